This design comes from an exercise in tuning for small area, a short achievable clock period and few clock cycles on the open sky130 flow, not from production work. RTL that was checked went through simulation tests only; none was proved equivalent to the original. Order is by start time. A run may have started before the one above it ended, and the first run may already hold edits. The series may have gaps, and a smaller design here may also do less where the tests do not look. Only the layout flow was run in runs 2 to 5, 8 to 13, 20 and 25; the RTL was not checked for function there. No activity file was given, so power comes from the tool's default toggle rates.

==> design.v <==
module LASER (
    input            CLK,
    input            RST,
    input      [3:0] X,
    input      [3:0] Y,
    output reg [3:0] C1X,
    output reg [3:0] C1Y,
    output reg [3:0] C2X,
    output reg [3:0] C2Y,
    output           DONE
);
    parameter READ      = 3'd0;    
    parameter CIRCLE1   = 3'd1;    
    parameter ASSIGN1   = 3'd2;    
    parameter CIRCLE2   = 3'd3;    
    parameter ASSIGN2   = 3'd4;    
    parameter FINISH    = 3'd5;    
    wire signed [8:0] distance_temp_1;  
    wire signed [8:0] distance_temp_2;  
    wire signed [8:0] distance1_1;      
    wire signed [8:0] distance2_1;      
    wire signed [8:0] distance1_2;      
    wire signed [8:0] distance2_2;      
    reg  [2:0] cur_state;
    reg  [2:0] nxt_state;
    reg  [3:0] temp_X;
    reg  [3:0] temp_Y;
    reg  [9:0] prev_max_points;   
    reg  [9:0] prev_max_points1;  
    reg  [9:0] prev_max_points2;  
    reg  [9:0] count_points;      
    reg  [9:0] count_points1;     
    reg  [9:0] count_points2;     
    reg  [9:0] max_points;        
    reg  [3:0] store_X [39:0];    
    reg  [3:0] store_Y [39:0];    
    reg  [5:0] counter_rd;        
    reg  [2:0] counter;
    always @(*) begin
        case (cur_state)
            READ: begin
                if(counter_rd == 6'd39)
                    nxt_state = CIRCLE1;
                else
                    nxt_state = READ;
            end
            CIRCLE1: begin
                if(temp_X == 4'd15 && temp_Y == 4'd15 && counter_rd == 6'd40)
                    nxt_state = ASSIGN1;
                else
                    nxt_state = CIRCLE1;
            end
            ASSIGN1:
                if(counter_rd == 6'd1) begin
                    if(DONE)
                    nxt_state = READ;
                    else
                        nxt_state = CIRCLE2;
                end
                else
                    nxt_state = ASSIGN1;
            CIRCLE2: begin
                if(temp_X == 4'd15 && temp_Y == 4'd15 && counter_rd == 6'd40)
                    nxt_state = ASSIGN2;
                else
                    nxt_state = CIRCLE2;
            end
            ASSIGN2:
                if(counter_rd == 6'd1) begin
                    if(DONE)
                    nxt_state = READ;
                    else
                        nxt_state = CIRCLE1;
                end
                else
                    nxt_state = ASSIGN2;
            default: 
                nxt_state = READ;
        endcase
    end
    always @(posedge CLK) begin
        if(RST)
            cur_state <= READ;
        else
            cur_state <= nxt_state;
    end
    always @(posedge CLK) begin
        if(RST)
            counter_rd <= 6'd0;
        else if(cur_state == ASSIGN1 || cur_state == ASSIGN2) begin
            if(counter_rd == 6'd1)
                counter_rd <= 6'd0;
            else
                counter_rd <= counter_rd + 6'd1;
        end
        else if(cur_state == READ) begin
            if(counter_rd == 6'd39)
                counter_rd <= 6'd0;
            else if(~DONE)
                counter_rd <= counter_rd + 6'd1;
        end
        else begin
            if(counter_rd == 6'd40)
                counter_rd <= 6'd0;
            else if(~DONE)
                counter_rd <= counter_rd + 6'd2;
        end
    end
    integer idx;
    always @(posedge CLK) begin
        if(RST) begin
            for(idx=0; idx<40; idx=idx+1)
                store_X[idx] <= 4'd0;
        end
        else if(cur_state == READ)
            store_X[counter_rd] <= X;
    end
    always @(posedge CLK) begin
        if(RST) begin
            for(idx=0; idx<40; idx=idx+1)
                store_Y[idx] <= 4'd0;
        end
        else if(cur_state == READ)
            store_Y[counter_rd] <= Y;
    end
    always @(posedge CLK) begin
        if(RST) begin
            temp_X <= 4'd0;
            temp_Y <= 4'd0;
        end
        else if(cur_state == CIRCLE1 || cur_state == CIRCLE2) begin
            if(counter_rd == 6'd40) begin
                if(temp_X == 4'd15) begin
                    temp_X <= 4'd0;
                    temp_Y <= temp_Y + 4'd1;
                end
                else
                    temp_X <= temp_X + 4'd1;
            end
            else begin
                temp_X <= temp_X;
                temp_Y <= temp_Y; 
            end
        end
        else if(cur_state == ASSIGN1 || cur_state == ASSIGN2) begin
            temp_X <= 4'd0;
            temp_Y <= 4'd0;
        end
        else if(DONE) begin
            temp_X <= 4'd0;
            temp_Y <= 4'd0;
        end   
    end
    always @(posedge CLK) begin
        if(RST) begin
            C1X <= 4'd0;
            C1Y <= 4'd0;
        end
        else if(cur_state == CIRCLE1) begin
            if(count_points >= max_points) begin
                C1X <= temp_X;
                C1Y <= temp_Y;
            end
        end
        else if(cur_state == READ) begin
            C1X <= 4'd0;
            C1Y <= 4'd0;
        end
    end
    always @(posedge CLK) begin
        if(RST) begin
            C2X <= 4'd0;
            C2Y <= 4'd0;
        end
        else if(cur_state == CIRCLE2) begin
            if(count_points >= max_points) begin
                C2X <= temp_X;
                C2Y <= temp_Y;
            end
        end
        else if(cur_state == READ) begin
            C2X <= 4'd0;
            C2Y <= 4'd0;
        end
    end
    always @(posedge CLK) begin
        if(RST)
            prev_max_points <= 10'd0;
        else if((cur_state == ASSIGN1 || cur_state == ASSIGN2) && counter_rd == 6'd0)
            prev_max_points <= max_points;
        else if(cur_state == READ)
            prev_max_points <= 10'd0;
    end
    assign distance_temp_1 = (temp_X-store_X[counter_rd])*(temp_X-store_X[counter_rd]) + (temp_Y-store_Y[counter_rd])*(temp_Y-store_Y[counter_rd]);
    assign distance_temp_2 = (temp_X-store_X[counter_rd + 6'd1])*(temp_X-store_X[counter_rd + 6'd1]) + (temp_Y-store_Y[counter_rd + 6'd1])*(temp_Y-store_Y[counter_rd + 6'd1]);
    assign distance1_1 = (C1X-store_X[counter_rd])*(C1X-store_X[counter_rd]) + (C1Y-store_Y[counter_rd])*(C1Y-store_Y[counter_rd]);
    assign distance2_1 = (C2X-store_X[counter_rd])*(C2X-store_X[counter_rd]) + (C2Y-store_Y[counter_rd])*(C2Y-store_Y[counter_rd]);
    assign distance1_2 = (C1X-store_X[counter_rd + 6'd1])*(C1X-store_X[counter_rd + 6'd1]) + (C1Y-store_Y[counter_rd + 6'd1])*(C1Y-store_Y[counter_rd + 6'd1]);
    assign distance2_2 = (C2X-store_X[counter_rd + 6'd1])*(C2X-store_X[counter_rd + 6'd1]) + (C2Y-store_Y[counter_rd + 6'd1])*(C2Y-store_Y[counter_rd + 6'd1]);
    always @(posedge CLK) begin
        if(RST)
            count_points <= 10'd0;
        else if(cur_state == CIRCLE1) begin
            if(counter_rd == 6'd40)
                count_points <= 10'd0;
            else if((distance_temp_1 <= 9'd16 && distance2_2 <= 9'd16) || (distance_temp_2 <= 9'd16 && distance2_1 <= 9'd16) ||
                    (distance_temp_1 <= 9'd16 && distance_temp_2 <= 9'd16) || (distance2_1 <= 9'd16 && distance2_2 <= 9'd16))
                count_points <= count_points + 10'd2;
            else if(distance_temp_1 > 9'd16 && distance_temp_2 > 9'd16 && distance2_1 > 9'd16 && distance2_2 > 9'd16)
                count_points <= count_points;
            else
                count_points <= count_points + 10'd1;
        end
        else if(cur_state == CIRCLE2) begin
            if(counter_rd == 6'd40)
                count_points <= 10'd0;
            else if((distance_temp_1 <= 9'd16 && distance1_2 <= 9'd16) || (distance_temp_2 <= 9'd16 && distance1_1 <= 9'd16) ||
                    (distance_temp_1 <= 9'd16 && distance_temp_2 <= 9'd16) || (distance1_1 <= 9'd16 && distance1_2 <= 9'd16))
                count_points <= count_points + 10'd2;
            else if(distance_temp_1 > 9'd16 && distance_temp_2 > 9'd16 && distance1_1 > 9'd16 && distance1_2 > 9'd16)
                count_points <= count_points;
            else
                count_points <= count_points + 10'd1;
        end
        else
            count_points <= 10'd0;                            
    end
    always @(posedge CLK) begin
        if(RST)
            max_points <= 10'd0;
        else if(DONE)
            max_points <= 10'd0;
        else begin
            if(count_points > max_points)
                max_points <= count_points;
        end
    end
    always @(posedge CLK) begin
        if(RST)
            counter <= 3'd0;
        else if((cur_state == ASSIGN1 || cur_state == ASSIGN2) && counter_rd == 6'd0) begin
            if(max_points == prev_max_points)
                counter <= counter + 3'd1;
            else
                counter <= 3'd0;
        end
        else if(cur_state == READ)
            counter <= 3'd0;
    end
    assign DONE = (counter == 3'd3)? 1'd1 : 1'd0;
endmodule
==> run.sh <==
#!/bin/bash
# synth_recipe.tcl (not shown) runs the flow's synth.tcl, then flattens the netlist and writes it again
# the make line also repeats each setting of config.mk as NAME=value (left out here)
make -C /OpenROAD-flow-scripts/flow DESIGN_CONFIG=/design/flow/config.mk WORK_HOME=/design/flow/orfs CLKGATE_MAP_FILE= SYNTH_SCRIPT=/design/flow/synth_recipe.tcl finish
==> config.mk <==
export PLATFORM = sky130hd
export DESIGN_NAME = LASER
export DESIGN_NICKNAME = LASER
export VERILOG_FILES = /design/flow/design.v
export SDC_FILE = /design/flow/constraint.sdc
export NUM_CORES = 4
export LEC_CHECK = 0
export CAP_MARGIN = 20
export CORE_MARGIN = 2
export CORE_UTILIZATION = 40
export SLEW_MARGIN = 20
==> constraint.sdc <==
create_clock -name core_clock -period 11.0 [get_ports {CLK}]
set_input_delay 2.2000 -clock core_clock [delete_from_list [all_inputs] [get_ports {CLK}]]
set_output_delay 2.2000 -clock core_clock [all_outputs]
set_load 0.01 [all_outputs]
==> summary.md, run 1 <==
| Metric | Value |
|---|---|
| Top post-synthesis cells by area | edfxtp_1, mux4_2, fa_1 |
| Post-Route Utilization | 44.04% |
| Number of synthesized flops with an enable pin | 512 |
| Die height | 320.3 um |
| Port Buffers | 26 |
| Setup Crit Path Kind | register to register |
| Cells after Synth | 2,979 |
| Ys Warns | 1 |
| Die ar. | 102,600 um2 |
| Dpl cell area | 41,900 um2 |
| Post-CTS Resized | 0 |
| Worst-path clk slew | 0.06 ns |
| Initial Util | 40.15% |
| TritonCTS Buffers | 59 |
| Post-Route Skew | 0.02177 ns |
| CTS max path bufs | 3 |
| Crit share post-route | 93.13% |
| Synthesized flop and latch total | 584 |
| HP Class | register to register |
| Largest net degree at the start of global routing | 76 |
| Total track usage | 20.76% |
| Num rows | 116 |
| Vias in the first global route | 24,810 |
| Required @ worst endpoint | 11.49 ns |
| Max-slew violation count | 0 |
| Drt initial violations | 2,207 |
| Chip Width | 320.3 um |
| P&R area growth vs syn | 9.693% |
| Crit-path max FO | 20 |
| Worst rel slew slack | 24.69% |
| Post-route ant nets | 0 |
| Fillcell total | 8,891 |
| Cell taking the most area after synthesis | edfxtp_1 |
| Initial antenna violation count | 1 |
| Skew-Pair Late Insertion Delay | 0.64 ns |
| MaxCap Viol Count | 0 |
| Mapped cell area | 40,030 um2 |
| Final hold slack | 0.4785 ns |
| # DRC | 0 |
| CTS Sinks | 584 |
| Detailed Routing Iterations Pass 1 | 5 |
| Io pins | 27 |
| H-Tree Depth | 2 |
| CP max stage cell | dfxtp_4 |
| Via count | 24,530 |
| Number of diodes | 0 |
| First-pass GRT wire length | 160.8 mm |
| CP startpoint kind | register |
| Fraction of layout cells with a size suffix above 1 | 17.65% |
| Peak Freq | 97.62 MHz |
| Dpl hpwl | 75.75 mm |
| Fin area | 43,910 um2 |
| RSZ-0062 raised after global routing | no |
| Gpl congestion | 0.8707 |
| Vias per Instance | 5.673 |
| Critical Path Sink Type | register |
| Post-synth cell types | 79 |
| Hold Startpoint | prev_max_points[8] |
| Core area | 99,710 um2 |
| Clock root buffer | clkbuf_16 |
| GR Overflow Total | 0 |
| Prevailing post-synth register cell | edfxtp_1 |
| Crit path from | counter_rd[0] |
| Mean Syn Cell Area | 13.44 um2 |
| Final hold vios | 0 |
| Total negative slack | 0 ns |
| CTS tree | yes |
| Wire per inst | 24.27 um |
| Post-CTS setup buffers | 0 |
| Aggregate routed wire length | 104.9 mm |
| Post-synth ARST share | 0% |
| CTS Hold Buffers Added | 0 |
| Clock period minus worst slack | 10.24 ns |
| Layout Nets | 3,374 |
| R2R Path Start | counter_rd[0] |
| Worst-Margin Slew | 1.126 ns |
| # setup viols final | 0 |
| Status | finished clean |
| Sequential area share after synthesis | 42.01% |
| CP arrival | 10.73 ns |
| Share of the synthesized area in the top cell type | 38.41% |
| Crit-path max cell delay | 0.61 ns |
worst max-delay path: cells and delay by family, from the launching register on:
kind / cells / cell delay [ns]
compound gates: 9 / 1.90
fa+ha+maj: 9 / 4.02
buf+inv: 8 / 0.98
flops: 1 / 0.61
mux: 3 / 1.44
simple gates: 5 / 1.10
cells in the mapped netlist (4+ instances only):
library cell and n:
or2_1 40, or2_2 10, and2_1 338, a31o_1 4
mux2i_1 11, o21ai_0 16, nand3_1 33, nor3b_1 8
o21ai_1 4, or3b_2 8, nand2_1 113, xor2_1 37
clkbuf_1 103, nor2_1 222, mux4_2 336, xnor3_1 18
edfxtp_1 512, dfxtp_1 72, o31ai_1 4, inv_1 315
o2bb2ai_1 5, o2111ai_1 5, nor2b_1 21, nor3_1 25
nand3b_1 5, nor4_1 5, a211oi_1 14, and3_1 6
a21o_1 20, a21oi_1 74, a31oi_1 14, buf_1 33
ha_1 189, nand4_1 11, nand2b_1 26, a211oi_2 4
xnor2_1 56, fa_1 200
final timing paths:
check	endpoint	slack (ns)	cells after the start
setup / recovery	count_points[4]	0.76	34
hold / removal	prev_max_points[8]	0.48	2
setup reg to reg	count_points[4]	0.76	34
hold reg to reg	prev_max_points[8]	0.48	2
kinds of logic after synthesis:
| family | synth area share [%] |
|---|---|
| AO/OA/AOI/OAI | 3.760 |
| XOR/XNOR | 3.129 |
| adder cells (fa/ha/maj) | 15.91 |
| buffers and inverters | 4.301 |
| flip-flops | 42.01 |
| multiplexers | 19.21 |
| AND/OR/NAND/NOR | 11.68 |
stage by stage:
stage               cells  setup WS, ns
finish               4324        0.7558
global route         4324        0.1205
CTS                  4323        0.7595
detailed placement   4211        0.7820
global placement     4211        0.8443
floorplan            2979        0.1821
cells in the final DEF (no fill, tap or decap), types with 55 or more instances in the layout:
cell / instances
edfxtp_1: 512
and2_1: 338
mux4_2: 336
inv_1: 315
nor2_1: 220
fa_1: 200
ha_1: 188
nand2_1: 113
a21oi_1: 73
dfxtp_1: 67
clkbuf_16: 60
xnor2_1: 55
registers in the layout, summed over array words and instances, names as in the netlist, named ones only:
name,cells
cur_state,3
C1Y,4
temp_Y,4
C1X,4
prev_max_points,10
store_X,256
C2X,4
temp_X,4
max_points,10
C2Y,4
counter_rd,6
count_points,10
counter,3
store_Y,256
layout make-up:
type / count / area [um2] / share of cell area (%)
repair buffers: 76 / 730.7 / 1.664
clock inverters: 39 / 449.2 / 1.023
flip-flops and latches: 584 / 16830 / 38.33
clock buffers: 73 / 1550 / 3.531
well taps: 1298 / 1624 / 3.699
inverters: 316 / 1186 / 2.701
multi-input cells: 1938 / 21540 / 49.05
metal layers:
| metal | up-vias | track usage, % | wire (um) |
|---|---|---|---|
| met1 | 12800 | 28.47 | 43790 |
| li1 | 10800 | - | - |
| met3 | 161 | 2.513 | 5958 |
| met4 | 2 | 6.364 | 3384 |
| met5 | - | 0 | 12 |
| met2 | 770 | 34.64 | 51790 |
Testbench counts, summed over its fixed seeds: cycles 1,771,978.
Power of run 1 is left out: the tool's default activity adds up to more than one toggle a clock period on the data nets, which glitch-free logic cannot reach.
--- run 2: outline of the changes from run 1 ---
design.v: 251 -> 2026 lines; modules unchanged: 0
  LASER: edited, 251 -> 2026 lines, shown in part
==> module LASER as of run 2, first 61 of 2026 lines <==
module LASER (
    input            CLK,
    input            RST,
    input      [3:0] X,
    input      [3:0] Y,
    output reg [3:0] C1X,
    output reg [3:0] C1Y,
    output reg [3:0] C2X,
    output reg [3:0] C2Y,
    output reg       DONE
);
  reg [159:0] tx, ty;
  reg [39:0]  tm;
  reg         inp;        
  reg  [5:0]  icnt;
  reg         s0v;        
  reg  [3:0]  row;
  reg         mcyc;       
  reg         pend;       
  reg         mv;         
  reg  [5:0]  B;
  reg  [1:0]  cnt;
  reg  [5:0]  bcnt;
  reg  [3:0]  bx, by;
  wire [3:0] yq = mcyc ? by : row;
  function [8:0] lohi(input [3:0] y, input [3:0] px, input [3:0] py, input full);
    reg [4:0] dy; reg e4, e3, e2, e0; reg [2:0] wd; reg [4:0] lo, hi;
    begin
      dy = {1'b0, y} - {1'b0, py};
      e4 = (dy == 5'd0);
      e3 = (dy <= 5'd2) | (dy >= 5'd30);
      e2 = (dy <= 5'd3) | (dy >= 5'd29);
      e0 = (dy <= 5'd4) | (dy >= 5'd28);
      wd = e4 ? 3'd4 : e3 ? 3'd3 : e2 ? 3'd2 : 3'd0;
      lo = {1'b0, px} - {2'b0, wd};
      hi = {1'b0, px} + {2'b0, wd};
      lohi[8] = full | e0;
      lohi[7:4] = full ? 4'd0 : (lo[4] ? 4'd0 : lo[3:0]);
      lohi[3:0] = full ? 4'd15 : (hi[4] ? 4'd15 : hi[3:0]);
    end
  endfunction
  function [15:0] therm(input [8:0] lh);
    reg [3:0] l, h; integer x;
    begin
      l = lh[7:4]; h = lh[3:0];
      for (x = 0; x < 16; x = x + 1)
        therm[x] = lh[8] & (l <= x) & (x <= h);
    end
  endfunction
  wire [8:0] lh0 = lohi(yq, tx[3:0], ty[3:0], tm[0] & ~mcyc);
  wire [15:0] bv0 = therm(lh0);
  wire hit0 = lh0[8] & (lh0[7:4] <= bx) & (bx <= lh0[3:0]);
  wire b0_0 = bv0[0];
  wire b0_1 = bv0[1];
  wire b0_2 = bv0[2];
  wire b0_3 = bv0[3];
  wire b0_4 = bv0[4];
  wire b0_5 = bv0[5];
  wire b0_6 = bv0[6];
  wire b0_7 = bv0[7];
  wire b0_8 = bv0[8];
==> run 2 against run 1 <==
Compared with the run above:
- setup slack improved by 0.24 ns
- synthesized cell count rose to 2.8 times the previous value
- non-clock buffer count shrank 3
- area after synthesis grew 79%
- hold slack got worse by 0.15 ns
- clock skew increased by 0.040 ns
- register-to-register slack better by 0.24 ns
- via count increased to 2.5 times the previous value
- still clean
==> summary.md, run 2 <==
| Metric | Value |
|---|---|
| Fillcell total | 17,490 (+97%) |
| CTS Hold Buffers Added | 0 (unchanged) |
| Cell taking the most area after synthesis | fa_1 |
| Cells after Synth | 8,360 (+180%) |
| Prevailing post-synth register cell | dfxtp_1 |
| Mean Syn Cell Area | 8.562 um2 (-36%) |
| Mux cell area share after synthesis | 0.8635% (-18 points) |
| Worst-path clk slew | 0.06 ns (about the same) |
| Crit share post-route | 90.92% (-2.2 points) |
| Total negative slack | 0 ns (unchanged) |
| TritonCTS Buffers | 73 (+24%) |
| Die ar. | 182,400 um2 (+78%) |
| Vias in the first global route | 60,950 (+150%) |
| Core area | 178,000 um2 (+79%) |
| Status | finished clean |
| Wire per inst | 24.62 um (+1.5%) |
| Layout Nets | 9,905 (+190%) |
| Post-CTS setup buffers | 0 (unchanged) |
| Aggregate routed wire length | 264.6 mm (+150%) |
| Worst rel slew slack | 18.26% (-6.4 points) |
| Io pins | 27 (unchanged) |
| Largest net degree at the start of global routing | 49 (-36%) |
| Initial antenna violation count | 10 (+9) |
| Drt initial violations | 5,947 (+170%) |
| Chip Width | 427.0 um (+33%) |
| Critical Path Sink Type | register |
| Dpl hpwl | 219.7 mm (+190%) |
| CP arrival | 10.68 ns (-0.05 ns) |
| Peak Freq | 99.99 MHz (+2.4%) |
| Most used routing layer | met2 |
| Largest regs | tx (160), ty (160), c1 (96) |
| Commonest cells post-synth | inv_1, ha_1, fa_1, nand2_1, dfxtp_1 |
| RSZ-0062 raised after global routing | no |
| Initial Util | 40.21% (+0.061 points) |
| Final hold vios | 0 (unchanged) |
| Detailed Routing Iterations Pass 1 | 6 (+1) |
| Mapped cell area | 71,580 um2 (+79%) |
| Sequential area share after synthesis | 15.51% (-27 points) |
| Fraction of the mapped netlist area in compound gates | 21.41% (+18 points) |
| Met3 usage | 4.307% (+1.8 points) |
| P&R area growth vs syn | 7.694% |
| Synthesized flop and latch total | 532 (-8.9%) |
| Port Buffers | 26 (unchanged) |
| Post-route ant nets | 0 (unchanged) |
| Fraction of layout cells with a size suffix above 1 | 4.447% (-13 points) |
| Ys Warns | 2 (+1) |
| GR Overflow Total | 0 (unchanged) |
| Post-synthesis adder-cell area fraction | 34.45% (+19 points) |
| Max-slew violation count | 0 (unchanged) |
| Synth Area in Simple Gates | 16.20% (+4.5 points) |
| Vias per Instance | 5.808 (+2.4%) |
| # setup viols final | 0 (unchanged) |
| Crit-path max FO | 16 (-20%) |
| CP startpoint kind | register |
| Clock period minus worst slack | 10.00 ns (-0.2427 ns) |
| CTS Sinks | 532 (-8.9%) |
| Grt met1 use | 38.83% (+10 points) |
| CTS tree | yes |
| Most frequent cells in the layout | inv_1, ha_1, fa_1 |
| Worst-Margin Slew | 1.222 ns (+0.09604 ns) |
| Setup Crit Path Kind | register to register |
| Most common cell after layout, fill and taps aside | inv_1 |
| First-pass GRT wire length | 391.2 mm (+140%) |
| CTS max path bufs | 3 (unchanged) |
| H-Tree Depth | 3 (+1) |
| Post-Route Skew | 0.06144 ns (+0.03967 ns) |
| Number of synthesized flops with an enable pin | 45 (-91%) |
| Required @ worst endpoint | 11.68 ns (+0.19 ns) |
| Num rows | 155 (+34%) |
| Post-CTS Resized | 0 (unchanged) |
| Post-Synth XOR/XNOR Area | 3.980% (+0.85 points) |
| # DRC | 0 (unchanged) |
| Gpl congestion | 1.059 (+22%) |
| HP Class | register to register |
| Top post-synthesis cells by area | fa_1, ha_1, dfxtp_1 |
| Skew-Pair Late Insertion Delay | 0.75 ns (+0.11 ns) |
| Total track usage | 28.66% (+7.9 points) |
| Most frequent cell after synthesis | inv_1 |
| MaxCap Viol Count | 0 (unchanged) |
| Clock root buffer | clkbuf_16 |
| Largest family of logic cells by synthesized area | adder cells |
| Post-synth cell types | 117 (+48%) |
| Global routing usage on met2 | 45.03% (+10 points) |
| Die height | 427.0 um (+33%) |
| Via count | 62,430 (+150%) |
| Share of the synthesized area in the top cell type | 18.43% (-20 points) |
| Post-synth ARST share | 0% (unchanged) |
[run 2: cell count changes after synthesis, moves of 409 or more]
cell	before	now
a21oi_1	74	483
ha_1	189	906
edfxtp_1	512	45
dfxtp_1	72	487
fa_1	200	659
inv_1	315	1253
[run 2: cell type report]
class	instances	area, um2	share of cell area, %
diodes	7	17.52	0.02272
flip-flops and latches	532	11100	14.40
clock inverters	38	531.8	0.6898
inverters	1255	4711	6.111
repair buffers	73	630.6	0.8180
well taps	2355	2947	3.822
clock buffers	94	2057	2.668
multi-input cells	6395	55090	71.46
[run 2: final timing paths]
kind	startpoint	endpoint	slack, ns	cells after the start
min reg2reg	y1[2]	ry[2]	0.33	0
max	row[0]	c1[14][4]	1.0	26
min	y1[2]	ry[2]	0.33	0
max reg2reg	row[0]	c1[14][4]	1.0	26
[run 2: metal layers]
| layer | part of all wire [%] | wire length [um] | vias up |
|---|---|---|---|
| met5 | 0.010 | 27 | - |
| met1 | 44 | 117200 | 30480 |
| met3 | 6.7 | 17670 | 504 |
| met4 | 5.2 | 13670 | 4 |
| li1 | - | - | 29120 |
| met2 | 44 | 116000 | 2327 |
[run 2: logic make-up (layout without fill, tap and decap cells)]
logic type,count (synthesis),after routing
compound gates,2206,2206
fa+ha+maj,1578,1578
flops,532,532
mux,59,59
xor+xnor,319,319
other cells,0,7
simple gates,2233,2233
buf+inv,1433,1460
[run 2: per-stage QoR]
| stage | cell area [um2] | instances | utilization [%] | setup WS, ns | hold WS [ns] |
|---|---|---|---|---|---|
| 5_1_grt | 77080 | 10750 | 43.29 | 0.5929 | 0.3334 |
| 4_1_cts | 77050 | 10740 | 43.28 | 1.049 | 0.3317 |
| 6_report | 77090 | 10750 | 43.30 | 0.9985 | 0.3282 |
| 3_3_place_gp | 74460 | 10610 | 41.82 | 1.100 | 0.3108 |
| 3_5_place_dp | 74460 | 10610 | 41.82 | 1.110 | 0.3138 |
| 2_1_floorplan | 71580 | 8360 | - | 0.4500 | 0.3096 |
[run 2: critical path, stage by stage (launching register included)]
cell	delay, ns
edfxtp_1	0.49
mux2i_4	0.78
buf_12	0.28
buf_4	0.24
ha_1	0.19
inv_1	0.05
fa_1	0.39
xnor2_1	0.18
a211o_1	0.25
nor3_1	0.49
nor2_1	0.11
or2_2	0.33
ha_1	0.30
o21bai_1	0.15
a21oi_1	0.09
xnor2_1	0.53
o32ai_1	0.43
a2111oi_0	0.86
fa_1	0.57
fa_1	0.57
fa_1	0.47
fa_1	0.53
fa_1	0.46
fa_1	0.43
ha_1	0.34
a31oi_1	0.21
xnor2_1	0.14
Power of run 2 is not shown: the default activity estimate is doubtful for this run.
--- run 3: outline of the changes from run 2 ---
design.v: 2026 -> 2471 lines; modules unchanged: 0
  LASER: edited, 2026 -> 2471 lines, shown in part
==> module LASER, changes in run 3, first 50 of 4430 lines <==
@@ -11,2016 +11,2461 @@
 );
   reg [159:0] tx, ty;
   reg [39:0]  tm;
-  reg         inp;        
+  reg         inp, inp_d;    
   reg  [5:0]  icnt;
-  reg         s0v;        
-  reg  [3:0]  row;
-  reg         mcyc;       
-  reg         pend;       
-  reg         mv;         
+  reg  [3:0]  yq;            
+  reg         aV, aM;        
+  reg         bV, bM, bL, cV, cL, dV, dL, eV, eL;
+  reg  [3:0]  bY, cY, dY, eY;
+  reg  [3:0]  mx;            
+  reg         pe;            
+  reg         mv;            
   reg  [5:0]  B;
   reg  [1:0]  cnt;
   reg  [5:0]  bcnt;
   reg  [3:0]  bx, by;
-  wire [3:0] yq = mcyc ? by : row;
-  function [8:0] lohi(input [3:0] y, input [3:0] px, input [3:0] py, input full);
-    reg [4:0] dy; reg e4, e3, e2, e0; reg [2:0] wd; reg [4:0] lo, hi;
+  function [2:0] rclass(input [3:0] y, input [3:0] p);
+    reg [4:0] d;
     begin
-      dy = {1'b0, y} - {1'b0, py};
-      e4 = (dy == 5'd0);
-      e3 = (dy <= 5'd2) | (dy >= 5'd30);
-      e2 = (dy <= 5'd3) | (dy >= 5'd29);
-      e0 = (dy <= 5'd4) | (dy >= 5'd28);
-      wd = e4 ? 3'd4 : e3 ? 3'd3 : e2 ? 3'd2 : 3'd0;
-      lo = {1'b0, px} - {2'b0, wd};
-      hi = {1'b0, px} + {2'b0, wd};
-      lohi[8] = full | e0;
-      lohi[7:4] = full ? 4'd0 : (lo[4] ? 4'd0 : lo[3:0]);
-      lohi[3:0] = full ? 4'd15 : (hi[4] ? 4'd15 : hi[3:0]);
+      d = {1'b0, y} - {1'b0, p};
+      if (d == 5'd0)                       rclass = 3'b111;
+      else if (d <= 5'd2 || d >= 5'd30)    rclass = 3'b110;
+      else if (d == 5'd3 || d == 5'd29)    rclass = 3'b101;
+      else if (d == 5'd4 || d == 5'd28)    rclass = 3'b100;
+      else                                 rclass = 3'b000;
     end
   endfunction
-  function [15:0] therm(input [8:0] lh);
-    reg [3:0] l, h; integer x;
==> run 3 against run 2 <==
Compared with the run above:
- flip-flop and latch count increased by 367
- area after synthesis increased by 5.7%
- critical path type unchanged
- critical path depth decreased by 8
- setup slack improved by 3.9 ns
- clock skew increased by 0.016 ns
- register-to-register slack improved by 3.9 ns
- first-iteration DRC count decreased by 16%
- cell count increased by 0.12%
- highest routed layer is now met4
==> summary.md, run 3 <==
| Metric | Value |
|---|---|
| CTS tree | yes |
| Pwr per Cell Area | 217.7 nW/um2 |
| Setup slack after placement | 4.878 ns (+3.768 ns) |
| Initial antenna violation count | 7 (-3) |
| Io pins | 27 (unchanged) |
| Prevailing post-synth register cell | dfxtp_1 |
| CP bufs+invs | 2 (-1) |
| Hold Path End | eY[1] |
| CTS max path bufs | 3 (unchanged) |
| Clock period minus worst slack | 6.096 ns (-3.905 ns) |
| CP most frequent cell | ha_1 |
| Post-CTS setup buffers | 0 (unchanged) |
| Maximum VDD drop | 0.1668 mV |
| CTS Hold Buffers Added | 0 (unchanged) |
| Most frequent cells in the layout | inv_1, ha_1, dfxtp_1 |
| Total negative slack | 0 ns (unchanged) |
| Setup Crit Path Kind | register to register |
| Total power | 0.01793 W |
| Crit share post-route | 55.42% (-36 points) |
| Largest regs | tx (160), ty (160), tm (40) |
| Post-Route Skew | 0.07745 ns (+0.01602 ns) |
| Cell taking the most area after synthesis | dfxtp_1 |
| Max-slew violation count | 0 (unchanged) |
| Layout Nets | 9,801 (-1.0%) |
| Clock root buffer | clkbuf_16 |
| Hold path cells | 0 (unchanged) |
| Status | finished clean |
| Commonest cells post-synth | inv_1, ha_1, dfxtp_1, fa_1, nand2_1 |
| Post-synth cell types | 104 (-11%) |
| Post-CTS Resized | 0 (unchanged) |
| Number of synthesized flops with an enable pin | 33 (-27%) |
| CP arrival | 6.62 ns (-4.06 ns) |
| Die height | 438.8 um (+2.8%) |
| CP startpoint kind | register |
| Largest net degree at the start of global routing | 42 (-14%) |
| Critical Path Sink Type | register |
| R2R cell count | 18 (-31%) |
| Final hold vios | 0 (unchanged) |
| R2R setup slack | 4.90 ns (+3.91 ns) |
| Total track usage | 24.85% (-3.8 points) |
| Post-synth ARST share | 0% (unchanged) |
| Most frequent cell after synthesis | inv_1 |
| Crit-path max FO | 16 (unchanged) |
| Dpl hpwl | 198.9 mm (-9.5%) |
| HP Class | register to register |
| # setup viols final | 0 (unchanged) |
| RSZ-0062 raised after global routing | no |
| Mapped cell area | 75,630 um2 (+5.7%) |
| Detailed Routing Iterations Pass 1 | 19 (+13) |
| Final WS setup | 4.904 ns (+3.905 ns) |
| Sequential area share after synthesis | 24.23% (+8.7 points) |
| Num rows | 159 (+2.6%) |
| Aggregate routed wire length | 241.3 mm (-8.8%) |
| Top post-synthesis cells by area | dfxtp_1, fa_1, ha_1 |
| Chip Width | 438.8 um (+2.8%) |
| Fillcell total | 18,230 (+4.2%) |
| Hold Startpoint | dY[1] |
| CP delay by family, top | compound AO/OA/AOI/OAI gates |
| Ys Warns | 1 (-1) |
| R2r endpoint | mx[1] |
| Peak Freq | 164.0 MHz (+64%) |
| Pleak | 38.62 nW |
| CP max stage cell | o31ai_2 |
| Vias per Instance | 5.480 (-5.6%) |
| R2R Path Start | gc2[2] |
| Core area | 187,800 um2 (+5.5%) |
| Footprint of the multi-input gates | 51,990 um2 (-5.6%) |
| First-pass GRT wire length | 363.5 mm (-7.1%) |
| MaxCap Viol Count | 0 (unchanged) |
| Required @ worst endpoint | 11.52 ns (-0.16 ns) |
| Crit-path max cell delay | 0.91 ns (+0.05 ns) |
| Mean Syn Cell Area | 9.293 um2 (+8.5%) |
| Most common cell after layout, fill and taps aside | inv_1 |
| CTS Sinks | 899 (+69%) |
| H-Tree Depth | 3 (unchanged) |
| Gpl congestion | 0.9993 (-5.6%) |
| Port Buffers | 26 (unchanged) |
| Cell-by-cell listing of the critical path | inv_1, ha_1, a21o_1, a31oi_1, o21ai_1, a221oi_1, inv_1, ha_1, o21a_1, nor2_1, o31ai_2, mux2_2, ha_1, nor2b_1, o21ai_0, a41oi_2, nor2b_2, mux2_2 |
| Post-route ant nets | 0 (unchanged) |
| P&R area growth vs syn | 8.887% |
| Via count | 58,980 (-5.5%) |
| Drt initial violations | 5,015 (-16%) |
| Worst-path clk slew | 0.06 ns (about the same) |
| Synthesized flop and latch total | 899 (+69%) |
| Register Area | 18,330 um2 (+65%) |
| Die ar. | 192,600 um2 (+5.6%) |
| Vias in the first global route | 58,530 (-4.0%) |
| Worst rel slew slack | 27.23% (+9.0 points) |
| Cells after Synth | 8,139 (-2.6%) |
| GR Overflow Total | 0 (unchanged) |
| Post-Route Utilization | 43.85% (+0.55 points) |
| Skew-Pair Late Insertion Delay | 0.78 ns (+0.03 ns) |
| TritonCTS Buffers | 101 (+38%) |
| Wire per inst | 22.42 um (-8.9%) |
| Worst-Margin Slew | 1.085 ns (-0.1366 ns) |
| Share of the synthesized area in the top cell type | 22.92% (+4.5 points) |
| Initial Util | 40.27% (+0.067 points) |
| Fraction of layout cells with a size suffix above 1 | 4.695% (+0.25 points) |
| # DRC | 0 (unchanged) |
## run 3: cell count changes in the layout (fill, tap and decap cells not counted), sizes merged, moves of 58 or more
cell	before	now
a21oi	488	430
a41o	10	114
nand3	175	92
dfxtp	487	866
xnor2	183	124
mux2i	37	132
## run 3: final cells by class
cell class / instances / area share (%)
Tap cell: 2495 / 3.791
Inverter: 1275 / 5.823
Multi-Input combinational cell: 5851 / 63.12
Antenna cell: 3 / 0.009116
Timing Repair Buffer: 50 / 0.5895
Clock buffer: 126 / 3.414
Clock inverter: 63 / 0.9906
Sequential cell: 899 / 22.26
## run 3: logic make-up after synthesis
kind of cell | share of synthesized area, %
AO/OA/AOI/OAI | 17.20
XOR/XNOR | 2.571
adder cells (fa/ha/maj) | 33.20
buffers and inverters | 7.046
flip-flops | 24.23
multiplexers | 1.955
AND/OR/NAND/NOR | 13.79
## run 3: worst max path at each step
stage,startpoint,to,slack (ns),depth (start not counted)
5_1_grt,gc2[2],mx[2],4.60,18
3_3_place_gp,gc2[2],mx[1],4.69,18
2_1_floorplan,gc2[2],mx[0],6.25,21
3_5_place_dp,gc2[2],mx[1],4.88,18
4_1_cts,gc2[2],mx[1],4.88,18
6_report,gc2[2],mx[1],4.90,18
## run 3: routing by layer
layer  vias up  GRT usage [%]  share of wire, %
li1      27920              -                 -
met1     28730          34.41                46
met2      1953          38.70                44
met3       374          3.772               6.5
met4         0          10.05               4.4
met5         -              0                 0
## run 3: report_power, final
| group | total, W | internal (W) | switching (W) |
|---|---|---|---|
| sequential | 0.00427 | 0.00389 | 0.000377 |
| combinational | 0.00999 | 0.00377 | 0.00622 |
| clock | 0.00367 | 0.00210 | 0.00157 |
## run 3: metrics by stage
| step | std cells | area [um2] | hold WS [ns] |
|---|---|---|---|
| 2_1_floorplan | 8139 | 75630 | 0.3096 |
| 4_1_cts | 10760 | 82350 | 0.3239 |
| 5_1_grt | 10760 | 82350 | 0.3175 |
| 3_3_place_gp | 10570 | 78690 | 0.3099 |
| 6_report | 10760 | 82360 | 0.3204 |
| 3_5_place_dp | 10570 | 78720 | 0.3121 |
## Run 4: large edit since run 3, in outline
design.v: 2471 -> 2688 lines; modules unchanged: 0
  LASER: edited, 2471 -> 2688 lines, shown in part
==> module LASER, changes in run 4, first 47 of 2214 lines <==
@@ -15,8 +15,8 @@
   reg  [5:0]  icnt;
   reg  [3:0]  yq;            
   reg         aV, aM;        
-  reg         bV, bM, bL, cV, cL, dV, dL, eV, eL;
-  reg  [3:0]  bY, cY, dY, eY;
+  reg         bV, bM, bL, cV, cL, dV, dL, eV, eL, fV, fL;
+  reg  [3:0]  bY, cY, dY, eY, fY;
   reg  [3:0]  mx;            
   reg         pe;            
   reg         mv;            
@@ -46,6 +46,26 @@
       lohi[3:0] = (full | hi[4]) ? 4'd15 : hi[3:0];
     end
   endfunction
+  function [15:0] therm(input [2:0] c, input [3:0] px);
+    reg w2, w3, w4; integer x;
+    begin
+      w2 = c[1] | c[0]; w3 = c[1]; w4 = c[1] & c[0];
+      for (x = 0; x < 16; x = x + 1)
+        therm[x] = c[2]
+          & ((px <= x) | (w2 & (px <= x + 2)) | (w3 & (px <= x + 3)) | (w4 & (px <= x + 4)))
+          & ((px >= x) | (w2 & (px + 2 >= x)) | (w3 & (px + 3 >= x)) | (w4 & (px + 4 >= x)));
+    end
+  endfunction
+  function [15:0] rings(input [2:0] c, input [3:0] px);
+    reg w2, w3, w4; reg [23:0] oh; integer x;
+    begin
+      w2 = c[1] | c[0]; w3 = c[1]; w4 = c[1] & c[0];
+      oh = 24'd0; oh[px + 4] = 1'b1;
+      for (x = 0; x < 16; x = x + 1)
+        rings[x] = c[2] & (oh[x+4] | (w2 & (oh[x+3] | oh[x+5] | oh[x+2] | oh[x+6]))
+                       | (w3 & (oh[x+1] | oh[x+7])) | (w4 & (oh[x] | oh[x+8])));
+    end
+  endfunction
   reg [2:0] ca0;
   reg [2:0] ca1;
   reg [2:0] ca2;
@@ -128,7 +148,7 @@
     ca38 <= rclass(yq, ty[155:152]);
     ca39 <= rclass(yq, ty[159:156]);
   end
-  wire [8:0] lh0 = lohi(ca0, tx[7:4], tm[1] & ~bM);
+  wire [8:0] lh0 = lohi(ca0, tx[7:4], tm[1]);
   wire hit0 = lh0[8] & (lh0[7:4] <= mx) & (mx <= lh0[3:0]);
   wire b0_0 = lh0[8] & (lh0[7:4] <= 4'd0) & (4'd0 <= lh0[3:0]);
   wire b0_1 = lh0[8] & (lh0[7:4] <= 4'd1) & (4'd1 <= lh0[3:0]);
==> run 4 against run 3 <==
Compared with the run above:
- still clean on timing, DRC and antenna
- register-to-register slack improved by 1.5 ns
- clock skew is 0.0050 ns higher
- cell count grew 2.1%
- sequential share of layout area is 2.0 points higher
- non-clock buffer count is 8 higher
- count of clock-buffer cells in the layout grew 20
- die area grew 2.3%
- design area rose by 2.8%
- combinational power down 12%
- power fell by 1.0%
- largest cell class unchanged
==> summary.md, run 4 <==
| Metric | Value |
|---|---|
| Dpl cell area | 80,580 um2 (+2.4%) |
| CTS max path bufs | 3 (unchanged) |
| Die ar. | 197,000 um2 (+2.3%) |
| Die height | 443.9 um (+1.2%) |
| Hold Startpoint | ty[78] |
| CTS Sinks | 1,011 (+12%) |
| Final hold vios | 0 (unchanged) |
| R2R setup slack | 6.45 ns (+1.54 ns) |
| Worst-Margin Slew | 1.120 ns (+0.03488 ns) |
| Number of synthesized flops with an enable pin | 33 (unchanged) |
| Crit-path max FO | 10 (-6) |
| Total track usage | 25.10% (+0.25 points) |
| Fillcell total | 18,580 (+1.9%) |
| Pleak | 39.98 nW (+3.5%) |
| Dpl hpwl | 205.1 mm (+3.1%) |
| RSZ-0062 raised after global routing | no |
| MaxCap Viol Count | 0 (unchanged) |
| Post-CTS setup buffers | 0 (unchanged) |
| Num rows | 161 (+1.3%) |
| Cell taking the most area after synthesis | dfxtp_1 |
| Required @ worst endpoint | 11.63 ns (+0.11 ns) |
| Post-synth ARST share | 0% (unchanged) |
| Sequential area share after synthesis | 26.58% (+2.3 points) |
| Fin area | 84,650 um2 (+2.8%) |
| Mapped cell area | 77,400 um2 (+2.3%) |
| Pwr per Cell Area | 209.6 nW/um2 (-3.7%) |
| Total power | 0.01775 W (-1.0%) |
| Io pins | 27 (unchanged) |
| Peak Freq | 219.6 MHz (+34%) |
| Setup Crit Path Kind | register to register |
| R2r endpoint | tm[1] |
| Post-route ant nets | 0 (unchanged) |
| Maximum VDD drop | 0.1812 mV (+8.6%) |
| Clock period minus worst slack | 4.554 ns (-1.543 ns) |
| # setup viols final | 0 (unchanged) |
| Vias in the first global route | 60,070 (+2.6%) |
| Most frequent cells in the layout | inv_1, dfxtp_1, ha_1 |
| Worst-path clk slew | 0.06 ns (about the same) |
| Clock root buffer | clkbuf_16 |
| Post-synth cell types | 94 (-9.6%) |
| Initial antenna violation count | 10 (+3) |
| Commonest cells post-synth | inv_1, dfxtp_1, ha_1, fa_1, nand2_1 |
| Aggregate routed wire length | 250.4 mm (+3.8%) |
| Initial Util | 40.23% (about the same) |
| Most frequent cell after synthesis | inv_1 |
| Critical Path Sink Type | register |
| Most common cell after layout, fill and taps aside | inv_1 |
| Ys Warns | 1 (unchanged) |
| Status | finished clean |
| Post-CTS Resized | 0 (unchanged) |
| HP Class | register to register |
| R2R cell count | 16 (-2) |
| CTS tree | yes |
| Post-Route Skew | 0.08246 ns (+0.005010 ns) |
| Top post-synthesis cells by area | dfxtp_1, fa_1, ha_1 |
| Worst rel slew slack | 23.41% (-3.8 points) |
| Wire per inst | 22.80 um (+1.7%) |
| Hold Path End | ty[82] |
| Core area | 192,400 um2 (+2.4%) |
| Synthesized flop and latch total | 1,011 (+12%) |
| P&R area growth vs syn | 9.371% |
| Setup slack after placement | 6.458 ns (+1.579 ns) |
| Fraction of layout cells with a size suffix above 1 | 4.415% (-0.28 points) |
| Cells after Synth | 8,287 (+1.8%) |
| Port Buffers | 26 (unchanged) |
| Prevailing post-synth register cell | dfxtp_1 |
| Vias per Instance | 5.483 (about the same) |
| Detailed Routing Iterations Pass 1 | 6 (-13) |
| R2R Path Start | tx[3] |
| Final hold slack | 0.2909 ns (-0.02958 ns) |
| Gpl congestion | 1.001 (+0.20%) |
| Share of the synthesized area in the top cell type | 25.30% (+2.4 points) |
| # DRC | 0 (unchanged) |
| First-pass GRT wire length | 375.2 mm (+3.2%) |
| TritonCTS Buffers | 118 (+17%) |
| Crit share post-route | 41.40% (-14 points) |
| Total negative slack | 0 ns (unchanged) |
| CTS Hold Buffers Added | 0 (unchanged) |
| Via count | 60,220 (+2.1%) |
| Max-slew violation count | 0 (unchanged) |
| Drt initial violations | 5,021 (+0.12%) |
| Layout Nets | 9,954 (+1.6%) |
| Largest regs | tx (160), ty (160), tm (40) |
| Chip Width | 443.9 um (+1.2%) |
| Skew-Pair Late Insertion Delay | 0.81 ns (+0.03 ns) |
| GR Overflow Total | 0 (unchanged) |
| Mean Syn Cell Area | 9.340 um2 (+0.51%) |
| CP startpoint kind | register |
| Largest net degree at the start of global routing | 38 (-9.5%) |
| Hold path cells | 0 (unchanged) |
| H-Tree Depth | 3 (unchanged) |
| Final WS setup | 6.446 ns (+1.543 ns) |
| CP arrival | 5.19 ns (-1.43 ns) |
[run 4: cell types whose count changed after synthesis, moves of 24 or more]
cell and change:
a32oi_1 +24, a41o_1 -113, and2_1 -57, dfxtp_1 +112
nand2b_1 -56, nand4_1 +50, nor2_1 +59, nor2b_1 +28
o21a_1 +73, o21ai_0 +29, o21bai_1 -33
[run 4: final cells by class]
type	count	area, um2	area share [%]
clock inverter	74	812.0	0.9592
tap	2526	3161	3.733
sequential	1011	20570	24.30
multi-input combinational	5899	51610	60.97
timing repair buffer	58	500.5	0.5912
inverter	1261	4735	5.593
clock buffer	146	3239	3.827
antenna	9	22.52	0.02660
[run 4: logic make-up (layout without fill, tap and decap cells)]
logic type | after synthesis | in the layout | share of synthesized area, %
compound gates | 1877 | 1877 | 16.20
other cells | 0 | 9 | 0
flops | 1011 | 1011 | 26.58
fa+ha+maj | 1606 | 1606 | 32.30
simple gates | 2018 | 2018 | 13.38
xor+xnor | 233 | 233 | 2.637
mux | 165 | 165 | 2.156
buf+inv | 1377 | 1539 | 6.751
[run 4: worst max path at each step]
stage,startpoint,end,depth (start not counted)
after floorplan,yq[1],ca24[0],7
after global placement,tx[3],tm[1],16
after detailed placement,tx[3],tm[1],16
after CTS,tx[3],tm[1],16
after global routing,tx[3],tm[1],16
final,tx[3],tm[1],16
[run 4: report_power, final]
| part | switching (W) | internal, W | total, W | leakage [nW] |
|---|---|---|---|---|
| clock network | 0.00175 | 0.00232 | 0.00408 | 1.96 |
| registers | 0.000508 | 0.00436 | 0.00487 | 8.44 |
| logic | 0.00535 | 0.00345 | 0.00880 | 29.6 |
[run 4: per-layer routing]
metal / wire, um / track usage (%)
met5: 12 / 0
met4: 10240 / 9.204
met1: 114100 / 34.52
met3: 13590 / 3.461
met2: 112500 / 40.13
[run 4: worst max-delay path: stages, from the launching register on]
cell and delay [ns]:
dfxtp_1 0.55, and2_1 0.24, inv_1 0.08, fa_1 0.52
fa_1 0.44, fa_1 0.54, inv_1 0.05, fa_1 0.53
ha_1 0.14, inv_1 0.06, fa_1 0.38, xor2_1 0.16
xnor2_1 0.18, xnor2_1 0.16, nor3_1 0.06, a31oi_1 0.18
o41ai_1 0.10
[run 4: stage by stage]
stage	instances	util (%)
after floorplan	8287	-
after global placement	10760	41.89
after detailed placement	10760	41.89
after CTS	10980	43.99
after global routing	10980	43.99
final	10980	44.00
==> run 5: changes to the inputs <==
--- a/config.mk
+++ b/config.mk
@@ -8,4 +8,5 @@
 export CAP_MARGIN = 20
 export CORE_MARGIN = 2
 export CORE_UTILIZATION = 40
+export SETUP_SLACK_MARGIN = 5
 export SLEW_MARGIN = 20
==> run 5 against run 4 <==
Compared with the run above:
- global-route usage is the same
- area after synthesis is the same
- first-iteration DRC count unchanged
- critical path depth is the same
- clock power about the same
- critical path type unchanged
==> summary.md, run 5 <==
| Metric | Value |
|---|---|
| Core area | 192,400 um2 (unchanged) |
| CP startpoint kind | register |
| Die height | 443.9 um (unchanged) |
| Pleak | 39.98 nW (unchanged) |
| Total negative slack | 0 ns (unchanged) |
| Max-slew violation count | 0 (unchanged) |
| Required @ worst endpoint | 11.63 ns (about the same) |
| Clock root buffer | clkbuf_16 |
| R2r endpoint | tm[1] |
| R2R setup slack | 6.45 ns (about the same) |
| # setup viols final | 0 (unchanged) |
| Largest net degree at the start of global routing | 38 (unchanged) |
| Setup Crit Path Kind | register to register |
| Commonest cells post-synth | inv_1, dfxtp_1, ha_1, fa_1, nand2_1 |
| Hold path cells | 0 (unchanged) |
| Synth Area in Simple Gates | 13.38% (unchanged) |
| Pwr per Cell Area | 209.6 nW/um2 (unchanged) |
| Crit share post-route | 41.40% (unchanged) |
| Cell taking the most area after synthesis | dfxtp_1 |
| Post-synthesis adder-cell area fraction | 32.30% (unchanged) |
| R2R Path Start | tx[3] |
| Vias per Instance | 5.483 (unchanged) |
| MaxCap Viol Count | 0 (unchanged) |
| Ys Warns | 1 (unchanged) |
| Gpl congestion | 1.001 (unchanged) |
| Via count | 60,220 (unchanged) |
| CTS Sinks | 1,011 (unchanged) |
| Skew-Pair Late Insertion Delay | 0.81 ns (about the same) |
| Post-Synth XOR/XNOR Area | 2.637% (unchanged) |
| Top post-synthesis cells by area | dfxtp_1, fa_1, ha_1 |
| Most common cell after layout, fill and taps aside | inv_1 |
| R2R cell count | 16 (unchanged) |
| Io pins | 27 (unchanged) |
| Wire per inst | 22.80 um (unchanged) |
| Crit-path max FO | 10 (unchanged) |
| Drt initial violations | 5,021 (unchanged) |
| # DRC | 0 (unchanged) |
| Hold Path End | ty[82] |
| Cells after Synth | 8,287 (unchanged) |
| Dpl hpwl | 205.1 mm (unchanged) |
| P&R area growth vs syn | 9.371% (unchanged) |
| CP most frequent cell | fa_1 |
| GR Overflow Total | 0 (unchanged) |
| Num rows | 161 (unchanged) |
| Initial Util | 40.23% (unchanged) |
| Worst-path clk slew | 0.06 ns (about the same) |
| Total power | 0.01775 W (unchanged) |
| Peak Freq | 219.6 MHz (unchanged) |
| Post-Route Skew | 0.08246 ns (unchanged) |
| CTS max path bufs | 3 (unchanged) |
| Total track usage | 25.10% (unchanged) |
| Critical Path Sink Type | register |
| Aggregate routed wire length | 250.4 mm (unchanged) |
| Sequential area share after synthesis | 26.58% (unchanged) |
| First-pass GRT wire length | 375.2 mm (unchanged) |
| Clock period minus worst slack | 4.554 ns (unchanged) |
| Final hold vios | 0 (unchanged) |
| HP Class | register to register |
| TritonCTS Buffers | 118 (unchanged) |
| Mapped cell area | 77,400 um2 (unchanged) |
| Fraction of layout cells with a size suffix above 1 | 4.415% (unchanged) |
| CTS tree | yes |
| Layout Nets | 9,954 (unchanged) |
| Maximum VDD drop | 0.1812 mV (unchanged) |
| RSZ-0062 raised after global routing | no |
| Post-route ant nets | 0 (unchanged) |
| Post-synth ARST share | 0% (unchanged) |
| Mux cell area share after synthesis | 2.156% (unchanged) |
| CP max stage cell | dfxtp_1 |
| Post-synth cell types | 94 (unchanged) |
| Crit-path max cell delay | 0.55 ns (about the same) |
| H-Tree Depth | 3 (unchanged) |
| Number of synthesized flops with an enable pin | 33 (unchanged) |
| Hold Startpoint | ty[78] |
| Prevailing post-synth register cell | dfxtp_1 |
| Synthesized flop and latch total | 1,011 (unchanged) |
| Post-CTS Resized | 0 (unchanged) |
| Post-CTS setup buffers | 0 (unchanged) |
| Post-Route Utilization | 44.00% (unchanged) |
| Most frequent cells in the layout | inv_1, dfxtp_1, ha_1 |
| Initial antenna violation count | 10 (unchanged) |
| CP arrival | 5.19 ns (about the same) |
| Worst rel slew slack | 23.41% (unchanged) |
| Share of the synthesized area in the top cell type | 25.30% (unchanged) |
| Largest regs | tx (160), ty (160), tm (40) |
| Status | finished clean |
| Worst-Margin Slew | 1.120 ns (unchanged) |
| Detailed Routing Iterations Pass 1 | 6 (unchanged) |
| CTS Hold Buffers Added | 0 (unchanged) |
| Chip Width | 443.9 um (unchanged) |
| Cell-by-cell listing of the critical path | and2_1, inv_1, fa_1, fa_1, fa_1, inv_1, fa_1, ha_1, inv_1, fa_1, xor2_1, xnor2_1, xnor2_1, nor3_1, a31oi_1, o41ai_1 |
| Mean Syn Cell Area | 9.340 um2 (unchanged) |
| Port Buffers | 26 (unchanged) |
| Vias in the first global route | 60,070 (unchanged) |
| Fraction of the mapped netlist area in compound gates | 16.20% (unchanged) |
| Largest family of logic cells by synthesized area | adder cells |
| Most frequent cell after synthesis | inv_1 |
| Die ar. | 197,000 um2 (unchanged) |
## run 5: cell counts after synthesis
Identical to the previous run, type by type.
## run 5: area by class of cell
| class | count | area (um2) |
|---|---|---|
| repair buffers | 58 | 500.5 |
| multi-input cells | 5899 | 51610 |
| flip-flops and latches | 1011 | 20570 |
| fillers | 18580 | 107700 |
| clock buffers | 146 | 3239 |
| well taps | 2526 | 3161 |
| inverters | 1261 | 4735 |
| clock inverters | 74 | 812.0 |
| diodes | 9 | 22.52 |
## run 5: where the power goes
group / total, W / internal, W / switching, W
Combinational: 0.00880 / 0.00345 / 0.00535
Clock: 0.00408 / 0.00232 / 0.00175
Sequential: 0.00487 / 0.00436 / 0.000508
Total: 0.0177 / 0.0101 / 0.00761
## run 5: how the worst max path moves through the flow
stage / from / slack (ns) / endpoint / cells past startpoint
6_report: tx[3] / 6.45 / tm[1] / 16
4_1_cts: tx[3] / 6.43 / tm[1] / 16
5_1_grt: tx[3] / 6.15 / tm[1] / 16
3_5_place_dp: tx[3] / 6.46 / tm[1] / 16
3_3_place_gp: tx[3] / 6.41 / tm[1] / 16
2_1_floorplan: yq[1] / 6.62 / ca24[0] / 7
## run 5: stage by stage
step           setup WS, ns  cell area (um2)  hold slack, ns  cells
5_1_grt               6.145            84630          0.3063  10980
4_1_cts               6.435            84630          0.2954  10980
2_1_floorplan         6.616            77400          0.3096   8287
3_5_place_dp          6.458            80580          0.3138  10760
6_report              6.446            84650          0.2909  10980
3_3_place_gp          6.412            80580          0.3097  10760
## run 5: metal layers
metal	wire length, um	up-vias	global-route usage [%]
met1	114100	29430	34.52
met3	13590	412	3.461
met4	10240	2	9.204
met2	112500	1883	40.13
li1	-	28490	-
met5	12	-	0
## run 5: critical path, delay by kind of cell, from the launching register on
kind	cells	cell delay [ns]
DFF	1	0.55
buffers and inverters	3	0.19
adders and majority gates	6	2.55
xor gates and xnor gates	3	0.50
and+or+nand+nor	2	0.30
AOI/OAI and AO/OA	2	0.28
## run 5: cells by family (layout without fill, tap and decap cells)
logic type / Yosys count / in the layout
XOR/XNOR: 233 / 233
AND/OR/NAND/NOR: 2018 / 2018
adder cells (fa/ha/maj): 1606 / 1606
buffers and inverters: 1377 / 1539
other: 0 / 9
multiplexers: 165 / 165
AO/OA/AOI/OAI: 1877 / 1877
flip-flops: 1011 / 1011
==> run 6: changes to the inputs <==
--- a/design.v
+++ b/design.v
@@ -14,11 +14,10 @@
   reg         inp, inp_d;    
   reg  [5:0]  icnt;
   reg  [3:0]  yq;            
-  reg         aV, aM;        
+  reg         aV;            
   reg         bV, bM, bL, cV, cL, dV, dL, eV, eL, fV, fL;
   reg  [3:0]  bY, cY, dY, eY, fY;
   reg  [3:0]  mx;            
-  reg         pe;            
   reg         mv;            
   reg  [5:0]  B;
   reg  [1:0]  cnt;
@@ -107,46 +106,46 @@
   reg [2:0] ca38;
   reg [2:0] ca39;
   always @(posedge CLK) begin
-    ca0 <= rclass(yq, ty[3:0]);
-    ca1 <= rclass(yq, ty[7:4]);
-    ca2 <= rclass(yq, ty[11:8]);
-    ca3 <= rclass(yq, ty[15:12]);
-    ca4 <= rclass(yq, ty[19:16]);
-    ca5 <= rclass(yq, ty[23:20]);
-    ca6 <= rclass(yq, ty[27:24]);
-    ca7 <= rclass(yq, ty[31:28]);
-    ca8 <= rclass(yq, ty[35:32]);
-    ca9 <= rclass(yq, ty[39:36]);
-    ca10 <= rclass(yq, ty[43:40]);
-    ca11 <= rclass(yq, ty[47:44]);
-    ca12 <= rclass(yq, ty[51:48]);
-    ca13 <= rclass(yq, ty[55:52]);
-    ca14 <= rclass(yq, ty[59:56]);
-    ca15 <= rclass(yq, ty[63:60]);
-    ca16 <= rclass(yq, ty[67:64]);
-    ca17 <= rclass(yq, ty[71:68]);
-    ca18 <= rclass(yq, ty[75:72]);
-    ca19 <= rclass(yq, ty[79:76]);
-    ca20 <= rclass(yq, ty[83:80]);
-    ca21 <= rclass(yq, ty[87:84]);
-    ca22 <= rclass(yq, ty[91:88]);
-    ca23 <= rclass(yq, ty[95:92]);
-    ca24 <= rclass(yq, ty[99:96]);
-    ca25 <= rclass(yq, ty[103:100]);
-    ca26 <= rclass(yq, ty[107:104]);
-    ca27 <= rclass(yq, ty[111:108]);
-    ca28 <= rclass(yq, ty[115:112]);
-    ca29 <= rclass(yq, ty[119:116]);
-    ca30 <= rclass(yq, ty[123:120]);
-    ca31 <= rclass(yq, ty[127:124]);
-    ca32 <= rclass(yq, ty[131:128]);
-    ca33 <= rclass(yq, ty[135:132]);
-    ca34 <= rclass(yq, ty[139:136]);
-    ca35 <= rclass(yq, ty[143:140]);
-    ca36 <= rclass(yq, ty[147:144]);
-    ca37 <= rclass(yq, ty[151:148]);
-    ca38 <= rclass(yq, ty[155:152]);
-    ca39 <= rclass(yq, ty[159:156]);
+    ca0 <= rclass(ya, ty[3:0]);
+    ca1 <= rclass(ya, ty[7:4]);
+    ca2 <= rclass(ya, ty[11:8]);
+    ca3 <= rclass(ya, ty[15:12]);
+    ca4 <= rclass(ya, ty[19:16]);
+    ca5 <= rclass(ya, ty[23:20]);
+    ca6 <= rclass(ya, ty[27:24]);
+    ca7 <= rclass(ya, ty[31:28]);
+    ca8 <= rclass(ya, ty[35:32]);
+    ca9 <= rclass(ya, ty[39:36]);
+    ca10 <= rclass(ya, ty[43:40]);
+    ca11 <= rclass(ya, ty[47:44]);
+    ca12 <= rclass(ya, ty[51:48]);
+    ca13 <= rclass(ya, ty[55:52]);
+    ca14 <= rclass(ya, ty[59:56]);
+    ca15 <= rclass(ya, ty[63:60]);
+    ca16 <= rclass(ya, ty[67:64]);
+    ca17 <= rclass(ya, ty[71:68]);
+    ca18 <= rclass(ya, ty[75:72]);
+    ca19 <= rclass(ya, ty[79:76]);
+    ca20 <= rclass(ya, ty[83:80]);
+    ca21 <= rclass(ya, ty[87:84]);
+    ca22 <= rclass(ya, ty[91:88]);
+    ca23 <= rclass(ya, ty[95:92]);
+    ca24 <= rclass(ya, ty[99:96]);
+    ca25 <= rclass(ya, ty[103:100]);
+    ca26 <= rclass(ya, ty[107:104]);
+    ca27 <= rclass(ya, ty[111:108]);
+    ca28 <= rclass(ya, ty[115:112]);
+    ca29 <= rclass(ya, ty[119:116]);
+    ca30 <= rclass(ya, ty[123:120]);
+    ca31 <= rclass(ya, ty[127:124]);
+    ca32 <= rclass(ya, ty[131:128]);
+    ca33 <= rclass(ya, ty[135:132]);
+    ca34 <= rclass(ya, ty[139:136]);
+    ca35 <= rclass(ya, ty[143:140]);
+    ca36 <= rclass(ya, ty[147:144]);
+    ca37 <= rclass(ya, ty[151:148]);
+    ca38 <= rclass(ya, ty[155:152]);
+    ca39 <= rclass(ya, ty[159:156]);
   end
   wire [8:0] lh0 = lohi(ca0, tx[7:4], tm[1]);
   wire hit0 = lh0[8] & (lh0[7:4] <= mx) & (mx <= lh0[3:0]);
@@ -2629,31 +2628,32 @@
   wire [5:0] nbc = take ? fc : bcnt;
   wire [3:0] nbx = take ? fi : bx;
   wire [3:0] nby = take ? fY : by;
+  wire       pe  = fV & fL;                  
+  wire [3:0] ya  = pe ? nby : yq;            
   wire [3:0] ox = mv ? C2X : C1X;
   wire [3:0] oy = mv ? C2Y : C1Y;
-  wire       same = (bx == ox) && (by == oy);
-  wire       eqB  = (bcnt == B);
+  wire       same = (nbx == ox) && (nby == oy);
+  wire       eqB  = (nbc == B);
   wire       fin  = same | (eqB & (cnt == 2'd2));
   wire [3:0] hx = tx[3:0], hy = ty[3:0];
-  wire in00 = (hx <= 4'd4) && (hy <= 4'd4) && ({2'b0, hx} * {2'b0, hx} + {2'b0, hy} * {2'b0, hy} <= 6'd16);
+  wire in00 = ((hx == 4'd0) & (hy <= 4'd4)) | ((hx <= 4'd2) & (hy <= 4'd3)) |
+              ((hx <= 4'd3) & (hy <= 4'd2)) | ((hx <= 4'd4) & (hy == 4'd0));
   wire [39:0] hitv = {hit39,hit38,hit37,hit36,hit35,hit34,hit33,hit32,hit31,hit30,hit29,hit28,hit27,hit26,hit25,hit24,hit23,hit22,hit21,hit20,hit19,hit18,hit17,hit16,hit15,hit14,hit13,hit12,hit11,hit10,hit9,hit8,hit7,hit6,hit5,hit4,hit3,hit2,hit1,hit0};
   always @(posedge CLK) begin
     tx <= {tx[155:0], inp ? X : tx[159:156]};
     ty <= {ty[155:0], inp ? Y : ty[159:156]};
     if (bM)      tm <= {hitv[37:0], hitv[39:38]};
-    else if (aM) tm <= 40'd0;
+    else if (pe) tm <= 40'd0;
     else         tm <= {tm[38:1], inp_d ? in00 : tm[0], tm[39]};
     bY <= yq; cY <= bY; dY <= cY; eY <= dY; fY <= eY;
     bL <= (yq == 4'd15); cL <= bL; dL <= cL; eL <= dL; fL <= eL;
     bcnt <= nbc; bx <= nbx; by <= nby;
     if (RST) begin
       inp <= 1'b1; inp_d <= 1'b0; icnt <= 6'd0; DONE <= 1'b0;
-      aV <= 1'b0; aM <= 1'b0; bV <= 1'b0; bM <= 1'b0; cV <= 1'b0; dV <= 1'b0; eV <= 1'b0; fV <= 1'b0;
-      pe <= 1'b0;
+      aV <= 1'b0; bV <= 1'b0; bM <= 1'b0; cV <= 1'b0; dV <= 1'b0; eV <= 1'b0; fV <= 1'b0;
     end else begin
       inp_d <= inp;
-      bV <= aV & ~aM; bM <= aM; cV <= bV; dV <= cV; eV <= dV; fV <= eV;
-      pe <= 1'b0; aM <= 1'b0;
+      bV <= aV; bM <= pe; cV <= bV; dV <= cV; eV <= dV; fV <= eV;
       if (inp) begin
         icnt <= icnt + 6'd1;
         C1X <= 4'd0; C1Y <= 4'd0; C2X <= 4'd0; C2Y <= 4'd0;
@@ -2666,17 +2666,15 @@
       if (DONE) begin
         DONE <= 1'b0; inp <= 1'b1; icnt <= 6'd0;
       end
-      if (aV & ~aM) begin
+      if (aV) begin
         yq <= yq + 4'd1;
         if (yq == 4'd15) aV <= 1'b0;
       end
-      if (fV & fL) begin
-        pe <= 1'b1; aM <= 1'b1; yq <= nby; mx <= nbx;
-      end
       if (pe) begin
-        if (mv) begin C2X <= bx; C2Y <= by; end
-        else    begin C1X <= bx; C1Y <= by; end
-        B <= bcnt; cnt <= eqB ? cnt + 2'd1 : 2'd0;
+        mx <= nbx;
+        if (mv) begin C2X <= nbx; C2Y <= nby; end
+        else    begin C1X <= nbx; C1Y <= nby; end
+        B <= nbc; cnt <= eqB ? cnt + 2'd1 : 2'd0;
         bcnt <= 6'd0;
         if (fin) DONE <= 1'b1;
         else begin
--- a/config.mk
+++ b/config.mk
@@ -8,5 +8,4 @@
 export CAP_MARGIN = 20
 export CORE_MARGIN = 2
 export CORE_UTILIZATION = 40
-export SETUP_SLACK_MARGIN = 5
 export SLEW_MARGIN = 20
==> run 6 against run 5 <==
Compared with the run above:
- sequential share of layout area grew 0.40 points
- register-to-register slack worse by 0.99 ns
- count of clock-buffer cells in the layout grew 2
- first-iteration DRC count increased by 2.9%
- wire length is 2.1% lower
- clock power rose by 3%
- global-route usage rose by 0.18 points
- design area fell by 1.7%
- critical path type unchanged
- critical endpoint is now ca26[0]
- largest cell class unchanged
==> summary.md, run 6 <==
| Metric | Value |
|---|---|
| Status | finished clean |
| CTS max path bufs | 3 (unchanged) |
| Cell taking the most area after synthesis | dfxtp_1 |
| Post-synth ARST share | 0% (unchanged) |
| Total track usage | 25.28% (+0.18 points) |
| Prevailing post-synth register cell | dfxtp_1 |
| Worst-Margin Slew | 1.035 ns (-0.08441 ns) |
| Fin area | 83,220 um2 (-1.7%) |
| Max-slew violation count | 0 (unchanged) |
| CP arrival | 6.23 ns (+1.04 ns) |
| Post-CTS setup buffers | 0 (unchanged) |
| Required @ worst endpoint | 11.68 ns (+0.05 ns) |
| CTS Hold Buffers Added | 0 (unchanged) |
| Setup Crit Path Kind | register to register |
| GR Overflow Total | 0 (unchanged) |
| Via count | 58,780 (-2.4%) |
| Layout Nets | 9,862 (-0.92%) |
| Post-synthesis adder-cell area fraction | 32.77% (+0.47 points) |
| Largest family of logic cells by synthesized area | adder cells |
| Chip Width | 439.2 um (-1.1%) |
| Total power | 0.01904 W (+7.3%) |
| Most frequent cell after synthesis | inv_1 |
| Largest net degree at the start of global routing | 54 (+42%) |
| Most frequent cells in the layout | inv_1, dfxtp_1, ha_1 |
| HP Class | register to register |
| # setup viols final | 0 (unchanged) |
| Clock root buffer | clkbuf_16 |
| Gpl congestion | 0.9847 (-1.7%) |
| Share of the synthesized area in the top cell type | 25.82% (+0.52 points) |
| Core area | 188,000 um2 (-2.3%) |
| Final hold slack | 0.2957 ns (+0.004806 ns) |
| Dpl hpwl | 200.2 mm (-2.4%) |
| CP delay by family, top | compound AO/OA/AOI/OAI gates |
| Clock period minus worst slack | 5.548 ns (+0.9944 ns) |
| Drt initial violations | 5,165 (+2.9%) |
| Vias in the first global route | 58,680 (-2.3%) |
| RSZ-0062 raised after global routing | no |
| Post-route ant nets | 0 (unchanged) |
| Post-synth cell types | 85 (-9.6%) |
| Post-Route Skew | 0.08849 ns (+0.006031 ns) |
| Cell-by-cell listing of the critical path | inv_1, ha_1, o211ai_1, o21ai_2, a41oi_4, mux2i_1, nor2_1, a21oi_4, buf_4, ha_1, inv_1, a21o_1, a21oi_1, xor2_1, a2111o_1, mux2_2, o22ai_1 |
| Peak Freq | 180.2 MHz (-18%) |
| Io pins | 27 (unchanged) |
| Number of synthesized flops with an enable pin | 33 (unchanged) |
| Critical Path Sink Type | register |
| Top post-synthesis cells by area | dfxtp_1, fa_1, ha_1 |
| Fraction of the mapped netlist area in compound gates | 14.93% (-1.3 points) |
| CP bufs+invs | 3 (unchanged) |
| Total negative slack | 0 ns (unchanged) |
| Mapped cell area | 75,750 um2 (-2.1%) |
| Ys Warns | 1 (unchanged) |
| Maximum VDD drop | 0.1360 mV (-25%) |
| Vias per Instance | 5.415 (-1.2%) |
| Final hold vios | 0 (unchanged) |
| Largest regs | tx (160), ty (160), tm (40) |
| P&R area growth vs syn | 9.857% |
| Post-Route Utilization | 44.27% (+0.26 points) |
| Crit-path max cell delay | 0.75 ns (+0.20 ns) |
| Crit share post-route | 50.44% (+9.0 points) |
| Synthesized flop and latch total | 1,010 (-0.099%) |
| Wire per inst | 22.59 um (-0.93%) |
| Detailed Routing Iterations Pass 1 | 7 (+1) |
| Crit-path max FO | 32 (+22) |
| Fraction of layout cells with a size suffix above 1 | 4.691% (+0.28 points) |
| Hold Path End | eY[1] |
| Most common cell after layout, fill and taps aside | inv_1 |
| Initial antenna violation count | 15 (+5) |
| CP startpoint kind | register |
| Port Buffers | 26 (unchanged) |
| CP max stage cell | a41oi_4 |
| Die ar. | 192,900 um2 (-2.1%) |
| Num rows | 159 (-1.2%) |
| Initial Util | 40.29% (+0.060 points) |
| R2R setup slack | 5.45 ns (-0.99 ns) |
| Dpl cell area | 79,030 um2 (-1.9%) |
| CTS Sinks | 1,010 (-0.099%) |
| R2R Path Start | bcnt[1] |
| Worst rel slew slack | 29.19% (+5.8 points) |
| Post-Synth XOR/XNOR Area | 3.341% (+0.70 points) |
| Synth Area in Simple Gates | 12.60% (-0.78 points) |
| # DRC | 0 (unchanged) |
| Cells after Synth | 8,182 (-1.3%) |
| Hold Startpoint | dY[1] |
| Hold path cells | 0 (unchanged) |
| Skew-Pair Late Insertion Delay | 0.82 ns (about the same) |
| Aggregate routed wire length | 245.1 mm (-2.1%) |
| H-Tree Depth | 3 (unchanged) |
| CTS tree | yes |
| First-pass GRT wire length | 368.8 mm (-1.7%) |
| Commonest cells post-synth | inv_1, dfxtp_1, ha_1, fa_1, nand2_1 |
| Worst-path clk slew | 0.06 ns (about the same) |
| Post-CTS Resized | 0 (unchanged) |
| R2r endpoint | ca26[0] |
| Sequential area share after synthesis | 27.13% (+0.55 points) |
| Pleak | 39.62 nW (-0.90%) |
| TritonCTS Buffers | 114 (-3.4%) |
| MaxCap Viol Count | 0 (unchanged) |
| Pwr per Cell Area | 228.8 nW/um2 (+9.2%) |
| Die height | 439.2 um (-1.1%) |
| Mean Syn Cell Area | 9.258 um2 (-0.87%) |
| R2R cell count | 17 (+1) |
| Mux cell area share after synthesis | 2.309% (+0.15 points) |
-- run 6: final cells by class --
class / count / area [um2]
Fill cell: 18100 / 104800
Antenna cell: 3 / 7.507
Inverter: 1294 / 4868
Clock inverter: 67 / 1007
Timing Repair Buffer: 56 / 485.5
Sequential cell: 1010 / 20550
Multi-Input combinational cell: 5781 / 50010
Clock buffer: 148 / 3171
Tap cell: 2495 / 3122
-- run 6: where the power goes --
part / total (W) / leakage (nW) / switching, W / internal (W)
logic: 0.00990 / 29.2 / 0.00603 / 0.00387
clock network: 0.00419 / 2.00 / 0.00175 / 0.00244
registers: 0.00495 / 8.43 / 0.000537 / 0.00441
total: 0.0190 / 39.6 / 0.00831 / 0.0107
-- run 6: stage by stage --
| stage | setup WS (ns) | instances |
|---|---|---|
| global route | 5.127 | 10850 |
| global placement | 5.601 | 10640 |
| detailed placement | 5.503 | 10640 |
| floorplan | 2.939 | 8182 |
| finish | 5.452 | 10850 |
| CTS | 5.422 | 10850 |
-- run 6: worst reg2reg max path, stage by stage, from the launching register on --
cell and delay, ns:
dfxtp_1 0.36, inv_1 0.06, ha_1 0.29, o211ai_1 0.20, o21ai_2 0.11, a41oi_4 0.75, mux2i_1 0.39, nor2_1 0.13
a21oi_4 0.56, buf_4 0.62, ha_1 0.53, inv_1 0.05, a21o_1 0.17, a21oi_1 0.20, xor2_1 0.14, a2111o_1 0.43
mux2_2 0.28, o22ai_1 0.14
-- run 6: cells by family (layout without fill, tap and decap cells) --
| kind of cell | count (synthesis) | after routing |
|---|---|---|
| xor+xnor | 289 | 289 |
| other cells | 0 | 3 |
| mux | 168 | 168 |
| buf+inv | 1391 | 1565 |
| simple gates | 1971 | 1971 |
| flops | 1010 | 1010 |
| compound gates | 1758 | 1758 |
| fa+ha+maj | 1595 | 1595 |
-- run 6: worst max-delay path by stage --
| stage | to | from | cells past startpoint | slack, ns |
|---|---|---|---|---|
| floorplan | ca7[0] | fc[0] | 13 | 2.94 |
| CTS | ca26[0] | bcnt[1] | 17 | 5.42 |
| global route | ca25[0] | bcnt[1] | 17 | 5.13 |
| finish | ca26[0] | bcnt[1] | 17 | 5.45 |
| global placement | ca9[0] | fc[0] | 17 | 5.60 |
| detailed placement | ca26[0] | bcnt[1] | 17 | 5.50 |
-- run 6: per-layer routing --
| layer | global-route usage [%] | vias up | routed length, um |
|---|---|---|---|
| met2 | 40.19 | 1941 | 109300 |
| met4 | 8.990 | 10 | 9519 |
| met1 | 35.17 | 28710 | 111900 |
| met3 | 3.243 | 393 | 14310 |
| li1 | - | 27730 | - |
| met5 | 0 | - | 63 |
Testbench counts for the RTL of run 6, summed over its fixed seeds: cycles 6,950.
==> run 7: changes to the inputs <==
==> flow/run.sh (new file) <==
#!/bin/bash
# The standard layout (standard.sh), with one change: the buffer that
# buffer_ports puts on every input and output port is sky130_fd_sc_hd__buf_2.
set -euo pipefail
bash standard.sh BUFFER_PORTS_ARGS="-buffer_cell sky130_fd_sc_hd__buf_2" finish > orfs_make.log 2>&1
==> standard.sh (new file) <==
#!/bin/bash
# synth_recipe.tcl (not shown) runs the flow's synth.tcl, then flattens the netlist and writes it again
# the make line also repeats each setting of config.mk as NAME=value (left out here)
make -C /OpenROAD-flow-scripts/flow DESIGN_CONFIG=/design/flow/config.mk WORK_HOME=/design/flow/orfs CLKGATE_MAP_FILE= SYNTH_SCRIPT=/design/flow/synth_recipe.tcl "${@:-finish}"
removed: run.sh
==> run 7 against run 6 <==
Compared with the run above:
- area after synthesis unchanged
- utilization decreased by 0.18 points
- via count rose by 0.16%
- combinational power decreased by 0.7%
- clock power shrank 4%
- sequential power barely moved
- count of clock-buffer cells in the layout is 10 lower
- sequential share of layout area increased by 0.10 points
- critical path type unchanged
- critical endpoint is now ca9[0]
==> summary.md, run 7 <==
| Metric | Value |
|---|---|
| # DRC | 0 (unchanged) |
| CTS tree | yes |
| Cells after Synth | 8,182 (unchanged) |
| Share of the synthesized area in the top cell type | 25.82% (unchanged) |
| Max-slew violation count | 0 (unchanged) |
| Critical Path End | ca9[0] |
| MaxCap Viol Count | 0 (unchanged) |
| Register Area | 20,550 um2 (unchanged) |
| R2R cell count | 17 (unchanged) |
| Post-CTS Resized | 0 (unchanged) |
| CP bufs+invs | 3 (unchanged) |
| R2r endpoint | ca9[0] |
| Drt initial violations | 5,721 (+11%) |
| P&R area growth vs syn | 9.415% |
| Worst-Margin Slew | 1.034 ns (-0.001601 ns) |
| Total track usage | 25.02% (-0.26 points) |
| Gpl congestion | 1.002 (+1.8%) |
| HP Class | register to register |
| Post-route non-filler standard cell count | 10,860 (+0.028%) |
| Setup Crit Path Kind | register to register |
| Initial Util | 40.29% (unchanged) |
| Mean Syn Cell Area | 9.258 um2 (unchanged) |
| CP arrival | 5.76 ns (-0.47 ns) |
| Vias per Instance | 5.422 (+0.13%) |
| Post-route ant nets | 0 (unchanged) |
| Vias in the first global route | 58,440 (-0.42%) |
| Commonest cells post-synth | inv_1, dfxtp_1, ha_1, fa_1, nand2_1 |
| CP delay by family, top | compound AO/OA/AOI/OAI gates |
| Largest regs | tx (160), ty (160), tm (40) |
| Critical Path Sink Type | register |
| Worst-path clk slew | 0.06 ns (about the same) |
| Initial antenna violation count | 15 (unchanged) |
| Port Buffers | 26 (unchanged) |
| TritonCTS Buffers | 114 (unchanged) |
| Switching share of power | 43.94% (+0.27 points) |
| CP startpoint kind | register |
| Combinational group share of total power | 52.2% (+0.2 points) |
| Synthesized flop and latch total | 1,010 (unchanged) |
| Dpl hpwl | 198.3 mm (-0.98%) |
| Number of synthesized flops with an enable pin | 33 (unchanged) |
| Io pins | 27 (unchanged) |
| Cell-by-cell listing of the critical path | inv_1, ha_1, nor3b_1, o21ai_2, a41oi_4, mux2i_1, nor2_1, a21oi_4, buf_4, ha_1, inv_1, a21o_1, a21oi_1, xor2_1, a2111o_1, mux2_2, o22ai_1 |
| Post-Route Skew | 0.04605 ns (-0.04244 ns) |
| Largest net degree at the start of global routing | 41 (-24%) |
| First-pass GRT wire length | 365.5 mm (-0.91%) |
| Critical path depth in cells | 17 (unchanged) |
| # setup viols final | 0 (unchanged) |
| Via count | 58,870 (+0.16%) |
| Sequential area share after synthesis | 27.13% (unchanged) |
| Crit-path max cell delay | 0.71 ns (-0.04 ns) |
| R2R Path Start | fc[0] |
| CTS Sinks | 1,010 (unchanged) |
| Ys Warns | 1 (unchanged) |
| Mapped cell area | 75,750 um2 (unchanged) |
| Pwr per Cell Area | 227.0 nW/um2 (-0.77%) |
| Prevailing post-synth register cell | dfxtp_1 |
| Fraction of layout cells with a size suffix above 1 | 4.989% (+0.30 points) |
| Placed cell count | 10,640 (+0.019%) |
| Core area | 188,000 um2 (unchanged) |
| Clock root buffer | clkbuf_16 |
| Die height | 439.2 um (unchanged) |
| Status | finished clean |
| CP max stage cell | buf_4 |
| GR Overflow Total | 0 (unchanged) |
| RSZ-0062 raised after global routing | no |
| CTS max path bufs | 3 (unchanged) |
| Num rows | 159 (unchanged) |
| Crit-path max FO | 33 (+3.1%) |
| Skew-Pair Late Insertion Delay | 0.80 ns (-0.02 ns) |
| Most frequent cell after synthesis | inv_1 |
| Pleak | 39.56 nW (-0.14%) |
| Footprint of the multi-input gates | 50,010 um2 (about the same) |
| Fillcell total | 18,060 (-0.23%) |
| CTS Hold Buffers Added | 0 (unchanged) |
| Worst rel slew slack | 29.29% (+0.11 points) |
| Most common cell after layout, fill and taps aside | inv_1 |
| Maximum VDD drop | 0.1500 mV (+10%) |
| Top post-synthesis cells by area | dfxtp_1, fa_1, ha_1 |
| R2R setup slack | 5.91 ns (+0.46 ns) |
| Post-CTS setup buffers | 0 (unchanged) |
| Most frequent cells in the layout | inv_1, dfxtp_1, ha_1 |
| Psw | 0.008269 W (-0.55%) |
| Cell taking the most area after synthesis | dfxtp_1 |
| Peak Freq | 196.6 MHz (+9.1%) |
| Wire per inst | 22.40 um (-0.81%) |
| Die ar. | 192,900 um2 (unchanged) |
| Final hold vios | 0 (unchanged) |
| Crit path from | fc[0] |
| Detailed Routing Iterations Pass 1 | 9 (+2) |
| Clock period minus worst slack | 5.085 ns (-0.4630 ns) |
| Layout Nets | 9,864 (+0.020%) |
| Clock share of power | 21.5% (-0.5 points) |
| H-Tree Depth | 3 (unchanged) |
| Total negative slack | 0 ns (unchanged) |
| Aggregate routed wire length | 243.2 mm (-0.79%) |
| Required @ worst endpoint | 11.68 ns (about the same) |
| Chip Width | 439.2 um (unchanged) |
| Post-synth ARST share | 0% (unchanged) |
| Crit share post-route | 46.23% (-4.2 points) |
| Share of power burned in registers | 26.3% (+0.3 points) |
| Int Pwr | 0.01055 W (-1.7%) |
| Post-synth cell types | 85 (unchanged) |
-- run 7: worst min-delay path by stage --
stage / from / endpoint / slack (ns) / cells past startpoint
finish: cY[1] / dY[1] / 0.32 / 0
global placement: cY[1] / dY[1] / 0.31 / 0
detailed placement: eY[3] / fY[3] / 0.31 / 0
floorplan: bL / cL / 0.31 / 0
global route: bY[3] / cY[3] / 0.33 / 0
CTS: dL / eL / 0.32 / 0
-- run 7: layout make-up --
type | instances | share of cell area, %
Inverter | 1294 | 5.874
Clock inverter | 77 | 1.116
Tap cell | 2495 | 3.766
Sequential cell | 1010 | 24.79
Timing Repair Buffer | 58 | 0.4468
Antenna cell | 4 | 0.01208
Multi-Input combinational cell | 5781 | 60.33
Clock buffer | 138 | 3.659
-- run 7: metrics by stage --
| step | worst slack, ns | utilization [%] | hold slack [ns] | instance area [um2] | total power [W] |
|---|---|---|---|---|---|
| after floorplan | 2.939 | - | 0.3096 | 75750 | 0.01150 |
| after global placement | 6.027 | 41.98 | 0.3115 | 78920 | 0.01451 |
| after detailed placement | 5.908 | 41.98 | 0.3121 | 78920 | 0.01466 |
| after CTS | 5.859 | 44.08 | 0.3237 | 82870 | 0.01879 |
| after global routing | 5.680 | 44.08 | 0.3329 | 82870 | 0.02020 |
| final | 5.915 | 44.09 | 0.3238 | 82880 | 0.01882 |
-- run 7: layer usage --
metal	GRT usage [%]	share of wire, %	vias up
met5	0	0.019	-
li1	-	-	27730
met2	40.05	45	2133
met4	9.234	4.1	6
met1	34.34	45	28590
met3	3.376	6.6	411
-- run 7: power by group through the flow --
stage / combinational (W) / sequential, W / clock (W)
after floorplan: 0.00677 / 0.00472 / 0
after global placement: 0.00949 / 0.00502 / 0
after detailed placement: 0.00963 / 0.00503 / 0
after CTS: 0.00972 / 0.00496 / 0.00411
after global routing: 0.0110 / 0.00499 / 0.00426
final: 0.00983 / 0.00495 / 0.00404
-- run 7: cells by family (layout without fill, tap and decap cells) --
| logic type | after synthesis | count (layout) | share of synthesized area [%] |
|---|---|---|---|
| buffers and inverters | 1391 | 1567 | 6.927 |
| multiplexers | 168 | 168 | 2.309 |
| AO/OA/AOI/OAI | 1758 | 1758 | 14.93 |
| adder cells (fa/ha/maj) | 1595 | 1595 | 32.77 |
| XOR/XNOR | 289 | 289 | 3.341 |
| AND/OR/NAND/NOR | 1971 | 1971 | 12.60 |
| other | 0 | 4 | 0 |
| flip-flops | 1010 | 1010 | 27.13 |
-- run 7: worst reg2reg max path: cells and delay by family, from the launching register on --
family,cells,cell delay [ns]
AO/OA/AOI/OAI,7,1.99
buffers and inverters,3,0.82
adder cells (fa/ha/maj),2,0.71
multiplexers,2,0.62
flip-flops,1,0.37
AND/OR/NAND/NOR,2,0.34
XOR/XNOR,1,0.13
==> run 8: changes to the inputs <==
--- a/design.v
+++ b/design.v
@@ -18,6 +18,7 @@
   reg         bV, bM, bL, cV, cL, dV, dL, eV, eL, fV, fL;
   reg  [3:0]  bY, cY, dY, eY, fY;
   reg  [3:0]  mx;            
+  wire        tk15;
   reg         mv;            
   reg  [5:0]  B;
   reg  [1:0]  cnt;
@@ -106,46 +107,46 @@
   reg [2:0] ca38;
   reg [2:0] ca39;
   always @(posedge CLK) begin
-    ca0 <= rclass(ya, ty[3:0]);
-    ca1 <= rclass(ya, ty[7:4]);
-    ca2 <= rclass(ya, ty[11:8]);
-    ca3 <= rclass(ya, ty[15:12]);
-    ca4 <= rclass(ya, ty[19:16]);
-    ca5 <= rclass(ya, ty[23:20]);
-    ca6 <= rclass(ya, ty[27:24]);
-    ca7 <= rclass(ya, ty[31:28]);
-    ca8 <= rclass(ya, ty[35:32]);
-    ca9 <= rclass(ya, ty[39:36]);
-    ca10 <= rclass(ya, ty[43:40]);
-    ca11 <= rclass(ya, ty[47:44]);
-    ca12 <= rclass(ya, ty[51:48]);
-    ca13 <= rclass(ya, ty[55:52]);
-    ca14 <= rclass(ya, ty[59:56]);
-    ca15 <= rclass(ya, ty[63:60]);
-    ca16 <= rclass(ya, ty[67:64]);
-    ca17 <= rclass(ya, ty[71:68]);
-    ca18 <= rclass(ya, ty[75:72]);
-    ca19 <= rclass(ya, ty[79:76]);
-    ca20 <= rclass(ya, ty[83:80]);
-    ca21 <= rclass(ya, ty[87:84]);
-    ca22 <= rclass(ya, ty[91:88]);
-    ca23 <= rclass(ya, ty[95:92]);
-    ca24 <= rclass(ya, ty[99:96]);
-    ca25 <= rclass(ya, ty[103:100]);
-    ca26 <= rclass(ya, ty[107:104]);
-    ca27 <= rclass(ya, ty[111:108]);
-    ca28 <= rclass(ya, ty[115:112]);
-    ca29 <= rclass(ya, ty[119:116]);
-    ca30 <= rclass(ya, ty[123:120]);
-    ca31 <= rclass(ya, ty[127:124]);
-    ca32 <= rclass(ya, ty[131:128]);
-    ca33 <= rclass(ya, ty[135:132]);
-    ca34 <= rclass(ya, ty[139:136]);
-    ca35 <= rclass(ya, ty[143:140]);
-    ca36 <= rclass(ya, ty[147:144]);
-    ca37 <= rclass(ya, ty[151:148]);
-    ca38 <= rclass(ya, ty[155:152]);
-    ca39 <= rclass(ya, ty[159:156]);
+    ca0 <= tk15 ? rclass(4'd15, ty[3:0]) : rclass(yq, ty[3:0]);
+    ca1 <= tk15 ? rclass(4'd15, ty[7:4]) : rclass(yq, ty[7:4]);
+    ca2 <= tk15 ? rclass(4'd15, ty[11:8]) : rclass(yq, ty[11:8]);
+    ca3 <= tk15 ? rclass(4'd15, ty[15:12]) : rclass(yq, ty[15:12]);
+    ca4 <= tk15 ? rclass(4'd15, ty[19:16]) : rclass(yq, ty[19:16]);
+    ca5 <= tk15 ? rclass(4'd15, ty[23:20]) : rclass(yq, ty[23:20]);
+    ca6 <= tk15 ? rclass(4'd15, ty[27:24]) : rclass(yq, ty[27:24]);
+    ca7 <= tk15 ? rclass(4'd15, ty[31:28]) : rclass(yq, ty[31:28]);
+    ca8 <= tk15 ? rclass(4'd15, ty[35:32]) : rclass(yq, ty[35:32]);
+    ca9 <= tk15 ? rclass(4'd15, ty[39:36]) : rclass(yq, ty[39:36]);
+    ca10 <= tk15 ? rclass(4'd15, ty[43:40]) : rclass(yq, ty[43:40]);
+    ca11 <= tk15 ? rclass(4'd15, ty[47:44]) : rclass(yq, ty[47:44]);
+    ca12 <= tk15 ? rclass(4'd15, ty[51:48]) : rclass(yq, ty[51:48]);
+    ca13 <= tk15 ? rclass(4'd15, ty[55:52]) : rclass(yq, ty[55:52]);
+    ca14 <= tk15 ? rclass(4'd15, ty[59:56]) : rclass(yq, ty[59:56]);
+    ca15 <= tk15 ? rclass(4'd15, ty[63:60]) : rclass(yq, ty[63:60]);
+    ca16 <= tk15 ? rclass(4'd15, ty[67:64]) : rclass(yq, ty[67:64]);
+    ca17 <= tk15 ? rclass(4'd15, ty[71:68]) : rclass(yq, ty[71:68]);
+    ca18 <= tk15 ? rclass(4'd15, ty[75:72]) : rclass(yq, ty[75:72]);
+    ca19 <= tk15 ? rclass(4'd15, ty[79:76]) : rclass(yq, ty[79:76]);
+    ca20 <= tk15 ? rclass(4'd15, ty[83:80]) : rclass(yq, ty[83:80]);
+    ca21 <= tk15 ? rclass(4'd15, ty[87:84]) : rclass(yq, ty[87:84]);
+    ca22 <= tk15 ? rclass(4'd15, ty[91:88]) : rclass(yq, ty[91:88]);
+    ca23 <= tk15 ? rclass(4'd15, ty[95:92]) : rclass(yq, ty[95:92]);
+    ca24 <= tk15 ? rclass(4'd15, ty[99:96]) : rclass(yq, ty[99:96]);
+    ca25 <= tk15 ? rclass(4'd15, ty[103:100]) : rclass(yq, ty[103:100]);
+    ca26 <= tk15 ? rclass(4'd15, ty[107:104]) : rclass(yq, ty[107:104]);
+    ca27 <= tk15 ? rclass(4'd15, ty[111:108]) : rclass(yq, ty[111:108]);
+    ca28 <= tk15 ? rclass(4'd15, ty[115:112]) : rclass(yq, ty[115:112]);
+    ca29 <= tk15 ? rclass(4'd15, ty[119:116]) : rclass(yq, ty[119:116]);
+    ca30 <= tk15 ? rclass(4'd15, ty[123:120]) : rclass(yq, ty[123:120]);
+    ca31 <= tk15 ? rclass(4'd15, ty[127:124]) : rclass(yq, ty[127:124]);
+    ca32 <= tk15 ? rclass(4'd15, ty[131:128]) : rclass(yq, ty[131:128]);
+    ca33 <= tk15 ? rclass(4'd15, ty[135:132]) : rclass(yq, ty[135:132]);
+    ca34 <= tk15 ? rclass(4'd15, ty[139:136]) : rclass(yq, ty[139:136]);
+    ca35 <= tk15 ? rclass(4'd15, ty[143:140]) : rclass(yq, ty[143:140]);
+    ca36 <= tk15 ? rclass(4'd15, ty[147:144]) : rclass(yq, ty[147:144]);
+    ca37 <= tk15 ? rclass(4'd15, ty[151:148]) : rclass(yq, ty[151:148]);
+    ca38 <= tk15 ? rclass(4'd15, ty[155:152]) : rclass(yq, ty[155:152]);
+    ca39 <= tk15 ? rclass(4'd15, ty[159:156]) : rclass(yq, ty[159:156]);
   end
   wire [8:0] lh0 = lohi(ca0, tx[7:4], tm[1]);
   wire hit0 = lh0[8] & (lh0[7:4] <= mx) & (mx <= lh0[3:0]);
@@ -2629,7 +2630,7 @@
   wire [3:0] nbx = take ? fi : bx;
   wire [3:0] nby = take ? fY : by;
   wire       pe  = fV & fL;                  
-  wire [3:0] ya  = pe ? nby : yq;            
+  assign     tk15 = pe & take;
   wire [3:0] ox = mv ? C2X : C1X;
   wire [3:0] oy = mv ? C2Y : C1Y;
   wire       same = (nbx == ox) && (nby == oy);
@@ -2669,7 +2670,8 @@
       if (aV) begin
         yq <= yq + 4'd1;
         if (yq == 4'd15) aV <= 1'b0;
-      end
+      end else if (~inp)
+        yq <= nby;
       if (pe) begin
         mx <= nbx;
         if (mv) begin C2X <= nbx; C2Y <= nby; end
==> run 8 against run 7 <==
Compared with the run above:
- register-to-register slack better by 0.64 ns
- largest cell class unchanged
- clock power increased by 3%
- critical path depth grew 2
- highest routed layer unchanged
- largest power group unchanged
- sequential share of layout area decreased by 0.44 points
- still clean on timing, DRC and antenna
- critical endpoint is now gc1[1]
==> summary.md, run 8 <==
| Metric | Value |
|---|---|
| Status | finished clean |
| Share of the synthesized area in the top cell type | 25.37% (-0.45 points) |
| R2R Path Start | cn5[0] |
| Gpl congestion | 1.007 (+0.45%) |
| H-Tree Depth | 3 (unchanged) |
| Most common cell after layout, fill and taps aside | inv_1 |
| Synthesized flop and latch total | 1,010 (unchanged) |
| CP arrival | 5.12 ns (-0.64 ns) |
| Die height | 443.0 um (+0.87%) |
| CP bufs+invs | 2 (-1) |
| Port Buffers | 26 (unchanged) |
| Worst-Margin Slew | 0.9636 ns (-0.07021 ns) |
| Cell-by-cell listing of the critical path | inv_1, ha_1, nand2b_1, a21o_1, a21o_1, a21o_1, a21o_1, a21oi_2, mux2i_1, inv_1, ha_1, nand2b_1, a21o_1, a21oi_1, nor2b_1, o21ai_0, nand2b_1, a21oi_2, mux2i_1 |
| Mapped cell area | 77,090 um2 (+1.8%) |
| GR Overflow Total | 0 (unchanged) |
| Setup Crit Path Kind | register to register |
| Post-route ant nets | 0 (unchanged) |
| TritonCTS Buffers | 114 (unchanged) |
| Drt initial violations | 5,230 (-8.6%) |
| Vias in the first global route | 60,270 (+3.1%) |
| Largest net degree at the start of global routing | 61 (+49%) |
| Post-synthesis adder-cell area fraction | 31.93% (-0.83 points) |
| CTS tree | yes |
| Num rows | 161 (+1.3%) |
| Post-CTS setup buffers | 0 (unchanged) |
| Clock period minus worst slack | 4.445 ns (-0.6403 ns) |
| R2R setup slack | 6.56 ns (+0.64 ns) |
| Sequential area share after synthesis | 26.66% (-0.47 points) |
| CTS Hold Buffers Added | 0 (unchanged) |
| Post-synth ARST share | 0% (unchanged) |
| Detailed Routing Iterations Pass 1 | 6 (-3) |
| Commonest cells post-synth | inv_1, dfxtp_1, ha_1, fa_1, nor2_1 |
| Required @ worst endpoint | 11.68 ns (about the same) |
| Total track usage | 25.73% (+0.71 points) |
| Number of synthesized flops with an enable pin | 33 (unchanged) |
| Worst rel slew slack | 35.26% (+6.0 points) |
| Post-Route Skew | 0.04956 ns (+0.003505 ns) |
| Post-synth cell types | 79 (-7.1%) |
| Wire per inst | 23.07 um (+3.0%) |
| CP most frequent cell | a21o_1 |
| # DRC | 0 (unchanged) |
| Critical path depth in cells | 19 (+2) |
| Aggregate routed wire length | 256.4 mm (+5.4%) |
| Crit-path max cell delay | 0.52 ns (-0.19 ns) |
| Mean Syn Cell Area | 9.148 um2 (-1.2%) |
| Maximum VDD drop | 0.1537 mV (+2.5%) |
| P&R area growth vs syn | 9.443% (about the same) |
| Post-Synth XOR/XNOR Area | 3.908% (+0.57 points) |
| Pleak | 39.93 nW (+0.91%) |
| Max-slew violation count | 0 (unchanged) |
| Clock root buffer | clkbuf_16 |
| Prevailing post-synth register cell | dfxtp_1 |
| Cells after Synth | 8,427 (+3.0%) |
| Dpl hpwl | 210.7 mm (+6.3%) |
| Core area | 192,000 um2 (+2.1%) |
| Post-CTS Resized | 0 (unchanged) |
| Fraction of the mapped netlist area in compound gates | 16.25% (+1.3 points) |
| Final hold vios | 0 (unchanged) |
| Total negative slack | 0 ns (unchanged) |
| HP Class | register to register |
| CTS Sinks | 1,010 (unchanged) |
| Largest regs | tx (160), ty (160), tm (40) |
| Largest family of logic cells by synthesized area | adder cells |
| Crit share post-route | 40.41% (-5.8 points) |
| Most used routing layer | met2 |
| Ys Warns | 1 (unchanged) |
| CP delay by family, top | compound AO/OA/AOI/OAI gates |
| Critical Path End | gc1[1] |
| CP startpoint kind | register |
| Grt met1 use | 35.65% (+1.3 points) |
| Met3 usage | 3.420% (+0.044 points) |
| Most frequent cell after synthesis | inv_1 |
| Most frequent cells in the layout | inv_1, dfxtp_1, ha_1 |
| Skew-Pair Late Insertion Delay | 0.79 ns (about the same) |
| Die ar. | 196,300 um2 (+1.7%) |
| Initial antenna violation count | 10 (-5) |
| Cell taking the most area after synthesis | dfxtp_1 |
| CTS max path bufs | 3 (unchanged) |
| Mux cell area share after synthesis | 2.389% (+0.080 points) |
| Vias per Instance | 5.512 (+1.7%) |
| CP max stage cell | a21oi_2 |
| Crit-path max FO | 8 (-76%) |
| Pwr per Cell Area | 227.1 nW/um2 (about the same) |
| R2R cell count | 19 (+2) |
| Fraction of layout cells with a size suffix above 1 | 4.253% (-0.74 points) |
| Initial Util | 40.16% (-0.14 points) |
| Top post-synthesis cells by area | dfxtp_1, fa_1, ha_1 |
| Layout Nets | 10,080 (+2.1%) |
| Io pins | 27 (unchanged) |
| Critical Path Sink Type | register |
| Crit path from | cn5[0] |
| Global routing usage on met2 | 41.20% (+1.1 points) |
| # setup viols final | 0 (unchanged) |
| MaxCap Viol Count | 0 (unchanged) |
| Via count | 61,270 (+4.1%) |
| First-pass GRT wire length | 382.1 mm (+4.6%) |
| Worst-path clk slew | 0.06 ns (about the same) |
| RSZ-0062 raised after global routing | no |
| Total power | 0.01916 W (+1.8%) |
| Synth Area in Simple Gates | 12.33% (-0.27 points) |
| Peak Freq | 225.0 MHz (+14%) |
| R2r endpoint | gc1[1] |
| Chip Width | 443.0 um (+0.87%) |
[run 8: cell types whose count changed after synthesis, moves of 68 or more]
| cell | change |
|---|---|
| nor2_1 | +182 |
| a21oi_1 | +92 |
| a31oi_1 | +70 |
| o211ai_1 | +72 |
| nand2_1 | -84 |
| inv_1 | -68 |
[run 8: per-stage QoR]
stage	setup slack [ns]	cells	utilization, %	instance area [um2]	hold WS (ns)
after floorplan	6.703	8427	-	77090	0.3096
after global placement	6.334	10900	41.78	80210	0.3108
after detailed placement	6.393	10900	41.78	80210	0.3121
after CTS	6.347	11110	43.94	84340	0.3228
after global routing	6.361	11110	43.94	84350	0.3322
final	6.555	11120	43.95	84370	0.3234
[run 8: metal layers]
metal  vias to the layer above  share of wire, %
li1                      28830                 -
met1                     30030                45
met2                      2022                45
met3                       391               5.7
met4                         2               3.7
met5                         -            0.0051
[run 8: area by class of cell]
cell class	instances	area, um2
Tap cell	2526	3161
Fill cell	18600	107600
Antenna cell	7	17.52
Sequential cell	1010	20550
Inverter	1223	4602
Clock buffer	156	3262
Clock inverter	54	877.1
Multi-Input combinational cell	6081	51520
Timing Repair Buffer	59	377.9
[run 8: worst register-to-register path: stages (launching register included)]
cell and delay [ns]:
dfxtp_1 0.33, inv_1 0.05, ha_1 0.26, nand2b_1 0.14, a21o_1 0.17, a21o_1 0.17
a21o_1 0.17, a21o_1 0.18, a21oi_2 0.52, mux2i_1 0.45, inv_1 0.10, ha_1 0.28
nand2b_1 0.14, a21o_1 0.17, a21oi_1 0.15, nor2b_1 0.06, o21ai_0 0.14, nand2b_1 0.10
a21oi_2 0.45, mux2i_1 0.33
[run 8: logic make-up (layout without fill, tap and decap cells)]
| group | after synthesis | count (layout) |
|---|---|---|
| AO/OA/AOI/OAI | 1956 | 1956 |
| flip-flops | 1010 | 1010 |
| multiplexers | 180 | 180 |
| AND/OR/NAND/NOR | 2022 | 2022 |
| other | 0 | 7 |
| XOR/XNOR | 344 | 344 |
| buffers and inverters | 1336 | 1492 |
| adder cells (fa/ha/maj) | 1579 | 1579 |
[run 8: worst min path at each step]
stage,to,from,slack [ns],depth (start not counted)
after global placement,dY[0],cY[0],0.31,0
after floorplan,cL,bL,0.31,0
after CTS,eY[1],dY[1],0.32,0
after detailed placement,fY[0],eY[0],0.31,0
final,eY[1],dY[1],0.32,0
after global routing,cY[3],bY[3],0.33,0
[run 8: report_power, final]
part	leakage, nW	internal [W]	switching (W)
sequential	8.43	0.00441	0.000585
combinational	29.5	0.00392	0.00610
clock	1.97	0.00247	0.00169
==> run 9: changes to the inputs <==
--- a/design.v
+++ b/design.v
@@ -36,11 +36,14 @@
     end
   endfunction
   function [8:0] lohi(input [2:0] c, input [3:0] px, input full);
-    reg [2:0] wd; reg [4:0] lo, hi;
+    reg [4:0] lo, hi;
     begin
-      wd = (c[1:0] == 2'd0) ? 3'd0 : {1'b0, c[1:0]} + 3'd1;
-      lo = {1'b0, px} - {2'b0, wd};
-      hi = {1'b0, px} + {2'b0, wd};
+      case (c[1:0])
+        2'd0:    begin lo = {1'b0, px};         hi = {1'b0, px};         end
+        2'd1:    begin lo = {1'b0, px} - 5'd2;  hi = {1'b0, px} + 5'd2;  end
+        2'd2:    begin lo = {1'b0, px} - 5'd3;  hi = {1'b0, px} + 5'd3;  end
+        default: begin lo = {1'b0, px} - 5'd4;  hi = {1'b0, px} + 5'd4;  end
+      endcase
       lohi[8]   = full | c[2];
       lohi[7:4] = (full | lo[4]) ? 4'd0 : lo[3:0];
       lohi[3:0] = (full | hi[4]) ? 4'd15 : hi[3:0];
==> run 9 against run 8 <==
Compared with the run above:
- area after synthesis grew 5.0%
- first-iteration DRC count grew 20%
- hold slack lost 0.0014 ns
- clock skew rose by 0.0097 ns
- wire length grew 3.9%
- cell count is 9.1% higher
- utilization fell by 0.36 points
- maximum frequency down 7.3%
- sequential power up 7.4%
- register-to-register slack got worse by 0.35 ns
- sequential share of layout area fell by 0.98 points
- critical path type unchanged
- critical endpoint is now fc[0]
- largest cell class unchanged
==> summary.md, run 9 <==
| Metric | Value |
|---|---|
| # setup viols final | 0 (unchanged) |
| Dpl hpwl | 210.9 mm (about the same) |
| Die ar. | 206,000 um2 (+4.9%) |
| Layout Nets | 10,870 (+7.8%) |
| TritonCTS Buffers | 113 (-0.88%) |
| Synthesized flop and latch total | 1,010 (unchanged) |
| Post-synth ARST share | 0% (unchanged) |
| Post-route ant nets | 0 (unchanged) |
| Drt initial violations | 6,296 (+20%) |
| Prevailing post-synth register cell | dfxtp_1 |
| Vias per Instance | 5.591 (+1.4%) |
| Switching share of power | 45.20% (+1.5 points) |
| # DRC | 0 (unchanged) |
| Fillcell total | 19,540 (+5.1%) |
| Fin area | 87,910 um2 (+4.2%) |
| Chip Width | 453.8 um (+2.4%) |
| GR Overflow Total | 0 (unchanged) |
| Total track usage | 25.49% (-0.24 points) |
| Required @ worst endpoint | 11.66 ns (-0.02 ns) |
| Status | finished clean |
| Via count | 67,790 (+11%) |
| Mux cell area share after synthesis | 2.246% (-0.14 points) |
| Fraction of the mapped netlist area in compound gates | 19.70% (+3.4 points) |
| CP max stage cell | a21oi_1 |
| Most common cell after layout, fill and taps aside | inv_1 |
| Post-CTS setup buffers | 0 (unchanged) |
| HP Class | register to register |
| Final WS setup | 6.206 ns (-0.3494 ns) |
| Sequential area share after synthesis | 25.39% (-1.3 points) |
| Largest net degree at the start of global routing | 83 (+36%) |
| Number of synthesized flops with an enable pin | 33 (unchanged) |
| CTS Sinks | 1,010 (unchanged) |
| Most frequent cells in the layout | inv_1, dfxtp_1, ha_1 |
| Register Area | 20,550 um2 (unchanged) |
| Cell taking the most area after synthesis | dfxtp_1 |
| Vias in the first global route | 65,640 (+8.9%) |
| Skew-Pair Late Insertion Delay | 0.81 ns (+0.02 ns) |
| Post-Route Skew | 0.05923 ns (+0.009676 ns) |
| Wire per inst | 21.97 um (-4.8%) |
| Critical Path Sink Type | register |
| R2R setup slack | 6.21 ns (-0.35 ns) |
| Int Pwr | 0.01128 W (+4.5%) |
| Crit-path max cell delay | 0.86 ns (+0.34 ns) |
| Post-Synth XOR/XNOR Area | 3.203% (-0.71 points) |
| Crit share post-route | 43.58% (+3.2 points) |
| Clock root buffer | clkbuf_16 |
| Max-slew violation count | 0 (unchanged) |
| P&R area growth vs syn | 8.614% |
| Largest regs | tx (160), ty (160), tm (40) |
| Pleak | 41.43 nW (+3.8%) |
| First-pass GRT wire length | 403.4 mm (+5.6%) |
| Setup slack after placement | 5.895 ns (-0.4980 ns) |
| MaxCap Viol Count | 0 (unchanged) |
| Share of power burned in registers | 26.0% (about the same) |
| CTS tree | yes |
| Combinational group share of total power | 54.3% (+2.0 points) |
| Worst rel slew slack | 26.11% (-9.2 points) |
| Die height | 453.8 um (+2.4%) |
| Core area | 201,700 um2 (+5.1%) |
| Most frequent cell after synthesis | inv_1 |
| Post-CTS Resized | 0 (unchanged) |
| Worst-Margin Slew | 1.108 ns (+0.1447 ns) |
| Dpl cell area | 83,910 um2 (+4.6%) |
| Initial antenna violation count | 12 (+2) |
| Cell-by-cell listing of the critical path | inv_1, ha_1, nand2b_1, a21o_1, a21o_1, a21o_1, a21o_1, a21oi_1, mux2i_1, ha_1, nand2b_1, a21o_1, a21o_1, a21o_1, a21o_1, a21oi_2, inv_1, mux2i_1 |
| Peak Freq | 208.6 MHz (-7.3%) |
| CTS max path bufs | 3 (unchanged) |
| Final hold vios | 0 (unchanged) |
| CTS Hold Buffers Added | 0 (unchanged) |
| Commonest cells post-synth | inv_1, dfxtp_1, ha_1, nand2_1, a21oi_1 |
| Mean Syn Cell Area | 8.630 um2 (-5.7%) |
| Cells after Synth | 9,379 (+11%) |
| Largest family of logic cells by synthesized area | adder cells |
| Mapped cell area | 80,940 um2 (+5.0%) |
| CP arrival | 5.46 ns (+0.34 ns) |
| Initial Util | 40.13% (about the same) |
| Ys Warns | 1 (unchanged) |
| Setup Crit Path Kind | register to register |
| Gpl congestion | 1.015 (+0.77%) |
| Crit-path max FO | 11 (+3) |
| Clock share of power | 19.7% (-2.0 points) |
| Clock period minus worst slack | 4.794 ns (+0.3494 ns) |
| Post-synthesis adder-cell area fraction | 28.61% (-3.3 points) |
| Detailed Routing Iterations Pass 1 | 9 (+3) |
| Post-synth cell types | 95 (+20%) |
| Psw | 0.009301 W (+11%) |
| RSZ-0062 raised after global routing | no |
| Num rows | 165 (+2.5%) |
| CP startpoint kind | register |
| Fraction of layout cells with a size suffix above 1 | 4.117% (-0.14 points) |
| CP most frequent cell | a21o_1 |
| Aggregate routed wire length | 266.4 mm (+3.9%) |
| CP bufs+invs | 2 (unchanged) |
| Io pins | 27 (unchanged) |
| CP delay by family, top | compound AO/OA/AOI/OAI gates |
| Footprint of the multi-input gates | 54,600 um2 (+6.0%) |
| Pwr per Cell Area | 234.1 nW/um2 (+3.1%) |
| Synth Area in Simple Gates | 13.68% (+1.3 points) |
| Worst-path clk slew | 0.06 ns (about the same) |
| Total negative slack | 0 ns (unchanged) |
| Maximum VDD drop | 0.2388 mV (+55%) |
| Share of the synthesized area in the top cell type | 24.17% (-1.2 points) |
| H-Tree Depth | 3 (unchanged) |
| Port Buffers | 26 (unchanged) |
| Top post-synthesis cells by area | dfxtp_1, ha_1, fa_1 |
[run 9: kinds of logic (layout without fill, tap and decap cells)]
group | Yosys count | in the layout
XOR/XNOR | 296 | 296
multiplexers | 177 | 177
buffers and inverters | 1533 | 1602
adder cells (fa/ha/maj) | 1512 | 1512
other | 0 | 6
AND/OR/NAND/NOR | 2372 | 2372
flip-flops | 1010 | 1010
AO/OA/AOI/OAI | 2479 | 2479
[run 9: through the flow]
step	total power (W)	hold slack (ns)	cells	utilization [%]
after floorplan	0.01261	0.3096	9379	-
after global placement	0.01617	0.3104	11910	41.60
after detailed placement	0.01636	0.3121	11910	41.60
after CTS	0.02050	0.3273	12120	43.57
after global routing	0.02210	0.3291	12120	43.58
final	0.02058	0.3220	12130	43.58
[run 9: cell type report]
type / count / share of cell area, %
Sequential cell: 1010 / 23.38
Clock inverter: 73 / 1.062
Inverter: 1332 / 5.705
Clock buffer: 136 / 3.463
Multi-Input combinational cell: 6836 / 62.12
Timing Repair Buffer: 61 / 0.4569
Tap cell: 2672 / 3.803
Antenna cell: 6 / 0.01708
[run 9: path summary, 6_finish.rpt]
kind,startpoint,end,cells past startpoint
setup / recovery,gc3[0],fc[0],18
hold / removal,dY[3],eY[3],0
setup reg to reg,gc3[0],fc[0],18
hold reg to reg,dY[3],eY[3],0
[run 9: layer usage]
layer	share of wire, %	GRT usage, %
met3	7.1	4.151
met4	3.7	9.131
met1	45	35.08
met2	44	40.23
met5	0	0
[run 9: power groups by stage]
stage / registers [W] / clock network, W / logic (W)
2_1_floorplan: 0.00495 / 0 / 0.00766
3_3_place_gp: 0.00541 / 0 / 0.0108
3_5_place_dp: 0.00542 / 0 / 0.0109
4_1_cts: 0.00535 / 0.00412 / 0.0110
5_1_grt: 0.00542 / 0.00427 / 0.0124
6_report: 0.00536 / 0.00405 / 0.0112
==> run 10: changes to the inputs <==
--- a/design.v
+++ b/design.v
@@ -36,14 +36,11 @@
     end
   endfunction
   function [8:0] lohi(input [2:0] c, input [3:0] px, input full);
-    reg [4:0] lo, hi;
+    reg [2:0] wd; reg [4:0] lo, hi;
     begin
-      case (c[1:0])
-        2'd0:    begin lo = {1'b0, px};         hi = {1'b0, px};         end
-        2'd1:    begin lo = {1'b0, px} - 5'd2;  hi = {1'b0, px} + 5'd2;  end
-        2'd2:    begin lo = {1'b0, px} - 5'd3;  hi = {1'b0, px} + 5'd3;  end
-        default: begin lo = {1'b0, px} - 5'd4;  hi = {1'b0, px} + 5'd4;  end
-      endcase
+      wd = (c[1:0] == 2'd0) ? 3'd0 : {1'b0, c[1:0]} + 3'd1;
+      lo = {1'b0, px} - {2'b0, wd};
+      hi = {1'b0, px} + {2'b0, wd};
       lohi[8]   = full | c[2];
       lohi[7:4] = (full | lo[4]) ? 4'd0 : lo[3:0];
       lohi[3:0] = (full | hi[4]) ? 4'd15 : hi[3:0];
@@ -69,6 +66,31 @@
                        | (w3 & (oh[x+1] | oh[x+7])) | (w4 & (oh[x] | oh[x+8])));
     end
   endfunction
+  function [3:0] rclass4(input [3:0] y, input [3:0] p);
+    reg [4:0] d;
+    begin
+      d = {1'b0, y} - {1'b0, p};
+      rclass4[3] = (d <= 5'd4) | (d >= 5'd28);
+      rclass4[2] = (d <= 5'd3) | (d >= 5'd29);
+      rclass4[1] = (d <= 5'd2) | (d >= 5'd30);
+      rclass4[0] = (d == 5'd0);
+    end
+  endfunction
+  function [15:0] rings2(input [3:0] g, input [3:0] px, input full);
+    reg [3:0] ph, pl; reg [23:0] oh; reg G0, G2, G3, G4; integer k, x;
+    begin
+      for (k = 0; k < 4; k = k + 1) begin
+        ph[k] = full | (px[3:2] == k);
+        pl[k] = full | (px[1:0] == k);
+      end
+      oh = 24'd0;
+      for (k = 0; k < 16; k = k + 1) oh[k + 4] = ph[k / 4] & pl[k % 4];
+      G0 = full | g[3]; G2 = full | g[2]; G3 = full | g[1]; G4 = full | g[0];
+      for (x = 0; x < 16; x = x + 1)
+        rings2[x] = (G0 & oh[x+4]) | (G2 & (oh[x+3] | oh[x+5] | oh[x+2] | oh[x+6]))
+                  | (G3 & (oh[x+1] | oh[x+7])) | (G4 & (oh[x] | oh[x+8]));
+    end
+  endfunction
   reg [2:0] ca0;
   reg [2:0] ca1;
   reg [2:0] ca2;
@@ -2572,61 +2594,76 @@
     cn14 <= sum14[5:0];
     cn15 <= sum15[5:0];
   end
-  wire td0_0 = (cn1 >= cn0);
-  wire [5:0] cd0_0 = td0_0 ? cn1 : cn0;
-  wire [3:0] id0_0 = td0_0 ? 4'd1 : 4'd0;
-  wire td0_1 = (cn3 >= cn2);
-  wire [5:0] cd0_1 = td0_1 ? cn3 : cn2;
-  wire [3:0] id0_1 = td0_1 ? 4'd3 : 4'd2;
-  wire td0_2 = (cn5 >= cn4);
-  wire [5:0] cd0_2 = td0_2 ? cn5 : cn4;
-  wire [3:0] id0_2 = td0_2 ? 4'd5 : 4'd4;
-  wire td0_3 = (cn7 >= cn6);
-  wire [5:0] cd0_3 = td0_3 ? cn7 : cn6;
-  wire [3:0] id0_3 = td0_3 ? 4'd7 : 4'd6;
-  wire td0_4 = (cn9 >= cn8);
-  wire [5:0] cd0_4 = td0_4 ? cn9 : cn8;
-  wire [3:0] id0_4 = td0_4 ? 4'd9 : 4'd8;
-  wire td0_5 = (cn11 >= cn10);
-  wire [5:0] cd0_5 = td0_5 ? cn11 : cn10;
-  wire [3:0] id0_5 = td0_5 ? 4'd11 : 4'd10;
-  wire td0_6 = (cn13 >= cn12);
-  wire [5:0] cd0_6 = td0_6 ? cn13 : cn12;
-  wire [3:0] id0_6 = td0_6 ? 4'd13 : 4'd12;
-  wire td0_7 = (cn15 >= cn14);
-  wire [5:0] cd0_7 = td0_7 ? cn15 : cn14;
-  wire [3:0] id0_7 = td0_7 ? 4'd15 : 4'd14;
-  wire td1_0 = (cd0_1 >= cd0_0);
-  wire [5:0] cd1_0 = td1_0 ? cd0_1 : cd0_0;
-  wire [3:0] id1_0 = td1_0 ? id0_1 : id0_0;
-  wire td1_1 = (cd0_3 >= cd0_2);
-  wire [5:0] cd1_1 = td1_1 ? cd0_3 : cd0_2;
-  wire [3:0] id1_1 = td1_1 ? id0_3 : id0_2;
-  wire td1_2 = (cd0_5 >= cd0_4);
-  wire [5:0] cd1_2 = td1_2 ? cd0_5 : cd0_4;
-  wire [3:0] id1_2 = td1_2 ? id0_5 : id0_4;
-  wire td1_3 = (cd0_7 >= cd0_6);
-  wire [5:0] cd1_3 = td1_3 ? cd0_7 : cd0_6;
-  wire [3:0] id1_3 = td1_3 ? id0_7 : id0_6;
+  wire d_0_ge10 = (cn1 >= cn0);
+  wire d_0_ge20 = (cn2 >= cn0);
+  wire d_0_ge21 = (cn2 >= cn1);
+  wire d_0_ge30 = (cn3 >= cn0);
+  wire d_0_ge31 = (cn3 >= cn1);
+  wire d_0_ge32 = (cn3 >= cn2);
+  wire d_0_s0 = ~d_0_ge10 & ~d_0_ge20 & ~d_0_ge30;
+  wire d_0_s1 = d_0_ge10 & ~d_0_ge21 & ~d_0_ge31;
+  wire d_0_s2 = d_0_ge20 & d_0_ge21 & ~d_0_ge32;
+  wire d_0_s3 = d_0_ge30 & d_0_ge31 & d_0_ge32;
+  wire [5:0] cd_0 = ({6{d_0_s0}} & cn0) | ({6{d_0_s1}} & cn1) | ({6{d_0_s2}} & cn2) | ({6{d_0_s3}} & cn3);
+  wire [3:0] id_0 = ({4{d_0_s0}} & 4'd0) | ({4{d_0_s1}} & 4'd1) | ({4{d_0_s2}} & 4'd2) | ({4{d_0_s3}} & 4'd3);
+  wire d_1_ge10 = (cn5 >= cn4);
+  wire d_1_ge20 = (cn6 >= cn4);
+  wire d_1_ge21 = (cn6 >= cn5);
+  wire d_1_ge30 = (cn7 >= cn4);
+  wire d_1_ge31 = (cn7 >= cn5);
+  wire d_1_ge32 = (cn7 >= cn6);
+  wire d_1_s0 = ~d_1_ge10 & ~d_1_ge20 & ~d_1_ge30;
+  wire d_1_s1 = d_1_ge10 & ~d_1_ge21 & ~d_1_ge31;
+  wire d_1_s2 = d_1_ge20 & d_1_ge21 & ~d_1_ge32;
+  wire d_1_s3 = d_1_ge30 & d_1_ge31 & d_1_ge32;
+  wire [5:0] cd_1 = ({6{d_1_s0}} & cn4) | ({6{d_1_s1}} & cn5) | ({6{d_1_s2}} & cn6) | ({6{d_1_s3}} & cn7);
+  wire [3:0] id_1 = ({4{d_1_s0}} & 4'd4) | ({4{d_1_s1}} & 4'd5) | ({4{d_1_s2}} & 4'd6) | ({4{d_1_s3}} & 4'd7);
+  wire d_2_ge10 = (cn9 >= cn8);
+  wire d_2_ge20 = (cn10 >= cn8);
+  wire d_2_ge21 = (cn10 >= cn9);
+  wire d_2_ge30 = (cn11 >= cn8);
+  wire d_2_ge31 = (cn11 >= cn9);
+  wire d_2_ge32 = (cn11 >= cn10);
+  wire d_2_s0 = ~d_2_ge10 & ~d_2_ge20 & ~d_2_ge30;
+  wire d_2_s1 = d_2_ge10 & ~d_2_ge21 & ~d_2_ge31;
+  wire d_2_s2 = d_2_ge20 & d_2_ge21 & ~d_2_ge32;
+  wire d_2_s3 = d_2_ge30 & d_2_ge31 & d_2_ge32;
+  wire [5:0] cd_2 = ({6{d_2_s0}} & cn8) | ({6{d_2_s1}} & cn9) | ({6{d_2_s2}} & cn10) | ({6{d_2_s3}} & cn11);
+  wire [3:0] id_2 = ({4{d_2_s0}} & 4'd8) | ({4{d_2_s1}} & 4'd9) | ({4{d_2_s2}} & 4'd10) | ({4{d_2_s3}} & 4'd11);
+  wire d_3_ge10 = (cn13 >= cn12);
+  wire d_3_ge20 = (cn14 >= cn12);
+  wire d_3_ge21 = (cn14 >= cn13);
+  wire d_3_ge30 = (cn15 >= cn12);
+  wire d_3_ge31 = (cn15 >= cn13);
+  wire d_3_ge32 = (cn15 >= cn14);
+  wire d_3_s0 = ~d_3_ge10 & ~d_3_ge20 & ~d_3_ge30;
+  wire d_3_s1 = d_3_ge10 & ~d_3_ge21 & ~d_3_ge31;
+  wire d_3_s2 = d_3_ge20 & d_3_ge21 & ~d_3_ge32;
+  wire d_3_s3 = d_3_ge30 & d_3_ge31 & d_3_ge32;
+  wire [5:0] cd_3 = ({6{d_3_s0}} & cn12) | ({6{d_3_s1}} & cn13) | ({6{d_3_s2}} & cn14) | ({6{d_3_s3}} & cn15);
+  wire [3:0] id_3 = ({4{d_3_s0}} & 4'd12) | ({4{d_3_s1}} & 4'd13) | ({4{d_3_s2}} & 4'd14) | ({4{d_3_s3}} & 4'd15);
   reg [5:0] gc0, gc1, gc2, gc3; reg [3:0] gi0, gi1, gi2, gi3;
   always @(posedge CLK) begin
-    gc0 <= cd1_0; gi0 <= id1_0;
-    gc1 <= cd1_1; gi1 <= id1_1;
-    gc2 <= cd1_2; gi2 <= id1_2;
-    gc3 <= cd1_3; gi3 <= id1_3;
+    gc0 <= cd_0; gi0 <= id_0;
+    gc1 <= cd_1; gi1 <= id_1;
+    gc2 <= cd_2; gi2 <= id_2;
+    gc3 <= cd_3; gi3 <= id_3;
   end
-  wire te0_0 = (gc1 >= gc0);
-  wire [5:0] ce0_0 = te0_0 ? gc1 : gc0;
-  wire [3:0] ie0_0 = te0_0 ? gi1 : gi0;
-  wire te0_1 = (gc3 >= gc2);
-  wire [5:0] ce0_1 = te0_1 ? gc3 : gc2;
-  wire [3:0] ie0_1 = te0_1 ? gi3 : gi2;
-  wire te1_0 = (ce0_1 >= ce0_0);
-  wire [5:0] ce1_0 = te1_0 ? ce0_1 : ce0_0;
-  wire [3:0] ie1_0 = te1_0 ? ie0_1 : ie0_0;
+  wire e_0_ge10 = (gc1 >= gc0);
+  wire e_0_ge20 = (gc2 >= gc0);
+  wire e_0_ge21 = (gc2 >= gc1);
+  wire e_0_ge30 = (gc3 >= gc0);
+  wire e_0_ge31 = (gc3 >= gc1);
+  wire e_0_ge32 = (gc3 >= gc2);
+  wire e_0_s0 = ~e_0_ge10 & ~e_0_ge20 & ~e_0_ge30;
+  wire e_0_s1 = e_0_ge10 & ~e_0_ge21 & ~e_0_ge31;
+  wire e_0_s2 = e_0_ge20 & e_0_ge21 & ~e_0_ge32;
+  wire e_0_s3 = e_0_ge30 & e_0_ge31 & e_0_ge32;
+  wire [5:0] ce_0 = ({6{e_0_s0}} & gc0) | ({6{e_0_s1}} & gc1) | ({6{e_0_s2}} & gc2) | ({6{e_0_s3}} & gc3);
+  wire [3:0] ie_0 = ({4{e_0_s0}} & gi0) | ({4{e_0_s1}} & gi1) | ({4{e_0_s2}} & gi2) | ({4{e_0_s3}} & gi3);
   reg [5:0] fc; reg [3:0] fi;
   always @(posedge CLK) begin
-    fc <= ce1_0; fi <= ie1_0;
+    fc <= ce_0; fi <= ie_0;
   end
   wire       take = fV & (fc >= bcnt);
   wire [5:0] nbc = take ? fc : bcnt;
==> run 10 against run 9 <==
Compared with the run above:
- clock skew down 0.021 ns
- combinational power down 19%
- non-clock buffer count shrank 2
- wire length is 1.1% lower
- power decreased by 11%
- area after synthesis fell by 3.2%
- via count decreased by 7.7%
- maximum frequency rose by 17%
- global-route usage up 0.71 points
- setup slack improved by 0.69 ns
- utilization is 0.51 points higher
- first-iteration DRC count decreased by 6.9%
- critical endpoint is now r9_1_2
- largest cell class unchanged
- largest power group unchanged
==> summary.md, run 10 <==
| Metric | Value |
|---|---|
| Status | finished clean |
| Core area | 194,800 um2 (-3.4%) |
| Hold path cells | 0 (unchanged) |
| Post-synth cell types | 83 (-13%) |
| Hold Startpoint | eY[2] |
| Max-slew violation count | 0 (unchanged) |
| R2R cell count | 14 (-4) |
| GR Overflow Total | 0 (unchanged) |
| Switching share of power | 43.50% (-1.7 points) |
| Largest regs | tx (160), ty (160), tm (40) |
| Via count | 62,600 (-7.7%) |
| Post-synth ARST share | 0% (unchanged) |
| Largest net degree at the start of global routing | 61 (-27%) |
| Fraction of layout cells with a size suffix above 1 | 4.291% (+0.17 points) |
| Num rows | 162 (-1.8%) |
| Ys Warns | 1 (unchanged) |
| Pwr per Cell Area | 213.7 nW/um2 (-8.7%) |
| Maximum VDD drop | 0.1741 mV (-27%) |
| # DRC | 0 (unchanged) |
| Cell taking the most area after synthesis | dfxtp_1 |
| Post-route ant nets | 0 (unchanged) |
| Initial Util | 40.23% (+0.10 points) |
| Sequential area share after synthesis | 26.30% (+0.91 points) |
| Die height | 446.6 um (-1.6%) |
| Vias in the first global route | 62,240 (-5.2%) |
| Dpl hpwl | 216.4 mm (+2.6%) |
| CP startpoint kind | register |
| Commonest cells post-synth | inv_1, ha_1, dfxtp_1, fa_1, nor2_1 |
| First-pass GRT wire length | 393.5 mm (-2.5%) |
| Most frequent cell after synthesis | inv_1 |
| Gpl congestion | 1.030 (+1.5%) |
| Number of synthesized flops with an enable pin | 33 (unchanged) |
| Wire per inst | 23.18 um (+5.5%) |
| Synthesized flop and latch total | 1,013 (+0.30%) |
| Mean Syn Cell Area | 9.132 um2 (+5.8%) |
| Share of the synthesized area in the top cell type | 25.04% (+0.87 points) |
| Crit-path max FO | 8 (-3) |
| Clock share of power | 23.3% (+3.6 points) |
| Psw | 0.007986 W (-14%) |
| Pleak | 40.45 nW (-2.4%) |
| R2r endpoint | r9_1_2 |
| Top post-synthesis cells by area | dfxtp_1, ha_1, fa_1 |
| CTS max path bufs | 3 (unchanged) |
| MaxCap Viol Count | 0 (unchanged) |
| Layout Nets | 10,340 (-4.9%) |
| RSZ-0062 raised after global routing | no |
| Int Pwr | 0.01037 W (-8.0%) |
| Io pins | 27 (unchanged) |
| Worst-Margin Slew | 1.132 ns (+0.02394 ns) |
| Most common cell after layout, fill and taps aside | inv_1 |
| Post-CTS setup buffers | 0 (unchanged) |
| Die ar. | 199,500 um2 (-3.2%) |
| Required @ worst endpoint | 11.63 ns (-0.03 ns) |
| Initial antenna violation count | 12 (unchanged) |
| Clock period minus worst slack | 4.102 ns (-0.6927 ns) |
| Post-Route Skew | 0.03791 ns (-0.02133 ns) |
| Peak Freq | 243.8 MHz (+17%) |
| CTS Sinks | 1,013 (+0.30%) |
| CP arrival | 4.73 ns (-0.73 ns) |
| Prevailing post-synth register cell | dfxtp_1 |
| Critical Path Sink Type | register |
| Setup Crit Path Kind | register to register |
| Detailed Routing Iterations Pass 1 | 7 (-2) |
| Hold Path End | fY[2] |
| Crit share post-route | 37.29% (-6.3 points) |
| Drt initial violations | 5,863 (-6.9%) |
| Clock root buffer | clkbuf_16 |
| Share of power burned in registers | 27.3% (+1.3 points) |
| Total negative slack | 0 ns (unchanged) |
| Cells after Synth | 8,581 (-8.5%) |
| Total track usage | 26.20% (+0.71 points) |
| Final hold vios | 0 (unchanged) |
| Vias per Instance | 5.507 (-1.5%) |
| Combinational group share of total power | 49.4% (-4.9 points) |
| Mapped cell area | 78,360 um2 (-3.2%) |
| # setup viols final | 0 (unchanged) |
| Post-CTS Resized | 0 (unchanged) |
| CTS Hold Buffers Added | 0 (unchanged) |
| Aggregate routed wire length | 263.4 mm (-1.1%) |
| P&R area growth vs syn | 9.608% |
| Fillcell total | 18,610 (-4.8%) |
| Skew-Pair Late Insertion Delay | 0.78 ns (-0.03 ns) |
| R2R setup slack | 6.90 ns (+0.69 ns) |
| CTS tree | yes |
| Total power | 0.01836 W (-11%) |
| Port Buffers | 26 (unchanged) |
| R2R Path Start | ca24[0] |
| Worst-path clk slew | 0.06 ns (about the same) |
| H-Tree Depth | 3 (unchanged) |
| TritonCTS Buffers | 112 (-0.88%) |
| Worst rel slew slack | 24.52% (-1.6 points) |
| Chip Width | 446.6 um (-1.6%) |
| Most frequent cells in the layout | inv_1, ha_1, dfxtp_1 |
| HP Class | register to register |
[run 10: cell families (layout without fill, tap and decap cells)]
group,count (synthesis),in the layout,synth area share [%]
compound gates,1992,1992,16.31
xor+xnor,358,358,4.002
fa+ha+maj,1686,1686,33.13
buf+inv,1282,1441,6.159
flops,1013,1013,26.30
mux,68,68,0.9149
other cells,0,3,0
simple gates,2182,2182,13.18
[run 10: power groups by stage]
| stage | Sequential, W | Combinational, W | Clock (W) |
|---|---|---|---|
| finish | 0.00500 | 0.00907 | 0.00428 |
| detailed placement | 0.00507 | 0.00882 | 0 |
| floorplan | 0.00470 | 0.00611 | 0 |
| CTS | 0.00500 | 0.00890 | 0.00436 |
| global route | 0.00504 | 0.0101 | 0.00448 |
| global placement | 0.00507 | 0.00864 | 0 |
[run 10: worst max-delay path, stage by stage, from the launching register on]
cell and delay [ns]:
dfxtp_1 0.33, inv_1 0.05, ha_1 0.35, inv_1 0.10, fa_1 0.43, nor2b_1 0.15
o21ai_0 0.21, nand2b_1 0.12, a21oi_1 0.52, nor2_1 0.18, o21ai_0 0.16, a31oi_1 0.11
a21boi_0 0.24, fa_1 0.56, fa_1 0.45
[run 10: metrics by stage]
stage	utilization (%)	hold WS [ns]	cell area [um2]	instances	worst slack, ns
2_1_floorplan	-	0.3096	78360	8581	6.703
3_3_place_gp	41.91	0.3105	81650	11150	6.881
3_5_place_dp	41.92	0.3121	81650	11150	6.940
4_1_cts	44.07	0.3264	85850	11360	6.947
5_1_grt	44.09	0.3245	85880	11370	6.532
6_report	44.09	0.3220	85890	11370	6.898
[run 10: layout make-up]
cell class	instances	area, um2	share of cell area, %
sequential	1013	20610	24.00
multi-input combinational	6286	52970	61.68
clock buffer	138	3113	3.625
inverter	1171	4407	5.131
timing repair buffer	59	400.4	0.4662
tap	2624	3283	3.823
clock inverter	73	1089	1.267
antenna	3	7.507	0.008741
[run 10: layer usage]
| layer | wire length [um] | vias to the layer above | track usage, % |
|---|---|---|---|
| met3 | 16600 | 433 | 3.405 |
| met4 | 11940 | 2 | 10.86 |
| met5 | 8 | - | 0 |
| li1 | - | 29430 | - |
| met1 | 119500 | 30550 | 36.41 |
| met2 | 115400 | 2180 | 40.96 |
[run 10: worst max path at each step]
stage / from / endpoint / slack (ns) / cells after the start
detailed placement: ca27[0] / r9_0_3 / 6.94 / 14
floorplan: yq[1] / ca11[0] / 6.70 / 7
global placement: ca27[0] / r2_0_3 / 6.88 / 12
finish: ca24[0] / r9_1_2 / 6.90 / 14
global route: ca27[0] / r1_0_3 / 6.53 / 12
CTS: ca27[0] / r9_0_3 / 6.95 / 14
## Run 11: large edit since run 10, in outline
design.v: 2728 -> 2984 lines; modules unchanged: 0
  LASER: edited, 2728 -> 2984 lines, shown in part
==> module LASER as of run 11, first 55 of 2984 lines <==
module LASER (
    input            CLK,
    input            RST,
    input      [3:0] X,
    input      [3:0] Y,
    output reg [3:0] C1X,
    output reg [3:0] C1Y,
    output reg [3:0] C2X,
    output reg [3:0] C2Y,
    output reg       DONE
);
  reg [159:0] tx, ty;
  reg [39:0]  tm;
  reg         inp, inp_d;    
  reg  [5:0]  icnt;
  reg  [3:0]  yq;            
  reg         aV;            
  reg         bV, bM, bL, cV, cL, dV, dL, eV, eL, fV, fL;
  reg  [3:0]  bY, cY, dY, eY, fY;
  reg  [3:0]  mx;            
  wire        tk15;
  reg         mv;            
  reg  [5:0]  B;
  reg  [1:0]  cnt;
  reg  [5:0]  bcnt;
  reg  [3:0]  bx, by;
  function [2:0] rclass(input [3:0] y, input [3:0] p);
    reg [4:0] d;
    begin
      d = {1'b0, y} - {1'b0, p};
      if (d == 5'd0)                       rclass = 3'b111;
      else if (d <= 5'd2 || d >= 5'd30)    rclass = 3'b110;
      else if (d == 5'd3 || d == 5'd29)    rclass = 3'b101;
      else if (d == 5'd4 || d == 5'd28)    rclass = 3'b100;
      else                                 rclass = 3'b000;
    end
  endfunction
  function [8:0] lohi(input [2:0] c, input [3:0] px, input full);
    reg [2:0] wd; reg [4:0] lo, hi;
    begin
      wd = (c[1:0] == 2'd0) ? 3'd0 : {1'b0, c[1:0]} + 3'd1;
      lo = {1'b0, px} - {2'b0, wd};
      hi = {1'b0, px} + {2'b0, wd};
      lohi[8]   = full | c[2];
      lohi[7:4] = (full | lo[4]) ? 4'd0 : lo[3:0];
      lohi[3:0] = (full | hi[4]) ? 4'd15 : hi[3:0];
    end
  endfunction
  function [15:0] therm(input [2:0] c, input [3:0] px);
    reg w2, w3, w4; integer x;
    begin
      w2 = c[1] | c[0]; w3 = c[1]; w4 = c[1] & c[0];
      for (x = 0; x < 16; x = x + 1)
        therm[x] = c[2]
          & ((px <= x) | (w2 & (px <= x + 2)) | (w3 & (px <= x + 3)) | (w4 & (px <= x + 4)))
==> run 11 against run 10 <==
Compared with the run above:
- sequential share of layout area up 1.6 points
- synthesized cell count up 7.1%
- design area up 5.5%
- first-iteration DRC count down 7.8%
- count of clock-buffer cells in the layout up 25
- via count up 4.5%
- maximum frequency up 6.4%
- utilization up 0.12 points
- register-to-register slack better by 0.25 ns
- area after synthesis up 5.6%
- wire length up 3.9%
- cell count up 5.9%
- largest power group unchanged
==> summary.md, run 11 <==
| Metric | Value |
|---|---|
| Post-Route Skew | 0.03707 ns (-0.0008370 ns) |
| Pleak | 43.12 nW (+6.6%) |
| Worst-Margin Slew | 1.186 ns (+0.05409 ns) |
| Dpl hpwl | 223.8 mm (+3.4%) |
| Initial Util | 40.35% (+0.13 points) |
| Largest regs | tx (160), ty (160), tm (40) |
| Most frequent cell after synthesis | inv_1 |
| Synthesized flop and latch total | 1,141 (+13%) |
| Io pins | 27 (unchanged) |
| Sequential area share after synthesis | 28.01% (+1.7 points) |
| Share of the synthesized area in the top cell type | 26.81% (+1.8 points) |
| Clock period minus worst slack | 3.856 ns (-0.2458 ns) |
| H-Tree Depth | 4 (+1) |
| CP delay by family, top | adder cells |
| Die height | 458.8 um (+2.7%) |
| Prevailing post-synth register cell | dfxtp_1 |
| Most frequent cells in the layout | inv_1, dfxtp_1, ha_1 |
| Int Pwr | 0.01183 W (+14%) |
| Switching share of power | 43.82% (+0.31 points) |
| Worst-path clk slew | 0.06 ns (about the same) |
| CTS tree | yes |
| Gpl congestion | 0.9922 (-3.6%) |
| Maximum VDD drop | 0.2238 mV (+29%) |
| Post-CTS Resized | 0 (unchanged) |
| Crit-path max FO | 3 (-5) |
| Total negative slack | 0 ns (unchanged) |
| Initial antenna violation count | 20 (+8) |
| Aggregate routed wire length | 273.8 mm (+3.9%) |
| Post-synth cell types | 78 (-6.0%) |
| Skew-Pair Late Insertion Delay | 0.81 ns (+0.03 ns) |
| Psw | 0.009227 W (+16%) |
| Die ar. | 210,500 um2 (+5.5%) |
| Critical Path Sink Type | register |
| Status | finished clean |
| Post-route ant nets | 0 (unchanged) |
| Post-CTS setup buffers | 0 (unchanged) |
| Peak Freq | 259.3 MHz (+6.4%) |
| RSZ-0062 raised after global routing | no |
| Required @ worst endpoint | 11.70 ns (+0.07 ns) |
| Worst rel slew slack | 19.87% (-4.6 points) |
| Share of power burned in registers | 26.2% (-1.1 points) |
| CP arrival | 4.55 ns (-0.18 ns) |
| Via count | 65,380 (+4.5%) |
| HP Class | register to register |
| Top post-synthesis cells by area | dfxtp_1, fa_1, ha_1 |
| First-pass GRT wire length | 408.8 mm (+3.9%) |
| Fraction of layout cells with a size suffix above 1 | 4.198% (-0.092 points) |
| P&R area growth vs syn | 9.571% (about the same) |
| Layout Nets | 10,930 (+5.7%) |
| Most common cell after layout, fill and taps aside | inv_1 |
| CP bufs+invs | 0 (-2) |
| Max-slew violation count | 0 (unchanged) |
| Pwr per Cell Area | 232.3 nW/um2 (+8.7%) |
| Final hold vios | 0 (unchanged) |
| Number of synthesized flops with an enable pin | 33 (unchanged) |
| CP most frequent cell | fa_1 |
| Num rows | 166 (+2.5%) |
| # setup viols final | 0 (unchanged) |
| Cell-by-cell listing of the critical path | fa_1, fa_1, fa_1, fa_1, fa_1, ha_1, a31oi_1, xnor2_1 |
| Cell taking the most area after synthesis | dfxtp_1 |
| Crit share post-route | 35.05% (-2.2 points) |
| CP max stage cell | dfxtp_1 |
| Post-synth ARST share | 0% (unchanged) |
| Chip Width | 458.8 um (+2.7%) |
| Combinational group share of total power | 51.1% (+1.7 points) |
| Largest net degree at the start of global routing | 64 (+4.9%) |
| CTS Sinks | 1,141 (+13%) |
| Vias in the first global route | 64,780 (+4.1%) |
| Drt initial violations | 5,406 (-7.8%) |
| Fillcell total | 19,690 (+5.8%) |
| Clock share of power | 22.7% (-0.6 points) |
| Total power | 0.02106 W (+15%) |
| Clock root buffer | clkbuf_16 |
| CP startpoint kind | register |
| Crit-path max cell delay | 0.56 ns (about the same) |
| Port Buffers | 26 (unchanged) |
| TritonCTS Buffers | 134 (+20%) |
| CTS Hold Buffers Added | 0 (unchanged) |
| Mapped cell area | 82,720 um2 (+5.6%) |
| Core area | 205,000 um2 (+5.2%) |
| Mean Syn Cell Area | 8.998 um2 (-1.5%) |
| # DRC | 0 (unchanged) |
| Vias per Instance | 5.432 (-1.4%) |
| CTS max path bufs | 3 (unchanged) |
| Wire per inst | 22.74 um (-1.9%) |
| Ys Warns | 1 (unchanged) |
| MaxCap Viol Count | 0 (unchanged) |
| Cells after Synth | 9,194 (+7.1%) |
| GR Overflow Total | 0 (unchanged) |
| Total track usage | 25.76% (-0.44 points) |
| Detailed Routing Iterations Pass 1 | 8 (+1) |
| Setup Crit Path Kind | register to register |
| Commonest cells post-synth | inv_1, dfxtp_1, ha_1, nand2_1, fa_1 |
## run 11: cell types whose count changed in the layout (fill, tap and decap cells not counted), moves of 32 or more
| cell | previous run | this run |
|---|---|---|
| a211oi_1 | 108 | 49 |
| a22oi_1 | 55 | 17 |
| and2_1 | 44 | 76 |
| dfxtp_1 | 978 | 1107 |
| inv_1 | 1163 | 1586 |
| nand2_1 | 565 | 659 |
| nand2b_1 | 237 | 187 |
| nand3_1 | 155 | 221 |
| nor2_1 | 640 | 568 |
| nor2b_1 | 208 | 149 |
| o211ai_1 | 103 | 192 |
| o21ai_0 | 460 | 498 |
| o21bai_1 | 27 | 67 |
## run 11: worst paths after layout
kind / to / slack (ns) / start / cells past startpoint
worst min-delay path: fL / 0.32 / eL / 0
worst max-delay path: cn10[4] / 7.14 / r10_0_1 / 8
worst min register to register: fL / 0.32 / eL / 0
worst max register to register: cn10[4] / 7.14 / r10_0_1 / 8
## run 11: worst reg2reg max path, stage by stage, from the launching register on
cell and delay, ns:
dfxtp_1 0.56, fa_1 0.57, fa_1 0.48, fa_1 0.46, fa_1 0.46, fa_1 0.50, ha_1 0.36, a31oi_1 0.22
xnor2_1 0.15
## run 11: layout make-up
type	instances	area, um2	share of cell area, %
clock buffers	163	3675	4.054
well taps	2688	3363	3.711
inverters	1594	5995	6.613
diodes	12	30.03	0.03313
clock inverters	76	1027	1.133
flip-flops and latches	1141	23170	25.57
multi-input cells	6302	52980	58.46
repair buffers	61	392.9	0.4334
## run 11: metal layers
metal | track usage, % | share of wire (%) | up-vias
met5 | 0 | 0.0044 | -
met4 | 9.576 | 4.0 | 2
met3 | 3.936 | 6.3 | 442
met2 | 40.63 | 44 | 2189
met1 | 35.54 | 45 | 31940
li1 | - | - | 30810
## run 11: metrics by stage
stage	cell area (um2)	util (%)	hold WS (ns)	worst slack (ns)	cells
floorplan	82720	-	0.3096	6.703	9194
global route	90610	44.20	0.3301	6.993	12030
CTS	90610	44.20	0.3199	7.142	12030
detailed placement	85900	41.90	0.3121	7.192	11790
finish	90640	44.22	0.3203	7.144	12040
global placement	85900	41.90	0.3115	7.220	11790
## run 11: power by group through the flow
| stage | Clock, W | Combinational, W | Sequential, W |
|---|---|---|---|
| after floorplan | 0 | 0.00692 | 0.00531 |
| after global placement | 0 | 0.0103 | 0.00558 |
| after detailed placement | 0 | 0.0105 | 0.00559 |
| after CTS | 0.00486 | 0.0106 | 0.00551 |
| after global routing | 0.00503 | 0.0119 | 0.00557 |
| final | 0.00478 | 0.0108 | 0.00552 |
## run 11: cell families after synthesis
family	synth area share, %
multiplexers	0.8939
flip-flops	28.01
XOR/XNOR	3.737
adder cells (fa/ha/maj)	31.35
AND/OR/NAND/NOR	11.97
buffers and inverters	7.989
AO/OA/AOI/OAI	16.04
==> run 12: changes to the inputs <==
--- a/design.v
+++ b/design.v
@@ -18,7 +18,9 @@
   reg         bV, bM, bL, cV, cL, dV, dL, eV, eL, fV, fL;
   reg  [3:0]  bY, cY, dY, eY, fY;
   reg  [3:0]  mx;            
-  wire        tk15;
+  wire [3:0]  ya;            
+  reg         aS, bS, cS, dS, eS, fS;    
+  reg         tail, tfirst, tookd, ended;
   reg         mv;            
   reg  [5:0]  B;
   reg  [1:0]  cnt;
@@ -132,46 +134,46 @@
   reg [2:0] ca38;
   reg [2:0] ca39;
   always @(posedge CLK) begin
-    ca0 <= tk15 ? rclass(4'd15, ty[3:0]) : rclass(yq, ty[3:0]);
-    ca1 <= tk15 ? rclass(4'd15, ty[7:4]) : rclass(yq, ty[7:4]);
-    ca2 <= tk15 ? rclass(4'd15, ty[11:8]) : rclass(yq, ty[11:8]);
-    ca3 <= tk15 ? rclass(4'd15, ty[15:12]) : rclass(yq, ty[15:12]);
-    ca4 <= tk15 ? rclass(4'd15, ty[19:16]) : rclass(yq, ty[19:16]);
-    ca5 <= tk15 ? rclass(4'd15, ty[23:20]) : rclass(yq, ty[23:20]);
-    ca6 <= tk15 ? rclass(4'd15, ty[27:24]) : rclass(yq, ty[27:24]);
-    ca7 <= tk15 ? rclass(4'd15, ty[31:28]) : rclass(yq, ty[31:28]);
-    ca8 <= tk15 ? rclass(4'd15, ty[35:32]) : rclass(yq, ty[35:32]);
-    ca9 <= tk15 ? rclass(4'd15, ty[39:36]) : rclass(yq, ty[39:36]);
-    ca10 <= tk15 ? rclass(4'd15, ty[43:40]) : rclass(yq, ty[43:40]);
-    ca11 <= tk15 ? rclass(4'd15, ty[47:44]) : rclass(yq, ty[47:44]);
-    ca12 <= tk15 ? rclass(4'd15, ty[51:48]) : rclass(yq, ty[51:48]);
-    ca13 <= tk15 ? rclass(4'd15, ty[55:52]) : rclass(yq, ty[55:52]);
-    ca14 <= tk15 ? rclass(4'd15, ty[59:56]) : rclass(yq, ty[59:56]);
-    ca15 <= tk15 ? rclass(4'd15, ty[63:60]) : rclass(yq, ty[63:60]);
-    ca16 <= tk15 ? rclass(4'd15, ty[67:64]) : rclass(yq, ty[67:64]);
-    ca17 <= tk15 ? rclass(4'd15, ty[71:68]) : rclass(yq, ty[71:68]);
-    ca18 <= tk15 ? rclass(4'd15, ty[75:72]) : rclass(yq, ty[75:72]);
-    ca19 <= tk15 ? rclass(4'd15, ty[79:76]) : rclass(yq, ty[79:76]);
-    ca20 <= tk15 ? rclass(4'd15, ty[83:80]) : rclass(yq, ty[83:80]);
-    ca21 <= tk15 ? rclass(4'd15, ty[87:84]) : rclass(yq, ty[87:84]);
-    ca22 <= tk15 ? rclass(4'd15, ty[91:88]) : rclass(yq, ty[91:88]);
-    ca23 <= tk15 ? rclass(4'd15, ty[95:92]) : rclass(yq, ty[95:92]);
-    ca24 <= tk15 ? rclass(4'd15, ty[99:96]) : rclass(yq, ty[99:96]);
-    ca25 <= tk15 ? rclass(4'd15, ty[103:100]) : rclass(yq, ty[103:100]);
-    ca26 <= tk15 ? rclass(4'd15, ty[107:104]) : rclass(yq, ty[107:104]);
-    ca27 <= tk15 ? rclass(4'd15, ty[111:108]) : rclass(yq, ty[111:108]);
-    ca28 <= tk15 ? rclass(4'd15, ty[115:112]) : rclass(yq, ty[115:112]);
-    ca29 <= tk15 ? rclass(4'd15, ty[119:116]) : rclass(yq, ty[119:116]);
-    ca30 <= tk15 ? rclass(4'd15, ty[123:120]) : rclass(yq, ty[123:120]);
-    ca31 <= tk15 ? rclass(4'd15, ty[127:124]) : rclass(yq, ty[127:124]);
-    ca32 <= tk15 ? rclass(4'd15, ty[131:128]) : rclass(yq, ty[131:128]);
-    ca33 <= tk15 ? rclass(4'd15, ty[135:132]) : rclass(yq, ty[135:132]);
-    ca34 <= tk15 ? rclass(4'd15, ty[139:136]) : rclass(yq, ty[139:136]);
-    ca35 <= tk15 ? rclass(4'd15, ty[143:140]) : rclass(yq, ty[143:140]);
-    ca36 <= tk15 ? rclass(4'd15, ty[147:144]) : rclass(yq, ty[147:144]);
-    ca37 <= tk15 ? rclass(4'd15, ty[151:148]) : rclass(yq, ty[151:148]);
-    ca38 <= tk15 ? rclass(4'd15, ty[155:152]) : rclass(yq, ty[155:152]);
-    ca39 <= tk15 ? rclass(4'd15, ty[159:156]) : rclass(yq, ty[159:156]);
+    ca0 <= rclass(ya, ty[3:0]);
+    ca1 <= rclass(ya, ty[7:4]);
+    ca2 <= rclass(ya, ty[11:8]);
+    ca3 <= rclass(ya, ty[15:12]);
+    ca4 <= rclass(ya, ty[19:16]);
+    ca5 <= rclass(ya, ty[23:20]);
+    ca6 <= rclass(ya, ty[27:24]);
+    ca7 <= rclass(ya, ty[31:28]);
+    ca8 <= rclass(ya, ty[35:32]);
+    ca9 <= rclass(ya, ty[39:36]);
+    ca10 <= rclass(ya, ty[43:40]);
+    ca11 <= rclass(ya, ty[47:44]);
+    ca12 <= rclass(ya, ty[51:48]);
+    ca13 <= rclass(ya, ty[55:52]);
+    ca14 <= rclass(ya, ty[59:56]);
+    ca15 <= rclass(ya, ty[63:60]);
+    ca16 <= rclass(ya, ty[67:64]);
+    ca17 <= rclass(ya, ty[71:68]);
+    ca18 <= rclass(ya, ty[75:72]);
+    ca19 <= rclass(ya, ty[79:76]);
+    ca20 <= rclass(ya, ty[83:80]);
+    ca21 <= rclass(ya, ty[87:84]);
+    ca22 <= rclass(ya, ty[91:88]);
+    ca23 <= rclass(ya, ty[95:92]);
+    ca24 <= rclass(ya, ty[99:96]);
+    ca25 <= rclass(ya, ty[103:100]);
+    ca26 <= rclass(ya, ty[107:104]);
+    ca27 <= rclass(ya, ty[111:108]);
+    ca28 <= rclass(ya, ty[115:112]);
+    ca29 <= rclass(ya, ty[119:116]);
+    ca30 <= rclass(ya, ty[123:120]);
+    ca31 <= rclass(ya, ty[127:124]);
+    ca32 <= rclass(ya, ty[131:128]);
+    ca33 <= rclass(ya, ty[135:132]);
+    ca34 <= rclass(ya, ty[139:136]);
+    ca35 <= rclass(ya, ty[143:140]);
+    ca36 <= rclass(ya, ty[147:144]);
+    ca37 <= rclass(ya, ty[151:148]);
+    ca38 <= rclass(ya, ty[155:152]);
+    ca39 <= rclass(ya, ty[159:156]);
   end
   wire [8:0] lh0 = lohi(ca0, tx[7:4], tm[1]);
   wire hit0 = lh0[8] & (lh0[7:4] <= mx) & (mx <= lh0[3:0]);
@@ -2921,17 +2923,20 @@
   always @(posedge CLK) begin
     fc <= ce_0; fi <= ie_0;
   end
-  wire       take = fV & (fc >= bcnt);
+  wire       cur  = fV & ~fS;                  
+  wire       take = cur & (fc >= bcnt);
   wire [5:0] nbc = take ? fc : bcnt;
   wire [3:0] nbx = take ? fi : bx;
   wire [3:0] nby = take ? fY : by;
-  wire       pe  = fV & fL;                  
-  assign     tk15 = pe & take;
+  wire       pe  = cur & fL;                   
   wire [3:0] ox = mv ? C2X : C1X;
   wire [3:0] oy = mv ? C2Y : C1Y;
   wire       same = (nbx == ox) && (nby == oy);
   wire       eqB  = (nbc == B);
   wire       fin  = same | (eqB & (cnt == 2'd2));
+  wire       kall = pe & (fin | take);         
+  wire       issue = tail & (tfirst | tookd);
+  assign     ya = issue ? by : yq;
   wire [3:0] hx = tx[3:0], hy = ty[3:0];
   wire in00 = ((hx == 4'd0) & (hy <= 4'd4)) | ((hx <= 4'd2) & (hy <= 4'd3)) |
               ((hx <= 4'd3) & (hy <= 4'd2)) | ((hx <= 4'd4) & (hy == 4'd0));
@@ -2939,23 +2944,33 @@
   always @(posedge CLK) begin
     tx <= {tx[155:0], inp ? X : tx[159:156]};
     ty <= {ty[155:0], inp ? Y : ty[159:156]};
-    if (bM)      tm <= {hitv[37:0], hitv[39:38]};
-    else if (pe) tm <= 40'd0;
+    if (issue)   tm <= 40'd0;
+    else if (bM) tm <= {hitv[37:0], hitv[39:38]};
     else         tm <= {tm[38:1], inp_d ? in00 : tm[0], tm[39]};
     bY <= yq; cY <= bY; dY <= cY; eY <= dY; fY <= eY;
     bL <= (yq == 4'd15); cL <= bL; dL <= cL; eL <= dL; fL <= eL;
+    bS <= aS & ~pe; cS <= bS & ~pe; dS <= cS & ~pe; eS <= dS & ~pe; fS <= eS & ~pe;
     bcnt <= nbc; bx <= nbx; by <= nby;
+    tookd <= take;
+    if (issue) mx <= bx;
     if (RST) begin
       inp <= 1'b1; inp_d <= 1'b0; icnt <= 6'd0; DONE <= 1'b0;
       aV <= 1'b0; bV <= 1'b0; bM <= 1'b0; cV <= 1'b0; dV <= 1'b0; eV <= 1'b0; fV <= 1'b0;
+      tail <= 1'b0; tfirst <= 1'b0; ended <= 1'b0;
     end else begin
       inp_d <= inp;
-      bV <= aV; bM <= pe; cV <= bV; dV <= cV; eV <= dV; fV <= eV;
+      bV <= aV & ~issue & ~kall;
+      bM <= issue & ~kall;
+      cV <= bV & ~(issue & bS) & ~kall;
+      dV <= cV & ~(issue & cS) & ~kall;
+      eV <= dV & ~(issue & dS) & ~kall;
+      fV <= eV & ~(issue & eS) & ~kall;
+      tfirst <= 1'b0;
       if (inp) begin
         icnt <= icnt + 6'd1;
         C1X <= 4'd0; C1Y <= 4'd0; C2X <= 4'd0; C2Y <= 4'd0;
         mv <= 1'b0; B <= 6'd0; cnt <= 2'd0; bcnt <= 6'd0;
-        yq <= 4'd0;
+        yq <= 4'd0; aS <= 1'b0;
         if (icnt == 6'd39) begin
           inp <= 1'b0; aV <= 1'b1;
         end
@@ -2963,20 +2978,29 @@
       if (DONE) begin
         DONE <= 1'b0; inp <= 1'b1; icnt <= 6'd0;
       end
-      if (aV) begin
+      if (issue) begin
+        aV <= 1'b1; yq <= 4'd0; aS <= ~(ended | pe);
+        if (ended | pe) begin tail <= 1'b0; ended <= 1'b0; end
+      end else if (aV) begin
         yq <= yq + 4'd1;
-        if (yq == 4'd15) aV <= 1'b0;
-      end else if (~inp)
-        yq <= nby;
+        if (yq == 4'd15) begin
+          aV <= 1'b0;
+          if (~aS) begin tail <= 1'b1; tfirst <= 1'b1; end
+        end
+      end
       if (pe) begin
-        mx <= nbx;
+        aS <= 1'b0;
         if (mv) begin C2X <= nbx; C2Y <= nby; end
         else    begin C1X <= nbx; C1Y <= nby; end
         B <= nbc; cnt <= eqB ? cnt + 2'd1 : 2'd0;
         bcnt <= 6'd0;
-        if (fin) DONE <= 1'b1;
-        else begin
-          mv <= ~mv; aV <= 1'b1; yq <= 4'd0;
+        mv <= ~mv;
+        if (fin) begin
+          DONE <= 1'b1; tail <= 1'b0; ended <= 1'b0; aV <= 1'b0;
+        end else if (take) begin
+          tail <= 1'b1; ended <= 1'b1; aV <= 1'b0;
+        end else begin
+          tail <= 1'b0; ended <= 1'b0;
         end
       end
     end
==> run 12 against run 11 <==
Compared with the run above:
- die area down 1.7%
- via count down 3.7%
- sequential share of layout area up 0.59 points
- combinational power up 8%
- critical path type unchanged
- critical endpoint is now ca12[0]
- sequential power up 2%
- non-clock buffer count down 6
- first-iteration DRC count up 12%
- synthesized cell count down 3.3%
- utilization about the same
- power up 5.9%
- design area down 1.3%
- hold slack better by 0.0039 ns
- still clean on timing, DRC and antenna
==> summary.md, run 12 <==
| Metric | Value |
|---|---|
| Crit share post-route | 39.06% (+4.0 points) |
| Maximum VDD drop | 0.2124 mV (-5.1%) |
| Synth Area in Simple Gates | 12.60% (+0.63 points) |
| Initial Util | 40.24% (-0.11 points) |
| Core area | 202,100 um2 (-1.4%) |
| Wire per inst | 22.79 um (+0.19%) |
| Setup Crit Path Kind | register to register |
| Via count | 62,950 (-3.7%) |
| Fraction of the mapped netlist area in compound gates | 14.84% (-1.2 points) |
| Pleak | 42.75 nW (-0.84%) |
| # setup viols final | 0 (unchanged) |
| Post-route ant nets | 0 (unchanged) |
| Die height | 454.9 um (-0.84%) |
| Sequential area share after synthesis | 28.75% (+0.74 points) |
| Required @ worst endpoint | 11.73 ns (+0.03 ns) |
| Number of synthesized flops with an enable pin | 34 (+3.0%) |
| R2R Path Start | tail |
| CP startpoint kind | register |
| # DRC | 0 (unchanged) |
| CTS Hold Buffers Added | 0 (unchanged) |
| Share of the synthesized area in the top cell type | 27.50% (+0.68 points) |
| Chip Width | 454.9 um (-0.84%) |
| Worst-Margin Slew | 0.9755 ns (-0.2109 ns) |
| CTS tree | yes |
| Max-slew violation count | 0 (unchanged) |
| First-pass GRT wire length | 397.2 mm (-2.8%) |
| Mean Syn Cell Area | 9.147 um2 (+1.7%) |
| Largest family of logic cells by synthesized area | adder cells |
| MaxCap Viol Count | 0 (unchanged) |
| Commonest cells post-synth | inv_1, dfxtp_1, ha_1, fa_1, nand2_1 |
| Ys Warns | 1 (unchanged) |
| Mapped cell area | 81,330 um2 (-1.7%) |
| Aggregate routed wire length | 267.2 mm (-2.4%) |
| CTS max path bufs | 3 (unchanged) |
| Post-Synth XOR/XNOR Area | 3.242% (-0.50 points) |
| Worst rel slew slack | 34.47% (+15 points) |
| Total track usage | 25.69% (-0.076 points) |
| Fin area | 89,420 um2 (-1.3%) |
| Detailed Routing Iterations Pass 1 | 8 (unchanged) |
| Clock period minus worst slack | 4.296 ns (+0.4405 ns) |
| Crit path from | tail |
| Mux cell area share after synthesis | 0.7523% (-0.14 points) |
| Cell taking the most area after synthesis | dfxtp_1 |
| Pwr per Cell Area | 249.3 nW/um2 (+7.3%) |
| Total power | 0.02229 W (+5.9%) |
| Setup slack after placement | 6.719 ns (-0.4726 ns) |
| Dpl cell area | 84,510 um2 (-1.6%) |
| Final hold vios | 0 (unchanged) |
| Largest net degree at the start of global routing | 43 (-33%) |
| Post-Route Skew | 0.05632 ns (+0.01925 ns) |
| Synthesized flop and latch total | 1,151 (+0.88%) |
| Post-synthesis adder-cell area fraction | 31.90% (+0.55 points) |
| RSZ-0062 raised after global routing | no |
| Crit-path max FO | 26 (+23) |
| Status | finished clean |
| H-Tree Depth | 4 (unchanged) |
| Fraction of layout cells with a size suffix above 1 | 4.310% (+0.11 points) |
| Final hold slack | 0.3242 ns (+0.003895 ns) |
| Critical Path Sink Type | register |
| Most frequent cell after synthesis | inv_1 |
| GR Overflow Total | 0 (unchanged) |
| Initial antenna violation count | 10 (-50%) |
| Peak Freq | 232.8 MHz (-10%) |
| Drt initial violations | 6,042 (+12%) |
| Gpl congestion | 1.003 (+1.1%) |
| Io pins | 27 (unchanged) |
| Post-CTS Resized | 0 (unchanged) |
| Dpl hpwl | 217.3 mm (-2.9%) |
| Most frequent cells in the layout | inv_1, dfxtp_1, ha_1 |
| HP Class | register to register |
| CP arrival | 5.03 ns (+0.48 ns) |
| Vias in the first global route | 63,000 (-2.7%) |
| Prevailing post-synth register cell | dfxtp_1 |
| Top post-synthesis cells by area | dfxtp_1, ha_1, fa_1 |
| Vias per Instance | 5.368 (-1.2%) |
| Die ar. | 206,900 um2 (-1.7%) |
| P&R area growth vs syn | 9.949% |
| Post-CTS setup buffers | 0 (unchanged) |
| Post-synth ARST share | 0% (unchanged) |
| Post-synth cell types | 74 (-5.1%) |
| Skew-Pair Late Insertion Delay | 0.84 ns (+0.03 ns) |
| Port Buffers | 26 (unchanged) |
| Most common cell after layout, fill and taps aside | inv_1 |
| Final WS setup | 6.704 ns (-0.4405 ns) |
| TritonCTS Buffers | 136 (+1.5%) |
| Largest regs | tx (160), ty (160), tm (40) |
| Clock root buffer | clkbuf_16 |
| Total negative slack | 0 ns (unchanged) |
| Worst-path clk slew | 0.06 ns (about the same) |
| Num rows | 165 (-0.60%) |
| Hold Startpoint | bY[2] |
| Cells after Synth | 8,891 (-3.3%) |
| CTS Sinks | 1,151 (+0.88%) |
| Layout Nets | 10,640 (-2.6%) |
[run 12: cell types whose count changed after synthesis, sizes merged, moves of 66 or more]
cell,previous run,this run
o21ai,503,430
nand4,11,133
o211ai,192,125
nor2,569,444
a31oi,92,26
a21oi,554,449
a21o,167,262
xor2,165,99
[run 12: worst paths after layout]
| check | cells after the start | endpoint | slack [ns] |
|---|---|---|---|
| worst max register to register | 13 | ca12[0] | 6.70 |
| worst min register to register | 0 | cY[2] | 0.32 |
| worst min-delay path | 0 | cY[2] | 0.32 |
| worst max-delay path | 13 | ca12[0] | 6.70 |
[run 12: per-stage QoR]
step,cells,util (%)
floorplan,8891,-
global placement,11480,41.81
detailed placement,11480,41.81
CTS,11720,44.23
global route,11720,44.24
finish,11730,44.24
[run 12: cells by family after synthesis]
group                      after synthesis
adders and majority gates             1685
buffers and inverters                 1707
xor gates and xnor gates               301
DFF                                   1151
and+or+nand+nor                       2122
muxes                                   58
AOI/OAI and AO/OA                     1867
[run 12: area by class of cell]
cell class | instances | area (um2)
multi-input combinational | 6033 | 51530
sequential | 1151 | 23390
clock inverter | 71 | 1197
inverter | 1568 | 5898
timing repair buffer | 55 | 347.8
tap | 2672 | 3343
fill | 19400 | 112700
clock buffer | 171 | 3695
antenna | 7 | 17.52
[run 12: report_power, final]
group / internal, W / leakage, nW / switching [W] / total [W]
Combinational: 0.00447 / 30.8 / 0.00727 / 0.0117
Sequential: 0.00502 / 9.58 / 0.000592 / 0.00561
Clock: 0.00294 / 2.38 / 0.00200 / 0.00494
[run 12: metal layers]
metal / GRT usage [%] / wire length [um] / up-vias
li1: - / - / 29740
met1: 35.43 / 121400 / 30630
met2: 40.48 / 117900 / 2156
met3: 4.075 / 17040 / 429
met4: 9.499 / 10820 / 2
met5: 0 / 12 / -
[run 12: worst max-delay path: stages, from the launching register on]
cell and delay, ns:
dfxtp_1 0.33, o21ai_1 0.07, buf_4 0.19, inv_2 0.59, nand2_1 0.15, nand2_2 0.68, buf_4 0.62, ha_1 0.38
a21oi_1 0.18, xnor2_1 0.10, o21bai_1 0.17, or2_2 0.32, mux2i_1 0.17, a21o_1 0.14
==> run 13: changes to the inputs <==
--- a/config.mk
+++ b/config.mk
@@ -7,5 +7,5 @@
 export LEC_CHECK = 0
 export CAP_MARGIN = 20
 export CORE_MARGIN = 2
-export CORE_UTILIZATION = 40
+export CORE_UTILIZATION = 60
 export SLEW_MARGIN = 20
==> run 13 against run 12 <==
Compared with the run above:
- synthesized cell count did not move
- clock power decreased by 7.9%
- wire length shrank 5.6%
- hold slack barely moved
- cell count shrank 7.6%
- maximum frequency up 1.3%
- clock skew shrank 0.021 ns
- via count increased by 1.8%
- global-route usage is 11 points higher
- count of clock-buffer cells in the layout rose by 3
- combinational power hardly changed
==> summary.md, run 13 <==
| Metric | Value |
|---|---|
| Sequential area share after synthesis | 28.75% (unchanged) |
| Prevailing post-synth register cell | dfxtp_1 |
| Io pins | 27 (unchanged) |
| Dpl cell area | 83,420 um2 (-1.3%) |
| CP arrival | 4.95 ns (-0.08 ns) |
| P&R area growth vs syn | 8.134% |
| Largest regs | tx (160), ty (160), tm (40) |
| CP max stage cell | mux2i_4 |
| Cells after Synth | 8,891 (unchanged) |
| Most frequent cell after synthesis | inv_1 |
| Initial Util | 60.26% (+20 points) |
| CTS Hold Buffers Added | 0 (unchanged) |
| GR Overflow Total | 0 (unchanged) |
| Maximum VDD drop | 0.2508 mV (+18%) |
| Mean Syn Cell Area | 9.147 um2 (unchanged) |
| Die ar. | 138,500 um2 (-33%) |
| Detailed Routing Iterations Pass 1 | 6 (-2) |
| H-Tree Depth | 4 (unchanged) |
| Clock period minus worst slack | 4.243 ns (-0.05306 ns) |
| Fillcell total | 11,230 (-42%) |
| Psw | 0.01003 W (+1.7%) |
| Peak Freq | 235.7 MHz (+1.3%) |
| Combinational group share of total power | 54.1% (+1.4 points) |
| Cell-by-cell listing of the critical path | o21ai_1, buf_4, mux2i_4, buf_4, buf_4, ha_1, inv_1, a21o_1, a21oi_1, xnor2_1, a21oi_1, nand2_1, mux2_2, o22ai_1 |
| Vias in the first global route | 61,930 (-1.7%) |
| Pleak | 42.58 nW (-0.42%) |
| Grt met1 use | 50.96% (+16 points) |
| Crit-path max cell delay | 0.86 ns (+0.18 ns) |
| Worst-path clk slew | 0.06 ns (about the same) |
| Aggregate routed wire length | 252.4 mm (-5.6%) |
| Status | finished clean |
| Share of the synthesized area in the top cell type | 27.50% (unchanged) |
| HP Class | register to register |
| Num rows | 135 (-18%) |
| Post-CTS setup buffers | 0 (unchanged) |
| Total negative slack | 0 ns (unchanged) |
| Number of synthesized flops with an enable pin | 34 (unchanged) |
| # DRC | 0 (unchanged) |
| Vias per Instance | 5.916 (+10%) |
| Global routing usage on met2 | 55.78% (+15 points) |
| Switching share of power | 45.21% (+0.98 points) |
| Most frequent cells in the layout | inv_1, dfxtp_1, ha_1 |
| Share of power burned in registers | 25.3% (about the same) |
| Dpl hpwl | 206.9 mm (-4.8%) |
| Placed cell count | 10,590 (-7.7%) |
| Port Buffers | 26 (unchanged) |
| Drt initial violations | 6,587 (+9.0%) |
| Worst rel slew slack | 29.63% (-4.8 points) |
| Met3 usage | 6.374% (+2.3 points) |
| Die height | 372.2 um (-18%) |
| Skew-Pair Late Insertion Delay | 0.79 ns (-0.05 ns) |
| CTS Sinks | 1,151 (unchanged) |
| Post-Route Skew | 0.03565 ns (-0.02067 ns) |
| Cell taking the most area after synthesis | dfxtp_1 |
| CTS max path bufs | 3 (unchanged) |
| Crit-path max FO | 19 (-27%) |
| Post-route ant nets | 0 (unchanged) |
| Fraction of layout cells with a size suffix above 1 | 4.363% (+0.053 points) |
| MaxCap Viol Count | 0 (unchanged) |
| Commonest cells post-synth | inv_1, dfxtp_1, ha_1, fa_1, nand2_1 |
| Wire per inst | 23.29 um (+2.2%) |
| Required @ worst endpoint | 11.70 ns (-0.03 ns) |
| Final hold vios | 0 (unchanged) |
| Top post-synthesis cells by area | dfxtp_1, ha_1, fa_1 |
| Post-synth ARST share | 0% (unchanged) |
| Core area | 135,000 um2 (-33%) |
| Crit share post-route | 38.58% (-0.48 points) |
| # setup viols final | 0 (unchanged) |
| Post-route non-filler standard cell count | 10,840 (-7.6%) |
| Total track usage | 36.30% (+11 points) |
| Largest net degree at the start of global routing | 44 (+2.3%) |
| Setup slack after placement | 6.848 ns (+0.1285 ns) |
| Clock root buffer | clkbuf_16 |
| Synthesized flop and latch total | 1,151 (unchanged) |
| Chip Width | 372.2 um (-18%) |
| Post-synth cell types | 74 (unchanged) |
| Setup Crit Path Kind | register to register |
| Initial antenna violation count | 25 (+15) |
| RSZ-0062 raised after global routing | no |
| Clock share of power | 20.5% (-1.7 points) |
| First-pass GRT wire length | 376.0 mm (-5.3%) |
| Post-CTS Resized | 0 (unchanged) |
| Gpl congestion | 1.038 (+3.6%) |
| Mapped cell area | 81,330 um2 (unchanged) |
| CP startpoint kind | register |
| Via count | 64,100 (+1.8%) |
| Most used routing layer | met2 |
| Critical Path Sink Type | register |
| CP most frequent cell | buf_4 |
| CTS tree | yes |
| Int Pwr | 0.01215 W (-2.3%) |
| Layout Nets | 10,640 (unchanged) |
| TritonCTS Buffers | 133 (-2.2%) |
| Fin area | 87,940 um2 (-1.7%) |
| Max-slew violation count | 0 (unchanged) |
| Final WS setup | 6.757 ns (+0.05306 ns) |
| Worst-Margin Slew | 1.033 ns (+0.05793 ns) |
| Ys Warns | 1 (unchanged) |
| Most common cell after layout, fill and taps aside | inv_1 |
| Pwr per Cell Area | 252.2 nW/um2 (+1.2%) |
run 13: cell count changes in the layout (fill, tap and decap cells not counted), sizes merged, moves of 4 or more:
cell	delta
inv	-4
diode	-5
clkinvlp	+11
clkinv	+4
bufinv	-13
run 13: worst paths after layout:
kind | startpoint | to | slack, ns | cells past startpoint
setup / recovery | tookd | ca21[0] | 6.76 | 14
hold / removal | bY[3] | cY[3] | 0.32 | 0
setup reg to reg | tookd | ca21[0] | 6.76 | 14
hold reg to reg | bY[3] | cY[3] | 0.32 | 0
run 13: cell families (layout without fill, tap and decap cells):
kind of cell | Yosys count | count (layout) | share of synthesized area (%)
DFF | 1151 | 1151 | 28.75
adders and majority gates | 1685 | 1685 | 31.90
AOI/OAI and AO/OA | 1867 | 1867 | 14.84
buffers and inverters | 1707 | 1869 | 7.908
xor gates and xnor gates | 301 | 301 | 3.242
and+or+nand+nor | 2122 | 2122 | 12.60
muxes | 58 | 58 | 0.7523
other | 0 | 2 | 0
run 13: worst max-delay path, delay by kind of cell (launching register included):
family	cells	cell delay (ns)
compound gates	5	1.00
xor+xnor	1	0.13
fa+ha+maj	1	0.27
buf+inv	4	1.12
flops	1	0.30
mux	2	1.14
simple gates	1	0.13
run 13: cell type report:
type | instances | area (um2) | area share (%)
flip-flops and latches | 1151 | 23390 | 26.59
diodes | 2 | 5.005 | 0.005691
repair buffers | 58 | 370.4 | 0.4211
inverters | 1568 | 5897 | 6.705
well taps | 1781 | 2228 | 2.534
clock inverters | 69 | 798.3 | 0.9077
clock buffers | 174 | 3724 | 4.234
multi-input cells | 6033 | 51530 | 58.60
run 13: power groups by stage:
stage	Combinational (W)	Sequential, W	Clock, W
after floorplan	0.00777	0.00540	0
after global placement	0.0113	0.00567	0
after detailed placement	0.0116	0.00568	0
after CTS	0.0117	0.00560	0.00461
after global routing	0.0132	0.00566	0.00476
final	0.0120	0.00562	0.00455
run 13: through the flow:
stage	utilization [%]	hold slack [ns]	total power [W]
2_1_floorplan	-	0.3096	0.01317
3_3_place_gp	61.81	0.3110	0.01700
3_5_place_dp	61.81	0.3121	0.01725
4_1_cts	65.16	0.3239	0.02188
5_1_grt	65.16	0.3247	0.02361
6_report	65.16	0.3240	0.02218
run 13: metal layers:
metal	part of all wire (%)	wire length (um)
met5	0.032	81
met4	4.3	10790
met3	8.7	21940
met2	44	110100
met1	43	109500
==> run 14: changes to the inputs <==
--- a/design.v
+++ b/design.v
@@ -11,14 +11,15 @@
 );
   reg [159:0] tx, ty;
   reg [39:0]  tm;
-  reg         inp, inp_d;    
+  reg         inp;           
   reg  [5:0]  icnt;
   reg  [3:0]  yq;            
   reg         aV;            
   reg         bV, bM, bL, cV, cL, dV, dL, eV, eL, fV, fL;
   reg  [3:0]  bY, cY, dY, eY, fY;
   reg  [3:0]  mx;            
-  wire [3:0]  ya;            
+  reg  [3:0]  ya;            
+  reg         issue;         
   reg         aS, bS, cS, dS, eS, fS;    
   reg         tail, tfirst, tookd, ended;
   reg         mv;            
@@ -173,7 +174,7 @@
     ca36 <= rclass(ya, ty[147:144]);
     ca37 <= rclass(ya, ty[151:148]);
     ca38 <= rclass(ya, ty[155:152]);
-    ca39 <= rclass(ya, ty[159:156]);
+    ca39 <= inp ? rclass(4'd0, Y) : rclass(ya, ty[159:156]);
   end
   wire [8:0] lh0 = lohi(ca0, tx[7:4], tm[1]);
   wire hit0 = lh0[8] & (lh0[7:4] <= mx) & (mx <= lh0[3:0]);
@@ -2935,18 +2936,26 @@
   wire       eqB  = (nbc == B);
   wire       fin  = same | (eqB & (cnt == 2'd2));
   wire       kall = pe & (fin | take);         
-  wire       issue = tail & (tfirst | tookd);
-  assign     ya = issue ? by : yq;
-  wire [3:0] hx = tx[3:0], hy = ty[3:0];
-  wire in00 = ((hx == 4'd0) & (hy <= 4'd4)) | ((hx <= 4'd2) & (hy <= 4'd3)) |
-              ((hx <= 4'd3) & (hy <= 4'd2)) | ((hx <= 4'd4) & (hy == 4'd0));
+  wire       tfirst_n = ~RST & ~issue & aV & (yq == 4'd15) & ~aS;
+  wire       tail_n = RST ? 1'b0 :
+                      pe ? (~fin & take) :
+                      (issue & (ended | pe)) ? 1'b0 :
+                      tfirst_n ? 1'b1 : tail;
+  wire       issue_n = tail_n & (tfirst_n | take);
+  wire [3:0] yq_n = issue ? 4'd0 : aV ? yq + 4'd1 : inp ? 4'd0 : yq;
+  always @(posedge CLK) begin
+    issue <= issue_n;
+    ya <= issue_n ? nby : yq_n;
+  end
+  wire in00 = ((X == 4'd0) & (Y <= 4'd4)) | ((X <= 4'd2) & (Y <= 4'd3)) |
+              ((X <= 4'd3) & (Y <= 4'd2)) | ((X <= 4'd4) & (Y == 4'd0));
   wire [39:0] hitv = {hit39,hit38,hit37,hit36,hit35,hit34,hit33,hit32,hit31,hit30,hit29,hit28,hit27,hit26,hit25,hit24,hit23,hit22,hit21,hit20,hit19,hit18,hit17,hit16,hit15,hit14,hit13,hit12,hit11,hit10,hit9,hit8,hit7,hit6,hit5,hit4,hit3,hit2,hit1,hit0};
   always @(posedge CLK) begin
     tx <= {tx[155:0], inp ? X : tx[159:156]};
     ty <= {ty[155:0], inp ? Y : ty[159:156]};
     if (issue)   tm <= 40'd0;
     else if (bM) tm <= {hitv[37:0], hitv[39:38]};
-    else         tm <= {tm[38:1], inp_d ? in00 : tm[0], tm[39]};
+    else         tm <= {tm[38:0], inp ? in00 : tm[39]};
     bY <= yq; cY <= bY; dY <= cY; eY <= dY; fY <= eY;
     bL <= (yq == 4'd15); cL <= bL; dL <= cL; eL <= dL; fL <= eL;
     bS <= aS & ~pe; cS <= bS & ~pe; dS <= cS & ~pe; eS <= dS & ~pe; fS <= eS & ~pe;
@@ -2954,11 +2963,10 @@
     tookd <= take;
     if (issue) mx <= bx;
     if (RST) begin
-      inp <= 1'b1; inp_d <= 1'b0; icnt <= 6'd0; DONE <= 1'b0;
+      inp <= 1'b1; icnt <= 6'd0; DONE <= 1'b0;
       aV <= 1'b0; bV <= 1'b0; bM <= 1'b0; cV <= 1'b0; dV <= 1'b0; eV <= 1'b0; fV <= 1'b0;
       tail <= 1'b0; tfirst <= 1'b0; ended <= 1'b0;
     end else begin
-      inp_d <= inp;
       bV <= aV & ~issue & ~kall;
       bM <= issue & ~kall;
       cV <= bV & ~(issue & bS) & ~kall;
@@ -2971,9 +2979,8 @@
         C1X <= 4'd0; C1Y <= 4'd0; C2X <= 4'd0; C2Y <= 4'd0;
         mv <= 1'b0; B <= 6'd0; cnt <= 2'd0; bcnt <= 6'd0;
         yq <= 4'd0; aS <= 1'b0;
-        if (icnt == 6'd39) begin
-          inp <= 1'b0; aV <= 1'b1;
-        end
+        if (icnt == 6'd38) aV <= 1'b1;    
+        if (icnt == 6'd39) inp <= 1'b0;
       end
       if (DONE) begin
         DONE <= 1'b0; inp <= 1'b1; icnt <= 6'd0;
--- a/config.mk
+++ b/config.mk
@@ -7,5 +7,5 @@
 export LEC_CHECK = 0
 export CAP_MARGIN = 20
 export CORE_MARGIN = 2
-export CORE_UTILIZATION = 60
+export CORE_UTILIZATION = 40
 export SLEW_MARGIN = 20
==> run 14 against run 13 <==
Compared with the run above:
- clock power up 4%
- area after synthesis about the same
- via count fell by 2.1%
==> summary.md, run 14 <==
| Metric | Value |
|---|---|
| CP bufs+invs | 4 (unchanged) |
| Worst rel slew slack | 28.73% (-0.90 points) |
| Detailed Routing Iterations Pass 1 | 6 (unchanged) |
| Post-CTS Resized | 0 (unchanged) |
| Critical Path Sink Type | register |
| Final WS setup | 7.084 ns (+0.3274 ns) |
| CP delay by family, top | adder cells |
| Max-slew violation count | 0 (unchanged) |
| Post-Route Skew | 0.02936 ns (-0.006293 ns) |
| Crit-path max FO | 3 (-16) |
| R2R setup slack | 7.08 ns (+0.33 ns) |
| Fillcell total | 19,540 (+74%) |
| MaxCap Viol Count | 0 (unchanged) |
| Cell-by-cell listing of the critical path | inv_1, fa_1, inv_1, fa_1, fa_1, inv_1, fa_1, fa_1, inv_1, ha_1, and4_1, o21a_1 |
| Crit-path max cell delay | 0.54 ns (-0.32 ns) |
| CP arrival | 4.60 ns (-0.35 ns) |
| Setup slack after placement | 6.979 ns (+0.1307 ns) |
| Largest net degree at the start of global routing | 46 (+4.5%) |
| Cell taking the most area after synthesis | dfxtp_1 |
| Total power | 0.01849 W (-17%) |
| Fraction of layout cells with a size suffix above 1 | 4.168% (-0.19 points) |
| Hold Startpoint | dY[1] |
| Mapped cell area | 81,400 um2 (about the same) |
| Port Buffers | 26 (unchanged) |
| Prevailing post-synth register cell | dfxtp_1 |
| Vias per Instance | 5.300 (-10%) |
| CTS Hold Buffers Added | 0 (unchanged) |
| # setup viols final | 0 (unchanged) |
| Wire per inst | 21.92 um (-5.9%) |
| Chip Width | 455.1 um (+22%) |
| Peak Freq | 255.4 MHz (+8.4%) |
| Total negative slack | 0 ns (unchanged) |
| Number of synthesized flops with an enable pin | 34 (unchanged) |
| CP startpoint kind | register |
| P&R area growth vs syn | 9.767% |
| Die height | 455.1 um (+22%) |
| Required @ worst endpoint | 11.68 ns (-0.02 ns) |
| Footprint of the multi-input gates | 51,260 um2 (-0.54%) |
| Most frequent cells in the layout | inv_1, dfxtp_1, ha_1 |
| Post-synth ARST share | 0% (unchanged) |
| Post-route ant nets | 0 (unchanged) |
| RSZ-0062 raised after global routing | no |
| Most frequent cell after synthesis | inv_1 |
| Initial antenna violation count | 14 (-44%) |
| Pwr per Cell Area | 207.0 nW/um2 (-18%) |
| Layout Nets | 10,750 (+1.1%) |
| R2r endpoint | cn3[5] |
| GR Overflow Total | 0 (unchanged) |
| Commonest cells post-synth | inv_1, dfxtp_1, ha_1, nand2_1, fa_1 |
| First-pass GRT wire length | 388.7 mm (+3.4%) |
| Worst-path clk slew | 0.06 ns (about the same) |
| Sequential area share after synthesis | 28.78% (about the same) |
| CP max stage cell | fa_1 |
| CTS max path bufs | 3 (unchanged) |
| Clock root buffer | clkbuf_16 |
| Io pins | 27 (unchanged) |
| CTS tree | yes |
| Initial Util | 40.23% (-20 points) |
| Hold Path End | eY[1] |
| Via count | 62,760 (-2.1%) |
| CP most frequent cell | fa_1 |
| Final hold vios | 0 (unchanged) |
| Largest regs | tx (160), ty (160), tm (40) |
| Die ar. | 207,100 um2 (+50%) |
| R2R cell count | 12 (-2) |
| Core area | 202,300 um2 (+50%) |
| Mean Syn Cell Area | 9.059 um2 (-0.96%) |
| Crit share post-route | 35.60% (-3.0 points) |
| Hold path cells | 0 (unchanged) |
| Drt initial violations | 5,187 (-21%) |
| Maximum VDD drop | 0.1865 mV (-26%) |
| Num rows | 165 (+22%) |
| Pleak | 43.44 nW (+2.0%) |
| Total track usage | 25.00% (-11 points) |
| Post-synth cell types | 74 (unchanged) |
| CTS Sinks | 1,153 (+0.17%) |
| Dpl hpwl | 212.5 mm (+2.7%) |
| TritonCTS Buffers | 138 (+3.8%) |
| Post-CTS setup buffers | 0 (unchanged) |
| Top post-synthesis cells by area | dfxtp_1, ha_1, fa_1 |
| HP Class | register to register |
| Cells after Synth | 8,985 (+1.1%) |
| H-Tree Depth | 4 (unchanged) |
| Ys Warns | 1 (unchanged) |
| Register Area | 23,430 um2 (+0.20%) |
| Clock period minus worst slack | 3.916 ns (-0.3274 ns) |
| Skew-Pair Late Insertion Delay | 0.80 ns (about the same) |
| Synthesized flop and latch total | 1,153 (+0.17%) |
| # DRC | 0 (unchanged) |
| Status | finished clean |
| Worst-Margin Slew | 1.061 ns (+0.02749 ns) |
| Setup Crit Path Kind | register to register |
| Share of the synthesized area in the top cell type | 27.52% (about the same) |
| Vias in the first global route | 62,940 (+1.6%) |
| Most common cell after layout, fill and taps aside | inv_1 |
| Aggregate routed wire length | 259.5 mm (+2.8%) |
| Gpl congestion | 0.9744 (-6.2%) |
| R2R Path Start | r3_0_4 |
## run 14: layout make-up
type	instances	share of cell area (%)
inverters	1665	7.006
clock inverters	73	0.9159
diodes	5	0.01400
clock buffers	178	4.327
repair buffers	56	0.3977
flip-flops and latches	1153	26.23
multi-input cells	6039	57.37
well taps	2672	3.742
## run 14: kinds of logic after synthesis
family                     Yosys count  share of synthesized area, %
DFF                               1153                         28.78
buffers and inverters             1793                         8.293
xor gates and xnor gates           311                         3.346
AOI/OAI and AO/OA                 1903                         14.95
muxes                               56                        0.7040
and+or+nand+nor                   2080                         11.99
adders and majority gates         1689                         31.94
## run 14: worst reg2reg max path: stages (launching register included)
cell and delay [ns]:
dfxtp_1 0.52, inv_1 0.11, fa_1 0.51, inv_1 0.05, fa_1 0.43, fa_1 0.54
inv_1 0.05, fa_1 0.46, fa_1 0.44, inv_1 0.07, ha_1 0.26, and4_1 0.19
o21a_1 0.17
## run 14: layer usage
metal | part of all wire, % | global-route usage (%) | wire, um | vias to the layer above
met4 | 4.7 | 10.69 | 12150 | 2
met3 | 5.6 | 3.544 | 14410 | 430
met5 | 0.0042 | 0 | 11 | -
li1 | - | - | - | 29860
met1 | 45 | 33.82 | 116900 | 30510
met2 | 45 | 39.88 | 116000 | 1950
## run 14: through the flow
| stage | area (um2) | hold WS [ns] | instances | utilization [%] |
|---|---|---|---|---|
| floorplan | 81400 | 0.3096 | 8985 | - |
| global placement | 84620 | 0.3127 | 11590 | 41.83 |
| detailed placement | 84630 | 0.3121 | 11590 | 41.83 |
| CTS | 89310 | 0.3248 | 11840 | 44.14 |
| global route | 89340 | 0.3306 | 11840 | 44.16 |
| finish | 89350 | 0.3250 | 11840 | 44.16 |
## run 14: worst max-delay path by stage
| stage | from | endpoint | depth (start not counted) |
|---|---|---|---|
| 2_1_floorplan | ya[1] | ca4[0] | 8 |
| 3_3_place_gp | RST | ya[2] | 7 |
| 3_5_place_dp | RST | ya[2] | 5 |
| 4_1_cts | r3_0_4 | cn3[5] | 12 |
| 5_1_grt | bcnt[2] | fV | 10 |
| 6_report | r3_0_4 | cn3[5] | 12 |
## run 14: report_power, final
| part | leakage, nW | internal, W | total, W | switching, W |
|---|---|---|---|---|
| clock network | 2.28 | 0.00273 | 0.00473 | 0.00199 |
| registers | 9.60 | 0.00484 | 0.00528 | 0.000436 |
| logic | 31.6 | 0.00328 | 0.00849 | 0.00521 |
| total | 43.4 | 0.0108 | 0.0185 | 0.00764 |
Testbench counts for the RTL of run 14, summed over its fixed seeds: cycles 6,413.
==> run 15: changes to the inputs <==
--- a/config.mk
+++ b/config.mk
@@ -5,6 +5,7 @@
 export SDC_FILE = /design/flow/constraint.sdc
 export NUM_CORES = 4
 export LEC_CHECK = 0
+export ABC_AREA = 1
 export CAP_MARGIN = 20
 export CORE_MARGIN = 2
 export CORE_UTILIZATION = 40
==> run 15 against run 14 <==
Compared with the run above:
- non-clock buffer count up 2
- via count up 6.9%
- power down 0.97%
- register-to-register slack better by 0.03 ns
- hold slack worse by 0.0067 ns
- clock power down 3%
- maximum frequency up 0.82%
- global-route usage up 0.53 points
- cell count up 11%
- combinational power about the same
- critical path type unchanged
- utilization up 0.072 points
- critical endpoint is now ca8[2]
==> summary.md, run 15 <==
| Metric | Value |
|---|---|
| Post-CTS setup buffers | 0 (unchanged) |
| CP most frequent cell | nand2_1 |
| Total track usage | 25.54% (+0.53 points) |
| P&R area growth vs syn | 9.748% (about the same) |
| Required @ worst endpoint | 11.75 ns (+0.07 ns) |
| Most frequent cell after synthesis | inv_1 |
| HP Class | register to register |
| Detailed Routing Iterations Pass 1 | 6 (unchanged) |
| Crit share post-route | 35.31% (-0.29 points) |
| Clock share of power | 25.1% (-0.5 points) |
| Post-route ant nets | 0 (unchanged) |
| Io pins | 27 (unchanged) |
| Number of synthesized flops with an enable pin | 34 (unchanged) |
| Cells after Synth | 10,160 (+13%) |
| Setup slack after placement | 7.022 ns (+0.04302 ns) |
| Pwr per Cell Area | 199.7 nW/um2 (-3.5%) |
| Crit path from | ya[1] |
| Cell taking the most area after synthesis | dfxtp_1 |
| CP arrival | 4.64 ns (+0.04 ns) |
| TritonCTS Buffers | 134 (-2.9%) |
| First-pass GRT wire length | 408.5 mm (+5.1%) |
| Worst-path clk slew | 0.06 ns (about the same) |
| Chip Width | 461.0 um (+1.3%) |
| Hold Startpoint | bY[3] |
| Die height | 461.0 um (+1.3%) |
| Share of power burned in registers | 28.7% (+0.2 points) |
| Footprint of the multi-input gates | 49,570 um2 (-3.3%) |
| Post-Route Utilization | 44.23% (+0.072 points) |
| Die ar. | 212,500 um2 (+2.6%) |
| Vias in the first global route | 67,400 (+7.1%) |
| Share of the synthesized area in the top cell type | 26.81% (-0.71 points) |
| Peak Freq | 257.5 MHz (+0.82%) |
| Ys Warns | 1 (unchanged) |
| Worst-Margin Slew | 1.016 ns (-0.04446 ns) |
| Largest net degree at the start of global routing | 37 (-20%) |
| Gpl congestion | 0.9914 (+1.7%) |
| Fraction of layout cells with a size suffix above 1 | 3.230% (-0.94 points) |
| MaxCap Viol Count | 0 (unchanged) |
| Register Area | 23,430 um2 (about the same) |
| Aggregate routed wire length | 271.7 mm (+4.7%) |
| Initial Util | 40.30% (+0.073 points) |
| Worst rel slew slack | 32.16% (+3.4 points) |
| Synthesized flop and latch total | 1,153 (unchanged) |
| Post-synth ARST share | 0% (unchanged) |
| Via count | 67,080 (+6.9%) |
| Post-Route Skew | 0.03197 ns (+0.002617 ns) |
| Mapped cell area | 83,540 um2 (+2.6%) |
| Port Buffers | 26 (unchanged) |
| CTS Hold Buffers Added | 0 (unchanged) |
| Vias per Instance | 5.082 (-4.1%) |
| Largest regs | tx (160), ty (160), tm (40) |
| Clock root buffer | clkbuf_16 |
| CP max stage cell | buf_4 |
| Sequential area share after synthesis | 28.04% (-0.74 points) |
| Final hold slack | 0.3183 ns (-0.006703 ns) |
| Layout Nets | 12,000 (+12%) |
| Most common cell after layout, fill and taps aside | inv_1 |
| Wire per inst | 20.58 um (-6.1%) |
| Hold path cells | 0 (unchanged) |
| # setup viols final | 0 (unchanged) |
| Num rows | 167 (+1.2%) |
| Switching share of power | 42.84% (+1.5 points) |
| Total negative slack | 0 ns (unchanged) |
| Skew-Pair Late Insertion Delay | 0.82 ns (+0.02 ns) |
| Setup Crit Path Kind | register to register |
| Combinational group share of total power | 46.2% (+0.3 points) |
| R2R Path Start | ya[1] |
| Post-synth cell types | 63 (-15%) |
| Int Pwr | 0.01047 W (-3.5%) |
| Fillcell total | 20,330 (+4.0%) |
| CTS Sinks | 1,153 (unchanged) |
| Total power | 0.01831 W (-0.97%) |
| Status | finished clean |
| Top post-synthesis cells by area | dfxtp_1, ha_1, fa_1 |
| CP startpoint kind | register |
| # DRC | 0 (unchanged) |
| H-Tree Depth | 4 (unchanged) |
| Cell-by-cell listing of the critical path | buf_4, buf_4, ha_1, nand3_1, nand2_1, xnor2_1, inv_1, nor2_1, nand2_1, o21ai_0, nor2_1, nand2_1 |
| R2R cell count | 12 (unchanged) |
| Final hold vios | 0 (unchanged) |
| Prevailing post-synth register cell | dfxtp_1 |
| Final WS setup | 7.116 ns (+0.03189 ns) |
| Drt initial violations | 5,558 (+7.2%) |
| Maximum VDD drop | 0.2134 mV (+14%) |
| Post-CTS Resized | 0 (unchanged) |
| Most frequent cells in the layout | inv_1, dfxtp_1, nand2_1 |
| Critical Path Sink Type | register |
| Max-slew violation count | 0 (unchanged) |
| Crit-path max cell delay | 0.69 ns (+0.15 ns) |
| Dpl hpwl | 226.5 mm (+6.6%) |
| Pleak | 47.77 nW (+9.9%) |
| CTS max path bufs | 3 (unchanged) |
| CTS tree | yes |
| Crit-path max FO | 36 (+33) |
| Psw | 0.007844 W (+2.6%) |
| Mean Syn Cell Area | 8.220 um2 (-9.3%) |
| GR Overflow Total | 0 (unchanged) |
| Initial antenna violation count | 15 (+1) |
| Commonest cells post-synth | inv_1, dfxtp_1, nand2_1, ha_1, nor2_1 |
| Clock period minus worst slack | 3.884 ns (-0.03189 ns) |
| RSZ-0062 raised after global routing | no |
| Core area | 207,300 um2 (+2.5%) |
## run 15: per-stage QoR
stage,instances,instance area [um2]
after floorplan,10160,83540
after global placement,12950,87170
after detailed placement,12950,87170
after CTS,13190,91660
after global routing,13190,91660
final,13200,91690
## run 15: worst paths after layout
path | slack (ns) | end
worst min-delay path | 0.32 | cY[3]
worst max register to register | 7.12 | ca8[2]
worst min register to register | 0.32 | cY[3]
worst max-delay path | 7.12 | ca8[2]
## run 15: power by group through the flow
stage	combinational (W)	clock [W]	sequential [W]
2_1_floorplan	0.00546	0	0.00515
3_3_place_gp	0.00809	0	0.00532
3_5_place_dp	0.00825	0	0.00533
4_1_cts	0.00832	0.00468	0.00525
5_1_grt	0.00943	0.00484	0.00530
6_report	0.00846	0.00460	0.00525
## run 15: kinds of logic after synthesis
family	after synthesis	synth area share [%]
buffers and inverters	2801	12.63
DFF	1153	28.04
AOI/OAI and AO/OA	1572	12.11
and+or+nand+nor	2666	13.14
adders and majority gates	1690	31.13
muxes	2	0.02396
xor gates and xnor gates	279	2.925
## run 15: worst max-delay path, delay by kind of cell, from the launching register on
family	cells	cell delay (ns)
buf+inv	3	1.39
compound gates	1	0.64
flops	1	0.61
simple gates	6	0.59
fa+ha+maj	1	0.36
xor+xnor	1	0.15
## run 15: area by class of cell
class / count / share of cell area (%)
inverter: 2743 / 11.24
timing repair buffer: 58 / 0.4039
clock buffer: 169 / 4.008
clock inverter: 69 / 0.8952
multi-input combinational: 6209 / 54.06
antenna: 10 / 0.02729
tap: 2788 / 3.805
sequential: 1153 / 25.56
## run 15: layer usage
metal  vias up  global-route usage (%)  share of wire [%]
met1     32400                   33.84                 44
met4        10                   9.841                4.2
met5         -                       0              0.027
met3       440                   4.226                5.9
met2      1900                   41.52                 45
li1      32330                       -                  -
==> run 16: changes to the inputs <==
--- a/config.mk
+++ b/config.mk
@@ -5,8 +5,9 @@
 export SDC_FILE = /design/flow/constraint.sdc
 export NUM_CORES = 4
 export LEC_CHECK = 0
-export ABC_AREA = 1
 export CAP_MARGIN = 20
 export CORE_MARGIN = 2
 export CORE_UTILIZATION = 40
+export CTS_CLUSTER_DIAMETER = 100
+export CTS_CLUSTER_SIZE = 24
 export SLEW_MARGIN = 20
==> run 16 against run 15 <==
Compared with the run above:
- count of clock-buffer cells in the layout is 93 lower
- cell count down 11%
- power down 8.7%
==> summary.md, run 16 <==
| Metric | Value |
|---|---|
| Die ar. | 207,100 um2 (-2.5%) |
| Cell taking the most area after synthesis | dfxtp_1 |
| Total track usage | 24.75% (-0.79 points) |
| Synthesized flop and latch total | 1,153 (unchanged) |
| Commonest cells post-synth | inv_1, dfxtp_1, ha_1, nand2_1, fa_1 |
| CP startpoint kind | register |
| RSZ-0062 raised after global routing | no |
| Post-synthesis adder-cell area fraction | 31.94% (+0.81 points) |
| Initial Util | 40.23% (-0.073 points) |
| Fraction of layout cells with a size suffix above 1 | 2.770% (-0.46 points) |
| Maximum VDD drop | 0.1791 mV (-16%) |
| Via count | 62,170 (-7.3%) |
| Post-route ant nets | 0 (unchanged) |
| Post-Route Utilization | 42.95% (-1.3 points) |
| Initial antenna violation count | 15 (unchanged) |
| CTS Hold Buffers Added | 0 (unchanged) |
| Psw | 0.007313 W (-6.8%) |
| Combinational group share of total power | 50.8% (+4.6 points) |
| Switching share of power | 43.76% (+0.92 points) |
| Aggregate routed wire length | 257.2 mm (-5.3%) |
| Final hold vios | 0 (unchanged) |
| First-pass GRT wire length | 385.6 mm (-5.6%) |
| Clock period minus worst slack | 3.870 ns (-0.01351 ns) |
| # DRC | 0 (unchanged) |
| Most frequent cells in the layout | inv_1, dfxtp_1, ha_1 |
| Worst-Margin Slew | 1.104 ns (+0.08743 ns) |
| Total negative slack | 0 ns (unchanged) |
| Cells after Synth | 8,985 (-12%) |
| Sequential area share after synthesis | 28.78% (+0.74 points) |
| Number of synthesized flops with an enable pin | 34 (unchanged) |
| Post-Synth XOR/XNOR Area | 3.346% (+0.42 points) |
| CTS max path bufs | 3 (unchanged) |
| Num rows | 165 (-1.2%) |
| Largest family of logic cells by synthesized area | adder cells |
| P&R area growth vs syn | 6.743% |
| GR Overflow Total | 0 (unchanged) |
| HP Class | register to register |
| Peak Freq | 258.4 MHz (+0.35%) |
| Critical Path Sink Type | register |
| Share of the synthesized area in the top cell type | 27.52% (+0.71 points) |
| Max-slew violation count | 0 (unchanged) |
| Mux cell area share after synthesis | 0.7040% (+0.68 points) |
| CTS Sinks | 1,153 (unchanged) |
| Worst rel slew slack | 26.25% (-5.9 points) |
| Worst-path clk slew | 0.10 ns (+0.04 ns) |
| Crit-path max FO | 3 (-92%) |
| # setup viols final | 0 (unchanged) |
| Layout Nets | 10,680 (-11%) |
| Clock share of power | 17.6% (-7.5 points) |
| Most frequent cell after synthesis | inv_1 |
| Pleak | 42.25 nW (-12%) |
| Core area | 202,300 um2 (-2.4%) |
| Pwr per Cell Area | 192.4 nW/um2 (-3.7%) |
| Clock root buffer | clkbuf_16 |
| Die height | 455.1 um (-1.3%) |
| Mean Syn Cell Area | 9.059 um2 (+10%) |
| Skew-Pair Late Insertion Delay | 0.74 ns (-0.08 ns) |
| Status | finished clean |
| Vias in the first global route | 62,090 (-7.9%) |
| Post-synth ARST share | 0% (unchanged) |
| Drt initial violations | 4,898 (-12%) |
| Synth Area in Simple Gates | 11.99% (-1.2 points) |
| Top post-synthesis cells by area | dfxtp_1, ha_1, fa_1 |
| Vias per Instance | 5.312 (+4.5%) |
| Post-synth cell types | 74 (+17%) |
| Fraction of the mapped netlist area in compound gates | 14.95% (+2.8 points) |
| Largest net degree at the start of global routing | 46 (+24%) |
| Crit share post-route | 35.19% (-0.12 points) |
| H-Tree Depth | 3 (-1) |
| Io pins | 27 (unchanged) |
| Post-CTS Resized | 0 (unchanged) |
| Dpl hpwl | 212.5 mm (-6.2%) |
| R2R setup slack | 7.13 ns (about the same) |
| Gpl congestion | 0.9744 (-1.7%) |
| Post-CTS setup buffers | 0 (unchanged) |
| Largest regs | tx (160), ty (160), tm (40) |
| Required @ worst endpoint | 11.64 ns (-0.11 ns) |
| Post-Route Skew | 0.04659 ns (+0.01461 ns) |
| TritonCTS Buffers | 69 (-49%) |
| MaxCap Viol Count | 0 (unchanged) |
| Ys Warns | 1 (unchanged) |
| Most common cell after layout, fill and taps aside | inv_1 |
| Wire per inst | 21.98 um (+6.8%) |
| Share of power burned in registers | 31.5% (+2.8 points) |
| Port Buffers | 26 (unchanged) |
| Detailed Routing Iterations Pass 1 | 9 (+3) |
| CP arrival | 4.51 ns (-0.13 ns) |
| Int Pwr | 0.009401 W (-10%) |
| Mapped cell area | 81,400 um2 (-2.6%) |
| Setup Crit Path Kind | register to register |
| CTS tree | yes |
| Prevailing post-synth register cell | dfxtp_1 |
| Chip Width | 455.1 um (-1.3%) |
-- run 16: cell count changes in the layout (fill, tap and decap cells not counted), moves of 80 or more --
| cell | previous run | this run |
|---|---|---|
| a21o_1 | 7 | 231 |
| a32o_1 | 80 | 0 |
| and2_1 | 0 | 80 |
| inv_1 | 2732 | 1658 |
| nand2_1 | 1073 | 654 |
| nand2b_1 | 0 | 148 |
| nand3_1 | 323 | 183 |
| nor2_1 | 1035 | 509 |
| nor2b_1 | 0 | 112 |
| nor3_1 | 61 | 174 |
| o211ai_1 | 225 | 119 |
| o21ai_0 | 352 | 481 |
| xnor2_1 | 100 | 202 |
-- run 16: final timing paths --
kind,from,end,cells after the start
max,r3_0_4,cn3[5],12
max reg2reg,r3_0_4,cn3[5],12
min,dY[1],eY[1],0
min reg2reg,dY[1],eY[1],0
-- run 16: per-layer routing --
layer  vias to the layer above  track usage (%)  part of all wire (%)
met2                      1852            39.65                    45
met4                         2            10.34                   4.5
met3                       373            2.816                   5.6
met5                         -                0                0.0047
met1                     30290            33.87                    45
li1                      29650                -                     -
-- run 16: per-stage QoR --
| stage | cells | cell area [um2] | power (W) | setup WS [ns] | hold slack (ns) |
|---|---|---|---|---|---|
| finish | 11700 | 86890 | 0.01671 | 7.130 | 0.3251 |
| global route | 11700 | 86870 | 0.01791 | 6.973 | 0.3417 |
| CTS | 11700 | 86850 | 0.01668 | 7.153 | 0.3319 |
| detailed placement | 11590 | 84630 | 0.01368 | 6.979 | 0.3121 |
| global placement | 11590 | 84620 | 0.01351 | 7.000 | 0.3127 |
| floorplan | 8985 | 81400 | 0.01071 | 6.764 | 0.3096 |
-- run 16: critical path, cell delays in order (launching register included) --
cell	delay [ns]
dfxtp_1	0.51
inv_1	0.10
fa_1	0.51
inv_1	0.05
fa_1	0.43
fa_1	0.54
inv_1	0.05
fa_1	0.46
fa_1	0.44
inv_1	0.07
ha_1	0.26
and4_1	0.19
o21a_1	0.17
-- run 16: cell type report --
type,instances,area [um2]
fillers,19750,115400
well taps,2672,3343
repair buffers,56,355.3
multi-input cells,6039,51250
clock inverters,35,467.9
clock buffers,76,1753
flip-flops and latches,1153,23430
inverters,1665,6260
diodes,8,20.02
-- run 16: power groups by stage --
stage	logic, W	registers (W)	clock network (W)
floorplan	0.00553	0.00517	0
global route	0.00942	0.00533	0.00317
detailed placement	0.00831	0.00536	0
CTS	0.00837	0.00527	0.00304
global placement	0.00816	0.00535	0
finish	0.00850	0.00527	0.00294
-- run 16: logic make-up (layout without fill, tap and decap cells) --
logic type | count (synthesis) | after routing
AOI/OAI and AO/OA | 1903 | 1903
xor gates and xnor gates | 311 | 311
adders and majority gates | 1689 | 1689
buffers and inverters | 1793 | 1832
DFF | 1153 | 1153
muxes | 56 | 56
other | 0 | 8
and+or+nand+nor | 2080 | 2080
==> run 17: changes to the inputs <==
--- a/design.v
+++ b/design.v
@@ -21,7 +21,7 @@
   reg  [3:0]  ya;            
   reg         issue;         
   reg         aS, bS, cS, dS, eS, fS;    
-  reg         tail, tfirst, tookd, ended;
+  reg         tail, tfirst, tookd, ended, kall;
   reg         mv;            
   reg  [5:0]  B;
   reg  [1:0]  cnt;
@@ -49,51 +49,6 @@
       lohi[3:0] = (full | hi[4]) ? 4'd15 : hi[3:0];
     end
   endfunction
-  function [15:0] therm(input [2:0] c, input [3:0] px);
-    reg w2, w3, w4; integer x;
-    begin
-      w2 = c[1] | c[0]; w3 = c[1]; w4 = c[1] & c[0];
-      for (x = 0; x < 16; x = x + 1)
-        therm[x] = c[2]
-          & ((px <= x) | (w2 & (px <= x + 2)) | (w3 & (px <= x + 3)) | (w4 & (px <= x + 4)))
-          & ((px >= x) | (w2 & (px + 2 >= x)) | (w3 & (px + 3 >= x)) | (w4 & (px + 4 >= x)));
-    end
-  endfunction
-  function [15:0] rings(input [2:0] c, input [3:0] px);
-    reg w2, w3, w4; reg [23:0] oh; integer x;
-    begin
-      w2 = c[1] | c[0]; w3 = c[1]; w4 = c[1] & c[0];
-      oh = 24'd0; oh[px + 4] = 1'b1;
-      for (x = 0; x < 16; x = x + 1)
-        rings[x] = c[2] & (oh[x+4] | (w2 & (oh[x+3] | oh[x+5] | oh[x+2] | oh[x+6]))
-                       | (w3 & (oh[x+1] | oh[x+7])) | (w4 & (oh[x] | oh[x+8])));
-    end
-  endfunction
-  function [3:0] rclass4(input [3:0] y, input [3:0] p);
-    reg [4:0] d;
-    begin
-      d = {1'b0, y} - {1'b0, p};
-      rclass4[3] = (d <= 5'd4) | (d >= 5'd28);
-      rclass4[2] = (d <= 5'd3) | (d >= 5'd29);
-      rclass4[1] = (d <= 5'd2) | (d >= 5'd30);
-      rclass4[0] = (d == 5'd0);
-    end
-  endfunction
-  function [15:0] rings2(input [3:0] g, input [3:0] px, input full);
-    reg [3:0] ph, pl; reg [23:0] oh; reg G0, G2, G3, G4; integer k, x;
-    begin
-      for (k = 0; k < 4; k = k + 1) begin
-        ph[k] = full | (px[3:2] == k);
-        pl[k] = full | (px[1:0] == k);
-      end
-      oh = 24'd0;
-      for (k = 0; k < 16; k = k + 1) oh[k + 4] = ph[k / 4] & pl[k % 4];
-      G0 = full | g[3]; G2 = full | g[2]; G3 = full | g[1]; G4 = full | g[0];
-      for (x = 0; x < 16; x = x + 1)
-        rings2[x] = (G0 & oh[x+4]) | (G2 & (oh[x+3] | oh[x+5] | oh[x+2] | oh[x+6]))
-                  | (G3 & (oh[x+1] | oh[x+7])) | (G4 & (oh[x] | oh[x+8]));
-    end
-  endfunction
   reg [2:0] ca0;
   reg [2:0] ca1;
   reg [2:0] ca2;
@@ -2932,10 +2887,11 @@
   wire       pe  = cur & fL;                   
   wire [3:0] ox = mv ? C2X : C1X;
   wire [3:0] oy = mv ? C2Y : C1Y;
-  wire       same = (nbx == ox) && (nby == oy);
-  wire       eqB  = (nbc == B);
-  wire       fin  = same | (eqB & (cnt == 2'd2));
-  wire       kall = pe & (fin | take);         
+  wire       eqBt = (fc == B), eqBb = (bcnt == B);
+  wire       fint = ((fi == ox) && (fY == oy)) | (eqBt & (cnt == 2'd2));
+  wire       finb = ((bx == ox) && (by == oy)) | (eqBb & (cnt == 2'd2));
+  wire       eqB  = take ? eqBt : eqBb;
+  wire       fin  = take ? fint : finb;
   wire       tfirst_n = ~RST & ~issue & aV & (yq == 4'd15) & ~aS;
   wire       tail_n = RST ? 1'b0 :
                       pe ? (~fin & take) :
@@ -2965,10 +2921,11 @@
     if (RST) begin
       inp <= 1'b1; icnt <= 6'd0; DONE <= 1'b0;
       aV <= 1'b0; bV <= 1'b0; bM <= 1'b0; cV <= 1'b0; dV <= 1'b0; eV <= 1'b0; fV <= 1'b0;
-      tail <= 1'b0; tfirst <= 1'b0; ended <= 1'b0;
+      tail <= 1'b0; tfirst <= 1'b0; ended <= 1'b0; kall <= 1'b0;
     end else begin
+      kall <= pe & (fin | take);
       bV <= aV & ~issue & ~kall;
-      bM <= issue & ~kall;
+      bM <= issue;
       cV <= bV & ~(issue & bS) & ~kall;
       dV <= cV & ~(issue & cS) & ~kall;
       eV <= dV & ~(issue & dS) & ~kall;
@@ -2985,6 +2942,7 @@
       if (DONE) begin
         DONE <= 1'b0; inp <= 1'b1; icnt <= 6'd0;
       end
+      if (kall) aV <= 1'b0;
       if (issue) begin
         aV <= 1'b1; yq <= 4'd0; aS <= ~(ended | pe);
         if (ended | pe) begin tail <= 1'b0; ended <= 1'b0; end
@@ -3003,9 +2961,9 @@
         bcnt <= 6'd0;
         mv <= ~mv;
         if (fin) begin
-          DONE <= 1'b1; tail <= 1'b0; ended <= 1'b0; aV <= 1'b0;
+          DONE <= 1'b1; tail <= 1'b0; ended <= 1'b0;
         end else if (take) begin
-          tail <= 1'b1; ended <= 1'b1; aV <= 1'b0;
+          tail <= 1'b1; ended <= 1'b1;
         end else begin
           tail <= 1'b0; ended <= 1'b0;
         end
--- a/config.mk
+++ b/config.mk
@@ -8,6 +8,4 @@
 export CAP_MARGIN = 20
 export CORE_MARGIN = 2
 export CORE_UTILIZATION = 40
-export CTS_CLUSTER_DIAMETER = 100
-export CTS_CLUSTER_SIZE = 24
 export SLEW_MARGIN = 20
==> run 17 against run 16 <==
Compared with the run above:
- clock skew shrank 0.012 ns
- critical path depth shrank 4
- largest cell class unchanged
- largest power group unchanged
- maximum frequency grew 4.8%
- first-iteration DRC count grew 5.7%
==> summary.md, run 17 <==
| Metric | Value |
|---|---|
| Post-route ant nets | 0 (unchanged) |
| Number of synthesized flops with an enable pin | 34 (unchanged) |
| CP delay by family, top | adder cells |
| Most frequent cell after synthesis | inv_1 |
| Dpl hpwl | 213.4 mm (+0.42%) |
| Clock period minus worst slack | 3.693 ns (-0.1777 ns) |
| Clock root buffer | clkbuf_16 |
| CP startpoint kind | register |
| Share of the synthesized area in the top cell type | 27.57% (+0.051 points) |
| Dpl cell area | 84,500 um2 (-0.14%) |
| CP max stage cell | fa_1 |
| Max-slew violation count | 0 (unchanged) |
| RSZ-0062 raised after global routing | no |
| Setup Crit Path Kind | register to register |
| Skew-Pair Late Insertion Delay | 0.82 ns (+0.08 ns) |
| Post-synth cell types | 83 (+12%) |
| Total negative slack | 0 ns (unchanged) |
| Maximum VDD drop | 0.1573 mV (-12%) |
| Post-synth ARST share | 0% (unchanged) |
| Mapped cell area | 81,320 um2 (about the same) |
| CTS Sinks | 1,154 (+0.087%) |
| Placed cell count | 11,480 (-0.87%) |
| Cell-by-cell listing of the critical path | fa_1, fa_1, fa_1, fa_1, fa_1, ha_1, a31oi_1, xnor2_1 |
| CTS Hold Buffers Added | 0 (unchanged) |
| Via count | 62,390 (+0.37%) |
| Pwr per Cell Area | 202.4 nW/um2 (+5.2%) |
| Num rows | 165 (unchanged) |
| Crit path from | r10_1_6 |
| Wire per inst | 22.23 um (+1.2%) |
| Footprint of the multi-input gates | 51,410 um2 (+0.30%) |
| Io pins | 27 (unchanged) |
| Most frequent cells in the layout | inv_1, dfxtp_1, ha_1 |
| Worst rel slew slack | 32.00% (+5.7 points) |
| Chip Width | 454.9 um (about the same) |
| Most common cell after layout, fill and taps aside | inv_1 |
| Drt initial violations | 5,179 (+5.7%) |
| Largest net degree at the start of global routing | 47 (+2.2%) |
| Aggregate routed wire length | 261.0 mm (+1.5%) |
| Crit-path max cell delay | 0.69 ns (+0.15 ns) |
| P&R area growth vs syn | 9.786% |
| CP bufs+invs | 0 (-4) |
| Post-CTS setup buffers | 0 (unchanged) |
| Final hold vios | 0 (unchanged) |
| Prevailing post-synth register cell | dfxtp_1 |
| H-Tree Depth | 4 (+1) |
| First-pass GRT wire length | 389.1 mm (+0.91%) |
| Critical Path Sink Type | register |
| Gpl congestion | 0.9753 (about the same) |
| TritonCTS Buffers | 136 (+97%) |
| Fin area | 89,280 um2 (+2.8%) |
| MaxCap Viol Count | 0 (unchanged) |
| Largest regs | tx (160), ty (160), tm (40) |
| Ys Warns | 1 (unchanged) |
| HP Class | register to register |
| Post-CTS Resized | 0 (unchanged) |
| R2r endpoint | cn10[4] |
| Peak Freq | 270.8 MHz (+4.8%) |
| Synthesized flop and latch total | 1,154 (+0.087%) |
| # setup viols final | 0 (unchanged) |
| Layout Nets | 10,650 (-0.31%) |
| CP arrival | 4.41 ns (-0.10 ns) |
| Core area | 202,100 um2 (-0.10%) |
| Total track usage | 25.12% (+0.37 points) |
| Port Buffers | 26 (unchanged) |
| Critical path depth in cells | 8 (-4) |
| Detailed Routing Iterations Pass 1 | 8 (-1) |
| Top post-synthesis cells by area | dfxtp_1, ha_1, fa_1 |
| Required @ worst endpoint | 11.72 ns (+0.08 ns) |
| R2R Path Start | r10_1_6 |
| Vias in the first global route | 62,320 (+0.37%) |
| Worst-path clk slew | 0.06 ns (-0.04 ns) |
| Commonest cells post-synth | inv_1, dfxtp_1, ha_1, nand2_1, fa_1 |
| Crit share post-route | 33.57% (-1.6 points) |
| Initial antenna violation count | 10 (-5) |
| CTS tree | yes |
| Fraction of layout cells with a size suffix above 1 | 3.863% (+1.1 points) |
| Die height | 454.9 um (about the same) |
| # DRC | 0 (unchanged) |
| Critical Path End | cn10[4] |
| Initial Util | 40.23% (about the same) |
| Vias per Instance | 5.315 (about the same) |
| Post-route non-filler standard cell count | 11,740 (+0.30%) |
| R2R cell count | 8 (-4) |
| Register Area | 23,450 um2 (about the same) |
| Post-Route Skew | 0.03484 ns (-0.01174 ns) |
| CTS max path bufs | 3 (unchanged) |
| Post-Route Utilization | 44.17% (+1.2 points) |
| Cells after Synth | 8,884 (-1.1%) |
| Fillcell total | 19,360 (-1.9%) |
| Mean Syn Cell Area | 9.153 um2 (+1.0%) |
| Status | finished clean |
| Crit-path max FO | 3 (unchanged) |
| R2R setup slack | 7.31 ns (+0.18 ns) |
| Worst-Margin Slew | 1.018 ns (-0.08605 ns) |
| GR Overflow Total | 0 (unchanged) |
| Sequential area share after synthesis | 28.83% (+0.052 points) |
| Pleak | 43.49 nW (+3.0%) |
| CP most frequent cell | fa_1 |
| Cell taking the most area after synthesis | dfxtp_1 |
| Die ar. | 206,900 um2 (about the same) |
## run 17: changes by cell type in the layout (fill, tap and decap cells not counted), sizes merged, moves of 30 or more
cell and change:
nor2 -136, clkbuf +109, inv -77, a21oi +39
nor2b +32, a21o -30
## run 17: logic make-up after synthesis
logic type | count (synthesis) | share of synthesized area [%]
buffers and inverters | 1716 | 7.978
DFF | 1154 | 28.83
and+or+nand+nor | 2031 | 12.05
adders and majority gates | 1689 | 31.97
AOI/OAI and AO/OA | 1919 | 15.00
xor gates and xnor gates | 305 | 3.285
muxes | 70 | 0.8924
## run 17: stage by stage
stage | hold slack, ns | power, W | worst slack [ns]
after floorplan | 0.3096 | 0.01037 | 6.562
after global placement | 0.3100 | 0.01304 | 7.024
after detailed placement | 0.3121 | 0.01319 | 6.995
after CTS | 0.3263 | 0.01808 | 7.335
after global routing | 0.3343 | 0.01927 | 7.028
final | 0.3258 | 0.01807 | 7.307
## run 17: how the worst min path moves through the flow
| stage | from | endpoint | slack [ns] | depth (start not counted) |
|---|---|---|---|---|
| finish | bY[2] | cY[2] | 0.33 | 0 |
| global route | eL | fL | 0.33 | 0 |
| CTS | bY[2] | cY[2] | 0.33 | 0 |
| detailed placement | bY[2] | cY[2] | 0.31 | 0 |
| global placement | dY[1] | eY[1] | 0.31 | 0 |
| floorplan | bL | cL | 0.31 | 0 |
## run 17: cell type report
type                            instances  share of cell area [%]
Clock inverter                         63                  0.9236
Inverter                             1594                   6.713
Timing Repair Buffer                   51                  0.3644
Antenna cell                            6                 0.01682
Multi-Input combinational cell       6014                   57.58
Sequential cell                      1154                   26.27
Clock buffer                          185                   4.384
Tap cell                             2672                   3.745
## run 17: per-layer routing
| layer | part of all wire [%] | routed length, um | GRT usage (%) |
|---|---|---|---|
| met2 | 44 | 115300 | 39.38 |
| met4 | 4.5 | 11770 | 10.58 |
| met1 | 46 | 119500 | 34.68 |
| met5 | 0 | 0 | 0 |
| met3 | 5.5 | 14430 | 3.466 |
## run 17: power by group
group	total [W]	switching, W	internal [W]
clock	0.00478	0.00197	0.00281
combinational	0.00801	0.00493	0.00308
sequential	0.00528	0.000440	0.00484
total	0.0181	0.00734	0.0107
Testbench counts for the RTL of run 17, summed over its fixed seeds: cycles 6,413.
==> run 18: changes to the inputs <==
--- a/config.mk
+++ b/config.mk
@@ -8,4 +8,6 @@
 export CAP_MARGIN = 20
 export CORE_MARGIN = 2
 export CORE_UTILIZATION = 40
+export CTS_CLUSTER_DIAMETER = 100
+export CTS_CLUSTER_SIZE = 28
 export SLEW_MARGIN = 20
==> run 18 against run 17 <==
Compared with the run above:
- still clean on timing, DRC and antenna
- critical path depth is the same
- power shrank 11%
- via count shrank 1.3%
- design area shrank 2.9%
- critical path type unchanged
==> summary.md, run 18 <==
| Metric | Value |
|---|---|
| Post-CTS Resized | 0 (unchanged) |
| Pwr per Cell Area | 185.2 nW/um2 (-8.5%) |
| # setup viols final | 0 (unchanged) |
| Die ar. | 206,900 um2 (unchanged) |
| Most frequent cells in the layout | inv_1, dfxtp_1, ha_1 |
| Register Area | 23,450 um2 (unchanged) |
| Io pins | 27 (unchanged) |
| Num rows | 165 (unchanged) |
| RSZ-0062 raised after global routing | no |
| Largest regs | tx (160), ty (160), tm (40) |
| Via count | 61,600 (-1.3%) |
| Peak Freq | 268.7 MHz (-0.78%) |
| Footprint of the multi-input gates | 51,410 um2 (unchanged) |
| Pleak | 42.18 nW (-3.0%) |
| Max-slew violation count | 0 (unchanged) |
| Crit-path max FO | 3 (unchanged) |
| Post-synth cell types | 83 (unchanged) |
| Commonest cells post-synth | inv_1, dfxtp_1, ha_1, nand2_1, fa_1 |
| Fillcell total | 19,600 (+1.2%) |
| Die height | 454.9 um (unchanged) |
| Wire per inst | 22.32 um (+0.40%) |
| Total negative slack | 0 ns (unchanged) |
| Post-CTS setup buffers | 0 (unchanged) |
| Fraction of layout cells with a size suffix above 1 | 2.457% (-1.4 points) |
| CTS Sinks | 1,154 (unchanged) |
| Initial antenna violation count | 15 (+5) |
| Synthesized flop and latch total | 1,154 (unchanged) |
| Gpl congestion | 0.9753 (unchanged) |
| Status | finished clean |
| Most common cell after layout, fill and taps aside | inv_1 |
| Largest net degree at the start of global routing | 47 (unchanged) |
| # DRC | 0 (unchanged) |
| Critical Path Sink Type | register |
| Detailed Routing Iterations Pass 1 | 8 (unchanged) |
| HP Class | register to register |
| Required @ worst endpoint | 11.69 ns (-0.03 ns) |
| Core area | 202,100 um2 (unchanged) |
| Top post-synthesis cells by area | dfxtp_1, ha_1, fa_1 |
| Skew-Pair Late Insertion Delay | 0.79 ns (-0.03 ns) |
| Worst rel slew slack | 31.36% (-0.64 points) |
| CTS Hold Buffers Added | 0 (unchanged) |
| Maximum VDD drop | 0.1750 mV (+11%) |
| Total track usage | 24.80% (-0.33 points) |
| Aggregate routed wire length | 258.6 mm (-0.91%) |
| Clock root buffer | clkbuf_16 |
| Ys Warns | 1 (unchanged) |
| Final WS setup | 7.278 ns (-0.02890 ns) |
| Final hold slack | 0.3300 ns (+0.004141 ns) |
| Chip Width | 454.9 um (unchanged) |
| Most frequent cell after synthesis | inv_1 |
| Worst-path clk slew | 0.11 ns (+0.05 ns) |
| GR Overflow Total | 0 (unchanged) |
| Setup Crit Path Kind | register to register |
| Dpl hpwl | 213.4 mm (unchanged) |
| Mean Syn Cell Area | 9.153 um2 (unchanged) |
| Crit share post-route | 33.83% (+0.26 points) |
| CTS tree | yes |
| Prevailing post-synth register cell | dfxtp_1 |
| CP arrival | 4.41 ns (about the same) |
| P&R area growth vs syn | 6.548% |
| MaxCap Viol Count | 0 (unchanged) |
| Final hold vios | 0 (unchanged) |
| Sequential area share after synthesis | 28.83% (unchanged) |
| TritonCTS Buffers | 60 (-56%) |
| H-Tree Depth | 2 (-2) |
| Share of the synthesized area in the top cell type | 27.57% (unchanged) |
| Initial Util | 40.23% (unchanged) |
| Vias per Instance | 5.316 (about the same) |
| Vias in the first global route | 61,380 (-1.5%) |
| Drt initial violations | 5,196 (+0.33%) |
| Setup slack after placement | 6.995 ns (unchanged) |
| Cell taking the most area after synthesis | dfxtp_1 |
| Post-synth ARST share | 0% (unchanged) |
| CTS max path bufs | 3 (unchanged) |
| Total power | 0.01605 W (-11%) |
| Cells after Synth | 8,884 (unchanged) |
| Worst-Margin Slew | 1.030 ns (+0.01182 ns) |
| Layout Nets | 10,570 (-0.71%) |
| Post-route ant nets | 0 (unchanged) |
| Post-Route Utilization | 42.87% (-1.3 points) |
| Port Buffers | 26 (unchanged) |
| Post-Route Skew | 0.04937 ns (+0.01452 ns) |
| First-pass GRT wire length | 385.4 mm (-0.96%) |
| Clock period minus worst slack | 3.722 ns (+0.02890 ns) |
| Mapped cell area | 81,320 um2 (unchanged) |
| CP startpoint kind | register |
| Number of synthesized flops with an enable pin | 34 (unchanged) |
run 18: changes by cell type in the layout (fill, tap and decap cells not counted), sizes merged:
cell	change
inv	-3
clkinv	-12
diode	-5
clkinvlp	-5
bufinv	-10
clkbuf	-118
run 18: cell families after synthesis:
kind of cell               after synthesis  synth area share [%]
and+or+nand+nor                       2031                 12.05
AOI/OAI and AO/OA                     1919                 15.00
DFF                                   1154                 28.83
xor gates and xnor gates               305                 3.285
muxes                                   70                0.8924
buffers and inverters                 1716                 7.978
adders and majority gates             1689                 31.97
run 18: area by class of cell:
| cell class | count | area share, % |
|---|---|---|
| diodes | 1 | 0.002888 |
| clock buffers | 67 | 1.788 |
| clock inverters | 33 | 0.6570 |
| inverters | 1594 | 6.917 |
| multi-input cells | 6014 | 59.33 |
| flip-flops and latches | 1154 | 27.07 |
| well taps | 2672 | 3.859 |
| repair buffers | 51 | 0.3755 |
run 18: worst paths after layout:
check / to / cells past startpoint / start / slack [ns]
max: cn10[4] / 8 / r10_1_6 / 7.28
min: cY[1] / 0 / bY[1] / 0.33
max reg2reg: cn10[4] / 8 / r10_1_6 / 7.28
min reg2reg: cY[1] / 0 / bY[1] / 0.33
run 18: power breakdown:
part	switching [W]	total (W)	internal [W]
Combinational	0.00491	0.00798	0.00307
Clock	0.00165	0.00280	0.00115
Sequential	0.000438	0.00527	0.00483
Total	0.00700	0.0160	0.00905
run 18: metal layers:
metal / share of wire [%] / wire, um / global-route usage, % / vias to the layer above
li1: - / - / - / 29450
met1: 46 / 118300 / 34.66 / 30040
met2: 44 / 114700 / 39.33 / 1754
met3: 5.6 / 14500 / 2.891 / 349
met4: 4.3 / 11110 / 9.178 / 2
met5: 0.0046 / 12 / 0 / -
run 18: stage by stage:
stage | area [um2] | instances
CTS | 86620 | 11580
finish | 86640 | 11590
global placement | 84500 | 11480
detailed placement | 84500 | 11480
global route | 86640 | 11590
floorplan | 81320 | 8884
run 18: critical path, cell delays in order, from the launching register on:
cell,delay (ns)
dfxtp_1,0.34
fa_1,0.68
fa_1,0.48
fa_1,0.47
fa_1,0.43
fa_1,0.51
ha_1,0.36
a31oi_1,0.21
xnor2_1,0.14
==> run 19: changes to the inputs <==
--- a/config.mk
+++ b/config.mk
@@ -9,5 +9,5 @@
 export CORE_MARGIN = 2
 export CORE_UTILIZATION = 40
 export CTS_CLUSTER_DIAMETER = 100
-export CTS_CLUSTER_SIZE = 28
+export CTS_CLUSTER_SIZE = 24
 export SLEW_MARGIN = 20
==> run 19 against run 18 <==
Compared with the run above:
- still clean
- clock power up 8.6%
- largest cell class unchanged
- area after synthesis unchanged
- highest routed layer unchanged
- critical endpoint unchanged
- count of clock-buffer cells in the layout up 17
==> summary.md, run 19 <==
| Metric | Value |
|---|---|
| Worst rel slew slack | 31.72% (+0.36 points) |
| Post-synth ARST share | 0% (unchanged) |
| Worst-Margin Slew | 1.024 ns (-0.005421 ns) |
| Most frequent cells in the layout | inv_1, dfxtp_1, ha_1 |
| Worst-path clk slew | 0.09 ns (-0.02 ns) |
| Dpl cell area | 84,500 um2 (unchanged) |
| Clock period minus worst slack | 3.693 ns (-0.02901 ns) |
| Int Pwr | 0.009278 W (+2.6%) |
| Io pins | 27 (unchanged) |
| Status | finished clean |
| R2R cell count | 8 (unchanged) |
| MaxCap Viol Count | 0 (unchanged) |
| R2R setup slack | 7.31 ns (+0.03 ns) |
| Critical Path Sink Type | register |
| Final WS setup | 7.307 ns (+0.02901 ns) |
| Vias in the first global route | 61,570 (+0.31%) |
| Cells after Synth | 8,884 (unchanged) |
| Ys Warns | 1 (unchanged) |
| Setup slack after placement | 6.995 ns (unchanged) |
| Combinational group share of total power | 49.1% (-0.6 points) |
| GR Overflow Total | 0 (unchanged) |
| Crit-path max FO | 3 (unchanged) |
| CP startpoint kind | register |
| Most common cell after layout, fill and taps aside | inv_1 |
| Synthesized flop and latch total | 1,154 (unchanged) |
| Layout Nets | 10,580 (+0.085%) |
| CTS Sinks | 1,154 (unchanged) |
| Drt initial violations | 5,227 (+0.60%) |
| Mapped cell area | 81,320 um2 (unchanged) |
| Post-CTS setup buffers | 0 (unchanged) |
| RSZ-0062 raised after global routing | no |
| Post-route ant nets | 0 (unchanged) |
| Post-Route Utilization | 42.99% (+0.12 points) |
| Crit share post-route | 33.57% (-0.26 points) |
| TritonCTS Buffers | 69 (+15%) |
| Total negative slack | 0 ns (unchanged) |
| Share of the synthesized area in the top cell type | 27.57% (unchanged) |
| Required @ worst endpoint | 11.66 ns (-0.03 ns) |
| Clock root buffer | clkbuf_16 |
| Chip Width | 454.9 um (unchanged) |
| Max-slew violation count | 0 (unchanged) |
| Vias per Instance | 5.326 (+0.19%) |
| Post-Route Skew | 0.03882 ns (-0.01055 ns) |
| # setup viols final | 0 (unchanged) |
| Num rows | 165 (unchanged) |
| CTS Hold Buffers Added | 0 (unchanged) |
| Cell taking the most area after synthesis | dfxtp_1 |
| Pwr per Cell Area | 187.6 nW/um2 (+1.3%) |
| Post-synth cell types | 83 (unchanged) |
| Initial antenna violation count | 13 (-2) |
| # DRC | 0 (unchanged) |
| Detailed Routing Iterations Pass 1 | 9 (+1) |
| Pleak | 42.31 nW (+0.30%) |
| Port Buffers | 26 (unchanged) |
| Clock share of power | 18.6% (+1.2 points) |
| Die ar. | 206,900 um2 (unchanged) |
| Gpl congestion | 0.9753 (unchanged) |
| Number of synthesized flops with an enable pin | 34 (unchanged) |
| Largest net degree at the start of global routing | 47 (unchanged) |
| Dpl hpwl | 213.4 mm (unchanged) |
| CP arrival | 4.35 ns (-0.06 ns) |
| Switching share of power | 43.09% (-0.54 points) |
| Maximum VDD drop | 0.1420 mV (-19%) |
| Hold path cells | 0 (unchanged) |
| Fin area | 86,890 um2 (+0.28%) |
| Prevailing post-synth register cell | dfxtp_1 |
| Via count | 61,800 (+0.33%) |
| Most frequent cell after synthesis | inv_1 |
| Initial Util | 40.23% (unchanged) |
| Core area | 202,100 um2 (unchanged) |
| First-pass GRT wire length | 386.1 mm (+0.18%) |
| P&R area growth vs syn | 6.848% |
| Aggregate routed wire length | 259.0 mm (+0.14%) |
| Setup Crit Path Kind | register to register |
| Sequential area share after synthesis | 28.83% (unchanged) |
| Largest regs | tx (160), ty (160), tm (40) |
| Post-CTS Resized | 0 (unchanged) |
| H-Tree Depth | 3 (+1) |
| Fraction of layout cells with a size suffix above 1 | 2.554% (+0.097 points) |
| Psw | 0.007026 W (+0.33%) |
| CTS tree | yes |
| HP Class | register to register |
| Fillcell total | 19,560 (-0.17%) |
| Top post-synthesis cells by area | dfxtp_1, ha_1, fa_1 |
| Total track usage | 24.87% (+0.076 points) |
| CTS max path bufs | 3 (unchanged) |
| Wire per inst | 22.32 um (about the same) |
| Commonest cells post-synth | inv_1, dfxtp_1, ha_1, nand2_1, fa_1 |
| Peak Freq | 270.8 MHz (+0.79%) |
| Mean Syn Cell Area | 9.153 um2 (unchanged) |
| Die height | 454.9 um (unchanged) |
| Share of power burned in registers | 32.3% (-0.5 points) |
| Final hold vios | 0 (unchanged) |
| Skew-Pair Late Insertion Delay | 0.74 ns (-0.05 ns) |
-- run 19: cell count changes in the layout (fill, tap and decap cells not counted) --
| cell | previous run | this run |
|---|---|---|
| clkinv_16 | 6 | 1 |
| clkinv_2 | 3 | 1 |
| clkbuf_1 | 6 | 10 |
| inv_6 | 2 | 3 |
| inv_8 | 3 | 4 |
| bufinv_16 | 2 | 4 |
| diode_2 | 1 | 4 |
| clkbuf_16 | 61 | 73 |
| clkbuf_8 | 0 | 1 |
| inv_16 | 3 | 4 |
| clkinv_8 | 7 | 8 |
| inv_12 | 4 | 1 |
-- run 19: final timing paths --
| check | start | end |
|---|---|---|
| setup / recovery | r10_1_6 | cn10[4] |
| hold reg to reg | bY[2] | cY[2] |
| setup reg to reg | r10_1_6 | cn10[4] |
| hold / removal | bY[2] | cY[2] |
-- run 19: layer usage --
metal	GRT usage (%)	part of all wire, %	wire length [um]	up-vias
met3	2.913	5.4	14040	342
met2	39.30	44	114800	1746
met1	34.65	46	118900	30220
met4	9.784	4.3	11130	6
li1	-	-	-	29490
met5	0	0.049	128	-
-- run 19: cell type report --
type / count / area (um2) / share of cell area (%)
tap: 2672 / 3343 / 3.848
clock inverter: 29 / 476.7 / 0.5486
timing repair buffer: 51 / 325.3 / 0.3744
multi-input combinational: 6014 / 51410 / 59.17
clock buffer: 84 / 1878 / 2.161
antenna: 4 / 10.01 / 0.01152
inverter: 1594 / 5993 / 6.898
sequential: 1154 / 23450 / 26.99
-- run 19: cells by family (layout without fill, tap and decap cells) --
group	after synthesis	after routing	share of synthesized area, %
compound gates	1919	1919	15.00
xor+xnor	305	305	3.285
fa+ha+maj	1689	1689	31.97
buf+inv	1716	1758	7.978
flops	1154	1154	28.83
mux	70	70	0.8924
other cells	0	4	0
simple gates	2031	2031	12.05
-- run 19: stage by stage --
step	hold slack (ns)	std cells	total power, W
after detailed placement	0.3121	11480	0.01319
after floorplan	0.3096	8884	0.01037
after global routing	0.3350	11600	0.01745
final	0.3319	11600	0.01630
after global placement	0.3100	11480	0.01304
after CTS	0.3286	11600	0.01629
-- run 19: worst max-delay path: stages (launching register included) --
cell	delay, ns
dfxtp_1	0.33
fa_1	0.69
fa_1	0.49
fa_1	0.47
fa_1	0.43
fa_1	0.51
ha_1	0.36
a31oi_1	0.21
xnor2_1	0.13
-- run 19: power groups by stage --
stage                     Clock (W)  Sequential (W)  Combinational, W
after global routing        0.00324         0.00532           0.00889
after detailed placement          0         0.00536           0.00783
after global placement            0         0.00535           0.00769
after floorplan                   0         0.00517           0.00521
after CTS                   0.00312         0.00527           0.00791
final                       0.00304         0.00527           0.00800
==> run 20: changes to the inputs <==
--- a/design.v
+++ b/design.v
@@ -131,8 +131,16 @@
     ca38 <= rclass(ya, ty[155:152]);
     ca39 <= inp ? rclass(4'd0, Y) : rclass(ya, ty[159:156]);
   end
+  function leq4(input [3:0] a, input [3:0] b);
+    reg c; integer k;
+    begin
+      c = 1'b1;
+      for (k = 0; k < 4; k = k + 1)
+        c = (b[k] & ~a[k]) | (b[k] & c) | (~a[k] & c);
+      leq4 = c;
+    end
+  endfunction
   wire [8:0] lh0 = lohi(ca0, tx[7:4], tm[1]);
-  wire hit0 = lh0[8] & (lh0[7:4] <= mx) & (mx <= lh0[3:0]);
   wire b0_0 = lh0[8] & (lh0[7:4] <= 4'd0) & (4'd0 <= lh0[3:0]);
   wire b0_1 = lh0[8] & (lh0[7:4] <= 4'd1) & (4'd1 <= lh0[3:0]);
   wire b0_2 = lh0[8] & (lh0[7:4] <= 4'd2) & (4'd2 <= lh0[3:0]);
@@ -149,8 +157,10 @@
   wire b0_13 = lh0[8] & (lh0[7:4] <= 4'd13) & (4'd13 <= lh0[3:0]);
   wire b0_14 = lh0[8] & (lh0[7:4] <= 4'd14) & (4'd14 <= lh0[3:0]);
   wire b0_15 = lh0[8] & (lh0[7:4] <= 4'd15) & (4'd15 <= lh0[3:0]);
+  wire hl0 = leq4(lh0[7:4], mx);
+  wire hh0 = leq4(mx, lh0[3:0]);
+  wire hit0 = lh0[8] & hl0 & hh0;
   wire [8:0] lh1 = lohi(ca1, tx[11:8], tm[2]);
-  wire hit1 = lh1[8] & (lh1[7:4] <= mx) & (mx <= lh1[3:0]);
   wire b1_0 = lh1[8] & (lh1[7:4] <= 4'd0) & (4'd0 <= lh1[3:0]);
   wire b1_1 = lh1[8] & (lh1[7:4] <= 4'd1) & (4'd1 <= lh1[3:0]);
   wire b1_2 = lh1[8] & (lh1[7:4] <= 4'd2) & (4'd2 <= lh1[3:0]);
@@ -167,8 +177,10 @@
   wire b1_13 = lh1[8] & (lh1[7:4] <= 4'd13) & (4'd13 <= lh1[3:0]);
   wire b1_14 = lh1[8] & (lh1[7:4] <= 4'd14) & (4'd14 <= lh1[3:0]);
   wire b1_15 = lh1[8] & (lh1[7:4] <= 4'd15) & (4'd15 <= lh1[3:0]);
+  wire hl1 = leq4(lh1[7:4], mx);
+  wire hh1 = leq4(mx, lh1[3:0]);
+  wire hit1 = lh1[8] & hl1 & hh1;
   wire [8:0] lh2 = lohi(ca2, tx[15:12], tm[3]);
-  wire hit2 = lh2[8] & (lh2[7:4] <= mx) & (mx <= lh2[3:0]);
   wire b2_0 = lh2[8] & (lh2[7:4] <= 4'd0) & (4'd0 <= lh2[3:0]);
   wire b2_1 = lh2[8] & (lh2[7:4] <= 4'd1) & (4'd1 <= lh2[3:0]);
   wire b2_2 = lh2[8] & (lh2[7:4] <= 4'd2) & (4'd2 <= lh2[3:0]);
@@ -185,8 +197,10 @@
   wire b2_13 = lh2[8] & (lh2[7:4] <= 4'd13) & (4'd13 <= lh2[3:0]);
   wire b2_14 = lh2[8] & (lh2[7:4] <= 4'd14) & (4'd14 <= lh2[3:0]);
   wire b2_15 = lh2[8] & (lh2[7:4] <= 4'd15) & (4'd15 <= lh2[3:0]);
+  wire hl2 = leq4(lh2[7:4], mx);
+  wire hh2 = leq4(mx, lh2[3:0]);
+  wire hit2 = lh2[8] & hl2 & hh2;
   wire [8:0] lh3 = lohi(ca3, tx[19:16], tm[4]);
-  wire hit3 = lh3[8] & (lh3[7:4] <= mx) & (mx <= lh3[3:0]);
   wire b3_0 = lh3[8] & (lh3[7:4] <= 4'd0) & (4'd0 <= lh3[3:0]);
   wire b3_1 = lh3[8] & (lh3[7:4] <= 4'd1) & (4'd1 <= lh3[3:0]);
   wire b3_2 = lh3[8] & (lh3[7:4] <= 4'd2) & (4'd2 <= lh3[3:0]);
@@ -203,8 +217,10 @@
   wire b3_13 = lh3[8] & (lh3[7:4] <= 4'd13) & (4'd13 <= lh3[3:0]);
   wire b3_14 = lh3[8] & (lh3[7:4] <= 4'd14) & (4'd14 <= lh3[3:0]);
   wire b3_15 = lh3[8] & (lh3[7:4] <= 4'd15) & (4'd15 <= lh3[3:0]);
+  wire hl3 = leq4(lh3[7:4], mx);
+  wire hh3 = leq4(mx, lh3[3:0]);
+  wire hit3 = lh3[8] & hl3 & hh3;
   wire [8:0] lh4 = lohi(ca4, tx[23:20], tm[5]);
-  wire hit4 = lh4[8] & (lh4[7:4] <= mx) & (mx <= lh4[3:0]);
   wire b4_0 = lh4[8] & (lh4[7:4] <= 4'd0) & (4'd0 <= lh4[3:0]);
   wire b4_1 = lh4[8] & (lh4[7:4] <= 4'd1) & (4'd1 <= lh4[3:0]);
   wire b4_2 = lh4[8] & (lh4[7:4] <= 4'd2) & (4'd2 <= lh4[3:0]);
@@ -221,8 +237,10 @@
   wire b4_13 = lh4[8] & (lh4[7:4] <= 4'd13) & (4'd13 <= lh4[3:0]);
   wire b4_14 = lh4[8] & (lh4[7:4] <= 4'd14) & (4'd14 <= lh4[3:0]);
   wire b4_15 = lh4[8] & (lh4[7:4] <= 4'd15) & (4'd15 <= lh4[3:0]);
+  wire hl4 = leq4(lh4[7:4], mx);
+  wire hh4 = leq4(mx, lh4[3:0]);
+  wire hit4 = lh4[8] & hl4 & hh4;
   wire [8:0] lh5 = lohi(ca5, tx[27:24], tm[6]);
-  wire hit5 = lh5[8] & (lh5[7:4] <= mx) & (mx <= lh5[3:0]);
   wire b5_0 = lh5[8] & (lh5[7:4] <= 4'd0) & (4'd0 <= lh5[3:0]);
   wire b5_1 = lh5[8] & (lh5[7:4] <= 4'd1) & (4'd1 <= lh5[3:0]);
   wire b5_2 = lh5[8] & (lh5[7:4] <= 4'd2) & (4'd2 <= lh5[3:0]);
@@ -239,8 +257,10 @@
   wire b5_13 = lh5[8] & (lh5[7:4] <= 4'd13) & (4'd13 <= lh5[3:0]);
   wire b5_14 = lh5[8] & (lh5[7:4] <= 4'd14) & (4'd14 <= lh5[3:0]);
   wire b5_15 = lh5[8] & (lh5[7:4] <= 4'd15) & (4'd15 <= lh5[3:0]);
+  wire hl5 = leq4(lh5[7:4], mx);
+  wire hh5 = leq4(mx, lh5[3:0]);
+  wire hit5 = lh5[8] & hl5 & hh5;
   wire [8:0] lh6 = lohi(ca6, tx[31:28], tm[7]);
-  wire hit6 = lh6[8] & (lh6[7:4] <= mx) & (mx <= lh6[3:0]);
   wire b6_0 = lh6[8] & (lh6[7:4] <= 4'd0) & (4'd0 <= lh6[3:0]);
   wire b6_1 = lh6[8] & (lh6[7:4] <= 4'd1) & (4'd1 <= lh6[3:0]);
   wire b6_2 = lh6[8] & (lh6[7:4] <= 4'd2) & (4'd2 <= lh6[3:0]);
@@ -257,8 +277,10 @@
   wire b6_13 = lh6[8] & (lh6[7:4] <= 4'd13) & (4'd13 <= lh6[3:0]);
   wire b6_14 = lh6[8] & (lh6[7:4] <= 4'd14) & (4'd14 <= lh6[3:0]);
   wire b6_15 = lh6[8] & (lh6[7:4] <= 4'd15) & (4'd15 <= lh6[3:0]);
+  wire hl6 = leq4(lh6[7:4], mx);
+  wire hh6 = leq4(mx, lh6[3:0]);
+  wire hit6 = lh6[8] & hl6 & hh6;
   wire [8:0] lh7 = lohi(ca7, tx[35:32], tm[8]);
-  wire hit7 = lh7[8] & (lh7[7:4] <= mx) & (mx <= lh7[3:0]);
   wire b7_0 = lh7[8] & (lh7[7:4] <= 4'd0) & (4'd0 <= lh7[3:0]);
   wire b7_1 = lh7[8] & (lh7[7:4] <= 4'd1) & (4'd1 <= lh7[3:0]);
   wire b7_2 = lh7[8] & (lh7[7:4] <= 4'd2) & (4'd2 <= lh7[3:0]);
@@ -275,8 +297,10 @@
   wire b7_13 = lh7[8] & (lh7[7:4] <= 4'd13) & (4'd13 <= lh7[3:0]);
   wire b7_14 = lh7[8] & (lh7[7:4] <= 4'd14) & (4'd14 <= lh7[3:0]);
   wire b7_15 = lh7[8] & (lh7[7:4] <= 4'd15) & (4'd15 <= lh7[3:0]);
+  wire hl7 = leq4(lh7[7:4], mx);
+  wire hh7 = leq4(mx, lh7[3:0]);
+  wire hit7 = lh7[8] & hl7 & hh7;
   wire [8:0] lh8 = lohi(ca8, tx[39:36], tm[9]);
-  wire hit8 = lh8[8] & (lh8[7:4] <= mx) & (mx <= lh8[3:0]);
   wire b8_0 = lh8[8] & (lh8[7:4] <= 4'd0) & (4'd0 <= lh8[3:0]);
   wire b8_1 = lh8[8] & (lh8[7:4] <= 4'd1) & (4'd1 <= lh8[3:0]);
   wire b8_2 = lh8[8] & (lh8[7:4] <= 4'd2) & (4'd2 <= lh8[3:0]);
@@ -293,8 +317,10 @@
   wire b8_13 = lh8[8] & (lh8[7:4] <= 4'd13) & (4'd13 <= lh8[3:0]);
   wire b8_14 = lh8[8] & (lh8[7:4] <= 4'd14) & (4'd14 <= lh8[3:0]);
   wire b8_15 = lh8[8] & (lh8[7:4] <= 4'd15) & (4'd15 <= lh8[3:0]);
+  wire hl8 = leq4(lh8[7:4], mx);
+  wire hh8 = leq4(mx, lh8[3:0]);
+  wire hit8 = lh8[8] & hl8 & hh8;
   wire [8:0] lh9 = lohi(ca9, tx[43:40], tm[10]);
-  wire hit9 = lh9[8] & (lh9[7:4] <= mx) & (mx <= lh9[3:0]);
   wire b9_0 = lh9[8] & (lh9[7:4] <= 4'd0) & (4'd0 <= lh9[3:0]);
   wire b9_1 = lh9[8] & (lh9[7:4] <= 4'd1) & (4'd1 <= lh9[3:0]);
   wire b9_2 = lh9[8] & (lh9[7:4] <= 4'd2) & (4'd2 <= lh9[3:0]);
@@ -311,8 +337,10 @@
   wire b9_13 = lh9[8] & (lh9[7:4] <= 4'd13) & (4'd13 <= lh9[3:0]);
   wire b9_14 = lh9[8] & (lh9[7:4] <= 4'd14) & (4'd14 <= lh9[3:0]);
   wire b9_15 = lh9[8] & (lh9[7:4] <= 4'd15) & (4'd15 <= lh9[3:0]);
+  wire hl9 = leq4(lh9[7:4], mx);
+  wire hh9 = leq4(mx, lh9[3:0]);
+  wire hit9 = lh9[8] & hl9 & hh9;
   wire [8:0] lh10 = lohi(ca10, tx[47:44], tm[11]);
-  wire hit10 = lh10[8] & (lh10[7:4] <= mx) & (mx <= lh10[3:0]);
   wire b10_0 = lh10[8] & (lh10[7:4] <= 4'd0) & (4'd0 <= lh10[3:0]);
   wire b10_1 = lh10[8] & (lh10[7:4] <= 4'd1) & (4'd1 <= lh10[3:0]);
   wire b10_2 = lh10[8] & (lh10[7:4] <= 4'd2) & (4'd2 <= lh10[3:0]);
@@ -329,8 +357,10 @@
   wire b10_13 = lh10[8] & (lh10[7:4] <= 4'd13) & (4'd13 <= lh10[3:0]);
   wire b10_14 = lh10[8] & (lh10[7:4] <= 4'd14) & (4'd14 <= lh10[3:0]);
   wire b10_15 = lh10[8] & (lh10[7:4] <= 4'd15) & (4'd15 <= lh10[3:0]);
+  wire hl10 = leq4(lh10[7:4], mx);
+  wire hh10 = leq4(mx, lh10[3:0]);
+  wire hit10 = lh10[8] & hl10 & hh10;
   wire [8:0] lh11 = lohi(ca11, tx[51:48], tm[12]);
-  wire hit11 = lh11[8] & (lh11[7:4] <= mx) & (mx <= lh11[3:0]);
   wire b11_0 = lh11[8] & (lh11[7:4] <= 4'd0) & (4'd0 <= lh11[3:0]);
   wire b11_1 = lh11[8] & (lh11[7:4] <= 4'd1) & (4'd1 <= lh11[3:0]);
   wire b11_2 = lh11[8] & (lh11[7:4] <= 4'd2) & (4'd2 <= lh11[3:0]);
@@ -347,8 +377,10 @@
   wire b11_13 = lh11[8] & (lh11[7:4] <= 4'd13) & (4'd13 <= lh11[3:0]);
   wire b11_14 = lh11[8] & (lh11[7:4] <= 4'd14) & (4'd14 <= lh11[3:0]);
   wire b11_15 = lh11[8] & (lh11[7:4] <= 4'd15) & (4'd15 <= lh11[3:0]);
+  wire hl11 = leq4(lh11[7:4], mx);
+  wire hh11 = leq4(mx, lh11[3:0]);
+  wire hit11 = lh11[8] & hl11 & hh11;
   wire [8:0] lh12 = lohi(ca12, tx[55:52], tm[13]);
-  wire hit12 = lh12[8] & (lh12[7:4] <= mx) & (mx <= lh12[3:0]);
   wire b12_0 = lh12[8] & (lh12[7:4] <= 4'd0) & (4'd0 <= lh12[3:0]);
   wire b12_1 = lh12[8] & (lh12[7:4] <= 4'd1) & (4'd1 <= lh12[3:0]);
   wire b12_2 = lh12[8] & (lh12[7:4] <= 4'd2) & (4'd2 <= lh12[3:0]);
@@ -365,8 +397,10 @@
   wire b12_13 = lh12[8] & (lh12[7:4] <= 4'd13) & (4'd13 <= lh12[3:0]);
   wire b12_14 = lh12[8] & (lh12[7:4] <= 4'd14) & (4'd14 <= lh12[3:0]);
   wire b12_15 = lh12[8] & (lh12[7:4] <= 4'd15) & (4'd15 <= lh12[3:0]);
+  wire hl12 = leq4(lh12[7:4], mx);
+  wire hh12 = leq4(mx, lh12[3:0]);
+  wire hit12 = lh12[8] & hl12 & hh12;
   wire [8:0] lh13 = lohi(ca13, tx[59:56], tm[14]);
-  wire hit13 = lh13[8] & (lh13[7:4] <= mx) & (mx <= lh13[3:0]);
   wire b13_0 = lh13[8] & (lh13[7:4] <= 4'd0) & (4'd0 <= lh13[3:0]);
   wire b13_1 = lh13[8] & (lh13[7:4] <= 4'd1) & (4'd1 <= lh13[3:0]);
   wire b13_2 = lh13[8] & (lh13[7:4] <= 4'd2) & (4'd2 <= lh13[3:0]);
@@ -383,8 +417,10 @@
   wire b13_13 = lh13[8] & (lh13[7:4] <= 4'd13) & (4'd13 <= lh13[3:0]);
   wire b13_14 = lh13[8] & (lh13[7:4] <= 4'd14) & (4'd14 <= lh13[3:0]);
   wire b13_15 = lh13[8] & (lh13[7:4] <= 4'd15) & (4'd15 <= lh13[3:0]);
+  wire hl13 = leq4(lh13[7:4], mx);
+  wire hh13 = leq4(mx, lh13[3:0]);
+  wire hit13 = lh13[8] & hl13 & hh13;
   wire [8:0] lh14 = lohi(ca14, tx[63:60], tm[15]);
-  wire hit14 = lh14[8] & (lh14[7:4] <= mx) & (mx <= lh14[3:0]);
   wire b14_0 = lh14[8] & (lh14[7:4] <= 4'd0) & (4'd0 <= lh14[3:0]);
   wire b14_1 = lh14[8] & (lh14[7:4] <= 4'd1) & (4'd1 <= lh14[3:0]);
   wire b14_2 = lh14[8] & (lh14[7:4] <= 4'd2) & (4'd2 <= lh14[3:0]);
@@ -401,8 +437,10 @@
   wire b14_13 = lh14[8] & (lh14[7:4] <= 4'd13) & (4'd13 <= lh14[3:0]);
   wire b14_14 = lh14[8] & (lh14[7:4] <= 4'd14) & (4'd14 <= lh14[3:0]);
   wire b14_15 = lh14[8] & (lh14[7:4] <= 4'd15) & (4'd15 <= lh14[3:0]);
+  wire hl14 = leq4(lh14[7:4], mx);
+  wire hh14 = leq4(mx, lh14[3:0]);
+  wire hit14 = lh14[8] & hl14 & hh14;
   wire [8:0] lh15 = lohi(ca15, tx[67:64], tm[16]);
-  wire hit15 = lh15[8] & (lh15[7:4] <= mx) & (mx <= lh15[3:0]);
   wire b15_0 = lh15[8] & (lh15[7:4] <= 4'd0) & (4'd0 <= lh15[3:0]);
   wire b15_1 = lh15[8] & (lh15[7:4] <= 4'd1) & (4'd1 <= lh15[3:0]);
   wire b15_2 = lh15[8] & (lh15[7:4] <= 4'd2) & (4'd2 <= lh15[3:0]);
@@ -419,8 +457,10 @@
   wire b15_13 = lh15[8] & (lh15[7:4] <= 4'd13) & (4'd13 <= lh15[3:0]);
   wire b15_14 = lh15[8] & (lh15[7:4] <= 4'd14) & (4'd14 <= lh15[3:0]);
   wire b15_15 = lh15[8] & (lh15[7:4] <= 4'd15) & (4'd15 <= lh15[3:0]);
+  wire hl15 = leq4(lh15[7:4], mx);
+  wire hh15 = leq4(mx, lh15[3:0]);
+  wire hit15 = lh15[8] & hl15 & hh15;
   wire [8:0] lh16 = lohi(ca16, tx[71:68], tm[17]);
-  wire hit16 = lh16[8] & (lh16[7:4] <= mx) & (mx <= lh16[3:0]);
   wire b16_0 = lh16[8] & (lh16[7:4] <= 4'd0) & (4'd0 <= lh16[3:0]);
   wire b16_1 = lh16[8] & (lh16[7:4] <= 4'd1) & (4'd1 <= lh16[3:0]);
   wire b16_2 = lh16[8] & (lh16[7:4] <= 4'd2) & (4'd2 <= lh16[3:0]);
@@ -437,8 +477,10 @@
   wire b16_13 = lh16[8] & (lh16[7:4] <= 4'd13) & (4'd13 <= lh16[3:0]);
   wire b16_14 = lh16[8] & (lh16[7:4] <= 4'd14) & (4'd14 <= lh16[3:0]);
   wire b16_15 = lh16[8] & (lh16[7:4] <= 4'd15) & (4'd15 <= lh16[3:0]);
+  wire hl16 = leq4(lh16[7:4], mx);
+  wire hh16 = leq4(mx, lh16[3:0]);
+  wire hit16 = lh16[8] & hl16 & hh16;
   wire [8:0] lh17 = lohi(ca17, tx[75:72], tm[18]);
-  wire hit17 = lh17[8] & (lh17[7:4] <= mx) & (mx <= lh17[3:0]);
   wire b17_0 = lh17[8] & (lh17[7:4] <= 4'd0) & (4'd0 <= lh17[3:0]);
   wire b17_1 = lh17[8] & (lh17[7:4] <= 4'd1) & (4'd1 <= lh17[3:0]);
   wire b17_2 = lh17[8] & (lh17[7:4] <= 4'd2) & (4'd2 <= lh17[3:0]);
@@ -455,8 +497,10 @@
   wire b17_13 = lh17[8] & (lh17[7:4] <= 4'd13) & (4'd13 <= lh17[3:0]);
   wire b17_14 = lh17[8] & (lh17[7:4] <= 4'd14) & (4'd14 <= lh17[3:0]);
   wire b17_15 = lh17[8] & (lh17[7:4] <= 4'd15) & (4'd15 <= lh17[3:0]);
+  wire hl17 = leq4(lh17[7:4], mx);
+  wire hh17 = leq4(mx, lh17[3:0]);
+  wire hit17 = lh17[8] & hl17 & hh17;
   wire [8:0] lh18 = lohi(ca18, tx[79:76], tm[19]);
-  wire hit18 = lh18[8] & (lh18[7:4] <= mx) & (mx <= lh18[3:0]);
   wire b18_0 = lh18[8] & (lh18[7:4] <= 4'd0) & (4'd0 <= lh18[3:0]);
   wire b18_1 = lh18[8] & (lh18[7:4] <= 4'd1) & (4'd1 <= lh18[3:0]);
   wire b18_2 = lh18[8] & (lh18[7:4] <= 4'd2) & (4'd2 <= lh18[3:0]);
@@ -473,8 +517,10 @@
   wire b18_13 = lh18[8] & (lh18[7:4] <= 4'd13) & (4'd13 <= lh18[3:0]);
   wire b18_14 = lh18[8] & (lh18[7:4] <= 4'd14) & (4'd14 <= lh18[3:0]);
   wire b18_15 = lh18[8] & (lh18[7:4] <= 4'd15) & (4'd15 <= lh18[3:0]);
+  wire hl18 = leq4(lh18[7:4], mx);
+  wire hh18 = leq4(mx, lh18[3:0]);
+  wire hit18 = lh18[8] & hl18 & hh18;
   wire [8:0] lh19 = lohi(ca19, tx[83:80], tm[20]);
-  wire hit19 = lh19[8] & (lh19[7:4] <= mx) & (mx <= lh19[3:0]);
   wire b19_0 = lh19[8] & (lh19[7:4] <= 4'd0) & (4'd0 <= lh19[3:0]);
   wire b19_1 = lh19[8] & (lh19[7:4] <= 4'd1) & (4'd1 <= lh19[3:0]);
   wire b19_2 = lh19[8] & (lh19[7:4] <= 4'd2) & (4'd2 <= lh19[3:0]);
@@ -491,8 +537,10 @@
   wire b19_13 = lh19[8] & (lh19[7:4] <= 4'd13) & (4'd13 <= lh19[3:0]);
   wire b19_14 = lh19[8] & (lh19[7:4] <= 4'd14) & (4'd14 <= lh19[3:0]);
   wire b19_15 = lh19[8] & (lh19[7:4] <= 4'd15) & (4'd15 <= lh19[3:0]);
+  wire hl19 = leq4(lh19[7:4], mx);
+  wire hh19 = leq4(mx, lh19[3:0]);
+  wire hit19 = lh19[8] & hl19 & hh19;
   wire [8:0] lh20 = lohi(ca20, tx[87:84], tm[21]);
-  wire hit20 = lh20[8] & (lh20[7:4] <= mx) & (mx <= lh20[3:0]);
   wire b20_0 = lh20[8] & (lh20[7:4] <= 4'd0) & (4'd0 <= lh20[3:0]);
   wire b20_1 = lh20[8] & (lh20[7:4] <= 4'd1) & (4'd1 <= lh20[3:0]);
   wire b20_2 = lh20[8] & (lh20[7:4] <= 4'd2) & (4'd2 <= lh20[3:0]);
@@ -509,8 +557,10 @@
   wire b20_13 = lh20[8] & (lh20[7:4] <= 4'd13) & (4'd13 <= lh20[3:0]);
   wire b20_14 = lh20[8] & (lh20[7:4] <= 4'd14) & (4'd14 <= lh20[3:0]);
   wire b20_15 = lh20[8] & (lh20[7:4] <= 4'd15) & (4'd15 <= lh20[3:0]);
+  wire hl20 = leq4(lh20[7:4], mx);
+  wire hh20 = leq4(mx, lh20[3:0]);
+  wire hit20 = lh20[8] & hl20 & hh20;
   wire [8:0] lh21 = lohi(ca21, tx[91:88], tm[22]);
-  wire hit21 = lh21[8] & (lh21[7:4] <= mx) & (mx <= lh21[3:0]);
   wire b21_0 = lh21[8] & (lh21[7:4] <= 4'd0) & (4'd0 <= lh21[3:0]);
   wire b21_1 = lh21[8] & (lh21[7:4] <= 4'd1) & (4'd1 <= lh21[3:0]);
   wire b21_2 = lh21[8] & (lh21[7:4] <= 4'd2) & (4'd2 <= lh21[3:0]);
@@ -527,8 +577,10 @@
   wire b21_13 = lh21[8] & (lh21[7:4] <= 4'd13) & (4'd13 <= lh21[3:0]);
   wire b21_14 = lh21[8] & (lh21[7:4] <= 4'd14) & (4'd14 <= lh21[3:0]);
   wire b21_15 = lh21[8] & (lh21[7:4] <= 4'd15) & (4'd15 <= lh21[3:0]);
+  wire hl21 = leq4(lh21[7:4], mx);
+  wire hh21 = leq4(mx, lh21[3:0]);
+  wire hit21 = lh21[8] & hl21 & hh21;
   wire [8:0] lh22 = lohi(ca22, tx[95:92], tm[23]);
-  wire hit22 = lh22[8] & (lh22[7:4] <= mx) & (mx <= lh22[3:0]);
   wire b22_0 = lh22[8] & (lh22[7:4] <= 4'd0) & (4'd0 <= lh22[3:0]);
   wire b22_1 = lh22[8] & (lh22[7:4] <= 4'd1) & (4'd1 <= lh22[3:0]);
   wire b22_2 = lh22[8] & (lh22[7:4] <= 4'd2) & (4'd2 <= lh22[3:0]);
@@ -545,8 +597,10 @@
   wire b22_13 = lh22[8] & (lh22[7:4] <= 4'd13) & (4'd13 <= lh22[3:0]);
   wire b22_14 = lh22[8] & (lh22[7:4] <= 4'd14) & (4'd14 <= lh22[3:0]);
   wire b22_15 = lh22[8] & (lh22[7:4] <= 4'd15) & (4'd15 <= lh22[3:0]);
+  wire hl22 = leq4(lh22[7:4], mx);
+  wire hh22 = leq4(mx, lh22[3:0]);
+  wire hit22 = lh22[8] & hl22 & hh22;
   wire [8:0] lh23 = lohi(ca23, tx[99:96], tm[24]);
-  wire hit23 = lh23[8] & (lh23[7:4] <= mx) & (mx <= lh23[3:0]);
   wire b23_0 = lh23[8] & (lh23[7:4] <= 4'd0) & (4'd0 <= lh23[3:0]);
   wire b23_1 = lh23[8] & (lh23[7:4] <= 4'd1) & (4'd1 <= lh23[3:0]);
   wire b23_2 = lh23[8] & (lh23[7:4] <= 4'd2) & (4'd2 <= lh23[3:0]);
@@ -563,8 +617,10 @@
   wire b23_13 = lh23[8] & (lh23[7:4] <= 4'd13) & (4'd13 <= lh23[3:0]);
   wire b23_14 = lh23[8] & (lh23[7:4] <= 4'd14) & (4'd14 <= lh23[3:0]);
   wire b23_15 = lh23[8] & (lh23[7:4] <= 4'd15) & (4'd15 <= lh23[3:0]);
+  wire hl23 = leq4(lh23[7:4], mx);
+  wire hh23 = leq4(mx, lh23[3:0]);
+  wire hit23 = lh23[8] & hl23 & hh23;
   wire [8:0] lh24 = lohi(ca24, tx[103:100], tm[25]);
-  wire hit24 = lh24[8] & (lh24[7:4] <= mx) & (mx <= lh24[3:0]);
   wire b24_0 = lh24[8] & (lh24[7:4] <= 4'd0) & (4'd0 <= lh24[3:0]);
   wire b24_1 = lh24[8] & (lh24[7:4] <= 4'd1) & (4'd1 <= lh24[3:0]);
   wire b24_2 = lh24[8] & (lh24[7:4] <= 4'd2) & (4'd2 <= lh24[3:0]);
@@ -581,8 +637,10 @@
   wire b24_13 = lh24[8] & (lh24[7:4] <= 4'd13) & (4'd13 <= lh24[3:0]);
   wire b24_14 = lh24[8] & (lh24[7:4] <= 4'd14) & (4'd14 <= lh24[3:0]);
   wire b24_15 = lh24[8] & (lh24[7:4] <= 4'd15) & (4'd15 <= lh24[3:0]);
+  wire hl24 = leq4(lh24[7:4], mx);
+  wire hh24 = leq4(mx, lh24[3:0]);
+  wire hit24 = lh24[8] & hl24 & hh24;
   wire [8:0] lh25 = lohi(ca25, tx[107:104], tm[26]);
-  wire hit25 = lh25[8] & (lh25[7:4] <= mx) & (mx <= lh25[3:0]);
   wire b25_0 = lh25[8] & (lh25[7:4] <= 4'd0) & (4'd0 <= lh25[3:0]);
   wire b25_1 = lh25[8] & (lh25[7:4] <= 4'd1) & (4'd1 <= lh25[3:0]);
   wire b25_2 = lh25[8] & (lh25[7:4] <= 4'd2) & (4'd2 <= lh25[3:0]);
@@ -599,8 +657,10 @@
   wire b25_13 = lh25[8] & (lh25[7:4] <= 4'd13) & (4'd13 <= lh25[3:0]);
   wire b25_14 = lh25[8] & (lh25[7:4] <= 4'd14) & (4'd14 <= lh25[3:0]);
   wire b25_15 = lh25[8] & (lh25[7:4] <= 4'd15) & (4'd15 <= lh25[3:0]);
+  wire hl25 = leq4(lh25[7:4], mx);
+  wire hh25 = leq4(mx, lh25[3:0]);
+  wire hit25 = lh25[8] & hl25 & hh25;
   wire [8:0] lh26 = lohi(ca26, tx[111:108], tm[27]);
-  wire hit26 = lh26[8] & (lh26[7:4] <= mx) & (mx <= lh26[3:0]);
   wire b26_0 = lh26[8] & (lh26[7:4] <= 4'd0) & (4'd0 <= lh26[3:0]);
   wire b26_1 = lh26[8] & (lh26[7:4] <= 4'd1) & (4'd1 <= lh26[3:0]);
   wire b26_2 = lh26[8] & (lh26[7:4] <= 4'd2) & (4'd2 <= lh26[3:0]);
@@ -617,8 +677,10 @@
   wire b26_13 = lh26[8] & (lh26[7:4] <= 4'd13) & (4'd13 <= lh26[3:0]);
   wire b26_14 = lh26[8] & (lh26[7:4] <= 4'd14) & (4'd14 <= lh26[3:0]);
   wire b26_15 = lh26[8] & (lh26[7:4] <= 4'd15) & (4'd15 <= lh26[3:0]);
+  wire hl26 = leq4(lh26[7:4], mx);
+  wire hh26 = leq4(mx, lh26[3:0]);
+  wire hit26 = lh26[8] & hl26 & hh26;
   wire [8:0] lh27 = lohi(ca27, tx[115:112], tm[28]);
-  wire hit27 = lh27[8] & (lh27[7:4] <= mx) & (mx <= lh27[3:0]);
   wire b27_0 = lh27[8] & (lh27[7:4] <= 4'd0) & (4'd0 <= lh27[3:0]);
   wire b27_1 = lh27[8] & (lh27[7:4] <= 4'd1) & (4'd1 <= lh27[3:0]);
   wire b27_2 = lh27[8] & (lh27[7:4] <= 4'd2) & (4'd2 <= lh27[3:0]);
@@ -635,8 +697,10 @@
   wire b27_13 = lh27[8] & (lh27[7:4] <= 4'd13) & (4'd13 <= lh27[3:0]);
   wire b27_14 = lh27[8] & (lh27[7:4] <= 4'd14) & (4'd14 <= lh27[3:0]);
   wire b27_15 = lh27[8] & (lh27[7:4] <= 4'd15) & (4'd15 <= lh27[3:0]);
+  wire hl27 = leq4(lh27[7:4], mx);
+  wire hh27 = leq4(mx, lh27[3:0]);
+  wire hit27 = lh27[8] & hl27 & hh27;
   wire [8:0] lh28 = lohi(ca28, tx[119:116], tm[29]);
-  wire hit28 = lh28[8] & (lh28[7:4] <= mx) & (mx <= lh28[3:0]);
   wire b28_0 = lh28[8] & (lh28[7:4] <= 4'd0) & (4'd0 <= lh28[3:0]);
   wire b28_1 = lh28[8] & (lh28[7:4] <= 4'd1) & (4'd1 <= lh28[3:0]);
   wire b28_2 = lh28[8] & (lh28[7:4] <= 4'd2) & (4'd2 <= lh28[3:0]);
@@ -653,8 +717,10 @@
   wire b28_13 = lh28[8] & (lh28[7:4] <= 4'd13) & (4'd13 <= lh28[3:0]);
   wire b28_14 = lh28[8] & (lh28[7:4] <= 4'd14) & (4'd14 <= lh28[3:0]);
   wire b28_15 = lh28[8] & (lh28[7:4] <= 4'd15) & (4'd15 <= lh28[3:0]);
+  wire hl28 = leq4(lh28[7:4], mx);
+  wire hh28 = leq4(mx, lh28[3:0]);
+  wire hit28 = lh28[8] & hl28 & hh28;
   wire [8:0] lh29 = lohi(ca29, tx[123:120], tm[30]);
-  wire hit29 = lh29[8] & (lh29[7:4] <= mx) & (mx <= lh29[3:0]);
   wire b29_0 = lh29[8] & (lh29[7:4] <= 4'd0) & (4'd0 <= lh29[3:0]);
   wire b29_1 = lh29[8] & (lh29[7:4] <= 4'd1) & (4'd1 <= lh29[3:0]);
   wire b29_2 = lh29[8] & (lh29[7:4] <= 4'd2) & (4'd2 <= lh29[3:0]);
@@ -671,8 +737,10 @@
   wire b29_13 = lh29[8] & (lh29[7:4] <= 4'd13) & (4'd13 <= lh29[3:0]);
   wire b29_14 = lh29[8] & (lh29[7:4] <= 4'd14) & (4'd14 <= lh29[3:0]);
   wire b29_15 = lh29[8] & (lh29[7:4] <= 4'd15) & (4'd15 <= lh29[3:0]);
+  wire hl29 = leq4(lh29[7:4], mx);
+  wire hh29 = leq4(mx, lh29[3:0]);
+  wire hit29 = lh29[8] & hl29 & hh29;
   wire [8:0] lh30 = lohi(ca30, tx[127:124], tm[31]);
-  wire hit30 = lh30[8] & (lh30[7:4] <= mx) & (mx <= lh30[3:0]);
   wire b30_0 = lh30[8] & (lh30[7:4] <= 4'd0) & (4'd0 <= lh30[3:0]);
   wire b30_1 = lh30[8] & (lh30[7:4] <= 4'd1) & (4'd1 <= lh30[3:0]);
   wire b30_2 = lh30[8] & (lh30[7:4] <= 4'd2) & (4'd2 <= lh30[3:0]);
@@ -689,8 +757,10 @@
   wire b30_13 = lh30[8] & (lh30[7:4] <= 4'd13) & (4'd13 <= lh30[3:0]);
   wire b30_14 = lh30[8] & (lh30[7:4] <= 4'd14) & (4'd14 <= lh30[3:0]);
   wire b30_15 = lh30[8] & (lh30[7:4] <= 4'd15) & (4'd15 <= lh30[3:0]);
+  wire hl30 = leq4(lh30[7:4], mx);
+  wire hh30 = leq4(mx, lh30[3:0]);
+  wire hit30 = lh30[8] & hl30 & hh30;
   wire [8:0] lh31 = lohi(ca31, tx[131:128], tm[32]);
-  wire hit31 = lh31[8] & (lh31[7:4] <= mx) & (mx <= lh31[3:0]);
   wire b31_0 = lh31[8] & (lh31[7:4] <= 4'd0) & (4'd0 <= lh31[3:0]);
   wire b31_1 = lh31[8] & (lh31[7:4] <= 4'd1) & (4'd1 <= lh31[3:0]);
   wire b31_2 = lh31[8] & (lh31[7:4] <= 4'd2) & (4'd2 <= lh31[3:0]);
@@ -707,8 +777,10 @@
   wire b31_13 = lh31[8] & (lh31[7:4] <= 4'd13) & (4'd13 <= lh31[3:0]);
   wire b31_14 = lh31[8] & (lh31[7:4] <= 4'd14) & (4'd14 <= lh31[3:0]);
   wire b31_15 = lh31[8] & (lh31[7:4] <= 4'd15) & (4'd15 <= lh31[3:0]);
+  wire hl31 = leq4(lh31[7:4], mx);
+  wire hh31 = leq4(mx, lh31[3:0]);
+  wire hit31 = lh31[8] & hl31 & hh31;
   wire [8:0] lh32 = lohi(ca32, tx[135:132], tm[33]);
-  wire hit32 = lh32[8] & (lh32[7:4] <= mx) & (mx <= lh32[3:0]);
   wire b32_0 = lh32[8] & (lh32[7:4] <= 4'd0) & (4'd0 <= lh32[3:0]);
   wire b32_1 = lh32[8] & (lh32[7:4] <= 4'd1) & (4'd1 <= lh32[3:0]);
   wire b32_2 = lh32[8] & (lh32[7:4] <= 4'd2) & (4'd2 <= lh32[3:0]);
@@ -725,8 +797,10 @@
   wire b32_13 = lh32[8] & (lh32[7:4] <= 4'd13) & (4'd13 <= lh32[3:0]);
   wire b32_14 = lh32[8] & (lh32[7:4] <= 4'd14) & (4'd14 <= lh32[3:0]);
   wire b32_15 = lh32[8] & (lh32[7:4] <= 4'd15) & (4'd15 <= lh32[3:0]);
+  wire hl32 = leq4(lh32[7:4], mx);
+  wire hh32 = leq4(mx, lh32[3:0]);
+  wire hit32 = lh32[8] & hl32 & hh32;
   wire [8:0] lh33 = lohi(ca33, tx[139:136], tm[34]);
-  wire hit33 = lh33[8] & (lh33[7:4] <= mx) & (mx <= lh33[3:0]);
   wire b33_0 = lh33[8] & (lh33[7:4] <= 4'd0) & (4'd0 <= lh33[3:0]);
   wire b33_1 = lh33[8] & (lh33[7:4] <= 4'd1) & (4'd1 <= lh33[3:0]);
   wire b33_2 = lh33[8] & (lh33[7:4] <= 4'd2) & (4'd2 <= lh33[3:0]);
@@ -743,8 +817,10 @@
   wire b33_13 = lh33[8] & (lh33[7:4] <= 4'd13) & (4'd13 <= lh33[3:0]);
   wire b33_14 = lh33[8] & (lh33[7:4] <= 4'd14) & (4'd14 <= lh33[3:0]);
   wire b33_15 = lh33[8] & (lh33[7:4] <= 4'd15) & (4'd15 <= lh33[3:0]);
+  wire hl33 = leq4(lh33[7:4], mx);
+  wire hh33 = leq4(mx, lh33[3:0]);
+  wire hit33 = lh33[8] & hl33 & hh33;
   wire [8:0] lh34 = lohi(ca34, tx[143:140], tm[35]);
-  wire hit34 = lh34[8] & (lh34[7:4] <= mx) & (mx <= lh34[3:0]);
   wire b34_0 = lh34[8] & (lh34[7:4] <= 4'd0) & (4'd0 <= lh34[3:0]);
   wire b34_1 = lh34[8] & (lh34[7:4] <= 4'd1) & (4'd1 <= lh34[3:0]);
   wire b34_2 = lh34[8] & (lh34[7:4] <= 4'd2) & (4'd2 <= lh34[3:0]);
@@ -761,8 +837,10 @@
   wire b34_13 = lh34[8] & (lh34[7:4] <= 4'd13) & (4'd13 <= lh34[3:0]);
   wire b34_14 = lh34[8] & (lh34[7:4] <= 4'd14) & (4'd14 <= lh34[3:0]);
   wire b34_15 = lh34[8] & (lh34[7:4] <= 4'd15) & (4'd15 <= lh34[3:0]);
+  wire hl34 = leq4(lh34[7:4], mx);
+  wire hh34 = leq4(mx, lh34[3:0]);
+  wire hit34 = lh34[8] & hl34 & hh34;
   wire [8:0] lh35 = lohi(ca35, tx[147:144], tm[36]);
-  wire hit35 = lh35[8] & (lh35[7:4] <= mx) & (mx <= lh35[3:0]);
   wire b35_0 = lh35[8] & (lh35[7:4] <= 4'd0) & (4'd0 <= lh35[3:0]);
   wire b35_1 = lh35[8] & (lh35[7:4] <= 4'd1) & (4'd1 <= lh35[3:0]);
   wire b35_2 = lh35[8] & (lh35[7:4] <= 4'd2) & (4'd2 <= lh35[3:0]);
@@ -779,8 +857,10 @@
   wire b35_13 = lh35[8] & (lh35[7:4] <= 4'd13) & (4'd13 <= lh35[3:0]);
   wire b35_14 = lh35[8] & (lh35[7:4] <= 4'd14) & (4'd14 <= lh35[3:0]);
   wire b35_15 = lh35[8] & (lh35[7:4] <= 4'd15) & (4'd15 <= lh35[3:0]);
+  wire hl35 = leq4(lh35[7:4], mx);
+  wire hh35 = leq4(mx, lh35[3:0]);
+  wire hit35 = lh35[8] & hl35 & hh35;
   wire [8:0] lh36 = lohi(ca36, tx[151:148], tm[37]);
-  wire hit36 = lh36[8] & (lh36[7:4] <= mx) & (mx <= lh36[3:0]);
   wire b36_0 = lh36[8] & (lh36[7:4] <= 4'd0) & (4'd0 <= lh36[3:0]);
   wire b36_1 = lh36[8] & (lh36[7:4] <= 4'd1) & (4'd1 <= lh36[3:0]);
   wire b36_2 = lh36[8] & (lh36[7:4] <= 4'd2) & (4'd2 <= lh36[3:0]);
@@ -797,8 +877,10 @@
   wire b36_13 = lh36[8] & (lh36[7:4] <= 4'd13) & (4'd13 <= lh36[3:0]);
   wire b36_14 = lh36[8] & (lh36[7:4] <= 4'd14) & (4'd14 <= lh36[3:0]);
   wire b36_15 = lh36[8] & (lh36[7:4] <= 4'd15) & (4'd15 <= lh36[3:0]);
+  wire hl36 = leq4(lh36[7:4], mx);
+  wire hh36 = leq4(mx, lh36[3:0]);
+  wire hit36 = lh36[8] & hl36 & hh36;
   wire [8:0] lh37 = lohi(ca37, tx[155:152], tm[38]);
-  wire hit37 = lh37[8] & (lh37[7:4] <= mx) & (mx <= lh37[3:0]);
   wire b37_0 = lh37[8] & (lh37[7:4] <= 4'd0) & (4'd0 <= lh37[3:0]);
   wire b37_1 = lh37[8] & (lh37[7:4] <= 4'd1) & (4'd1 <= lh37[3:0]);
   wire b37_2 = lh37[8] & (lh37[7:4] <= 4'd2) & (4'd2 <= lh37[3:0]);
@@ -815,8 +897,10 @@
   wire b37_13 = lh37[8] & (lh37[7:4] <= 4'd13) & (4'd13 <= lh37[3:0]);
   wire b37_14 = lh37[8] & (lh37[7:4] <= 4'd14) & (4'd14 <= lh37[3:0]);
   wire b37_15 = lh37[8] & (lh37[7:4] <= 4'd15) & (4'd15 <= lh37[3:0]);
+  wire hl37 = leq4(lh37[7:4], mx);
+  wire hh37 = leq4(mx, lh37[3:0]);
+  wire hit37 = lh37[8] & hl37 & hh37;
   wire [8:0] lh38 = lohi(ca38, tx[159:156], tm[39]);
-  wire hit38 = lh38[8] & (lh38[7:4] <= mx) & (mx <= lh38[3:0]);
   wire b38_0 = lh38[8] & (lh38[7:4] <= 4'd0) & (4'd0 <= lh38[3:0]);
   wire b38_1 = lh38[8] & (lh38[7:4] <= 4'd1) & (4'd1 <= lh38[3:0]);
   wire b38_2 = lh38[8] & (lh38[7:4] <= 4'd2) & (4'd2 <= lh38[3:0]);
@@ -833,8 +917,10 @@
   wire b38_13 = lh38[8] & (lh38[7:4] <= 4'd13) & (4'd13 <= lh38[3:0]);
   wire b38_14 = lh38[8] & (lh38[7:4] <= 4'd14) & (4'd14 <= lh38[3:0]);
   wire b38_15 = lh38[8] & (lh38[7:4] <= 4'd15) & (4'd15 <= lh38[3:0]);
+  wire hl38 = leq4(lh38[7:4], mx);
+  wire hh38 = leq4(mx, lh38[3:0]);
+  wire hit38 = lh38[8] & hl38 & hh38;
   wire [8:0] lh39 = lohi(ca39, tx[3:0], tm[0]);
-  wire hit39 = lh39[8] & (lh39[7:4] <= mx) & (mx <= lh39[3:0]);
   wire b39_0 = lh39[8] & (lh39[7:4] <= 4'd0) & (4'd0 <= lh39[3:0]);
   wire b39_1 = lh39[8] & (lh39[7:4] <= 4'd1) & (4'd1 <= lh39[3:0]);
   wire b39_2 = lh39[8] & (lh39[7:4] <= 4'd2) & (4'd2 <= lh39[3:0]);
@@ -851,6 +937,9 @@
   wire b39_13 = lh39[8] & (lh39[7:4] <= 4'd13) & (4'd13 <= lh39[3:0]);
   wire b39_14 = lh39[8] & (lh39[7:4] <= 4'd14) & (4'd14 <= lh39[3:0]);
   wire b39_15 = lh39[8] & (lh39[7:4] <= 4'd15) & (4'd15 <= lh39[3:0]);
+  wire hl39 = leq4(lh39[7:4], mx);
+  wire hh39 = leq4(mx, lh39[3:0]);
+  wire hit39 = lh39[8] & hl39 & hh39;
   wire p0_s1 = b0_0 ^ b1_0 ^ b2_0;
   wire p0_c1 = (b0_0 & b1_0) | (b0_0 & b2_0) | (b1_0 & b2_0);
   wire p0_s2 = b3_0 ^ b4_0 ^ b5_0;
==> run 20 against run 19 <==
Compared with the run above:
- synthesized cell count increased by 1.3%
- setup slack got worse by 0.090 ns
- combinational power decreased by 15%
- utilization decreased by 0.41 points
- maximum frequency decreased by 2.4%
- critical endpoint is now cn1[4]
- clock power decreased by 6.9%
- register-to-register slack got worse by 0.09 ns
- cell count decreased by 0.28%
- still clean on timing, DRC and antenna
- largest power group unchanged
- non-clock buffer count increased by 6
- die area decreased by 1.6%
- area after synthesis decreased by 1.6%
==> summary.md, run 20 <==
| Metric | Value |
|---|---|
| Top post-synthesis cells by area | dfxtp_1, fa_1, ha_1 |
| Gpl congestion | 0.9875 (+1.3%) |
| Crit-path max cell delay | 0.56 ns (-0.13 ns) |
| Number of synthesized flops with an enable pin | 34 (unchanged) |
| Final WS setup | 7.217 ns (-0.08986 ns) |
| Io pins | 27 (unchanged) |
| CP bufs+invs | 2 (+2) |
| MaxCap Viol Count | 0 (unchanged) |
| Setup slack after placement | 6.979 ns (-0.01642 ns) |
| Via count | 62,070 (+0.44%) |
| Maximum VDD drop | 0.1536 mV (+8.2%) |
| Post-synth ARST share | 0% (unchanged) |
| RSZ-0062 raised after global routing | no |
| First-pass GRT wire length | 379.1 mm (-1.8%) |
| Post-Route Utilization | 42.59% (-0.41 points) |
| Final hold vios | 0 (unchanged) |
| CP delay by family, top | adder cells |
| Max-slew violation count | 0 (unchanged) |
| CP most frequent cell | fa_1 |
| P&R area growth vs syn | 6.032% |
| CTS max path bufs | 3 (unchanged) |
| Detailed Routing Iterations Pass 1 | 7 (-2) |
| Share of the synthesized area in the top cell type | 28.02% (+0.45 points) |
| CP arrival | 4.44 ns (+0.09 ns) |
| Commonest cells post-synth | inv_1, dfxtp_1, ha_1, nand2_1, fa_1 |
| Most common cell after layout, fill and taps aside | inv_1 |
| Cells after Synth | 8,997 (+1.3%) |
| Peak Freq | 264.4 MHz (-2.4%) |
| Worst-Margin Slew | 1.058 ns (+0.03340 ns) |
| Initial antenna violation count | 13 (unchanged) |
| Post-synth cell types | 96 (+16%) |
| Sequential area share after synthesis | 29.30% (+0.47 points) |
| Critical Path Sink Type | register |
| Pwr per Cell Area | 175.0 nW/um2 (-6.7%) |
| Die ar. | 203,600 um2 (-1.6%) |
| Die height | 451.3 um (-0.79%) |
| Fillcell total | 19,350 (-1.1%) |
| Largest net degree at the start of global routing | 71 (+51%) |
| Met2 wire length | 112.3 mm (-2.2%) |
| CTS Sinks | 1,154 (unchanged) |
| Clock root buffer | clkbuf_16 |
| Required @ worst endpoint | 11.65 ns (about the same) |
| GR Overflow Total | 0 (unchanged) |
| Ys Warns | 1 (unchanged) |
| Drt initial violations | 5,898 (+13%) |
| Chip Width | 451.3 um (-0.79%) |
| Total power | 0.01485 W (-8.9%) |
| Cell-by-cell listing of the critical path | fa_1, fa_1, fa_1, inv_1, fa_1, fa_1, inv_1, ha_1, a31oi_1, xor2_1 |
| # DRC | 0 (unchanged) |
| Crit-path max FO | 3 (unchanged) |
| Post-CTS Resized | 0 (unchanged) |
| # setup viols final | 0 (unchanged) |
| Port Buffers | 26 (unchanged) |
| Worst rel slew slack | 29.40% (-2.3 points) |
| Most frequent cell after synthesis | inv_1 |
| Worst-path clk slew | 0.10 ns (about the same) |
| Dpl hpwl | 207.2 mm (-2.9%) |
| HP Class | register to register |
| Initial Util | 40.16% (-0.072 points) |
| Most frequent cells in the layout | inv_1, dfxtp_1, ha_1 |
| Aggregate routed wire length | 252.4 mm (-2.6%) |
| Top Layer Used | met5 |
| Fraction of layout cells with a size suffix above 1 | 2.504% (-0.050 points) |
| CTS tree | yes |
| Clock period minus worst slack | 3.783 ns (+0.08986 ns) |
| Mapped cell area | 80,020 um2 (-1.6%) |
| Cell taking the most area after synthesis | dfxtp_1 |
| TritonCTS Buffers | 66 (-4.3%) |
| Skew-Pair Late Insertion Delay | 0.75 ns (about the same) |
| Vias per Instance | 5.365 (+0.72%) |
| Core area | 199,200 um2 (-1.4%) |
| Crit share post-route | 34.39% (+0.82 points) |
| Largest regs | tx (160), ty (160), tm (40) |
| Post-CTS setup buffers | 0 (unchanged) |
| Layout Nets | 10,250 (-3.1%) |
| Num rows | 164 (-0.61%) |
| CP startpoint kind | register |
| Vias in the first global route | 60,940 (-1.0%) |
| Mean Syn Cell Area | 8.894 um2 (-2.8%) |
| Setup Crit Path Kind | register to register |
| Total negative slack | 0 ns (unchanged) |
| Pleak | 39.78 nW (-6.0%) |
| Wire per inst | 21.82 um (-2.3%) |
| CP max stage cell | fa_1 |
| Post-route ant nets | 0 (unchanged) |
| Prevailing post-synth register cell | dfxtp_1 |
| Status | finished clean |
| Detail Route met3 WL | 14.75 mm (+5.1%) |
| Total track usage | 24.47% (-0.40 points) |
| Synthesized flop and latch total | 1,154 (unchanged) |
| Post-Route Skew | 0.05715 ns (+0.01833 ns) |
| H-Tree Depth | 3 (unchanged) |
| Wire length on met1 | 114.5 mm (-3.7%) |
| CTS Hold Buffers Added | 0 (unchanged) |
[run 20: cell count changes in the layout (fill, tap and decap cells not counted), moves of 25 or more]
cell      change
o21ai_0      -80
o21ai_1      +66
nand2b_1     -57
nor2b_1      -73
a41oi_1      -80
nor2_1      +140
a31oi_1      +38
inv_1        +45
o22ai_1      +36
ha_1        -319
o21a_1       -25
maj3_1       +81
[run 20: logic make-up after synthesis]
kind of cell / Yosys count / synth area share (%)
AOI/OAI and AO/OA: 2044 / 16.48
xor gates and xnor gates: 337 / 3.688
adders and majority gates: 1456 / 28.58
buffers and inverters: 1889 / 8.955
DFF: 1154 / 29.30
muxes: 91 / 1.179
and+or+nand+nor: 2026 / 11.82
[run 20: final cells by class]
class,instances,area [um2],share of cell area (%)
sequential,1154,23450,27.64
timing repair buffer,57,375.4,0.4424
antenna,7,17.52,0.02064
clock inverter,22,341.6,0.4026
multi-input combinational,5954,49420,58.24
tap,2656,3323,3.917
clock buffer,79,1763,2.078
inverter,1640,6158,7.258
[run 20: worst paths after layout]
kind                             start  cells past startpoint      to  slack [ns]
worst max-delay path            r1_0_3                     10  cn1[4]        7.22
worst min-delay path                eL                      0      fL        0.34
worst max register to register  r1_0_3                     10  cn1[4]        7.22
worst min register to register      eL                      0      fL        0.34
[run 20: power breakdown]
part / switching, W / internal [W] / total [W] / leakage [nW]
sequential: 0.000424 / 0.00475 / 0.00517 / 9.60
clock: 0.00161 / 0.00123 / 0.00283 / 1.02
combinational: 0.00431 / 0.00254 / 0.00684 / 29.2
total: 0.00634 / 0.00851 / 0.0148 / 39.8
[run 20: per-stage QoR]
stage          cells  cell area, um2  hold WS (ns)
2_1_floorplan   8997           80020        0.3096
3_3_place_gp   11460           82730        0.3111
3_5_place_dp   11460           82730        0.3146
4_1_cts        11560           84830        0.3372
5_1_grt        11570           84840        0.3368
6_report       11570           84850        0.3357
[run 20: layer usage]
metal  GRT usage [%]  vias to the layer above
met5               0                        -
met2           38.73                     2017
met4           9.521                        6
met1           33.99                    30200
met3           2.964                      349
li1                -                    29490
==> run 21: changes to the inputs <==
--- a/design.v
+++ b/design.v
@@ -2897,48 +2897,57 @@
     cn14 <= sum14[5:0];
     cn15 <= sum15[5:0];
   end
-  wire d_0_ge10 = (cn1 >= cn0);
-  wire d_0_ge20 = (cn2 >= cn0);
-  wire d_0_ge21 = (cn2 >= cn1);
-  wire d_0_ge30 = (cn3 >= cn0);
-  wire d_0_ge31 = (cn3 >= cn1);
-  wire d_0_ge32 = (cn3 >= cn2);
+  function leq6(input [5:0] a, input [5:0] b);
+    reg c; integer k;
+    begin
+      c = 1'b1;
+      for (k = 0; k < 6; k = k + 1)
+        c = (b[k] & ~a[k]) | (b[k] & c) | (~a[k] & c);
+      leq6 = c;
+    end
+  endfunction
+  wire d_0_ge10 = leq6(cn0, cn1);
+  wire d_0_ge20 = leq6(cn0, cn2);
+  wire d_0_ge21 = leq6(cn1, cn2);
+  wire d_0_ge30 = leq6(cn0, cn3);
+  wire d_0_ge31 = leq6(cn1, cn3);
+  wire d_0_ge32 = leq6(cn2, cn3);
   wire d_0_s0 = ~d_0_ge10 & ~d_0_ge20 & ~d_0_ge30;
   wire d_0_s1 = d_0_ge10 & ~d_0_ge21 & ~d_0_ge31;
   wire d_0_s2 = d_0_ge20 & d_0_ge21 & ~d_0_ge32;
   wire d_0_s3 = d_0_ge30 & d_0_ge31 & d_0_ge32;
   wire [5:0] cd_0 = ({6{d_0_s0}} & cn0) | ({6{d_0_s1}} & cn1) | ({6{d_0_s2}} & cn2) | ({6{d_0_s3}} & cn3);
   wire [3:0] id_0 = ({4{d_0_s0}} & 4'd0) | ({4{d_0_s1}} & 4'd1) | ({4{d_0_s2}} & 4'd2) | ({4{d_0_s3}} & 4'd3);
-  wire d_1_ge10 = (cn5 >= cn4);
-  wire d_1_ge20 = (cn6 >= cn4);
-  wire d_1_ge21 = (cn6 >= cn5);
-  wire d_1_ge30 = (cn7 >= cn4);
-  wire d_1_ge31 = (cn7 >= cn5);
-  wire d_1_ge32 = (cn7 >= cn6);
+  wire d_1_ge10 = leq6(cn4, cn5);
+  wire d_1_ge20 = leq6(cn4, cn6);
+  wire d_1_ge21 = leq6(cn5, cn6);
+  wire d_1_ge30 = leq6(cn4, cn7);
+  wire d_1_ge31 = leq6(cn5, cn7);
+  wire d_1_ge32 = leq6(cn6, cn7);
   wire d_1_s0 = ~d_1_ge10 & ~d_1_ge20 & ~d_1_ge30;
   wire d_1_s1 = d_1_ge10 & ~d_1_ge21 & ~d_1_ge31;
   wire d_1_s2 = d_1_ge20 & d_1_ge21 & ~d_1_ge32;
   wire d_1_s3 = d_1_ge30 & d_1_ge31 & d_1_ge32;
   wire [5:0] cd_1 = ({6{d_1_s0}} & cn4) | ({6{d_1_s1}} & cn5) | ({6{d_1_s2}} & cn6) | ({6{d_1_s3}} & cn7);
   wire [3:0] id_1 = ({4{d_1_s0}} & 4'd4) | ({4{d_1_s1}} & 4'd5) | ({4{d_1_s2}} & 4'd6) | ({4{d_1_s3}} & 4'd7);
-  wire d_2_ge10 = (cn9 >= cn8);
-  wire d_2_ge20 = (cn10 >= cn8);
-  wire d_2_ge21 = (cn10 >= cn9);
-  wire d_2_ge30 = (cn11 >= cn8);
-  wire d_2_ge31 = (cn11 >= cn9);
-  wire d_2_ge32 = (cn11 >= cn10);
+  wire d_2_ge10 = leq6(cn8, cn9);
+  wire d_2_ge20 = leq6(cn8, cn10);
+  wire d_2_ge21 = leq6(cn9, cn10);
+  wire d_2_ge30 = leq6(cn8, cn11);
+  wire d_2_ge31 = leq6(cn9, cn11);
+  wire d_2_ge32 = leq6(cn10, cn11);
   wire d_2_s0 = ~d_2_ge10 & ~d_2_ge20 & ~d_2_ge30;
   wire d_2_s1 = d_2_ge10 & ~d_2_ge21 & ~d_2_ge31;
   wire d_2_s2 = d_2_ge20 & d_2_ge21 & ~d_2_ge32;
   wire d_2_s3 = d_2_ge30 & d_2_ge31 & d_2_ge32;
   wire [5:0] cd_2 = ({6{d_2_s0}} & cn8) | ({6{d_2_s1}} & cn9) | ({6{d_2_s2}} & cn10) | ({6{d_2_s3}} & cn11);
   wire [3:0] id_2 = ({4{d_2_s0}} & 4'd8) | ({4{d_2_s1}} & 4'd9) | ({4{d_2_s2}} & 4'd10) | ({4{d_2_s3}} & 4'd11);
-  wire d_3_ge10 = (cn13 >= cn12);
-  wire d_3_ge20 = (cn14 >= cn12);
-  wire d_3_ge21 = (cn14 >= cn13);
-  wire d_3_ge30 = (cn15 >= cn12);
-  wire d_3_ge31 = (cn15 >= cn13);
-  wire d_3_ge32 = (cn15 >= cn14);
+  wire d_3_ge10 = leq6(cn12, cn13);
+  wire d_3_ge20 = leq6(cn12, cn14);
+  wire d_3_ge21 = leq6(cn13, cn14);
+  wire d_3_ge30 = leq6(cn12, cn15);
+  wire d_3_ge31 = leq6(cn13, cn15);
+  wire d_3_ge32 = leq6(cn14, cn15);
   wire d_3_s0 = ~d_3_ge10 & ~d_3_ge20 & ~d_3_ge30;
   wire d_3_s1 = d_3_ge10 & ~d_3_ge21 & ~d_3_ge31;
   wire d_3_s2 = d_3_ge20 & d_3_ge21 & ~d_3_ge32;
@@ -2952,12 +2961,12 @@
     gc2 <= cd_2; gi2 <= id_2;
     gc3 <= cd_3; gi3 <= id_3;
   end
-  wire e_0_ge10 = (gc1 >= gc0);
-  wire e_0_ge20 = (gc2 >= gc0);
-  wire e_0_ge21 = (gc2 >= gc1);
-  wire e_0_ge30 = (gc3 >= gc0);
-  wire e_0_ge31 = (gc3 >= gc1);
-  wire e_0_ge32 = (gc3 >= gc2);
+  wire e_0_ge10 = leq6(gc0, gc1);
+  wire e_0_ge20 = leq6(gc0, gc2);
+  wire e_0_ge21 = leq6(gc1, gc2);
+  wire e_0_ge30 = leq6(gc0, gc3);
+  wire e_0_ge31 = leq6(gc1, gc3);
+  wire e_0_ge32 = leq6(gc2, gc3);
   wire e_0_s0 = ~e_0_ge10 & ~e_0_ge20 & ~e_0_ge30;
   wire e_0_s1 = e_0_ge10 & ~e_0_ge21 & ~e_0_ge31;
   wire e_0_s2 = e_0_ge20 & e_0_ge21 & ~e_0_ge32;
==> run 21 against run 20 <==
Compared with the run above:
- still clean
- via count shrank 0.14%
- area after synthesis shrank 1.4%
- hold slack lost 0.0047 ns
- sequential share of layout area grew 0.32 points
- global-route usage grew 0.29 points
- clock power grew 3%
- utilization grew 0.077 points
- critical path type unchanged
==> summary.md, run 21 <==
| Metric | Value |
|---|---|
| R2r endpoint | cn2[5] |
| Chip Width | 448.2 um (-0.69%) |
| Initial antenna violation count | 20 (+7) |
| Drt initial violations | 5,627 (-4.6%) |
| HP Class | register to register |
| Ys Warns | 1 (unchanged) |
| H-Tree Depth | 3 (unchanged) |
| Cell taking the most area after synthesis | dfxtp_1 |
| Pleak | 38.79 nW (-2.5%) |
| Layout Nets | 9,972 (-2.7%) |
| Worst-path clk slew | 0.10 ns (about the same) |
| Post-CTS setup buffers | 0 (unchanged) |
| Synthesized flop and latch total | 1,154 (unchanged) |
| Post-CTS Resized | 0 (unchanged) |
| Required @ worst endpoint | 11.64 ns (about the same) |
| CP arrival | 4.44 ns (about the same) |
| Post-Route Skew | 0.04352 ns (-0.01362 ns) |
| # setup viols final | 0 (unchanged) |
| Io pins | 27 (unchanged) |
| Sequential area share after synthesis | 29.71% (+0.41 points) |
| First-pass GRT wire length | 376.5 mm (-0.68%) |
| Share of the synthesized area in the top cell type | 28.41% (+0.39 points) |
| Most common cell after layout, fill and taps aside | inv_1 |
| CTS Sinks | 1,154 (unchanged) |
| Most frequent cells in the layout | inv_1, dfxtp_1, fa_1 |
| Core area | 196,600 um2 (-1.3%) |
| Worst-Margin Slew | 1.316 ns (+0.2588 ns) |
| Crit share post-route | 34.58% (+0.20 points) |
| CTS max path bufs | 3 (unchanged) |
| Die height | 448.2 um (-0.69%) |
| Post-route non-filler standard cell count | 11,450 (-0.99%) |
| Total negative slack | 0 ns (unchanged) |
| Cells after Synth | 8,871 (-1.4%) |
| Most frequent cell after synthesis | inv_1 |
| Number of synthesized flops with an enable pin | 34 (unchanged) |
| R2R Path Start | r2_1_4 |
| Via count | 61,980 (-0.14%) |
| Aggregate routed wire length | 251.2 mm (-0.47%) |
| Commonest cells post-synth | inv_1, dfxtp_1, fa_1, nand2_1, ha_1 |
| Port Buffers | 26 (unchanged) |
| Register Area | 23,450 um2 (about the same) |
| Die ar. | 200,900 um2 (-1.4%) |
| Vias per Instance | 5.411 (+0.87%) |
| Setup Crit Path Kind | register to register |
| Wire per inst | 21.93 um (+0.53%) |
| Top post-synthesis cells by area | dfxtp_1, fa_1, ha_1 |
| Worst rel slew slack | 11.65% (-18 points) |
| Skew-Pair Late Insertion Delay | 0.73 ns (-0.02 ns) |
| CTS Hold Buffers Added | 0 (unchanged) |
| Post-route ant nets | 0 (unchanged) |
| Hold path cells | 0 (unchanged) |
| Placed cell count | 11,340 (-1.0%) |
| R2R cell count | 10 (unchanged) |
| Dpl hpwl | 205.9 mm (-0.64%) |
| Num rows | 163 (-0.61%) |
| Vias in the first global route | 60,320 (-1.0%) |
| Crit-path max FO | 3 (unchanged) |
| Fraction of layout cells with a size suffix above 1 | 2.849% (+0.35 points) |
| Mean Syn Cell Area | 8.896 um2 (about the same) |
| Post-synth cell types | 102 (+6.3%) |
| Fillcell total | 19,450 (+0.51%) |
| Clock period minus worst slack | 3.804 ns (+0.02156 ns) |
| Post-synth ARST share | 0% (unchanged) |
| Peak Freq | 262.9 MHz (-0.57%) |
| GR Overflow Total | 0 (unchanged) |
| Maximum VDD drop | 0.2867 mV (+87%) |
| CTS tree | yes |
| MaxCap Viol Count | 0 (unchanged) |
| Final hold vios | 0 (unchanged) |
| Initial Util | 40.14% (about the same) |
| Detailed Routing Iterations Pass 1 | 6 (-1) |
| Gpl congestion | 1.000 (+1.3%) |
| CP startpoint kind | register |
| RSZ-0062 raised after global routing | no |
| Hold Startpoint | eY[1] |
| Largest net degree at the start of global routing | 81 (+14%) |
| Status | finished clean |
| # DRC | 0 (unchanged) |
| Largest regs | tx (160), ty (160), tm (40) |
| Footprint of the multi-input gates | 48,320 um2 (-2.2%) |
| Max-slew violation count | 0 (unchanged) |
| Total track usage | 24.76% (+0.29 points) |
| Mapped cell area | 78,920 um2 (-1.4%) |
| R2R setup slack | 7.20 ns (-0.02 ns) |
| Pwr per Cell Area | 265.7 nW/um2 (+52%) |
| TritonCTS Buffers | 68 (+3.0%) |
| Clock root buffer | clkbuf_16 |
| Hold Path End | fY[1] |
| Dpl cell area | 81,650 um2 (-1.3%) |
| Prevailing post-synth register cell | dfxtp_1 |
| Critical Path Sink Type | register |
| Fin area | 83,880 um2 (-1.1%) |
| P&R area growth vs syn | 6.285% |
==> run 21: worst max-delay path by stage <==
stage                  from       to  slack (ns)  cells past startpoint
floorplan             ya[1]  ca39[0]        6.79                      8
global placement       Y[1]    tm[0]        6.98                      9
detailed placement     Y[1]    tm[0]        6.90                      9
global route         r0_1_0   cn0[4]        7.03                     12
CTS                 r12_0_0  cn12[4]        7.21                     12
finish               r2_1_4   cn2[5]        7.20                     10
==> run 21: kinds of logic after synthesis <==
family	Yosys count	share of synthesized area [%]
other	1	0.004752
XOR/XNOR	338	3.751
flip-flops	1154	29.71
multiplexers	93	1.197
AO/OA/AOI/OAI	2086	17.46
adder cells (fa/ha/maj)	1305	26.53
AND/OR/NAND/NOR	2015	12.27
buffers and inverters	1879	9.086
==> run 21: cell type report <==
type,instances,share of cell area (%)
clock inverters,29,0.4729
inverters,1653,7.401
diodes,4,0.01193
clock buffers,79,2.165
repair buffers,55,0.4445
well taps,2640,3.938
flip-flops and latches,1154,27.96
multi-input cells,5840,57.61
==> run 21: critical path: stages (launching register included) <==
cell and delay, ns:
dfxtp_1 0.56, fa_1 0.53, fa_1 0.41, fa_1 0.51
inv_1 0.05, fa_1 0.50, inv_1 0.05, fa_1 0.39
ha_1 0.33, a41o_1 0.25, and2_1 0.15
==> run 21: power by group <==
group	leakage, nW	total (W)	switching, W	internal [W]
sequential	9.65	0.00602	0.000782	0.00524
clock	1.07	0.00291	0.00163	0.00127
combinational	28.1	0.0134	0.00836	0.00500
==> run 21: per-layer routing <==
metal | routed length (um) | global-route usage, % | share of wire [%]
met1 | 114500 | 34.55 | 46
met2 | 113300 | 39.65 | 45
met3 | 15510 | 3.252 | 6.2
met4 | 7800 | 7.867 | 3.1
met5 | 55 | 0 | 0.022
==> run 21: per-stage QoR <==
step	hold slack, ns	utilization [%]	worst slack (ns)	power [W]
after floorplan	0.3096	-	6.788	0.01458
after global placement	0.3100	41.53	6.979	0.01904
after detailed placement	0.3121	41.53	6.895	0.01919
after CTS	0.3354	42.66	7.209	0.02219
after global routing	0.3432	42.66	7.032	0.02407
final	0.3310	42.66	7.196	0.02228
Testbench counts for the RTL of run 21, summed over its fixed seeds: cycles 6,413.
==> run 22: changes to the inputs <==
--- a/config.mk
+++ b/config.mk
@@ -7,7 +7,7 @@
 export LEC_CHECK = 0
 export CAP_MARGIN = 20
 export CORE_MARGIN = 2
-export CORE_UTILIZATION = 40
+export CORE_UTILIZATION = 55
 export CTS_CLUSTER_DIAMETER = 100
 export CTS_CLUSTER_SIZE = 24
 export SLEW_MARGIN = 20
==> run 22 against run 21 <==
Compared with the run above:
- still clean on timing, DRC and antenna
- critical path depth rose by 2
- flip-flop and latch count did not move
- die area fell by 27%
- count of clock-buffer cells in the layout fell by 11
- sequential share of layout area rose by 0.48 points
- synthesized cell count did not move
- register-to-register slack improved by 0.02 ns
- sequential power barely moved
- highest routed layer unchanged
==> summary.md, run 22 <==
| Metric | Value |
|---|---|
| CP max stage cell | fa_1 |
| Post-synth ARST share | 0% (unchanged) |
| Crit-path max FO | 3 (unchanged) |
| Post-CTS Resized | 0 (unchanged) |
| Chip Width | 382.8 um (-15%) |
| Drt initial violations | 5,841 (+3.8%) |
| R2R setup slack | 7.22 ns (+0.02 ns) |
| Final hold vios | 0 (unchanged) |
| Worst-path clk slew | 0.10 ns (about the same) |
| MaxCap Viol Count | 0 (unchanged) |
| Fraction of layout cells with a size suffix above 1 | 2.561% (-0.29 points) |
| Cell taking the most area after synthesis | dfxtp_1 |
| R2r endpoint | cn0[4] |
| Total power | 0.02181 W (-2.1%) |
| Crit share post-route | 34.37% (-0.21 points) |
| Share of the synthesized area in the top cell type | 28.41% (unchanged) |
| Num rows | 138 (-15%) |
| # DRC | 0 (unchanged) |
| Cells after Synth | 8,871 (unchanged) |
| Most frequent cells in the layout | inv_1, dfxtp_1, fa_1 |
| Via count | 61,770 (-0.34%) |
| Required @ worst endpoint | 11.64 ns (about the same) |
| Setup Crit Path Kind | register to register |
| Core area | 141,900 um2 (-28%) |
| R2R cell count | 12 (+2) |
| Io pins | 27 (unchanged) |
| Mean Syn Cell Area | 8.896 um2 (unchanged) |
| Die height | 382.8 um (-15%) |
| RSZ-0062 raised after global routing | no |
| TritonCTS Buffers | 58 (-15%) |
| Hold path cells | 0 (unchanged) |
| Critical Path Sink Type | register |
| CP startpoint kind | register |
| Die ar. | 146,500 um2 (-27%) |
| Number of synthesized flops with an enable pin | 34 (unchanged) |
| Worst rel slew slack | 17.78% (+6.1 points) |
| Post-synth cell types | 102 (unchanged) |
| Cell-by-cell listing of the critical path | inv_1, fa_1, inv_1, fa_1, fa_1, inv_1, fa_1, fa_1, inv_1, ha_1, a31oi_1, xor2_1 |
| Mapped cell area | 78,920 um2 (unchanged) |
| Wire per inst | 22.79 um (+3.9%) |
| Pwr per Cell Area | 264.4 nW/um2 (-0.46%) |
| CTS max path bufs | 3 (unchanged) |
| Dpl hpwl | 198.1 mm (-3.8%) |
| Footprint of the multi-input gates | 48,310 um2 (about the same) |
| Sequential area share after synthesis | 29.71% (unchanged) |
| Clock period minus worst slack | 3.781 ns (-0.02329 ns) |
| CP bufs+invs | 4 (+2) |
| Prevailing post-synth register cell | dfxtp_1 |
| Initial Util | 55.60% (+15 points) |
| GR Overflow Total | 0 (unchanged) |
| CP delay by family, top | adder cells |
| Port Buffers | 26 (unchanged) |
| Worst-Margin Slew | 1.225 ns (-0.09128 ns) |
| Maximum VDD drop | 0.3564 mV (+24%) |
| CTS tree | yes |
| Hold Startpoint | dY[0] |
| Vias per Instance | 5.782 (+6.9%) |
| HP Class | register to register |
| Fillcell total | 12,870 (-34%) |
| Total track usage | 33.05% (+8.3 points) |
| # setup viols final | 0 (unchanged) |
| Peak Freq | 264.5 MHz (+0.62%) |
| Most frequent cell after synthesis | inv_1 |
| Gpl congestion | 0.9986 (-0.15%) |
| Initial antenna violation count | 17 (-15%) |
| Clock root buffer | clkbuf_16 |
| Hold Path End | eY[0] |
| Status | finished clean |
| Layout Nets | 9,963 (-0.090%) |
| Commonest cells post-synth | inv_1, dfxtp_1, fa_1, nand2_1, ha_1 |
| R2R Path Start | r0_1_0 |
| CTS Sinks | 1,154 (unchanged) |
| Post-route ant nets | 0 (unchanged) |
| Post-CTS setup buffers | 0 (unchanged) |
| Post-Route Skew | 0.03317 ns (-0.01035 ns) |
| Largest regs | tx (160), ty (160), tm (40) |
| Largest net degree at the start of global routing | 81 (unchanged) |
| Top post-synthesis cells by area | dfxtp_1, fa_1, ha_1 |
| Ys Warns | 1 (unchanged) |
| H-Tree Depth | 2 (-1) |
| Synthesized flop and latch total | 1,154 (unchanged) |
| Vias in the first global route | 59,940 (-0.63%) |
| Skew-Pair Late Insertion Delay | 0.73 ns (about the same) |
| First-pass GRT wire length | 368.8 mm (-2.1%) |
| Critical path depth in cells | 12 (+2) |
| Register Area | 23,450 um2 (unchanged) |
| Detailed Routing Iterations Pass 1 | 6 (unchanged) |
| P&R area growth vs syn | 4.500% |
| Crit-path max cell delay | 0.57 ns (about the same) |
| Aggregate routed wire length | 243.5 mm (-3.1%) |
| Most common cell after layout, fill and taps aside | inv_1 |
| Max-slew violation count | 0 (unchanged) |
| CP most frequent cell | fa_1 |
| Pleak | 38.55 nW (-0.60%) |
| CP arrival | 4.42 ns (-0.02 ns) |
| CTS Hold Buffers Added | 0 (unchanged) |
| Total negative slack | 0 ns (unchanged) |
==> run 22: per-layer routing <==
| metal | up-vias | track usage, % | part of all wire, % |
|---|---|---|---|
| li1 | 29180 | - | - |
| met1 | 29800 | 46.39 | 44 |
| met2 | 2361 | 50.16 | 43 |
| met3 | 426 | 5.276 | 7.8 |
| met4 | 4 | 14.95 | 5.2 |
| met5 | - | 0 | 0.010 |
==> run 22: area by class of cell <==
type                       count  area share [%]
timing repair buffer          56          0.4461
clock buffer                  68           1.895
antenna                        8         0.02428
clock inverter                14          0.2200
multi-input combinational   5840           58.58
tap                         1890           2.868
sequential                  1154           28.44
inverter                    1653           7.528
==> run 22: worst max path at each step <==
stage                        from       to
after floorplan             ya[1]  ca39[0]
after global placement       Y[0]    tm[0]
after detailed placement     Y[0]    tm[0]
after CTS                  r0_1_0   cn0[4]
after global routing      r13_1_0  cn13[4]
final                      r0_1_0   cn0[4]
==> run 22: kinds of logic after synthesis <==
logic type | after synthesis | synth area share, %
other | 1 | 0.004752
adders and majority gates | 1305 | 26.53
and+or+nand+nor | 2015 | 12.27
muxes | 93 | 1.197
AOI/OAI and AO/OA | 2086 | 17.46
xor gates and xnor gates | 338 | 3.751
buffers and inverters | 1879 | 9.086
DFF | 1154 | 29.71
==> run 22: per-stage QoR <==
step | std cells | worst slack, ns | utilization, % | instance area (um2) | hold slack (ns)
after floorplan | 8873 | 6.788 | - | 78920 | 0.3096
after global placement | 10590 | 7.026 | 56.86 | 80700 | 0.3102
after detailed placement | 10590 | 6.987 | 56.86 | 80700 | 0.3121
after CTS | 10680 | 7.237 | 58.09 | 82450 | 0.3348
after global routing | 10680 | 7.076 | 58.09 | 82450 | 0.3429
final | 10680 | 7.219 | 58.10 | 82470 | 0.3321
==> run 22: report_power, final <==
group / switching (W) / internal [W] / leakage, nW
logic: 0.00829 / 0.00497 / 28.1
clock network: 0.00146 / 0.00105 / 0.839
registers: 0.000807 / 0.00524 / 9.65
total: 0.0106 / 0.0113 / 38.6
==> run 23: changes to the inputs <==
--- a/design.v
+++ b/design.v
@@ -2262,7 +2262,6 @@
   wire q0_c32 = (q0_c30 & q0_s31) | (q0_c30 & q0_c21) | (q0_s31 & q0_c21);
   wire q0_s33 = q0_c31 ^ q0_c29 ^ q0_c27;
   wire q0_c33 = (q0_c31 & q0_c29) | (q0_c31 & q0_c27) | (q0_c29 & q0_c27);
-  wire [5:0] sum0 = {1'b0,q0_c33,q0_c32,q0_s32,q0_s30,q0_s22} + {1'b0,1'b0,q0_s33,1'b0,1'b0,q0_s23};
   wire q1_s47 = r1_0_0 ^ r1_0_1 ^ r1_0_2;
   wire q1_c47 = (r1_0_0 & r1_0_1) | (r1_0_0 & r1_0_2) | (r1_0_1 & r1_0_2);
   wire q1_s48 = r1_0_3 ^ r1_0_4 ^ r1_0_5;
@@ -2303,7 +2302,6 @@
   wire q1_c65 = (q1_c63 & q1_s64) | (q1_c63 & q1_c54) | (q1_s64 & q1_c54);
   wire q1_s66 = q1_c64 ^ q1_c62 ^ q1_c60;
   wire q1_c66 = (q1_c64 & q1_c62) | (q1_c64 & q1_c60) | (q1_c62 & q1_c60);
-  wire [5:0] sum1 = {1'b0,q1_c66,q1_c65,q1_s65,q1_s63,q1_s55} + {1'b0,1'b0,q1_s66,1'b0,1'b0,q1_s56};
   wire q2_s80 = r2_0_0 ^ r2_0_1 ^ r2_0_2;
   wire q2_c80 = (r2_0_0 & r2_0_1) | (r2_0_0 & r2_0_2) | (r2_0_1 & r2_0_2);
   wire q2_s81 = r2_0_3 ^ r2_0_4 ^ r2_0_5;
@@ -2344,7 +2342,6 @@
   wire q2_c98 = (q2_c96 & q2_s97) | (q2_c96 & q2_c87) | (q2_s97 & q2_c87);
   wire q2_s99 = q2_c97 ^ q2_c95 ^ q2_c93;
   wire q2_c99 = (q2_c97 & q2_c95) | (q2_c97 & q2_c93) | (q2_c95 & q2_c93);
-  wire [5:0] sum2 = {1'b0,q2_c99,q2_c98,q2_s98,q2_s96,q2_s88} + {1'b0,1'b0,q2_s99,1'b0,1'b0,q2_s89};
   wire q3_s113 = r3_0_0 ^ r3_0_1 ^ r3_0_2;
   wire q3_c113 = (r3_0_0 & r3_0_1) | (r3_0_0 & r3_0_2) | (r3_0_1 & r3_0_2);
   wire q3_s114 = r3_0_3 ^ r3_0_4 ^ r3_0_5;
@@ -2385,7 +2382,6 @@
   wire q3_c131 = (q3_c129 & q3_s130) | (q3_c129 & q3_c120) | (q3_s130 & q3_c120);
   wire q3_s132 = q3_c130 ^ q3_c128 ^ q3_c126;
   wire q3_c132 = (q3_c130 & q3_c128) | (q3_c130 & q3_c126) | (q3_c128 & q3_c126);
-  wire [5:0] sum3 = {1'b0,q3_c132,q3_c131,q3_s131,q3_s129,q3_s121} + {1'b0,1'b0,q3_s132,1'b0,1'b0,q3_s122};
   wire q4_s146 = r4_0_0 ^ r4_0_1 ^ r4_0_2;
   wire q4_c146 = (r4_0_0 & r4_0_1) | (r4_0_0 & r4_0_2) | (r4_0_1 & r4_0_2);
   wire q4_s147 = r4_0_3 ^ r4_0_4 ^ r4_0_5;
@@ -2426,7 +2422,6 @@
   wire q4_c164 = (q4_c162 & q4_s163) | (q4_c162 & q4_c153) | (q4_s163 & q4_c153);
   wire q4_s165 = q4_c163 ^ q4_c161 ^ q4_c159;
   wire q4_c165 = (q4_c163 & q4_c161) | (q4_c163 & q4_c159) | (q4_c161 & q4_c159);
-  wire [5:0] sum4 = {1'b0,q4_c165,q4_c164,q4_s164,q4_s162,q4_s154} + {1'b0,1'b0,q4_s165,1'b0,1'b0,q4_s155};
   wire q5_s179 = r5_0_0 ^ r5_0_1 ^ r5_0_2;
   wire q5_c179 = (r5_0_0 & r5_0_1) | (r5_0_0 & r5_0_2) | (r5_0_1 & r5_0_2);
   wire q5_s180 = r5_0_3 ^ r5_0_4 ^ r5_0_5;
@@ -2467,7 +2462,6 @@
   wire q5_c197 = (q5_c195 & q5_s196) | (q5_c195 & q5_c186) | (q5_s196 & q5_c186);
   wire q5_s198 = q5_c196 ^ q5_c194 ^ q5_c192;
   wire q5_c198 = (q5_c196 & q5_c194) | (q5_c196 & q5_c192) | (q5_c194 & q5_c192);
-  wire [5:0] sum5 = {1'b0,q5_c198,q5_c197,q5_s197,q5_s195,q5_s187} + {1'b0,1'b0,q5_s198,1'b0,1'b0,q5_s188};
   wire q6_s212 = r6_0_0 ^ r6_0_1 ^ r6_0_2;
   wire q6_c212 = (r6_0_0 & r6_0_1) | (r6_0_0 & r6_0_2) | (r6_0_1 & r6_0_2);
   wire q6_s213 = r6_0_3 ^ r6_0_4 ^ r6_0_5;
@@ -2508,7 +2502,6 @@
   wire q6_c230 = (q6_c228 & q6_s229) | (q6_c228 & q6_c219) | (q6_s229 & q6_c219);
   wire q6_s231 = q6_c229 ^ q6_c227 ^ q6_c225;
   wire q6_c231 = (q6_c229 & q6_c227) | (q6_c229 & q6_c225) | (q6_c227 & q6_c225);
-  wire [5:0] sum6 = {1'b0,q6_c231,q6_c230,q6_s230,q6_s228,q6_s220} + {1'b0,1'b0,q6_s231,1'b0,1'b0,q6_s221};
   wire q7_s245 = r7_0_0 ^ r7_0_1 ^ r7_0_2;
   wire q7_c245 = (r7_0_0 & r7_0_1) | (r7_0_0 & r7_0_2) | (r7_0_1 & r7_0_2);
   wire q7_s246 = r7_0_3 ^ r7_0_4 ^ r7_0_5;
@@ -2549,7 +2542,6 @@
   wire q7_c263 = (q7_c261 & q7_s262) | (q7_c261 & q7_c252) | (q7_s262 & q7_c252);
   wire q7_s264 = q7_c262 ^ q7_c260 ^ q7_c258;
   wire q7_c264 = (q7_c262 & q7_c260) | (q7_c262 & q7_c258) | (q7_c260 & q7_c258);
-  wire [5:0] sum7 = {1'b0,q7_c264,q7_c263,q7_s263,q7_s261,q7_s253} + {1'b0,1'b0,q7_s264,1'b0,1'b0,q7_s254};
   wire q8_s278 = r8_0_0 ^ r8_0_1 ^ r8_0_2;
   wire q8_c278 = (r8_0_0 & r8_0_1) | (r8_0_0 & r8_0_2) | (r8_0_1 & r8_0_2);
   wire q8_s279 = r8_0_3 ^ r8_0_4 ^ r8_0_5;
@@ -2590,7 +2582,6 @@
   wire q8_c296 = (q8_c294 & q8_s295) | (q8_c294 & q8_c285) | (q8_s295 & q8_c285);
   wire q8_s297 = q8_c295 ^ q8_c293 ^ q8_c291;
   wire q8_c297 = (q8_c295 & q8_c293) | (q8_c295 & q8_c291) | (q8_c293 & q8_c291);
-  wire [5:0] sum8 = {1'b0,q8_c297,q8_c296,q8_s296,q8_s294,q8_s286} + {1'b0,1'b0,q8_s297,1'b0,1'b0,q8_s287};
   wire q9_s311 = r9_0_0 ^ r9_0_1 ^ r9_0_2;
   wire q9_c311 = (r9_0_0 & r9_0_1) | (r9_0_0 & r9_0_2) | (r9_0_1 & r9_0_2);
   wire q9_s312 = r9_0_3 ^ r9_0_4 ^ r9_0_5;
@@ -2631,7 +2622,6 @@
   wire q9_c329 = (q9_c327 & q9_s328) | (q9_c327 & q9_c318) | (q9_s328 & q9_c318);
   wire q9_s330 = q9_c328 ^ q9_c326 ^ q9_c324;
   wire q9_c330 = (q9_c328 & q9_c326) | (q9_c328 & q9_c324) | (q9_c326 & q9_c324);
-  wire [5:0] sum9 = {1'b0,q9_c330,q9_c329,q9_s329,q9_s327,q9_s319} + {1'b0,1'b0,q9_s330,1'b0,1'b0,q9_s320};
   wire q10_s344 = r10_0_0 ^ r10_0_1 ^ r10_0_2;
   wire q10_c344 = (r10_0_0 & r10_0_1) | (r10_0_0 & r10_0_2) | (r10_0_1 & r10_0_2);
   wire q10_s345 = r10_0_3 ^ r10_0_4 ^ r10_0_5;
@@ -2672,7 +2662,6 @@
   wire q10_c362 = (q10_c360 & q10_s361) | (q10_c360 & q10_c351) | (q10_s361 & q10_c351);
   wire q10_s363 = q10_c361 ^ q10_c359 ^ q10_c357;
   wire q10_c363 = (q10_c361 & q10_c359) | (q10_c361 & q10_c357) | (q10_c359 & q10_c357);
-  wire [5:0] sum10 = {1'b0,q10_c363,q10_c362,q10_s362,q10_s360,q10_s352} + {1'b0,1'b0,q10_s363,1'b0,1'b0,q10_s353};
   wire q11_s377 = r11_0_0 ^ r11_0_1 ^ r11_0_2;
   wire q11_c377 = (r11_0_0 & r11_0_1) | (r11_0_0 & r11_0_2) | (r11_0_1 & r11_0_2);
   wire q11_s378 = r11_0_3 ^ r11_0_4 ^ r11_0_5;
@@ -2713,7 +2702,6 @@
   wire q11_c395 = (q11_c393 & q11_s394) | (q11_c393 & q11_c384) | (q11_s394 & q11_c384);
   wire q11_s396 = q11_c394 ^ q11_c392 ^ q11_c390;
   wire q11_c396 = (q11_c394 & q11_c392) | (q11_c394 & q11_c390) | (q11_c392 & q11_c390);
-  wire [5:0] sum11 = {1'b0,q11_c396,q11_c395,q11_s395,q11_s393,q11_s385} + {1'b0,1'b0,q11_s396,1'b0,1'b0,q11_s386};
   wire q12_s410 = r12_0_0 ^ r12_0_1 ^ r12_0_2;
   wire q12_c410 = (r12_0_0 & r12_0_1) | (r12_0_0 & r12_0_2) | (r12_0_1 & r12_0_2);
   wire q12_s411 = r12_0_3 ^ r12_0_4 ^ r12_0_5;
@@ -2754,7 +2742,6 @@
   wire q12_c428 = (q12_c426 & q12_s427) | (q12_c426 & q12_c417) | (q12_s427 & q12_c417);
   wire q12_s429 = q12_c427 ^ q12_c425 ^ q12_c423;
   wire q12_c429 = (q12_c427 & q12_c425) | (q12_c427 & q12_c423) | (q12_c425 & q12_c423);
-  wire [5:0] sum12 = {1'b0,q12_c429,q12_c428,q12_s428,q12_s426,q12_s418} + {1'b0,1'b0,q12_s429,1'b0,1'b0,q12_s419};
   wire q13_s443 = r13_0_0 ^ r13_0_1 ^ r13_0_2;
   wire q13_c443 = (r13_0_0 & r13_0_1) | (r13_0_0 & r13_0_2) | (r13_0_1 & r13_0_2);
   wire q13_s444 = r13_0_3 ^ r13_0_4 ^ r13_0_5;
@@ -2795,7 +2782,6 @@
   wire q13_c461 = (q13_c459 & q13_s460) | (q13_c459 & q13_c450) | (q13_s460 & q13_c450);
   wire q13_s462 = q13_c460 ^ q13_c458 ^ q13_c456;
   wire q13_c462 = (q13_c460 & q13_c458) | (q13_c460 & q13_c456) | (q13_c458 & q13_c456);
-  wire [5:0] sum13 = {1'b0,q13_c462,q13_c461,q13_s461,q13_s459,q13_s451} + {1'b0,1'b0,q13_s462,1'b0,1'b0,q13_s452};
   wire q14_s476 = r14_0_0 ^ r14_0_1 ^ r14_0_2;
   wire q14_c476 = (r14_0_0 & r14_0_1) | (r14_0_0 & r14_0_2) | (r14_0_1 & r14_0_2);
   wire q14_s477 = r14_0_3 ^ r14_0_4 ^ r14_0_5;
@@ -2836,7 +2822,6 @@
   wire q14_c494 = (q14_c492 & q14_s493) | (q14_c492 & q14_c483) | (q14_s493 & q14_c483);
   wire q14_s495 = q14_c493 ^ q14_c491 ^ q14_c489;
   wire q14_c495 = (q14_c493 & q14_c491) | (q14_c493 & q14_c489) | (q14_c491 & q14_c489);
-  wire [5:0] sum14 = {1'b0,q14_c495,q14_c494,q14_s494,q14_s492,q14_s484} + {1'b0,1'b0,q14_s495,1'b0,1'b0,q14_s485};
   wire q15_s509 = r15_0_0 ^ r15_0_1 ^ r15_0_2;
   wire q15_c509 = (r15_0_0 & r15_0_1) | (r15_0_0 & r15_0_2) | (r15_0_1 & r15_0_2);
   wire q15_s510 = r15_0_3 ^ r15_0_4 ^ r15_0_5;
@@ -2877,26 +2862,264 @@
   wire q15_c527 = (q15_c525 & q15_s526) | (q15_c525 & q15_c516) | (q15_s526 & q15_c516);
   wire q15_s528 = q15_c526 ^ q15_c524 ^ q15_c522;
   wire q15_c528 = (q15_c526 & q15_c524) | (q15_c526 & q15_c522) | (q15_c524 & q15_c522);
-  wire [5:0] sum15 = {1'b0,q15_c528,q15_c527,q15_s527,q15_s525,q15_s517} + {1'b0,1'b0,q15_s528,1'b0,1'b0,q15_s518};
-  reg [5:0] cn0, cn1, cn2, cn3, cn4, cn5, cn6, cn7, cn8, cn9, cn10, cn11, cn12, cn13, cn14, cn15;
+  reg s0_0_0;
+  reg s0_1_0;
+  reg s0_0_1;
+  reg s0_0_2;
+  reg s0_0_3;
+  reg s0_1_3;
+  reg s0_0_4;
+  reg s1_0_0;
+  reg s1_1_0;
+  reg s1_0_1;
+  reg s1_0_2;
+  reg s1_0_3;
+  reg s1_1_3;
+  reg s1_0_4;
+  reg s2_0_0;
+  reg s2_1_0;
+  reg s2_0_1;
+  reg s2_0_2;
+  reg s2_0_3;
+  reg s2_1_3;
+  reg s2_0_4;
+  reg s3_0_0;
+  reg s3_1_0;
+  reg s3_0_1;
+  reg s3_0_2;
+  reg s3_0_3;
+  reg s3_1_3;
+  reg s3_0_4;
+  reg s4_0_0;
+  reg s4_1_0;
+  reg s4_0_1;
+  reg s4_0_2;
+  reg s4_0_3;
+  reg s4_1_3;
+  reg s4_0_4;
+  reg s5_0_0;
+  reg s5_1_0;
+  reg s5_0_1;
+  reg s5_0_2;
+  reg s5_0_3;
+  reg s5_1_3;
+  reg s5_0_4;
+  reg s6_0_0;
+  reg s6_1_0;
+  reg s6_0_1;
+  reg s6_0_2;
+  reg s6_0_3;
+  reg s6_1_3;
+  reg s6_0_4;
+  reg s7_0_0;
+  reg s7_1_0;
+  reg s7_0_1;
+  reg s7_0_2;
+  reg s7_0_3;
+  reg s7_1_3;
+  reg s7_0_4;
+  reg s8_0_0;
+  reg s8_1_0;
+  reg s8_0_1;
+  reg s8_0_2;
+  reg s8_0_3;
+  reg s8_1_3;
+  reg s8_0_4;
+  reg s9_0_0;
+  reg s9_1_0;
+  reg s9_0_1;
+  reg s9_0_2;
+  reg s9_0_3;
+  reg s9_1_3;
+  reg s9_0_4;
+  reg s10_0_0;
+  reg s10_1_0;
+  reg s10_0_1;
+  reg s10_0_2;
+  reg s10_0_3;
+  reg s10_1_3;
+  reg s10_0_4;
+  reg s11_0_0;
+  reg s11_1_0;
+  reg s11_0_1;
+  reg s11_0_2;
+  reg s11_0_3;
+  reg s11_1_3;
+  reg s11_0_4;
+  reg s12_0_0;
+  reg s12_1_0;
+  reg s12_0_1;
+  reg s12_0_2;
+  reg s12_0_3;
+  reg s12_1_3;
+  reg s12_0_4;
+  reg s13_0_0;
+  reg s13_1_0;
+  reg s13_0_1;
+  reg s13_0_2;
+  reg s13_0_3;
+  reg s13_1_3;
+  reg s13_0_4;
+  reg s14_0_0;
+  reg s14_1_0;
+  reg s14_0_1;
+  reg s14_0_2;
+  reg s14_0_3;
+  reg s14_1_3;
+  reg s14_0_4;
+  reg s15_0_0;
+  reg s15_1_0;
+  reg s15_0_1;
+  reg s15_0_2;
+  reg s15_0_3;
+  reg s15_1_3;
+  reg s15_0_4;
   always @(posedge CLK) begin
-    cn0 <= sum0[5:0];
-    cn1 <= sum1[5:0];
-    cn2 <= sum2[5:0];
-    cn3 <= sum3[5:0];
-    cn4 <= sum4[5:0];
-    cn5 <= sum5[5:0];
-    cn6 <= sum6[5:0];
-    cn7 <= sum7[5:0];
-    cn8 <= sum8[5:0];
-    cn9 <= sum9[5:0];
-    cn10 <= sum10[5:0];
-    cn11 <= sum11[5:0];
-    cn12 <= sum12[5:0];
-    cn13 <= sum13[5:0];
-    cn14 <= sum14[5:0];
-    cn15 <= sum15[5:0];
+    s0_0_0 <= q0_s22;
+    s0_1_0 <= q0_s23;
+    s0_0_1 <= q0_s30;
+    s0_0_2 <= q0_s32;
+    s0_0_3 <= q0_c32;
+    s0_1_3 <= q0_s33;
+    s0_0_4 <= q0_c33;
+    s1_0_0 <= q1_s55;
+    s1_1_0 <= q1_s56;
+    s1_0_1 <= q1_s63;
+    s1_0_2 <= q1_s65;
+    s1_0_3 <= q1_c65;
+    s1_1_3 <= q1_s66;
+    s1_0_4 <= q1_c66;
+    s2_0_0 <= q2_s88;
+    s2_1_0 <= q2_s89;
+    s2_0_1 <= q2_s96;
+    s2_0_2 <= q2_s98;
+    s2_0_3 <= q2_c98;
+    s2_1_3 <= q2_s99;
+    s2_0_4 <= q2_c99;
+    s3_0_0 <= q3_s121;
+    s3_1_0 <= q3_s122;
+    s3_0_1 <= q3_s129;
+    s3_0_2 <= q3_s131;
+    s3_0_3 <= q3_c131;
+    s3_1_3 <= q3_s132;
+    s3_0_4 <= q3_c132;
+    s4_0_0 <= q4_s154;
+    s4_1_0 <= q4_s155;
+    s4_0_1 <= q4_s162;
+    s4_0_2 <= q4_s164;
+    s4_0_3 <= q4_c164;
+    s4_1_3 <= q4_s165;
+    s4_0_4 <= q4_c165;
+    s5_0_0 <= q5_s187;
+    s5_1_0 <= q5_s188;
+    s5_0_1 <= q5_s195;
+    s5_0_2 <= q5_s197;
+    s5_0_3 <= q5_c197;
+    s5_1_3 <= q5_s198;
+    s5_0_4 <= q5_c198;
+    s6_0_0 <= q6_s220;
+    s6_1_0 <= q6_s221;
+    s6_0_1 <= q6_s228;
+    s6_0_2 <= q6_s230;
+    s6_0_3 <= q6_c230;
+    s6_1_3 <= q6_s231;
+    s6_0_4 <= q6_c231;
+    s7_0_0 <= q7_s253;
+    s7_1_0 <= q7_s254;
+    s7_0_1 <= q7_s261;
+    s7_0_2 <= q7_s263;
+    s7_0_3 <= q7_c263;
+    s7_1_3 <= q7_s264;
+    s7_0_4 <= q7_c264;
+    s8_0_0 <= q8_s286;
+    s8_1_0 <= q8_s287;
+    s8_0_1 <= q8_s294;
+    s8_0_2 <= q8_s296;
+    s8_0_3 <= q8_c296;
+    s8_1_3 <= q8_s297;
+    s8_0_4 <= q8_c297;
+    s9_0_0 <= q9_s319;
+    s9_1_0 <= q9_s320;
+    s9_0_1 <= q9_s327;
+    s9_0_2 <= q9_s329;
+    s9_0_3 <= q9_c329;
+    s9_1_3 <= q9_s330;
+    s9_0_4 <= q9_c330;
+    s10_0_0 <= q10_s352;
+    s10_1_0 <= q10_s353;
+    s10_0_1 <= q10_s360;
+    s10_0_2 <= q10_s362;
+    s10_0_3 <= q10_c362;
+    s10_1_3 <= q10_s363;
+    s10_0_4 <= q10_c363;
+    s11_0_0 <= q11_s385;
+    s11_1_0 <= q11_s386;
+    s11_0_1 <= q11_s393;
+    s11_0_2 <= q11_s395;
+    s11_0_3 <= q11_c395;
+    s11_1_3 <= q11_s396;
+    s11_0_4 <= q11_c396;
+    s12_0_0 <= q12_s418;
+    s12_1_0 <= q12_s419;
+    s12_0_1 <= q12_s426;
+    s12_0_2 <= q12_s428;
+    s12_0_3 <= q12_c428;
+    s12_1_3 <= q12_s429;
+    s12_0_4 <= q12_c429;
+    s13_0_0 <= q13_s451;
+    s13_1_0 <= q13_s452;
+    s13_0_1 <= q13_s459;
+    s13_0_2 <= q13_s461;
+    s13_0_3 <= q13_c461;
+    s13_1_3 <= q13_s462;
+    s13_0_4 <= q13_c462;
+    s14_0_0 <= q14_s484;
+    s14_1_0 <= q14_s485;
+    s14_0_1 <= q14_s492;
+    s14_0_2 <= q14_s494;
+    s14_0_3 <= q14_c494;
+    s14_1_3 <= q14_s495;
+    s14_0_4 <= q14_c495;
+    s15_0_0 <= q15_s517;
+    s15_1_0 <= q15_s518;
+    s15_0_1 <= q15_s525;
+    s15_0_2 <= q15_s527;
+    s15_0_3 <= q15_c527;
+    s15_1_3 <= q15_s528;
+    s15_0_4 <= q15_c528;
   end
+  wire [5:0] sum0 = {1'b0,s0_0_4,s0_0_3,s0_0_2,s0_0_1,s0_0_0} + {1'b0,1'b0,s0_1_3,1'b0,1'b0,s0_1_0};
+  wire [5:0] cn0 = sum0[5:0];
+  wire [5:0] sum1 = {1'b0,s1_0_4,s1_0_3,s1_0_2,s1_0_1,s1_0_0} + {1'b0,1'b0,s1_1_3,1'b0,1'b0,s1_1_0};
+  wire [5:0] cn1 = sum1[5:0];
+  wire [5:0] sum2 = {1'b0,s2_0_4,s2_0_3,s2_0_2,s2_0_1,s2_0_0} + {1'b0,1'b0,s2_1_3,1'b0,1'b0,s2_1_0};
+  wire [5:0] cn2 = sum2[5:0];
+  wire [5:0] sum3 = {1'b0,s3_0_4,s3_0_3,s3_0_2,s3_0_1,s3_0_0} + {1'b0,1'b0,s3_1_3,1'b0,1'b0,s3_1_0};
+  wire [5:0] cn3 = sum3[5:0];
+  wire [5:0] sum4 = {1'b0,s4_0_4,s4_0_3,s4_0_2,s4_0_1,s4_0_0} + {1'b0,1'b0,s4_1_3,1'b0,1'b0,s4_1_0};
+  wire [5:0] cn4 = sum4[5:0];
+  wire [5:0] sum5 = {1'b0,s5_0_4,s5_0_3,s5_0_2,s5_0_1,s5_0_0} + {1'b0,1'b0,s5_1_3,1'b0,1'b0,s5_1_0};
+  wire [5:0] cn5 = sum5[5:0];
+  wire [5:0] sum6 = {1'b0,s6_0_4,s6_0_3,s6_0_2,s6_0_1,s6_0_0} + {1'b0,1'b0,s6_1_3,1'b0,1'b0,s6_1_0};
+  wire [5:0] cn6 = sum6[5:0];
+  wire [5:0] sum7 = {1'b0,s7_0_4,s7_0_3,s7_0_2,s7_0_1,s7_0_0} + {1'b0,1'b0,s7_1_3,1'b0,1'b0,s7_1_0};
+  wire [5:0] cn7 = sum7[5:0];
+  wire [5:0] sum8 = {1'b0,s8_0_4,s8_0_3,s8_0_2,s8_0_1,s8_0_0} + {1'b0,1'b0,s8_1_3,1'b0,1'b0,s8_1_0};
+  wire [5:0] cn8 = sum8[5:0];
+  wire [5:0] sum9 = {1'b0,s9_0_4,s9_0_3,s9_0_2,s9_0_1,s9_0_0} + {1'b0,1'b0,s9_1_3,1'b0,1'b0,s9_1_0};
+  wire [5:0] cn9 = sum9[5:0];
+  wire [5:0] sum10 = {1'b0,s10_0_4,s10_0_3,s10_0_2,s10_0_1,s10_0_0} + {1'b0,1'b0,s10_1_3,1'b0,1'b0,s10_1_0};
+  wire [5:0] cn10 = sum10[5:0];
+  wire [5:0] sum11 = {1'b0,s11_0_4,s11_0_3,s11_0_2,s11_0_1,s11_0_0} + {1'b0,1'b0,s11_1_3,1'b0,1'b0,s11_1_0};
+  wire [5:0] cn11 = sum11[5:0];
+  wire [5:0] sum12 = {1'b0,s12_0_4,s12_0_3,s12_0_2,s12_0_1,s12_0_0} + {1'b0,1'b0,s12_1_3,1'b0,1'b0,s12_1_0};
+  wire [5:0] cn12 = sum12[5:0];
+  wire [5:0] sum13 = {1'b0,s13_0_4,s13_0_3,s13_0_2,s13_0_1,s13_0_0} + {1'b0,1'b0,s13_1_3,1'b0,1'b0,s13_1_0};
+  wire [5:0] cn13 = sum13[5:0];
+  wire [5:0] sum14 = {1'b0,s14_0_4,s14_0_3,s14_0_2,s14_0_1,s14_0_0} + {1'b0,1'b0,s14_1_3,1'b0,1'b0,s14_1_0};
+  wire [5:0] cn14 = sum14[5:0];
+  wire [5:0] sum15 = {1'b0,s15_0_4,s15_0_3,s15_0_2,s15_0_1,s15_0_0} + {1'b0,1'b0,s15_1_3,1'b0,1'b0,s15_1_0};
+  wire [5:0] cn15 = sum15[5:0];
   function leq6(input [5:0] a, input [5:0] b);
     reg c; integer k;
     begin
==> run 23 against run 22 <==
Compared with the run above:
- critical endpoint is now gc1[3]
- power shrank 29%
- die area is 3.1% lower
- largest power group unchanged
- synthesized cell count decreased by 4.9%
- sequential power is 9.3% lower
- clock power is essentially flat
- via count decreased by 4.9%
- utilization down 0.078 points
- wire length fell by 5.5%
- non-clock buffer count is 6 lower
- hold slack improved by 0.00053 ns
- count of clock-buffer cells in the layout up 2
==> summary.md, run 23 <==
| Metric | Value |
|---|---|
| Vias per Instance | 5.790 (+0.13%) |
| GR Overflow Total | 0 (unchanged) |
| H-Tree Depth | 2 (unchanged) |
| Final hold vios | 0 (unchanged) |
| Skew-Pair Late Insertion Delay | 0.72 ns (about the same) |
| MaxCap Viol Count | 0 (unchanged) |
| Post-Route Utilization | 58.03% (-0.078 points) |
| Synthesized flop and latch total | 1,170 (+1.4%) |
| Worst rel slew slack | 26.89% (+9.1 points) |
| Total negative slack | 0 ns (unchanged) |
| Hold Startpoint | bY[3] |
| RSZ-0062 raised after global routing | no |
| CTS Hold Buffers Added | 0 (unchanged) |
| Worst-Margin Slew | 1.089 ns (-0.1358 ns) |
| CP arrival | 4.36 ns (-0.06 ns) |
| CP startpoint kind | register |
| Fillcell total | 12,240 (-4.9%) |
| CP max stage cell | a21boi_1 |
| TritonCTS Buffers | 58 (unchanged) |
| Met3 usage | 4.777% (-0.50 points) |
| Dpl hpwl | 188.8 mm (-4.7%) |
| Status | finished clean |
| Total track usage | 32.31% (-0.74 points) |
| Post-CTS setup buffers | 0 (unchanged) |
| Cell taking the most area after synthesis | dfxtp_1 |
| Top post-synthesis cells by area | dfxtp_1, fa_1, ha_1 |
| Drt initial violations | 5,357 (-8.3%) |
| CTS tree | yes |
| Cell-by-cell listing of the critical path | ha_1, ha_1, inv_1, maj3_1, maj3_1, maj3_1, maj3_1, o21ai_1, a21boi_1, a22oi_1, o221ai_1 |
| Clock period minus worst slack | 3.752 ns (-0.02861 ns) |
| Share of power burned in registers | 35.3% (+7.6 points) |
| Post-CTS Resized | 0 (unchanged) |
| Gpl congestion | 1.039 (+4.0%) |
| Number of synthesized flops with an enable pin | 34 (unchanged) |
| Worst-path clk slew | 0.09 ns (about the same) |
| Commonest cells post-synth | inv_1, dfxtp_1, fa_1, nor2_1, nand2_1 |
| Post-route non-filler standard cell count | 10,140 (-5.1%) |
| Switching share of power | 42.49% (-5.9 points) |
| Port Buffers | 26 (unchanged) |
| Most common cell after layout, fill and taps aside | inv_1 |
| Prevailing post-synth register cell | dfxtp_1 |
| Combinational group share of total power | 48.3% (-13 points) |
| Clock root buffer | clkbuf_16 |
| CP most frequent cell | maj3_1 |
| Die height | 376.9 um (-1.5%) |
| Hold Path End | cY[3] |
| R2R cell count | 11 (-1) |
| Initial Util | 55.49% (-0.11 points) |
| Num rows | 136 (-1.4%) |
| Placed cell count | 10,060 (-5.1%) |
| P&R area growth vs syn | 4.573% (about the same) |
| Via count | 58,720 (-4.9%) |
| Mapped cell area | 76,480 um2 (-3.1%) |
| Chip Width | 376.9 um (-1.5%) |
| Register Area | 23,770 um2 (+1.4%) |
| Clock share of power | 16.4% (+4.9 points) |
| Most frequent cell after synthesis | inv_1 |
| HP Class | register to register |
| Aggregate routed wire length | 230.2 mm (-5.5%) |
| # DRC | 0 (unchanged) |
| Most frequent cells in the layout | inv_1, dfxtp_1, fa_1 |
| Int Pwr | 0.008944 W (-21%) |
| Cells after Synth | 8,436 (-4.9%) |
| R2R setup slack | 7.25 ns (+0.03 ns) |
| Mean Syn Cell Area | 9.066 um2 (+1.9%) |
| CTS max path bufs | 3 (unchanged) |
| Largest net degree at the start of global routing | 87 (+7.4%) |
| Required @ worst endpoint | 11.60 ns (-0.04 ns) |
| Peak Freq | 266.5 MHz (+0.76%) |
| Dpl cell area | 78,220 um2 (-3.1%) |
| Vias in the first global route | 57,190 (-4.6%) |
| Share of the synthesized area in the top cell type | 29.74% (+1.3 points) |
| Grt met1 use | 45.01% (-1.4 points) |
| Footprint of the multi-input gates | 46,610 um2 (-3.5%) |
| Post-route ant nets | 0 (unchanged) |
| Most used routing layer | met2 |
| Die ar. | 142,100 um2 (-3.1%) |
| Crit-path max cell delay | 0.60 ns (+0.03 ns) |
| Core area | 137,800 um2 (-2.9%) |
| Detailed Routing Iterations Pass 1 | 9 (+3) |
| Post-synth cell types | 85 (-17%) |
| Post-synth ARST share | 0% (unchanged) |
| R2r endpoint | gc1[3] |
| Pleak | 37.23 nW (-3.4%) |
| Fraction of layout cells with a size suffix above 1 | 2.456% (-0.11 points) |
| # setup viols final | 0 (unchanged) |
| Crit-path max FO | 7 (+4) |
| CTS Sinks | 1,170 (+1.4%) |
| Wire per inst | 22.70 um (-0.43%) |
| Largest regs | tx (160), ty (160), tm (40) |
| First-pass GRT wire length | 348.2 mm (-5.6%) |
| Initial antenna violation count | 5 (-12) |
| Setup Crit Path Kind | register to register |
| Post-Route Skew | 0.02593 ns (-0.007244 ns) |
| Layout Nets | 9,526 (-4.4%) |
| Io pins | 27 (unchanged) |
| Maximum VDD drop | 0.1666 mV (-53%) |
| Max-slew violation count | 0 (unchanged) |
| Global routing usage on met2 | 51.32% (+1.2 points) |
| R2R Path Start | s5_0_0 |
| Crit share post-route | 34.11% (-0.26 points) |
| Fin area | 79,980 um2 (-3.0%) |
| Pwr per Cell Area | 194.4 nW/um2 (-26%) |
| Critical Path Sink Type | register |
| Psw | 0.006607 W (-37%) |
| Hold path cells | 0 (unchanged) |
| Ys Warns | 1 (unchanged) |
| Sequential area share after synthesis | 31.07% (+1.4 points) |
-- run 23: cell count changes after synthesis, sizes merged, moves of 32 or more --
cell    before   now
nor2       510   624
nand2b     113    58
nor2b      118    73
nand3      188   150
o21a        67    33
o21bai      87    45
inv       1652  1403
a22oi       79    47
buf         61    19
maj3       115   163
clkbuf     165   203
-- run 23: cell type report --
type                            count  share of cell area, %
Clock inverter                     13                 0.1815
Antenna cell                        1               0.003129
Inverter                         1404                  6.589
Tap cell                         1794                  2.807
Sequential cell                  1170                  29.73
Clock buffer                       70                  2.015
Timing Repair Buffer               50                 0.4036
Multi-Input combinational cell   5640                  58.28
-- run 23: worst max path at each step --
stage | slack (ns) | from | cells after the start | end
finish | 7.25 | s5_0_0 | 11 | gc1[3]
detailed placement | 7.04 | Y[0] | 10 | ca39[0]
floorplan | 6.68 | ya[1] | 8 | ca12[0]
global route | 7.10 | s9_0_0 | 11 | gc2[1]
CTS | 7.34 | s5_0_0 | 11 | gc1[3]
global placement | 6.94 | Y[1] | 12 | tm[0]
-- run 23: power groups by stage --
stage / Clock, W / Sequential (W) / Combinational [W]
floorplan: 0 / 0.00533 / 0.00513
global placement: 0 / 0.00556 / 0.00726
detailed placement: 0 / 0.00557 / 0.00736
CTS: 0.00260 / 0.00548 / 0.00740
global route: 0.00274 / 0.00555 / 0.00832
finish: 0.00254 / 0.00549 / 0.00752
-- run 23: cells by family (layout without fill, tap and decap cells) --
family,count (synthesis),after routing,share of synthesized area [%]
flip-flops,1170,1170,31.07
AO/OA/AOI/OAI,1954,1954,16.56
XOR/XNOR,378,378,4.329
multiplexers,65,65,0.8622
other,1,2,0.004903
adder cells (fa/ha/maj),1355,1355,28.02
AND/OR/NAND/NOR,1887,1887,11.16
buffers and inverters,1626,1537,7.993
-- run 23: metrics by stage --
| stage | setup slack (ns) | hold WS, ns | total power [W] |
|---|---|---|---|
| floorplan | 6.677 | 0.3096 | 0.01047 |
| global placement | 6.943 | 0.3105 | 0.01283 |
| detailed placement | 7.038 | 0.3121 | 0.01294 |
| CTS | 7.343 | 0.3338 | 0.01548 |
| global route | 7.101 | 0.3379 | 0.01661 |
| finish | 7.248 | 0.3326 | 0.01555 |
-- run 23: metal layers --
layer | vias up | share of wire, %
li1 | 27790 | -
met1 | 28460 | 44
met2 | 2100 | 45
met3 | 370 | 7.0
met4 | 0 | 4.0
met5 | - | 0
-- run 23: critical path: cells and delay by family (launching register included) --
kind / cells / cell delay (ns)
adders and majority gates: 6 / 2.01
DFF: 1 / 0.32
buffers and inverters: 1 / 0.09
AOI/OAI and AO/OA: 4 / 1.22
Testbench counts for the RTL of run 23, summed over its fixed seeds: cycles 6,413.
==> run 24: changes to the inputs <==
--- a/config.mk
+++ b/config.mk
@@ -7,7 +7,7 @@
 export LEC_CHECK = 0
 export CAP_MARGIN = 20
 export CORE_MARGIN = 2
-export CORE_UTILIZATION = 55
+export CORE_UTILIZATION = 40
 export CTS_CLUSTER_DIAMETER = 100
 export CTS_CLUSTER_SIZE = 24
 export SLEW_MARGIN = 20
==> run 24 against run 23 <==
Compared with the run above:
- first-iteration DRC count shrank 7.2%
- largest power group unchanged
- setup slack improved by 0.16 ns
- sequential power about the same
- register-to-register slack gained 0.16 ns
- largest cell class unchanged
- flip-flop and latch count stayed put
==> summary.md, run 24 <==
| Metric | Value |
|---|---|
| Hold Path End | eL |
| Post-route non-filler standard cell count | 10,870 (+7.2%) |
| Aggregate routed wire length | 235.8 mm (+2.4%) |
| CP startpoint kind | register |
| Total track usage | 24.00% (-8.3 points) |
| Post-Route Skew | 0.05078 ns (+0.02485 ns) |
| Status | finished clean |
| Pwr per Cell Area | 193.6 nW/um2 (-0.41%) |
| Crit-path max FO | 7 (unchanged) |
| Setup Crit Path Kind | register to register |
| First-pass GRT wire length | 355.7 mm (+2.1%) |
| Io pins | 27 (unchanged) |
| Critical Path Sink Type | register |
| Cell-by-cell listing of the critical path | ha_1, ha_1, inv_1, maj3_1, maj3_1, maj3_1, maj3_1, o21ai_1, a21boi_1, a22oi_1, o221ai_1 |
| Crit-path max cell delay | 0.53 ns (-0.07 ns) |
| Post-CTS Resized | 0 (unchanged) |
| Post-synth cell types | 85 (unchanged) |
| Placed cell count | 10,780 (+7.1%) |
| Initial Util | 40.26% (-15 points) |
| Mean Syn Cell Area | 9.066 um2 (unchanged) |
| Most common cell after layout, fill and taps aside | inv_1 |
| Detailed Routing Iterations Pass 1 | 7 (-2) |
| Port Buffers | 26 (unchanged) |
| MaxCap Viol Count | 0 (unchanged) |
| CTS max path bufs | 3 (unchanged) |
| Share of the synthesized area in the top cell type | 29.74% (unchanged) |
| R2r endpoint | gc1[3] |
| Peak Freq | 278.6 MHz (+4.5%) |
| Hold Startpoint | dL |
| # setup viols final | 0 (unchanged) |
| Initial antenna violation count | 9 (+4) |
| CTS Sinks | 1,170 (unchanged) |
| Cell taking the most area after synthesis | dfxtp_1 |
| CTS Hold Buffers Added | 0 (unchanged) |
| Commonest cells post-synth | inv_1, dfxtp_1, fa_1, nor2_1, nand2_1 |
| Sequential area share after synthesis | 31.07% (unchanged) |
| Total negative slack | 0 ns (unchanged) |
| Cells after Synth | 8,436 (unchanged) |
| CP arrival | 4.24 ns (-0.12 ns) |
| Layout Nets | 9,529 (+0.031%) |
| Drt initial violations | 4,973 (-7.2%) |
| Pleak | 37.29 nW (+0.16%) |
| # DRC | 0 (unchanged) |
| CP bufs+invs | 1 (unchanged) |
| Fillcell total | 18,380 (+50%) |
| Skew-Pair Late Insertion Delay | 0.76 ns (+0.04 ns) |
| Largest regs | tx (160), ty (160), tm (40) |
| Crit share post-route | 32.63% (-1.5 points) |
| Ys Warns | 1 (unchanged) |
| Post-synth ARST share | 0% (unchanged) |
| RSZ-0062 raised after global routing | no |
| Chip Width | 441.3 um (+17%) |
| Worst rel slew slack | 31.98% (+5.1 points) |
| Top post-synthesis cells by area | dfxtp_1, fa_1, ha_1 |
| R2R Path Start | s5_0_0 |
| P&R area growth vs syn | 5.932% |
| Core area | 190,000 um2 (+38%) |
| Post-route ant nets | 0 (unchanged) |
| Die height | 441.3 um (+17%) |
| Worst-Margin Slew | 1.014 ns (-0.07514 ns) |
| Most frequent cell after synthesis | inv_1 |
| HP Class | register to register |
| Prevailing post-synth register cell | dfxtp_1 |
| Number of synthesized flops with an enable pin | 34 (unchanged) |
| Die ar. | 194,700 um2 (+37%) |
| Clock period minus worst slack | 3.590 ns (-0.1626 ns) |
| Required @ worst endpoint | 11.65 ns (+0.05 ns) |
| Fraction of layout cells with a size suffix above 1 | 2.502% (+0.046 points) |
| Num rows | 160 (+18%) |
| Final hold vios | 0 (unchanged) |
| Vias per Instance | 5.397 (-6.8%) |
| Worst-path clk slew | 0.11 ns (+0.02 ns) |
| Post-CTS setup buffers | 0 (unchanged) |
| Largest net degree at the start of global routing | 87 (unchanged) |
| Max-slew violation count | 0 (unchanged) |
| Hold path cells | 0 (unchanged) |
| Mapped cell area | 76,480 um2 (unchanged) |
| GR Overflow Total | 0 (unchanged) |
| Gpl congestion | 1.014 (-2.4%) |
| Maximum VDD drop | 0.1384 mV (-17%) |
| H-Tree Depth | 2 (unchanged) |
| Dpl hpwl | 192.3 mm (+1.8%) |
| Wire per inst | 21.69 um (-4.4%) |
| CP most frequent cell | maj3_1 |
| Via count | 58,670 (-0.092%) |
| Clock root buffer | clkbuf_16 |
| Most frequent cells in the layout | inv_1, dfxtp_1, fa_1 |
| CP delay by family, top | adder cells |
| Vias in the first global route | 57,550 (+0.62%) |
| TritonCTS Buffers | 59 (+1.7%) |
| CTS tree | yes |
| CP max stage cell | a21boi_1 |
| Synthesized flop and latch total | 1,170 (unchanged) |
| R2R cell count | 11 (unchanged) |
| R2R setup slack | 7.41 ns (+0.16 ns) |
[run 24: cell counts after synthesis]
No cell type changed its count.
[run 24: final cells by class]
cell class | instances | area (um2) | area share [%]
multi-input cells | 5640 | 46610 | 57.53
flip-flops and latches | 1170 | 23770 | 29.34
inverters | 1404 | 5270 | 6.505
well taps | 2511 | 3142 | 3.878
clock buffers | 71 | 1594 | 1.968
repair buffers | 52 | 362.8 | 0.4479
clock inverters | 16 | 252.7 | 0.3120
diodes | 6 | 15.01 | 0.01853
[run 24: how the worst max path moves through the flow]
stage,from,end,cells after the start
CTS,C2Y[0],C2Y[0],1
global route,ca26[0],r14_0_8,11
floorplan,ya[1],ca12[0],8
detailed placement,Y[1],tm[0],12
global placement,Y[1],tm[0],12
finish,s5_0_0,gc1[3],11
[run 24: cells by family after synthesis]
kind of cell | synth area share (%)
adder cells (fa/ha/maj) | 28.02
buffers and inverters | 7.993
flip-flops | 31.07
other | 0.004903
AO/OA/AOI/OAI | 16.56
AND/OR/NAND/NOR | 11.16
multiplexers | 0.8622
XOR/XNOR | 4.329
[run 24: worst register-to-register path: cells and delay by family, from the launching register on]
kind / cells / cell delay (ns)
buf+inv: 1 / 0.08
compound gates: 4 / 1.09
fa+ha+maj: 6 / 2.00
flops: 1 / 0.33
[run 24: per-layer routing]
metal	global-route usage (%)	vias to the layer above	part of all wire (%)
met5	0	-	0.0093
met4	9.782	4	4.8
met3	3.316	329	6.2
met2	37.05	1978	43
met1	33.77	28550	46
li1	-	27810	-
[run 24: metrics by stage]
| step | power, W | worst slack [ns] | hold slack [ns] | area, um2 | util [%] |
|---|---|---|---|---|---|
| floorplan | 0.01047 | 6.677 | 0.3096 | 76480 | - |
| global placement | 0.01293 | 6.825 | 0.3097 | 79150 | 41.66 |
| detailed placement | 0.01304 | 6.954 | 0.3121 | 79150 | 41.66 |
| CTS | 0.01568 | 7.380 | 0.3292 | 81000 | 42.64 |
| global route | 0.01675 | 7.114 | 0.3380 | 81000 | 42.64 |
| finish | 0.01569 | 7.410 | 0.3315 | 81020 | 42.64 |
[run 24: power by group]
group / switching (W) / total, W / leakage, nW / internal, W
clock: 0.00149 / 0.00263 / 0.895 / 0.00114
sequential: 0.000508 / 0.00548 / 9.75 / 0.00497
combinational: 0.00465 / 0.00758 / 26.6 / 0.00293
total: 0.00665 / 0.0157 / 37.3 / 0.00904
==> run 25: changes to the inputs <==
--- a/design.v
+++ b/design.v
@@ -23,6 +23,7 @@
   reg         aS, bS, cS, dS, eS, fS;    
   reg         tail, tfirst, tookd, ended, kall;
   reg         mv;            
+  reg  [3:0]  s1x, s1y, s2x, s2y;    
   reg  [5:0]  B;
   reg  [1:0]  cnt;
   reg  [5:0]  bcnt;
@@ -3206,8 +3207,8 @@
   wire [3:0] nbx = take ? fi : bx;
   wire [3:0] nby = take ? fY : by;
   wire       pe  = cur & fL;                   
-  wire [3:0] ox = mv ? C2X : C1X;
-  wire [3:0] oy = mv ? C2Y : C1Y;
+  wire [3:0] ox = mv ? s2x : s1x;
+  wire [3:0] oy = mv ? s2y : s1y;
   wire       eqBt = (fc == B), eqBb = (bcnt == B);
   wire       fint = ((fi == ox) && (fY == oy)) | (eqBt & (cnt == 2'd2));
   wire       finb = ((bx == ox) && (by == oy)) | (eqBb & (cnt == 2'd2));
@@ -3226,6 +3227,12 @@
   end
   wire in00 = ((X == 4'd0) & (Y <= 4'd4)) | ((X <= 4'd2) & (Y <= 4'd3)) |
               ((X <= 4'd3) & (Y <= 4'd2)) | ((X <= 4'd4) & (Y == 4'd0));
+  always @(posedge CLK) begin
+    C1X <= (pe & ~mv) ? nbx : inp ? 4'd0 : s1x;
+    C1Y <= (pe & ~mv) ? nby : inp ? 4'd0 : s1y;
+    C2X <= (pe &  mv) ? nbx : inp ? 4'd0 : s2x;
+    C2Y <= (pe &  mv) ? nby : inp ? 4'd0 : s2y;
+  end
   wire [39:0] hitv = {hit39,hit38,hit37,hit36,hit35,hit34,hit33,hit32,hit31,hit30,hit29,hit28,hit27,hit26,hit25,hit24,hit23,hit22,hit21,hit20,hit19,hit18,hit17,hit16,hit15,hit14,hit13,hit12,hit11,hit10,hit9,hit8,hit7,hit6,hit5,hit4,hit3,hit2,hit1,hit0};
   always @(posedge CLK) begin
     tx <= {tx[155:0], inp ? X : tx[159:156]};
@@ -3254,7 +3261,7 @@
       tfirst <= 1'b0;
       if (inp) begin
         icnt <= icnt + 6'd1;
-        C1X <= 4'd0; C1Y <= 4'd0; C2X <= 4'd0; C2Y <= 4'd0;
+        s1x <= 4'd0; s1y <= 4'd0; s2x <= 4'd0; s2y <= 4'd0;
         mv <= 1'b0; B <= 6'd0; cnt <= 2'd0; bcnt <= 6'd0;
         yq <= 4'd0; aS <= 1'b0;
         if (icnt == 6'd38) aV <= 1'b1;    
@@ -3276,8 +3283,8 @@
       end
       if (pe) begin
         aS <= 1'b0;
-        if (mv) begin C2X <= nbx; C2Y <= nby; end
-        else    begin C1X <= nbx; C1Y <= nby; end
+        if (mv) begin s2x <= nbx; s2y <= nby; end
+        else    begin s1x <= nbx; s1y <= nby; end
         B <= nbc; cnt <= eqB ? cnt + 2'd1 : 2'd0;
         bcnt <= 6'd0;
         mv <= ~mv;
==> run 25 against run 24 <==
Compared with the run above:
- highest routed layer unchanged
- still clean
- sequential power grew 2%
- critical path depth grew 1
- flip-flop and latch count increased by 16
- setup slack worse by 0.076 ns
- area after synthesis increased by 1.2%
- clock skew is essentially flat
- sequential share of layout area is essentially flat
- wire length increased by 5.0%
- count of clock-buffer cells in the layout grew 5
- register-to-register slack worse by 0.08 ns
- utilization grew 0.080 points
==> summary.md, run 25 <==
| Metric | Value |
|---|---|
| Status | finished clean |
| Io pins | 27 (unchanged) |
| Pleak | 37.70 nW (+1.1%) |
| Most common cell after layout, fill and taps aside | inv_1 |
| Clock period minus worst slack | 3.666 ns (+0.07614 ns) |
| Share of the synthesized area in the top cell type | 29.80% (+0.063 points) |
| Required @ worst endpoint | 11.60 ns (-0.05 ns) |
| Fraction of layout cells with a size suffix above 1 | 2.827% (+0.32 points) |
| Maximum VDD drop | 0.1433 mV (+3.5%) |
| CP startpoint kind | register |
| H-Tree Depth | 3 (+1) |
| Aggregate routed wire length | 247.5 mm (+5.0%) |
| # setup viols final | 0 (unchanged) |
| Cell-by-cell listing of the critical path | inv_1, ha_1, ha_1, nor2b_1, o21a_1, o21ai_0, and2_1, nor2_1, a211oi_1, o311ai_0, fa_1, inv_1 |
| MaxCap Viol Count | 0 (unchanged) |
| CTS max path bufs | 3 (unchanged) |
| Share of power burned in registers | 33.6% (-1.3 points) |
| Int Pwr | 0.009369 W (+3.6%) |
| Post-CTS Resized | 0 (unchanged) |
| P&R area growth vs syn | 6.202% |
| Wire per inst | 22.61 um (+4.2%) |
| Clock share of power | 16.7% (about the same) |
| Psw | 0.007277 W (+9.5%) |
| Initial antenna violation count | 17 (+8) |
| Post-synth ARST share | 0% (unchanged) |
| Max-slew violation count | 0 (unchanged) |
| Chip Width | 443.9 um (+0.59%) |
| CP delay by family, top | adder cells |
| Clock root buffer | clkbuf_16 |
| CP bufs+invs | 2 (+1) |
| Total negative slack | 0 ns (unchanged) |
| Port Buffers | 26 (unchanged) |
| Cells after Synth | 8,469 (+0.39%) |
| Footprint of the multi-input gates | 47,430 um2 (+1.8%) |
| Layout Nets | 9,592 (+0.66%) |
| Vias per Instance | 5.472 (+1.4%) |
| Post-Route Skew | 0.05089 ns (+0.0001147 ns) |
| Largest net degree at the start of global routing | 61 (-30%) |
| First-pass GRT wire length | 372.6 mm (+4.8%) |
| Num rows | 161 (+0.63%) |
| Post-CTS setup buffers | 0 (unchanged) |
| RSZ-0062 raised after global routing | no |
| Post-synth cell types | 101 (+19%) |
| Crit-path max FO | 5 (-2) |
| Critical Path Sink Type | register |
| HP Class | register to register |
| Final hold slack | 0.3305 ns (-0.001049 ns) |
| Setup slack after placement | 7.017 ns (+0.06257 ns) |
| Dpl hpwl | 202.6 mm (+5.4%) |
| Gpl congestion | 0.9823 (-3.1%) |
| Total track usage | 24.90% (+0.89 points) |
| CTS tree | yes |
| Core area | 192,400 um2 (+1.3%) |
| Die height | 443.9 um (+0.59%) |
| Final hold vios | 0 (unchanged) |
| Switching share of power | 43.72% (+1.4 points) |
| Synthesized flop and latch total | 1,186 (+1.4%) |
| Combinational group share of total power | 49.7% (+1.4 points) |
| Skew-Pair Late Insertion Delay | 0.73 ns (-0.03 ns) |
| Post-route ant nets | 0 (unchanged) |
| Crit share post-route | 33.33% (+0.69 points) |
| Final WS setup | 7.334 ns (-0.07614 ns) |
| Initial Util | 40.23% (about the same) |
| GR Overflow Total | 0 (unchanged) |
| CTS Hold Buffers Added | 0 (unchanged) |
| # DRC | 0 (unchanged) |
| Commonest cells post-synth | inv_1, dfxtp_1, fa_1, nand2_1, ha_1 |
| Drt initial violations | 5,952 (+20%) |
| Crit-path max cell delay | 0.61 ns (+0.08 ns) |
| TritonCTS Buffers | 66 (+12%) |
| Worst rel slew slack | 33.38% (+1.4 points) |
| Most frequent cells in the layout | inv_1, dfxtp_1, fa_1 |
| Ys Warns | 1 (unchanged) |
| CP arrival | 4.26 ns (+0.02 ns) |
| Most frequent cell after synthesis | inv_1 |
| Vias in the first global route | 58,960 (+2.5%) |
| Via count | 59,910 (+2.1%) |
| Cell taking the most area after synthesis | dfxtp_1 |
| CTS Sinks | 1,186 (+1.4%) |
| Largest regs | tx (160), ty (160), tm (40) |
| Pwr per Cell Area | 202.5 nW/um2 (+4.6%) |
| Mapped cell area | 77,390 um2 (+1.2%) |
| Sequential area share after synthesis | 31.12% (+0.048 points) |
| Top post-synthesis cells by area | dfxtp_1, fa_1, ha_1 |
| Number of synthesized flops with an enable pin | 34 (unchanged) |
| Fillcell total | 18,630 (+1.4%) |
| Worst-path clk slew | 0.09 ns (-0.02 ns) |
| Die ar. | 197,000 um2 (+1.2%) |
| Mean Syn Cell Area | 9.138 um2 (+0.80%) |
| Prevailing post-synth register cell | dfxtp_1 |
| CP max stage cell | fa_1 |
| Detailed Routing Iterations Pass 1 | 8 (+1) |
| Setup Crit Path Kind | register to register |
| Register Area | 24,100 um2 (+1.4%) |
| Peak Freq | 272.8 MHz (-2.1%) |
| Worst-Margin Slew | 0.9932 ns (-0.02093 ns) |
==> run 25: cell count changes in the layout (fill, tap and decap cells not counted), sizes merged, moves of 32 or more <==
| cell | delta |
|---|---|
| nor2 | -126 |
| o21bai | +41 |
| o211ai | +35 |
| inv | -33 |
| maj3 | -33 |
| o21ai | +33 |
| nand2 | +32 |
==> run 25: final cells by class <==
type / count / area share, %
Clock buffer: 76 / 2.145
Antenna cell: 3 / 0.009134
Inverter: 1363 / 6.225
Tap cell: 2526 / 3.845
Timing Repair Buffer: 55 / 0.4384
Clock inverter: 22 / 0.3182
Multi-Input combinational cell: 5718 / 57.70
Sequential cell: 1186 / 29.32
==> run 25: cell families (layout without fill, tap and decap cells) <==
kind of cell	Yosys count	after routing	share of synthesized area, %
compound gates	2072	2072	17.65
mux	67	67	0.8746
other cells	1	4	0.004845
buf+inv	1565	1516	7.605
simple gates	1889	1889	11.30
fa+ha+maj	1322	1322	27.24
flops	1186	1186	31.12
xor+xnor	367	367	4.202
==> run 25: routing by layer <==
layer	global-route usage (%)	up-vias	routed length, um
li1	-	28250	-
met1	35.72	29360	116300
met2	38.17	2006	106800
met3	3.504	300	15260
met4	8.830	4	9097
met5	0	-	27
==> run 25: power by group through the flow <==
stage	clock, W	combinational (W)	sequential [W]
final	0.00279	0.00827	0.00559
after global routing	0.00301	0.00906	0.00565
after CTS	0.00287	0.00814	0.00558
after detailed placement	0	0.00812	0.00567
after global placement	0	0.00802	0.00567
after floorplan	0	0.00532	0.00543
==> run 25: final timing paths <==
| check | from | endpoint | slack [ns] | cells past startpoint |
|---|---|---|---|---|
| setup / recovery | ca5[0] | r1_0_1 | 7.33 | 12 |
| hold / removal | cY[3] | dY[3] | 0.33 | 0 |
| setup reg to reg | ca5[0] | r1_0_1 | 7.33 | 12 |
| hold reg to reg | cY[3] | dY[3] | 0.33 | 0 |
==> run 25: worst reg2reg max path: cells and delay by family, from the launching register on <==
kind,cells,cell delay [ns]
AND/OR/NAND/NOR,3,0.53
adder cells (fa/ha/maj),3,1.31
flip-flops,1,0.34
buffers and inverters,2,0.09
AO/OA/AOI/OAI,4,1.31
==> run 25: metrics by stage <==
| step | area, um2 | util (%) | instances | power, W |
|---|---|---|---|---|
| finish | 82190 | 42.72 | 10950 | 0.01665 |
| global route | 82190 | 42.72 | 10950 | 0.01771 |
| floorplan | 77390 | - | 8469 | 0.01075 |
| global placement | 80160 | 41.67 | 10850 | 0.01369 |
| detailed placement | 80160 | 41.67 | 10850 | 0.01379 |
| CTS | 82180 | 42.72 | 10950 | 0.01659 |

==> separate check: timing with driven ports <==
The results above use ideal ports. As a check the final layouts listed here were re-extracted and re-timed, cells and wires unchanged. Step 1: set_driving_cell puts a clkbuf_16 on CLK and a buf_2 on each other input, an assumption about the parent block. Step 2 moves the port delays by t, midway between the first and last clock arrival at a register: inputs arrive t later, outputs are due t later. That takes back most of the time a late clock gives input paths. Slacks: ideal ports / drivers / drivers and shift; pairs: ideal ports / drivers.
run | t, ns | setup WS [ns] | hold slack, ns | worst slew at a driven data input, ns | cell pins on the clock port's net
run 1 | 0.687 | 0.756 / 0.756 / 0.756 | 0.479 / 0.479 / 0.479 | 0.06 | 1
run 2 | 0.815 | 0.999 / 0.999 / 0.999 | 0.328 / 0.328 / 0.328 | 0.13 | 1
run 3 | 0.831 | 4.904 / 4.904 / 4.904 | 0.320 / 0.320 / 0.320 | 0.06 | 1
run 4 | 0.865 | 6.446 / 6.446 / 6.446 | 0.291 / 0.291 / 0.291 | 0.04 | 1
run 5 | 0.865 | 6.446 / 6.446 / 6.446 | 0.291 / 0.291 / 0.291 | 0.04 | 1
run 6 | 0.861 | 5.452 / 5.452 / 5.452 | 0.296 / 0.296 / 0.296 | 0.03 | 1
run 7 | 0.866 | 5.915 / 5.915 / 5.915 | 0.324 / 0.324 / 0.324 | 0.03 | 1
run 8 | 0.851 | 6.555 / 6.555 / 6.555 | 0.323 / 0.323 / 0.323 | 0.04 | 1
run 9 | 0.861 | 6.206 / 6.206 / 6.206 | 0.322 / 0.322 / 0.322 | 0.04 | 1
run 10 | 0.842 | 6.898 / 6.898 / 6.898 | 0.322 / 0.322 / 0.322 | 0.07 | 1
run 11 | 0.870 | 7.144 / 7.144 / 7.144 | 0.320 / 0.320 / 0.320 | 0.03 | 1
run 12 | 0.895 | 6.704 / 6.704 / 6.704 | 0.324 / 0.324 / 0.324 | 0.04 | 1
run 13 | 0.867 | 6.757 / 6.757 / 6.757 | 0.324 / 0.324 / 0.324 | 0.05 | 1
run 14 | 0.871 | 7.084 / 7.084 / 6.935 | 0.325 / 0.325 / 0.325 | 0.04 | 1
run 15 | 0.885 | 7.116 / 7.116 / 7.116 | 0.318 / 0.318 / 0.318 | 0.03 | 1
run 16 | 0.803 | 7.130 / 7.130 / 6.979 | 0.325 / 0.325 / 0.325 | 0.04 | 1
run 17 | 0.884 | 7.307 / 7.307 / 6.969 | 0.326 / 0.326 / 0.326 | 0.04 | 1
run 18 | 0.853 | 7.278 / 7.278 / 7.017 | 0.330 / 0.330 / 0.330 | 0.04 | 1
run 19 | 0.804 | 7.307 / 7.307 / 7.011 | 0.332 / 0.332 / 0.332 | 0.04 | 1
run 20 | 0.804 | 7.217 / 7.217 / 7.002 | 0.336 / 0.336 / 0.336 | 0.03 | 1
run 21 | 0.800 | 7.196 / 7.196 / 6.883 | 0.331 / 0.331 / 0.331 | 0.03 | 1
run 22 | 0.793 | 7.219 / 7.219 / 6.966 | 0.332 / 0.332 / 0.332 | 0.04 | 1
run 23 | 0.790 | 7.248 / 7.248 / 7.016 | 0.333 / 0.333 / 0.333 | 0.04 | 1
run 24 | 0.816 | 7.410 / 7.358 / 6.945 | 0.332 / 0.332 / 0.332 | 0.03 | 1
run 25 | 0.774 | 7.334 / 7.334 / 6.984 | 0.330 / 0.330 / 0.330 | 0.06 | 1
After both steps setup and hold are still met in every run listed. The setup slack of run 24, which loses most, moves by -0.052 ns with the drivers and by -0.465 ns with both steps.
